This design comes from an exercise in tuning for small area, a short achievable clock period and few clock cycles on the open sky130 flow, not from production work.
At most, simulation tests tie the RTL to the original design; equivalence was not proved.
Order is by start time. A run may have started before the one above it ended, and the first run may already hold edits.
Some runs may be left out. An edit can pass the tests and still lose a function that they never use.
For runs 10 to 12, 16, 18, 25 to 29 and 34, only the layout was checked, not whether the RTL still works.
Power is estimated from default activity; no workload was simulated.

==> design/flow/design.v <==
module butter_fly_1(
    input clk,
    input rst_n,
    input in_valid,
    input signed[21:0] data_in_real,
    input signed[21:0] data_in_imag,
    input signed[21:0] data_in_delay_real,
    input signed[21:0] data_in_delay_imag,
    output [5:0] counter,
    output reg out_valid,
    output reg signed[21:0] data_out_delay_real,
    output reg signed[21:0] data_out_delay_imag,
    output signed[15:0] data_out_real,
    output signed[15:0] data_out_imag
);
reg valid,nxt_valid;
reg [1:0] curr_state;
reg [1:0] next_state;
reg [5:0] reg_counter;
reg [5:0] nxt_counter;
reg [22:0] reg_data_out_real,reg_data_out_imag;
assign counter = reg_counter;
assign data_out_real = reg_data_out_real[21:6];
assign data_out_imag = reg_data_out_imag[21:6];
always@(*)begin
    nxt_valid = (reg_counter<31)?valid:'d0;
    nxt_counter = (valid || in_valid)?reg_counter + 'd1:reg_counter;
end
always@(*)begin
    case (curr_state)
    2'b00: begin
        data_out_delay_real = data_in_real;
        data_out_delay_imag = data_in_imag;
        reg_data_out_real = data_in_delay_real;
        reg_data_out_imag = data_in_delay_imag;
        out_valid = 'd0;
        next_state = 2'b01;
    end
    2'b01: begin
        data_out_delay_real = data_in_delay_real - data_in_real;
        data_out_delay_imag = data_in_delay_imag - data_in_imag;
        reg_data_out_real = data_in_delay_real + data_in_real;
        reg_data_out_imag = data_in_delay_imag + data_in_imag;
        out_valid = 'd1;
        next_state = 2'b10;
    end
    2'b10:begin
        data_out_delay_real = data_in_real;
        data_out_delay_imag = data_in_imag;
        reg_data_out_real = data_in_delay_real;
        reg_data_out_imag = data_in_delay_imag;
        out_valid = 'd1;
        next_state = (reg_counter==32)?2'b11:2'b01;
    end
    2'b11:begin
        next_state = 2'b11;
        data_out_delay_real = 'd0;
        data_out_delay_imag = 'd0;
        reg_data_out_real = 'd0;
        reg_data_out_imag = 'd0;
        out_valid = 'd0;
    end
    endcase
end
always@(posedge clk or negedge rst_n)begin
    if(!rst_n)begin
        reg_counter <= 0;
        valid <= 0;
        curr_state <= 0;
    end
    else begin
        if(in_valid)begin
            reg_counter <= nxt_counter;
            valid <= in_valid;
            curr_state <= next_state;
        end
        else if(valid)begin
            reg_counter <= nxt_counter;
            valid <= nxt_valid;
            curr_state <= next_state;
        end
        else if(next_state == 2'b11)begin
            curr_state <= 2'b11;
        end
    end
end
endmodule
module butter_fly_2(
    input clk,
    input rst_n,
    input in_valid,
    input signed[21:0] data_in_real,
    input signed[21:0] data_in_imag,
    input signed[21:0] wnr_in_real,
    input signed[21:0] wnr_in_imag,
    input signed[21:0] data_in_delay_real,
    input signed[21:0] data_in_delay_imag,
    output [5:0] counter,
    output reg out_valid,
    output reg signed[21:0] data_out_delay_real,
    output reg signed[21:0] data_out_delay_imag,
    output reg signed[21:0] data_out_real,
    output reg signed[21:0] data_out_imag
);
reg valid,nxt_valid;
reg [1:0] curr_state;
reg [1:0] next_state;
reg [5:0] reg_counter;
reg [5:0] nxt_counter;
wire signed [45:0] temp_real,temp_imag;
assign temp_real = wnr_in_real*data_in_delay_real - wnr_in_imag*data_in_delay_imag;
assign temp_imag = wnr_in_real*data_in_delay_imag + wnr_in_imag*data_in_delay_real;
assign counter = reg_counter;
always@(*)begin
    nxt_valid = (reg_counter<32)?valid:'d0;
    nxt_counter = (valid || in_valid)?reg_counter + 'd1:reg_counter;
end
always@(*)begin
    case (curr_state)
    2'b00: begin
        data_out_delay_real = data_in_real;
        data_out_delay_imag = data_in_imag;
        data_out_real = data_in_delay_real;
        data_out_imag = data_in_delay_imag;
        out_valid = 'd0;
        next_state = (reg_counter <1)?2'b00:2'b01;
    end
    2'b01: begin
        data_out_delay_real = data_in_delay_real - data_in_real;
        data_out_delay_imag = data_in_delay_imag - data_in_imag;
        data_out_real = data_in_delay_real + data_in_real;
        data_out_imag = data_in_delay_imag + data_in_imag;
        out_valid = 'd1;
        next_state = (reg_counter%4==3)?2'b10:2'b01;
    end
    2'b10:begin
        data_out_delay_real = data_in_real;
        data_out_delay_imag = data_in_imag;
        data_out_real = temp_real[29:6];
        data_out_imag = temp_imag[29:6];
        out_valid = 'd1;
        next_state = (reg_counter==33)?2'b11:(reg_counter%4==1)?2'b01:2'b10;
    end
    2'b11:begin
        next_state = 2'b11;
        data_out_delay_real = 'd0;
        data_out_delay_imag = 'd0;
        data_out_real = 'd0;
        data_out_imag = 'd0;
        out_valid = 'd0;
    end
    endcase
end
always@(posedge clk or negedge rst_n)begin
    if(!rst_n)begin
        reg_counter <= 0;
        valid <= 0;
        curr_state <= 0;
    end
    else begin
        if(in_valid)begin
            reg_counter <= nxt_counter;
            valid <= in_valid;
            curr_state <= next_state;
        end
        else if(valid)begin
            reg_counter <= nxt_counter;
            valid <= nxt_valid;
            curr_state <= next_state;
        end
        else if(next_state == 2'b11)begin
            curr_state <= 2'b11;
        end
    end
end
endmodule
module butter_fly_4(
    input clk,
    input rst_n,
    input in_valid,
    input signed[21:0] data_in_real,
    input signed[21:0] data_in_imag,
    input signed[21:0] wnr_in_real,
    input signed[21:0] wnr_in_imag,
    input signed[21:0] data_in_delay_real,
    input signed[21:0] data_in_delay_imag,
    output [5:0] counter,
    output reg out_valid,
    output reg signed[21:0] data_out_delay_real,
    output reg signed[21:0] data_out_delay_imag,
    output reg signed[21:0] data_out_real,
    output reg signed[21:0] data_out_imag
);
reg valid,nxt_valid;
reg [1:0] curr_state;
reg [1:0] next_state;
reg [5:0] reg_counter;
reg [5:0] nxt_counter;
wire signed [45:0] temp_real,temp_imag;
assign temp_real = wnr_in_real*data_in_delay_real - wnr_in_imag*data_in_delay_imag;
assign temp_imag = wnr_in_real*data_in_delay_imag + wnr_in_imag*data_in_delay_real;
assign counter = reg_counter;
always@(*)begin
    nxt_valid = (reg_counter<34)?valid:'d0;
    nxt_counter = (valid || in_valid)?reg_counter + 'd1:reg_counter;
end
always@(*)begin
    case (curr_state)
    2'b00: begin
        data_out_delay_real = data_in_real;
        data_out_delay_imag = data_in_imag;
        data_out_real = data_in_delay_real;
        data_out_imag = data_in_delay_imag;
        out_valid = 'd0;
        next_state = (reg_counter <3)?2'b00:2'b01;
    end
    2'b01: begin
        data_out_delay_real = data_in_delay_real - data_in_real;
        data_out_delay_imag = data_in_delay_imag - data_in_imag;
        data_out_real = data_in_delay_real + data_in_real;
        data_out_imag = data_in_delay_imag + data_in_imag;
        out_valid = 'd1;
        next_state = (reg_counter%8==7)?2'b10:2'b01;
    end
    2'b10:begin
        data_out_delay_real = data_in_real;
        data_out_delay_imag = data_in_imag;
        data_out_real = temp_real[29:6];
        data_out_imag = temp_imag[29:6];
        out_valid = 'd1;
        next_state = (reg_counter==35)?2'b11:(reg_counter%8==3)?2'b01:2'b10;
    end
    2'b11:begin
        next_state = 2'b11;
        data_out_delay_real = 'd0;
        data_out_delay_imag = 'd0;
        data_out_real = 'd0;
        data_out_imag = 'd0;
        out_valid = 'd0;
    end
    endcase
end
always@(posedge clk or negedge rst_n)begin
    if(!rst_n)begin
        reg_counter <= 0;
        valid <= 0;
        curr_state <= 0;
    end
    else begin
        if(in_valid)begin
            reg_counter <= nxt_counter;
            valid <= in_valid;
            curr_state <= next_state;
        end
        else if(valid)begin
            reg_counter <= nxt_counter;
            valid <= nxt_valid;
            curr_state <= next_state;
        end
        else if(next_state == 2'b11)begin
            curr_state <= 2'b11;
        end
    end
end
endmodule
module butter_fly_8(
    input clk,
    input rst_n,
    input in_valid,
    input signed[21:0] data_in_real,
    input signed[21:0] data_in_imag,
    input signed[21:0] wnr_in_real,
    input signed[21:0] wnr_in_imag,
    input signed[21:0] data_in_delay_real,
    input signed[21:0] data_in_delay_imag,
    output [5:0] counter,
    output reg out_valid,
    output reg signed[21:0] data_out_delay_real,
    output reg signed[21:0] data_out_delay_imag,
    output reg signed[21:0] data_out_real,
    output reg signed[21:0] data_out_imag
);
reg valid,nxt_valid;
reg [5:0] nxt_counter;
reg [1:0] curr_state;
reg [1:0] next_state;
reg [5:0] reg_counter;
wire signed [45:0] temp_real,temp_imag;
assign temp_real = wnr_in_real*data_in_delay_real - wnr_in_imag*data_in_delay_imag;
assign temp_imag = wnr_in_real*data_in_delay_imag + wnr_in_imag*data_in_delay_real;
assign counter = reg_counter;
always@(*)begin
    nxt_valid = (reg_counter<38)?valid:'d0;
    nxt_counter = (valid || in_valid)?reg_counter + 'd1:reg_counter;
end
always@(*)begin
    case (curr_state)
    2'b00: begin
        data_out_delay_real = data_in_real;
        data_out_delay_imag = data_in_imag;
        data_out_real = data_in_delay_real;
        data_out_imag = data_in_delay_imag;
        out_valid = 'd0;
        next_state = ((reg_counter%24) <7)?2'b00:2'b01;
    end
    2'b01: begin
        data_out_delay_real = data_in_delay_real - data_in_real;
        data_out_delay_imag = data_in_delay_imag - data_in_imag;
        data_out_real = data_in_delay_real + data_in_real;
        data_out_imag = data_in_delay_imag + data_in_imag;
        out_valid = 'd1;
        next_state = ((reg_counter%24) <15)? (reg_counter==31)?2'b10:2'b01   :2'b10;
    end
    2'b10:begin
        data_out_delay_real = data_in_real;
        data_out_delay_imag = data_in_imag;
        data_out_real = temp_real[29:6];
        data_out_imag = temp_imag[29:6];
        out_valid = 'd1;
        next_state = ((reg_counter%'d24) <23)?(reg_counter=='d39)?2'b11:2'b10:(reg_counter==23)?2'b01:2'b11;
    end
    2'b11:begin
        next_state = 2'b11;
        data_out_delay_real = 'd0;
        data_out_delay_imag = 'd0;
        data_out_real = 'd0;
        data_out_imag = 'd0;
        out_valid = 'd0;
    end
    default:begin
        next_state = 2'b11;
        data_out_delay_real = 'd0;
        data_out_delay_imag = 'd0;
        data_out_real = 'd0;
        data_out_imag = 'd0;
        out_valid = 'd0;
    end
    endcase
end
always@(posedge clk or negedge rst_n)begin
    if(!rst_n)begin
        reg_counter <= 0;
        valid <= 0;
        curr_state <= 0;
    end
    else begin
        if(in_valid)begin
            reg_counter <= nxt_counter;
            valid <= in_valid;
            curr_state <= next_state;
        end
        else if(valid)begin
            reg_counter <= nxt_counter;
            valid <= nxt_valid;
            curr_state <= next_state;
        end
        else if(next_state == 2'b11)begin
            curr_state <= 2'b11;
        end
    end
end
endmodule
module butter_fly_16(
    input clk,
    input rst_n,
    input in_valid,
    input signed[21:0] data_in_real,
    input signed[21:0] data_in_imag,
    input signed[21:0] wnr_in_real,
    input signed[21:0] wnr_in_imag,
    input signed[21:0] data_in_delay_real,
    input signed[21:0] data_in_delay_imag,
    output [5:0] counter,
    output reg out_valid,
    output reg signed[21:0] data_out_delay_real,
    output reg signed[21:0] data_out_delay_imag,
    output reg signed[21:0] data_out_real,
    output reg signed[21:0] data_out_imag
);
reg valid,nxt_valid;
reg [5:0] nxt_counter;
reg [1:0] curr_state;
reg [1:0] next_state;
reg [5:0] reg_counter;
wire signed [45:0] temp_real,temp_imag;
assign temp_real = wnr_in_real*data_in_delay_real - wnr_in_imag*data_in_delay_imag;
assign temp_imag = wnr_in_real*data_in_delay_imag + wnr_in_imag*data_in_delay_real;
assign counter = reg_counter;
always@(*)begin
    nxt_valid = (reg_counter<46)?valid:'d0;
    nxt_counter = (valid || in_valid)?reg_counter + 'd1:reg_counter;
end
always@(*)begin
    case (curr_state)
    2'b00: begin
        data_out_delay_real = data_in_real;
        data_out_delay_imag = data_in_imag;
        data_out_real = data_in_delay_real;
        data_out_imag = data_in_delay_imag;
        out_valid = 'd0;
        next_state = (reg_counter<15)?2'b00:2'b01;
    end
    2'b01: begin
        data_out_delay_real = data_in_delay_real - data_in_real;
        data_out_delay_imag = data_in_delay_imag - data_in_imag;
        data_out_real = data_in_delay_real + data_in_real;
        data_out_imag = data_in_delay_imag + data_in_imag;
        out_valid = 'd1;
        next_state = (reg_counter<31)?2'b01:2'b10;
    end
    2'b10:begin
        data_out_delay_real = data_in_real;
        data_out_delay_imag = data_in_imag;
        data_out_real = temp_real[29:6];
        data_out_imag = temp_imag[29:6];
        out_valid = 'd1;
        next_state = (reg_counter<47)?2'b10:2'b11;
    end
    2'b11:begin
        out_valid = 'd0;
        data_out_delay_real = 'd0;
        data_out_delay_imag = 'd0;
        data_out_real = 'd0;
        data_out_imag = 'd0;
        next_state = 2'b11;
    end
    endcase
end
always@(posedge clk or negedge rst_n)begin
    if(!rst_n)begin
        reg_counter <= 0;
        valid <= 0;
        curr_state <= 0;
    end
    else begin
        if(in_valid)begin
            reg_counter <= nxt_counter;
            valid <= in_valid;
            curr_state <= next_state;
        end
        else if(valid)begin
            reg_counter <= nxt_counter;
            valid <= nxt_valid;
            curr_state <= next_state;
        end
        else if(next_state == 2'b11)begin
            curr_state <= next_state;
        end
    end
end
endmodule
module Rom2(
    input clk,
    input rst_n,
    input [5:0] address,
    output reg [21:0] data_real_out,
    output reg [21:0] data_imag_out
);
always@(*)begin
    case (address)
    6'b000100:begin
        data_real_out=22'b0000000000000001000000;
        data_imag_out=22'b0000000000000000000000;
    end
    6'b000101:begin
        data_real_out=22'b0000000000000000000000;
        data_imag_out=22'b1111111111111111000000;
    end
    6'b001000:begin
        data_real_out=22'b0000000000000001000000;
        data_imag_out=22'b0000000000000000000000;
    end
    6'b001001:begin
        data_real_out=22'b0000000000000000000000;
        data_imag_out=22'b1111111111111111000000;
    end
    6'b001100:begin
        data_real_out=22'b0000000000000001000000;
        data_imag_out=22'b0000000000000000000000;
    end
    6'b001101:begin
        data_real_out=22'b0000000000000000000000;
        data_imag_out=22'b1111111111111111000000;
    end
    6'b010000:begin
        data_real_out=22'b0000000000000001000000;
        data_imag_out=22'b0000000000000000000000;
    end
    6'b010001:begin
        data_real_out=22'b0000000000000000000000;
        data_imag_out=22'b1111111111111111000000;
    end
    6'b010100:begin
        data_real_out=22'b0000000000000001000000;
        data_imag_out=22'b0000000000000000000000;
    end
    6'b010101:begin
        data_real_out=22'b0000000000000000000000;
        data_imag_out=22'b1111111111111111000000;
    end
    6'b011000:begin
        data_real_out=22'b0000000000000001000000;
        data_imag_out=22'b0000000000000000000000;
    end
    6'b011001:begin
        data_real_out=22'b0000000000000000000000;
        data_imag_out=22'b1111111111111111000000;
    end
    6'b011100:begin
        data_real_out=22'b0000000000000001000000;
        data_imag_out=22'b0000000000000000000000;
    end
    6'b011101:begin
        data_real_out=22'b0000000000000000000000;
        data_imag_out=22'b1111111111111111000000;
    end
    6'b100000:begin
        data_real_out=22'b0000000000000001000000;
        data_imag_out=22'b0000000000000000000000;
    end
    6'b100001:begin
        data_real_out=22'b0000000000000000000000;
        data_imag_out=22'b1111111111111111000000;
    end
    default:begin
        data_real_out=23'b0000000000000001000000;
        data_imag_out=23'b0000000000000000000000;
    end
    endcase
end
endmodule
module Rom4(
    input clk,
    input rst_n,
    input [5:0] address,
    output reg [21:0] data_real_out,
    output reg [21:0] data_imag_out
);
always@(*)begin
    case (address)
    6'b001000:begin
        data_real_out=22'b0000000000000001000000;
        data_imag_out=22'b0000000000000000000000;
    end
    6'b001001:begin
        data_real_out=22'b0000000000000000101101;
        data_imag_out=22'b1111111111111111010011;
    end
    6'b001010:begin
        data_real_out=22'b0000000000000000000000;
        data_imag_out=22'b1111111111111111000000;
    end
    6'b001011:begin
        data_real_out=22'b1111111111111111010011;
        data_imag_out=22'b1111111111111111010011;
    end
    6'b010000:begin
        data_real_out=22'b0000000000000001000000;
        data_imag_out=22'b0000000000000000000000;
    end
    6'b010001:begin
        data_real_out=22'b0000000000000000101101;
        data_imag_out=22'b1111111111111111010011;
    end
    6'b010010:begin
        data_real_out=22'b0000000000000000000000;
        data_imag_out=22'b1111111111111111000000;
    end
    6'b010011:begin
        data_real_out=22'b1111111111111111010011;
        data_imag_out=22'b1111111111111111010011;
    end
    6'b011000:begin
        data_real_out=22'b0000000000000001000000;
        data_imag_out=22'b0000000000000000000000;
    end
    6'b011001:begin
        data_real_out=22'b0000000000000000101101;
        data_imag_out=22'b1111111111111111010011;
    end
    6'b011010:begin
        data_real_out=22'b0000000000000000000000;
        data_imag_out=22'b1111111111111111000000;
    end
    6'b011011:begin
        data_real_out=22'b1111111111111111010011;
        data_imag_out=22'b1111111111111111010011;
    end
    6'b100000:begin
        data_real_out=22'b0000000000000001000000;
        data_imag_out=22'b0000000000000000000000;
    end
    6'b100001:begin
        data_real_out=22'b0000000000000000101101;
        data_imag_out=22'b1111111111111111010011;
    end
    6'b100010:begin
        data_real_out=22'b0000000000000000000000;
        data_imag_out=22'b1111111111111111000000;
    end
    6'b100011:begin
        data_real_out=22'b1111111111111111010011;
        data_imag_out=22'b1111111111111111010011;
    end
    default:begin
        data_real_out=23'b0000000000000001000000;
        data_imag_out=23'b0000000000000000000000;
    end
    endcase
end
endmodule
module Rom8(
    input clk,
    input rst_n,
    input [5:0] address,
    output reg [21:0] data_real_out,
    output reg [21:0] data_imag_out
);
always@(*)begin
    case (address)
    6'b010000:begin
        data_real_out=22'b0000000000000001000000;
        data_imag_out=22'b0000000000000000000000;
    end
    6'b010001:begin
        data_real_out=22'b0000000000000000111011;
        data_imag_out=22'b1111111111111111101000;
    end
    6'b010010:begin
        data_real_out=22'b0000000000000000101101;
        data_imag_out=22'b1111111111111111010011;
    end
    6'b010011:begin
        data_real_out=22'b0000000000000000011000;
        data_imag_out=22'b1111111111111111000101;
    end
    6'b010100:begin
        data_real_out=22'b0000000000000000000000;
        data_imag_out=22'b1111111111111111000000;
    end
    6'b010101:begin
        data_real_out=22'b1111111111111111101000;
        data_imag_out=22'b1111111111111111000101;
    end
    6'b010110:begin
        data_real_out=22'b1111111111111111010011;
        data_imag_out=22'b1111111111111111010011;
    end
    6'b010111:begin
        data_real_out=22'b1111111111111111000101;
        data_imag_out=22'b1111111111111111101000;
    end
    6'b100000:begin
        data_real_out=22'b0000000000000001000000;
        data_imag_out=22'b0000000000000000000000;
    end
    6'b100001:begin
        data_real_out=22'b0000000000000000111011;
        data_imag_out=22'b1111111111111111101000;
    end
    6'b100010:begin
        data_real_out=22'b0000000000000000101101;
        data_imag_out=22'b1111111111111111010011;
    end
    6'b100011:begin
        data_real_out=22'b0000000000000000011000;
        data_imag_out=22'b1111111111111111000101;
    end
    6'b100100:begin
        data_real_out=22'b0000000000000000000000;
        data_imag_out=22'b1111111111111111000000;
    end
    6'b100101:begin
        data_real_out=22'b1111111111111111101000;
        data_imag_out=22'b1111111111111111000101;
    end
    6'b100110:begin
        data_real_out=22'b1111111111111111010011;
        data_imag_out=22'b1111111111111111010011;
    end
    6'b100111:begin
        data_real_out=22'b1111111111111111000101;
        data_imag_out=22'b1111111111111111101000;
    end
    default:begin
        data_real_out=23'b0000000000000001000000;
        data_imag_out=23'b0000000000000000000000;
    end
    endcase
end
endmodule
module Rom16(
    input clk,
    input rst_n,
    input [5:0] address,
    output reg [21:0] data_real_out,
    output reg [21:0] data_imag_out
);
always@(*)begin
    case (address)
    6'b100000:begin
        data_real_out=22'b0000000000000001000000;
        data_imag_out=22'b0000000000000000000000;
    end
    6'b100001:begin
        data_real_out=22'b0000000000000000111111;
        data_imag_out=22'b1111111111111111110100;
    end
    6'b100010:begin
        data_real_out=22'b0000000000000000111011;
        data_imag_out=22'b1111111111111111101000;
    end
    6'b100011:begin
        data_real_out=22'b0000000000000000110101;
        data_imag_out=22'b1111111111111111011100;
    end
    6'b100100:begin
        data_real_out=22'b0000000000000000101101;
        data_imag_out=22'b1111111111111111010011;
    end
    6'b100101:begin
        data_real_out=22'b0000000000000000100100;
        data_imag_out=22'b1111111111111111001011;
    end
    6'b100110:begin
        data_real_out=22'b0000000000000000011000;
        data_imag_out=22'b1111111111111111000101;
    end
    6'b100111:begin
        data_real_out=22'b0000000000000000001100;
        data_imag_out=22'b1111111111111111000001;
    end
    6'b101000:begin
        data_real_out=22'b0000000000000000000000;
        data_imag_out=22'b1111111111111111000000;
    end
    6'b101001:begin
        data_real_out=22'b1111111111111111110100;
        data_imag_out=22'b1111111111111111000001;
    end
    6'b101010:begin
        data_real_out=22'b1111111111111111101000;
        data_imag_out=22'b1111111111111111000101;
    end
    6'b101011:begin
        data_real_out=22'b1111111111111111011100;
        data_imag_out=22'b1111111111111111001011;
    end
    6'b101100:begin
        data_real_out=22'b1111111111111111010011;
        data_imag_out=22'b1111111111111111010011;
    end
    6'b101101:begin
        data_real_out=22'b1111111111111111001011;
        data_imag_out=22'b1111111111111111011100;
    end
    6'b101110:begin
        data_real_out=22'b1111111111111111000101;
        data_imag_out=22'b1111111111111111101000;
    end
    6'b101111:begin
        data_real_out=22'b1111111111111111000001;
        data_imag_out=22'b1111111111111111110100;
    end
    default:begin
        data_real_out=23'b0000000000000001000000;
        data_imag_out=23'b0000000000000000000000;
    end
    endcase
end
endmodule
module shift_register_1(
    input clk,
    input in_valid,
    input rst_n,
    input signed [21:0] data_real_in,
    input signed [21:0] data_imag_in,
    output signed [21:0] data_real_out,
    output signed [21:0] data_imag_out
);
reg [5:0] nxt_counter,counter;
reg valid,nxt_valid;
reg [21:0] shift_register_real,shift_register_imag;
reg [21:0] t_shift_register_real,t_shift_register_imag;
assign data_real_out = shift_register_real[21:0];
assign data_imag_out = shift_register_imag[21:0];
always@(*)begin
    nxt_valid = (counter<31)?valid:'d0;
    nxt_counter = (valid || in_valid)?counter + 'd1:counter;
    t_shift_register_real = shift_register_real;
    t_shift_register_imag = shift_register_imag;
end
always@(posedge clk or negedge rst_n)begin
    if(!rst_n)begin
        counter <= 0;
        valid <= 0;
        shift_register_real <= 0;
        shift_register_imag <= 0;
    end
    else begin
        if(in_valid)begin
            shift_register_real <= (t_shift_register_real<<22) + data_real_in;
            shift_register_imag <= (t_shift_register_imag<<22) + data_imag_in;
            counter <= nxt_counter;
            valid <= in_valid;
        end
        else if(valid)begin
            shift_register_real <= (t_shift_register_real<<22) + data_real_in;
            shift_register_imag <= (t_shift_register_imag<<22) + data_imag_in;
            counter <= nxt_counter;
            valid <= nxt_valid;
        end
    end
end
endmodule
module shift_register_2(
    input clk,
    input in_valid,
    input rst_n,
    input signed [21:0] data_real_in,
    input signed [21:0] data_imag_in,
    output signed [21:0] data_real_out,
    output signed [21:0] data_imag_out
);
reg [5:0] nxt_counter,counter;
reg valid,nxt_valid;
reg [43:0] shift_register_real,shift_register_imag;
reg [43:0] t_shift_register_real,t_shift_register_imag;
assign data_real_out = shift_register_real[43:22];
assign data_imag_out = shift_register_imag[43:22];
always@(*)begin
    nxt_valid = (counter<32)?valid:'d0;
    nxt_counter = (valid || in_valid)?counter + 'd1:counter;
    t_shift_register_real = shift_register_real;
    t_shift_register_imag = shift_register_imag;
end
always@(posedge clk or negedge rst_n)begin
    if(!rst_n)begin
        counter <= 0;
        valid <= 0;
        shift_register_real <= 0;
        shift_register_imag <= 0;
    end
    else begin
        if(in_valid)begin
            shift_register_real <= (t_shift_register_real<<22) + data_real_in;
            shift_register_imag <= (t_shift_register_imag<<22) + data_imag_in;
            counter <= nxt_counter;
            valid <= in_valid;
        end
        else if(valid)begin
            shift_register_real <= (t_shift_register_real<<22) + data_real_in;
            shift_register_imag <= (t_shift_register_imag<<22) + data_imag_in;
            counter <= nxt_counter;
            valid <= nxt_valid;
        end
    end
end
endmodule
module shift_register_4(
    input clk,
    input in_valid,
    input rst_n,
    input signed [21:0] data_real_in,
    input signed [21:0] data_imag_in,
    output signed [21:0] data_real_out,
    output signed [21:0] data_imag_out
);
reg [5:0] nxt_counter,counter;
reg valid,nxt_valid;
reg [87:0] shift_register_real,shift_register_imag;
reg [87:0] t_shift_register_real,t_shift_register_imag;
assign data_real_out = shift_register_real[87:66];
assign data_imag_out = shift_register_imag[87:66];
always@(*)begin
    nxt_valid = (counter<34)?valid:'d0;
    nxt_counter = (valid || in_valid)?counter + 'd1:counter;
    t_shift_register_real = shift_register_real;
    t_shift_register_imag = shift_register_imag;
end
always@(posedge clk or negedge rst_n)begin
    if(!rst_n)begin
        counter <= 0;
        valid <= 0;
        shift_register_real <= 0;
        shift_register_imag <= 0;
    end
    else begin
        if(in_valid)begin
            shift_register_real <= (t_shift_register_real<<22) + data_real_in;
            shift_register_imag <= (t_shift_register_imag<<22) + data_imag_in;
            counter <= nxt_counter;
            valid <= in_valid;
        end
        else if(valid)begin
            shift_register_real <= (t_shift_register_real<<22) + data_real_in;
            shift_register_imag <= (t_shift_register_imag<<22) + data_imag_in;
            counter <= nxt_counter;
            valid <= nxt_valid;
        end
    end
end
endmodule
module shift_register_8(
    input clk,
    input in_valid,
    input rst_n,
    input signed [21:0] data_real_in,
    input signed [21:0] data_imag_in,
    output signed [21:0] data_real_out,
    output signed [21:0] data_imag_out
);
reg [5:0] nxt_counter,counter;
reg valid,nxt_valid;
reg [175:0] shift_register_real,shift_register_imag;
reg [175:0] t_shift_register_real,t_shift_register_imag;
assign data_real_out = shift_register_real[175:154];
assign data_imag_out = shift_register_imag[175:154];
always@(*)begin
    nxt_valid = (counter<38)?valid:'d0;
    nxt_counter = (valid || in_valid)?counter + 'd1:counter;
    t_shift_register_real = shift_register_real;
    t_shift_register_imag = shift_register_imag;
end
always@(posedge clk or negedge rst_n)begin
    if(!rst_n)begin
        counter <= 0;
        valid <= 0;
        shift_register_real <= 0;
        shift_register_imag <= 0;
    end
    else begin
        if(in_valid)begin
            shift_register_real <= (t_shift_register_real<<22) + data_real_in;
            shift_register_imag <= (t_shift_register_imag<<22) + data_imag_in;
            counter <= nxt_counter;
            valid <= in_valid;
        end
        else if(valid)begin
            shift_register_real <= (t_shift_register_real<<22) + data_real_in;
            shift_register_imag <= (t_shift_register_imag<<22) + data_imag_in;
            counter <= nxt_counter;
            valid <= nxt_valid;
        end
    end
end
endmodule
module shift_register_16(
    input clk,
    input in_valid,
    input rst_n,
    input signed [21:0] data_real_in,
    input signed [21:0] data_imag_in,
    output signed [21:0] data_real_out,
    output signed [21:0] data_imag_out
);
reg [5:0] nxt_counter,counter;
reg valid,nxt_valid;
reg [351:0] shift_register_real,shift_register_imag;
reg [351:0] t_shift_register_real,t_shift_register_imag;
assign data_real_out = shift_register_real[351:330];
assign data_imag_out = shift_register_imag[351:330];
always@(*)begin
    nxt_valid = (counter<46)?valid:'d0;
    nxt_counter = (valid || in_valid)?counter + 'd1:counter;
    t_shift_register_real = shift_register_real;
    t_shift_register_imag = shift_register_imag;
end
always@(posedge clk or negedge rst_n)begin
    if(!rst_n)begin
        counter <= 0;
        valid <= 0;
        shift_register_real <= 0;
        shift_register_imag <= 0;
    end
    else begin
        if(in_valid)begin
            shift_register_real <= (t_shift_register_real<<22) + data_real_in;
            shift_register_imag <= (t_shift_register_imag<<22) + data_imag_in;
            counter <= nxt_counter;
            valid <= in_valid;
        end
        else if(valid)begin
            shift_register_real <= (t_shift_register_real<<22) + data_real_in;
            shift_register_imag <= (t_shift_register_imag<<22) + data_imag_in;
            counter <= nxt_counter;
            valid <= nxt_valid;
        end
    end
end
endmodule
module FFT(
input clk,
input rst_n,
input in_valid,
input signed [11:0] din_r,
input signed [11:0] din_i,
output out_valid,
output signed [15:0] dout_r,
output signed [15:0] dout_i
);
wire signed [21:0] data_real_in_16,data_imag_in_16;
wire signed [21:0] data_real_in_8,data_imag_in_8;
wire signed [21:0] data_real_in_4,data_imag_in_4;
wire signed [21:0] data_real_in_2,data_imag_in_2;
wire signed [21:0] data_real_in_1,data_imag_in_1;
wire signed [21:0] stage5_data_real_out,stage5_data_imag_out;
wire signed [21:0] stage4_data_real_out,stage4_data_imag_out;
wire signed [21:0] stage3_data_real_out,stage3_data_imag_out;
wire signed [21:0] stage2_data_real_out,stage2_data_imag_out;
wire signed [15:0] stage1_data_real_out,stage1_data_imag_out;
wire signed [21:0] data_real_out_16,data_imag_out_16;
wire signed [21:0] data_real_out_8,data_imag_out_8;
wire signed [21:0] data_real_out_4,data_imag_out_4;
wire signed [21:0] data_real_out_2,data_imag_out_2;
wire signed [21:0] data_real_out_1,data_imag_out_1;
wire signed [21:0] wnr_real_out_16,wnr_imag_out_16;
wire signed [21:0] wnr_real_out_8,wnr_imag_out_8;
wire signed [21:0] wnr_real_out_4,wnr_imag_out_4;
wire signed [21:0] wnr_real_out_2,wnr_imag_out_2;
wire signed [21:0] wnr_real_out_1,wnr_imag_out_1;
reg signed [21:0] reg_din_r,reg_din_i;
reg reg_valid;
reg reg_valid_16;
reg reg_valid_8;
reg reg_valid_4;
reg reg_valid_2;
reg reg_valid_1;
wire [5:0] counter_16,counter_8,counter_4,counter_2,counter_1;
wire [4:0] counter;
assign counter = counter_1[4:0]-1;
wire out_valid_16,out_valid_8,out_valid_4,out_valid_2,out_valid_1;
reg reg_out_valid;
reg signed [15:0] r_dout_r,r_dout_i;
assign out_valid = reg_out_valid;
assign dout_r = r_dout_r;
assign dout_i = r_dout_i;
reg signed [21:0] reg_stage5_data_real_out,reg_stage5_data_imag_out;
reg signed [21:0] reg_stage4_data_real_out,reg_stage4_data_imag_out;
reg signed [21:0] reg_stage3_data_real_out,reg_stage3_data_imag_out;
reg signed [21:0] reg_stage2_data_real_out,reg_stage2_data_imag_out;
reg signed [15:0] reg_stage1_data_real_out,reg_stage1_data_imag_out;
reg signed [15:0] reg_dout_r[0:31];
reg signed [15:0] reg_dout_i[0:31];
reg [4:0] nxt_output_counter,output_counter;
reg ordering_done;
always @(*) begin
    nxt_output_counter = output_counter + 'd1;
end
always@(posedge clk or negedge rst_n)begin
    if(!rst_n)begin
        reg_din_r <= 'd0;
        reg_din_i <= 'd0;
        reg_valid <= 'd0;
        reg_valid_16 <= 'd0;
        reg_valid_8 <= 'd0;
        reg_valid_4 <= 'd0;
        reg_valid_2 <= 'd0;
        reg_valid_1 <= 'd0;
        reg_out_valid <= 'd0;
        r_dout_r <= 'd0;
        r_dout_i <= 'd0;
        reg_stage5_data_real_out <= 'd0;
        reg_stage5_data_imag_out <= 'd0;
        reg_stage4_data_real_out <= 'd0;
        reg_stage4_data_imag_out <= 'd0;
        reg_stage3_data_real_out <= 'd0;
        reg_stage3_data_imag_out <= 'd0;
        reg_stage2_data_real_out <= 'd0;
        reg_stage2_data_imag_out <= 'd0;
        reg_stage1_data_real_out <= 'd0;
        reg_stage1_data_imag_out <= 'd0;
        output_counter <= 'd0;
    end
    else begin
        reg_din_r <= { {4{din_r[11]}}, din_r, 6'b0};
        reg_din_i <= { {4{din_i[11]}}, din_i, 6'b0};
        reg_valid <= in_valid;
        reg_valid_16 <= out_valid_16;
        reg_valid_8 <= out_valid_8;
        reg_valid_4 <= out_valid_4;
        reg_valid_2 <= out_valid_2;
        reg_valid_1 <= out_valid_1;
        reg_stage5_data_real_out <= stage5_data_real_out;
        reg_stage5_data_imag_out <= stage5_data_imag_out;
        reg_stage4_data_real_out <= stage4_data_real_out;
        reg_stage4_data_imag_out <= stage4_data_imag_out;
        reg_stage3_data_real_out <= stage3_data_real_out;
        reg_stage3_data_imag_out <= stage3_data_imag_out;
        reg_stage2_data_real_out <= stage2_data_real_out;
        reg_stage2_data_imag_out <= stage2_data_imag_out;
        reg_stage1_data_real_out <= stage1_data_real_out;
        reg_stage1_data_imag_out <= stage1_data_imag_out;
        if(ordering_done)begin
            r_dout_r <= reg_dout_r[output_counter];
            r_dout_i <= reg_dout_i[output_counter];
            output_counter <= nxt_output_counter;
            reg_out_valid <= 1'd1;
        end
    end
end
always@(posedge clk or negedge rst_n)begin
    if(!rst_n)begin
        ordering_done <= 'd0;
         reg_dout_r[0]<='d0;
         reg_dout_i[0]<='d0;
         reg_dout_r[16]<='d0;
         reg_dout_i[16]<='d0;
         reg_dout_r[8]<='d0;
         reg_dout_i[8]<='d0;
         reg_dout_r[24]<='d0;
         reg_dout_i[24]<='d0;
         reg_dout_r[4]<='d0;
         reg_dout_i[4]<='d0;
         reg_dout_r[20]<='d0;
         reg_dout_i[20]<='d0;
         reg_dout_r[12]<='d0;
         reg_dout_i[12]<='d0;
         reg_dout_r[28]<='d0;
         reg_dout_i[28]<='d0;
         reg_dout_r[2]<='d0;
         reg_dout_i[2]<='d0;
         reg_dout_r[18]<='d0;
         reg_dout_i[18]<='d0;
         reg_dout_r[10]<='d0;
         reg_dout_i[10]<='d0;
         reg_dout_r[26]<='d0;
         reg_dout_i[26]<='d0;
         reg_dout_r[6]<='d0;
         reg_dout_i[6]<='d0;
         reg_dout_r[22]<='d0;
         reg_dout_i[22]<='d0;
         reg_dout_r[14]<='d0;
         reg_dout_i[14]<='d0;
         reg_dout_r[30]<='d0;
         reg_dout_i[30]<='d0;
         reg_dout_r[1]<='d0;
         reg_dout_i[1]<='d0;
         reg_dout_r[17]<='d0;
         reg_dout_i[17]<='d0;
         reg_dout_r[9]<='d0;
         reg_dout_i[9]<='d0;
         reg_dout_r[25]<='d0;
         reg_dout_i[25]<='d0;
         reg_dout_r[5]<='d0;
         reg_dout_i[5]<='d0;
         reg_dout_r[21]<='d0;
         reg_dout_i[21]<='d0;
         reg_dout_r[13]<='d0;
         reg_dout_i[13]<='d0;
         reg_dout_r[29]<='d0;
         reg_dout_i[29]<='d0;
         reg_dout_r[3]<='d0;
         reg_dout_i[3]<='d0;
         reg_dout_r[19]<='d0;
         reg_dout_i[19]<='d0;
         reg_dout_r[11]<='d0;
         reg_dout_i[11]<='d0;
         reg_dout_r[27]<='d0;
         reg_dout_i[27]<='d0;
         reg_dout_r[7]<='d0;
         reg_dout_i[7]<='d0;
         reg_dout_r[23]<='d0;
         reg_dout_i[23]<='d0;
         reg_dout_r[15]<='d0;
         reg_dout_i[15]<='d0;
         reg_dout_r[31]<='d0;
         reg_dout_i[31]<='d0;
    end
    else begin
    if (counter_1 >0 && counter_1<33)begin
    case(counter)
        5'b00000:begin
         reg_dout_r[0]<=stage1_data_real_out;
         reg_dout_i[0]<=stage1_data_imag_out;
         ordering_done <= 'd0;
         end
        5'b00001:begin
         reg_dout_r[16]<=stage1_data_real_out;
         reg_dout_i[16]<=stage1_data_imag_out;
         ordering_done <= 'd0;
         end
        5'b00010:begin
         reg_dout_r[8]<=stage1_data_real_out;
         reg_dout_i[8]<=stage1_data_imag_out;
         ordering_done <= 'd0;
         end
        5'b00011:begin
         reg_dout_r[24]<=stage1_data_real_out;
         reg_dout_i[24]<=stage1_data_imag_out;
         ordering_done <= 'd0;
         end
        5'b00100:begin
         reg_dout_r[4]<=stage1_data_real_out;
         reg_dout_i[4]<=stage1_data_imag_out;
         ordering_done <= 'd0;
         end
        5'b00101:begin
         reg_dout_r[20]<=stage1_data_real_out;
         reg_dout_i[20]<=stage1_data_imag_out;
         ordering_done <= 'd0;
         end
        5'b00110:begin
         reg_dout_r[12]<=stage1_data_real_out;
         reg_dout_i[12]<=stage1_data_imag_out;
         ordering_done <= 'd0;
         end
        5'b00111:begin
         reg_dout_r[28]<=stage1_data_real_out;
         reg_dout_i[28]<=stage1_data_imag_out;
         ordering_done <= 'd0;
         end
        5'b01000:begin
         reg_dout_r[2]<=stage1_data_real_out;
         reg_dout_i[2]<=stage1_data_imag_out;
         ordering_done <= 'd0;
         end
        5'b01001:begin
         reg_dout_r[18]<=stage1_data_real_out;
         reg_dout_i[18]<=stage1_data_imag_out;
         ordering_done <= 'd0;
         end
        5'b01010:begin
         reg_dout_r[10]<=stage1_data_real_out;
         reg_dout_i[10]<=stage1_data_imag_out;
         ordering_done <= 'd0;
         end
        5'b01011:begin
         reg_dout_r[26]<=stage1_data_real_out;
         reg_dout_i[26]<=stage1_data_imag_out;
         ordering_done <= 'd0;
         end
        5'b01100:begin
         reg_dout_r[6]<=stage1_data_real_out;
         reg_dout_i[6]<=stage1_data_imag_out;
         ordering_done <= 'd0;
         end
        5'b01101:begin
         reg_dout_r[22]<=stage1_data_real_out;
         reg_dout_i[22]<=stage1_data_imag_out;
         ordering_done <= 'd0;
         end
        5'b01110:begin
         reg_dout_r[14]<=stage1_data_real_out;
         reg_dout_i[14]<=stage1_data_imag_out;
         ordering_done <= 'd0;
         end
        5'b01111:begin
         reg_dout_r[30]<=stage1_data_real_out;
         reg_dout_i[30]<=stage1_data_imag_out;
         ordering_done <= 'd0;
         end
        5'b10000:begin
         reg_dout_r[1]<=stage1_data_real_out;
         reg_dout_i[1]<=stage1_data_imag_out;
         ordering_done <= 'd0;
         end
        5'b10001:begin
         reg_dout_r[17]<=stage1_data_real_out;
         reg_dout_i[17]<=stage1_data_imag_out;
         ordering_done <= 'd0;
         end
        5'b10010:begin
         reg_dout_r[9]<=stage1_data_real_out;
         reg_dout_i[9]<=stage1_data_imag_out;
         ordering_done <= 'd0;
         end
        5'b10011:begin
         reg_dout_r[25]<=stage1_data_real_out;
         reg_dout_i[25]<=stage1_data_imag_out;
         ordering_done <= 'd0;
         end
        5'b10100:begin
         reg_dout_r[5]<=stage1_data_real_out;
         reg_dout_i[5]<=stage1_data_imag_out;
         ordering_done <= 'd0;
         end
        5'b10101:begin
         reg_dout_r[21]<=stage1_data_real_out;
         reg_dout_i[21]<=stage1_data_imag_out;
         ordering_done <= 'd0;
         end
        5'b10110:begin
         reg_dout_r[13]<=stage1_data_real_out;
         reg_dout_i[13]<=stage1_data_imag_out;
         ordering_done <= 'd0;
         end
        5'b10111:begin
         reg_dout_r[29]<=stage1_data_real_out;
         reg_dout_i[29]<=stage1_data_imag_out;
         ordering_done <= 'd0;
         end
        5'b11000:begin
         reg_dout_r[3]<=stage1_data_real_out;
         reg_dout_i[3]<=stage1_data_imag_out;
         ordering_done <= 'd0;
         end
        5'b11001:begin
         reg_dout_r[19]<=stage1_data_real_out;
         reg_dout_i[19]<=stage1_data_imag_out;
         ordering_done <= 'd0;
         end
        5'b11010:begin
         reg_dout_r[11]<=stage1_data_real_out;
         reg_dout_i[11]<=stage1_data_imag_out;
         ordering_done <= 'd0;
         end
        5'b11011:begin
         reg_dout_r[27]<=stage1_data_real_out;
         reg_dout_i[27]<=stage1_data_imag_out;
         ordering_done <= 'd0;
         end
        5'b11100:begin
         reg_dout_r[7]<=stage1_data_real_out;
         reg_dout_i[7]<=stage1_data_imag_out;
         ordering_done <= 'd0;
         end
        5'b11101:begin
         reg_dout_r[23]<=stage1_data_real_out;
         reg_dout_i[23]<=stage1_data_imag_out;
         ordering_done <= 'd0;
         end
        5'b11110:begin
         reg_dout_r[15]<=stage1_data_real_out;
         reg_dout_i[15]<=stage1_data_imag_out;
         ordering_done <= 'd0;
         end
        5'b11111:begin
         reg_dout_r[31]<=stage1_data_real_out;
         reg_dout_i[31]<=stage1_data_imag_out;
         ordering_done <= 'd1;
         end
    endcase
    end
    end
end
butter_fly_16 butter16(
    .clk(clk),
    .rst_n(rst_n),
    .in_valid(reg_valid),
    .data_in_real(reg_din_r),
    .data_in_imag(reg_din_i),
    .wnr_in_real(wnr_real_out_16),
    .wnr_in_imag(wnr_imag_out_16),
    .data_in_delay_real(data_real_out_16),
    .data_in_delay_imag(data_imag_out_16),
    .out_valid(out_valid_16),
    .counter(counter_16),
    .data_out_delay_real(data_real_in_16),
    .data_out_delay_imag(data_imag_in_16),
    .data_out_real(stage5_data_real_out),
    .data_out_imag(stage5_data_imag_out)
);
Rom16 rom16(
    .clk(clk),
    .rst_n(rst_n),
    .address(counter_16),
    .data_real_out(wnr_real_out_16),
    .data_imag_out(wnr_imag_out_16)
);
shift_register_16 SR16 (
    .clk(clk),
    .in_valid(reg_valid),
    .rst_n(rst_n),
    .data_real_in(data_real_in_16),
    .data_imag_in(data_imag_in_16),
    .data_real_out(data_real_out_16),
    .data_imag_out(data_imag_out_16)
    );
butter_fly_8 butter8(
    .clk(clk),
    .rst_n(rst_n),
    .in_valid(reg_valid_16),
    .data_in_real(reg_stage5_data_real_out),
    .data_in_imag(reg_stage5_data_imag_out),
    .wnr_in_real(wnr_real_out_8),
    .wnr_in_imag(wnr_imag_out_8),
    .data_in_delay_real(data_real_out_8),
    .data_in_delay_imag(data_imag_out_8),
    .out_valid(out_valid_8),
    .counter(counter_8),
    .data_out_delay_real(data_real_in_8),
    .data_out_delay_imag(data_imag_in_8),
    .data_out_real(stage4_data_real_out),
    .data_out_imag(stage4_data_imag_out)
);
Rom8 rom8(
    .clk(clk),
    .rst_n(rst_n),
    .address(counter_8),
    .data_real_out(wnr_real_out_8),
    .data_imag_out(wnr_imag_out_8)
);
shift_register_8 SR8 (
    .clk(clk),
    .in_valid(reg_valid_16),
    .rst_n(rst_n),
    .data_real_in(data_real_in_8),
    .data_imag_in(data_imag_in_8),
    .data_real_out(data_real_out_8),
    .data_imag_out(data_imag_out_8)
    );
butter_fly_4 butter4(
    .clk(clk),
    .rst_n(rst_n),
    .in_valid(reg_valid_8),
    .data_in_real(reg_stage4_data_real_out),
    .data_in_imag(reg_stage4_data_imag_out),
    .wnr_in_real(wnr_real_out_4),
    .wnr_in_imag(wnr_imag_out_4),
    .data_in_delay_real(data_real_out_4),
    .data_in_delay_imag(data_imag_out_4),
    .out_valid(out_valid_4),
    .counter(counter_4),
    .data_out_delay_real(data_real_in_4),
    .data_out_delay_imag(data_imag_in_4),
    .data_out_real(stage3_data_real_out),
    .data_out_imag(stage3_data_imag_out)
);
shift_register_4 SR4 (
    .clk(clk),
    .in_valid(reg_valid_8),
    .rst_n(rst_n),
    .data_real_in(data_real_in_4),
    .data_imag_in(data_imag_in_4),
    .data_real_out(data_real_out_4),
    .data_imag_out(data_imag_out_4)
    );
Rom4 rom4(
    .clk(clk),
    .rst_n(rst_n),
    .address(counter_4),
    .data_real_out(wnr_real_out_4),
    .data_imag_out(wnr_imag_out_4)
);
butter_fly_2 butter2(
    .clk(clk),
    .rst_n(rst_n),
    .in_valid(reg_valid_4),
    .data_in_real(reg_stage3_data_real_out),
    .data_in_imag(reg_stage3_data_imag_out),
    .wnr_in_real(wnr_real_out_2),
    .wnr_in_imag(wnr_imag_out_2),
    .data_in_delay_real(data_real_out_2),
    .data_in_delay_imag(data_imag_out_2),
    .out_valid(out_valid_2),
    .counter(counter_2),
    .data_out_delay_real(data_real_in_2),
    .data_out_delay_imag(data_imag_in_2),
    .data_out_real(stage2_data_real_out),
    .data_out_imag(stage2_data_imag_out)
);
shift_register_2 SR2 (
    .clk(clk),
    .in_valid(reg_valid_4),
    .rst_n(rst_n),
    .data_real_in(data_real_in_2),
    .data_imag_in(data_imag_in_2),
    .data_real_out(data_real_out_2),
    .data_imag_out(data_imag_out_2)
    );
Rom2 rom2(
    .clk(clk),
    .rst_n(rst_n),
    .address(counter_2),
    .data_real_out(wnr_real_out_2),
    .data_imag_out(wnr_imag_out_2)
);
butter_fly_1 butter1(
    .clk(clk),
    .rst_n(rst_n),
    .in_valid(reg_valid_2),
    .data_in_real(reg_stage2_data_real_out),
    .data_in_imag(reg_stage2_data_imag_out),
    .data_in_delay_real(data_real_out_1),
    .data_in_delay_imag(data_imag_out_1),
    .out_valid(out_valid_1),
    .counter(counter_1),
    .data_out_delay_real(data_real_in_1),
    .data_out_delay_imag(data_imag_in_1),
    .data_out_real(stage1_data_real_out),
    .data_out_imag(stage1_data_imag_out)
);
shift_register_1 SR1 (
    .clk(clk),
    .in_valid(reg_valid_2),
    .rst_n(rst_n),
    .data_real_in(data_real_in_1),
    .data_imag_in(data_imag_in_1),
    .data_real_out(data_real_out_1),
    .data_imag_out(data_imag_out_1)
    );
endmodule
==> design/flow/run.sh <==
#!/bin/bash
# synth_recipe.tcl (not shown) runs the flow's synth.tcl, then flattens the netlist and writes it again
# the make line also repeats each setting of config.mk as NAME=value (left out here)
make -C /OpenROAD-flow-scripts/flow DESIGN_CONFIG=/design/flow/config.mk WORK_HOME=/design/flow/orfs CLKGATE_MAP_FILE= SYNTH_SCRIPT=/design/flow/synth_recipe.tcl finish
==> design/flow/config.mk <==
export PLATFORM = sky130hd
export DESIGN_NAME = FFT
export DESIGN_NICKNAME = FFT
export VERILOG_FILES = /design/flow/design.v
export SDC_FILE = /design/flow/constraint.sdc
export NUM_CORES = 4
export LEC_CHECK = 0
export CAP_MARGIN = 20
export CORE_MARGIN = 2
export CORE_UTILIZATION = 40
export SLEW_MARGIN = 20
==> design/flow/constraint.sdc <==
create_clock -name core_clock -period 12.0 [get_ports {clk}]
set_input_delay 2.4000 -clock core_clock [delete_from_list [all_inputs] [get_ports {clk}]]
set_output_delay 2.4000 -clock core_clock [all_outputs]
set_load 0.01 [all_outputs]
==> results.cfg, run 1 <==
[route]
ant_nets = 0
drt_wirelength_um = 664000
num_vias = 165000
detailedRoute.firstPassIterationCount = 10
viasPerCell = 5.17
detailedRoute.firstIterationViolations = 14100
routed_wire_length_per_instance_um = 20.8
route.detailed.drc = 0

[yosys]
synth_flop_cell = sky130_fd_sc_hd__dfrtp_1
yosysWarningCount = 17
post_synth.cell_area_avg_um2 = 9.33
netlist_instances = 24600
syn-num-nets = 29300
async_reset_ff_frac = 1.00
syn_area_um2 = 230000
synth-seq-cells = 2712
edff_count_synth = 0
library_cells_used_by_synthesis = 101
synth.yosys.seq_area_share = 0.296

[timing]
final_setup_violation_count = 0
unrepaired_setup_endpoints_after_global_routing = no
finalCriticalPeriod_ps = 10760
hold_viol = 0
skew_ps = 133
fin_setup_tns_ps = 0
number_of_max_slew_violations_in_the_final_report = 0
max_slew_margin = 0.214
fmax_mhz = 92.9
post-route-period-util = 0.897
worstMarginPinSlew_ps = 1180

[cts]
cts_sinks = 2712
clk_pin_slew_worst_paths_ps = 60
cts_buffer_depth = 4
tritoncts = done
clockRootBuffer = sky130_fd_sc_hd__clkbuf_16
clock_h_tree_levels = 5
tritoncts.num_buffers = 294
post_cts_buffers = 0
clk_latency_ps = 1000
ctsHoldBuffers = 0
cts_resized = 0

[worst_setup_path]
critical_path_s_slowest_cell = sky130_fd_sc_hd__fa_1
crit_fanout = 20
cp-end-kind = flip-flop
worstPathArrival_ps = 11500
slowest_delay_ps = 950
setup.worst_path.start_class = flip-flop
crit_path_frequent_cell = sky130_fd_sc_hd__fa_1
required_ps = 12740
crit_type = reg2reg

[global_route]
wire_length_of_the_first_global_routing_pass_um = 1030000
first_global_vias = 169000
groute.usage.overall = 0.230
antenna_found_initial = 16
grt_max_degree = 224
grt-ovfl-total = 0

[floorplan]
die_height_um = 762
core_area_um2 = 573000
top_level_ports = 60
floorplan.rows = 278
dieArea_um2 = 580000
dieWidth_um = 762
initial_core_util = 0.401

[final_layout]
fillCellCount = 55600
design.final.nets = 28900
synthToLayoutAreaGrowth_pct = 8.62
post_route_cells_drive_above_1_share = 0.0460

[run]
maxCapViolations = 0

[worst_hold_path]
hold_path_class = reg2reg

[placement]
place.gp.congestion = 0.920
place.detailed.hpwl_um = 484000
port_buffers = 59

[run_status]
outcome = no timing/DRC/antenna violations
kinds of logic after synthesis:
family          after synthesis  synth area share
fa+ha+maj                  4712             0.351
compound gates             3308            0.0908
mux                          97           0.00452
buf+inv                    5192            0.0849
flops                      2712             0.296
other cells                   1         0.0000163
simple gates               7791             0.143
xor+xnor                    793            0.0303
sequential cells by signal (all words and copies together) (netlist names), 44 cells and up:
name                      cells
SR8.shift_register_real     176
SR2.shift_register_real      44
SR2.shift_register_imag      44
SR8.shift_register_imag     176
SR16.shift_register_real    352
SR4.shift_register_imag      88
reg_dout_r                  512
reg_dout_i                  512
SR4.shift_register_real      88
SR16.shift_register_imag    352
worst max-delay path: cells and delay by family, from the launching register on:
family,cells,cell delay [ps]
mux,1,100
flops,1,570
simple gates,6,740
compound gates,9,2000
fa+ha+maj,11,5940
buf+inv,7,1260
cells in the mapped netlist, drive strengths merged, types with 54 or more instances:
master	instances	area, µm²
clkbuf	1123	4220
a222oi	65	651
inv	4021	15100
a21oi	1580	7920
nand3	126	631
a22oi	276	2070
xor2	184	1620
o21bai	71	537
a211oi	54	410
a221oi	277	2430
nand4	66	419
a21o	92	691
nand2	4350	16300
nand2b	121	757
fa	2883	57700
a22o	72	631
xnor2	609	5330
o21ai	407	2040
and2	595	3720
nor2	1859	6980
and3	158	988
ha	1829	22900
nor3	248	1240
dfrtp	2712	67900
nor2b	115	727
layout make-up:
type	instances	area, µm²	area share
Multi-Input combinational cell	16700	143000	0.574
Timing Repair Buffer	438	3690	0.0148
Clock inverter	128	1710	0.00686
Tap cell	7560	9460	0.0379
Sequential cell	2712	67900	0.272
Inverter	4028	15100	0.0606
Clock buffer	401	8370	0.0336
Antenna cell	13	32.5	0.000130
through the flow:
stage               hold slack, ps  instances  setup WS (ps)  cell area (µm²)  utilization
floorplan                      435      24600           2140           230000            -
global placement               448      31400           1300           239000        0.418
detailed placement             454      31400           1260           239000        0.418
CTS                            355      32000           1230           249000        0.436
global route                   377      32000            543           249000        0.436
finish                         334      32000           1240           249000        0.436
layout by cell type (no fill, tap or decap), types with 402 or more instances in the layout:
| cell | instances |
|---|---|
| sky130_fd_sc_hd__a21oi_1 | 1566 |
| sky130_fd_sc_hd__ha_1 | 1820 |
| sky130_fd_sc_hd__nor2_1 | 1786 |
| sky130_fd_sc_hd__fa_1 | 2883 |
| sky130_fd_sc_hd__dfrtp_1 | 2710 |
| sky130_fd_sc_hd__xnor2_1 | 608 |
| sky130_fd_sc_hd__inv_1 | 4019 |
| sky130_fd_sc_hd__and2_1 | 593 |
| sky130_fd_sc_hd__nand2_1 | 4350 |
| sky130_fd_sc_hd__o21ai_0 | 402 |
worst paths after layout:
check                                                           from                                        end  slack (ps)  cells after the start
min reg2reg                SR16.shift_register_imag[157]$_DFFE_PN0P_  SR16.shift_register_imag[179]$_DFFE_PN0P_         330                      2
max reg2reg                      butter16.reg_counter[1]$_DFFE_PN0P_     reg_stage5_data_imag_out[21]$_DFF_PN0_        1240                     34
min                        SR16.shift_register_imag[157]$_DFFE_PN0P_  SR16.shift_register_imag[179]$_DFFE_PN0P_         330                      2
min in group asynchronous                                      rst_n               reg_dout_i[5][3]$_DFFE_PN0P_        1370                      1
max in group asynchronous                                      rst_n                      reg_valid_8$_DFF_PN0_        8180                      3
max                              butter16.reg_counter[1]$_DFFE_PN0P_     reg_stage5_data_imag_out[21]$_DFF_PN0_        1240                     34
per-layer routing:
| layer | GRT usage | vias up | part of all wire |
|---|---|---|---|
| li1 | - | 76000 | - |
| met1 | 0.325 | 83600 | 0.44 |
| met2 | 0.372 | 4847 | 0.46 |
| met3 | 0.0299 | 963 | 0.064 |
| met4 | 0.0630 | 2 | 0.032 |
| met5 | 0 | - | 0.000020 |
Testbench counts, summed over its fixed seeds: cycles 25,600.
Power of run 1 is not shown: default switching activity piles up to over one toggle a cycle in this logic, so the estimate is an artifact.
==> inputs of run 2 (changes only) <==
==> design/flow/design.v (replaced) <==
module FFT(
input clk,
input rst_n,
input in_valid,
input signed [11:0] din_r,
input signed [11:0] din_i,
output out_valid,
output signed [15:0] dout_r,
output signed [15:0] dout_i
);
reg [6:0] cnt;       
reg       ov;
always @(posedge clk or negedge rst_n) begin
    if (!rst_n) begin
        cnt <= 7'd0;
        ov  <= 1'b0;
    end else begin
        if ((cnt != 7'd0 || in_valid) && cnt != 7'd127) cnt <= cnt + 7'd1;
        if (cnt == 7'd58) ov <= 1'b1;
    end
end
assign out_valid = ov;
wire [6:0] i1 = cnt - 7'd1;    
wire [6:0] i2 = cnt - 7'd18;   
wire [6:0] i3 = cnt - 7'd27;   
wire [6:0] i4 = cnt - 7'd32;   
wire [6:0] i5 = cnt - 7'd35;   
wire [6:0] pa = cnt - 7'd37;   
wire [6:0] pb = cnt - 7'd52;   
reg signed [11:0] xr, xi;
always @(posedge clk) begin
    xr <= din_r;
    xi <= din_i;
end
reg signed [12:0] d1r [0:15];
reg signed [12:0] d1i [0:15];
wire signed [12:0] t1r = d1r[15], t1i = d1i[15];
wire signed [12:0] s1r = t1r + xr, s1i = t1i + xi;
wire signed [12:0] f1r = t1r - xr, f1i = t1i - xi;
integer k;
always @(posedge clk) begin
    d1r[0] <= i1[4] ? f1r : {xr[11], xr};
    d1i[0] <= i1[4] ? f1i : {xi[11], xi};
    for (k = 1; k < 16; k = k + 1) begin
        d1r[k] <= d1r[k-1];
        d1i[k] <= d1i[k-1];
    end
end
wire [3:0] m1 = i1[3:0] + 4'd1;
wire signed [12:0] u1r = m1[3] ? d1i[14] : d1r[14];
wire signed [12:0] u1i = m1[3] ? -d1r[14] : d1i[14];
reg [6:0] c1, s1;
wire signed [7:0] c1x = {1'b0, c1}, s1x = {1'b0, s1};
always @(*) begin
    case (m1[2:0])
        3'd0: begin c1 = 7'd64; s1 = 7'd0;  end
        3'd1: begin c1 = 7'd63; s1 = 7'd12; end
        3'd2: begin c1 = 7'd59; s1 = 7'd24; end
        3'd3: begin c1 = 7'd53; s1 = 7'd36; end
        3'd4: begin c1 = 7'd45; s1 = 7'd45; end
        3'd5: begin c1 = 7'd36; s1 = 7'd53; end
        3'd6: begin c1 = 7'd24; s1 = 7'd59; end
        default: begin c1 = 7'd12; s1 = 7'd63; end
    endcase
end
wire signed [19:0] p1r = u1r * c1x + u1i * s1x;
wire signed [19:0] p1i = u1i * c1x - u1r * s1x;
reg signed [19:0] q1r, q1i, o1r, o1i;
always @(posedge clk) begin
    q1r <= p1r;
    q1i <= p1i;
    o1r <= i1[4] ? {s1r[12], s1r, 6'd0} : q1r;
    o1i <= i1[4] ? {s1i[12], s1i, 6'd0} : q1i;
end
reg signed [20:0] d2r [0:7];
reg signed [20:0] d2i [0:7];
wire signed [20:0] t2r = d2r[7], t2i = d2i[7];
wire signed [20:0] s2r = t2r + o1r, s2i = t2i + o1i;
wire signed [20:0] f2r = t2r - o1r, f2i = t2i - o1i;
always @(posedge clk) begin
    d2r[0] <= i2[3] ? f2r : o1r;
    d2i[0] <= i2[3] ? f2i : o1i;
    for (k = 1; k < 8; k = k + 1) begin
        d2r[k] <= d2r[k-1];
        d2i[k] <= d2i[k-1];
    end
end
wire [2:0] m2 = i2[2:0] + 3'd1;
wire signed [20:0] u2r = m2[2] ? d2i[6] : d2r[6];
wire signed [20:0] u2i = m2[2] ? -d2r[6] : d2i[6];
reg [6:0] c2, s2;
wire signed [7:0] c2x = {1'b0, c2}, s2x = {1'b0, s2};
always @(*) begin
    case (m2[1:0])
        2'd0: begin c2 = 7'd64; s2 = 7'd0;  end
        2'd1: begin c2 = 7'd59; s2 = 7'd24; end
        2'd2: begin c2 = 7'd45; s2 = 7'd45; end
        default: begin c2 = 7'd24; s2 = 7'd59; end
    endcase
end
wire signed [27:0] p2r = u2r * c2x + u2i * s2x;
wire signed [27:0] p2i = u2i * c2x - u2r * s2x;
reg signed [20:0] q2r, q2i, o2r, o2i;
always @(posedge clk) begin
    q2r <= p2r[26:6];
    q2i <= p2i[26:6];
    o2r <= i2[3] ? s2r : q2r;
    o2i <= i2[3] ? s2i : q2i;
end
reg signed [21:0] d3r [0:3];
reg signed [21:0] d3i [0:3];
wire signed [21:0] t3r = d3r[3], t3i = d3i[3];
wire signed [21:0] s3r = t3r + o2r, s3i = t3i + o2i;
wire signed [21:0] f3r = t3r - o2r, f3i = t3i - o2i;
always @(posedge clk) begin
    d3r[0] <= i3[2] ? f3r : o2r;
    d3i[0] <= i3[2] ? f3i : o2i;
    for (k = 1; k < 4; k = k + 1) begin
        d3r[k] <= d3r[k-1];
        d3i[k] <= d3i[k-1];
    end
end
wire [1:0] m3 = i3[1:0] + 2'd1;
wire signed [21:0] u3r = m3[1] ? d3i[2] : d3r[2];
wire signed [21:0] u3i = m3[1] ? -d3r[2] : d3i[2];
wire signed [22:0] a3 = u3r + u3i;      
wire signed [22:0] b3 = u3i - u3r;
wire signed [28:0] p3r = a3 * 29'sd45;
wire signed [28:0] p3i = b3 * 29'sd45;
reg signed [21:0] q3r, q3i, o3r, o3i;
always @(posedge clk) begin
    q3r <= m3[0] ? p3r[27:6] : u3r;
    q3i <= m3[0] ? p3i[27:6] : u3i;
    o3r <= i3[2] ? s3r : q3r;
    o3i <= i3[2] ? s3i : q3i;
end
reg signed [21:0] d4r [0:1];
reg signed [21:0] d4i [0:1];
wire signed [21:0] t4r = d4r[1], t4i = d4i[1];
wire signed [21:0] s4r = t4r + o3r, s4i = t4i + o3i;
wire signed [21:0] f4r = t4r - o3r, f4i = t4i - o3i;
reg signed [21:0] o4r, o4i;
always @(posedge clk) begin
    d4r[0] <= i4[1] ? f4r : o3r;
    d4i[0] <= i4[1] ? f4i : o3i;
    d4r[1] <= d4r[0];
    d4i[1] <= d4i[0];
    o4r <= i4[1] ? s4r : (i4[0] ? t4i : t4r);
    o4i <= i4[1] ? s4i : (i4[0] ? -t4r : t4i);
end
reg signed [21:0] d5r, d5i;
wire signed [21:0] s5r = d5r + o4r, s5i = d5i + o4i;
wire signed [21:0] f5r = d5r - o4r, f5i = d5i - o4i;
reg [31:0] o5;
always @(posedge clk) begin
    d5r <= i5[0] ? f5r : o4r;
    d5i <= i5[0] ? f5i : o4i;
    o5  <= i5[0] ? {s5r[21:6], s5i[21:6]} : {d5r[21:6], d5i[21:6]};
end
reg [31:0] ba [0:14];
wire sela = pa[4] & ~pa[0];
wire [31:0] outa = sela ? o5 : ba[14];
always @(posedge clk) begin
    ba[0] <= sela ? ba[14] : o5;
    for (k = 1; k < 15; k = k + 1) ba[k] <= ba[k-1];
end
reg [31:0] bb [0:5];
wire selb = pb[3] & ~pb[1];
wire [31:0] outb = selb ? outa : bb[5];
always @(posedge clk) begin
    bb[0] <= selb ? bb[5] : outa;
    for (k = 1; k < 6; k = k + 1) bb[k] <= bb[k-1];
end
reg [31:0] dout;
always @(posedge clk) dout <= outb;
assign dout_r = dout[31:16];
assign dout_i = dout[15:0];
endmodule
==> results.cfg, run 2 <==
[route]
viasPerCell = 4.88
detailedRoute.firstPassIterationCount = 6
detailedRoute.firstIterationViolations = 3640
route.detailed.drc = 0
routed_wire_length_per_instance_um = 18.5
num_vias = 66900
ant_nets = 0
drt_wirelength_um = 253000

[worst_setup_path]
slowest_delay_ps = 760
critical_path_s_slowest_cell = sky130_fd_sc_hd__dfrtp_4
rr_endpoint = q3r[20]$_DFF_P_
crit_fanout = 48
r2r_setup_slack_ps = 1510
crit_type = reg2reg
worstPathArrival_ps = 11180
required_ps = 12690
cell_depth_of_the_worst_flop_to_flop_path = 31
cp-end-kind = flip-flop
crit-reg2reg-launch = cnt[1]$_DFFE_PN0P_
timing.critical_path.from = cnt[1]$_DFFE_PN0P_
setup.worst_path.start_class = flip-flop

[cts]
cts_buffer_depth = 4
cts_sinks = 2124
tritoncts.num_buffers = 218
clk_pin_slew_worst_paths_ps = 60
clk_latency_ps = 900
cts_resized = 0
clockRootBuffer = sky130_fd_sc_hd__clkbuf_16
tritoncts = done
clock_h_tree_levels = 4
ctsHoldBuffers = 0
post_cts_buffers = 0

[worst_hold_path]
hp-start = ba[1][3]$_DFF_P_
hold_path_class = reg2reg
holdPathEnd = ba[2][3]$_DFF_P_
hold_path_depth = 0

[timing]
hold_viol = 0
skew_ps = 122
worstMarginPinSlew_ps = 1120
final_setup_violation_count = 0
max_slew_margin = 0.230
fmax_mhz = 95.3
post-route-period-util = 0.874
unrepaired_setup_endpoints_after_global_routing = no
number_of_max_slew_violations_in_the_final_report = 0
fin_setup_tns_ps = 0
finalCriticalPeriod_ps = 10490

[yosys]
netlist_instances = 10100
async_reset_ff_frac = 0.00377
post_synth.cell_area_avg_um2 = 10.3
syn_area_um2 = 104000
post-synth-top-count-cell = sky130_fd_sc_hd__dfxtp_1
syn-num-nets = 11900
synth.yosys.seq_area_share = 0.408
cell_accounting_for_the_most_synthesized_area = sky130_fd_sc_hd__dfxtp_1
synth-seq-cells = 2124
most_numerous_cell_types_in_the_synthesized_netlist = sky130_fd_sc_hd__dfxtp_1 (2116), sky130_fd_sc_hd__inv_1 (1435), sky130_fd_sc_hd__fa_1 (885), sky130_fd_sc_hd__ha_1 (883), sky130_fd_sc_hd__nand2_1 (819)
edff_count_synth = 0
yosysWarningCount = 11
netlist.area_leader.share = 0.406
ys_top_cells_by_area = sky130_fd_sc_hd__dfxtp_1 (41%), sky130_fd_sc_hd__fa_1 (17%), sky130_fd_sc_hd__ha_1 (11%)
synth_flop_cell = sky130_fd_sc_hd__dfxtp_1
library_cells_used_by_synthesis = 89

[global_route]
groute.usage.overall = 0.192
grt-ovfl-total = 0
wire_length_of_the_first_global_routing_pass_um = 399000
grt_max_degree = 84
antenna_found_initial = 15
first_global_vias = 70300

[floorplan]
initial_core_util = 0.402
core_area_um2 = 259000
floorplan.rows = 187
dieWidth_um = 515
dieArea_um2 = 265000
die_height_um = 515
top_level_ports = 60

[final_layout]
leading_cell_type_in_the_layout_fill_and_taps_excluded = sky130_fd_sc_hd__dfxtp_1
final_cell_mix = sky130_fd_sc_hd__dfxtp_1 (2116), sky130_fd_sc_hd__inv_1 (1434), sky130_fd_sc_hd__fa_1 (885)
synthToLayoutAreaGrowth_pct = 11.4
design.final.nets = 11900
post_route_cells_drive_above_1_share = 0.0579
largest-register = ba
largestRegisters = ba (480), d1i (208), d1r (208)
largest_reg_flops = 480

[placement]
place.gp.congestion = 0.910
place.detailed.hpwl_um = 200000
port_buffers = 59

[run_status]
outcome = no timing/DRC/antenna violations

[run]
maxCapViolations = 0
-- run 2: cells by family (layout without fill, tap and decap cells) --
kind of cell	count (synthesis)	after routing	synth area share
compound gates	1479	1479	0.0863
xor+xnor	534	534	0.0450
fa+ha+maj	1768	1768	0.276
buf+inv	1714	1940	0.0618
flops	2124	2124	0.408
mux	245	245	0.0249
other cells	0	5	0
simple gates	2222	2222	0.0980
-- run 2: how the worst max path moves through the flow --
stage          cells after the start  slack, ps         endpoint
2_1_floorplan                     37       2430  q1r[18]$_DFF_P_
3_3_place_gp                      31       1780  q3r[20]$_DFF_P_
5_1_grt                           31        860  q3r[20]$_DFF_P_
4_1_cts                           31       1550  q3r[20]$_DFF_P_
6_report                          31       1510  q3r[20]$_DFF_P_
3_5_place_dp                      31       1560  q3r[20]$_DFF_P_
-- run 2: area by class of cell --
type                    count  area [µm²]
fillers                 24100      143000
multi-input cells        6248       55400
flip-flops and latches   2124       42600
clock buffers             280        6070
inverters                1436        5390
well taps                3402        4260
clock inverters           111        1440
repair buffers            113         996
diodes                      5        12.5
-- run 2: routing by layer --
metal  GRT usage  part of all wire  up-vias
met5           0           0.00016        -
met4      0.0545             0.029        6
met3      0.0291             0.044      396
met2       0.330              0.48     1333
met1       0.250              0.45    32700
li1            -                 -    32500
-- run 2: critical path, delay by kind of cell (launching register included) --
kind | cells | cell delay (ps)
buffers and inverters | 3 | 920
and+or+nand+nor | 6 | 930
adders and majority gates | 7 | 2920
DFF | 1 | 760
AOI/OAI and AO/OA | 12 | 3770
xor gates and xnor gates | 2 | 550
muxes | 1 | 480
-- run 2: stage by stage --
step | setup slack [ps] | instances | cell area (µm²) | hold WS (ps) | util
2_1_floorplan | 2430 | 10100 | 104000 | 310 | -
3_3_place_gp | 1780 | 13300 | 109000 | 310 | 0.419
3_5_place_dp | 1560 | 13300 | 109000 | 312 | 0.419
4_1_cts | 1550 | 13700 | 116000 | 256 | 0.448
5_1_grt | 857 | 13700 | 116000 | 258 | 0.448
6_report | 1510 | 13700 | 116000 | 251 | 0.448
Testbench counts for the RTL of run 2, summed over its fixed seeds: cycles 23,040.
Power of run 2 is left out for the same reason.
==> inputs of run 3 (changes only) <==
--- a/design/flow/config.mk
+++ b/design/flow/config.mk
@@ -5,6 +5,7 @@
 export SDC_FILE = /design/flow/constraint.sdc
 export NUM_CORES = 4
 export LEC_CHECK = 0
+export ABC_CLOCK_PERIOD_IN_PS = 3000
 export CAP_MARGIN = 20
 export CORE_MARGIN = 2
 export CORE_UTILIZATION = 40
==> results.cfg, run 3 <==
[run_status]
outcome = no timing/DRC/antenna violations

[yosys]
syn_area_um2 = 104000
synth_compound_gate_area_share = 0.0863
ys_top_cells_by_area = sky130_fd_sc_hd__dfxtp_1 (41%), sky130_fd_sc_hd__fa_1 (17%), sky130_fd_sc_hd__ha_1 (11%)
syn-num-nets = 11900
most_numerous_cell_types_in_the_synthesized_netlist = sky130_fd_sc_hd__dfxtp_1 (2116), sky130_fd_sc_hd__inv_1 (1435), sky130_fd_sc_hd__fa_1 (885), sky130_fd_sc_hd__ha_1 (883), sky130_fd_sc_hd__nand2_1 (819)
synth.yosys.seq_area_share = 0.408
post-synth-top-count-cell = sky130_fd_sc_hd__dfxtp_1
edff_count_synth = 0
yosysWarningCount = 11
synth-simple-area-share = 0.0980
synth-seq-cells = 2124
async_reset_ff_frac = 0.00377
yosys.area_share.xor_xnor = 0.0450
synth_top_family_by_area = adder cells
synthMuxAreaShare = 0.0249
netlist.area_leader.share = 0.406
synth_fa_ha_area_frac = 0.276
library_cells_used_by_synthesis = 89
cell_accounting_for_the_most_synthesized_area = sky130_fd_sc_hd__dfxtp_1
synth_flop_cell = sky130_fd_sc_hd__dfxtp_1
netlist_instances = 10100
post_synth.cell_area_avg_um2 = 10.3

[run]
maxCapViolations = 0

[worst_setup_path]
worst-path-buf-inv = 3
critPathTopFamily = compound AO/OA/AOI/OAI gates
crit_fanout = 48
setup.worst_path.start_class = flip-flop
crit_type = reg2reg
cp-end-kind = flip-flop
r2r_setup_slack_ps = 1510
required_ps = 12690
crit-reg2reg-launch = cnt[1]$_DFFE_PN0P_
cell_depth_of_the_worst_flop_to_flop_path = 31
rr_endpoint = q3r[20]$_DFF_P_
slowest_delay_ps = 760
critical_path_s_slowest_cell = sky130_fd_sc_hd__dfrtp_4
worstPathArrival_ps = 11180

[worst_hold_path]
hp-start = ba[1][3]$_DFF_P_
hold_path_depth = 0
hold_path_class = reg2reg
holdPathEnd = ba[2][3]$_DFF_P_

[final_layout]
design.final.nets = 11900
register_area_um2 = 42600
largest_reg_flops = 480
finalCoreUtilization = 0.448
multi_input_gate_area_um2 = 55400
largest-register = ba
leading_cell_type_in_the_layout_fill_and_taps_excluded = sky130_fd_sc_hd__dfxtp_1
fillCellCount = 24100
largestRegisters = ba (480), d1i (208), d1r (208)
final_cell_mix = sky130_fd_sc_hd__dfxtp_1 (2116), sky130_fd_sc_hd__inv_1 (1434), sky130_fd_sc_hd__fa_1 (885)
post_route_cells_drive_above_1_share = 0.0579
synthToLayoutAreaGrowth_pct = 11.4

[cts]
clk_latency_ps = 900
tritoncts.num_buffers = 218
clk_pin_slew_worst_paths_ps = 60
ctsHoldBuffers = 0
clockRootBuffer = sky130_fd_sc_hd__clkbuf_16
clock_h_tree_levels = 4
cts_resized = 0
cts_sinks = 2124
tritoncts = done
post_cts_buffers = 0
cts_buffer_depth = 4

[timing]
hold_viol = 0
unrepaired_setup_endpoints_after_global_routing = no
final_critical_path_setup_slack_ps = 1510
post-route-period-util = 0.874
finalCriticalPeriod_ps = 10490
skew_ps = 122
final_setup_violation_count = 0
max_slew_margin = 0.230
fin_setup_tns_ps = 0
fmax_mhz = 95.3
worstMarginPinSlew_ps = 1120
number_of_max_slew_violations_in_the_final_report = 0

[placement]
placement_setup_slack_ps = 1560
port_buffers = 59
place.gp.congestion = 0.910
place.detailed.hpwl_um = 200000

[route]
detailedRoute.firstPassIterationCount = 6
viasPerCell = 4.88
routed_wire_length_per_instance_um = 18.5
drt_wirelength_um = 253000
ant_nets = 0
route.detailed.drc = 0
detailedRoute.firstIterationViolations = 3640
num_vias = 66900

[floorplan]
dieArea_um2 = 265000
initial_core_util = 0.402
core_area_um2 = 259000
top_level_ports = 60
floorplan.rows = 187
dieWidth_um = 515
die_height_um = 515

[global_route]
groute.usage.overall = 0.192
first_global_vias = 70300
antenna_found_initial = 15
wire_length_of_the_first_global_routing_pass_um = 399000
grt-ovfl-total = 0
grt_max_degree = 84
## run 3: cell counts after synthesis
Identical to the previous run, type by type.
## run 3: cell type report
class | instances | share of cell area
Multi-Input combinational cell | 6248 | 0.477
Antenna cell | 5 | 0.000108
Timing Repair Buffer | 113 | 0.00857
Clock buffer | 280 | 0.0523
Sequential cell | 2124 | 0.366
Inverter | 1436 | 0.0464
Tap cell | 3402 | 0.0366
Clock inverter | 111 | 0.0124
## run 3: through the flow
stage / cells / instance area, µm² / hold slack [ps]
2_1_floorplan: 10100 / 104000 / 310
3_3_place_gp: 13300 / 109000 / 310
3_5_place_dp: 13300 / 109000 / 312
4_1_cts: 13700 / 116000 / 256
5_1_grt: 13700 / 116000 / 258
6_report: 13700 / 116000 / 251
## run 3: logic make-up (layout without fill, tap and decap cells)
group | count (synthesis) | in the layout
adder cells (fa/ha/maj) | 1768 | 1768
buffers and inverters | 1714 | 1940
AO/OA/AOI/OAI | 1479 | 1479
XOR/XNOR | 534 | 534
other | 0 | 5
multiplexers | 245 | 245
flip-flops | 2124 | 2124
AND/OR/NAND/NOR | 2222 | 2222
## run 3: how the worst max path moves through the flow
stage	startpoint	end	slack, ps	cells past startpoint
floorplan	cnt[0]$_DFFE_PN0P_	q1r[18]$_DFF_P_	2430	37
global placement	cnt[1]$_DFFE_PN0P_	q3r[20]$_DFF_P_	1780	31
detailed placement	cnt[1]$_DFFE_PN0P_	q3r[20]$_DFF_P_	1560	31
CTS	cnt[1]$_DFFE_PN0P_	q3r[20]$_DFF_P_	1550	31
global route	cnt[1]$_DFFE_PN0P_	q3r[20]$_DFF_P_	860	31
finish	cnt[1]$_DFFE_PN0P_	q3r[20]$_DFF_P_	1510	31
## run 3: layer usage
metal,global-route usage,up-vias,wire length [µm]
met4,0.0545,6,7430
li1,-,32500,-
met1,0.250,32700,113000
met3,0.0291,396,11200
met2,0.330,1333,122000
met5,0,-,41
Power of run 3 is left out for the same reason.
--- run 4: outline of the changes from run 3 ---
design/flow/design.v: 178 -> 265 lines; modules unchanged: 0
  twb: new, 26 lines, not shown
  csa6: new, 13 lines, not shown
  FFT: edited, 178 -> 226 lines, not shown
--- a/design/flow/config.mk
+++ b/design/flow/config.mk
@@ -5,7 +5,6 @@
 export SDC_FILE = /design/flow/constraint.sdc
 export NUM_CORES = 4
 export LEC_CHECK = 0
-export ABC_CLOCK_PERIOD_IN_PS = 3000
 export CAP_MARGIN = 20
 export CORE_MARGIN = 2
 export CORE_UTILIZATION = 40
==> results.cfg, run 4 <==
[final_layout]
largestRegisters = ba (480), d1i (208), d1r (208)
finalNonFillerCells = 14000
largest_reg_flops = 480
largest-register = ba
register_area_um2 = 45000
fillCellCount = 23700
synthToLayoutAreaGrowth_pct = 11.9
leading_cell_type_in_the_layout_fill_and_taps_excluded = sky130_fd_sc_hd__dfxtp_1
multi_input_gate_area_um2 = 52000
design.final.nets = 11600
post_route_cells_drive_above_1_share = 0.0545
final_cell_mix = sky130_fd_sc_hd__dfxtp_1 (2230), sky130_fd_sc_hd__inv_1 (1011), sky130_fd_sc_hd__nand2_1 (832)

[cts]
cts_resized = 0
clk_pin_slew_worst_paths_ps = 60
clockRootBuffer = sky130_fd_sc_hd__clkbuf_16
post_cts_buffers = 0
ctsHoldBuffers = 0
cts_sinks = 2243
tritoncts.num_buffers = 232
tritoncts = done
cts_buffer_depth = 4
clock_h_tree_levels = 4
clk_latency_ps = 890

[yosys]
syn_area_um2 = 102000
synth_flop_cell = sky130_fd_sc_hd__dfxtp_1
async_reset_ff_frac = 0.00357
post_synth.cell_area_avg_um2 = 9.74
synth.yosys.seq_area_share = 0.440
edff_count_synth = 0
post-synth-top-count-cell = sky130_fd_sc_hd__dfxtp_1
synth-seq-cells = 2243
netlist_instances = 10500
syn-num-nets = 11700
netlist.area_leader.share = 0.439
most_numerous_cell_types_in_the_synthesized_netlist = sky130_fd_sc_hd__dfxtp_1 (2235), sky130_fd_sc_hd__inv_1 (1014), sky130_fd_sc_hd__nand2_1 (833), sky130_fd_sc_hd__ha_1 (774), sky130_fd_sc_hd__nor2_1 (711)
yosysWarningCount = 11
library_cells_used_by_synthesis = 93
ys_top_cells_by_area = sky130_fd_sc_hd__dfxtp_1 (44%), sky130_fd_sc_hd__ha_1 (9.5%), sky130_fd_sc_hd__fa_1 (7.6%)
cell_accounting_for_the_most_synthesized_area = sky130_fd_sc_hd__dfxtp_1

[worst_setup_path]
crit_type = reg2reg
slowest_delay_ps = 670
cp-end-kind = flip-flop
worstPathArrival_ps = 6550
setup.worst_path.start_class = flip-flop
r2r_setup_slack_ps = 6160
required_ps = 12710
timing.critical_path.from = a3i[5]$_DFF_P_
crit-reg2reg-launch = a3i[5]$_DFF_P_
crit_fanout = 5
list_of_cells_traversed_by_the_critical_path = inv_1, fa_1, ha_1, a21o_1, a2111oi_0, a211oi_1, o31a_1, a21oi_1, xnor2_1, nor2_1, ha_1, a21o_1, a21o_1, a2111oi_0, o211a_1, o21ai_0, nand4_1, a41oi_1, xnor2_1, xnor2_1, mux2i_1
critical_path_s_slowest_cell = sky130_fd_sc_hd__a2111oi_0

[timing]
number_of_max_slew_violations_in_the_final_report = 0
worstMarginPinSlew_ps = 1150
fin_setup_tns_ps = 0
skew_ps = 62.1
finalCriticalPeriod_ps = 5840
fmax_mhz = 171
post-route-period-util = 0.487
final_critical_path_setup_slack_ps = 6160
unrepaired_setup_endpoints_after_global_routing = no
hold_viol = 0
max_slew_margin = 0.228
final_setup_violation_count = 0

[route]
route.detailed.drc = 0
routed_wire_length_per_instance_um = 19.5
drt_wirelength_um = 274000
detailedRoute.firstIterationViolations = 5399
ant_nets = 0
detailedRoute.firstPassIterationCount = 7
num_vias = 72400
viasPerCell = 5.17

[floorplan]
initial_core_util = 0.402
dieWidth_um = 509
top_level_ports = 60
die_height_um = 509
core_area_um2 = 254000
floorplan.rows = 185
dieArea_um2 = 259000

[global_route]
antenna_found_initial = 12
grt-ovfl-total = 0
grt_max_degree = 103
first_global_vias = 72000
groute.usage.overall = 0.207
wire_length_of_the_first_global_routing_pass_um = 419000

[placement]
place.detailed.hpwl_um = 210000
placement_setup_slack_ps = 6150
port_buffers = 59
post-place-cells = 13600
place.gp.congestion = 0.931

[run]
maxCapViolations = 0

[run_status]
outcome = no timing/DRC/antenna violations

[worst_hold_path]
hold_path_class = reg2reg
hp-start = d4r[0][10]$_DFF_P_
-- run 4: changes by cell type after synthesis, moves of 119 or more --
cell / previous run / this run
sky130_fd_sc_hd__inv_1: 1435 / 1014
sky130_fd_sc_hd__xnor2_1: 423 / 543
sky130_fd_sc_hd__dfxtp_1: 2116 / 2235
sky130_fd_sc_hd__xor2_1: 110 / 247
sky130_fd_sc_hd__fa_1: 885 / 389
sky130_fd_sc_hd__a21oi_1: 393 / 599
-- run 4: final timing paths --
kind	to	cells after the start
setup / recovery	o3i[21]$_DFF_P_	21
hold reg to reg	d4r[1][10]$_DFF_P_	0
hold / removal	d4r[1][10]$_DFF_P_	0
setup reg to reg	o3i[21]$_DFF_P_	21
min in group asynchronous	cnt[4]$_DFFE_PN0P_	1
max in group asynchronous	cnt[0]$_DFFE_PN0P_	1
-- run 4: area by class of cell --
| cell class | count | area share |
|---|---|---|
| inverter | 1018 | 0.0335 |
| tap | 3366 | 0.0369 |
| timing repair buffer | 122 | 0.00931 |
| multi-input combinational | 6839 | 0.455 |
| sequential | 2243 | 0.394 |
| clock inverter | 108 | 0.0139 |
| clock buffer | 309 | 0.0573 |
| antenna | 3 | 0.0000657 |
-- run 4: cell families after synthesis --
group / synth area share
AO/OA/AOI/OAI: 0.139
XOR/XNOR: 0.0680
adder cells (fa/ha/maj): 0.171
buffers and inverters: 0.0512
flip-flops: 0.440
multiplexers: 0.0156
AND/OR/NAND/NOR: 0.115
-- run 4: routing by layer --
metal,vias to the layer above,share of wire,GRT usage
li1,35100,-,-
met1,34900,0.43,0.263
met2,1961,0.48,0.354
met3,483,0.051,0.0276
met4,6,0.039,0.0785
met5,-,0.00015,0
-- run 4: critical path, delay by kind of cell, from the launching register on --
family / cells / cell delay (ps)
AOI/OAI and AO/OA: 11 / 3270
adders and majority gates: 3 / 1200
xor gates and xnor gates: 3 / 500
DFF: 1 / 380
and+or+nand+nor: 2 / 200
buffers and inverters: 1 / 110
muxes: 1 / 80
-- run 4: through the flow --
stage / util / hold WS [ps] / instance area (µm²)
finish: 0.450 / 288 / 114000
global route: 0.450 / 304 / 114000
CTS: 0.450 / 292 / 114000
detailed placement: 0.418 / 312 / 106000
global placement: 0.418 / 309 / 106000
floorplan: - / 310 / 102000
Testbench counts for the RTL of run 4, summed over its fixed seeds: cycles 22,528.
Power of run 4 is left out for the same reason.
==> inputs of run 5 (changes only) <==
==> design/flow/design.v (replaced) <==
module twb #(parameter RW = 14, parameter PW = 20) (
    input  signed [RW-1:0] r1,
    input  signed [RW-1:0] r2,
    input  ben, bneg, cen, cneg, den, e16, e32, fen, f8, fneg,
    input  [5:0] kr,
    input  [5:0] ki,
    output [PW-1:0] sr, cr,
    output [PW-1:0] si, ci
);
wire signed [PW-1:0] x1 = r1, x2 = r2;
wire fpos = ~fneg;
wire [PW-1:0] a1 = {x1[PW-7:0], kr};
wire [PW-1:0] a2 = {x2[PW-7:0], ki};
wire [PW-1:0] b1 = ({PW{ben}} & x1) ^ {PW{bneg}};
wire [PW-1:0] b2 = ({PW{ben}} & x2) ^ {PW{bneg}};
wire [PW-1:0] c1 = ({PW{cen}} & (x1 <<< 2)) ^ {PW{cneg}};
wire [PW-1:0] c2 = ({PW{cen}} & (x2 <<< 2)) ^ {PW{cneg}};
wire [PW-1:0] d1 = ({PW{den}} & (x1 <<< 4)) ^ {PW{den}};
wire [PW-1:0] d2 = ({PW{den}} & (x2 <<< 4)) ^ {PW{den}};
wire [PW-1:0] e1 = ({PW{e16}} & (x1 <<< 4)) | ({PW{e32}} & (x1 <<< 5));
wire [PW-1:0] e2 = ({PW{e16}} & (x2 <<< 4)) | ({PW{e32}} & (x2 <<< 5));
wire [PW-1:0] g1 = {PW{fen}} & (f8 ? (x1 <<< 3) : (x1 <<< 2));
wire [PW-1:0] g2 = {PW{fen}} & (f8 ? (x2 <<< 3) : (x2 <<< 2));
csa6 #(.W(PW)) ur (.t1(a1), .t2(b1), .t3(c1), .t4(d1), .t5(e2), .t6(g2 ^ {PW{fneg}}), .s(sr), .c(cr));
csa6 #(.W(PW)) ui (.t1(a2), .t2(b2), .t3(c2), .t4(d2), .t5(~e1), .t6(g1 ^ {PW{fpos}}), .s(si), .c(ci));
endmodule
module csa6 #(parameter W = 20) (
    input  [W-1:0] t1, t2, t3, t4, t5, t6,
    output [W-1:0] s, c
);
wire [W-1:0] s1 = t1 ^ t2 ^ t3;
wire [W-1:0] c1 = {((t1 & t2) | (t1 & t3) | (t2 & t3)), 1'b0};
wire [W-1:0] s2 = t4 ^ t5 ^ t6;
wire [W-1:0] c2 = {((t4 & t5) | (t4 & t6) | (t5 & t6)), 1'b0};
wire [W-1:0] s3 = s1 ^ c1 ^ s2;
wire [W-1:0] c3 = {((s1 & c1) | (s1 & s2) | (c1 & s2)), 1'b0};
assign s = s3 ^ c3 ^ c2;
assign c = {((s3 & c3) | (s3 & c2) | (c3 & c2)), 1'b0};
endmodule
module twa #(parameter W = 14) (
    input  signed [W-2:0] vr,
    input  signed [W-2:0] vi,
    input  [4:0] c,
    output [W-1:0] r
);
wire signed [W-1:0] xr = vr, xi = vi;
wire [W-1:0] a = (c[4] ? xi : xr) ^ {W{c[3]}};
wire [W-1:0] b = {W{c[2]}} & ((c[1] ? xr : xi) ^ {W{c[0]}});
wire ci = c[3] | (c[2] & c[0]);
wire [W:0] t = {a, 1'b1} + {b, ci};
assign r = t[W:1];
endmodule
module FFT(
input clk,
input rst_n,
input in_valid,
input signed [11:0] din_r,
input signed [11:0] din_i,
output out_valid,
output signed [15:0] dout_r,
output signed [15:0] dout_i
);
reg [6:0] cnt;       
reg       ov;
wire [6:0] cnt_n = ((cnt != 7'd0 || in_valid) && cnt != 7'd127) ? cnt + 7'd1 : cnt;
function [16:0] ctlf;
    input [6:0] c;
    reg [6:0] j0, j1, j2, k2, j3, k3, j4, j5, ja, jb;
    begin
        j0 = c - 7'd1;      
        j1 = c + 7'd1;      
        k2 = c - 7'd18;     
        j2 = c - 7'd16;     
        k3 = c - 7'd27;     
        j3 = c - 7'd26;     
        j4 = c - 7'd32;     
        j5 = c - 7'd35;     
        ja = c - 7'd36;     
        jb = c - 7'd51;     
        ctlf = {j0[4], j1[3:0], k2[3], j2[2:0], k3[2], j3[1:0], j4[1:0], j5[0],
                ja[4] & ~ja[0], jb[3] & ~jb[1]};
    end
endfunction
reg [16:0] ctl;
always @(posedge clk or negedge rst_n) begin
    if (!rst_n) begin
        cnt <= 7'd0;
        ov  <= 1'b0;
        ctl <= ctlf(7'd0);
    end else begin
        cnt <= cnt_n;
        ctl <= (cnt != 7'd0 || in_valid) ? ctlf(cnt + 7'd1) : ctlf(7'd0);
        if (cnt == 7'd57) ov <= 1'b1;
    end
end
assign out_valid = ov;
wire       ph1 = ctl[16];
wire [3:0] m1  = ctl[15:12];
wire       ph2 = ctl[11];
wire [2:0] m2  = ctl[10:8];
wire       ph3 = ctl[7];
wire [1:0] m3  = ctl[6:5];
wire [1:0] i4  = ctl[4:3];
wire       i5  = ctl[2];
wire       sela = ctl[1];
wire       selb = ctl[0];
integer k;
reg signed [11:0] xr, xi;
always @(posedge clk) begin
    xr <= din_r;
    xi <= din_i;
end
reg signed [12:0] d1r [0:15];
reg signed [12:0] d1i [0:15];
wire signed [12:0] t1r = d1r[15], t1i = d1i[15];
wire signed [12:0] s1r = t1r + xr, s1i = t1i + xi;
wire signed [12:0] f1r = t1r - xr, f1i = t1i - xi;
always @(posedge clk) begin
    d1r[0] <= ph1 ? f1r : {xr[11], xr};
    d1i[0] <= ph1 ? f1i : {xi[11], xi};
    for (k = 1; k < 16; k = k + 1) begin
        d1r[k] <= d1r[k-1];
        d1i[k] <= d1i[k-1];
    end
end
function [9:0] op1;
    input [3:0] m;
    case (m)
        4'd0: op1 = 10'b00000_10000;   
        4'd1: op1 = 10'b00000_10000;   
        4'd2: op1 = 10'b00000_10000;   
        4'd3: op1 = 10'b00000_10000;   
        4'd4: op1 = 10'b00100_10111;   
        4'd5: op1 = 10'b01000_10000;   
        4'd6: op1 = 10'b01000_10000;   
        4'd7: op1 = 10'b01000_10000;   
        4'd8: op1 = 10'b10000_01000;   
        4'd9: op1 = 10'b10000_01000;   
        4'd10: op1 = 10'b10000_01000;   
        4'd11: op1 = 10'b10000_01000;   
        4'd12: op1 = 10'b10111_01101;   
        4'd13: op1 = 10'b11000_01000;   
        4'd14: op1 = 10'b11000_01000;   
        4'd15: op1 = 10'b11000_01000;   
        default: op1 = 10'd0;
    endcase
endfunction
function [21:0] tc1;
    input [3:0] m;
    case (m)
        4'd0: tc1 = 22'b0000000000_000000_000010;
        4'd1: tc1 = 22'b1100010101_000010_000010;
        4'd2: tc1 = 22'b1111001111_000011_000011;
        4'd3: tc1 = 22'b1010101100_000001_000011;
        4'd4: tc1 = 22'b1011100000_000010_000100;
        4'd5: tc1 = 22'b1010101100_000001_000011;
        4'd6: tc1 = 22'b1111001111_000011_000011;
        4'd7: tc1 = 22'b1100010101_000010_000010;
        4'd8: tc1 = 22'b0000000000_000000_000010;
        4'd9: tc1 = 22'b1100010101_000010_000010;
        4'd10: tc1 = 22'b1111001111_000011_000011;
        4'd11: tc1 = 22'b1010101100_000001_000011;
        4'd12: tc1 = 22'b1011100000_000010_110001;
        4'd13: tc1 = 22'b1010101100_000001_000011;
        4'd14: tc1 = 22'b1111001111_000011_000011;
        4'd15: tc1 = 22'b1100010101_000010_000010;
        default: tc1 = 22'd0;
    endcase
endfunction
function [0:0] ts1;
    input [3:0] m;
    case (m)
        4'd0: ts1 = 1'b0;
        4'd1: ts1 = 1'b0;
        4'd2: ts1 = 1'b0;
        4'd3: ts1 = 1'b0;
        4'd4: ts1 = 1'b0;
        4'd5: ts1 = 1'b1;
        4'd6: ts1 = 1'b1;
        4'd7: ts1 = 1'b1;
        4'd8: ts1 = 1'b0;
        4'd9: ts1 = 1'b0;
        4'd10: ts1 = 1'b0;
        4'd11: ts1 = 1'b0;
        4'd12: ts1 = 1'b0;
        4'd13: ts1 = 1'b1;
        4'd14: ts1 = 1'b1;
        4'd15: ts1 = 1'b1;
        default: ts1 = 1'd0;
    endcase
endfunction
reg [9:0] y1o;
always @(posedge clk) y1o <= op1(m1 + 4'd1);
wire [13:0] r1r, r1i;
twa #(.W(14)) ta1r (.vr(d1r[13]), .vi(d1i[13]), .c(y1o[9:5]), .r(r1r));
twa #(.W(14)) ta1i (.vr(d1r[13]), .vi(d1i[13]), .c(y1o[4:0]), .r(r1i));
reg signed [13:0] a1r, a1i;
reg [21:0] a1c;
reg a1s;
always @(posedge clk) begin
    a1r <= r1r; a1i <= r1i; a1c <= tc1(m1); a1s <= ts1(m1);
end
wire [19:0] b1sr, b1cr, b1si, b1ci;
twb #(.RW(14), .PW(20)) tw1 (.r1(a1r), .r2(a1i),
    .ben(a1c[21]), .bneg(a1c[20]), .cen(a1c[19]), .cneg(a1c[18]), .den(a1c[17]),
    .e16(a1c[16]), .e32(a1c[15]), .fen(a1c[14]), .f8(a1c[13]), .fneg(a1c[12]),
    .kr(a1c[11:6]), .ki(a1c[5:0]), .sr(b1sr), .cr(b1cr), .si(b1si), .ci(b1ci));
reg [19:0] q1sr, q1cr, q1si, q1ci;
reg q1s;
always @(posedge clk) begin
    q1sr <= b1sr; q1cr <= b1cr; q1si <= b1si; q1ci <= b1ci;
    q1s <= a1s;
end
wire [19:0] h1r = q1sr + q1cr, h1i = q1si + q1ci;
wire signed [19:0] p1r = q1s ? h1i : h1r;
wire signed [19:0] p1i = q1s ? h1r : h1i;
reg signed [19:0] o1r, o1i;
always @(posedge clk) begin
    o1r <= ph1 ? {s1r[12], s1r, 6'd0} : p1r;
    o1i <= ph1 ? {s1i[12], s1i, 6'd0} : p1i;
end
reg signed [20:0] d2r [0:7];
reg signed [20:0] d2i [0:7];
wire signed [20:0] t2r = d2r[7], t2i = d2i[7];
wire signed [20:0] s2r = t2r + o1r, s2i = t2i + o1i;
wire signed [20:0] f2r = t2r - o1r, f2i = t2i - o1i;
always @(posedge clk) begin
    d2r[0] <= ph2 ? f2r : o1r;
    d2i[0] <= ph2 ? f2i : o1i;
    for (k = 1; k < 8; k = k + 1) begin
        d2r[k] <= d2r[k-1];
        d2i[k] <= d2i[k-1];
    end
end
function [9:0] op2;
    input [2:0] m;
    case (m)
        3'd0: op2 = 10'b00000_10000;   
        3'd1: op2 = 10'b00000_10000;   
        3'd2: op2 = 10'b00100_10111;   
        3'd3: op2 = 10'b01000_10000;   
        3'd4: op2 = 10'b10000_01000;   
        3'd5: op2 = 10'b10000_01000;   
        3'd6: op2 = 10'b10111_01101;   
        3'd7: op2 = 10'b11000_01000;   
        default: op2 = 10'd0;
    endcase
endfunction
function [21:0] tc2;
    input [2:0] m;
    case (m)
        3'd0: tc2 = 22'b0000000000_000000_000010;
        3'd1: tc2 = 22'b1111001111_000011_000011;
        3'd2: tc2 = 22'b1011100000_000010_000100;
        3'd3: tc2 = 22'b1111001111_000011_000011;
        3'd4: tc2 = 22'b0000000000_000000_000010;
        3'd5: tc2 = 22'b1111001111_000011_000011;
        3'd6: tc2 = 22'b1011100000_000010_110001;
        3'd7: tc2 = 22'b1111001111_000011_000011;
        default: tc2 = 22'd0;
    endcase
endfunction
function [0:0] ts2;
    input [2:0] m;
    case (m)
        3'd0: ts2 = 1'b0;
        3'd1: ts2 = 1'b0;
        3'd2: ts2 = 1'b0;
        3'd3: ts2 = 1'b1;
        3'd4: ts2 = 1'b0;
        3'd5: ts2 = 1'b0;
        3'd6: ts2 = 1'b0;
        3'd7: ts2 = 1'b1;
        default: ts2 = 1'd0;
    endcase
endfunction
reg [9:0] y2o;
always @(posedge clk) y2o <= op2(m2 + 3'd1);
wire [21:0] r2r, r2i;
twa #(.W(22)) ta2r (.vr(d2r[5]), .vi(d2i[5]), .c(y2o[9:5]), .r(r2r));
twa #(.W(22)) ta2i (.vr(d2r[5]), .vi(d2i[5]), .c(y2o[4:0]), .r(r2i));
reg signed [21:0] a2r, a2i;
reg [21:0] a2c;
reg a2s;
always @(posedge clk) begin
    a2r <= r2r; a2i <= r2i; a2c <= tc2(m2); a2s <= ts2(m2);
end
wire [26:0] b2sr, b2cr, b2si, b2ci;
twb #(.RW(22), .PW(27)) tw2 (.r1(a2r), .r2(a2i),
    .ben(a2c[21]), .bneg(a2c[20]), .cen(a2c[19]), .cneg(a2c[18]), .den(a2c[17]),
    .e16(a2c[16]), .e32(a2c[15]), .fen(a2c[14]), .f8(a2c[13]), .fneg(a2c[12]),
    .kr(a2c[11:6]), .ki(a2c[5:0]), .sr(b2sr), .cr(b2cr), .si(b2si), .ci(b2ci));
wire [6:0] l2r = b2sr[5:0] + b2cr[5:0], l2i = b2si[5:0] + b2ci[5:0];
reg [20:0] q2sr, q2cr, q2si, q2ci;
reg q2lr, q2li, q2s;
always @(posedge clk) begin
    q2sr <= b2sr[26:6]; q2cr <= b2cr[26:6]; q2si <= b2si[26:6]; q2ci <= b2ci[26:6];
    q2lr <= l2r[6]; q2li <= l2i[6];
    q2s <= a2s;
end
wire [20:0] h2r = q2sr + q2cr + q2lr, h2i = q2si + q2ci + q2li;
wire signed [20:0] p2r = q2s ? h2i : h2r;
wire signed [20:0] p2i = q2s ? h2r : h2i;
reg signed [20:0] o2r, o2i;
always @(posedge clk) begin
    o2r <= ph2 ? s2r : p2r;
    o2i <= ph2 ? s2i : p2i;
end
reg signed [21:0] d3r [0:3];
reg signed [21:0] d3i [0:3];
wire signed [21:0] t3r = d3r[3], t3i = d3i[3];
wire signed [21:0] s3r = t3r + o2r, s3i = t3i + o2i;
wire signed [21:0] f3r = t3r - o2r, f3i = t3i - o2i;
always @(posedge clk) begin
    d3r[0] <= ph3 ? f3r : o2r;
    d3i[0] <= ph3 ? f3i : o2i;
    for (k = 1; k < 4; k = k + 1) begin
        d3r[k] <= d3r[k-1];
        d3i[k] <= d3i[k-1];
    end
end
function [11:0] op3;
    input [1:0] m;
    case (m)
        2'd0: op3 = {10'b00000_10000, 1'b0, 1'b0};   
        2'd1: op3 = {10'b00100_10111, 1'b1, 1'b0};   
        2'd2: op3 = {10'b10000_01000, 1'b0, 1'b0};   
        2'd3: op3 = {10'b10111_01101, 1'b1, 1'b1};   
        default: op3 = 12'd0;
    endcase
endfunction
reg [9:0] y3o;
always @(posedge clk) y3o <= op3(m3 + 2'd1) >> 2;
wire [11:0] y3 = op3(m3);
wire [22:0] r3r, r3i;
twa #(.W(23)) ta3r (.vr(d3r[2]), .vi(d3i[2]), .c(y3o[9:5]), .r(r3r));
twa #(.W(23)) ta3i (.vr(d3r[2]), .vi(d3i[2]), .c(y3o[4:0]), .r(r3i));
reg signed [22:0] a3r, a3i;
reg a3k, a3x;
always @(posedge clk) begin
    a3r <= r3r; a3i <= r3i; a3k <= y3[1]; a3x <= y3[0];
end
wire signed [27:0] x3r = a3r, x3i = a3i;
wire [27:0] h3r = {x3r[21:0], 6'd0} + x3r + ~(x3r <<< 2) + ~(x3r <<< 4) + 28'd2;
wire [27:0] h3i = {x3i[21:0], a3x, 1'b0, a3x, a3x, 1'b0, a3x} + x3i + ~(x3i <<< 2) + ~(x3i <<< 4) + 28'd2;
wire signed [21:0] p3r = a3k ? h3r[27:6] : a3r[21:0];
wire signed [21:0] p3i = a3k ? h3i[27:6] : a3i[21:0];
reg signed [21:0] o3r, o3i;
always @(posedge clk) begin
    o3r <= ph3 ? s3r : p3r;
    o3i <= ph3 ? s3i : p3i;
end
reg signed [21:0] d4r [0:1];
reg signed [21:0] d4i [0:1];
wire signed [21:0] t4r = d4r[1], t4i = d4i[1];
wire signed [21:0] s4r = t4r + o3r, s4i = t4i + o3i;
wire signed [21:0] f4r = t4r - o3r, f4i = t4i - o3i;
reg signed [21:0] o4r, o4i;
always @(posedge clk) begin
    d4r[0] <= i4[1] ? f4r : o3r;
    d4i[0] <= i4[1] ? f4i : o3i;
    d4r[1] <= d4r[0];
    d4i[1] <= d4i[0];
    o4r <= i4[1] ? s4r : (i4[0] ? t4i : t4r);
    o4i <= i4[1] ? s4i : (i4[0] ? -t4r : t4i);
end
reg signed [21:0] d5r, d5i;
wire signed [21:0] s5r = d5r + o4r, s5i = d5i + o4i;
wire signed [21:0] f5r = d5r - o4r, f5i = d5i - o4i;
always @(posedge clk) begin
    d5r <= i5 ? f5r : o4r;
    d5i <= i5 ? f5i : o4i;
end
wire [31:0] o5 = i5 ? {s5r[21:6], s5i[21:6]} : {d5r[21:6], d5i[21:6]};
reg [31:0] ba [0:14];
wire [31:0] outa = sela ? o5 : ba[14];
always @(posedge clk) begin
    ba[0] <= sela ? ba[14] : o5;
    for (k = 1; k < 15; k = k + 1) ba[k] <= ba[k-1];
end
reg [31:0] bb [0:5];
wire [31:0] outb = selb ? outa : bb[5];
always @(posedge clk) begin
    bb[0] <= selb ? bb[5] : outa;
    for (k = 1; k < 6; k = k + 1) bb[k] <= bb[k-1];
end
reg [31:0] dout;
always @(posedge clk) dout <= outb;
assign dout_r = dout[31:16];
assign dout_i = dout[15:0];
endmodule
==> results.cfg, run 5 <==
[run_status]
outcome = no timing/DRC/antenna violations

[global_route]
antenna_found_initial = 4
first_global_vias = 66100
grt_max_degree = 104
grt-ovfl-total = 0
wire_length_of_the_first_global_routing_pass_um = 370000
groute.usage.overall = 0.185

[yosys]
synth.yosys.seq_area_share = 0.464
post-synth-top-count-cell = sky130_fd_sc_hd__dfxtp_1
yosysWarningCount = 21
post_synth.cell_area_avg_um2 = 10.3
most_numerous_cell_types_in_the_synthesized_netlist = sky130_fd_sc_hd__dfxtp_1 (2282), sky130_fd_sc_hd__inv_1 (1032), sky130_fd_sc_hd__ha_1 (682), sky130_fd_sc_hd__nand2_1 (642), sky130_fd_sc_hd__xnor2_1 (564)
netlist_instances = 9650
syn-num-nets = 10800
async_reset_ff_frac = 0.00912
edff_count_synth = 0
synth_flop_cell = sky130_fd_sc_hd__dfxtp_1
netlist.area_leader.share = 0.458
cell_accounting_for_the_most_synthesized_area = sky130_fd_sc_hd__dfxtp_1
synth-seq-cells = 2303
ys_top_cells_by_area = sky130_fd_sc_hd__dfxtp_1 (46%), sky130_fd_sc_hd__fa_1 (8.7%), sky130_fd_sc_hd__ha_1 (8.6%)
library_cells_used_by_synthesis = 99
syn_area_um2 = 99700

[floorplan]
floorplan.rows = 183
dieArea_um2 = 253000
top_level_ports = 60
initial_core_util = 0.401
dieWidth_um = 503
die_height_um = 503
core_area_um2 = 248000

[cts]
cts_sinks = 2303
cts_resized = 0
clock_h_tree_levels = 4
tritoncts = done
ctsHoldBuffers = 0
clk_latency_ps = 900
clk_pin_slew_worst_paths_ps = 60
cts_buffer_depth = 3
clockRootBuffer = sky130_fd_sc_hd__clkbuf_16
post_cts_buffers = 0
tritoncts.num_buffers = 227

[worst_setup_path]
worstPathArrival_ps = 5260
setup.worst_path.start_class = flip-flop
cp-end-kind = flip-flop
list_of_cells_traversed_by_the_critical_path = inv_1, fa_1, inv_1, fa_1, ha_1, o21a_1, o2111ai_1, o21ai_1, a311oi_1, nor2b_1, a311oi_1, o2bb2ai_1, o21bai_1, xnor2_1, a211oi_1, a21oi_1
crit_type = reg2reg
crit_fanout = 5
slowest_delay_ps = 590
critical_path_s_slowest_cell = sky130_fd_sc_hd__fa_1
required_ps = 12700

[placement]
place.detailed.hpwl_um = 179000
port_buffers = 59
place.gp.congestion = 0.893
post-place-cells = 12700

[timing]
post-route-period-util = 0.380
fmax_mhz = 219
finalCriticalPeriod_ps = 4560
worstMarginPinSlew_ps = 1100
unrepaired_setup_endpoints_after_global_routing = no
max_slew_margin = 0.270
skew_ps = 108
fin_setup_tns_ps = 0
number_of_max_slew_violations_in_the_final_report = 0
final_setup_violation_count = 0
hold_viol = 0

[final_layout]
largest_reg_flops = 480
synthToLayoutAreaGrowth_pct = 12.2
final_cell_mix = sky130_fd_sc_hd__dfxtp_1 (2274), sky130_fd_sc_hd__inv_1 (1031), sky130_fd_sc_hd__ha_1 (682)
leading_cell_type_in_the_layout_fill_and_taps_excluded = sky130_fd_sc_hd__dfxtp_1
largest-register = ba
post_route_cells_drive_above_1_share = 0.0589
largestRegisters = ba (480), d1i (208), d1r (208)
finalNonFillerCells = 13200
design.final.nets = 10800

[route]
ant_nets = 0
routed_wire_length_per_instance_um = 17.9
viasPerCell = 4.91
detailedRoute.firstPassIterationCount = 5
num_vias = 64700
detailedRoute.firstIterationViolations = 3414
route.detailed.drc = 0
drt_wirelength_um = 235000

[run]
maxCapViolations = 0

[worst_hold_path]
hold_path_class = reg2reg
run 5: logic make-up after synthesis:
| group | count (synthesis) | synth area share |
|---|---|---|
| DFF | 2303 | 0.464 |
| and+or+nand+nor | 1966 | 0.0921 |
| AOI/OAI and AO/OA | 1742 | 0.113 |
| buffers and inverters | 1379 | 0.0522 |
| adders and majority gates | 1118 | 0.173 |
| xor gates and xnor gates | 776 | 0.0682 |
| muxes | 366 | 0.0377 |
run 5: per-stage QoR:
step                hold slack [ps]  setup WS (ps)   util  instance area [µm²]
finish                          269           7440  0.450               112000
global route                    276           7070  0.450               112000
CTS                             268           7410  0.450               112000
detailed placement              312           7480  0.417               104000
global placement                310           7440  0.417               104000
floorplan                       310           8110      -                99700
run 5: critical path, delay by kind of cell (launching register included):
family	cells	cell delay, ps
AO/OA/AOI/OAI	9	2140
adder cells (fa/ha/maj)	3	1320
flip-flops	1	400
XOR/XNOR	1	130
AND/OR/NAND/NOR	1	200
buffers and inverters	2	200
run 5: final timing paths:
kind | start | end | slack [ps] | cells past startpoint
max | a3i[1]$_DFF_P_ | o3i[21]$_DFF_P_ | 7440 | 16
max in group asynchronous | rst_n | ctl[9]$_DFF_PN0_ | 9270 | 1
min | d4r[0][4]$_DFF_P_ | d4r[1][4]$_DFF_P_ | 270 | 0
min in group asynchronous | rst_n | cnt[5]$_DFFE_PN0P_ | 2060 | 1
max reg2reg | a3i[1]$_DFF_P_ | o3i[21]$_DFF_P_ | 7440 | 16
min reg2reg | d4r[0][4]$_DFF_P_ | d4r[1][4]$_DFF_P_ | 270 | 0
run 5: layer usage:
| layer | up-vias | GRT usage | share of wire |
|---|---|---|---|
| met5 | - | 0 | 0.000085 |
| met4 | 2 | 0.0614 | 0.031 |
| met3 | 370 | 0.0235 | 0.037 |
| met2 | 1213 | 0.320 | 0.48 |
| met1 | 31400 | 0.239 | 0.45 |
| li1 | 31700 | - | - |
run 5: cell type report:
| cell class | count | area, µm² |
|---|---|---|
| multi-input combinational | 5968 | 48200 |
| tap | 3330 | 4170 |
| clock inverter | 115 | 1810 |
| fill | 23200 | 136000 |
| clock buffer | 308 | 6400 |
| antenna | 4 | 10.0 |
| timing repair buffer | 111 | 1020 |
| inverter | 1038 | 3900 |
| sequential | 2303 | 46300 |
Testbench counts for the RTL of run 5, summed over its fixed seeds: cycles 22,784.
Power of run 5 is not shown: the default activity estimate is doubtful for this run.
--- run 6: outline of the changes from run 5 ---
design/flow/design.v: 391 -> 487 lines; modules unchanged: 2
  tpa: new, 12 lines
  bfd: new, 12 lines, not shown
  t45: new, 16 lines, not shown
  FFT: edited, 339 -> 408 lines, shown in part
  removed: twa
==> module tpa as of run 6 <==
module tpa #(parameter W = 14) (
    input  signed [W-2:0] vr,
    input  signed [W-2:0] vi,
    input  e,
    output [W-1:0] r1,
    output [W-1:0] r2
);
wire signed [W-1:0] xr = vr, xi = vi;
assign r1 = xr + ({W{e}} & xi);
wire [W:0] t = {xi, 1'b1} + {({W{e}} & ~xr), e};
assign r2 = t[W:1];
endmodule
==> module FFT, changes in run 6, first 14 of 542 lines <==
@@ -8,51 +8,243 @@
 output signed [15:0] dout_r,
 output signed [15:0] dout_i
 );
+integer k;
+function [21:0] tc1;
+    input [3:0] n;
+    case (n)
+        4'd0: tc1 = 22'b0000000000_000000_000010;   
+        4'd1: tc1 = 22'b1100010101_000010_000010;   
+        4'd2: tc1 = 22'b1111001111_000011_000011;   
+        4'd3: tc1 = 22'b1010101100_000001_000011;   
+        4'd4: tc1 = 22'b1011100000_000010_000100;   
+        4'd5: tc1 = 22'b1010101100_000001_000011;   
==> results.cfg, run 6 <==
[run_status]
outcome = no timing/DRC/antenna violations

[route]
routed_wire_length_per_instance_um = 17.8
detailedRoute.firstPassIterationCount = 6
ant_nets = 0
drt_wirelength_um = 231000
viasPerCell = 4.95
detailedRoute.firstIterationViolations = 4206
route.detailed.drc = 0
num_vias = 64200

[cts]
clockRootBuffer = sky130_fd_sc_hd__clkbuf_16
clk_latency_ps = 890
tritoncts.num_buffers = 228
cts_buffer_depth = 3
cts_sinks = 2405
tritoncts = done
ctsHoldBuffers = 0
post_cts_buffers = 0
clock_h_tree_levels = 4
cts_resized = 0
clk_pin_slew_worst_paths_ps = 70

[yosys]
yosysWarningCount = 21
most_numerous_cell_types_in_the_synthesized_netlist = sky130_fd_sc_hd__dfxtp_1 (2381), sky130_fd_sc_hd__ha_1 (701), sky130_fd_sc_hd__inv_1 (697), sky130_fd_sc_hd__nor2_1 (631), sky130_fd_sc_hd__nand2_1 (560)
synth.yosys.seq_area_share = 0.482
async_reset_ff_frac = 0.00998
post_synth.cell_area_avg_um2 = 10.7
edff_count_synth = 0
library_cells_used_by_synthesis = 83
syn-num-nets = 10500
netlist_instances = 9388
cell_accounting_for_the_most_synthesized_area = sky130_fd_sc_hd__dfxtp_1
ys_top_cells_by_area = sky130_fd_sc_hd__dfxtp_1 (48%), sky130_fd_sc_hd__ha_1 (8.7%), sky130_fd_sc_hd__fa_1 (8.5%)
synth_flop_cell = sky130_fd_sc_hd__dfxtp_1
syn_area_um2 = 100000
synth-seq-cells = 2405
netlist.area_leader.share = 0.475
post-synth-top-count-cell = sky130_fd_sc_hd__dfxtp_1

[placement]
place.detailed.hpwl_um = 173000
place_area_um2 = 104000
place.gp.congestion = 0.890
placement_setup_slack_ps = 7100
port_buffers = 59
post-place-cells = 12500

[timing]
fin_setup_tns_ps = 0
final_setup_violation_count = 0
hold_viol = 0
post-route-period-util = 0.417
fmax_mhz = 200
skew_ps = 104
max_slew_margin = 0.240
finalCriticalPeriod_ps = 5000
worstMarginPinSlew_ps = 1130
number_of_max_slew_violations_in_the_final_report = 0
final_critical_path_setup_slack_ps = 7000
unrepaired_setup_endpoints_after_global_routing = no

[floorplan]
core_area_um2 = 249000
dieArea_um2 = 255000
die_height_um = 505
initial_core_util = 0.403
floorplan.rows = 183
dieWidth_um = 505
top_level_ports = 60

[global_route]
antenna_found_initial = 5
grt-ovfl-total = 0
grt_use_met2 = 0.293
groute.usage.overall = 0.179
met3_usage = 0.0261
global_route.peak_usage_layer = met2
globalRouteMet1Util = 0.243
grt_max_degree = 97
wire_length_of_the_first_global_routing_pass_um = 364000
first_global_vias = 65100

[worst_setup_path]
required_ps = 12720
cp-end-kind = flip-flop
worstPathArrival_ps = 5720
crit_fanout = 76
crit_type = reg2reg
setup.worst_path.start_class = flip-flop

[power_and_ir_drop]
cellPowerDensity_nw_per_um2 = 281
ir_worst_vdd_mv = 0.227
power.static_leakage_nw = 50.3

[final_layout]
leading_cell_type_in_the_layout_fill_and_taps_excluded = sky130_fd_sc_hd__dfxtp_1
largest-register = ba
finalCoreUtilization = 0.453
final_cell_mix = sky130_fd_sc_hd__dfxtp_1 (2376), sky130_fd_sc_hd__ha_1 (701), sky130_fd_sc_hd__inv_1 (694)
largestRegisters = ba (480), d1i (208), d1r (208)
synthToLayoutAreaGrowth_pct = 12.5
finalNonFillerCells = 13000
design.final.nets = 10600
largest_reg_flops = 480
post_route_cells_drive_above_1_share = 0.0718
fin_area_um2 = 113000

[worst_hold_path]
hold_path_class = reg2reg

[run]
maxCapViolations = 0
run 6: path summary, 6_finish.rpt:
kind / slack [ps] / end / start / depth (start not counted)
max in group asynchronous: 9560 / ctl[17]$_DFF_PN0_ / rst_n / 2
max reg2reg: 7000 / d2i[0][18]$_DFF_P_ / ctl[18]$_DFF_PN1_ / 13
min in group asynchronous: 2010 / ctl[28]$_DFF_PN0_ / rst_n / 2
min reg2reg: 280 / ba[4][17]$_DFF_P_ / ba[3][17]$_DFF_P_ / 0
max: 7000 / d2i[0][18]$_DFF_P_ / ctl[18]$_DFF_PN1_ / 13
min: 280 / ba[4][17]$_DFF_P_ / ba[3][17]$_DFF_P_ / 0
run 6: worst max-delay path, cell delays in order (launching register included):
cell	delay (ps)
sky130_fd_sc_hd__dfstp_4	850
sky130_fd_sc_hd__buf_4	830
sky130_fd_sc_hd__mux2i_1	270
sky130_fd_sc_hd__ha_1	310
sky130_fd_sc_hd__a21o_1	190
sky130_fd_sc_hd__a21oi_1	270
sky130_fd_sc_hd__o32ai_1	160
sky130_fd_sc_hd__a311oi_1	520
sky130_fd_sc_hd__o311ai_0	420
sky130_fd_sc_hd__a21oi_1	390
sky130_fd_sc_hd__o21bai_1	110
sky130_fd_sc_hd__a21oi_1	190
sky130_fd_sc_hd__xnor2_1	80
sky130_fd_sc_hd__mux2_2	250
run 6: cell type report:
cell class	count	area, µm²
fill	22800	136000
inverter	702	2640
clock inverter	137	2140
timing repair buffer	95	861
multi-input combinational	6008	48300
tap	3330	4170
antenna	1	2.50
clock buffer	295	6350
sequential	2405	48300
run 6: routing by layer:
metal | share of wire | routed length (µm)
met1 | 0.47 | 108000
met4 | 0.032 | 7470
met3 | 0.043 | 9880
met5 | 0 | 0
met2 | 0.46 | 106000
run 6: logic make-up after synthesis:
family | share of synthesized area
xor+xnor | 0.0643
flops | 0.482
buf+inv | 0.0366
simple gates | 0.0927
mux | 0.0444
fa+ha+maj | 0.172
compound gates | 0.108
run 6: through the flow:
stage          hold WS, ps  power [mW]
2_1_floorplan          310        20.4
3_3_place_gp           309        23.6
3_5_place_dp           312        23.9
4_1_cts                281        32.0
5_1_grt                285        33.9
6_report               277        31.7
run 6: power breakdown:
| part | internal [mW] | switching [mW] | total [mW] |
|---|---|---|---|
| Sequential | 11.0 | 1.55 | 12.6 |
| Clock | 4.61 | 3.25 | 7.87 |
| Combinational | 4.87 | 6.44 | 11.3 |
Testbench counts for the RTL of run 6, summed over its fixed seeds: cycles 22,784.
==> inputs of run 7 (changes only) <==
--- a/design/flow/design.v
+++ b/design/flow/design.v
@@ -54,12 +54,13 @@
     input  [1:0] w,
     output [W-1:0] fr, fi
 );
-wire [W-1:0] ar = w[1] ? ti : tr, br = w[1] ? vi : vr;
-wire [W-1:0] ai = w[1] ? tr : ti, bi = w[1] ? vr : vi;
-wire [W:0] ur = {ar ^ {W{w[0]}}, 1'b1} + {br ^ {W{~w[0]}}, 1'b1};
-wire [W:0] ui = {ai ^ {W{w[1]}}, 1'b1} + {bi ^ {W{~w[1]}}, 1'b1};
-assign fr = ur[W:1];
-assign fi = ui[W:1];
+wire nx = w[1] | w[0], ny = w[1] & w[0], px = ~nx, py = ~ny;
+wire [W:0] zx = {tr, 1'b1} + {~vr, px};
+wire [W:0] zy = {ti, 1'b1} + {~vi, py};
+wire [W-1:0] x = zx[W:1] ^ {W{nx}};
+wire [W-1:0] y = zy[W:1] ^ {W{ny}};
+assign fr = w[1] ? y : x;
+assign fi = w[1] ? x : y;
 endmodule
 module t45 (
     input  signed [22:0] x,
--- a/design/flow/config.mk
+++ b/design/flow/config.mk
@@ -7,5 +7,5 @@
 export LEC_CHECK = 0
 export CAP_MARGIN = 20
 export CORE_MARGIN = 2
-export CORE_UTILIZATION = 40
+export CORE_UTILIZATION = 60
 export SLEW_MARGIN = 20
==> results.cfg, run 7 <==
[run_status]
outcome = no timing/DRC/antenna violations

[worst_setup_path]
critPathTopFamily = compound AO/OA/AOI/OAI gates
slowest_delay_ps = 690
required_ps = 12760
crit_type = reg2reg
cp-end-kind = flip-flop
critical_path_s_slowest_cell = sky130_fd_sc_hd__inv_1
setup.worst_path.start_class = flip-flop
r2r_setup_slack_ps = 7290
crit_fanout = 23
list_of_cells_traversed_by_the_critical_path = inv_1, nor2_1, ha_1, fa_1, a21o_1, a21oi_2, o21ai_2, o41ai_4, o21ai_2, o41a_1, a31o_1, or4_1, a31o_1, a21oi_2, xnor2_1
worst-path-buf-inv = 1
worstPathArrival_ps = 5470

[cts]
post_cts_buffers = 0
cts_buffer_depth = 3
cts_resized = 0
clock_h_tree_levels = 4
clk_latency_ps = 880
tritoncts.num_buffers = 228
clk_pin_slew_worst_paths_ps = 60
ctsHoldBuffers = 0
cts_sinks = 2405
clockRootBuffer = sky130_fd_sc_hd__clkbuf_16
tritoncts = done

[floorplan]
dieArea_um2 = 167000
core_area_um2 = 163000
initial_core_util = 0.604
die_height_um = 409
floorplan.rows = 148
dieWidth_um = 409
top_level_ports = 60

[yosys]
cell_accounting_for_the_most_synthesized_area = sky130_fd_sc_hd__dfxtp_1
yosysWarningCount = 21
post-synth-top-count-cell = sky130_fd_sc_hd__dfxtp_1
synth.yosys.seq_area_share = 0.491
netlist.area_leader.share = 0.485
most_numerous_cell_types_in_the_synthesized_netlist = sky130_fd_sc_hd__dfxtp_1 (2381), sky130_fd_sc_hd__inv_1 (818), sky130_fd_sc_hd__nor2_1 (751), sky130_fd_sc_hd__ha_1 (701), sky130_fd_sc_hd__xnor2_1 (561)
edff_count_synth = 0
ys_top_cells_by_area = sky130_fd_sc_hd__dfxtp_1 (48%), sky130_fd_sc_hd__ha_1 (8.9%), sky130_fd_sc_hd__fa_1 (8.5%)
library_cells_used_by_synthesis = 104
async_reset_ff_frac = 0.00998
syn_area_um2 = 98400
syn-num-nets = 10500
synth-seq-cells = 2405
post_synth.cell_area_avg_um2 = 10.5
netlist_instances = 9352
synth_flop_cell = sky130_fd_sc_hd__dfxtp_1

[timing]
number_of_max_slew_violations_in_the_final_report = 0
finalCriticalPeriod_ps = 4710
hold_slack_ps = 296
worstMarginPinSlew_ps = 1130
fmax_mhz = 212
fin_setup_tns_ps = 0
final_setup_violation_count = 0
unrepaired_setup_endpoints_after_global_routing = no
skew_ps = 54.0
hold_viol = 0
max_slew_margin = 0.245
post-route-period-util = 0.393

[placement]
place_area_um2 = 101000
port_buffers = 59
post-place-cells = 11300
place.gp.congestion = 0.874
place.detailed.hpwl_um = 164000

[run]
maxCapViolations = 0

[power_and_ir_drop]
power.static_leakage_nw = 48.7
cellPowerDensity_nw_per_um2 = 289
ir_worst_vdd_mv = 0.197

[final_layout]
finalNonFillerCells = 11700
largest-register = ba
fin_area_um2 = 109000
largest_reg_flops = 480
leading_cell_type_in_the_layout_fill_and_taps_excluded = sky130_fd_sc_hd__dfxtp_1
largestRegisters = ba (480), d1i (208), d1r (208)
synthToLayoutAreaGrowth_pct = 10.8
post_route_cells_drive_above_1_share = 0.0602
final_cell_mix = sky130_fd_sc_hd__dfxtp_1 (2377), sky130_fd_sc_hd__inv_1 (815), sky130_fd_sc_hd__nor2_1 (751)
design.final.nets = 10500

[route]
routed_wire_length_per_instance_um = 18.8
drt_wirelength_um = 220000
viasPerCell = 5.33
detailedRoute.firstIterationViolations = 4033
route.detailed.drc = 0
ant_nets = 0
detailedRoute.firstPassIterationCount = 6
num_vias = 62600

[global_route]
groute.usage.overall = 0.264
first_global_vias = 62800
wire_length_of_the_first_global_routing_pass_um = 349000
grt_max_degree = 97
antenna_found_initial = 1
grt-ovfl-total = 0

[worst_hold_path]
hold_path_class = reg2reg
run 7: cell type report:
class,instances,area [µm²]
repair buffers,105,936
well taps,2175,2720
flip-flops and latches,2405,48300
multi-input cells,5803,45700
clock buffers,319,6570
fillers,12700,53800
diodes,1,2.50
clock inverters,109,1600
inverters,828,3110
run 7: stage by stage:
| step | total power, mW | worst slack [ps] | utilization |
|---|---|---|---|
| 3_5_place_dp | 24.0 | 7320 | 0.619 |
| 3_3_place_gp | 23.7 | 7320 | 0.619 |
| 5_1_grt | 33.7 | 6980 | 0.669 |
| 4_1_cts | 31.7 | 7290 | 0.669 |
| 6_report | 31.5 | 7290 | 0.669 |
| 2_1_floorplan | 20.7 | 7960 | - |
run 7: layer usage:
layer,vias to the layer above,share of wire,track usage
met1,30100,0.47,0.373
met4,0,0.027,0.0780
met3,341,0.047,0.0391
met2,1405,0.45,0.422
met5,-,0,0
li1,30800,-,-
run 7: final timing paths:
kind	from	end	cells after the start
setup reg to reg	ctl[19]$_DFF_PN0_	a2r[20]$_DFF_P_	15
hold / removal	d3r[2][21]$_DFF_P_	d3r[3][21]$_DFF_P_	0
hold reg to reg	d3r[2][21]$_DFF_P_	d3r[3][21]$_DFF_P_	0
setup / recovery	ctl[19]$_DFF_PN0_	a2r[20]$_DFF_P_	15
max in group asynchronous	rst_n	ctl[21]$_DFF_PN0_	2
min in group asynchronous	rst_n	ctl[20]$_DFF_PN0_	2
run 7: kinds of logic after synthesis:
| group | share of synthesized area |
|---|---|
| DFF | 0.491 |
| and+or+nand+nor | 0.0982 |
| AOI/OAI and AO/OA | 0.106 |
| buffers and inverters | 0.0442 |
| adders and majority gates | 0.174 |
| xor gates and xnor gates | 0.0658 |
| muxes | 0.0206 |
run 7: report_power, final:
part	total [mW]	switching, mW	leakage [nW]	internal [mW]
registers	12.4	1.37	20.3	11.0
logic	11.6	6.75	24.4	4.86
clock network	7.55	3.14	3.99	4.41
Testbench counts for the RTL of run 7, summed over its fixed seeds: cycles 22,784.
==> inputs of run 8 (changes only) <==
==> design/flow/flow/run.sh (new file) <==
#!/bin/bash
# Layout flow: the standard flow (standard.sh, unchanged synthesis),
# with repair_timing aiming for 8.5 ns of setup slack and the port buffers
# made from buf_4 cells. Full tool output goes to standard.log.
set -e
bash standard.sh SETUP_SLACK_MARGIN=8.5 TNS_END_PERCENT=100 \
    'BUFFER_PORTS_ARGS=-buffer_cell sky130_fd_sc_hd__buf_4' finish > standard.log 2>&1
==> design/flow/standard.sh (new file) <==
#!/bin/bash
# synth_recipe.tcl (not shown) runs the flow's synth.tcl, then flattens the netlist and writes it again
# the make line also repeats each setting of config.mk as NAME=value (left out here)
make -C /OpenROAD-flow-scripts/flow DESIGN_CONFIG=/design/flow/config.mk WORK_HOME=/design/flow/orfs CLKGATE_MAP_FILE= SYNTH_SCRIPT=/design/flow/synth_recipe.tcl "${@:-finish}"
--- a/design/flow/config.mk
+++ b/design/flow/config.mk
@@ -7,5 +7,5 @@
 export LEC_CHECK = 0
 export CAP_MARGIN = 20
 export CORE_MARGIN = 2
-export CORE_UTILIZATION = 60
+export CORE_UTILIZATION = 40
 export SLEW_MARGIN = 20
removed: design/flow/run.sh
==> results.cfg, run 8 <==
[run_status]
outcome = no timing/DRC/antenna violations

[timing]
fin_setup_tns_ps = 0
number_of_max_slew_violations_in_the_final_report = 0
unrepaired_setup_endpoints_after_global_routing = yes
post-route-period-util = 0.317
final_setup_violation_count = 0
skew_ps = 102
finalCriticalPeriod_ps = 3800
final_critical_path_setup_slack_ps = 8200
worstMarginPinSlew_ps = 972
hold_viol = 0
fmax_mhz = 263
max_slew_margin = 0.352

[floorplan]
floorplan.rows = 182
dieWidth_um = 500
initial_core_util = 0.401
top_level_ports = 60
die_height_um = 500
core_area_um2 = 245000
dieArea_um2 = 250000

[route]
num_vias = 62700
viasPerCell = 4.87
detailedRoute.firstIterationViolations = 3411
detailedRoute.firstPassIterationCount = 6
ant_nets = 0
route.detailed.drc = 0
routed_wire_length_per_instance_um = 17.4
drt_wirelength_um = 224000

[cts]
cts_sinks = 2405
clock_h_tree_levels = 4
tritoncts = done
cts_buffer_depth = 3
clk_latency_ps = 910
clk_pin_slew_worst_paths_ps = 60
clockRootBuffer = sky130_fd_sc_hd__clkbuf_16
tritoncts.num_buffers = 232
ctsHoldBuffers = 0

[global_route]
antenna_found_initial = 9
first_global_vias = 64200
grt-ovfl-total = 0
wire_length_of_the_first_global_routing_pass_um = 351000
groute.usage.overall = 0.177
grt_max_degree = 90

[yosys]
syn_area_um2 = 98400
post_synth.cell_area_avg_um2 = 10.5
cell_accounting_for_the_most_synthesized_area = sky130_fd_sc_hd__dfxtp_1
synthMuxAreaShare = 0.0206
netlist.area_leader.share = 0.485
synth_top_family_by_area = adder cells
synth_flop_cell = sky130_fd_sc_hd__dfxtp_1
most_numerous_cell_types_in_the_synthesized_netlist = sky130_fd_sc_hd__dfxtp_1 (2381), sky130_fd_sc_hd__inv_1 (818), sky130_fd_sc_hd__nor2_1 (751), sky130_fd_sc_hd__ha_1 (701), sky130_fd_sc_hd__xnor2_1 (561)
yosysWarningCount = 21
async_reset_ff_frac = 0.00998
syn-num-nets = 10500
synth_fa_ha_area_frac = 0.174
synth_compound_gate_area_share = 0.106
netlist_instances = 9352
synth.yosys.seq_area_share = 0.491
synth-seq-cells = 2405
synth-simple-area-share = 0.0982
edff_count_synth = 0
library_cells_used_by_synthesis = 104
post-synth-top-count-cell = sky130_fd_sc_hd__dfxtp_1
yosys.area_share.xor_xnor = 0.0658
ys_top_cells_by_area = sky130_fd_sc_hd__dfxtp_1 (48%), sky130_fd_sc_hd__ha_1 (8.9%), sky130_fd_sc_hd__fa_1 (8.5%)

[power_and_ir_drop]
pwr-share-clk = 0.244
ir_worst_vdd_mv = 0.177
swShare = 0.357
total_power_mw = 32.1
seq_power_share = 0.385
cellPowerDensity_nw_per_um2 = 286
power.static_leakage_nw = 49.5
internal_power_mw = 20.7
comb_power_share = 0.371
net_switching_mw = 11.5

[worst_setup_path]
worst-path-buf-inv = 1
cp-end-kind = output port
crit_fanout = 2
critPathTopFamily = flip-flops
worstPathArrival_ps = 1400
slowest_delay_ps = 390
crit_type = reg2out
critical_path_s_slowest_cell = sky130_fd_sc_hd__dfrtp_1
list_of_cells_traversed_by_the_critical_path = buf_6
required_ps = 9600
setup.worst_path.start_class = flip-flop

[placement]
place.gp.congestion = 0.884
post-place-cells = 12400
place_area_um2 = 102000
placement_setup_slack_ps = 7200
place.detailed.hpwl_um = 166000
port_buffers = 59

[final_layout]
register_area_um2 = 48400
fillCellCount = 22300
synthToLayoutAreaGrowth_pct = 14.2
finalNonFillerCells = 12900
largest-register = ba
design.final.nets = 10600
largest_reg_flops = 480
fin_area_um2 = 112000
leading_cell_type_in_the_layout_fill_and_taps_excluded = sky130_fd_sc_hd__dfxtp_1
final_cell_mix = sky130_fd_sc_hd__dfxtp_1 (2337), sky130_fd_sc_hd__inv_1 (815), sky130_fd_sc_hd__nor2_1 (749)
post_route_cells_drive_above_1_share = 0.0927
largestRegisters = ba (480), d1i (208), d1r (208)
multi_input_gate_area_um2 = 46600

[worst_hold_path]
hold_path_class = reg2reg

[run]
maxCapViolations = 0
-- run 8: power by group through the flow --
stage	logic, mW	clock network (mW)	registers (mW)
floorplan	8.73	0	12.0
global placement	11.2	0	12.4
detailed placement	11.4	0	12.5
CTS	11.7	8.02	12.4
global route	13.3	8.35	12.7
finish	11.9	7.83	12.4
-- run 8: through the flow --
step                hold WS [ps]   util
finish                       271  0.458
global route                 270  0.458
CTS                          276  0.454
detailed placement           312  0.416
global placement             309  0.416
floorplan                    310      -
-- run 8: cell type report --
class | instances | area share
Multi-Input combinational cell | 5803 | 0.415
Inverter | 828 | 0.0278
Timing Repair inverter | 1 | 0.0000669
Clock buffer | 320 | 0.0591
Timing Repair Buffer | 172 | 0.0144
Sequential cell | 2405 | 0.431
Antenna cell | 1 | 0.0000223
Tap cell | 3220 | 0.0359
Clock inverter | 120 | 0.0166
-- run 8: repair_timing --
item	CTS	global route
buffers inserted	32	24
resized for setup	142	119
endpoints found under the setup margin	118	152
pin swaps	34	38
cloned	4	2
-- run 8: cells by family after synthesis --
kind of cell,Yosys count
compound gates,1655
flops,2405
xor+xnor,739
mux,194
simple gates,2095
fa+ha+maj,1120
buf+inv,1144
-- run 8: worst reg2reg max path, cell delays in order, from the launching register on --
cell	delay, ps
sky130_fd_sc_hd__dfrtp_4	490
sky130_fd_sc_hd__buf_4	160
sky130_fd_sc_hd__and2_4	140
sky130_fd_sc_hd__fa_2	350
sky130_fd_sc_hd__a21o_1	170
sky130_fd_sc_hd__a21oi_2	190
sky130_fd_sc_hd__o21ai_2	110
sky130_fd_sc_hd__o41ai_4	280
sky130_fd_sc_hd__o21ai_2	130
sky130_fd_sc_hd__o41a_1	350
sky130_fd_sc_hd__a31o_1	250
sky130_fd_sc_hd__or4_4	420
sky130_fd_sc_hd__a31o_1	230
sky130_fd_sc_hd__a21oi_2	160
sky130_fd_sc_hd__xnor2_1	130
-- run 8: path summary, 6_finish.rpt --
path / cells past startpoint / end / slack (ps) / startpoint
min: 0 / ba[10][19]$_DFF_P_ / 270 / ba[9][19]$_DFF_P_
max: 1 / out_valid / 8200 / ov$_DFFE_PN0N_
max reg2reg: 14 / a2r[20]$_DFF_P_ / 8310 / ctl[19]$_DFF_PN0_
max in group asynchronous: 1 / ctl[26]$_DFF_PN0_ / 10130 / rst_n
min in group asynchronous: 1 / ctl[19]$_DFF_PN0_ / 1480 / rst_n
min reg2reg: 0 / ba[10][19]$_DFF_P_ / 270 / ba[9][19]$_DFF_P_
-- run 8: per-layer routing --
metal / GRT usage / part of all wire / up-vias
met1: 0.222 / 0.44 / 30300
met5: 0 / 0.000031 / -
met4: 0.0587 / 0.033 / 2
li1: - / - / 30900
met3: 0.0245 / 0.038 / 419
met2: 0.311 / 0.49 / 1135
==> inputs of run 9 (changes only) <==
==> design/flow/flow/run.sh (replaced) <==
#!/bin/bash
# Layout flow: the standard flow (standard.sh, unchanged synthesis),
# with repair_timing aiming for 8.0 ns of setup slack and the port buffers
# made from buf_4 cells. Full tool output goes to standard.log.
set -e
bash standard.sh SETUP_SLACK_MARGIN=8.0 TNS_END_PERCENT=100 \
    'BUFFER_PORTS_ARGS=-buffer_cell sky130_fd_sc_hd__buf_4' finish > standard.log 2>&1
==> results.cfg, run 9 <==
[run_status]
outcome = no timing/DRC/antenna violations

[timing]
post-route-period-util = 0.321
skew_ps = 103
max_slew_margin = 0.311
hold_viol = 0
unrepaired_setup_endpoints_after_global_routing = yes
worstMarginPinSlew_ps = 1030
fmax_mhz = 259
fin_setup_tns_ps = 0
number_of_max_slew_violations_in_the_final_report = 0
final_setup_violation_count = 0
finalCriticalPeriod_ps = 3850

[cts]
clk_pin_slew_worst_paths_ps = 60
clock_h_tree_levels = 4
tritoncts.num_buffers = 232
cts_buffer_depth = 3
clockRootBuffer = sky130_fd_sc_hd__clkbuf_16
clk_latency_ps = 910
tritoncts = done
cts_sinks = 2405

[worst_hold_path]
hp-start = ba[5][27]$_DFF_P_
hold_path_class = reg2reg
hold_path_depth = 0

[route]
drt_wirelength_um = 221000
detailedRoute.firstIterationViolations = 3378
num_vias = 62300
routed_wire_length_per_instance_um = 17.2
viasPerCell = 4.86
route.detailed.drc = 0
detailedRoute.firstPassIterationCount = 8
ant_nets = 0

[worst_setup_path]
critPathTopFamily = flip-flops
cp-end-kind = output port
setup.worst_path.start_class = flip-flop
crit_fanout = 1
required_ps = 9600
crit_cells = 1
crit-reg2reg-launch = ctl[19]$_DFF_PN0_
slowest_delay_ps = 400
timing.critical_path.from = dout[9]$_DFF_P_
worst-path-buf-inv = 1
critical_path_s_slowest_cell = sky130_fd_sc_hd__dfxtp_1
worstPathArrival_ps = 1450
crit_type = reg2out
cell_depth_of_the_worst_flop_to_flop_path = 15
list_of_cells_traversed_by_the_critical_path = buf_4

[global_route]
first_global_vias = 63500
grt_max_degree = 96
antenna_found_initial = 9
grt-ovfl-total = 0
groute.usage.overall = 0.174
wire_length_of_the_first_global_routing_pass_um = 346000

[placement]
place_area_um2 = 102000
place.gp.congestion = 0.869
place.detailed.hpwl_um = 166000
port_buffers = 59

[yosys]
netlist_instances = 9352
synth_flop_cell = sky130_fd_sc_hd__dfxtp_1
most_numerous_cell_types_in_the_synthesized_netlist = sky130_fd_sc_hd__dfxtp_1 (2381), sky130_fd_sc_hd__inv_1 (818), sky130_fd_sc_hd__nor2_1 (751), sky130_fd_sc_hd__ha_1 (701), sky130_fd_sc_hd__xnor2_1 (561)
post-synth-top-count-cell = sky130_fd_sc_hd__dfxtp_1
syn-num-nets = 10500
library_cells_used_by_synthesis = 104
cell_accounting_for_the_most_synthesized_area = sky130_fd_sc_hd__dfxtp_1
syn_area_um2 = 98400
synth-seq-cells = 2405
edff_count_synth = 0
ys_top_cells_by_area = sky130_fd_sc_hd__dfxtp_1 (48%), sky130_fd_sc_hd__ha_1 (8.9%), sky130_fd_sc_hd__fa_1 (8.5%)
synth.yosys.seq_area_share = 0.491
async_reset_ff_frac = 0.00998
post_synth.cell_area_avg_um2 = 10.5
netlist.area_leader.share = 0.485
yosysWarningCount = 21

[final_layout]
largestRegisters = ba (480), d1i (208), d1r (208)
largest_reg_flops = 480
design.final.nets = 10500
post_route_cells_drive_above_1_share = 0.0709
largest-register = ba
synthToLayoutAreaGrowth_pct = 12.5
fin_area_um2 = 111000
finalCoreUtilization = 0.451
leading_cell_type_in_the_layout_fill_and_taps_excluded = sky130_fd_sc_hd__dfxtp_1
final_cell_mix = sky130_fd_sc_hd__dfxtp_1 (2377), sky130_fd_sc_hd__inv_1 (814), sky130_fd_sc_hd__nor2_1 (751)
fillCellCount = 22500

[floorplan]
top_level_ports = 60
floorplan.rows = 182
initial_core_util = 0.401
dieArea_um2 = 250000
core_area_um2 = 245000
die_height_um = 500
dieWidth_um = 500

[power_and_ir_drop]
cellPowerDensity_nw_per_um2 = 286
ir_worst_vdd_mv = 0.156
power.static_leakage_nw = 48.9

[run]
maxCapViolations = 0
==> run 9: repair_timing <==
item	CTS	global route
setup endpoints to repair	16	14
pin swaps	0	14
gates cloned	1	0
hold buffers	0	0
gates resized for setup	6	14
setup buffers	2	8
==> run 9: path summary, 6_finish.rpt <==
check | end | slack (ps)
setup / recovery | dout_i[9] | 8150
hold / removal | ba[6][27]$_DFF_P_ | 270
setup reg to reg | a2r[20]$_DFF_P_ | 8160
hold reg to reg | ba[6][27]$_DFF_P_ | 270
max in group asynchronous | ctl[24]$_DFF_PN1_ | 10210
min in group asynchronous | ctl[19]$_DFF_PN0_ | 1430
==> run 9: layer usage <==
layer | global-route usage | share of wire
met5 | 0 | 0.000059
met2 | 0.305 | 0.48
met1 | 0.223 | 0.45
met3 | 0.0254 | 0.038
met4 | 0.0496 | 0.024
==> run 9: logic make-up (layout without fill, tap and decap cells) <==
| family | Yosys count | in the layout | synth area share |
|---|---|---|---|
| AOI/OAI and AO/OA | 1655 | 1655 | 0.106 |
| xor gates and xnor gates | 739 | 739 | 0.0658 |
| adders and majority gates | 1120 | 1120 | 0.174 |
| buffers and inverters | 1144 | 1384 | 0.0442 |
| DFF | 2405 | 2405 | 0.491 |
| muxes | 194 | 194 | 0.0206 |
| other | 0 | 5 | 0 |
| and+or+nand+nor | 2095 | 2095 | 0.0982 |
==> run 9: area by class of cell <==
class / count / area (µm²) / area share
diodes: 5 / 12.5 / 0.000113
clock buffers: 303 / 6420 / 0.0581
clock inverters: 135 / 2000 / 0.0181
inverters: 828 / 3110 / 0.0281
multi-input cells: 5803 / 45800 / 0.414
flip-flops and latches: 2405 / 48300 / 0.437
well taps: 3220 / 4030 / 0.0364
repair buffers: 117 / 903 / 0.00817
repair inverters: 1 / 5.00 / 0.0000452
==> run 9: report_power, final <==
group / switching (mW) / internal, mW
sequential: 1.33 / 11.0
combinational: 6.75 / 4.82
clock: 3.23 / 4.52
total: 11.3 / 20.3
==> run 9: through the flow <==
| step | setup WS (ps) | power [mW] | hold slack (ps) | instances |
|---|---|---|---|---|
| final | 8150 | 31.7 | 265 | 12800 |
| after CTS | 7970 | 31.9 | 251 | 12800 |
| after floorplan | 8010 | 20.7 | 310 | 9352 |
| after global routing | 7940 | 33.9 | 260 | 12800 |
| after detailed placement | 7250 | 24.0 | 312 | 12400 |
| after global placement | 7220 | 23.7 | 310 | 12400 |
==> inputs of run 10 (changes only) <==
--- a/design/flow/design.v
+++ b/design/flow/design.v
@@ -333,7 +333,6 @@
 reg signed [12:0] d1r [0:15];
 reg signed [12:0] d1i [0:15];
 wire signed [12:0] t1r = d1r[15], t1i = d1i[15];
-wire signed [12:0] s1r = t1r + xr, s1i = t1i + xi;
 wire signed [12:0] f1r, f1i;
 bfd #(.W(13)) bf1 (.tr(t1r), .ti(t1i), .vr({xr[11], xr}), .vi({xi[11], xi}), .w(w1), .fr(f1r), .fi(f1i));
 always @(posedge clk) begin
@@ -363,18 +362,18 @@
     q1sr <= b1sr; q1cr <= b1cr; q1si <= b1si; q1ci <= b1ci;
     q1s <= a1s;
 end
-wire [19:0] h1r = q1sr + q1cr, h1i = q1si + q1ci;
-wire signed [19:0] p1r = q1s ? h1i : h1r;
-wire signed [19:0] p1i = q1s ? h1r : h1i;
+wire [19:0] g1ar = ph1 ? {t1r[12], t1r, 6'd0} : q1sr, g1br = ph1 ? {xr[11], xr[11], xr, 6'd0} : q1cr;
+wire [19:0] g1ai = ph1 ? {t1i[12], t1i, 6'd0} : q1si, g1bi = ph1 ? {xi[11], xi[11], xi, 6'd0} : q1ci;
+wire [19:0] h1r = g1ar + g1br, h1i = g1ai + g1bi;
+wire sw1 = q1s & ~ph1;
 reg signed [19:0] o1r, o1i;
 always @(posedge clk) begin
-    o1r <= ph1 ? {s1r[12], s1r, 6'd0} : p1r;
-    o1i <= ph1 ? {s1i[12], s1i, 6'd0} : p1i;
+    o1r <= sw1 ? h1i : h1r;
+    o1i <= sw1 ? h1r : h1i;
 end
 reg signed [20:0] d2r [0:7];
 reg signed [20:0] d2i [0:7];
 wire signed [20:0] t2r = d2r[7], t2i = d2i[7];
-wire signed [20:0] s2r = t2r + o1r, s2i = t2i + o1i;
 wire signed [20:0] f2r, f2i;
 bfd #(.W(21)) bf2 (.tr(t2r), .ti(t2i), .vr({o1r[19], o1r}), .vi({o1i[19], o1i}), .w(w2), .fr(f2r), .fi(f2i));
 always @(posedge clk) begin
@@ -404,18 +403,18 @@
     q2sr <= b2sr; q2cr <= b2cr; q2si <= b2si; q2ci <= b2ci;
     q2s <= a2s;
 end
-wire [26:0] h2r = q2sr + q2cr, h2i = q2si + q2ci;
-wire signed [20:0] p2r = q2s ? h2i[26:6] : h2r[26:6];
-wire signed [20:0] p2i = q2s ? h2r[26:6] : h2i[26:6];
+wire [26:0] g2ar = ph2 ? {t2r, 6'd0} : q2sr, g2br = ph2 ? {o1r[19], o1r, 6'd0} : q2cr;
+wire [26:0] g2ai = ph2 ? {t2i, 6'd0} : q2si, g2bi = ph2 ? {o1i[19], o1i, 6'd0} : q2ci;
+wire [26:0] h2r = g2ar + g2br, h2i = g2ai + g2bi;
+wire sw2 = q2s & ~ph2;
 reg signed [20:0] o2r, o2i;
 always @(posedge clk) begin
-    o2r <= ph2 ? s2r : p2r;
-    o2i <= ph2 ? s2i : p2i;
+    o2r <= sw2 ? h2i[26:6] : h2r[26:6];
+    o2i <= sw2 ? h2r[26:6] : h2i[26:6];
 end
 reg signed [21:0] d3r [0:3];
 reg signed [21:0] d3i [0:3];
 wire signed [21:0] t3r = d3r[3], t3i = d3i[3];
-wire signed [21:0] s3r = t3r + o2r, s3i = t3i + o2i;
 wire signed [21:0] f3r, f3i;
 bfd #(.W(22)) bf3 (.tr(t3r), .ti(t3i), .vr({o2r[20], o2r}), .vi({o2i[20], o2i}), .w(w3), .fr(f3r), .fi(f3i));
 always @(posedge clk) begin
@@ -440,11 +439,13 @@
 always @(posedge clk) begin
     q3sr <= b3sr; q3cr <= b3cr; q3si <= b3si; q3ci <= b3ci;
 end
-wire [27:0] h3r = q3sr + q3cr, h3i = q3si + q3ci;
+wire [27:0] g3ar = ph3 ? {t3r, 6'd0} : q3sr, g3br = ph3 ? {o2r[20], o2r, 6'd0} : q3cr;
+wire [27:0] g3ai = ph3 ? {t3i, 6'd0} : q3si, g3bi = ph3 ? {o2i[20], o2i, 6'd0} : q3ci;
+wire [27:0] h3r = g3ar + g3br, h3i = g3ai + g3bi;
 reg signed [21:0] o3r, o3i;
 always @(posedge clk) begin
-    o3r <= ph3 ? s3r : h3r[27:6];
-    o3i <= ph3 ? s3i : h3i[27:6];
+    o3r <= h3r[27:6];
+    o3i <= h3i[27:6];
 end
 reg signed [21:0] d4r [0:1];
 reg signed [21:0] d4i [0:1];
==> design/flow/flow/run.sh (replaced) <==
#!/bin/bash
# Layout flow: the standard flow (standard.sh, unchanged synthesis),
# with repair_timing aiming for 8.6 ns of setup slack and the port buffers
# made from buf_4 cells. Full tool output goes to standard.log.
set -e
bash standard.sh SETUP_SLACK_MARGIN=8.6 TNS_END_PERCENT=100 \
    'BUFFER_PORTS_ARGS=-buffer_cell sky130_fd_sc_hd__buf_4' finish > standard.log 2>&1
==> results.cfg, run 10 <==
[timing]
worstMarginPinSlew_ps = 1030
post-route-period-util = 0.318
final_setup_violation_count = 0
finalCriticalPeriod_ps = 3810
fmax_mhz = 262
number_of_max_slew_violations_in_the_final_report = 0
hold_slack_ps = 277
unrepaired_setup_endpoints_after_global_routing = yes
skew_ps = 74.6
fin_setup_tns_ps = 0
max_slew_margin = 0.303
hold_viol = 0

[global_route]
antenna_found_initial = 9
groute.usage.overall = 0.189
wire_length_of_the_first_global_routing_pass_um = 362000
first_global_vias = 63800
grt_max_degree = 83
grt-ovfl-total = 0

[worst_setup_path]
worstPathArrival_ps = 1410
crit_type = reg2out
worst-path-buf-inv = 1
cp-end-kind = output port
required_ps = 9600
crit_fanout = 2
setup.worst_path.start_class = flip-flop
slowest_delay_ps = 390
critPathTopFamily = flip-flops
list_of_cells_traversed_by_the_critical_path = buf_6
critical_path_s_slowest_cell = sky130_fd_sc_hd__dfrtp_1

[cts]
clk_pin_slew_worst_paths_ps = 60
clockRootBuffer = sky130_fd_sc_hd__clkbuf_16
clock_h_tree_levels = 4
tritoncts.num_buffers = 238
cts_buffer_depth = 3
cts_sinks = 2405
tritoncts = done
clk_latency_ps = 900

[route]
num_vias = 62500
detailedRoute.firstPassIterationCount = 6
routed_wire_length_per_instance_um = 18.6
ant_nets = 0
drt_wirelength_um = 235000
detailedRoute.firstIterationViolations = 3387
viasPerCell = 4.94
route.detailed.drc = 0

[yosys]
synth.yosys.seq_area_share = 0.500
syn-num-nets = 10000
yosysWarningCount = 21
syn_area_um2 = 96500
ys_top_cells_by_area = sky130_fd_sc_hd__dfxtp_1 (49%), sky130_fd_sc_hd__fa_1 (8.5%), sky130_fd_sc_hd__ha_1 (7.7%)
post-synth-top-count-cell = sky130_fd_sc_hd__dfxtp_1
netlist_instances = 8991
edff_count_synth = 0
cell_accounting_for_the_most_synthesized_area = sky130_fd_sc_hd__dfxtp_1
async_reset_ff_frac = 0.00998
synth-seq-cells = 2405
synth_flop_cell = sky130_fd_sc_hd__dfxtp_1
library_cells_used_by_synthesis = 101
post_synth.cell_area_avg_um2 = 10.7
netlist.area_leader.share = 0.494
most_numerous_cell_types_in_the_synthesized_netlist = sky130_fd_sc_hd__dfxtp_1 (2381), sky130_fd_sc_hd__inv_1 (779), sky130_fd_sc_hd__nor2_1 (645), sky130_fd_sc_hd__ha_1 (595), sky130_fd_sc_hd__nand2_1 (573)

[final_layout]
final_cell_mix = sky130_fd_sc_hd__dfxtp_1 (2322), sky130_fd_sc_hd__inv_1 (767), sky130_fd_sc_hd__nor2_1 (632)
largest-register = ba
post_route_cells_drive_above_1_share = 0.156
fin_area_um2 = 114000
leading_cell_type_in_the_layout_fill_and_taps_excluded = sky130_fd_sc_hd__dfxtp_1
largest_reg_flops = 480
largestRegisters = ba (480), d1i (208), d1r (208)
finalNonFillerCells = 12600
design.final.nets = 10300
synthToLayoutAreaGrowth_pct = 18.3

[power_and_ir_drop]
cellPowerDensity_nw_per_um2 = 286
total_power_mw = 32.7
power.static_leakage_nw = 49.9
ir_worst_vdd_mv = 0.179

[floorplan]
dieArea_um2 = 245000
top_level_ports = 60
floorplan.rows = 180
initial_core_util = 0.402
die_height_um = 495
core_area_um2 = 240000
dieWidth_um = 495

[run]
maxCapViolations = 0

[placement]
place_area_um2 = 100000
place.detailed.hpwl_um = 168000
post-place-cells = 12000
place.gp.congestion = 0.904
port_buffers = 59

[run_status]
outcome = no timing/DRC/antenna violations

[worst_hold_path]
hold_path_class = reg2reg
run 10: repair_timing:
action,4_1_cts,5_1_grt
endpoints found under the setup margin,380,222
hold buffers,0,0
resized for setup,453,248
setup buffers,126,66
pin swaps,139,173
gates cloned,20,3
run 10: layout make-up:
cell class / instances / area, µm²
fill: 21500 / 126000
inverter: 782 / 2960
tap: 3185 / 3990
timing repair buffer: 322 / 3520
sequential: 2405 / 48400
clock inverter: 117 / 1690
timing repair inverter: 1 / 8.76
antenna: 6 / 15.0
multi-input combinational: 5508 / 46800
clock buffer: 323 / 6760
run 10: logic make-up (layout without fill, tap and decap cells):
logic type,count (synthesis),count (layout),synth area share
flip-flops,2405,2405,0.500
XOR/XNOR,598,598,0.0544
adder cells (fa/ha/maj),1008,1008,0.163
multiplexers,371,371,0.0421
other,0,6,0
AND/OR/NAND/NOR,2093,2093,0.102
AO/OA/AOI/OAI,1438,1438,0.0963
buffers and inverters,1078,1545,0.0421
run 10: worst paths after layout:
path | startpoint | endpoint | slack, ps | cells past startpoint
worst max register to register | ctl[23]$_DFF_PN1_ | o2r[19]$_DFF_P_ | 8300 | 17
worst min-delay path | d3r[2][10]$_DFF_P_ | d3r[3][10]$_DFF_P_ | 280 | 0
worst max-delay path | ov$_DFFE_PN0N_ | out_valid | 8190 | 1
max in group asynchronous | rst_n | ctl[21]$_DFF_PN0_ | 10220 | 1
min in group asynchronous | rst_n | ctl[19]$_DFF_PN0_ | 1420 | 1
worst min register to register | d3r[2][10]$_DFF_P_ | d3r[3][10]$_DFF_P_ | 280 | 0
run 10: stage by stage:
step                utilization  setup WS [ps]
floorplan                     -           8430
global placement          0.418           7070
detailed placement        0.418           7040
CTS                       0.468           8110
global route              0.475           8120
finish                    0.475           8190
run 10: report_power, final:
| group | leakage, nW | switching (mW) | internal [mW] |
|---|---|---|---|
| Combinational | 25.4 | 6.57 | 5.32 |
| Clock | 4.11 | 3.22 | 4.56 |
| Sequential | 20.3 | 1.86 | 11.1 |
| Total | 49.9 | 11.7 | 21.0 |
run 10: routing by layer:
metal / global-route usage / part of all wire / vias to the layer above
met5: 0 / 0.00021 / -
met1: 0.234 / 0.43 / 30500
met4: 0.0712 / 0.040 / 8
met3: 0.0261 / 0.040 / 466
met2: 0.330 / 0.49 / 1207
li1: - / - / 30300
==> inputs of run 11 (changes only) <==
--- a/design/flow/design.v
+++ b/design/flow/design.v
@@ -280,13 +280,13 @@
     input [6:0] c;
     reg [6:0] i1, i2, i3, i4, i5, ja, jb, n1, n2, n3;
     begin
-        i1 = c - 7'd1;  n1 = c + 7'd1;
-        i2 = c - 7'd18; n2 = c - 7'd16;
-        i3 = c - 7'd27; n3 = c - 7'd25;
-        i4 = c - 7'd32;
-        i5 = c - 7'd35;
-        ja = c - 7'd36;
-        jb = c - 7'd51;
+        i1 = c;         n1 = c + 7'd2;
+        i2 = c - 7'd17; n2 = c - 7'd15;
+        i3 = c - 7'd26; n3 = c - 7'd24;
+        i4 = c - 7'd31;
+        i5 = c - 7'd34;
+        ja = c - 7'd35;
+        jb = c - 7'd50;
         ctlf = {i1[4], n1[3:0], te1(n1[3:0]), wr1(i1[3:0]),         
                 i2[3], n2[2:0], te2(n2[2:0]), wr2(i2[2:0]),         
                 i3[2], n3[1:0], te3(n3[1:0]), wr3(i3[1:0]),         
@@ -304,7 +304,7 @@
     end else begin
         if ((cnt != 7'd0 || in_valid) && cnt != 7'd127) cnt <= cnt + 7'd1;
         ctl <= (cnt != 7'd0 || in_valid) ? ctlf(cnt + 7'd1) : ctlf(7'd0);
-        if (cnt == 7'd57) ov <= 1'b1;
+        if (cnt == 7'd56) ov <= 1'b1;
     end
 end
 assign out_valid = ov;
@@ -325,11 +325,7 @@
 wire       ph5 = ctl[7];
 wire       sela = ctl[6];
 wire       selb = ctl[5];
-reg signed [11:0] xr, xi;
-always @(posedge clk) begin
-    xr <= din_r;
-    xi <= din_i;
-end
+wire signed [11:0] xr = din_r, xi = din_i;
 reg signed [12:0] d1r [0:15];
 reg signed [12:0] d1i [0:15];
 wire signed [12:0] t1r = d1r[15], t1i = d1i[15];
==> results.cfg, run 11 <==
[final_layout]
fillCellCount = 21400
design.final.nets = 10200
largest_reg_flops = 480
largest-register = ba
post_route_cells_drive_above_1_share = 0.160
synthToLayoutAreaGrowth_pct = 18.5
largestRegisters = ba (480), d1i (208), d1r (208)
leading_cell_type_in_the_layout_fill_and_taps_excluded = sky130_fd_sc_hd__dfxtp_1
final_cell_mix = sky130_fd_sc_hd__dfxtp_1 (2312), sky130_fd_sc_hd__inv_1 (767), sky130_fd_sc_hd__nor2_1 (608)

[placement]
place.detailed.hpwl_um = 166000
place.gp.congestion = 0.878
port_buffers = 59

[timing]
fin_setup_tns_ps = 0
worstMarginPinSlew_ps = 1120
number_of_max_slew_violations_in_the_final_report = 0
hold_viol = 0
post-route-period-util = 0.333
fmax_mhz = 251
skew_ps = 88.5
final_setup_violation_count = 0
unrepaired_setup_endpoints_after_global_routing = yes
finalCriticalPeriod_ps = 3990
max_slew_margin = 0.250

[route]
viasPerCell = 4.86
num_vias = 61000
detailedRoute.firstPassIterationCount = 6
detailedRoute.firstIterationViolations = 2975
route.detailed.drc = 0
routed_wire_length_per_instance_um = 18.5
drt_wirelength_um = 232000
ant_nets = 0

[worst_setup_path]
critPathCapture = d1r[0][11]$_DFF_P_
crit_type = in2reg
critical_path_s_slowest_cell = sky130_fd_sc_hd__or4_4
rr_endpoint = o2i[12]$_DFF_P_
timing.critical_path.from = din_r[0]
cell_depth_of_the_worst_flop_to_flop_path = 15
list_of_cells_traversed_by_the_critical_path = buf_12, inv_12, ha_4, nor3b_2, o21ai_2, a21oi_2, and3b_2, o31ai_4, buf_6, a31o_4, or4_4, o21ai_2, xnor2_1, mux2i_1
crit_cells = 14
crit_path_frequent_cell = sky130_fd_sc_hd__o21ai_2
required_ps = 12740
critPathTopFamily = simple AND/OR/NAND/NOR gates
slowest_delay_ps = 510
crit_fanout = 3
crit-reg2reg-launch = ctl[23]$_DFF_PN1_
worstPathArrival_ps = 4730
cp-end-kind = flip-flop
r2r_setup_slack_ps = 8370
setup.worst_path.start_class = primary input
worst-path-buf-inv = 3

[global_route]
grt_max_degree = 88
antenna_found_initial = 10
grt-ovfl-total = 0
groute.usage.overall = 0.188
wire_length_of_the_first_global_routing_pass_um = 358000
first_global_vias = 62700

[cts]
cts_sinks = 2383
tritoncts.num_buffers = 236
clk_pin_slew_worst_paths_ps = 60
clockRootBuffer = sky130_fd_sc_hd__clkbuf_16
clock_h_tree_levels = 4
clk_latency_ps = 910
tritoncts = done
cts_buffer_depth = 3

[run_status]
outcome = no timing/DRC/antenna violations

[yosys]
library_cells_used_by_synthesis = 101
netlist_instances = 8902
cell_accounting_for_the_most_synthesized_area = sky130_fd_sc_hd__dfxtp_1
synth_flop_cell = sky130_fd_sc_hd__dfxtp_1
async_reset_ff_frac = 0.0109
syn_area_um2 = 95800
synth.yosys.seq_area_share = 0.500
yosysWarningCount = 21
ys_top_cells_by_area = sky130_fd_sc_hd__dfxtp_1 (49%), sky130_fd_sc_hd__fa_1 (8.6%), sky130_fd_sc_hd__ha_1 (7.7%)
post-synth-top-count-cell = sky130_fd_sc_hd__dfxtp_1
syn-num-nets = 9934
synth-seq-cells = 2383
post_synth.cell_area_avg_um2 = 10.8
edff_count_synth = 0
most_numerous_cell_types_in_the_synthesized_netlist = sky130_fd_sc_hd__dfxtp_1 (2357), sky130_fd_sc_hd__inv_1 (778), sky130_fd_sc_hd__nor2_1 (623), sky130_fd_sc_hd__ha_1 (593), sky130_fd_sc_hd__nand2_1 (552)
netlist.area_leader.share = 0.493

[run]
maxCapViolations = 0

[floorplan]
top_level_ports = 60
initial_core_util = 0.402
dieWidth_um = 493
floorplan.rows = 179
dieArea_um2 = 243000
core_area_um2 = 238000
die_height_um = 493

[worst_hold_path]
hold_path_class = reg2reg
[run 11: cell count changes after synthesis, moves of 13 or more]
cell | previous run | this run
sky130_fd_sc_hd__nor3_1 | 143 | 120
sky130_fd_sc_hd__a211oi_1 | 55 | 34
sky130_fd_sc_hd__nand2_1 | 573 | 552
sky130_fd_sc_hd__or3_1 | 51 | 35
sky130_fd_sc_hd__nand3_1 | 109 | 77
sky130_fd_sc_hd__a31oi_1 | 63 | 38
sky130_fd_sc_hd__dfxtp_1 | 2381 | 2357
sky130_fd_sc_hd__o22ai_1 | 6 | 19
sky130_fd_sc_hd__mux2i_1 | 93 | 121
sky130_fd_sc_hd__o21ai_0 | 307 | 328
sky130_fd_sc_hd__xor2_1 | 154 | 178
sky130_fd_sc_hd__a21oi_1 | 428 | 478
sky130_fd_sc_hd__nor2_1 | 645 | 623
[run 11: cells by family (layout without fill, tap and decap cells)]
| family | after synthesis | count (layout) | synth area share |
|---|---|---|---|
| flip-flops | 2383 | 2383 | 0.500 |
| buffers and inverters | 1079 | 1553 | 0.0424 |
| XOR/XNOR | 630 | 630 | 0.0578 |
| other | 0 | 3 | 0 |
| multiplexers | 403 | 403 | 0.0458 |
| AO/OA/AOI/OAI | 1429 | 1429 | 0.0939 |
| AND/OR/NAND/NOR | 1972 | 1972 | 0.0968 |
| adder cells (fa/ha/maj) | 1006 | 1006 | 0.164 |
[run 11: how the worst min path moves through the flow]
stage	startpoint	end	cells past startpoint
global route	d4r[0][21]$_DFF_P_	d4r[1][21]$_DFF_P_	0
detailed placement	ba[10][30]$_DFF_P_	ba[11][30]$_DFF_P_	0
floorplan	ba[9][0]$_DFF_P_	ba[10][0]$_DFF_P_	0
global placement	d2r[2][16]$_DFF_P_	d2r[3][16]$_DFF_P_	0
CTS	ba[5][9]$_DFF_P_	ba[6][9]$_DFF_P_	0
finish	ba[4][28]$_DFF_P_	ba[5][28]$_DFF_P_	0
[run 11: repair_timing]
item | CTS | global route
cloned | 14 | 4
pin swaps | 177 | 182
endpoints found under the setup margin | 353 | 219
hold buffers | 0 | 0
setup buffers | 128 | 87
gates resized for setup | 434 | 230
[run 11: worst register-to-register path, delay by kind of cell (launching register included)]
family          cells  cell delay, ps
flops               1             710
xor+xnor            1             190
compound gates      6            1540
mux                 1             110
buf+inv             4             380
simple gates        2             440
fa+ha+maj           1             170
[run 11: stage by stage]
stage	hold slack, ps	std cells	utilization	setup WS, ps	area (µm²)
CTS	246	12500	0.469	7990	112000
detailed placement	312	11900	0.419	6760	99800
floorplan	310	8902	-	7420	96200
global route	257	12500	0.477	7960	114000
global placement	310	11900	0.419	6860	99800
finish	256	12500	0.477	8010	114000
[run 11: layout make-up]
class                           count  area [µm²]  area share
Multi-Input combinational cell   5440       46700       0.412
Clock inverter                    124        1640      0.0144
Inverter                          781        2970      0.0262
Tap cell                         3167        3960      0.0349
Sequential cell                  2383       48000       0.423
Timing Repair Buffer              336        3610      0.0318
Antenna cell                        3        7.51   0.0000661
Clock buffer                      312        6630      0.0584
[run 11: layer usage]
layer	global-route usage	wire length, µm
met1	0.237	102000
met2	0.328	113000
met3	0.0253	8450
met4	0.0653	8740
met5	0	32
Power of run 11 is not shown: the default activity estimate is doubtful for this run.
==> inputs of run 12 (changes only) <==
--- a/design/flow/design.v
+++ b/design/flow/design.v
@@ -280,13 +280,13 @@
     input [6:0] c;
     reg [6:0] i1, i2, i3, i4, i5, ja, jb, n1, n2, n3;
     begin
-        i1 = c;         n1 = c + 7'd2;
-        i2 = c - 7'd17; n2 = c - 7'd15;
-        i3 = c - 7'd26; n3 = c - 7'd24;
-        i4 = c - 7'd31;
-        i5 = c - 7'd34;
-        ja = c - 7'd35;
-        jb = c - 7'd50;
+        i1 = c - 7'd1;  n1 = c + 7'd1;
+        i2 = c - 7'd18; n2 = c - 7'd16;
+        i3 = c - 7'd27; n3 = c - 7'd25;
+        i4 = c - 7'd32;
+        i5 = c - 7'd35;
+        ja = c - 7'd36;
+        jb = c - 7'd51;
         ctlf = {i1[4], n1[3:0], te1(n1[3:0]), wr1(i1[3:0]),         
                 i2[3], n2[2:0], te2(n2[2:0]), wr2(i2[2:0]),         
                 i3[2], n3[1:0], te3(n3[1:0]), wr3(i3[1:0]),         
@@ -304,7 +304,7 @@
     end else begin
         if ((cnt != 7'd0 || in_valid) && cnt != 7'd127) cnt <= cnt + 7'd1;
         ctl <= (cnt != 7'd0 || in_valid) ? ctlf(cnt + 7'd1) : ctlf(7'd0);
-        if (cnt == 7'd56) ov <= 1'b1;
+        if (cnt == 7'd57) ov <= 1'b1;
     end
 end
 assign out_valid = ov;
@@ -325,7 +325,11 @@
 wire       ph5 = ctl[7];
 wire       sela = ctl[6];
 wire       selb = ctl[5];
-wire signed [11:0] xr = din_r, xi = din_i;
+reg signed [11:0] xr, xi;
+always @(posedge clk) begin
+    xr <= din_r;
+    xi <= din_i;
+end
 reg signed [12:0] d1r [0:15];
 reg signed [12:0] d1i [0:15];
 wire signed [12:0] t1r = d1r[15], t1i = d1i[15];
==> design/flow/flow/run.sh (replaced) <==
#!/bin/bash
# Layout flow: the standard flow (standard.sh, unchanged synthesis),
# with repair_timing aiming for 8.25 ns of setup slack and the port buffers
# made from buf_4 cells. Full tool output goes to standard.log.
set -e
bash standard.sh SETUP_SLACK_MARGIN=8.25 TNS_END_PERCENT=100  \
    'BUFFER_PORTS_ARGS=-buffer_cell sky130_fd_sc_hd__buf_4' finish > standard.log 2>&1
==> results.cfg, run 12 <==
[run_status]
outcome = no timing/DRC/antenna violations

[timing]
hold_viol = 0
fin_setup_tns_ps = 0
finalCriticalPeriod_ps = 3810
post-route-period-util = 0.318
worstMarginPinSlew_ps = 1070
skew_ps = 102
fmax_mhz = 262
unrepaired_setup_endpoints_after_global_routing = yes
final_setup_violation_count = 0
max_slew_margin = 0.285
hold_slack_ps = 249
number_of_max_slew_violations_in_the_final_report = 0

[cts]
clockRootBuffer = sky130_fd_sc_hd__clkbuf_16
cts_buffer_depth = 3
tritoncts.num_buffers = 234
cts_sinks = 2405
clk_pin_slew_worst_paths_ps = 70
clk_latency_ps = 920
tritoncts = done
ctsHoldBuffers = 0
clock_h_tree_levels = 4

[route]
route.detailed.drc = 0
routed_wire_length_per_instance_um = 18.4
drt_wirelength_um = 231000
num_vias = 61800
ant_nets = 0
detailedRoute.firstPassIterationCount = 5
detailedRoute.firstIterationViolations = 3367
viasPerCell = 4.92

[worst_setup_path]
crit_fanout = 2
rr_endpoint = o2i[20]$_DFF_P_
crit-reg2reg-launch = ctl[23]$_DFF_PN1_
r2r_setup_slack_ps = 8230
list_of_cells_traversed_by_the_critical_path = buf_6
required_ps = 9600
cp-end-kind = output port
critPathTopFamily = flip-flops
slowest_delay_ps = 390
worstPathArrival_ps = 1410
cell_depth_of_the_worst_flop_to_flop_path = 15
worst-path-buf-inv = 1
setup.worst_path.start_class = flip-flop
crit_type = reg2out
critical_path_s_slowest_cell = sky130_fd_sc_hd__dfrtp_1

[yosys]
ys_top_cells_by_area = sky130_fd_sc_hd__dfxtp_1 (49%), sky130_fd_sc_hd__fa_1 (8.5%), sky130_fd_sc_hd__ha_1 (7.7%)
async_reset_ff_frac = 0.00998
post-synth-top-count-cell = sky130_fd_sc_hd__dfxtp_1
synth-simple-area-share = 0.102
netlist.area_leader.share = 0.494
library_cells_used_by_synthesis = 101
post_synth.cell_area_avg_um2 = 10.7
synth_fa_ha_area_frac = 0.163
yosys.area_share.xor_xnor = 0.0544
netlist_instances = 8991
synth_flop_cell = sky130_fd_sc_hd__dfxtp_1
edff_count_synth = 0
synthMuxAreaShare = 0.0421
yosysWarningCount = 21
synth_top_family_by_area = adder cells
synth_compound_gate_area_share = 0.0963
synth.yosys.seq_area_share = 0.500
syn_area_um2 = 96500
synth-seq-cells = 2405
most_numerous_cell_types_in_the_synthesized_netlist = sky130_fd_sc_hd__dfxtp_1 (2381), sky130_fd_sc_hd__inv_1 (779), sky130_fd_sc_hd__nor2_1 (645), sky130_fd_sc_hd__ha_1 (595), sky130_fd_sc_hd__nand2_1 (573)
syn-num-nets = 10000
cell_accounting_for_the_most_synthesized_area = sky130_fd_sc_hd__dfxtp_1

[power_and_ir_drop]
total_power_mw = 32.0
comb_power_share = 0.352
swShare = 0.356
ir_worst_vdd_mv = 0.199
internal_power_mw = 20.6
seq_power_share = 0.404
pwr-share-clk = 0.244
cellPowerDensity_nw_per_um2 = 286
power.static_leakage_nw = 49.1
net_switching_mw = 11.4

[final_layout]
leading_cell_type_in_the_layout_fill_and_taps_excluded = sky130_fd_sc_hd__dfxtp_1
post_route_cells_drive_above_1_share = 0.125
final_cell_mix = sky130_fd_sc_hd__dfxtp_1 (2346), sky130_fd_sc_hd__inv_1 (773), sky130_fd_sc_hd__nor2_1 (639)
synthToLayoutAreaGrowth_pct = 15.7
largest_reg_flops = 480
largestRegisters = ba (480), d1i (208), d1r (208)
largest-register = ba
design.final.nets = 10200

[floorplan]
floorplan.rows = 180
core_area_um2 = 240000
initial_core_util = 0.402
top_level_ports = 60
dieArea_um2 = 245000
dieWidth_um = 495
die_height_um = 495

[worst_hold_path]
hold_path_class = reg2reg
hp-start = d4r[0][10]$_DFF_P_
hold_path_depth = 0
holdPathEnd = d4r[1][10]$_DFF_P_

[placement]
place.detailed.hpwl_um = 167000
port_buffers = 59
place.gp.congestion = 0.894

[global_route]
antenna_found_initial = 11
grt-ovfl-total = 0
first_global_vias = 62700
wire_length_of_the_first_global_routing_pass_um = 356000
grt_max_degree = 83
groute.usage.overall = 0.186

[run]
maxCapViolations = 0
==> run 12: kinds of logic (layout without fill, tap and decap cells) <==
family	count (synthesis)	in the layout
AOI/OAI and AO/OA	1438	1438
xor gates and xnor gates	598	598
adders and majority gates	1008	1008
buffers and inverters	1078	1454
DFF	2405	2405
muxes	371	371
other	0	10
and+or+nand+nor	2093	2093
==> run 12: repair_timing <==
action / in CTS / in global routing
pin swaps: 38 / 78
setup endpoints to repair: 174 / 124
buffers inserted: 62 / 47
gates cloned: 11 / 6
gates resized for setup: 167 / 143
==> run 12: cell type report <==
cell class | count | area, µm²
tap | 3185 | 3990
multi-input combinational | 5508 | 45200
sequential | 2405 | 48400
timing repair buffer | 230 | 2590
clock buffer | 322 | 6740
antenna | 10 | 25.0
fill | 21700 | 129000
clock inverter | 120 | 1750
inverter | 782 | 2960
==> run 12: metal layers <==
metal | vias up | GRT usage | wire length (µm)
li1 | 30100 | - | -
met1 | 29900 | 0.235 | 101000
met2 | 1256 | 0.315 | 110000
met3 | 496 | 0.0264 | 9460
met4 | 10 | 0.0824 | 10400
met5 | - | 0 | 65
==> run 12: per-stage QoR <==
step	instance area [µm²]	util	setup WS (ps)	cells
2_1_floorplan	96500	-	8250	8991
3_3_place_gp	100000	0.417	7090	12000
3_5_place_dp	100000	0.417	7060	12000
4_1_cts	110000	0.459	8110	12500
5_1_grt	112000	0.464	8110	12600
6_report	112000	0.464	8190	12600
==> run 12: power groups by stage <==
| stage | registers [mW] | clock network [mW] | logic, mW |
|---|---|---|---|
| floorplan | 12.1 | 0 | 8.24 |
| global placement | 13.0 | 0 | 10.4 |
| detailed placement | 13.1 | 0 | 10.7 |
| CTS | 12.9 | 7.99 | 10.9 |
| global route | 13.2 | 8.31 | 12.6 |
| finish | 12.9 | 7.81 | 11.2 |
==> run 12: how the worst max path moves through the flow <==
| stage | start | end | slack [ps] | cells past startpoint |
|---|---|---|---|---|
| global route | ctl[23]$_DFF_PN1_ | o2i[19]$_DFF_P_ | 8110 | 17 |
| detailed placement | ctl[23]$_DFF_PN1_ | o2i[20]$_DFF_P_ | 7060 | 13 |
| global placement | ctl[23]$_DFF_PN1_ | o2i[20]$_DFF_P_ | 7090 | 13 |
| CTS | ov$_DFFE_PN0N_ | out_valid | 8110 | 1 |
| finish | ov$_DFFE_PN0N_ | out_valid | 8190 | 1 |
| floorplan | ctl[27]$_DFF_PN1_ | a3i[20]$_DFF_P_ | 8250 | 16 |
==> inputs of run 13 (changes only) <==
==> design/flow/design.v: back to that of run 7 <==
==> results.cfg, run 13 <==
[run_status]
outcome = no timing/DRC/antenna violations

[floorplan]
core_area_um2 = 245000
floorplan.rows = 182
die_height_um = 500
top_level_ports = 60
dieArea_um2 = 250000
initial_core_util = 0.401
dieWidth_um = 500

[timing]
final_setup_violation_count = 0
number_of_max_slew_violations_in_the_final_report = 0
post-route-period-util = 0.317
unrepaired_setup_endpoints_after_global_routing = yes
worstMarginPinSlew_ps = 1020
skew_ps = 73.9
hold_viol = 0
finalCriticalPeriod_ps = 3810
max_slew_margin = 0.319
fmax_mhz = 263
fin_setup_tns_ps = 0
hold_slack_ps = 286

[global_route]
grt_use_met2 = 0.306
first_global_vias = 63900
wire_length_of_the_first_global_routing_pass_um = 349000
antenna_found_initial = 6
met3_usage = 0.0255
globalRouteMet1Util = 0.222
groute.usage.overall = 0.176
global_route.peak_usage_layer = met2
grt-ovfl-total = 0
grt_max_degree = 82

[yosys]
yosysWarningCount = 21
syn_area_um2 = 98400
edff_count_synth = 0
cell_accounting_for_the_most_synthesized_area = sky130_fd_sc_hd__dfxtp_1
netlist_instances = 9352
most_numerous_cell_types_in_the_synthesized_netlist = sky130_fd_sc_hd__dfxtp_1 (2381), sky130_fd_sc_hd__inv_1 (818), sky130_fd_sc_hd__nor2_1 (751), sky130_fd_sc_hd__ha_1 (701), sky130_fd_sc_hd__xnor2_1 (561)
yosys.area_share.xor_xnor = 0.0658
library_cells_used_by_synthesis = 104
netlist.area_leader.share = 0.485
post-synth-top-count-cell = sky130_fd_sc_hd__dfxtp_1
synthMuxAreaShare = 0.0206
ys_top_cells_by_area = sky130_fd_sc_hd__dfxtp_1 (48%), sky130_fd_sc_hd__ha_1 (8.9%), sky130_fd_sc_hd__fa_1 (8.5%)
syn-num-nets = 10500
synth-simple-area-share = 0.0982
async_reset_ff_frac = 0.00998
synth-seq-cells = 2405
synth.yosys.seq_area_share = 0.491
synth_compound_gate_area_share = 0.106
post_synth.cell_area_avg_um2 = 10.5
synth_fa_ha_area_frac = 0.174
synth_top_family_by_area = adder cells
synth_flop_cell = sky130_fd_sc_hd__dfxtp_1

[route]
ant_nets = 0
num_vias = 62500
routed_wire_length_per_instance_um = 17.3
detailedRoute.firstIterationViolations = 3541
viasPerCell = 4.87
detailedRoute.firstPassIterationCount = 7
drt_wirelength_um = 222000
route.detailed.drc = 0

[placement]
place.gp.congestion = 0.874
port_buffers = 59
place.detailed.hpwl_um = 166000

[cts]
cts_buffer_depth = 3
clockRootBuffer = sky130_fd_sc_hd__clkbuf_16
cts_sinks = 2405
tritoncts.num_buffers = 233
clock_h_tree_levels = 4
clk_pin_slew_worst_paths_ps = 60
clk_latency_ps = 890
tritoncts = done

[final_layout]
multi_input_gate_area_um2 = 46000
design.final.nets = 10500
synthToLayoutAreaGrowth_pct = 13.1
largest_reg_flops = 480
fillCellCount = 22500
largestRegisters = ba (480), d1i (208), d1r (208)
final_cell_mix = sky130_fd_sc_hd__dfxtp_1 (2344), sky130_fd_sc_hd__inv_1 (814), sky130_fd_sc_hd__nor2_1 (751)
register_area_um2 = 48400
largest-register = ba
post_route_cells_drive_above_1_share = 0.0800
leading_cell_type_in_the_layout_fill_and_taps_excluded = sky130_fd_sc_hd__dfxtp_1

[worst_hold_path]
hp-start = ba[11][21]$_DFF_P_
hold_path_class = reg2reg

[worst_setup_path]
worstPathArrival_ps = 4590
critPathCapture = a2r[20]$_DFF_P_
crit_fanout = 4
required_ps = 12780
cp-end-kind = flip-flop
crit_type = reg2reg
timing.critical_path.from = ctl[19]$_DFF_PN0_
rr_endpoint = a2r[20]$_DFF_P_
r2r_setup_slack_ps = 8190
cell_depth_of_the_worst_flop_to_flop_path = 15
setup.worst_path.start_class = flip-flop
crit-reg2reg-launch = ctl[19]$_DFF_PN0_

[power_and_ir_drop]
ir_worst_vdd_mv = 0.180
cellPowerDensity_nw_per_um2 = 287
power.static_leakage_nw = 49.2

[run]
maxCapViolations = 0
## run 13: metrics by stage
stage / worst slack [ps] / total power [mW] / utilization / std cells / instance area, µm²
6_report: 8190 / 31.9 / 0.454 / 12800 / 111000
5_1_grt: 8080 / 34.2 / 0.454 / 12800 / 111000
4_1_cts: 8030 / 32.1 / 0.452 / 12800 / 111000
3_5_place_dp: 7260 / 24.0 / 0.416 / 12400 / 102000
3_3_place_gp: 7210 / 23.7 / 0.416 / 12400 / 102000
2_1_floorplan: 8260 / 20.7 / - / 9352 / 98400
## run 13: cell families (layout without fill, tap and decap cells)
logic type | after synthesis | after routing
AND/OR/NAND/NOR | 2095 | 2095
multiplexers | 194 | 194
AO/OA/AOI/OAI | 1655 | 1655
other | 0 | 4
adder cells (fa/ha/maj) | 1120 | 1120
XOR/XNOR | 739 | 739
buffers and inverters | 1144 | 1401
flip-flops | 2405 | 2405
## run 13: critical path: stages, from the launching register on
cell	delay, ps
sky130_fd_sc_hd__dfrtp_4	510
sky130_fd_sc_hd__clkinvlp_4	90
sky130_fd_sc_hd__nor2_1	50
sky130_fd_sc_hd__ha_2	180
sky130_fd_sc_hd__fa_2	350
sky130_fd_sc_hd__a21o_1	180
sky130_fd_sc_hd__a21oi_2	160
sky130_fd_sc_hd__o21ai_2	100
sky130_fd_sc_hd__o41ai_4	370
sky130_fd_sc_hd__o21ai_2	130
sky130_fd_sc_hd__o41a_1	460
sky130_fd_sc_hd__a31o_1	260
sky130_fd_sc_hd__or4_4	430
sky130_fd_sc_hd__a31o_1	200
sky130_fd_sc_hd__a21oi_2	140
sky130_fd_sc_hd__xnor2_1	120
## run 13: worst min path at each step
stage                         endpoint  slack, ps  depth (start not counted)
global route        d2r[5][10]$_DFF_P_        290                          0
floorplan            ba[10][0]$_DFF_P_        310                          0
CTS                 ba[12][21]$_DFF_P_        270                          0
global placement    ba[12][13]$_DFF_P_        310                          0
detailed placement  ba[14][11]$_DFF_P_        310                          0
finish              ba[12][21]$_DFF_P_        290                          0
## run 13: per-layer routing
metal,wire [µm],vias to the layer above
li1,-,30800
met1,99600,30200
met2,107000,1133
met3,8550,408
met4,7060,2
met5,11,-
## run 13: final cells by class
cell class,instances,area share
Sequential cell,2405,0.435
Multi-Input combinational cell,5803,0.414
Clock buffer,314,0.0600
Tap cell,3220,0.0362
Inverter,828,0.0280
Clock inverter,128,0.0172
Timing Repair Buffer,130,0.0102
Antenna cell,4,0.0000900
Timing Repair inverter,1,0.0000450
## run 13: repair_timing
action,in CTS,in global routing
setup buffers,8,14
cloned,1,0
pin swaps,0,17
setup endpoints to repair,67,77
hold buffers,0,0
resized for setup,78,45
## run 13: where the power goes
part	total (mW)	internal, mW	switching [mW]
clock network	7.88	4.66	3.22
logic	11.7	4.91	6.78
registers	12.4	11.0	1.35
total	31.9	20.6	11.4
Testbench counts for the RTL of run 13, summed over its fixed seeds: cycles 22,784.
==> inputs of run 14 (changes only) <==
--- a/design/flow/design.v
+++ b/design/flow/design.v
@@ -287,9 +287,9 @@
         i5 = c - 7'd35;
         ja = c - 7'd36;
         jb = c - 7'd51;
-        ctlf = {i1[4], n1[3:0], te1(n1[3:0]), wr1(i1[3:0]),         
-                i2[3], n2[2:0], te2(n2[2:0]), wr2(i2[2:0]),         
-                i3[2], n3[1:0], te3(n3[1:0]), wr3(i3[1:0]),         
+        ctlf = {i1[4], n1[3:0], te1(n1[3:0]) & ~n1[4], wr1(i1[3:0]),         
+                i2[3], n2[2:0], te2(n2[2:0]) & ~n2[3], wr2(i2[2:0]),         
+                i3[2], n3[1:0], te3(n3[1:0]) & ~n3[2], wr3(i3[1:0]),         
                 i4[1], i4[0], 1'b0,                                 
                 i5[0], ja[4] & ~ja[0], jb[3] & ~jb[1],              
                 5'd0};
@@ -330,30 +330,31 @@
     xr <= din_r;
     xi <= din_i;
 end
-reg signed [12:0] d1r [0:15];
-reg signed [12:0] d1i [0:15];
-wire signed [12:0] t1r = d1r[15], t1i = d1i[15];
-wire signed [12:0] s1r = t1r + xr, s1i = t1i + xi;
+reg signed [12:0] d1r [0:13];
+reg signed [12:0] d1i [0:13];
+reg signed [13:0] d1r14, d1i14, d1r15, d1i15;
+wire signed [12:0] t1r = d1r15[12:0], t1i = d1i15[12:0];
 wire signed [12:0] f1r, f1i;
 bfd #(.W(13)) bf1 (.tr(t1r), .ti(t1i), .vr({xr[11], xr}), .vi({xi[11], xi}), .w(w1), .fr(f1r), .fi(f1i));
 always @(posedge clk) begin
     d1r[0] <= ph1 ? f1r : {xr[11], xr};
     d1i[0] <= ph1 ? f1i : {xi[11], xi};
-    for (k = 1; k < 16; k = k + 1) begin
+    for (k = 1; k < 14; k = k + 1) begin
         d1r[k] <= d1r[k-1];
         d1i[k] <= d1i[k-1];
     end
+    d1r14 <= r1r; d1i14 <= r1i;
+    d1r15 <= d1r14; d1i15 <= d1i14;
 end
 wire [13:0] r1r, r1i;
 tpa #(.W(14)) ta1 (.vr(d1r[13]), .vi(d1i[13]), .e(e1), .r1(r1r), .r2(r1i));
-reg signed [13:0] a1r, a1i;
 reg [21:0] a1c;
 reg a1s;
 always @(posedge clk) begin
-    a1r <= r1r; a1i <= r1i; a1c <= tc1(m1); a1s <= ts1(m1);
+    a1c <= tc1(m1); a1s <= ts1(m1);
 end
 wire [19:0] b1sr, b1cr, b1si, b1ci;
-twb #(.RW(14), .PW(20)) tw1 (.r1(a1r), .r2(a1i),
+twb #(.RW(14), .PW(20)) tw1 (.r1(d1r14), .r2(d1i14),
     .ben(a1c[21]), .bneg(a1c[20]), .cen(a1c[19]), .cneg(a1c[18]), .den(a1c[17]),
     .e16(a1c[16]), .e32(a1c[15]), .fen(a1c[14]), .f8(a1c[13]), .fneg(a1c[12]),
     .kr(a1c[11:6]), .ki(a1c[5:0]), .sr(b1sr), .cr(b1cr), .si(b1si), .ci(b1ci));
@@ -363,38 +364,40 @@
     q1sr <= b1sr; q1cr <= b1cr; q1si <= b1si; q1ci <= b1ci;
     q1s <= a1s;
 end
-wire [19:0] h1r = q1sr + q1cr, h1i = q1si + q1ci;
-wire signed [19:0] p1r = q1s ? h1i : h1r;
-wire signed [19:0] p1i = q1s ? h1r : h1i;
+wire [19:0] g1ar = ph1 ? {t1r[12], t1r, 6'd0} : q1sr, g1br = ph1 ? {xr[11], xr[11], xr, 6'd0} : q1cr;
+wire [19:0] g1ai = ph1 ? {t1i[12], t1i, 6'd0} : q1si, g1bi = ph1 ? {xi[11], xi[11], xi, 6'd0} : q1ci;
+wire [19:0] h1r = g1ar + g1br, h1i = g1ai + g1bi;
+wire sw1 = q1s & ~ph1;
 reg signed [19:0] o1r, o1i;
 always @(posedge clk) begin
-    o1r <= ph1 ? {s1r[12], s1r, 6'd0} : p1r;
-    o1i <= ph1 ? {s1i[12], s1i, 6'd0} : p1i;
+    o1r <= sw1 ? h1i : h1r;
+    o1i <= sw1 ? h1r : h1i;
 end
-reg signed [20:0] d2r [0:7];
-reg signed [20:0] d2i [0:7];
-wire signed [20:0] t2r = d2r[7], t2i = d2i[7];
-wire signed [20:0] s2r = t2r + o1r, s2i = t2i + o1i;
+reg signed [20:0] d2r [0:5];
+reg signed [20:0] d2i [0:5];
+reg signed [21:0] d2r6, d2i6, d2r7, d2i7;
+wire signed [20:0] t2r = d2r7[20:0], t2i = d2i7[20:0];
 wire signed [20:0] f2r, f2i;
 bfd #(.W(21)) bf2 (.tr(t2r), .ti(t2i), .vr({o1r[19], o1r}), .vi({o1i[19], o1i}), .w(w2), .fr(f2r), .fi(f2i));
 always @(posedge clk) begin
     d2r[0] <= ph2 ? f2r : o1r;
     d2i[0] <= ph2 ? f2i : o1i;
-    for (k = 1; k < 8; k = k + 1) begin
+    for (k = 1; k < 6; k = k + 1) begin
         d2r[k] <= d2r[k-1];
         d2i[k] <= d2i[k-1];
     end
+    d2r6 <= r2r; d2i6 <= r2i;
+    d2r7 <= d2r6; d2i7 <= d2i6;
 end
 wire [21:0] r2r, r2i;
 tpa #(.W(22)) ta2 (.vr(d2r[5]), .vi(d2i[5]), .e(e2), .r1(r2r), .r2(r2i));
-reg signed [21:0] a2r, a2i;
 reg [21:0] a2c;
 reg a2s;
 always @(posedge clk) begin
-    a2r <= r2r; a2i <= r2i; a2c <= tc2(m2); a2s <= ts2(m2);
+    a2c <= tc2(m2); a2s <= ts2(m2);
 end
 wire [26:0] b2sr, b2cr, b2si, b2ci;
-twb #(.RW(22), .PW(27)) tw2 (.r1(a2r), .r2(a2i),
+twb #(.RW(22), .PW(27)) tw2 (.r1(d2r6), .r2(d2i6),
     .ben(a2c[21]), .bneg(a2c[20]), .cen(a2c[19]), .cneg(a2c[18]), .den(a2c[17]),
     .e16(a2c[16]), .e32(a2c[15]), .fen(a2c[14]), .f8(a2c[13]), .fneg(a2c[12]),
     .kr(a2c[11:6]), .ki(a2c[5:0]), .sr(b2sr), .cr(b2cr), .si(b2si), .ci(b2ci));
@@ -404,47 +407,47 @@
     q2sr <= b2sr; q2cr <= b2cr; q2si <= b2si; q2ci <= b2ci;
     q2s <= a2s;
 end
-wire [26:0] h2r = q2sr + q2cr, h2i = q2si + q2ci;
-wire signed [20:0] p2r = q2s ? h2i[26:6] : h2r[26:6];
-wire signed [20:0] p2i = q2s ? h2r[26:6] : h2i[26:6];
+wire [26:0] g2ar = ph2 ? {t2r, 6'd0} : q2sr, g2br = ph2 ? {o1r[19], o1r, 6'd0} : q2cr;
+wire [26:0] g2ai = ph2 ? {t2i, 6'd0} : q2si, g2bi = ph2 ? {o1i[19], o1i, 6'd0} : q2ci;
+wire [26:0] h2r = g2ar + g2br, h2i = g2ai + g2bi;
+wire sw2 = q2s & ~ph2;
 reg signed [20:0] o2r, o2i;
 always @(posedge clk) begin
-    o2r <= ph2 ? s2r : p2r;
-    o2i <= ph2 ? s2i : p2i;
+    o2r <= sw2 ? h2i[26:6] : h2r[26:6];
+    o2i <= sw2 ? h2r[26:6] : h2i[26:6];
 end
-reg signed [21:0] d3r [0:3];
-reg signed [21:0] d3i [0:3];
-wire signed [21:0] t3r = d3r[3], t3i = d3i[3];
-wire signed [21:0] s3r = t3r + o2r, s3i = t3i + o2i;
+reg signed [21:0] d3r [0:1];
+reg signed [21:0] d3i [0:1];
+reg signed [22:0] d3r2, d3i2, d3r3, d3i3;
+wire signed [21:0] t3r = d3r3[21:0], t3i = d3i3[21:0];
 wire signed [21:0] f3r, f3i;
 bfd #(.W(22)) bf3 (.tr(t3r), .ti(t3i), .vr({o2r[20], o2r}), .vi({o2i[20], o2i}), .w(w3), .fr(f3r), .fi(f3i));
 always @(posedge clk) begin
     d3r[0] <= ph3 ? f3r : o2r;
     d3i[0] <= ph3 ? f3i : o2i;
-    for (k = 1; k < 4; k = k + 1) begin
-        d3r[k] <= d3r[k-1];
-        d3i[k] <= d3i[k-1];
-    end
+    d3r[1] <= d3r[0];
+    d3i[1] <= d3i[0];
+    d3r2 <= r3r; d3i2 <= r3i;
+    d3r3 <= d3r2; d3i3 <= d3i2;
 end
 wire [22:0] r3r, r3i;
 tpa #(.W(23)) ta3 (.vr(d3r[1]), .vi(d3i[1]), .e(e3), .r1(r3r), .r2(r3i));
-reg signed [22:0] a3r, a3i;
 reg a3k;
-always @(posedge clk) begin
-    a3r <= r3r; a3i <= r3i; a3k <= te3(m3);
-end
+always @(posedge clk) a3k <= te3(m3);
 wire [27:0] b3sr, b3cr, b3si, b3ci;
-t45 tm3r (.x(a3r), .e(a3k), .s(b3sr), .c(b3cr));
-t45 tm3i (.x(a3i), .e(a3k), .s(b3si), .c(b3ci));
+t45 tm3r (.x(d3r2), .e(a3k), .s(b3sr), .c(b3cr));
+t45 tm3i (.x(d3i2), .e(a3k), .s(b3si), .c(b3ci));
 reg [27:0] q3sr, q3cr, q3si, q3ci;
 always @(posedge clk) begin
     q3sr <= b3sr; q3cr <= b3cr; q3si <= b3si; q3ci <= b3ci;
 end
-wire [27:0] h3r = q3sr + q3cr, h3i = q3si + q3ci;
+wire [27:0] g3ar = ph3 ? {t3r, 6'd0} : q3sr, g3br = ph3 ? {o2r[20], o2r, 6'd0} : q3cr;
+wire [27:0] g3ai = ph3 ? {t3i, 6'd0} : q3si, g3bi = ph3 ? {o2i[20], o2i, 6'd0} : q3ci;
+wire [27:0] h3r = g3ar + g3br, h3i = g3ai + g3bi;
 reg signed [21:0] o3r, o3i;
 always @(posedge clk) begin
-    o3r <= ph3 ? s3r : h3r[27:6];
-    o3i <= ph3 ? s3i : h3i[27:6];
+    o3r <= h3r[27:6];
+    o3i <= h3i[27:6];
 end
 reg signed [21:0] d4r [0:1];
 reg signed [21:0] d4i [0:1];
==> design/flow/flow/run.sh (replaced) <==
#!/bin/bash
# Layout flow: the standard flow (standard.sh, unchanged synthesis),
# with repair_timing aiming for 8.25 ns of setup slack and the port buffers
# made from buf_4 cells. Full tool output goes to standard.log.
set -e
bash standard.sh SETUP_SLACK_MARGIN=8.25 TNS_END_PERCENT=100 \
    'BUFFER_PORTS_ARGS=-buffer_cell sky130_fd_sc_hd__buf_4' finish > standard.log 2>&1
==> results.cfg, run 14 <==
[floorplan]
dieWidth_um = 486
dieArea_um2 = 237000
initial_core_util = 0.401
top_level_ports = 60
floorplan.rows = 177
core_area_um2 = 232000
die_height_um = 486

[yosys]
synth_top_family_by_area = adder cells
synth_flop_cell = sky130_fd_sc_hd__dfxtp_1
library_cells_used_by_synthesis = 92
synth-seq-cells = 2295
edff_count_synth = 0
post_synth.cell_area_avg_um2 = 10.7
syn-num-nets = 9715
netlist_instances = 8681
netlist.area_leader.share = 0.488
yosysWarningCount = 21
synth_fa_ha_area_frac = 0.169
synth-simple-area-share = 0.0956
synth_compound_gate_area_share = 0.0927
post-synth-top-count-cell = sky130_fd_sc_hd__dfxtp_1
most_numerous_cell_types_in_the_synthesized_netlist = sky130_fd_sc_hd__dfxtp_1 (2269), sky130_fd_sc_hd__inv_1 (736), sky130_fd_sc_hd__nor2_1 (652), sky130_fd_sc_hd__ha_1 (595), sky130_fd_sc_hd__nand2_1 (552)
synthMuxAreaShare = 0.0454
cell_accounting_for_the_most_synthesized_area = sky130_fd_sc_hd__dfxtp_1
synth.yosys.seq_area_share = 0.495
async_reset_ff_frac = 0.0113
ys_top_cells_by_area = sky130_fd_sc_hd__dfxtp_1 (49%), sky130_fd_sc_hd__fa_1 (8.9%), sky130_fd_sc_hd__ha_1 (8.0%)
syn_area_um2 = 93100
yosys.area_share.xor_xnor = 0.0611

[placement]
place.gp.congestion = 0.884
placement_setup_slack_ps = 6800
post-place-cells = 11500
place.detailed.hpwl_um = 158000
place_area_um2 = 96700
port_buffers = 59

[timing]
finalCriticalPeriod_ps = 3820
post-route-period-util = 0.318
fin_setup_tns_ps = 0
final_critical_path_setup_slack_ps = 8180
fmax_mhz = 262
hold_viol = 0
unrepaired_setup_endpoints_after_global_routing = yes
worstMarginPinSlew_ps = 1180
final_setup_violation_count = 0
max_slew_margin = 0.211
skew_ps = 103
number_of_max_slew_violations_in_the_final_report = 0

[worst_hold_path]
hp-start = d4i[0][8]$_DFF_P_
hold_path_depth = 0
hold_path_class = reg2reg

[route]
routed_wire_length_per_instance_um = 18.1
num_vias = 58900
route.detailed.drc = 0
viasPerCell = 4.88
detailedRoute.firstIterationViolations = 3545
drt_wirelength_um = 219000
ant_nets = 0
detailedRoute.firstPassIterationCount = 6

[global_route]
antenna_found_initial = 21
first_global_vias = 59800
grt-ovfl-total = 0
grt_max_degree = 93
groute.usage.overall = 0.182
wire_length_of_the_first_global_routing_pass_um = 339000

[final_layout]
leading_cell_type_in_the_layout_fill_and_taps_excluded = sky130_fd_sc_hd__dfxtp_1
fillCellCount = 21100
register_area_um2 = 46200
post_route_cells_drive_above_1_share = 0.125
finalCoreUtilization = 0.462
multi_input_gate_area_um2 = 44200
largestRegisters = ba (480), bb (192)
largest_reg_flops = 480
design.final.nets = 9858
fin_area_um2 = 107000
largest-register = ba
synthToLayoutAreaGrowth_pct = 15.1
final_cell_mix = sky130_fd_sc_hd__dfxtp_1 (2231), sky130_fd_sc_hd__inv_1 (730), sky130_fd_sc_hd__nor2_1 (645)
finalNonFillerCells = 12100

[worst_setup_path]
required_ps = 12700
cp-end-kind = flip-flop
setup.worst_path.start_class = flip-flop
crit_type = reg2reg
crit-reg2reg-launch = ctl[23]$_DFF_PN1_
crit_fanout = 8
worstPathArrival_ps = 4520
timing.critical_path.from = ctl[23]$_DFF_PN1_
cell_depth_of_the_worst_flop_to_flop_path = 15

[run_status]
outcome = no timing/DRC/antenna violations

[cts]
tritoncts = done
cts_sinks = 2295
clock_h_tree_levels = 4
clk_latency_ps = 900
clk_pin_slew_worst_paths_ps = 60
cts_buffer_depth = 3
tritoncts.num_buffers = 226
clockRootBuffer = sky130_fd_sc_hd__clkbuf_16

[power_and_ir_drop]
power.static_leakage_nw = 47.3
ir_worst_vdd_mv = 0.227
cellPowerDensity_nw_per_um2 = 265

[run]
maxCapViolations = 0
run 14: where the power goes:
group | switching (mW) | total [mW] | internal [mW]
clock | 3.12 | 7.40 | 4.28
combinational | 5.03 | 9.02 | 3.99
sequential | 1.47 | 12.0 | 10.5
run 14: worst paths after layout:
check	slack [ps]	end
worst max-delay path	8180	o2r[19]$_DFF_P_
worst min-delay path	290	d4i[1][8]$_DFF_P_
worst max register to register	8180	o2r[19]$_DFF_P_
worst min register to register	290	d4i[1][8]$_DFF_P_
max in group asynchronous	10150	ctl[21]$_DFF_PN0_
min in group asynchronous	1460	ov$_DFFE_PN0N_
run 14: logic make-up (layout without fill, tap and decap cells):
family	after synthesis	count (layout)
flops	2295	2295
fa+ha+maj	1008	1008
compound gates	1399	1399
other cells	0	6
mux	385	385
buf+inv	1022	1364
xor+xnor	649	649
simple gates	1923	1923
run 14: timing repair:
item | in CTS | in global routing
cloned | 7 | 8
pin swaps | 30 | 67
gates resized for setup | 200 | 130
hold buffers | 0 | 0
setup buffers | 39 | 36
endpoints found under the setup margin | 170 | 132
run 14: metrics by stage:
step | hold slack, ps | total power, mW
CTS | 290 | 28.5
floorplan | 310 | 18.1
finish | 289 | 28.4
detailed placement | 312 | 20.8
global placement | 310 | 20.5
global route | 292 | 30.3
run 14: critical path: stages (launching register included):
cell,delay (ps)
sky130_fd_sc_hd__dfstp_4,680
sky130_fd_sc_hd__buf_6,140
sky130_fd_sc_hd__buf_6,120
sky130_fd_sc_hd__buf_16,130
sky130_fd_sc_hd__mux2_4,320
sky130_fd_sc_hd__ha_4,280
sky130_fd_sc_hd__o21a_1,160
sky130_fd_sc_hd__nor2_2,60
sky130_fd_sc_hd__a211oi_4,240
sky130_fd_sc_hd__o2111ai_2,190
sky130_fd_sc_hd__a32oi_2,290
sky130_fd_sc_hd__a41oi_2,220
sky130_fd_sc_hd__a21oi_4,250
sky130_fd_sc_hd__a31oi_1,130
sky130_fd_sc_hd__xnor2_1,160
sky130_fd_sc_hd__mux2_2,260
run 14: routing by layer:
metal / wire [µm] / track usage
met5: 27 / 0
met4: 7170 / 0.0623
met3: 10800 / 0.0279
met2: 99500 / 0.296
met1: 101000 / 0.247
run 14: area by class of cell:
cell class / instances / share of cell area
Antenna cell: 6 / 0.000140
Clock buffer: 300 / 0.0590
Clock inverter: 127 / 0.0157
Inverter: 738 / 0.0260
Multi-Input combinational cell: 5364 / 0.413
Sequential cell: 2295 / 0.431
Tap cell: 3043 / 0.0355
Timing Repair Buffer: 198 / 0.0199
Timing Repair inverter: 1 / 0.0000467
Testbench counts for the RTL of run 14, summed over its fixed seeds: cycles 22,784.
==> inputs of run 15 (changes only) <==
==> design/flow/flow/run.sh (replaced) <==
#!/bin/bash
# Layout flow: the standard flow (standard.sh, unchanged synthesis),
# with repair_timing aiming for 8.5 ns of setup slack and the port buffers
# made from buf_4 cells. Full tool output goes to standard.log.
set -e
bash standard.sh SETUP_SLACK_MARGIN=8.5 TNS_END_PERCENT=100  \
    'BUFFER_PORTS_ARGS=-buffer_cell sky130_fd_sc_hd__buf_4' finish > standard.log 2>&1
==> results.cfg, run 15 <==
[run_status]
outcome = no timing/DRC/antenna violations

[final_layout]
leading_cell_type_in_the_layout_fill_and_taps_excluded = sky130_fd_sc_hd__dfxtp_1
largest-register = ba
post_route_cells_drive_above_1_share = 0.150
synthToLayoutAreaGrowth_pct = 17.6
register_area_um2 = 46200
design.final.nets = 9943
finalNonFillerCells = 12200
largest_reg_flops = 480
final_cell_mix = sky130_fd_sc_hd__dfxtp_1 (2214), sky130_fd_sc_hd__inv_1 (730), sky130_fd_sc_hd__nor2_1 (638)
fillCellCount = 20800
largestRegisters = ba (480), bb (192)
fin_area_um2 = 109000
multi_input_gate_area_um2 = 45300

[power_and_ir_drop]
swShare = 0.341
seq_power_share = 0.415
cellPowerDensity_nw_per_um2 = 264
power.static_leakage_nw = 48.1
total_power_mw = 28.9
pwr-share-clk = 0.261
net_switching_mw = 9.85
internal_power_mw = 19.0
ir_worst_vdd_mv = 0.183
comb_power_share = 0.324

[route]
routed_wire_length_per_instance_um = 18.4
detailedRoute.firstIterationViolations = 3657
ant_nets = 0
viasPerCell = 4.91
drt_wirelength_um = 224000
route.detailed.drc = 0
num_vias = 59600
detailedRoute.firstPassIterationCount = 6

[yosys]
async_reset_ff_frac = 0.0113
netlist_instances = 8681
yosysWarningCount = 21
most_numerous_cell_types_in_the_synthesized_netlist = sky130_fd_sc_hd__dfxtp_1 (2269), sky130_fd_sc_hd__inv_1 (736), sky130_fd_sc_hd__nor2_1 (652), sky130_fd_sc_hd__ha_1 (595), sky130_fd_sc_hd__nand2_1 (552)
syn-num-nets = 9715
post_synth.cell_area_avg_um2 = 10.7
ys_top_cells_by_area = sky130_fd_sc_hd__dfxtp_1 (49%), sky130_fd_sc_hd__fa_1 (8.9%), sky130_fd_sc_hd__ha_1 (8.0%)
cell_accounting_for_the_most_synthesized_area = sky130_fd_sc_hd__dfxtp_1
synth_flop_cell = sky130_fd_sc_hd__dfxtp_1
netlist.area_leader.share = 0.488
library_cells_used_by_synthesis = 92
edff_count_synth = 0
post-synth-top-count-cell = sky130_fd_sc_hd__dfxtp_1
synth.yosys.seq_area_share = 0.495
syn_area_um2 = 93100
synth-seq-cells = 2295

[placement]
place.gp.congestion = 0.884
port_buffers = 59
place_area_um2 = 96700
placement_setup_slack_ps = 6770
place.detailed.hpwl_um = 158000
post-place-cells = 11500

[floorplan]
core_area_um2 = 232000
dieWidth_um = 486
die_height_um = 486
top_level_ports = 60
floorplan.rows = 177
dieArea_um2 = 237000
initial_core_util = 0.401

[worst_hold_path]
hp-start = d1i[4][9]$_DFF_P_
hold_path_class = reg2reg

[global_route]
groute.usage.overall = 0.186
met3_usage = 0.0285
grt_use_met2 = 0.306
grt-ovfl-total = 0
first_global_vias = 60500
grt_max_degree = 84
globalRouteMet1Util = 0.250
global_route.peak_usage_layer = met2
wire_length_of_the_first_global_routing_pass_um = 345000
antenna_found_initial = 16

[timing]
skew_ps = 74.2
worstMarginPinSlew_ps = 1170
max_slew_margin = 0.218
unrepaired_setup_endpoints_after_global_routing = yes
finalCriticalPeriod_ps = 3810
fmax_mhz = 262
fin_setup_tns_ps = 0
number_of_max_slew_violations_in_the_final_report = 0
final_critical_path_setup_slack_ps = 8190
post-route-period-util = 0.318
final_setup_violation_count = 0
hold_viol = 0

[cts]
ctsHoldBuffers = 0
cts_buffer_depth = 3
tritoncts = done
clk_pin_slew_worst_paths_ps = 70
clock_h_tree_levels = 4
tritoncts.num_buffers = 225
clockRootBuffer = sky130_fd_sc_hd__clkbuf_16
clk_latency_ps = 910
cts_sinks = 2295

[worst_setup_path]
cp-end-kind = output port
critical_path_s_slowest_cell = sky130_fd_sc_hd__dfrtp_1
timing.critical_path.from = ov$_DFFE_PN0N_
crit-reg2reg-launch = ctl[23]$_DFF_PN1_
crit_type = reg2out
crit_fanout = 2
worstPathArrival_ps = 1410
critPathTopFamily = flip-flops
required_ps = 9600
list_of_cells_traversed_by_the_critical_path = buf_6
worst-path-buf-inv = 1
setup.worst_path.start_class = flip-flop
slowest_delay_ps = 390

[run]
maxCapViolations = 0
## run 15: cell types whose count changed in the layout (fill, tap and decap cells not counted), sizes merged, moves of 3 or more
cell / previous run / this run
buf: 187 / 265
bufbuf: 2 / 10
clkbuf: 309 / 301
bufinv: 24 / 30
clkinv: 69 / 63
clkinvlp: 26 / 29
## run 15: layout make-up
| cell class | count | share of cell area |
|---|---|---|
| flip-flops and latches | 2295 | 0.422 |
| multi-input cells | 5364 | 0.414 |
| clock buffers | 294 | 0.0573 |
| well taps | 3043 | 0.0348 |
| repair buffers | 282 | 0.0289 |
| inverters | 738 | 0.0254 |
| clock inverters | 130 | 0.0176 |
| repair inverters | 3 | 0.000137 |
| diodes | 4 | 0.0000914 |
## run 15: power groups by stage
stage | registers, mW | clock network [mW] | logic [mW]
4_1_cts | 12.0 | 7.70 | 9.00
6_report | 12.0 | 7.53 | 9.35
2_1_floorplan | 11.4 | 0 | 6.70
3_5_place_dp | 12.1 | 0 | 8.70
3_3_place_gp | 12.1 | 0 | 8.52
5_1_grt | 12.3 | 8.01 | 10.5
## run 15: through the flow
stage | utilization | hold slack (ps)
2_1_floorplan | - | 310
4_1_cts | 0.463 | 275
6_report | 0.472 | 282
3_3_place_gp | 0.417 | 310
3_5_place_dp | 0.417 | 312
5_1_grt | 0.472 | 285
## run 15: path summary, 6_finish.rpt
kind                       cells after the start                  to  slack [ps]
max in group asynchronous                      1   ctl[19]$_DFF_PN0_       10190
setup / recovery                               1           out_valid        8190
hold reg to reg                                0   d1i[5][9]$_DFF_P_         280
setup reg to reg                              16     o2r[19]$_DFF_P_        8210
min in group asynchronous                      1  cnt[1]$_DFFE_PN0P_        1440
hold / removal                                 0   d1i[5][9]$_DFF_P_         280
## run 15: what timing repair did
item,4_1_cts,5_1_grt
pin swaps,65,138
endpoints found under the setup margin,279,194
gates cloned,18,8
resized for setup,305,283
setup buffers,83,70
## run 15: kinds of logic (layout without fill, tap and decap cells)
| group | Yosys count | count (layout) | share of synthesized area |
|---|---|---|---|
| compound gates | 1399 | 1399 | 0.0927 |
| xor+xnor | 649 | 649 | 0.0611 |
| fa+ha+maj | 1008 | 1008 | 0.169 |
| buf+inv | 1022 | 1447 | 0.0413 |
| flops | 2295 | 2295 | 0.495 |
| mux | 385 | 385 | 0.0454 |
| other cells | 0 | 4 | 0 |
| simple gates | 1923 | 1923 | 0.0956 |
## run 15: per-layer routing
metal | up-vias | wire (µm)
met4 | 6 | 7550
met2 | 1315 | 103000
met1 | 28900 | 102000
li1 | 29000 | -
met3 | 406 | 10600
met5 | - | 35
==> inputs of run 16 (changes only) <==
--- a/design/flow/design.v
+++ b/design/flow/design.v
@@ -359,19 +359,17 @@
     .e16(a1c[16]), .e32(a1c[15]), .fen(a1c[14]), .f8(a1c[13]), .fneg(a1c[12]),
     .kr(a1c[11:6]), .ki(a1c[5:0]), .sr(b1sr), .cr(b1cr), .si(b1si), .ci(b1ci));
 reg [19:0] q1sr, q1cr, q1si, q1ci;
-reg q1s;
 always @(posedge clk) begin
-    q1sr <= b1sr; q1cr <= b1cr; q1si <= b1si; q1ci <= b1ci;
-    q1s <= a1s;
+    q1sr <= a1s ? b1si : b1sr; q1cr <= a1s ? b1ci : b1cr;
+    q1si <= a1s ? b1sr : b1si; q1ci <= a1s ? b1cr : b1ci;
 end
 wire [19:0] g1ar = ph1 ? {t1r[12], t1r, 6'd0} : q1sr, g1br = ph1 ? {xr[11], xr[11], xr, 6'd0} : q1cr;
 wire [19:0] g1ai = ph1 ? {t1i[12], t1i, 6'd0} : q1si, g1bi = ph1 ? {xi[11], xi[11], xi, 6'd0} : q1ci;
 wire [19:0] h1r = g1ar + g1br, h1i = g1ai + g1bi;
-wire sw1 = q1s & ~ph1;
 reg signed [19:0] o1r, o1i;
 always @(posedge clk) begin
-    o1r <= sw1 ? h1i : h1r;
-    o1i <= sw1 ? h1r : h1i;
+    o1r <= h1r;
+    o1i <= h1i;
 end
 reg signed [20:0] d2r [0:5];
 reg signed [20:0] d2i [0:5];
@@ -402,19 +400,17 @@
     .e16(a2c[16]), .e32(a2c[15]), .fen(a2c[14]), .f8(a2c[13]), .fneg(a2c[12]),
     .kr(a2c[11:6]), .ki(a2c[5:0]), .sr(b2sr), .cr(b2cr), .si(b2si), .ci(b2ci));
 reg [26:0] q2sr, q2cr, q2si, q2ci;
-reg q2s;
 always @(posedge clk) begin
-    q2sr <= b2sr; q2cr <= b2cr; q2si <= b2si; q2ci <= b2ci;
-    q2s <= a2s;
+    q2sr <= a2s ? b2si : b2sr; q2cr <= a2s ? b2ci : b2cr;
+    q2si <= a2s ? b2sr : b2si; q2ci <= a2s ? b2cr : b2ci;
 end
 wire [26:0] g2ar = ph2 ? {t2r, 6'd0} : q2sr, g2br = ph2 ? {o1r[19], o1r, 6'd0} : q2cr;
 wire [26:0] g2ai = ph2 ? {t2i, 6'd0} : q2si, g2bi = ph2 ? {o1i[19], o1i, 6'd0} : q2ci;
 wire [26:0] h2r = g2ar + g2br, h2i = g2ai + g2bi;
-wire sw2 = q2s & ~ph2;
 reg signed [20:0] o2r, o2i;
 always @(posedge clk) begin
-    o2r <= sw2 ? h2i[26:6] : h2r[26:6];
-    o2i <= sw2 ? h2r[26:6] : h2i[26:6];
+    o2r <= h2r[26:6];
+    o2i <= h2i[26:6];
 end
 reg signed [21:0] d3r [0:1];
 reg signed [21:0] d3i [0:1];
==> design/flow/flow/run.sh (replaced) <==
#!/bin/bash
# Layout flow: the standard flow (standard.sh, unchanged synthesis),
# with repair_timing aiming for 8.25 ns of setup slack and the port buffers
# made from buf_4 cells. Full tool output goes to standard.log.
set -e
bash standard.sh SETUP_SLACK_MARGIN=8.25 TNS_END_PERCENT=100 \
    'BUFFER_PORTS_ARGS=-buffer_cell sky130_fd_sc_hd__buf_4' finish > standard.log 2>&1
==> results.cfg, run 16 <==
[worst_setup_path]
cp-end-kind = output port
slowest_delay_ps = 360
worst-path-buf-inv = 1
critPathTopFamily = flip-flops
list_of_cells_traversed_by_the_critical_path = buf_6
required_ps = 9600
crit_fanout = 1
worstPathArrival_ps = 1380
crit_type = reg2out
crit-reg2reg-launch = ctl[16]$_DFF_PN1_
timing.critical_path.from = dout[5]$_DFF_P_
setup.worst_path.start_class = flip-flop
critical_path_s_slowest_cell = sky130_fd_sc_hd__dfxtp_2

[timing]
finalCriticalPeriod_ps = 3780
fin_setup_tns_ps = 0
post-route-period-util = 0.315
worstMarginPinSlew_ps = 1050
final_setup_violation_count = 0
hold_viol = 0
hold_slack_ps = 267
unrepaired_setup_endpoints_after_global_routing = yes
max_slew_margin = 0.298
final_critical_path_setup_slack_ps = 8220
number_of_max_slew_violations_in_the_final_report = 0
fmax_mhz = 264
skew_ps = 116

[final_layout]
finalCoreUtilization = 0.459
largestRegisters = ba (480), bb (192)
post_route_cells_drive_above_1_share = 0.129
largest_reg_flops = 480
largest-register = ba
fin_area_um2 = 108000
synthToLayoutAreaGrowth_pct = 13.9
design.final.nets = 9929
finalNonFillerCells = 12200
leading_cell_type_in_the_layout_fill_and_taps_excluded = sky130_fd_sc_hd__dfxtp_1
final_cell_mix = sky130_fd_sc_hd__dfxtp_1 (2230), sky130_fd_sc_hd__inv_1 (737), sky130_fd_sc_hd__nor2_1 (605)

[power_and_ir_drop]
seq_power_share = 0.399
net_switching_mw = 11.2
swShare = 0.361
total_power_mw = 30.9
pwr-share-clk = 0.244
cellPowerDensity_nw_per_um2 = 286
ir_worst_vdd_mv = 0.221
comb_power_share = 0.357
power.static_leakage_nw = 47.3
internal_power_mw = 19.8

[cts]
tritoncts.num_buffers = 226
ctsHoldBuffers = 0
clock_h_tree_levels = 4
clk_pin_slew_worst_paths_ps = 60
clk_latency_ps = 940
tritoncts = done
cts_sinks = 2293
cts_buffer_depth = 3
clockRootBuffer = sky130_fd_sc_hd__clkbuf_16

[placement]
place.gp.congestion = 0.900
placement_setup_slack_ps = 7150
place_area_um2 = 98600
place.detailed.hpwl_um = 163000
port_buffers = 59
post-place-cells = 11800

[route]
routed_wire_length_per_instance_um = 18.4
detailedRoute.firstIterationViolations = 3201
detailedRoute.firstPassIterationCount = 5
num_vias = 60200
route.detailed.drc = 0
viasPerCell = 4.92
drt_wirelength_um = 225000
ant_nets = 0

[floorplan]
floorplan.rows = 178
dieArea_um2 = 241000
top_level_ports = 60
dieWidth_um = 491
core_area_um2 = 236000
initial_core_util = 0.403
die_height_um = 491

[yosys]
netlist_instances = 8803
netlist.area_leader.share = 0.478
ys_top_cells_by_area = sky130_fd_sc_hd__dfxtp_1 (48%), sky130_fd_sc_hd__fa_1 (8.7%), sky130_fd_sc_hd__ha_1 (7.8%)
library_cells_used_by_synthesis = 101
synth_flop_cell = sky130_fd_sc_hd__dfxtp_1
synth.yosys.seq_area_share = 0.485
cell_accounting_for_the_most_synthesized_area = sky130_fd_sc_hd__dfxtp_1
syn-num-nets = 9836
post-synth-top-count-cell = sky130_fd_sc_hd__dfxtp_1
edff_count_synth = 0
yosysWarningCount = 21
synth-seq-cells = 2293
most_numerous_cell_types_in_the_synthesized_netlist = sky130_fd_sc_hd__dfxtp_1 (2267), sky130_fd_sc_hd__inv_1 (739), sky130_fd_sc_hd__nor2_1 (607), sky130_fd_sc_hd__ha_1 (594), sky130_fd_sc_hd__nand2_1 (531)
syn_area_um2 = 95000
post_synth.cell_area_avg_um2 = 10.8
async_reset_ff_frac = 0.0113

[global_route]
groute.usage.overall = 0.185
grt-ovfl-total = 0
antenna_found_initial = 9
wire_length_of_the_first_global_routing_pass_um = 352000
first_global_vias = 62000
grt_max_degree = 90

[run_status]
outcome = no timing/DRC/antenna violations

[worst_hold_path]
hp-start = bb[2][9]$_DFF_P_
hold_path_class = reg2reg

[run]
maxCapViolations = 0
==> run 16: changes by cell type after synthesis, sizes merged, moves of 16 or more <==
cell / delta
a211oi: +22
nand2: -20
nand2b: +31
nor2: -45
mux2: +140
a21oi: -35
xor2: -16
and2: -26
o31ai: +19
nor3: +34
o21ai: -54
==> run 16: worst register-to-register path, delay by kind of cell (launching register included) <==
kind | cells | cell delay, ps
buffers and inverters | 2 | 860
DFF | 1 | 680
and+or+nand+nor | 2 | 170
muxes | 2 | 670
AOI/OAI and AO/OA | 4 | 900
adders and majority gates | 1 | 360
==> run 16: final timing paths <==
path	end	depth (start not counted)	slack, ps
min reg2reg	bb[3][9]$_DFF_P_	0	270
max	dout_i[5]	1	8220
min in group asynchronous	ctl[19]$_DFF_PN0_	1	1480
max in group asynchronous	ctl[23]$_DFF_PN1_	1	10140
max reg2reg	o3r[21]$_DFF_P_	11	8270
min	bb[3][9]$_DFF_P_	0	270
==> run 16: cells by family after synthesis <==
group                    count (synthesis)  share of synthesized area
adder cells (fa/ha/maj)               1007                      0.165
flip-flops                            2293                      0.485
buffers and inverters                 1032                     0.0410
XOR/XNOR                               639                     0.0592
multiplexers                           531                     0.0617
AND/OR/NAND/NOR                       1940                     0.0964
AO/OA/AOI/OAI                         1361                     0.0918
==> run 16: layout make-up <==
cell class,count,area [µm²]
Fill cell,21700,127000
Sequential cell,2293,46100
Multi-Input combinational cell,5478,45500
Clock buffer,293,6340
Tap cell,3150,3940
Inverter,745,2810
Clock inverter,136,1900
Timing Repair Buffer,150,1570
Timing Repair inverter,2,10.0
Antenna cell,2,5.00
==> run 16: per-layer routing <==
metal | share of wire | vias to the layer above | global-route usage
met2 | 0.47 | 1280 | 0.312
li1 | - | 29300 | -
met3 | 0.046 | 460 | 0.0301
met4 | 0.042 | 2 | 0.0735
met5 | 0.000049 | - | 0
met1 | 0.44 | 29200 | 0.235
==> run 16: power groups by stage <==
| stage | sequential, mW | clock, mW | combinational (mW) |
|---|---|---|---|
| floorplan | 11.5 | 0 | 8.32 |
| global placement | 12.5 | 0 | 10.6 |
| detailed placement | 12.5 | 0 | 10.8 |
| CTS | 12.4 | 7.73 | 11.0 |
| global route | 12.6 | 8.04 | 12.4 |
| finish | 12.3 | 7.55 | 11.0 |
==> run 16: timing repair <==
action	in CTS	in global routing
gates resized for setup	106	66
cloned	6	1
pin swaps	12	29
setup buffers	27	22
setup endpoints to repair	197	93
==> inputs of run 17 (changes only) <==
--- a/design/flow/design.v
+++ b/design/flow/design.v
@@ -359,17 +359,19 @@
     .e16(a1c[16]), .e32(a1c[15]), .fen(a1c[14]), .f8(a1c[13]), .fneg(a1c[12]),
     .kr(a1c[11:6]), .ki(a1c[5:0]), .sr(b1sr), .cr(b1cr), .si(b1si), .ci(b1ci));
 reg [19:0] q1sr, q1cr, q1si, q1ci;
+reg q1s;
 always @(posedge clk) begin
-    q1sr <= a1s ? b1si : b1sr; q1cr <= a1s ? b1ci : b1cr;
-    q1si <= a1s ? b1sr : b1si; q1ci <= a1s ? b1cr : b1ci;
+    q1sr <= b1sr; q1cr <= b1cr; q1si <= b1si; q1ci <= b1ci;
+    q1s <= a1s;
 end
 wire [19:0] g1ar = ph1 ? {t1r[12], t1r, 6'd0} : q1sr, g1br = ph1 ? {xr[11], xr[11], xr, 6'd0} : q1cr;
 wire [19:0] g1ai = ph1 ? {t1i[12], t1i, 6'd0} : q1si, g1bi = ph1 ? {xi[11], xi[11], xi, 6'd0} : q1ci;
 wire [19:0] h1r = g1ar + g1br, h1i = g1ai + g1bi;
+wire sw1 = q1s & ~ph1;
 reg signed [19:0] o1r, o1i;
 always @(posedge clk) begin
-    o1r <= h1r;
-    o1i <= h1i;
+    o1r <= sw1 ? h1i : h1r;
+    o1i <= sw1 ? h1r : h1i;
 end
 reg signed [20:0] d2r [0:5];
 reg signed [20:0] d2i [0:5];
@@ -400,17 +402,19 @@
     .e16(a2c[16]), .e32(a2c[15]), .fen(a2c[14]), .f8(a2c[13]), .fneg(a2c[12]),
     .kr(a2c[11:6]), .ki(a2c[5:0]), .sr(b2sr), .cr(b2cr), .si(b2si), .ci(b2ci));
 reg [26:0] q2sr, q2cr, q2si, q2ci;
+reg q2s;
 always @(posedge clk) begin
-    q2sr <= a2s ? b2si : b2sr; q2cr <= a2s ? b2ci : b2cr;
-    q2si <= a2s ? b2sr : b2si; q2ci <= a2s ? b2cr : b2ci;
+    q2sr <= b2sr; q2cr <= b2cr; q2si <= b2si; q2ci <= b2ci;
+    q2s <= a2s;
 end
 wire [26:0] g2ar = ph2 ? {t2r, 6'd0} : q2sr, g2br = ph2 ? {o1r[19], o1r, 6'd0} : q2cr;
 wire [26:0] g2ai = ph2 ? {t2i, 6'd0} : q2si, g2bi = ph2 ? {o1i[19], o1i, 6'd0} : q2ci;
 wire [26:0] h2r = g2ar + g2br, h2i = g2ai + g2bi;
+wire sw2 = q2s & ~ph2;
 reg signed [20:0] o2r, o2i;
 always @(posedge clk) begin
-    o2r <= h2r[26:6];
-    o2i <= h2i[26:6];
+    o2r <= sw2 ? h2i[26:6] : h2r[26:6];
+    o2i <= sw2 ? h2r[26:6] : h2i[26:6];
 end
 reg signed [21:0] d3r [0:1];
 reg signed [21:0] d3i [0:1];
==> design/flow/flow/run.sh (replaced) <==
#!/bin/bash
# Layout flow: the standard flow (standard.sh, unchanged synthesis),
# with repair_timing aiming for 8.25 ns of setup slack and the port buffers
# made from buf_4 cells. Full tool output goes to standard.log.
set -e
bash standard.sh CORE_UTILIZATION=60 PLACE_DENSITY=0.7 SETUP_SLACK_MARGIN=8.25 TNS_END_PERCENT=100  \
    'BUFFER_PORTS_ARGS=-buffer_cell sky130_fd_sc_hd__buf_4' finish > standard.log 2>&1
--- a/design/flow/config.mk
+++ b/design/flow/config.mk
@@ -7,5 +7,6 @@
 export LEC_CHECK = 0
 export CAP_MARGIN = 20
 export CORE_MARGIN = 2
-export CORE_UTILIZATION = 40
+export CORE_UTILIZATION = 60
+export PLACE_DENSITY = 0.7
 export SLEW_MARGIN = 20
==> results.cfg, run 17 <==
[final_layout]
largestRegisters = ba (480), bb (192)
synthToLayoutAreaGrowth_pct = 13.0
fillCellCount = 11500
design.final.nets = 9825
fin_area_um2 = 105000
largest-register = ba
finalNonFillerCells = 11000
post_route_cells_drive_above_1_share = 0.115
largest_reg_flops = 480
leading_cell_type_in_the_layout_fill_and_taps_excluded = sky130_fd_sc_hd__dfxtp_1
final_cell_mix = sky130_fd_sc_hd__dfxtp_1 (2229), sky130_fd_sc_hd__inv_1 (733), sky130_fd_sc_hd__nor2_1 (650)

[run_status]
outcome = no timing/DRC/antenna violations

[worst_hold_path]
hold_path_class = reg2reg
hp-start = ba[9][17]$_DFF_P_

[yosys]
async_reset_ff_frac = 0.0113
synth_flop_cell = sky130_fd_sc_hd__dfxtp_1
syn-num-nets = 9715
netlist_instances = 8681
most_numerous_cell_types_in_the_synthesized_netlist = sky130_fd_sc_hd__dfxtp_1 (2269), sky130_fd_sc_hd__inv_1 (736), sky130_fd_sc_hd__nor2_1 (652), sky130_fd_sc_hd__ha_1 (595), sky130_fd_sc_hd__nand2_1 (552)
yosysWarningCount = 21
cell_accounting_for_the_most_synthesized_area = sky130_fd_sc_hd__dfxtp_1
edff_count_synth = 0
synth-seq-cells = 2295
post_synth.cell_area_avg_um2 = 10.7
netlist.area_leader.share = 0.488
library_cells_used_by_synthesis = 92
syn_area_um2 = 93100
ys_top_cells_by_area = sky130_fd_sc_hd__dfxtp_1 (49%), sky130_fd_sc_hd__fa_1 (8.9%), sky130_fd_sc_hd__ha_1 (8.0%)
post-synth-top-count-cell = sky130_fd_sc_hd__dfxtp_1
synth.yosys.seq_area_share = 0.495

[floorplan]
floorplan.rows = 144
top_level_ports = 60
dieWidth_um = 398
initial_core_util = 0.604
die_height_um = 398
core_area_um2 = 154000
dieArea_um2 = 158000

[cts]
ctsHoldBuffers = 0
clk_pin_slew_worst_paths_ps = 60
clockRootBuffer = sky130_fd_sc_hd__clkbuf_16
cts_sinks = 2295
tritoncts = done
clk_latency_ps = 900
cts_buffer_depth = 3
tritoncts.num_buffers = 215
clock_h_tree_levels = 4

[timing]
finalCriticalPeriod_ps = 3830
worstMarginPinSlew_ps = 1050
hold_viol = 0
max_slew_margin = 0.296
number_of_max_slew_violations_in_the_final_report = 0
fmax_mhz = 261
skew_ps = 84.2
fin_setup_tns_ps = 0
final_setup_violation_count = 0
unrepaired_setup_endpoints_after_global_routing = yes
post-route-period-util = 0.320

[route]
routed_wire_length_per_instance_um = 19.8
ant_nets = 0
detailedRoute.firstIterationViolations = 3928
route.detailed.drc = 0
drt_wirelength_um = 219000
num_vias = 59800
viasPerCell = 5.42
detailedRoute.firstPassIterationCount = 5

[global_route]
grt_max_degree = 97
wire_length_of_the_first_global_routing_pass_um = 338000
antenna_found_initial = 8
grt-ovfl-total = 0
groute.usage.overall = 0.275
first_global_vias = 60300

[worst_setup_path]
list_of_cells_traversed_by_the_critical_path = buf_6
setup.worst_path.start_class = flip-flop
worstPathArrival_ps = 1430
required_ps = 9600
cp-end-kind = output port
critical_path_s_slowest_cell = sky130_fd_sc_hd__dfrtp_2
crit_fanout = 2
crit-reg2reg-launch = ctl[16]$_DFF_PN1_
slowest_delay_ps = 450
crit_type = reg2out
timing.critical_path.from = ov$_DFFE_PN0N_
worst-path-buf-inv = 1
critPathTopFamily = flip-flops

[placement]
place.detailed.hpwl_um = 155000
port_buffers = 59
place.gp.congestion = 0.906
post-place-cells = 10500
place_area_um2 = 95400

[power_and_ir_drop]
ir_worst_vdd_mv = 0.178
total_power_mw = 28.4
cellPowerDensity_nw_per_um2 = 270
power.static_leakage_nw = 47.0

[run]
maxCapViolations = 0
-- run 17: what timing repair did --
| action | in CTS | in global routing |
|---|---|---|
| gates resized for setup | 141 | 107 |
| cloned | 6 | 7 |
| buffers inserted | 36 | 25 |
| endpoints found under the setup margin | 158 | 125 |
| pin swaps | 21 | 35 |
-- run 17: layout make-up --
| class | instances | area, µm² | area share |
|---|---|---|---|
| sequential | 2295 | 46200 | 0.439 |
| multi-input combinational | 5364 | 43800 | 0.416 |
| clock buffer | 288 | 6030 | 0.0574 |
| inverter | 738 | 2780 | 0.0264 |
| tap | 2044 | 2560 | 0.0243 |
| timing repair buffer | 176 | 1940 | 0.0184 |
| clock inverter | 114 | 1900 | 0.0181 |
| antenna | 3 | 7.51 | 0.0000714 |
| timing repair inverter | 1 | 5.00 | 0.0000476 |
-- run 17: path summary, 6_finish.rpt --
kind | endpoint | slack, ps | cells past startpoint
setup / recovery | out_valid | 8170 | 1
hold / removal | ba[10][17]$_DFF_P_ | 280 | 0
setup reg to reg | o3i[15]$_DFF_P_ | 8300 | 14
hold reg to reg | ba[10][17]$_DFF_P_ | 280 | 0
max in group asynchronous | ctl[23]$_DFF_PN1_ | 10120 | 1
min in group asynchronous | ctl[13]$_DFF_PN0_ | 1480 | 1
-- run 17: metal layers --
metal	vias up	global-route usage	share of wire
met4	8	0.0969	0.034
met3	454	0.0487	0.062
met2	1696	0.445	0.46
met5	-	0	0.00025
met1	28900	0.372	0.45
li1	28700	-	-
-- run 17: cell families after synthesis --
logic type | after synthesis | share of synthesized area
and+or+nand+nor | 1923 | 0.0956
DFF | 2295 | 0.495
buffers and inverters | 1022 | 0.0413
adders and majority gates | 1008 | 0.169
AOI/OAI and AO/OA | 1399 | 0.0927
xor gates and xnor gates | 649 | 0.0611
muxes | 385 | 0.0454
-- run 17: report_power, final --
part           total [mW]  switching (mW)  internal [mW]
Combinational        8.95            5.01           3.94
Clock                7.37            3.06           4.32
Sequential           12.1            1.58           10.5
Total                28.4            9.65           18.8
-- run 17: per-stage QoR --
stage | util | hold slack (ps) | worst slack (ps)
after floorplan | - | 310 | 8210
after global placement | 0.619 | 310 | 7110
after detailed placement | 0.619 | 312 | 7090
after CTS | 0.677 | 280 | 8110
after global routing | 0.683 | 288 | 8120
final | 0.683 | 279 | 8170
Testbench counts for the RTL of run 17, summed over its fixed seeds: cycles 22,784.
==> inputs of run 18 (changes only) <==
--- a/design/flow/design.v
+++ b/design/flow/design.v
@@ -359,19 +359,17 @@
     .e16(a1c[16]), .e32(a1c[15]), .fen(a1c[14]), .f8(a1c[13]), .fneg(a1c[12]),
     .kr(a1c[11:6]), .ki(a1c[5:0]), .sr(b1sr), .cr(b1cr), .si(b1si), .ci(b1ci));
 reg [19:0] q1sr, q1cr, q1si, q1ci;
-reg q1s;
 always @(posedge clk) begin
-    q1sr <= b1sr; q1cr <= b1cr; q1si <= b1si; q1ci <= b1ci;
-    q1s <= a1s;
+    q1sr <= a1s ? b1si : b1sr; q1cr <= a1s ? b1ci : b1cr;
+    q1si <= a1s ? b1sr : b1si; q1ci <= a1s ? b1cr : b1ci;
 end
 wire [19:0] g1ar = ph1 ? {t1r[12], t1r, 6'd0} : q1sr, g1br = ph1 ? {xr[11], xr[11], xr, 6'd0} : q1cr;
 wire [19:0] g1ai = ph1 ? {t1i[12], t1i, 6'd0} : q1si, g1bi = ph1 ? {xi[11], xi[11], xi, 6'd0} : q1ci;
 wire [19:0] h1r = g1ar + g1br, h1i = g1ai + g1bi;
-wire sw1 = q1s & ~ph1;
 reg signed [19:0] o1r, o1i;
 always @(posedge clk) begin
-    o1r <= sw1 ? h1i : h1r;
-    o1i <= sw1 ? h1r : h1i;
+    o1r <= h1r;
+    o1i <= h1i;
 end
 reg signed [20:0] d2r [0:5];
 reg signed [20:0] d2i [0:5];
@@ -402,19 +400,17 @@
     .e16(a2c[16]), .e32(a2c[15]), .fen(a2c[14]), .f8(a2c[13]), .fneg(a2c[12]),
     .kr(a2c[11:6]), .ki(a2c[5:0]), .sr(b2sr), .cr(b2cr), .si(b2si), .ci(b2ci));
 reg [26:0] q2sr, q2cr, q2si, q2ci;
-reg q2s;
 always @(posedge clk) begin
-    q2sr <= b2sr; q2cr <= b2cr; q2si <= b2si; q2ci <= b2ci;
-    q2s <= a2s;
+    q2sr <= a2s ? b2si : b2sr; q2cr <= a2s ? b2ci : b2cr;
+    q2si <= a2s ? b2sr : b2si; q2ci <= a2s ? b2cr : b2ci;
 end
 wire [26:0] g2ar = ph2 ? {t2r, 6'd0} : q2sr, g2br = ph2 ? {o1r[19], o1r, 6'd0} : q2cr;
 wire [26:0] g2ai = ph2 ? {t2i, 6'd0} : q2si, g2bi = ph2 ? {o1i[19], o1i, 6'd0} : q2ci;
 wire [26:0] h2r = g2ar + g2br, h2i = g2ai + g2bi;
-wire sw2 = q2s & ~ph2;
 reg signed [20:0] o2r, o2i;
 always @(posedge clk) begin
-    o2r <= sw2 ? h2i[26:6] : h2r[26:6];
-    o2i <= sw2 ? h2r[26:6] : h2i[26:6];
+    o2r <= h2r[26:6];
+    o2i <= h2i[26:6];
 end
 reg signed [21:0] d3r [0:1];
 reg signed [21:0] d3i [0:1];
==> results.cfg, run 18 <==
[run_status]
outcome = no timing/DRC/antenna violations

[yosys]
synth_flop_cell = sky130_fd_sc_hd__dfxtp_1
synth-seq-cells = 2293
post_synth.cell_area_avg_um2 = 10.8
post-synth-top-count-cell = sky130_fd_sc_hd__dfxtp_1
most_numerous_cell_types_in_the_synthesized_netlist = sky130_fd_sc_hd__dfxtp_1 (2267), sky130_fd_sc_hd__inv_1 (739), sky130_fd_sc_hd__nor2_1 (607), sky130_fd_sc_hd__ha_1 (594), sky130_fd_sc_hd__nand2_1 (531)
netlist_instances = 8803
yosysWarningCount = 21
syn_area_um2 = 95000
netlist.area_leader.share = 0.478
synth.yosys.seq_area_share = 0.485
library_cells_used_by_synthesis = 101
ys_top_cells_by_area = sky130_fd_sc_hd__dfxtp_1 (48%), sky130_fd_sc_hd__fa_1 (8.7%), sky130_fd_sc_hd__ha_1 (7.8%)
async_reset_ff_frac = 0.0113
edff_count_synth = 0
syn-num-nets = 9836
cell_accounting_for_the_most_synthesized_area = sky130_fd_sc_hd__dfxtp_1

[cts]
cts_buffer_depth = 3
clockRootBuffer = sky130_fd_sc_hd__clkbuf_16
tritoncts.num_buffers = 217
tritoncts = done
clk_pin_slew_worst_paths_ps = 70
ctsHoldBuffers = 0
clk_latency_ps = 890
cts_sinks = 2293
clock_h_tree_levels = 4

[global_route]
first_global_vias = 61400
grt_max_degree = 91
groute.usage.overall = 0.277
wire_length_of_the_first_global_routing_pass_um = 348000
antenna_found_initial = 11
grt-ovfl-total = 0

[worst_setup_path]
crit_type = reg2out
crit_cells = 1
crit_fanout = 2
list_of_cells_traversed_by_the_critical_path = buf_6
required_ps = 9600
cp-end-kind = output port
slowest_delay_ps = 410
critPathTopFamily = flip-flops
worst-path-buf-inv = 1
worstPathArrival_ps = 1430
setup.worst_path.start_class = flip-flop
critical_path_s_slowest_cell = sky130_fd_sc_hd__dfrtp_1
cell_depth_of_the_worst_flop_to_flop_path = 12

[final_layout]
synthToLayoutAreaGrowth_pct = 12.0
multi_input_gate_area_um2 = 45500
leading_cell_type_in_the_layout_fill_and_taps_excluded = sky130_fd_sc_hd__dfxtp_1
register_area_um2 = 46100
largest_reg_flops = 480
design.final.nets = 9906
post_route_cells_drive_above_1_share = 0.126
fillCellCount = 11900
largestRegisters = ba (480), bb (192)
largest-register = ba
final_cell_mix = sky130_fd_sc_hd__dfxtp_1 (2228), sky130_fd_sc_hd__inv_1 (737), sky130_fd_sc_hd__nor2_1 (605)

[timing]
fin_setup_tns_ps = 0
finalCriticalPeriod_ps = 3830
skew_ps = 49.8
max_slew_margin = 0.337
hold_slack_ps = 288
final_setup_violation_count = 0
hold_viol = 0
fmax_mhz = 261
unrepaired_setup_endpoints_after_global_routing = yes
post-route-period-util = 0.319
number_of_max_slew_violations_in_the_final_report = 0
worstMarginPinSlew_ps = 970

[floorplan]
top_level_ports = 60
floorplan.rows = 146
die_height_um = 402
core_area_um2 = 158000
dieWidth_um = 402
dieArea_um2 = 162000
initial_core_util = 0.602

[placement]
port_buffers = 59
place.gp.congestion = 0.915
place.detailed.hpwl_um = 164000

[power_and_ir_drop]
cellPowerDensity_nw_per_um2 = 292
ir_worst_vdd_mv = 0.245
power.static_leakage_nw = 47.1

[worst_hold_path]
hold_path_depth = 0
hold_path_class = reg2reg

[route]
highest_layer = met5
route.detailed.drc = 0
routed_wire_length_per_instance_um = 20.2
viasPerCell = 5.47
sum_of_met2_wire_segment_lengths_after_detailed_routing_um = 105000
wl_met3_um = 12300
ant_nets = 0
detailedRoute.firstPassIterationCount = 6
detailedRoute.firstIterationViolations = 4190
drt_wirelength_um = 225000
wl_met1_um = 98100
num_vias = 60900

[run]
maxCapViolations = 0
-- run 18: timing repair --
item / 4_1_cts / 5_1_grt
setup endpoints to repair: 176 / 97
pin swaps: 5 / 24
gates resized for setup: 89 / 73
buffers inserted: 17 / 21
gates cloned: 3 / 1
-- run 18: cells by family after synthesis --
logic type,share of synthesized area
flops,0.485
simple gates,0.0964
compound gates,0.0918
buf+inv,0.0410
fa+ha+maj,0.165
xor+xnor,0.0592
mux,0.0617
-- run 18: final timing paths --
check	from	endpoint	slack, ps
worst min register to register	d2i[4][2]$_DFF_P_	d2i[5][2]$_DFF_P_	290
min in group asynchronous	rst_n	ctl[13]$_DFF_PN0_	1470
worst min-delay path	d2i[4][2]$_DFF_P_	d2i[5][2]$_DFF_P_	290
worst max-delay path	ov$_DFFE_PN0N_	out_valid	8170
worst max register to register	ctl[16]$_DFF_PN1_	o3r[21]$_DFF_P_	8310
max in group asynchronous	rst_n	ctl[21]$_DFF_PN0_	10140
-- run 18: layer usage --
layer  vias to the layer above  track usage
met5                         -            0
met1                     29500        0.365
met2                      1600        0.454
li1                      29300            -
met4                         4        0.120
met3                       481       0.0426
-- run 18: final cells by class --
class,instances,area share
flip-flops and latches,2293,0.434
multi-input cells,5478,0.428
clock buffers,270,0.0558
inverters,745,0.0264
well taps,2072,0.0244
clock inverters,142,0.0194
repair buffers,136,0.0127
repair inverters,2,0.0000941
diodes,2,0.0000471
-- run 18: metrics by stage --
step,area (µm²),instances,power (mW),util,setup WS (ps)
finish,106000,11100,31.0,0.674,8170
floorplan,95000,8803,19.8,-,8260
global placement,97200,10700,23.1,0.616,7480
detailed placement,97200,10700,23.4,0.616,7390
CTS,106000,11100,31.0,0.670,8100
global route,106000,11100,33.0,0.674,8120
-- run 18: power by group --
part           switching (mW)  internal [mW]  total (mW)
logic                    6.34           4.82        11.2
clock network            3.10           4.33        7.43
registers                1.88           10.6        12.4
total                    11.3           19.7        31.0
==> inputs of run 19 (changes only) <==
--- a/design/flow/design.v
+++ b/design/flow/design.v
@@ -359,17 +359,19 @@
     .e16(a1c[16]), .e32(a1c[15]), .fen(a1c[14]), .f8(a1c[13]), .fneg(a1c[12]),
     .kr(a1c[11:6]), .ki(a1c[5:0]), .sr(b1sr), .cr(b1cr), .si(b1si), .ci(b1ci));
 reg [19:0] q1sr, q1cr, q1si, q1ci;
+reg q1s;
 always @(posedge clk) begin
-    q1sr <= a1s ? b1si : b1sr; q1cr <= a1s ? b1ci : b1cr;
-    q1si <= a1s ? b1sr : b1si; q1ci <= a1s ? b1cr : b1ci;
+    q1sr <= b1sr; q1cr <= b1cr; q1si <= b1si; q1ci <= b1ci;
+    q1s <= a1s;
 end
 wire [19:0] g1ar = ph1 ? {t1r[12], t1r, 6'd0} : q1sr, g1br = ph1 ? {xr[11], xr[11], xr, 6'd0} : q1cr;
 wire [19:0] g1ai = ph1 ? {t1i[12], t1i, 6'd0} : q1si, g1bi = ph1 ? {xi[11], xi[11], xi, 6'd0} : q1ci;
 wire [19:0] h1r = g1ar + g1br, h1i = g1ai + g1bi;
+wire sw1 = q1s & ~ph1;
 reg signed [19:0] o1r, o1i;
 always @(posedge clk) begin
-    o1r <= h1r;
-    o1i <= h1i;
+    o1r <= sw1 ? h1i : h1r;
+    o1i <= sw1 ? h1r : h1i;
 end
 reg signed [20:0] d2r [0:5];
 reg signed [20:0] d2i [0:5];
@@ -400,17 +402,19 @@
     .e16(a2c[16]), .e32(a2c[15]), .fen(a2c[14]), .f8(a2c[13]), .fneg(a2c[12]),
     .kr(a2c[11:6]), .ki(a2c[5:0]), .sr(b2sr), .cr(b2cr), .si(b2si), .ci(b2ci));
 reg [26:0] q2sr, q2cr, q2si, q2ci;
+reg q2s;
 always @(posedge clk) begin
-    q2sr <= a2s ? b2si : b2sr; q2cr <= a2s ? b2ci : b2cr;
-    q2si <= a2s ? b2sr : b2si; q2ci <= a2s ? b2cr : b2ci;
+    q2sr <= b2sr; q2cr <= b2cr; q2si <= b2si; q2ci <= b2ci;
+    q2s <= a2s;
 end
 wire [26:0] g2ar = ph2 ? {t2r, 6'd0} : q2sr, g2br = ph2 ? {o1r[19], o1r, 6'd0} : q2cr;
 wire [26:0] g2ai = ph2 ? {t2i, 6'd0} : q2si, g2bi = ph2 ? {o1i[19], o1i, 6'd0} : q2ci;
 wire [26:0] h2r = g2ar + g2br, h2i = g2ai + g2bi;
+wire sw2 = q2s & ~ph2;
 reg signed [20:0] o2r, o2i;
 always @(posedge clk) begin
-    o2r <= h2r[26:6];
-    o2i <= h2i[26:6];
+    o2r <= sw2 ? h2i[26:6] : h2r[26:6];
+    o2i <= sw2 ? h2r[26:6] : h2i[26:6];
 end
 reg signed [21:0] d3r [0:1];
 reg signed [21:0] d3i [0:1];
==> design/flow/flow/run.sh (replaced) <==
#!/bin/bash
# Layout flow: the standard flow (standard.sh, unchanged synthesis),
# with repair_timing aiming for 8.25 ns of setup slack and the port buffers
# made from buf_4 cells. Full tool output goes to standard.log.
set -e
bash standard.sh CORE_UTILIZATION=70 PLACE_DENSITY=0.8 SETUP_SLACK_MARGIN=8.25 TNS_END_PERCENT=100  \
    'BUFFER_PORTS_ARGS=-buffer_cell sky130_fd_sc_hd__buf_4' finish > standard.log 2>&1
--- a/design/flow/config.mk
+++ b/design/flow/config.mk
@@ -7,6 +7,6 @@
 export LEC_CHECK = 0
 export CAP_MARGIN = 20
 export CORE_MARGIN = 2
-export CORE_UTILIZATION = 60
-export PLACE_DENSITY = 0.7
+export CORE_UTILIZATION = 70
+export PLACE_DENSITY = 0.8
 export SLEW_MARGIN = 20
==> results.cfg, run 19 <==
[global_route]
grt_max_degree = 81
antenna_found_initial = 17
first_global_vias = 62600
wire_length_of_the_first_global_routing_pass_um = 349000
grt-ovfl-total = 0
groute.usage.overall = 0.331

[route]
detailedRoute.firstIterationViolations = 5383
viasPerCell = 5.74
num_vias = 61500
detailedRoute.firstPassIterationCount = 7
ant_nets = 0
route.detailed.drc = 0
routed_wire_length_per_instance_um = 21.2
drt_wirelength_um = 227000

[worst_setup_path]
critPathTopFamily = flip-flops
critical_path_s_slowest_cell = sky130_fd_sc_hd__dfrtp_2
cp-end-kind = output port
crit_fanout = 2
worst-path-buf-inv = 1
crit_type = reg2out
list_of_cells_traversed_by_the_critical_path = buf_6
required_ps = 9600
setup.worst_path.start_class = flip-flop
slowest_delay_ps = 480
worstPathArrival_ps = 1450

[cts]
clk_pin_slew_worst_paths_ps = 70
tritoncts.num_buffers = 210
tritoncts = done
clockRootBuffer = sky130_fd_sc_hd__clkbuf_16
clock_h_tree_levels = 4
cts_buffer_depth = 3
cts_sinks = 2295
ctsHoldBuffers = 0
clk_latency_ps = 910

[floorplan]
initial_core_util = 0.706
die_height_um = 369
dieWidth_um = 369
core_area_um2 = 132000
dieArea_um2 = 136000
floorplan.rows = 133
top_level_ports = 60

[final_layout]
post_route_cells_drive_above_1_share = 0.117
n_antenna_cell = 0
largest-register = ba
leading_cell_type_in_the_layout_fill_and_taps_excluded = sky130_fd_sc_hd__dfxtp_1
fin_area_um2 = 105000
design.final.nets = 9818
largest_reg_flops = 480
final_cell_mix = sky130_fd_sc_hd__dfxtp_1 (2229), sky130_fd_sc_hd__inv_1 (731), sky130_fd_sc_hd__nor2_1 (648)
fillCellCount = 7837
synthToLayoutAreaGrowth_pct = 12.4
largestRegisters = ba (480), bb (192)

[power_and_ir_drop]
total_power_mw = 28.5
power.static_leakage_nw = 46.9
cellPowerDensity_nw_per_um2 = 272
ir_worst_vdd_mv = 0.213

[timing]
fin_setup_tns_ps = 0
finalCriticalPeriod_ps = 3850
worstMarginPinSlew_ps = 1150
fmax_mhz = 260
post-route-period-util = 0.321
unrepaired_setup_endpoints_after_global_routing = yes
final_setup_violation_count = 0
hold_viol = 0
max_slew_margin = 0.234
number_of_max_slew_violations_in_the_final_report = 0
skew_ps = 100

[yosys]
synth-seq-cells = 2295
yosysWarningCount = 21
library_cells_used_by_synthesis = 92
most_numerous_cell_types_in_the_synthesized_netlist = sky130_fd_sc_hd__dfxtp_1 (2269), sky130_fd_sc_hd__inv_1 (736), sky130_fd_sc_hd__nor2_1 (652), sky130_fd_sc_hd__ha_1 (595), sky130_fd_sc_hd__nand2_1 (552)
syn-num-nets = 9715
synth_flop_cell = sky130_fd_sc_hd__dfxtp_1
syn_area_um2 = 93100
netlist_instances = 8681
async_reset_ff_frac = 0.0113
netlist.area_leader.share = 0.488
ys_top_cells_by_area = sky130_fd_sc_hd__dfxtp_1 (49%), sky130_fd_sc_hd__fa_1 (8.9%), sky130_fd_sc_hd__ha_1 (8.0%)
cell_accounting_for_the_most_synthesized_area = sky130_fd_sc_hd__dfxtp_1
synth.yosys.seq_area_share = 0.495
post-synth-top-count-cell = sky130_fd_sc_hd__dfxtp_1
post_synth.cell_area_avg_um2 = 10.7
edff_count_synth = 0

[run]
maxCapViolations = 0

[placement]
port_buffers = 59
place_area_um2 = 95000
place.gp.congestion = 0.936
place.detailed.hpwl_um = 153000

[worst_hold_path]
hold_path_class = reg2reg

[run_status]
outcome = no timing/DRC/antenna violations
==> run 19: changes by cell type after synthesis, moves of 16 or more <==
cell                       delta
sky130_fd_sc_hd__nand2_1     +21
sky130_fd_sc_hd__o31ai_1     -18
sky130_fd_sc_hd__and2_1      +25
sky130_fd_sc_hd__mux2_2     -142
sky130_fd_sc_hd__nand2b_1    -31
sky130_fd_sc_hd__xor2_1      +16
sky130_fd_sc_hd__a211oi_1    -21
sky130_fd_sc_hd__o21ai_0     +64
sky130_fd_sc_hd__a21oi_1     +37
sky130_fd_sc_hd__nor3_1      -34
sky130_fd_sc_hd__nor2_1      +45
==> run 19: layer usage <==
| metal | vias up | GRT usage | routed length, µm |
|---|---|---|---|
| met2 | 2340 | 0.542 | 107000 |
| met1 | 30000 | 0.436 | 93400 |
| met5 | - | 0 | 42 |
| li1 | 28700 | - | - |
| met4 | 6 | 0.129 | 9110 |
| met3 | 541 | 0.0609 | 17500 |
==> run 19: worst paths after layout <==
| check | slack, ps | endpoint | cells after the start | from |
|---|---|---|---|---|
| max | 8150 | out_valid | 1 | ov$_DFFE_PN0N_ |
| min | 260 | d2i[3][1]$_DFF_P_ | 0 | d2i[2][1]$_DFF_P_ |
| max reg2reg | 8200 | o2i[19]$_DFF_P_ | 14 | ctl[23]$_DFF_PN1_ |
| min reg2reg | 260 | d2i[3][1]$_DFF_P_ | 0 | d2i[2][1]$_DFF_P_ |
| max in group asynchronous | 10120 | ctl[18]$_DFF_PN1_ | 1 | rst_n |
| min in group asynchronous | 1490 | ctl[13]$_DFF_PN0_ | 1 | rst_n |
==> run 19: what timing repair did <==
| action | CTS | global route |
|---|---|---|
| cloned | 8 | 5 |
| endpoints found under the setup margin | 188 | 145 |
| endpoints found under the hold margin | 0 | 0 |
| pin swaps | 19 | 40 |
| gates resized for setup | 138 | 114 |
| buffers inserted | 32 | 34 |
==> run 19: cell type report <==
class | instances | area [µm²] | share of cell area
Sequential cell | 2295 | 46200 | 0.442
Multi-Input combinational cell | 5364 | 43800 | 0.419
Clock buffer | 278 | 6000 | 0.0574
Inverter | 738 | 2780 | 0.0266
Tap cell | 1755 | 2200 | 0.0210
Timing Repair Buffer | 174 | 1890 | 0.0181
Clock inverter | 115 | 1690 | 0.0162
Timing Repair inverter | 1 | 5.00 | 0.0000479
==> run 19: cell families after synthesis <==
family | Yosys count | share of synthesized area
xor gates and xnor gates | 649 | 0.0611
DFF | 2295 | 0.495
muxes | 385 | 0.0454
adders and majority gates | 1008 | 0.169
and+or+nand+nor | 1923 | 0.0956
AOI/OAI and AO/OA | 1399 | 0.0927
buffers and inverters | 1022 | 0.0413
==> run 19: power by group <==
part,total (mW),internal [mW],switching (mW)
Sequential,12.2,10.5,1.66
Clock,7.21,4.14,3.07
Combinational,9.08,3.96,5.12
==> run 19: per-stage QoR <==
step / worst slack [ps] / instances / hold WS [ps] / util
after floorplan: 8210 / 8681 / 310 / -
after global placement: 6420 / 10200 / 310 / 0.720
after detailed placement: 6350 / 10200 / 312 / 0.720
after CTS: 8110 / 10700 / 258 / 0.787
after global routing: 8090 / 10700 / 273 / 0.794
final: 8150 / 10700 / 257 / 0.794
Testbench counts for the RTL of run 19, summed over its fixed seeds: cycles 22,784.
==> inputs of run 20 (changes only) <==
==> design/flow/flow/run.sh (replaced) <==
#!/bin/bash
# Layout flow: the standard flow (standard.sh, unchanged synthesis),
# with repair_timing aiming for 8.25 ns of setup slack and the port buffers
# made from buf_4 cells. Full tool output goes to standard.log.
set -e
bash standard.sh CORE_UTILIZATION=60 PLACE_DENSITY=0.7 SETUP_SLACK_MARGIN=8.25 TNS_END_PERCENT=100 GPL_TIMING_DRIVEN=1 \
    'BUFFER_PORTS_ARGS=-buffer_cell sky130_fd_sc_hd__buf_4' finish > standard.log 2>&1
--- a/design/flow/config.mk
+++ b/design/flow/config.mk
@@ -7,6 +7,6 @@
 export LEC_CHECK = 0
 export CAP_MARGIN = 20
 export CORE_MARGIN = 2
-export CORE_UTILIZATION = 70
-export PLACE_DENSITY = 0.8
+export CORE_UTILIZATION = 60
+export PLACE_DENSITY = 0.7
 export SLEW_MARGIN = 20
==> results.cfg, run 20 <==
[yosys]
synth-seq-cells = 2295
syn_area_um2 = 93100
library_cells_used_by_synthesis = 92
most_numerous_cell_types_in_the_synthesized_netlist = sky130_fd_sc_hd__dfxtp_1 (2269), sky130_fd_sc_hd__inv_1 (736), sky130_fd_sc_hd__nor2_1 (652), sky130_fd_sc_hd__ha_1 (595), sky130_fd_sc_hd__nand2_1 (552)
netlist.area_leader.share = 0.488
synth.yosys.seq_area_share = 0.495
ys_top_cells_by_area = sky130_fd_sc_hd__dfxtp_1 (49%), sky130_fd_sc_hd__fa_1 (8.9%), sky130_fd_sc_hd__ha_1 (8.0%)
syn-num-nets = 9715
synth_flop_cell = sky130_fd_sc_hd__dfxtp_1
netlist_instances = 8681
async_reset_ff_frac = 0.0113
cell_accounting_for_the_most_synthesized_area = sky130_fd_sc_hd__dfxtp_1
edff_count_synth = 0
yosysWarningCount = 21
post-synth-top-count-cell = sky130_fd_sc_hd__dfxtp_1
post_synth.cell_area_avg_um2 = 10.7

[timing]
skew_ps = 84.2
fin_setup_tns_ps = 0
fmax_mhz = 261
hold_viol = 0
unrepaired_setup_endpoints_after_global_routing = yes
hold_slack_ps = 279
number_of_max_slew_violations_in_the_final_report = 0
worstMarginPinSlew_ps = 1050
max_slew_margin = 0.296
post-route-period-util = 0.320
final_critical_path_setup_slack_ps = 8170
finalCriticalPeriod_ps = 3830
final_setup_violation_count = 0

[cts]
clock_h_tree_levels = 4
clk_latency_ps = 900
tritoncts = done
clk_pin_slew_worst_paths_ps = 60
ctsHoldBuffers = 0
clockRootBuffer = sky130_fd_sc_hd__clkbuf_16
tritoncts.num_buffers = 215
cts_buffer_depth = 3
cts_sinks = 2295

[run]
maxCapViolations = 0

[worst_setup_path]
critPathTopFamily = flip-flops
slowest_delay_ps = 450
critical_path_s_slowest_cell = sky130_fd_sc_hd__dfrtp_2
cp-end-kind = output port
worstPathArrival_ps = 1430
required_ps = 9600
crit_fanout = 2
setup.worst_path.start_class = flip-flop
r2r_setup_slack_ps = 8300
list_of_cells_traversed_by_the_critical_path = buf_6
worst-path-buf-inv = 1
crit_type = reg2out

[placement]
placement_setup_slack_ps = 7090
port_buffers = 59
place.gp.congestion = 0.906
place.detailed.hpwl_um = 155000

[route]
drt_wirelength_um = 219000
route.detailed.drc = 0
detailedRoute.firstIterationViolations = 3928
num_vias = 59800
viasPerCell = 5.42
routed_wire_length_per_instance_um = 19.8
detailedRoute.firstPassIterationCount = 5
ant_nets = 0

[floorplan]
dieWidth_um = 398
floorplan.rows = 144
top_level_ports = 60
core_area_um2 = 154000
initial_core_util = 0.604
die_height_um = 398
dieArea_um2 = 158000

[final_layout]
largest_reg_flops = 480
largestRegisters = ba (480), bb (192)
post_route_cells_drive_above_1_share = 0.115
fillCellCount = 11500
leading_cell_type_in_the_layout_fill_and_taps_excluded = sky130_fd_sc_hd__dfxtp_1
final_cell_mix = sky130_fd_sc_hd__dfxtp_1 (2229), sky130_fd_sc_hd__inv_1 (733), sky130_fd_sc_hd__nor2_1 (650)
largest-register = ba
design.final.nets = 9825
synthToLayoutAreaGrowth_pct = 13.0

[global_route]
wire_length_of_the_first_global_routing_pass_um = 338000
grt-ovfl-total = 0
grt_max_degree = 97
groute.usage.overall = 0.275
first_global_vias = 60300
antenna_found_initial = 8

[power_and_ir_drop]
cellPowerDensity_nw_per_um2 = 270
total_power_mw = 28.4
ir_worst_vdd_mv = 0.178
power.static_leakage_nw = 47.0

[worst_hold_path]
hold_path_class = reg2reg

[run_status]
outcome = no timing/DRC/antenna violations
## run 20: cell count changes in the layout (fill, tap and decap cells not counted), sizes merged
cell      before  now
bufbuf         4    5
inv          742  744
bufinv        26   34
clkbuf       283  297
diode          0    3
buf          165  162
clkinvlp      24   17
clkinv        62   58
## run 20: cell type report
cell class / count / area (µm²) / share of cell area
Timing Repair inverter: 1 / 5.00 / 0.0000476
Timing Repair Buffer: 176 / 1940 / 0.0184
Sequential cell: 2295 / 46200 / 0.439
Multi-Input combinational cell: 5364 / 43800 / 0.416
Antenna cell: 3 / 7.51 / 0.0000714
Clock inverter: 114 / 1900 / 0.0181
Tap cell: 2044 / 2560 / 0.0243
Clock buffer: 288 / 6030 / 0.0574
Inverter: 738 / 2780 / 0.0264
## run 20: cell families after synthesis
family | after synthesis | synth area share
flip-flops | 2295 | 0.495
AND/OR/NAND/NOR | 1923 | 0.0956
AO/OA/AOI/OAI | 1399 | 0.0927
buffers and inverters | 1022 | 0.0413
adder cells (fa/ha/maj) | 1008 | 0.169
XOR/XNOR | 649 | 0.0611
multiplexers | 385 | 0.0454
## run 20: path summary, 6_finish.rpt
path	depth (start not counted)	to	startpoint
max	1	out_valid	ov$_DFFE_PN0N_
min	0	ba[10][17]$_DFF_P_	ba[9][17]$_DFF_P_
max reg2reg	14	o3i[15]$_DFF_P_	ctl[16]$_DFF_PN1_
min reg2reg	0	ba[10][17]$_DFF_P_	ba[9][17]$_DFF_P_
max in group asynchronous	1	ctl[23]$_DFF_PN1_	rst_n
min in group asynchronous	1	ctl[13]$_DFF_PN0_	rst_n
## run 20: power breakdown
part           switching, mW  internal [mW]  leakage [nW]
Clock                   3.06           4.32          3.83
Combinational           5.01           3.94          23.8
Sequential              1.58           10.5          19.4
Total                   9.65           18.8          47.0
## run 20: through the flow
step	area [µm²]	util	cells
floorplan	93100	-	8681
global placement	95400	0.619	10500
detailed placement	95400	0.619	10500
CTS	104000	0.677	11000
global route	105000	0.683	11000
finish	105000	0.683	11000
## run 20: layer usage
layer	track usage	part of all wire	wire length, µm
met5	0	0.00025	54
met4	0.0969	0.034	7410
met3	0.0487	0.062	13700
met2	0.445	0.46	99800
met1	0.372	0.45	97700
## run 20: repair_timing
action / 4_1_cts / 5_1_grt
hold endpoints to repair: 0 / 0
pin swaps: 21 / 35
setup buffers: 36 / 25
resized for setup: 141 / 107
gates cloned: 6 / 7
setup endpoints to repair: 158 / 125
==> inputs of run 21 (changes only) <==
==> design/flow/flow/run.sh (replaced) <==
#!/bin/bash
# Layout flow: the standard flow (standard.sh, unchanged synthesis),
# with repair_timing aiming for 8.35 ns of setup slack and the port buffers
# made from buf_4 cells. Full tool output goes to standard.log.
set -e
bash standard.sh CORE_UTILIZATION=60 PLACE_DENSITY=0.7 SETUP_SLACK_MARGIN=8.35 TNS_END_PERCENT=100  \
    'BUFFER_PORTS_ARGS=-buffer_cell sky130_fd_sc_hd__buf_4' finish > standard.log 2>&1
==> results.cfg, run 21 <==
[final_layout]
largest_reg_flops = 480
finalCoreUtilization = 0.687
leading_cell_type_in_the_layout_fill_and_taps_excluded = sky130_fd_sc_hd__dfxtp_1
final_cell_mix = sky130_fd_sc_hd__dfxtp_1 (2229), sky130_fd_sc_hd__inv_1 (733), sky130_fd_sc_hd__nor2_1 (648)
largest-register = ba
post_route_cells_drive_above_1_share = 0.126
fillCellCount = 11200
design.final.nets = 9856
largestRegisters = ba (480), bb (192)
synthToLayoutAreaGrowth_pct = 13.7

[route]
num_vias = 59900
detailedRoute.firstPassIterationCount = 6
routed_wire_length_per_instance_um = 19.8
route.detailed.drc = 0
ant_nets = 0
viasPerCell = 5.42
drt_wirelength_um = 219000
detailedRoute.firstIterationViolations = 3805

[worst_setup_path]
critical_path_s_slowest_cell = sky130_fd_sc_hd__dfrtp_2
cp-end-kind = output port
required_ps = 9600
crit_type = reg2out
crit_fanout = 2
worstPathArrival_ps = 1420
list_of_cells_traversed_by_the_critical_path = buf_6
setup.worst_path.start_class = flip-flop
worst-path-buf-inv = 1
critPathTopFamily = flip-flops
slowest_delay_ps = 460

[global_route]
wire_length_of_the_first_global_routing_pass_um = 335000
grt-ovfl-total = 0
grt_max_degree = 99
first_global_vias = 60300
antenna_found_initial = 16
groute.usage.overall = 0.273

[placement]
place.detailed.hpwl_um = 153000
placement_setup_slack_ps = 7200
port_buffers = 59
place.gp.congestion = 0.935

[yosys]
syn_area_um2 = 93100
netlist_instances = 8681
most_numerous_cell_types_in_the_synthesized_netlist = sky130_fd_sc_hd__dfxtp_1 (2269), sky130_fd_sc_hd__inv_1 (736), sky130_fd_sc_hd__nor2_1 (652), sky130_fd_sc_hd__ha_1 (595), sky130_fd_sc_hd__nand2_1 (552)
async_reset_ff_frac = 0.0113
library_cells_used_by_synthesis = 92
post-synth-top-count-cell = sky130_fd_sc_hd__dfxtp_1
yosysWarningCount = 21
synth.yosys.seq_area_share = 0.495
netlist.area_leader.share = 0.488
edff_count_synth = 0
post_synth.cell_area_avg_um2 = 10.7
cell_accounting_for_the_most_synthesized_area = sky130_fd_sc_hd__dfxtp_1
syn-num-nets = 9715
synth-seq-cells = 2295
ys_top_cells_by_area = sky130_fd_sc_hd__dfxtp_1 (49%), sky130_fd_sc_hd__fa_1 (8.9%), sky130_fd_sc_hd__ha_1 (8.0%)
synth_flop_cell = sky130_fd_sc_hd__dfxtp_1

[power_and_ir_drop]
cellPowerDensity_nw_per_um2 = 267
ir_worst_vdd_mv = 0.192
total_power_mw = 28.3
power.static_leakage_nw = 47.1

[cts]
tritoncts.num_buffers = 213
clk_pin_slew_worst_paths_ps = 60
clk_latency_ps = 870
cts_sinks = 2295
tritoncts = done
clockRootBuffer = sky130_fd_sc_hd__clkbuf_16
cts_buffer_depth = 3
clock_h_tree_levels = 4

[floorplan]
floorplan.rows = 144
top_level_ports = 60
dieWidth_um = 398
initial_core_util = 0.604
dieArea_um2 = 158000
die_height_um = 398
core_area_um2 = 154000

[timing]
final_critical_path_setup_slack_ps = 8180
number_of_max_slew_violations_in_the_final_report = 0
skew_ps = 66.7
unrepaired_setup_endpoints_after_global_routing = yes
fin_setup_tns_ps = 0
fmax_mhz = 262
post-route-period-util = 0.318
final_setup_violation_count = 0
hold_viol = 0
finalCriticalPeriod_ps = 3820
worstMarginPinSlew_ps = 1160
max_slew_margin = 0.228

[worst_hold_path]
hold_path_class = reg2reg

[run]
maxCapViolations = 0

[run_status]
outcome = no timing/DRC/antenna violations
## run 21: cell counts after synthesis
No cell type changed its count.
## run 21: layout make-up
type / instances / area (µm²) / share of cell area
flip-flops and latches: 2295 / 46200 / 0.436
multi-input cells: 5364 / 44400 / 0.419
clock buffers: 289 / 6080 / 0.0574
inverters: 738 / 2780 / 0.0263
well taps: 2044 / 2560 / 0.0242
repair buffers: 208 / 2250 / 0.0213
clock inverters: 102 / 1570 / 0.0148
repair inverters: 2 / 10.0 / 0.0000946
diodes: 4 / 10.0 / 0.0000946
## run 21: logic make-up after synthesis
kind of cell,Yosys count,share of synthesized area
DFF,2295,0.495
and+or+nand+nor,1923,0.0956
AOI/OAI and AO/OA,1399,0.0927
buffers and inverters,1022,0.0413
adders and majority gates,1008,0.169
xor gates and xnor gates,649,0.0611
muxes,385,0.0454
## run 21: layer usage
metal  part of all wire  track usage  up-vias
li1                   -            -    28800
met1               0.44        0.364    29100
met2               0.47        0.450     1651
met3              0.057       0.0434      419
met4              0.036        0.100        4
met5            0.00014            0        -
## run 21: what timing repair did
item | 4_1_cts | 5_1_grt
setup endpoints to repair | 168 | 143
gates resized for setup | 183 | 192
gates cloned | 5 | 6
setup buffers | 54 | 43
pin swaps | 34 | 77
hold buffers | 0 | 0
## run 21: report_power, final
part           internal [mW]  total [mW]  switching [mW]  leakage, nW
Sequential              10.5        12.1            1.56         19.4
Combinational           4.01        9.06            5.05         24.1
Clock                   4.15        7.16            3.01         3.70
## run 21: metrics by stage
stage	instances	hold slack, ps	instance area [µm²]
floorplan	8681	310	93200
detailed placement	10500	312	95400
global route	11000	281	106000
global placement	10500	309	95400
finish	11000	278	106000
CTS	11000	278	104000
## run 21: worst paths after layout
path                              startpoint           endpoint  slack, ps  depth (start not counted)
max                           ov$_DFFE_PN0N_          out_valid       8180                          1
min                        d1r[4][0]$_DFF_P_  d1r[5][0]$_DFF_P_        280                          0
max reg2reg                ctl[23]$_DFF_PN1_    o2i[20]$_DFF_P_       8250                         16
min reg2reg                d1r[4][0]$_DFF_P_  d1r[5][0]$_DFF_P_        280                          0
max in group asynchronous              rst_n  ctl[21]$_DFF_PN0_      10080                          1
min in group asynchronous              rst_n  ctl[13]$_DFF_PN0_       1480                          1
==> inputs of run 22 (changes only) <==
--- a/design/flow/design.v
+++ b/design/flow/design.v
@@ -304,7 +304,7 @@
     end else begin
         if ((cnt != 7'd0 || in_valid) && cnt != 7'd127) cnt <= cnt + 7'd1;
         ctl <= (cnt != 7'd0 || in_valid) ? ctlf(cnt + 7'd1) : ctlf(7'd0);
-        if (cnt == 7'd57) ov <= 1'b1;
+        ov  <= (cnt >= 7'd57);     
     end
 end
 assign out_valid = ov;
==> design/flow/flow/run.sh (replaced) <==
#!/bin/bash
# Layout flow: the standard flow (standard.sh, unchanged synthesis),
# with repair_timing aiming for 8.25 ns of setup slack and the port buffers
# made from buf_4 cells. Full tool output goes to standard.log.
set -e
bash standard.sh CORE_UTILIZATION=60 PLACE_DENSITY=0.7 SETUP_SLACK_MARGIN=8.25 TNS_END_PERCENT=100  \
    'BUFFER_PORTS_ARGS=-buffer_cell sky130_fd_sc_hd__buf_4' finish > standard.log 2>&1
==> results.cfg, run 22 <==
[worst_setup_path]
worst-path-buf-inv = 1
critPathTopFamily = flip-flops
cp-end-kind = output port
slowest_delay_ps = 460
crit_fanout = 1
list_of_cells_traversed_by_the_critical_path = buf_6
critical_path_s_slowest_cell = sky130_fd_sc_hd__dfrtp_2
worstPathArrival_ps = 1440
setup.worst_path.start_class = flip-flop
crit_type = reg2out
required_ps = 9600

[timing]
max_slew_margin = 0.362
skew_ps = 94.6
worstMarginPinSlew_ps = 956
finalCriticalPeriod_ps = 3840
hold_viol = 0
post-route-period-util = 0.320
unrepaired_setup_endpoints_after_global_routing = yes
fmax_mhz = 261
number_of_max_slew_violations_in_the_final_report = 0
final_setup_violation_count = 0
fin_setup_tns_ps = 0

[yosys]
syn_area_um2 = 93600
yosysWarningCount = 21
synth_fa_ha_area_frac = 0.168
synth-simple-area-share = 0.0968
async_reset_ff_frac = 0.0113
synth-seq-cells = 2295
synth.yosys.seq_area_share = 0.492
netlist_instances = 8714
library_cells_used_by_synthesis = 112
post_synth.cell_area_avg_um2 = 10.7
post-synth-top-count-cell = sky130_fd_sc_hd__dfxtp_1
ys_top_cells_by_area = sky130_fd_sc_hd__dfxtp_1 (49%), sky130_fd_sc_hd__fa_1 (8.8%), sky130_fd_sc_hd__ha_1 (8.0%)
synth_top_family_by_area = adder cells
synth_flop_cell = sky130_fd_sc_hd__dfxtp_1
synthMuxAreaShare = 0.0462
yosys.area_share.xor_xnor = 0.0595
syn-num-nets = 9751
synth_compound_gate_area_share = 0.0947
edff_count_synth = 0
most_numerous_cell_types_in_the_synthesized_netlist = sky130_fd_sc_hd__dfxtp_1 (2269), sky130_fd_sc_hd__inv_1 (756), sky130_fd_sc_hd__nor2_1 (637), sky130_fd_sc_hd__ha_1 (598), sky130_fd_sc_hd__nand2_1 (554)
cell_accounting_for_the_most_synthesized_area = sky130_fd_sc_hd__dfxtp_1
netlist.area_leader.share = 0.485

[route]
routed_wire_length_per_instance_um = 19.4
drt_wirelength_um = 215000
detailedRoute.firstIterationViolations = 4220
route.detailed.drc = 0
viasPerCell = 5.39
num_vias = 59500
ant_nets = 0
detailedRoute.firstPassIterationCount = 6

[floorplan]
top_level_ports = 60
initial_core_util = 0.606
core_area_um2 = 155000
die_height_um = 399
dieArea_um2 = 159000
floorplan.rows = 144
dieWidth_um = 399

[cts]
cts_sinks = 2295
clockRootBuffer = sky130_fd_sc_hd__clkbuf_16
tritoncts.num_buffers = 217
clock_h_tree_levels = 4
cts_buffer_depth = 3
clk_pin_slew_worst_paths_ps = 60
tritoncts = done
clk_latency_ps = 870

[final_layout]
post_route_cells_drive_above_1_share = 0.114
leading_cell_type_in_the_layout_fill_and_taps_excluded = sky130_fd_sc_hd__dfxtp_1
synthToLayoutAreaGrowth_pct = 12.5
design.final.nets = 9841
finalCoreUtilization = 0.682
final_cell_mix = sky130_fd_sc_hd__dfxtp_1 (2248), sky130_fd_sc_hd__inv_1 (753), sky130_fd_sc_hd__nor2_1 (636)
largest_reg_flops = 480
largestRegisters = ba (480), bb (192)
largest-register = ba

[global_route]
antenna_found_initial = 13
first_global_vias = 59200
grt-ovfl-total = 0
grt_max_degree = 78
groute.usage.overall = 0.267
wire_length_of_the_first_global_routing_pass_um = 331000

[power_and_ir_drop]
total_power_mw = 28.4
power.static_leakage_nw = 47.3
ir_worst_vdd_mv = 0.163
cellPowerDensity_nw_per_um2 = 269

[run_status]
outcome = no timing/DRC/antenna violations

[run]
maxCapViolations = 0

[placement]
port_buffers = 59
place.gp.congestion = 0.899
place.detailed.hpwl_um = 154000

[worst_hold_path]
hold_path_class = reg2reg
==> run 22: metrics by stage <==
stage / setup WS, ps / instance area (µm²) / cells / hold slack [ps]
2_1_floorplan: 8220 / 93700 / 8714 / 310
3_3_place_gp: 7120 / 95900 / 10600 / 309
3_5_place_dp: 7100 / 95900 / 10600 / 312
4_1_cts: 8100 / 104000 / 11000 / 271
5_1_grt: 8090 / 105000 / 11000 / 268
6_report: 8160 / 105000 / 11000 / 275
==> run 22: cell type report <==
class,count,area [µm²]
Fill cell,11500,49200
Clock inverter,116,1790
Clock buffer,290,6090
Timing Repair Buffer,162,1650
Multi-Input combinational cell,5366,44200
Tap cell,2044,2560
Timing Repair inverter,2,10.0
Antenna cell,3,7.51
Inverter,760,2860
Sequential cell,2295,46200
==> run 22: report_power, final <==
| part | total [mW] | switching (mW) | internal [mW] |
|---|---|---|---|
| clock network | 7.32 | 3.07 | 4.25 |
| registers | 12.0 | 1.52 | 10.5 |
| logic | 9.05 | 5.11 | 3.94 |
==> run 22: cell families (layout without fill, tap and decap cells) <==
kind of cell / count (synthesis) / count (layout)
flip-flops: 2295 / 2295
adder cells (fa/ha/maj): 1011 / 1011
buffers and inverters: 1053 / 1330
XOR/XNOR: 634 / 634
other: 0 / 3
AND/OR/NAND/NOR: 1939 / 1939
AO/OA/AOI/OAI: 1387 / 1387
multiplexers: 395 / 395
==> run 22: what timing repair did <==
action	CTS	global route
setup buffers	25	29
hold buffers	0	0
resized for setup	65	122
pin swaps	5	46
endpoints found under the setup margin	123	94
cloned	3	7
==> run 22: path summary, 6_finish.rpt <==
kind | startpoint | cells past startpoint | slack (ps) | to
min | d2r[3][11]$_DFF_P_ | 0 | 270 | d2r[4][11]$_DFF_P_
max | ov$_DFF_PN0_ | 1 | 8160 | out_valid
max in group asynchronous | rst_n | 1 | 10070 | ctl[21]$_DFF_PN0_
max reg2reg | ctl[16]$_DFF_PN1_ | 12 | 8220 | o3r[21]$_DFF_P_
min in group asynchronous | rst_n | 1 | 1530 | cnt[2]$_DFFE_PN0P_
min reg2reg | d2r[3][11]$_DFF_P_ | 0 | 270 | d2r[4][11]$_DFF_P_
==> run 22: per-layer routing <==
| layer | vias up | global-route usage | routed length (µm) | share of wire |
|---|---|---|---|---|
| met5 | - | 0 | 26 | 0.00012 |
| met4 | 4 | 0.0761 | 6240 | 0.029 |
| met3 | 375 | 0.0419 | 12200 | 0.057 |
| met2 | 1490 | 0.423 | 96000 | 0.45 |
| met1 | 28900 | 0.379 | 100000 | 0.47 |
| li1 | 28800 | - | - | - |
Testbench counts for the RTL of run 22, summed over its fixed seeds: cycles 22,784.
==> inputs of run 23 (changes only) <==
==> design/flow/flow/run.sh (replaced) <==
#!/bin/bash
# Layout flow: the standard flow (standard.sh, unchanged synthesis),
# with repair_timing aiming for 8.25 ns of setup slack and the port buffers
# made from buf_4 cells. Full tool output goes to standard.log.
set -e
bash standard.sh CORE_UTILIZATION=60 PLACE_DENSITY=0.7 SETUP_SLACK_MARGIN=8.25 TNS_END_PERCENT=100 CTS_CLUSTER_SIZE=30 CTS_CLUSTER_DIAMETER=60 \
    'BUFFER_PORTS_ARGS=-buffer_cell sky130_fd_sc_hd__buf_4' finish > standard.log 2>&1
==> results.cfg, run 23 <==
[final_layout]
post_route_cells_drive_above_1_share = 0.100
fillCellCount = 11800
largestRegisters = ba (480), bb (192)
final_cell_mix = sky130_fd_sc_hd__dfxtp_1 (2263), sky130_fd_sc_hd__inv_1 (753), sky130_fd_sc_hd__nor2_1 (635)
fin_area_um2 = 103000
largest_reg_flops = 480
largest-register = ba
synthToLayoutAreaGrowth_pct = 9.71
leading_cell_type_in_the_layout_fill_and_taps_excluded = sky130_fd_sc_hd__dfxtp_1
design.final.nets = 9769

[yosys]
yosysWarningCount = 21
cell_accounting_for_the_most_synthesized_area = sky130_fd_sc_hd__dfxtp_1
synth-simple-area-share = 0.0968
most_numerous_cell_types_in_the_synthesized_netlist = sky130_fd_sc_hd__dfxtp_1 (2269), sky130_fd_sc_hd__inv_1 (756), sky130_fd_sc_hd__nor2_1 (637), sky130_fd_sc_hd__ha_1 (598), sky130_fd_sc_hd__nand2_1 (554)
library_cells_used_by_synthesis = 112
yosys.area_share.xor_xnor = 0.0595
post_synth.cell_area_avg_um2 = 10.7
syn_area_um2 = 93600
synth_flop_cell = sky130_fd_sc_hd__dfxtp_1
synth_compound_gate_area_share = 0.0947
ys_top_cells_by_area = sky130_fd_sc_hd__dfxtp_1 (49%), sky130_fd_sc_hd__fa_1 (8.8%), sky130_fd_sc_hd__ha_1 (8.0%)
post-synth-top-count-cell = sky130_fd_sc_hd__dfxtp_1
synth.yosys.seq_area_share = 0.492
syn-num-nets = 9751
netlist_instances = 8714
synth_top_family_by_area = adder cells
async_reset_ff_frac = 0.0113
synth-seq-cells = 2295
synth_fa_ha_area_frac = 0.168
edff_count_synth = 0
synthMuxAreaShare = 0.0462
netlist.area_leader.share = 0.485

[timing]
unrepaired_setup_endpoints_after_global_routing = yes
fmax_mhz = 263
final_setup_violation_count = 0
skew_ps = 44.0
post-route-period-util = 0.317
number_of_max_slew_violations_in_the_final_report = 0
max_slew_margin = 0.335
hold_viol = 0
finalCriticalPeriod_ps = 3800
fin_setup_tns_ps = 0
worstMarginPinSlew_ps = 996

[worst_setup_path]
crit_type = reg2out
r2r_setup_slack_ps = 8290
setup.worst_path.start_class = flip-flop
list_of_cells_traversed_by_the_critical_path = buf_6
critical_path_s_slowest_cell = sky130_fd_sc_hd__dfrtp_2
slowest_delay_ps = 470
crit_fanout = 1
cp-end-kind = output port
worst-path-buf-inv = 1
required_ps = 9600
critPathTopFamily = flip-flops
worstPathArrival_ps = 1400

[route]
detailedRoute.firstIterationViolations = 4154
route.detailed.drc = 0
viasPerCell = 5.41
routed_wire_length_per_instance_um = 19.3
detailedRoute.firstPassIterationCount = 5
num_vias = 58900
ant_nets = 0
drt_wirelength_um = 210000

[floorplan]
core_area_um2 = 155000
die_height_um = 399
floorplan.rows = 144
initial_core_util = 0.606
dieArea_um2 = 159000
dieWidth_um = 399
top_level_ports = 60

[power_and_ir_drop]
comb_power_share = 0.340
net_switching_mw = 9.54
power.static_leakage_nw = 46.0
cellPowerDensity_nw_per_um2 = 258
ir_worst_vdd_mv = 0.170
pwr-share-clk = 0.209
internal_power_mw = 16.9
seq_power_share = 0.452
swShare = 0.360

[run_status]
outcome = no timing/DRC/antenna violations

[cts]
clockRootBuffer = sky130_fd_sc_hd__clkbuf_16
clk_latency_ps = 800
cts_sinks = 2295
clock_h_tree_levels = 4
tritoncts.num_buffers = 141
ctsHoldBuffers = 0
tritoncts = done
clk_pin_slew_worst_paths_ps = 100
cts_buffer_depth = 3

[worst_hold_path]
hold_path_class = reg2reg

[global_route]
globalRouteMet1Util = 0.378
first_global_vias = 58200
grt-ovfl-total = 0
groute.usage.overall = 0.262
grt_use_met2 = 0.413
global_route.peak_usage_layer = met2
grt_max_degree = 78
antenna_found_initial = 9
wire_length_of_the_first_global_routing_pass_um = 325000
met3_usage = 0.0373

[placement]
place_area_um2 = 95900
place.detailed.hpwl_um = 154000
port_buffers = 59
place.gp.congestion = 0.899

[run]
maxCapViolations = 0
## run 23: metrics by stage
stage	util	hold WS (ps)	instances	setup slack (ps)	total power, mW
2_1_floorplan	-	310	8714	8220	18.2
3_3_place_gp	0.620	309	10600	7120	20.5
3_5_place_dp	0.620	312	10600	7100	20.8
4_1_cts	0.658	300	10800	8140	26.5
5_1_grt	0.664	299	10900	8160	28.2
6_report	0.665	300	10900	8200	26.5
## run 23: layout make-up
type                    instances  area, µm²  share of cell area
clock buffers                 150       3690              0.0359
inverters                     760       2860              0.0278
clock inverters                94       1570              0.0152
diodes                         10       25.0            0.000244
well taps                    2044       2560              0.0249
multi-input cells            5366      44200               0.431
repair buffers                166       1650              0.0161
repair inverters                2       10.0           0.0000974
flip-flops and latches       2295      46100               0.449
## run 23: cells by family (layout without fill, tap and decap cells)
family                   after synthesis  in the layout
multiplexers                         395            395
XOR/XNOR                             634            634
flip-flops                          2295           2295
adder cells (fa/ha/maj)             1011           1011
buffers and inverters               1053           1172
AO/OA/AOI/OAI                       1387           1387
other                                  0             10
AND/OR/NAND/NOR                     1939           1939
## run 23: path summary, 6_finish.rpt
kind                                    start                 end  cells after the start
hold / removal             d2i[1][20]$_DFF_P_  d2i[2][20]$_DFF_P_                      0
min in group asynchronous               rst_n   ctl[13]$_DFF_PN0_                      1
setup reg to reg            ctl[23]$_DFF_PN1_     o2r[14]$_DFF_P_                     15
setup / recovery                 ov$_DFF_PN0_           out_valid                      1
max in group asynchronous               rst_n   ctl[21]$_DFF_PN0_                      1
hold reg to reg            d2i[1][20]$_DFF_P_  d2i[2][20]$_DFF_P_                      0
## run 23: layer usage
layer  routed length, µm  vias up
met3               10600      338
met4                5870        0
met1              100000    28500
met5                   0        -
met2               93600     1416
li1                    -    28600
## run 23: what timing repair did
item | CTS | global route
setup endpoints to repair | 111 | 78
buffers inserted | 28 | 31
resized for setup | 49 | 99
cloned | 4 | 5
pin swaps | 8 | 47
## run 23: worst register-to-register path, cell delays in order (launching register included)
cell                        delay (ps)
sky130_fd_sc_hd__dfstp_4           680
sky130_fd_sc_hd__buf_12            170
sky130_fd_sc_hd__nor2b_1            80
sky130_fd_sc_hd__ha_1              280
sky130_fd_sc_hd__and4b_1           200
sky130_fd_sc_hd__o21a_1            170
sky130_fd_sc_hd__o21a_2            230
sky130_fd_sc_hd__o2111ai_4         270
sky130_fd_sc_hd__a311oi_4          180
sky130_fd_sc_hd__o2111ai_4         280
sky130_fd_sc_hd__buf_4             160
sky130_fd_sc_hd__nand2_2            70
sky130_fd_sc_hd__a21o_1            220
sky130_fd_sc_hd__a21oi_1           170
sky130_fd_sc_hd__xnor2_1           140
sky130_fd_sc_hd__mux2_2            290
## run 23: power by group through the flow
stage / Clock (mW) / Sequential [mW] / Combinational [mW]
after global placement: 0 / 12.0 / 8.46
final: 5.52 / 12.0 / 9.00
after detailed placement: 0 / 12.1 / 8.73
after CTS: 5.63 / 12.0 / 8.85
after floorplan: 0 / 11.4 / 6.81
after global routing: 5.91 / 12.2 / 10.0
==> inputs of run 24 (changes only) <==
==> design/flow/flow/run.sh (replaced) <==
#!/bin/bash
# Layout flow: the standard flow (standard.sh, unchanged synthesis),
# with repair_timing aiming for 8.25 ns of setup slack and the port buffers
# made from buf_4 cells. Full tool output goes to standard.log.
set -e
bash standard.sh CORE_UTILIZATION=60 PLACE_DENSITY=0.7 SETUP_SLACK_MARGIN=8.25 TNS_END_PERCENT=100 CTS_CLUSTER_SIZE=30 CTS_CLUSTER_DIAMETER=80 \
    'BUFFER_PORTS_ARGS=-buffer_cell sky130_fd_sc_hd__buf_4' finish > standard.log 2>&1
==> results.cfg, run 24 <==
[placement]
place.detailed.hpwl_um = 154000
place_area_um2 = 95900
place.gp.congestion = 0.899
post-place-cells = 10600
port_buffers = 59

[yosys]
synth-simple-area-share = 0.0968
yosys.area_share.xor_xnor = 0.0595
yosysWarningCount = 21
netlist_instances = 8714
synthMuxAreaShare = 0.0462
netlist.area_leader.share = 0.485
post_synth.cell_area_avg_um2 = 10.7
most_numerous_cell_types_in_the_synthesized_netlist = sky130_fd_sc_hd__dfxtp_1 (2269), sky130_fd_sc_hd__inv_1 (756), sky130_fd_sc_hd__nor2_1 (637), sky130_fd_sc_hd__ha_1 (598), sky130_fd_sc_hd__nand2_1 (554)
synth_fa_ha_area_frac = 0.168
library_cells_used_by_synthesis = 112
cell_accounting_for_the_most_synthesized_area = sky130_fd_sc_hd__dfxtp_1
synth_top_family_by_area = adder cells
edff_count_synth = 0
post-synth-top-count-cell = sky130_fd_sc_hd__dfxtp_1
async_reset_ff_frac = 0.0113
ys_top_cells_by_area = sky130_fd_sc_hd__dfxtp_1 (49%), sky130_fd_sc_hd__fa_1 (8.8%), sky130_fd_sc_hd__ha_1 (8.0%)
synth-seq-cells = 2295
syn-num-nets = 9751
syn_area_um2 = 93600
synth_flop_cell = sky130_fd_sc_hd__dfxtp_1
synth_compound_gate_area_share = 0.0947
synth.yosys.seq_area_share = 0.492

[worst_setup_path]
setup.worst_path.start_class = flip-flop
worst-path-buf-inv = 1
list_of_cells_traversed_by_the_critical_path = buf_6
crit_type = reg2out
critical_path_s_slowest_cell = sky130_fd_sc_hd__dfrtp_2
cp-end-kind = output port
rr_endpoint = o2r[14]$_DFF_P_
r2r_setup_slack_ps = 8280
cell_depth_of_the_worst_flop_to_flop_path = 15
critPathTopFamily = flip-flops
crit_fanout = 1
required_ps = 9600
slowest_delay_ps = 470
crit-reg2reg-launch = ctl[23]$_DFF_PN1_
worstPathArrival_ps = 1400

[cts]
tritoncts.num_buffers = 108
clockRootBuffer = sky130_fd_sc_hd__clkbuf_16
cts_sinks = 2295
clk_pin_slew_worst_paths_ps = 110
tritoncts = done
clock_h_tree_levels = 3
ctsHoldBuffers = 0
cts_buffer_depth = 3
clk_latency_ps = 790

[floorplan]
core_area_um2 = 155000
initial_core_util = 0.606
top_level_ports = 60
dieWidth_um = 399
dieArea_um2 = 159000
die_height_um = 399
floorplan.rows = 144

[final_layout]
final_cell_mix = sky130_fd_sc_hd__dfxtp_1 (2263), sky130_fd_sc_hd__inv_1 (753), sky130_fd_sc_hd__nor2_1 (634)
largest_reg_flops = 480
largest-register = ba
register_area_um2 = 46100
multi_input_gate_area_um2 = 44300
design.final.nets = 9742
synthToLayoutAreaGrowth_pct = 8.29
leading_cell_type_in_the_layout_fill_and_taps_excluded = sky130_fd_sc_hd__dfxtp_1
finalNonFillerCells = 10800
fin_area_um2 = 101000
post_route_cells_drive_above_1_share = 0.0942
largestRegisters = ba (480), bb (192)
fillCellCount = 12000
finalCoreUtilization = 0.656

[timing]
fin_setup_tns_ps = 0
max_slew_margin = 0.359
final_setup_violation_count = 0
number_of_max_slew_violations_in_the_final_report = 0
unrepaired_setup_endpoints_after_global_routing = yes
finalCriticalPeriod_ps = 3800
skew_ps = 52.3
worstMarginPinSlew_ps = 961
fmax_mhz = 263
post-route-period-util = 0.317
hold_viol = 0

[route]
ant_nets = 0
num_vias = 58500
detailedRoute.firstPassIterationCount = 6
drt_wirelength_um = 210000
viasPerCell = 5.40
detailedRoute.firstIterationViolations = 4269
routed_wire_length_per_instance_um = 19.4
route.detailed.drc = 0

[power_and_ir_drop]
cellPowerDensity_nw_per_um2 = 251
ir_worst_vdd_mv = 0.171
power.static_leakage_nw = 45.4

[run]
maxCapViolations = 0

[worst_hold_path]
hold_path_depth = 0
holdPathEnd = d3i[1][19]$_DFF_P_
hp-start = d3i[0][19]$_DFF_P_
hold_path_class = reg2reg

[global_route]
first_global_vias = 57400
wire_length_of_the_first_global_routing_pass_um = 323000
grt-ovfl-total = 0
groute.usage.overall = 0.260
grt_max_degree = 78
antenna_found_initial = 16

[run_status]
outcome = no timing/DRC/antenna violations
run 24: cell counts after synthesis:
No cell type changed its count.
run 24: cell families (layout without fill, tap and decap cells):
| family | after synthesis | after routing |
|---|---|---|
| compound gates | 1387 | 1387 |
| xor+xnor | 634 | 634 |
| fa+ha+maj | 1011 | 1011 |
| buf+inv | 1053 | 1107 |
| flops | 2295 | 2295 |
| mux | 395 | 395 |
| other cells | 0 | 7 |
| simple gates | 1939 | 1939 |
run 24: timing repair:
action	in CTS	in global routing
resized for setup	61	118
endpoints found under the setup margin	114	96
gates cloned	6	5
pin swaps	12	57
setup buffers	28	35
run 24: worst max-delay path by stage:
stage	start	to	slack [ps]	cells past startpoint
floorplan	ctl[16]$_DFF_PN1_	o3i[21]$_DFF_P_	8220	16
global placement	ctl[23]$_DFF_PN1_	o2i[20]$_DFF_P_	7120	13
detailed placement	ctl[23]$_DFF_PN1_	o2r[20]$_DFF_P_	7100	13
CTS	ov$_DFF_PN0_	out_valid	8130	1
global route	ctl[16]$_DFF_PN1_	o3i[21]$_DFF_P_	8140	16
finish	ov$_DFF_PN0_	out_valid	8200	1
run 24: metal layers:
layer	wire length, µm	vias to the layer above	track usage
met1	99400	28300	0.378
met5	193	-	0.00696
li1	-	28500	-
met4	5930	8	0.0668
met2	93200	1339	0.411
met3	11100	306	0.0318
run 24: cell type report:
| class | instances | area share |
|---|---|---|
| flip-flops and latches | 2295 | 0.455 |
| multi-input cells | 5366 | 0.437 |
| inverters | 760 | 0.0282 |
| clock buffers | 117 | 0.0273 |
| well taps | 2044 | 0.0252 |
| repair buffers | 172 | 0.0171 |
| clock inverters | 56 | 0.00983 |
| diodes | 7 | 0.000173 |
| repair inverters | 2 | 0.0000987 |
run 24: power breakdown:
group / internal, mW / switching, mW / total, mW
logic: 3.93 / 5.08 / 9.01
registers: 10.5 / 1.49 / 12.0
clock network: 1.87 / 2.66 / 4.52
run 24: per-stage QoR:
stage | power, mW | hold slack (ps) | setup slack [ps]
after floorplan | 18.2 | 310 | 8220
after global placement | 20.5 | 309 | 7120
after detailed placement | 20.8 | 312 | 7100
after CTS | 25.4 | 306 | 8130
after global routing | 27.2 | 320 | 8140
final | 25.5 | 306 | 8200
==> inputs of run 25 (changes only) <==
--- a/design/flow/design.v
+++ b/design/flow/design.v
@@ -78,6 +78,31 @@
 assign s = s1 ^ c1 ^ t4;
 assign c = {((s1 & c1) | (s1 & t4) | (c1 & t4)), 1'b0};
 endmodule
+module twb2 #(parameter RW = 22, parameter PW = 27) (
+    input  signed [RW-1:0] r1,
+    input  signed [RW-1:0] r2,
+    input  k2, k4,
+    output [PW-1:0] sr, cr,
+    output [PW-1:0] si, ci
+);
+wire signed [PW-1:0] x1 = r1, x2 = r2;
+wire en = k2 | k4;
+wire [1:0] k = {k2 | k4, k2};    
+wire [PW-1:0] a1 = {x1[PW-7:0], 4'b0000, k};
+wire [PW-1:0] a2 = {x2[PW-7:0], 4'b0000, k};
+wire [PW-1:0] b1 = ({PW{en}} & x1) ^ {PW{k2}};
+wire [PW-1:0] b2 = ({PW{en}} & x2) ^ {PW{k2}};
+wire [PW-1:0] c1 = ~(x1 <<< 2) & {PW{en}};
+wire [PW-1:0] c2 = ~(x2 <<< 2) & {PW{en}};
+wire [PW-1:0] d1 = ~(x1 <<< 4) & {PW{k4}};
+wire [PW-1:0] d2 = ~(x2 <<< 4) & {PW{k4}};
+wire [PW-1:0] e2 = (x2 <<< 5) & {PW{k2}};         
+wire [PW-1:0] e1 = ~(x1 <<< 5) & {PW{k2}};        
+wire [PW-1:0] f2 = ~(x2 <<< 3) & {PW{k2}};        
+wire [PW-1:0] f1 = (x1 <<< 3) & {PW{k2}};         
+csa6 #(.W(PW)) ur (.t1(a1), .t2(b1), .t3(c1), .t4(d1), .t5(e2), .t6(f2), .s(sr), .c(cr));
+csa6 #(.W(PW)) ui (.t1(a2), .t2(b2), .t3(c2), .t4(d2), .t5(e1), .t6(f1), .s(si), .c(ci));
+endmodule
 module FFT(
 input clk,
 input rst_n,
@@ -233,6 +258,20 @@
         default: wr2 = 2'd0;
     endcase
 endfunction
+function te2k;
+    input [2:0] n;
+    case (n)
+        3'd0: te2k = 1'b0;
+        3'd1: te2k = 1'b0;
+        3'd2: te2k = 1'b1;
+        3'd3: te2k = 1'b0;
+        3'd4: te2k = 1'b0;
+        3'd5: te2k = 1'b0;
+        3'd6: te2k = 1'b1;
+        3'd7: te2k = 1'b0;
+        default: te2k = 1'b0;
+    endcase
+endfunction
 function [21:0] tc3;
     input [1:0] n;
     case (n)
@@ -391,16 +430,14 @@
 end
 wire [21:0] r2r, r2i;
 tpa #(.W(22)) ta2 (.vr(d2r[5]), .vi(d2i[5]), .e(e2), .r1(r2r), .r2(r2i));
-reg [21:0] a2c;
+reg a2k2, a2k4;
 reg a2s;
 always @(posedge clk) begin
-    a2c <= tc2(m2); a2s <= ts2(m2);
+    a2k2 <= tc2(m2) == tc2(3'd1); a2k4 <= te2k(m2); a2s <= ts2(m2);
 end
 wire [26:0] b2sr, b2cr, b2si, b2ci;
-twb #(.RW(22), .PW(27)) tw2 (.r1(d2r6), .r2(d2i6),
-    .ben(a2c[21]), .bneg(a2c[20]), .cen(a2c[19]), .cneg(a2c[18]), .den(a2c[17]),
-    .e16(a2c[16]), .e32(a2c[15]), .fen(a2c[14]), .f8(a2c[13]), .fneg(a2c[12]),
-    .kr(a2c[11:6]), .ki(a2c[5:0]), .sr(b2sr), .cr(b2cr), .si(b2si), .ci(b2ci));
+twb2 #(.RW(22), .PW(27)) tw2 (.r1(d2r6), .r2(d2i6), .k2(a2k2), .k4(a2k4),
+    .sr(b2sr), .cr(b2cr), .si(b2si), .ci(b2ci));
 reg [26:0] q2sr, q2cr, q2si, q2ci;
 reg q2s;
 always @(posedge clk) begin
==> results.cfg, run 25 <==
[floorplan]
die_height_um = 397
dieWidth_um = 397
initial_core_util = 0.604
floorplan.rows = 144
core_area_um2 = 154000
top_level_ports = 60
dieArea_um2 = 158000

[final_layout]
design.final.nets = 9678
final_cell_mix = sky130_fd_sc_hd__dfxtp_1 (2260), sky130_fd_sc_hd__inv_1 (757), sky130_fd_sc_hd__nor2_1 (683)
register_area_um2 = 46100
fillCellCount = 11900
multi_input_gate_area_um2 = 43900
synthToLayoutAreaGrowth_pct = 9.01
largest-register = ba
largestRegisters = ba (480), bb (192)
post_route_cells_drive_above_1_share = 0.103
leading_cell_type_in_the_layout_fill_and_taps_excluded = sky130_fd_sc_hd__dfxtp_1
largest_reg_flops = 480
finalNonFillerCells = 10800

[route]
ant_nets = 0
route.detailed.drc = 0
viasPerCell = 5.42
detailedRoute.firstPassIterationCount = 5
detailedRoute.firstIterationViolations = 4083
num_vias = 58300
drt_wirelength_um = 210000
routed_wire_length_per_instance_um = 19.5

[cts]
cts_sinks = 2293
clock_h_tree_levels = 3
clk_pin_slew_worst_paths_ps = 110
tritoncts = done
ctsHoldBuffers = 0
clockRootBuffer = sky130_fd_sc_hd__clkbuf_16
tritoncts.num_buffers = 109
clk_latency_ps = 770
cts_buffer_depth = 3

[global_route]
antenna_found_initial = 8
grt_max_degree = 69
groute.usage.overall = 0.266
wire_length_of_the_first_global_routing_pass_um = 329000
first_global_vias = 57700
grt-ovfl-total = 0

[yosys]
ys_top_cells_by_area = sky130_fd_sc_hd__dfxtp_1 (49%), sky130_fd_sc_hd__fa_1 (8.9%), sky130_fd_sc_hd__ha_1 (8.0%)
library_cells_used_by_synthesis = 98
most_numerous_cell_types_in_the_synthesized_netlist = sky130_fd_sc_hd__dfxtp_1 (2267), sky130_fd_sc_hd__inv_1 (759), sky130_fd_sc_hd__nor2_1 (691), sky130_fd_sc_hd__ha_1 (593), sky130_fd_sc_hd__xnor2_1 (496)
post_synth.cell_area_avg_um2 = 10.8
synth-seq-cells = 2293
netlist.area_leader.share = 0.489
netlist_instances = 8622
syn_area_um2 = 92900
post-synth-top-count-cell = sky130_fd_sc_hd__dfxtp_1
syn-num-nets = 9653
synth.yosys.seq_area_share = 0.496
edff_count_synth = 0
cell_accounting_for_the_most_synthesized_area = sky130_fd_sc_hd__dfxtp_1
yosysWarningCount = 21
async_reset_ff_frac = 0.0113
synth_flop_cell = sky130_fd_sc_hd__dfxtp_1

[timing]
post-route-period-util = 0.316
worstMarginPinSlew_ps = 1050
final_critical_path_setup_slack_ps = 8210
skew_ps = 36.1
final_setup_violation_count = 0
max_slew_margin = 0.296
finalCriticalPeriod_ps = 3800
hold_viol = 0
fin_setup_tns_ps = 0
unrepaired_setup_endpoints_after_global_routing = yes
fmax_mhz = 264
number_of_max_slew_violations_in_the_final_report = 0

[power_and_ir_drop]
cellPowerDensity_nw_per_um2 = 252
ir_worst_vdd_mv = 0.148
power.static_leakage_nw = 45.3

[worst_setup_path]
crit_fanout = 7
worstPathArrival_ps = 4420
r2r_setup_slack_ps = 8210
cell_depth_of_the_worst_flop_to_flop_path = 16
setup.worst_path.start_class = flip-flop
cp-end-kind = flip-flop
crit-reg2reg-launch = ctl[23]$_DFF_PN1_
crit_type = reg2reg
rr_endpoint = o2i[20]$_DFF_P_
required_ps = 12630

[placement]
placement_setup_slack_ps = 6490
port_buffers = 59
place.detailed.hpwl_um = 154000
place.gp.congestion = 0.902
post-place-cells = 10500

[worst_hold_path]
holdPathEnd = d1r[11][10]$_DFF_P_
hold_path_class = reg2reg
hold_path_depth = 0
hp-start = d1r[10][10]$_DFF_P_

[run]
maxCapViolations = 0

[run_status]
outcome = no timing/DRC/antenna violations
[run 25: cell count changes after synthesis, sizes merged, moves of 13 or more]
cell    previous run  this run
nand2b            97        72
nand2            554       476
nor2             637       692
a21oi            485       439
o21ai            302       361
buf               71        58
and2             150       124
a21o              94       110
a31oi             52        36
xnor2            465       496
[run 25: timing repair]
item,4_1_cts,5_1_grt
setup endpoints to repair,217,103
resized for setup,118,141
buffers inserted,50,29
cloned,13,2
pin swaps,24,53
[run 25: routing by layer]
layer,GRT usage,share of wire,up-vias,wire length [µm]
met3,0.0416,0.063,255,13200
met2,0.408,0.44,1563,91800
met1,0.393,0.48,28300,99700
met5,0,0.000062,-,13
met4,0.0715,0.025,2,5210
li1,-,-,28300,-
[run 25: power breakdown]
| group | leakage, nW | switching, mW | internal [mW] |
|---|---|---|---|
| Sequential | 19.3 | 1.44 | 10.5 |
| Combinational | 24.1 | 5.11 | 3.93 |
| Clock | 1.84 | 2.63 | 1.91 |
| Total | 45.3 | 9.18 | 16.3 |
[run 25: cell type report]
| class | count | area share |
|---|---|---|
| sequential | 2293 | 0.455 |
| timing repair inverter | 2 | 0.0000989 |
| timing repair buffer | 193 | 0.0200 |
| clock inverter | 59 | 0.00904 |
| tap | 2044 | 0.0253 |
| clock buffer | 118 | 0.0286 |
| multi-input combinational | 5282 | 0.433 |
| inverter | 766 | 0.0285 |
| antenna | 4 | 0.0000989 |
[run 25: critical path, cell delays in order (launching register included)]
cell and delay (ps):
sky130_fd_sc_hd__dfstp_4 690, sky130_fd_sc_hd__buf_16 160, sky130_fd_sc_hd__buf_12 130, sky130_fd_sc_hd__mux2_2 360, sky130_fd_sc_hd__ha_4 260, sky130_fd_sc_hd__a21o_1 160
sky130_fd_sc_hd__nand2_2 110, sky130_fd_sc_hd__o211ai_4 120, sky130_fd_sc_hd__a2111oi_4 350, sky130_fd_sc_hd__buf_4 190, sky130_fd_sc_hd__o31ai_4 80, sky130_fd_sc_hd__and4_4 180
sky130_fd_sc_hd__o31a_1 310, sky130_fd_sc_hd__o21a_1 210, sky130_fd_sc_hd__nor2_2 100, sky130_fd_sc_hd__xnor2_1 140, sky130_fd_sc_hd__mux2i_1 100
[run 25: kinds of logic after synthesis]
| logic type | Yosys count | synth area share |
|---|---|---|
| buffers and inverters | 1047 | 0.0424 |
| muxes | 397 | 0.0468 |
| DFF | 2293 | 0.496 |
| AOI/OAI and AO/OA | 1380 | 0.0933 |
| and+or+nand+nor | 1839 | 0.0909 |
| xor gates and xnor gates | 660 | 0.0622 |
| adders and majority gates | 1006 | 0.169 |
[run 25: through the flow]
step	hold WS, ps	instance area [µm²]	total power, mW	util
after detailed placement	312	95200	20.8	0.619
after global routing	324	101000	27.2	0.658
after CTS	316	100000	25.5	0.653
final	309	101000	25.5	0.658
after floorplan	310	92900	18.1	-
after global placement	309	95200	20.5	0.619
[run 25: worst max-delay path by stage]
stage | startpoint | to
finish | ctl[23]$_DFF_PN1_ | o2i[20]$_DFF_P_
global route | ctl[23]$_DFF_PN1_ | o2i[20]$_DFF_P_
CTS | ov$_DFF_PN0_ | out_valid
detailed placement | ctl[23]$_DFF_PN1_ | o2i[20]$_DFF_P_
global placement | ctl[23]$_DFF_PN1_ | o2i[20]$_DFF_P_
floorplan | ctl[16]$_DFF_PN1_ | o3r[21]$_DFF_P_
==> inputs of run 26 (changes only) <==
--- a/design/flow/design.v
+++ b/design/flow/design.v
@@ -321,7 +321,7 @@
     begin
         i1 = c - 7'd1;  n1 = c + 7'd1;
         i2 = c - 7'd18; n2 = c - 7'd16;
-        i3 = c - 7'd27; n3 = c - 7'd25;
+        i3 = c - 7'd27; n3 = c - 7'd26;
         i4 = c - 7'd32;
         i5 = c - 7'd35;
         ja = c - 7'd36;
@@ -453,9 +453,9 @@
     o2r <= sw2 ? h2i[26:6] : h2r[26:6];
     o2i <= sw2 ? h2r[26:6] : h2i[26:6];
 end
-reg signed [21:0] d3r [0:1];
-reg signed [21:0] d3i [0:1];
-reg signed [22:0] d3r2, d3i2, d3r3, d3i3;
+reg signed [21:0] d3r [0:2];
+reg signed [21:0] d3i [0:2];
+reg signed [22:0] d3r3, d3i3;
 wire signed [21:0] t3r = d3r3[21:0], t3i = d3i3[21:0];
 wire signed [21:0] f3r, f3i;
 bfd #(.W(22)) bf3 (.tr(t3r), .ti(t3i), .vr({o2r[20], o2r}), .vi({o2i[20], o2i}), .w(w3), .fr(f3r), .fi(f3i));
@@ -464,20 +464,18 @@
     d3i[0] <= ph3 ? f3i : o2i;
     d3r[1] <= d3r[0];
     d3i[1] <= d3i[0];
-    d3r2 <= r3r; d3i2 <= r3i;
-    d3r3 <= d3r2; d3i3 <= d3i2;
+    d3r[2] <= d3r[1];
+    d3i[2] <= d3i[1];
+    d3r3 <= r3r; d3i3 <= r3i;
 end
 wire [22:0] r3r, r3i;
-tpa #(.W(23)) ta3 (.vr(d3r[1]), .vi(d3i[1]), .e(e3), .r1(r3r), .r2(r3i));
+tpa #(.W(23)) ta3 (.vr(d3r[2]), .vi(d3i[2]), .e(e3), .r1(r3r), .r2(r3i));
 reg a3k;
 always @(posedge clk) a3k <= te3(m3);
 wire [27:0] b3sr, b3cr, b3si, b3ci;
-t45 tm3r (.x(d3r2), .e(a3k), .s(b3sr), .c(b3cr));
-t45 tm3i (.x(d3i2), .e(a3k), .s(b3si), .c(b3ci));
-reg [27:0] q3sr, q3cr, q3si, q3ci;
-always @(posedge clk) begin
-    q3sr <= b3sr; q3cr <= b3cr; q3si <= b3si; q3ci <= b3ci;
-end
+t45 tm3r (.x(d3r3), .e(a3k), .s(b3sr), .c(b3cr));
+t45 tm3i (.x(d3i3), .e(a3k), .s(b3si), .c(b3ci));
+wire [27:0] q3sr = b3sr, q3cr = b3cr, q3si = b3si, q3ci = b3ci;
 wire [27:0] g3ar = ph3 ? {t3r, 6'd0} : q3sr, g3br = ph3 ? {o2r[20], o2r, 6'd0} : q3cr;
 wire [27:0] g3ai = ph3 ? {t3i, 6'd0} : q3si, g3bi = ph3 ? {o2i[20], o2i, 6'd0} : q3ci;
 wire [27:0] h3r = g3ar + g3br, h3i = g3ai + g3bi;
==> results.cfg, run 26 <==
[power_and_ir_drop]
total_power_mw = 24.9
pwr-share-clk = 0.170
seq_power_share = 0.457
swShare = 0.368
net_switching_mw = 9.16
power.static_leakage_nw = 44.5
cellPowerDensity_nw_per_um2 = 250
ir_worst_vdd_mv = 0.169
comb_power_share = 0.373
internal_power_mw = 15.7

[global_route]
grt_max_degree = 92
groute.usage.overall = 0.268
first_global_vias = 57900
grt-ovfl-total = 0
wire_length_of_the_first_global_routing_pass_um = 327000
antenna_found_initial = 6

[worst_setup_path]
cp-end-kind = flip-flop
crit_type = reg2reg
setup.worst_path.start_class = flip-flop
critical_path_s_slowest_cell = sky130_fd_sc_hd__dfxtp_4
r2r_setup_slack_ps = 7940
list_of_cells_traversed_by_the_critical_path = buf_4, buf_6, and2_4, ha_4, fa_1, nor2b_2, ha_1, nor4bb_1, a221o_1, a21o_1, a21oi_4, o21ai_4, a22oi_2, o31a_1, buf_4, buf_6, o21bai_4, a211oi_2, nor2_1
slowest_delay_ps = 400
crit_fanout = 5
required_ps = 12670
worstPathArrival_ps = 4730

[yosys]
synth-seq-cells = 2185
syn-num-nets = 9820
most_numerous_cell_types_in_the_synthesized_netlist = sky130_fd_sc_hd__dfxtp_1 (2159), sky130_fd_sc_hd__inv_1 (855), sky130_fd_sc_hd__nor2_1 (729), sky130_fd_sc_hd__nand2_1 (660), sky130_fd_sc_hd__ha_1 (591)
async_reset_ff_frac = 0.0119
cell_accounting_for_the_most_synthesized_area = sky130_fd_sc_hd__dfxtp_1
synthMuxAreaShare = 0.0385
synth_fa_ha_area_frac = 0.171
post_synth.cell_area_avg_um2 = 10.4
synth_flop_cell = sky130_fd_sc_hd__dfxtp_1
yosys.area_share.xor_xnor = 0.0608
library_cells_used_by_synthesis = 94
ys_top_cells_by_area = sky130_fd_sc_hd__dfxtp_1 (47%), sky130_fd_sc_hd__fa_1 (9.0%), sky130_fd_sc_hd__ha_1 (8.1%)
synth.yosys.seq_area_share = 0.482
synth-simple-area-share = 0.0993
yosysWarningCount = 21
netlist_instances = 8793
edff_count_synth = 0
syn_area_um2 = 91000
synth_compound_gate_area_share = 0.101
netlist.area_leader.share = 0.475
synth_top_family_by_area = adder cells
post-synth-top-count-cell = sky130_fd_sc_hd__dfxtp_1

[floorplan]
dieArea_um2 = 155000
die_height_um = 393
top_level_ports = 60
core_area_um2 = 150000
floorplan.rows = 142
dieWidth_um = 393
initial_core_util = 0.606

[cts]
tritoncts.num_buffers = 102
cts_buffer_depth = 3
clock_h_tree_levels = 3
ctsHoldBuffers = 0
cts_sinks = 2185
tritoncts = done
clk_latency_ps = 770
clk_pin_slew_worst_paths_ps = 120
clockRootBuffer = sky130_fd_sc_hd__clkbuf_16

[route]
routed_wire_length_per_instance_um = 19.3
num_vias = 59400
viasPerCell = 5.45
detailedRoute.firstPassIterationCount = 9
drt_wirelength_um = 211000
route.detailed.drc = 0
ant_nets = 0
detailedRoute.firstIterationViolations = 4180

[final_layout]
largest-register = ba
final_cell_mix = sky130_fd_sc_hd__dfxtp_1 (2143), sky130_fd_sc_hd__inv_1 (846), sky130_fd_sc_hd__nor2_1 (720)
fin_area_um2 = 99400
synthToLayoutAreaGrowth_pct = 9.22
leading_cell_type_in_the_layout_fill_and_taps_excluded = sky130_fd_sc_hd__dfxtp_1
post_route_cells_drive_above_1_share = 0.0986
largestRegisters = ba (480), bb (192)
largest_reg_flops = 480
design.final.nets = 9866

[timing]
fin_setup_tns_ps = 0
final_setup_violation_count = 0
max_slew_margin = 0.398
hold_viol = 0
worstMarginPinSlew_ps = 902
number_of_max_slew_violations_in_the_final_report = 0
skew_ps = 66.2
fmax_mhz = 246
finalCriticalPeriod_ps = 4060
unrepaired_setup_endpoints_after_global_routing = yes
post-route-period-util = 0.338

[run]
maxCapViolations = 0

[placement]
place.gp.congestion = 0.931
port_buffers = 59
place.detailed.hpwl_um = 155000
place_area_um2 = 93400

[worst_hold_path]
hold_path_class = reg2reg

[run_status]
outcome = no timing/DRC/antenna violations
## run 26: stage by stage
| step | hold slack (ps) | setup WS (ps) | util | std cells |
|---|---|---|---|---|
| 2_1_floorplan | 310 | 7880 | - | 8793 |
| 3_3_place_gp | 310 | 6760 | 0.621 | 10600 |
| 3_5_place_dp | 312 | 6700 | 0.621 | 10600 |
| 4_1_cts | 312 | 7960 | 0.653 | 10900 |
| 5_1_grt | 313 | 7760 | 0.661 | 10900 |
| 6_report | 313 | 7940 | 0.661 | 10900 |
## run 26: path summary, 6_finish.rpt
path / depth (start not counted) / end / start
min in group asynchronous: 1 / ctl[21]$_DFF_PN0_ / rst_n
hold / removal: 0 / d3r[1][1]$_DFF_P_ / d3r[0][1]$_DFF_P_
setup / recovery: 19 / o3i[18]$_DFF_P_ / a3k$_DFF_P_
setup reg to reg: 19 / o3i[18]$_DFF_P_ / a3k$_DFF_P_
hold reg to reg: 0 / d3r[1][1]$_DFF_P_ / d3r[0][1]$_DFF_P_
max in group asynchronous: 1 / ctl[23]$_DFF_PN1_ / rst_n
## run 26: cell type report
cell class	instances	area (µm²)
sequential	2185	43900
multi-input combinational	5467	43900
antenna	2	5.00
inverter	862	3250
clock buffer	109	2590
fill	11800	50900
timing repair inverter	1	5.00
clock inverter	52	922
timing repair buffer	220	2250
tap	2016	2520
## run 26: per-layer routing
metal  vias to the layer above  track usage  wire length (µm)
li1                      28700            -                 -
met1                     28700        0.379             95600
met2                      1572        0.422             94600
met3                       440       0.0293             10900
met4                         8        0.106              9540
met5                         -            0                50
## run 26: worst max-delay path, delay by kind of cell (launching register included)
family / cells / cell delay, ps
buffers and inverters: 4 / 510
adders and majority gates: 3 / 960
and+or+nand+nor: 4 / 490
DFF: 1 / 400
AOI/OAI and AO/OA: 8 / 1590
## run 26: kinds of logic (layout without fill, tap and decap cells)
| logic type | count (synthesis) | in the layout |
|---|---|---|
| flops | 2185 | 2185 |
| xor+xnor | 632 | 632 |
| simple gates | 2020 | 2020 |
| buf+inv | 1141 | 1244 |
| compound gates | 1490 | 1490 |
| mux | 323 | 323 |
| fa+ha+maj | 1002 | 1002 |
| other cells | 0 | 2 |
## run 26: power by group through the flow
stage / sequential (mW) / clock (mW) / combinational [mW]
2_1_floorplan: 10.9 / 0 / 6.88
3_3_place_gp: 11.4 / 0 / 8.62
3_5_place_dp: 11.5 / 0 / 8.81
4_1_cts: 11.4 / 4.32 / 8.98
5_1_grt: 11.6 / 4.58 / 10.3
6_report: 11.4 / 4.23 / 9.28
## run 26: timing repair
| item | CTS | global route |
|---|---|---|
| gates cloned | 9 | 3 |
| endpoints found under the setup margin | 255 | 217 |
| buffers inserted | 55 | 50 |
| resized for setup | 152 | 191 |
| pin swaps | 45 | 78 |
==> inputs of run 27 (changes only) <==
--- a/design/flow/design.v
+++ b/design/flow/design.v
@@ -54,11 +54,10 @@
     input  [1:0] w,
     output [W-1:0] fr, fi
 );
-wire nx = w[1] | w[0], ny = w[1] & w[0], px = ~nx, py = ~ny;
+wire nx = w[1] ^ w[0], px = ~nx;
 wire [W:0] zx = {tr, 1'b1} + {~vr, px};
-wire [W:0] zy = {ti, 1'b1} + {~vi, py};
 wire [W-1:0] x = zx[W:1] ^ {W{nx}};
-wire [W-1:0] y = zy[W:1] ^ {W{ny}};
+wire [W-1:0] y = ti - vi;
 assign fr = w[1] ? y : x;
 assign fi = w[1] ? x : y;
 endmodule
@@ -81,15 +80,15 @@
 module twb2 #(parameter RW = 22, parameter PW = 27) (
     input  signed [RW-1:0] r1,
     input  signed [RW-1:0] r2,
-    input  k2, k4,
+    input  k2, k4, cj,
     output [PW-1:0] sr, cr,
     output [PW-1:0] si, ci
 );
 wire signed [PW-1:0] x1 = r1, x2 = r2;
 wire en = k2 | k4;
-wire [1:0] k = {k2 | k4, k2};    
-wire [PW-1:0] a1 = {x1[PW-7:0], 4'b0000, k};
-wire [PW-1:0] a2 = {x2[PW-7:0], 4'b0000, k};
+wire [1:0] kr = {k2 | k4, k2}, ki = {k2 | k4, k2 & ~cj};
+wire [PW-1:0] a1 = {x1[PW-7:0], 4'b0000, kr};
+wire [PW-1:0] a2 = {x2[PW-7:0], 4'b0000, ki};
 wire [PW-1:0] b1 = ({PW{en}} & x1) ^ {PW{k2}};
 wire [PW-1:0] b2 = ({PW{en}} & x2) ^ {PW{k2}};
 wire [PW-1:0] c1 = ~(x1 <<< 2) & {PW{en}};
@@ -122,17 +121,17 @@
         4'd2: tc1 = 22'b1111001111_000011_000011;   
         4'd3: tc1 = 22'b1010101100_000001_000011;   
         4'd4: tc1 = 22'b1011100000_000010_000100;   
-        4'd5: tc1 = 22'b1010101100_000001_000011;   
-        4'd6: tc1 = 22'b1111001111_000011_000011;   
-        4'd7: tc1 = 22'b1100010101_000010_000010;   
+        4'd5: tc1 = 22'b1010101100_000001_000010;   
+        4'd6: tc1 = 22'b1111001111_000011_000010;   
+        4'd7: tc1 = 22'b1100010101_000010_000001;   
         4'd8: tc1 = 22'b0000000000_000000_000010;   
         4'd9: tc1 = 22'b1100010101_000010_000010;   
         4'd10: tc1 = 22'b1111001111_000011_000011;   
         4'd11: tc1 = 22'b1010101100_000001_000011;   
         4'd12: tc1 = 22'b1011100000_000010_000100;   
-        4'd13: tc1 = 22'b1010101100_000001_000011;   
-        4'd14: tc1 = 22'b1111001111_000011_000011;   
-        4'd15: tc1 = 22'b1100010101_000010_000010;   
+        4'd13: tc1 = 22'b1010101100_000001_000010;   
+        4'd14: tc1 = 22'b1111001111_000011_000010;   
+        4'd15: tc1 = 22'b1100010101_000010_000001;   
         default: tc1 = 22'd0;
     endcase
 endfunction
@@ -188,17 +187,17 @@
         4'd2: wr1 = 2'b00;
         4'd3: wr1 = 2'b00;
         4'd4: wr1 = 2'b00;
-        4'd5: wr1 = 2'b01;
-        4'd6: wr1 = 2'b01;
-        4'd7: wr1 = 2'b01;
+        4'd5: wr1 = 2'b11;
+        4'd6: wr1 = 2'b11;
+        4'd7: wr1 = 2'b11;
         4'd8: wr1 = 2'b10;
         4'd9: wr1 = 2'b10;
         4'd10: wr1 = 2'b10;
         4'd11: wr1 = 2'b10;
         4'd12: wr1 = 2'b10;
-        4'd13: wr1 = 2'b11;
-        4'd14: wr1 = 2'b11;
-        4'd15: wr1 = 2'b11;
+        4'd13: wr1 = 2'b01;
+        4'd14: wr1 = 2'b01;
+        4'd15: wr1 = 2'b01;
         default: wr1 = 2'd0;
     endcase
 endfunction
@@ -208,11 +207,11 @@
         3'd0: tc2 = 22'b0000000000_000000_000010;   
         3'd1: tc2 = 22'b1111001111_000011_000011;   
         3'd2: tc2 = 22'b1011100000_000010_000100;   
-        3'd3: tc2 = 22'b1111001111_000011_000011;   
+        3'd3: tc2 = 22'b1111001111_000011_000010;   
         3'd4: tc2 = 22'b0000000000_000000_000010;   
         3'd5: tc2 = 22'b1111001111_000011_000011;   
         3'd6: tc2 = 22'b1011100000_000010_000100;   
-        3'd7: tc2 = 22'b1111001111_000011_000011;   
+        3'd7: tc2 = 22'b1111001111_000011_000010;   
         default: tc2 = 22'd0;
     endcase
 endfunction
@@ -250,11 +249,11 @@
         3'd0: wr2 = 2'b00;
         3'd1: wr2 = 2'b00;
         3'd2: wr2 = 2'b00;
-        3'd3: wr2 = 2'b01;
+        3'd3: wr2 = 2'b11;
         3'd4: wr2 = 2'b10;
         3'd5: wr2 = 2'b10;
         3'd6: wr2 = 2'b10;
-        3'd7: wr2 = 2'b11;
+        3'd7: wr2 = 2'b01;
         default: wr2 = 2'd0;
     endcase
 endfunction
@@ -321,7 +320,7 @@
     begin
         i1 = c - 7'd1;  n1 = c + 7'd1;
         i2 = c - 7'd18; n2 = c - 7'd16;
-        i3 = c - 7'd27; n3 = c - 7'd26;
+        i3 = c - 7'd27; n3 = c - 7'd25;
         i4 = c - 7'd32;
         i5 = c - 7'd35;
         ja = c - 7'd36;
@@ -406,11 +405,11 @@
 wire [19:0] g1ar = ph1 ? {t1r[12], t1r, 6'd0} : q1sr, g1br = ph1 ? {xr[11], xr[11], xr, 6'd0} : q1cr;
 wire [19:0] g1ai = ph1 ? {t1i[12], t1i, 6'd0} : q1si, g1bi = ph1 ? {xi[11], xi[11], xi, 6'd0} : q1ci;
 wire [19:0] h1r = g1ar + g1br, h1i = g1ai + g1bi;
-wire sw1 = q1s & ~ph1;
+wire cj1 = q1s & ~ph1;
 reg signed [19:0] o1r, o1i;
 always @(posedge clk) begin
-    o1r <= sw1 ? h1i : h1r;
-    o1i <= sw1 ? h1r : h1i;
+    o1r <= h1r;
+    o1i <= h1i ^ {20{cj1}};
 end
 reg signed [20:0] d2r [0:5];
 reg signed [20:0] d2i [0:5];
@@ -433,10 +432,11 @@
 reg a2k2, a2k4;
 reg a2s;
 always @(posedge clk) begin
-    a2k2 <= tc2(m2) == tc2(3'd1); a2k4 <= te2k(m2); a2s <= ts2(m2);
+    a2k2 <= m2[0];        
+    a2k4 <= te2k(m2); a2s <= ts2(m2);
 end
 wire [26:0] b2sr, b2cr, b2si, b2ci;
-twb2 #(.RW(22), .PW(27)) tw2 (.r1(d2r6), .r2(d2i6), .k2(a2k2), .k4(a2k4),
+twb2 #(.RW(22), .PW(27)) tw2 (.r1(d2r6), .r2(d2i6), .k2(a2k2), .k4(a2k4), .cj(a2s),
     .sr(b2sr), .cr(b2cr), .si(b2si), .ci(b2ci));
 reg [26:0] q2sr, q2cr, q2si, q2ci;
 reg q2s;
@@ -447,15 +447,15 @@
 wire [26:0] g2ar = ph2 ? {t2r, 6'd0} : q2sr, g2br = ph2 ? {o1r[19], o1r, 6'd0} : q2cr;
 wire [26:0] g2ai = ph2 ? {t2i, 6'd0} : q2si, g2bi = ph2 ? {o1i[19], o1i, 6'd0} : q2ci;
 wire [26:0] h2r = g2ar + g2br, h2i = g2ai + g2bi;
-wire sw2 = q2s & ~ph2;
+wire cj2 = q2s & ~ph2;
 reg signed [20:0] o2r, o2i;
 always @(posedge clk) begin
-    o2r <= sw2 ? h2i[26:6] : h2r[26:6];
-    o2i <= sw2 ? h2r[26:6] : h2i[26:6];
+    o2r <= h2r[26:6];
+    o2i <= h2i[26:6] ^ {21{cj2}};
 end
-reg signed [21:0] d3r [0:2];
-reg signed [21:0] d3i [0:2];
-reg signed [22:0] d3r3, d3i3;
+reg signed [21:0] d3r [0:1];
+reg signed [21:0] d3i [0:1];
+reg signed [22:0] d3r2, d3i2, d3r3, d3i3;
 wire signed [21:0] t3r = d3r3[21:0], t3i = d3i3[21:0];
 wire signed [21:0] f3r, f3i;
 bfd #(.W(22)) bf3 (.tr(t3r), .ti(t3i), .vr({o2r[20], o2r}), .vi({o2i[20], o2i}), .w(w3), .fr(f3r), .fi(f3i));
@@ -464,18 +464,20 @@
     d3i[0] <= ph3 ? f3i : o2i;
     d3r[1] <= d3r[0];
     d3i[1] <= d3i[0];
-    d3r[2] <= d3r[1];
-    d3i[2] <= d3i[1];
-    d3r3 <= r3r; d3i3 <= r3i;
+    d3r2 <= r3r; d3i2 <= r3i;
+    d3r3 <= d3r2; d3i3 <= d3i2;
 end
 wire [22:0] r3r, r3i;
-tpa #(.W(23)) ta3 (.vr(d3r[2]), .vi(d3i[2]), .e(e3), .r1(r3r), .r2(r3i));
+tpa #(.W(23)) ta3 (.vr(d3r[1]), .vi(d3i[1]), .e(e3), .r1(r3r), .r2(r3i));
 reg a3k;
 always @(posedge clk) a3k <= te3(m3);
 wire [27:0] b3sr, b3cr, b3si, b3ci;
-t45 tm3r (.x(d3r3), .e(a3k), .s(b3sr), .c(b3cr));
-t45 tm3i (.x(d3i3), .e(a3k), .s(b3si), .c(b3ci));
-wire [27:0] q3sr = b3sr, q3cr = b3cr, q3si = b3si, q3ci = b3ci;
+t45 tm3r (.x(d3r2), .e(a3k), .s(b3sr), .c(b3cr));
+t45 tm3i (.x(d3i2), .e(a3k), .s(b3si), .c(b3ci));
+reg [27:0] q3sr, q3cr, q3si, q3ci;
+always @(posedge clk) begin
+    q3sr <= b3sr; q3cr <= b3cr; q3si <= b3si; q3ci <= b3ci;
+end
 wire [27:0] g3ar = ph3 ? {t3r, 6'd0} : q3sr, g3br = ph3 ? {o2r[20], o2r, 6'd0} : q3cr;
 wire [27:0] g3ai = ph3 ? {t3i, 6'd0} : q3si, g3bi = ph3 ? {o2i[20], o2i, 6'd0} : q3ci;
 wire [27:0] h3r = g3ar + g3br, h3i = g3ai + g3bi;
==> results.cfg, run 27 <==
[yosys]
synth_flop_cell = sky130_fd_sc_hd__dfxtp_1
async_reset_ff_frac = 0.0113
syn-num-nets = 9681
post_synth.cell_area_avg_um2 = 10.7
netlist_instances = 8648
ys_top_cells_by_area = sky130_fd_sc_hd__dfxtp_1 (49%), sky130_fd_sc_hd__fa_1 (8.9%), sky130_fd_sc_hd__ha_1 (8.0%)
netlist.area_leader.share = 0.488
library_cells_used_by_synthesis = 91
syn_area_um2 = 93000
edff_count_synth = 0
cell_accounting_for_the_most_synthesized_area = sky130_fd_sc_hd__dfxtp_1
synth.yosys.seq_area_share = 0.496
most_numerous_cell_types_in_the_synthesized_netlist = sky130_fd_sc_hd__dfxtp_1 (2268), sky130_fd_sc_hd__inv_1 (783), sky130_fd_sc_hd__nor2_1 (737), sky130_fd_sc_hd__ha_1 (592), sky130_fd_sc_hd__xnor2_1 (515)
synth-seq-cells = 2294
post-synth-top-count-cell = sky130_fd_sc_hd__dfxtp_1
yosysWarningCount = 21

[worst_hold_path]
hp-start = ba[0][1]$_DFF_P_
hold_path_depth = 0
holdPathEnd = ba[1][1]$_DFF_P_
hold_path_class = reg2reg

[timing]
worstMarginPinSlew_ps = 1110
unrepaired_setup_endpoints_after_global_routing = yes
final_setup_violation_count = 0
finalCriticalPeriod_ps = 3790
hold_viol = 0
post-route-period-util = 0.316
number_of_max_slew_violations_in_the_final_report = 0
skew_ps = 47.7
fmax_mhz = 264
max_slew_margin = 0.263
fin_setup_tns_ps = 0

[worst_setup_path]
cp-end-kind = flip-flop
r2r_setup_slack_ps = 8210
crit_type = reg2reg
crit_fanout = 4
crit-reg2reg-launch = ctl[16]$_DFF_PN1_
required_ps = 12690
cell_depth_of_the_worst_flop_to_flop_path = 14
rr_endpoint = o3r[20]$_DFF_P_
setup.worst_path.start_class = flip-flop
worstPathArrival_ps = 4480

[run_status]
outcome = no timing/DRC/antenna violations

[route]
detailedRoute.firstPassIterationCount = 7
num_vias = 58900
highest_layer = met5
wl_met1_um = 96000
routed_wire_length_per_instance_um = 19.9
sum_of_met2_wire_segment_lengths_after_detailed_routing_um = 101000
drt_wirelength_um = 215000
wl_met3_um = 11000
route.detailed.drc = 0
detailedRoute.firstIterationViolations = 3967
viasPerCell = 5.46
ant_nets = 0

[final_layout]
largestRegisters = ba (480), bb (192)
synthToLayoutAreaGrowth_pct = 9.21
post_route_cells_drive_above_1_share = 0.0968
largest_reg_flops = 480
design.final.nets = 9718
leading_cell_type_in_the_layout_fill_and_taps_excluded = sky130_fd_sc_hd__dfxtp_1
largest-register = ba
finalCoreUtilization = 0.659
final_cell_mix = sky130_fd_sc_hd__dfxtp_1 (2257), sky130_fd_sc_hd__inv_1 (780), sky130_fd_sc_hd__nor2_1 (736)

[run]
maxCapViolations = 0

[floorplan]
dieWidth_um = 398
core_area_um2 = 154000
floorplan.rows = 144
die_height_um = 398
dieArea_um2 = 158000
top_level_ports = 60
initial_core_util = 0.603

[cts]
clock_h_tree_levels = 3
cts_buffer_depth = 3
tritoncts.num_buffers = 107
cts_sinks = 2294
clk_pin_slew_worst_paths_ps = 110
clockRootBuffer = sky130_fd_sc_hd__clkbuf_16
tritoncts = done
clk_latency_ps = 780

[placement]
port_buffers = 59
place.detailed.hpwl_um = 157000
place.gp.congestion = 0.913

[power_and_ir_drop]
cellPowerDensity_nw_per_um2 = 251
ir_worst_vdd_mv = 0.148
power.static_leakage_nw = 45.3

[global_route]
first_global_vias = 58800
wire_length_of_the_first_global_routing_pass_um = 332000
grt-ovfl-total = 0
grt_max_degree = 89
antenna_found_initial = 9
groute.usage.overall = 0.269
-- run 27: cell types whose count changed after synthesis, moves of 21 or more --
| cell | before | now |
|---|---|---|
| sky130_fd_sc_hd__xor2_1 | 190 | 157 |
| sky130_fd_sc_hd__or3_1 | 30 | 55 |
| sky130_fd_sc_hd__nor3_1 | 90 | 122 |
| sky130_fd_sc_hd__nand2_1 | 660 | 437 |
| sky130_fd_sc_hd__dfxtp_1 | 2159 | 2268 |
| sky130_fd_sc_hd__inv_1 | 855 | 783 |
| sky130_fd_sc_hd__o21ai_0 | 429 | 294 |
| sky130_fd_sc_hd__mux2i_1 | 108 | 77 |
| sky130_fd_sc_hd__xnor2_1 | 442 | 515 |
| sky130_fd_sc_hd__o21a_1 | 55 | 76 |
| sky130_fd_sc_hd__mux2_2 | 213 | 269 |
| sky130_fd_sc_hd__and2_1 | 90 | 131 |
| sky130_fd_sc_hd__a21oi_1 | 469 | 428 |
| sky130_fd_sc_hd__a31oi_1 | 48 | 74 |
-- run 27: per-stage QoR --
stage	std cells	total power, mW	hold slack, ps	area (µm²)	setup slack [ps]
3_3_place_gp	10500	20.6	310	95300	6890
2_1_floorplan	8648	18.0	310	93000	8190
5_1_grt	10800	27.2	314	102000	8050
4_1_cts	10700	25.5	309	101000	8080
3_5_place_dp	10500	20.9	312	95300	6810
6_report	10800	25.5	303	102000	8210
-- run 27: layout make-up --
| class | instances | area [µm²] |
|---|---|---|
| Clock inverter | 56 | 921 |
| Clock buffer | 115 | 2770 |
| Fill cell | 11800 | 52500 |
| Antenna cell | 2 | 5.00 |
| Timing Repair inverter | 2 | 10.0 |
| Tap cell | 2044 | 2560 |
| Multi-Input combinational cell | 5292 | 44000 |
| Timing Repair Buffer | 200 | 2220 |
| Inverter | 788 | 2960 |
| Sequential cell | 2294 | 46100 |
-- run 27: logic make-up (layout without fill, tap and decap cells) --
logic type                 after synthesis  after routing  synth area share
buffers and inverters                 1062           1161            0.0430
muxes                                  346            346            0.0409
DFF                                   2294           2294             0.496
and+or+nand+nor                       1909           1909            0.0952
adders and majority gates             1006           1006             0.169
xor gates and xnor gates               674            674            0.0637
AOI/OAI and AO/OA                     1357           1357            0.0929
other                                    0              2                 0
-- run 27: worst max path at each step --
| stage | from | end | slack [ps] | depth (start not counted) |
|---|---|---|---|---|
| after floorplan | ctl[16]$_DFF_PN1_ | o3r[21]$_DFF_P_ | 8190 | 14 |
| after detailed placement | ctl[23]$_DFF_PN1_ | o2i[20]$_DFF_P_ | 6810 | 13 |
| final | ctl[16]$_DFF_PN1_ | o3r[20]$_DFF_P_ | 8210 | 14 |
| after global placement | ctl[23]$_DFF_PN1_ | o2i[20]$_DFF_P_ | 6890 | 13 |
| after CTS | ctl[23]$_DFF_PN1_ | o2i[20]$_DFF_P_ | 8080 | 13 |
| after global routing | ctl[16]$_DFF_PN1_ | o3i[21]$_DFF_P_ | 8050 | 14 |
-- run 27: what timing repair did --
| item | CTS | global route |
|---|---|---|
| cloned | 12 | 5 |
| resized for setup | 148 | 116 |
| hold buffers | 0 | 0 |
| pin swaps | 32 | 54 |
| setup endpoints to repair | 202 | 91 |
| buffers inserted | 42 | 40 |
-- run 27: worst max-delay path, cell delays in order (launching register included) --
cell and delay [ps]:
sky130_fd_sc_hd__dfstp_4 700, sky130_fd_sc_hd__buf_12 150, sky130_fd_sc_hd__buf_12 100, sky130_fd_sc_hd__buf_16 110
sky130_fd_sc_hd__mux2_4 310, sky130_fd_sc_hd__ha_4 290, sky130_fd_sc_hd__nand4_1 130, sky130_fd_sc_hd__or3b_4 430
sky130_fd_sc_hd__o21a_4 220, sky130_fd_sc_hd__o31a_1 360, sky130_fd_sc_hd__o21ai_4 230, sky130_fd_sc_hd__o41ai_4 100
sky130_fd_sc_hd__nor2b_1 170, sky130_fd_sc_hd__o21ai_1 100, sky130_fd_sc_hd__a2111oi_2 280
-- run 27: per-layer routing --
layer	track usage	vias to the layer above
met4	0.0824	6
li1	-	28400
met5	0	-
met1	0.366	28700
met2	0.450	1466
met3	0.0327	338
-- run 27: power breakdown --
| part | total, mW | internal (mW) | leakage, nW | switching, mW |
|---|---|---|---|---|
| Combinational | 9.02 | 3.90 | 24.2 | 5.12 |
| Clock | 4.46 | 1.84 | 1.77 | 2.62 |
| Sequential | 12.0 | 10.5 | 19.4 | 1.55 |
| Total | 25.5 | 16.2 | 45.3 | 9.29 |
==> inputs of run 28 (changes only) <==
==> design/flow/flow/run.sh (replaced) <==
#!/bin/bash
# Layout flow: the standard flow (standard.sh, unchanged synthesis),
# with repair_timing aiming for 8.35 ns of setup slack and the port buffers
# made from buf_4 cells. Full tool output goes to standard.log.
set -e
bash standard.sh CORE_UTILIZATION=60 PLACE_DENSITY=0.7 SETUP_SLACK_MARGIN=8.35 TNS_END_PERCENT=100 CTS_CLUSTER_SIZE=30 CTS_CLUSTER_DIAMETER=80 \
    'BUFFER_PORTS_ARGS=-buffer_cell sky130_fd_sc_hd__buf_4' finish > standard.log 2>&1
==> results.cfg, run 28 <==
[route]
sum_of_met2_wire_segment_lengths_after_detailed_routing_um = 101000
num_vias = 58500
highest_layer = met5
detailedRoute.firstIterationViolations = 3861
ant_nets = 0
wl_met1_um = 96900
viasPerCell = 5.42
drt_wirelength_um = 216000
route.detailed.drc = 0
wl_met3_um = 11700
detailedRoute.firstPassIterationCount = 6
routed_wire_length_per_instance_um = 20.0

[floorplan]
dieWidth_um = 398
top_level_ports = 60
core_area_um2 = 154000
dieArea_um2 = 158000
floorplan.rows = 144
die_height_um = 398
initial_core_util = 0.603

[timing]
final_critical_path_setup_slack_ps = 8290
hold_viol = 0
unrepaired_setup_endpoints_after_global_routing = yes
max_slew_margin = 0.335
fmax_mhz = 269
fin_setup_tns_ps = 0
final_setup_violation_count = 0
hold_slack_ps = 280
number_of_max_slew_violations_in_the_final_report = 0
finalCriticalPeriod_ps = 3710
worstMarginPinSlew_ps = 988
skew_ps = 72.6
post-route-period-util = 0.309

[global_route]
groute.usage.overall = 0.270
grt_max_degree = 83
first_global_vias = 58100
grt-ovfl-total = 0
antenna_found_initial = 15
wire_length_of_the_first_global_routing_pass_um = 333000

[run]
maxCapViolations = 0

[worst_setup_path]
crit_fanout = 1
crit_type = reg2out
required_ps = 9600
critical_path_s_slowest_cell = sky130_fd_sc_hd__dfxtp_4
cell_depth_of_the_worst_flop_to_flop_path = 13
cp-end-kind = output port
slowest_delay_ps = 410
list_of_cells_traversed_by_the_critical_path = buf_6
worstPathArrival_ps = 1310
worst-path-buf-inv = 1
setup.worst_path.start_class = flip-flop
critPathTopFamily = flip-flops
crit_cells = 1

[yosys]
syn_area_um2 = 93000
most_numerous_cell_types_in_the_synthesized_netlist = sky130_fd_sc_hd__dfxtp_1 (2268), sky130_fd_sc_hd__inv_1 (783), sky130_fd_sc_hd__nor2_1 (737), sky130_fd_sc_hd__ha_1 (592), sky130_fd_sc_hd__xnor2_1 (515)
async_reset_ff_frac = 0.0113
edff_count_synth = 0
library_cells_used_by_synthesis = 91
ys_top_cells_by_area = sky130_fd_sc_hd__dfxtp_1 (49%), sky130_fd_sc_hd__fa_1 (8.9%), sky130_fd_sc_hd__ha_1 (8.0%)
netlist_instances = 8648
post-synth-top-count-cell = sky130_fd_sc_hd__dfxtp_1
yosysWarningCount = 21
syn-num-nets = 9681
netlist.area_leader.share = 0.488
synth-seq-cells = 2294
synth_fa_ha_area_frac = 0.169
synth_flop_cell = sky130_fd_sc_hd__dfxtp_1
yosys.area_share.xor_xnor = 0.0637
synth_compound_gate_area_share = 0.0929
synth-simple-area-share = 0.0952
synth_top_family_by_area = adder cells
cell_accounting_for_the_most_synthesized_area = sky130_fd_sc_hd__dfxtp_1
synth.yosys.seq_area_share = 0.496
synthMuxAreaShare = 0.0409
post_synth.cell_area_avg_um2 = 10.7

[final_layout]
leading_cell_type_in_the_layout_fill_and_taps_excluded = sky130_fd_sc_hd__dfxtp_1
finalCoreUtilization = 0.662
largest-register = ba
fillCellCount = 11900
design.final.nets = 9730
largest_reg_flops = 480
final_cell_mix = sky130_fd_sc_hd__dfxtp_1 (2226), sky130_fd_sc_hd__inv_1 (780), sky130_fd_sc_hd__nor2_1 (733)
fin_area_um2 = 102000
finalNonFillerCells = 10800
post_route_cells_drive_above_1_share = 0.104
synthToLayoutAreaGrowth_pct = 9.73
largestRegisters = ba (480), bb (192)

[power_and_ir_drop]
cellPowerDensity_nw_per_um2 = 252
ir_worst_vdd_mv = 0.179
power.static_leakage_nw = 45.4
total_power_mw = 25.7

[placement]
post-place-cells = 10500
port_buffers = 59
placement_setup_slack_ps = 7150
place_area_um2 = 95300
place.detailed.hpwl_um = 159000
place.gp.congestion = 0.925

[cts]
clk_pin_slew_worst_paths_ps = 110
clock_h_tree_levels = 3
cts_buffer_depth = 3
clockRootBuffer = sky130_fd_sc_hd__clkbuf_16
tritoncts.num_buffers = 108
tritoncts = done
cts_sinks = 2294
ctsHoldBuffers = 0
clk_latency_ps = 800

[run_status]
outcome = no timing/DRC/antenna violations

[worst_hold_path]
hold_path_class = reg2reg
hold_path_depth = 0
[run 28: cell counts after synthesis]
No cell type changed its count.
[run 28: metal layers]
| layer | GRT usage | vias to the layer above |
|---|---|---|
| met3 | 0.0385 | 321 |
| met5 | 0 | - |
| met1 | 0.373 | 28300 |
| li1 | - | 28400 |
| met2 | 0.441 | 1433 |
| met4 | 0.0847 | 10 |
[run 28: cells by family (layout without fill, tap and decap cells)]
family	Yosys count	after routing
adders and majority gates	1006	1006
xor gates and xnor gates	674	674
other	0	3
AOI/OAI and AO/OA	1357	1357
muxes	346	346
buffers and inverters	1062	1173
and+or+nand+nor	1909	1909
DFF	2294	2294
[run 28: worst paths after layout]
kind                            slack [ps]                 end          startpoint
worst max register to register        8290     o3r[20]$_DFF_P_   ctl[16]$_DFF_PN1_
worst max-delay path                  8290           dout_i[8]     dout[8]$_DFF_P_
min in group asynchronous             1590   ctl[17]$_DFF_PN0_               rst_n
worst min-delay path                   280  d1i[9][12]$_DFF_P_  d1i[8][12]$_DFF_P_
worst min register to register         280  d1i[9][12]$_DFF_P_  d1i[8][12]$_DFF_P_
max in group asynchronous             9950   ctl[21]$_DFF_PN0_               rst_n
[run 28: power breakdown]
group | leakage [nW] | internal [mW] | switching [mW]
Combinational | 24.3 | 3.99 | 5.25
Sequential | 19.4 | 10.5 | 1.52
Clock | 1.79 | 1.84 | 2.67
[run 28: final cells by class]
type                    count  area (µm²)  share of cell area
inverters                 788        2980              0.0292
flip-flops and latches   2294       46200               0.452
well taps                2044        2560              0.0251
repair buffers            211        2390              0.0235
multi-input cells        5292       44100               0.433
diodes                      3        7.51           0.0000736
clock buffers             115        2740              0.0269
clock inverters            57        1020              0.0100
repair inverters            2        10.0           0.0000981
[run 28: what timing repair did]
item                                    CTS  global route
gates resized for setup                 245           134
setup buffers                            58            35
endpoints found under the setup margin  256           140
pin swaps                                43            77
cloned                                    8             7
==> inputs of run 29 (changes only) <==
==> design/flow/flow/run.sh (replaced) <==
#!/bin/bash
# Layout flow: the standard flow (standard.sh, unchanged synthesis),
# with repair_timing aiming for 8.35 ns of setup slack and the port buffers
# made from buf_4 cells. Full tool output goes to standard.log.
set -e
bash standard.sh CORE_UTILIZATION=65 PLACE_DENSITY=0.75 SETUP_SLACK_MARGIN=8.35 TNS_END_PERCENT=100 CTS_CLUSTER_SIZE=30 CTS_CLUSTER_DIAMETER=80 \
    'BUFFER_PORTS_ARGS=-buffer_cell sky130_fd_sc_hd__buf_4' finish > standard.log 2>&1
--- a/design/flow/config.mk
+++ b/design/flow/config.mk
@@ -7,6 +7,6 @@
 export LEC_CHECK = 0
 export CAP_MARGIN = 20
 export CORE_MARGIN = 2
-export CORE_UTILIZATION = 60
-export PLACE_DENSITY = 0.7
+export CORE_UTILIZATION = 65
+export PLACE_DENSITY = 0.75
 export SLEW_MARGIN = 20
==> results.cfg, run 29 <==
[worst_setup_path]
setup.worst_path.start_class = flip-flop
cp-end-kind = flip-flop
critical_path_s_slowest_cell = sky130_fd_sc_hd__dfstp_4
r2r_setup_slack_ps = 8200
required_ps = 12660
list_of_cells_traversed_by_the_critical_path = buf_12, buf_16, buf_16, mux2_2, ha_4, and3_2, a221oi_4, a31oi_4, a22o_1, or4_4, a31oi_4, o21bai_1, xnor2_1
timing.critical_path.from = ctl[16]$_DFF_PN1_
crit_fanout = 12
crit-reg2reg-launch = ctl[16]$_DFF_PN1_
rr_endpoint = o3i[21]$_DFF_P_
worstPathArrival_ps = 4460
cell_depth_of_the_worst_flop_to_flop_path = 13
crit_type = reg2reg
slowest_delay_ps = 710

[cts]
tritoncts = done
cts_sinks = 2294
clk_latency_ps = 790
tritoncts.num_buffers = 106
cts_buffer_depth = 3
clockRootBuffer = sky130_fd_sc_hd__clkbuf_16
clock_h_tree_levels = 3
clk_pin_slew_worst_paths_ps = 100

[final_layout]
largest_reg_flops = 480
final_cell_mix = sky130_fd_sc_hd__dfxtp_1 (2228), sky130_fd_sc_hd__inv_1 (781), sky130_fd_sc_hd__nor2_1 (732)
leading_cell_type_in_the_layout_fill_and_taps_excluded = sky130_fd_sc_hd__dfxtp_1
n_antenna_cell = 0
synthToLayoutAreaGrowth_pct = 9.90
fillCellCount = 10000
post_route_cells_drive_above_1_share = 0.111
largest-register = ba
design.final.nets = 9753
largestRegisters = ba (480), bb (192)

[power_and_ir_drop]
total_power_mw = 25.7
seq_power_share = 0.467
internal_power_mw = 16.3
power.static_leakage_nw = 45.6
comb_power_share = 0.361
net_switching_mw = 9.37
cellPowerDensity_nw_per_um2 = 251
pwr-share-clk = 0.172
swShare = 0.365
ir_worst_vdd_mv = 0.223

[yosys]
synth-seq-cells = 2294
netlist.area_leader.share = 0.488
netlist_instances = 8648
synth.yosys.seq_area_share = 0.496
yosys.area_share.xor_xnor = 0.0637
ys_top_cells_by_area = sky130_fd_sc_hd__dfxtp_1 (49%), sky130_fd_sc_hd__fa_1 (8.9%), sky130_fd_sc_hd__ha_1 (8.0%)
yosysWarningCount = 21
post-synth-top-count-cell = sky130_fd_sc_hd__dfxtp_1
synth-simple-area-share = 0.0952
syn_area_um2 = 93000
synth_flop_cell = sky130_fd_sc_hd__dfxtp_1
library_cells_used_by_synthesis = 91
syn-num-nets = 9681
edff_count_synth = 0
synth_top_family_by_area = adder cells
async_reset_ff_frac = 0.0113
post_synth.cell_area_avg_um2 = 10.7
cell_accounting_for_the_most_synthesized_area = sky130_fd_sc_hd__dfxtp_1
synth_compound_gate_area_share = 0.0929
most_numerous_cell_types_in_the_synthesized_netlist = sky130_fd_sc_hd__dfxtp_1 (2268), sky130_fd_sc_hd__inv_1 (783), sky130_fd_sc_hd__nor2_1 (737), sky130_fd_sc_hd__ha_1 (592), sky130_fd_sc_hd__xnor2_1 (515)
synthMuxAreaShare = 0.0409
synth_fa_ha_area_frac = 0.169

[route]
detailedRoute.firstIterationViolations = 4294
ant_nets = 0
drt_wirelength_um = 217000
detailedRoute.firstPassIterationCount = 6
viasPerCell = 5.57
num_vias = 59400
route.detailed.drc = 0
routed_wire_length_per_instance_um = 20.4

[floorplan]
core_area_um2 = 142000
die_height_um = 382
top_level_ports = 60
dieArea_um2 = 146000
initial_core_util = 0.656
dieWidth_um = 382
floorplan.rows = 138

[timing]
unrepaired_setup_endpoints_after_global_routing = yes
fmax_mhz = 263
post-route-period-util = 0.316
hold_viol = 0
max_slew_margin = 0.344
number_of_max_slew_violations_in_the_final_report = 0
skew_ps = 36.2
worstMarginPinSlew_ps = 983
fin_setup_tns_ps = 0
finalCriticalPeriod_ps = 3800
final_setup_violation_count = 0

[global_route]
antenna_found_initial = 13
first_global_vias = 58800
grt-ovfl-total = 0
wire_length_of_the_first_global_routing_pass_um = 333000
grt_max_degree = 76
groute.usage.overall = 0.292

[run_status]
outcome = no timing/DRC/antenna violations

[worst_hold_path]
holdPathEnd = d1i[2][6]$_DFF_P_
hold_path_depth = 0
hp-start = d1i[1][6]$_DFF_P_
hold_path_class = reg2reg

[run]
maxCapViolations = 0

[placement]
port_buffers = 59
place.detailed.hpwl_um = 156000
place.gp.congestion = 0.906
[run 29: through the flow]
stage	setup WS, ps	hold slack, ps	std cells	util	cell area [µm²]
2_1_floorplan	8270	310	8648	-	93000
3_3_place_gp	6780	309	10400	0.671	95100
3_5_place_dp	6680	312	10400	0.671	95100
4_1_cts	8200	300	10600	0.712	101000
5_1_grt	8110	300	10700	0.721	102000
6_report	8200	297	10700	0.721	102000
[run 29: layout make-up]
type | instances | area (µm²) | area share
clock buffer | 109 | 2670 | 0.0262
multi-input combinational | 5292 | 44400 | 0.435
tap | 1890 | 2360 | 0.0231
clock inverter | 57 | 896 | 0.00877
inverter | 788 | 2970 | 0.0291
sequential | 2294 | 46200 | 0.452
timing repair buffer | 237 | 2690 | 0.0263
timing repair inverter | 1 | 5.00 | 0.0000490
[run 29: power by group through the flow]
stage,combinational (mW),sequential [mW],clock (mW)
6_report,9.27,12.0,4.41
5_1_grt,10.3,12.2,4.75
4_1_cts,9.03,12.0,4.48
3_5_place_dp,8.76,12.1,0
3_3_place_gp,8.50,12.0,0
2_1_floorplan,6.68,11.4,0
[run 29: worst max path at each step]
stage,slack (ps),cells after the start,endpoint
floorplan,8270,15,o2i[20]$_DFF_P_
global placement,6780,12,o3i[21]$_DFF_P_
detailed placement,6680,12,o3i[21]$_DFF_P_
CTS,8200,15,o3i[21]$_DFF_P_
global route,8110,13,o3i[21]$_DFF_P_
finish,8200,13,o3i[21]$_DFF_P_
[run 29: per-layer routing]
layer,global-route usage,part of all wire,vias up
li1,-,-,28400
met1,0.401,0.44,29000
met2,0.482,0.47,1588
met3,0.0369,0.054,352
met4,0.0927,0.036,10
met5,0,0.00030,-
[run 29: repair_timing]
| item | CTS | global route |
|---|---|---|
| resized for setup | 274 | 150 |
| hold buffers | 0 | 0 |
| setup buffers | 67 | 48 |
| pin swaps | 59 | 79 |
| cloned | 15 | 5 |
| setup endpoints to repair | 290 | 167 |
[run 29: worst max-delay path, delay by kind of cell, from the launching register on]
| kind | cells | cell delay [ps] |
|---|---|---|
| AO/OA/AOI/OAI | 5 | 1060 |
| buffers and inverters | 3 | 420 |
| XOR/XNOR | 1 | 130 |
| multiplexers | 1 | 370 |
| flip-flops | 1 | 710 |
| adder cells (fa/ha/maj) | 1 | 260 |
| AND/OR/NAND/NOR | 2 | 750 |
[run 29: logic make-up (layout without fill, tap and decap cells)]
logic type / after synthesis / after routing
compound gates: 1357 / 1357
xor+xnor: 674 / 674
fa+ha+maj: 1006 / 1006
buf+inv: 1062 / 1192
flops: 2294 / 2294
mux: 346 / 346
simple gates: 1909 / 1909
==> inputs of run 30 (changes only) <==
--- a/design/flow/design.v
+++ b/design/flow/design.v
@@ -330,7 +330,7 @@
                 i3[2], n3[1:0], te3(n3[1:0]) & ~n3[2], wr3(i3[1:0]),         
                 i4[1], i4[0], 1'b0,                                 
                 i5[0], ja[4] & ~ja[0], jb[3] & ~jb[1],              
-                5'd0};
+                ~i1[4], ~i2[3], ~i3[2], 2'd0};
     end
 endfunction
 reg [CW-1:0] ctl;
@@ -363,6 +363,9 @@
 wire       ph5 = ctl[7];
 wire       sela = ctl[6];
 wire       selb = ctl[5];
+wire       pa1 = ~ctl[4];
+wire       pa2 = ~ctl[3];
+wire       pa3 = ~ctl[2];
 reg signed [11:0] xr, xi;
 always @(posedge clk) begin
     xr <= din_r;
@@ -402,8 +405,8 @@
     q1sr <= b1sr; q1cr <= b1cr; q1si <= b1si; q1ci <= b1ci;
     q1s <= a1s;
 end
-wire [19:0] g1ar = ph1 ? {t1r[12], t1r, 6'd0} : q1sr, g1br = ph1 ? {xr[11], xr[11], xr, 6'd0} : q1cr;
-wire [19:0] g1ai = ph1 ? {t1i[12], t1i, 6'd0} : q1si, g1bi = ph1 ? {xi[11], xi[11], xi, 6'd0} : q1ci;
+wire [19:0] g1ar = pa1 ? {t1r[12], t1r, 6'd0} : q1sr, g1br = pa1 ? {xr[11], xr[11], xr, 6'd0} : q1cr;
+wire [19:0] g1ai = pa1 ? {t1i[12], t1i, 6'd0} : q1si, g1bi = pa1 ? {xi[11], xi[11], xi, 6'd0} : q1ci;
 wire [19:0] h1r = g1ar + g1br, h1i = g1ai + g1bi;
 wire cj1 = q1s & ~ph1;
 reg signed [19:0] o1r, o1i;
@@ -444,8 +447,8 @@
     q2sr <= b2sr; q2cr <= b2cr; q2si <= b2si; q2ci <= b2ci;
     q2s <= a2s;
 end
-wire [26:0] g2ar = ph2 ? {t2r, 6'd0} : q2sr, g2br = ph2 ? {o1r[19], o1r, 6'd0} : q2cr;
-wire [26:0] g2ai = ph2 ? {t2i, 6'd0} : q2si, g2bi = ph2 ? {o1i[19], o1i, 6'd0} : q2ci;
+wire [26:0] g2ar = pa2 ? {t2r, 6'd0} : q2sr, g2br = pa2 ? {o1r[19], o1r, 6'd0} : q2cr;
+wire [26:0] g2ai = pa2 ? {t2i, 6'd0} : q2si, g2bi = pa2 ? {o1i[19], o1i, 6'd0} : q2ci;
 wire [26:0] h2r = g2ar + g2br, h2i = g2ai + g2bi;
 wire cj2 = q2s & ~ph2;
 reg signed [20:0] o2r, o2i;
@@ -478,8 +481,8 @@
 always @(posedge clk) begin
     q3sr <= b3sr; q3cr <= b3cr; q3si <= b3si; q3ci <= b3ci;
 end
-wire [27:0] g3ar = ph3 ? {t3r, 6'd0} : q3sr, g3br = ph3 ? {o2r[20], o2r, 6'd0} : q3cr;
-wire [27:0] g3ai = ph3 ? {t3i, 6'd0} : q3si, g3bi = ph3 ? {o2i[20], o2i, 6'd0} : q3ci;
+wire [27:0] g3ar = pa3 ? {t3r, 6'd0} : q3sr, g3br = pa3 ? {o2r[20], o2r, 6'd0} : q3cr;
+wire [27:0] g3ai = pa3 ? {t3i, 6'd0} : q3si, g3bi = pa3 ? {o2i[20], o2i, 6'd0} : q3ci;
 wire [27:0] h3r = g3ar + g3br, h3i = g3ai + g3bi;
 reg signed [21:0] o3r, o3i;
 always @(posedge clk) begin
==> design/flow/flow/run.sh (replaced) <==
#!/bin/bash
# Layout flow: the standard flow (standard.sh, unchanged synthesis),
# with repair_timing aiming for 8.35 ns of setup slack and the port buffers
# made from buf_4 cells. Full tool output goes to standard.log.
set -e
bash standard.sh CORE_UTILIZATION=60 PLACE_DENSITY=0.7 SETUP_SLACK_MARGIN=8.35 TNS_END_PERCENT=100 CTS_CLUSTER_SIZE=30 CTS_CLUSTER_DIAMETER=80 \
    'BUFFER_PORTS_ARGS=-buffer_cell sky130_fd_sc_hd__buf_4' finish > standard.log 2>&1
--- a/design/flow/config.mk
+++ b/design/flow/config.mk
@@ -7,6 +7,6 @@
 export LEC_CHECK = 0
 export CAP_MARGIN = 20
 export CORE_MARGIN = 2
-export CORE_UTILIZATION = 65
-export PLACE_DENSITY = 0.75
+export CORE_UTILIZATION = 60
+export PLACE_DENSITY = 0.7
 export SLEW_MARGIN = 20
==> results.cfg, run 30 <==
[run_status]
outcome = no timing/DRC/antenna violations

[final_layout]
synthToLayoutAreaGrowth_pct = 8.85
design.final.nets = 9699
post_route_cells_drive_above_1_share = 0.0932
leading_cell_type_in_the_layout_fill_and_taps_excluded = sky130_fd_sc_hd__dfxtp_1
largest-register = ba
register_area_um2 = 46200
largestRegisters = ba (480), bb (192)
multi_input_gate_area_um2 = 43600
fillCellCount = 12000
final_cell_mix = sky130_fd_sc_hd__dfxtp_1 (2228), sky130_fd_sc_hd__inv_1 (751), sky130_fd_sc_hd__nor2_1 (720)
fin_area_um2 = 101000
largest_reg_flops = 480

[timing]
skew_ps = 69.0
hold_viol = 0
final_critical_path_setup_slack_ps = 8330
worstMarginPinSlew_ps = 1050
hold_slack_ps = 309
final_setup_violation_count = 0
fin_setup_tns_ps = 0
fmax_mhz = 272
number_of_max_slew_violations_in_the_final_report = 0
finalCriticalPeriod_ps = 3670
post-route-period-util = 0.306
max_slew_margin = 0.301
unrepaired_setup_endpoints_after_global_routing = yes

[power_and_ir_drop]
swShare = 0.362
cellPowerDensity_nw_per_um2 = 254
power.static_leakage_nw = 44.8
seq_power_share = 0.464
ir_worst_vdd_mv = 0.160
net_switching_mw = 9.26
pwr-share-clk = 0.172
comb_power_share = 0.364
internal_power_mw = 16.3
total_power_mw = 25.6

[cts]
cts_sinks = 2297
clock_h_tree_levels = 3
clk_latency_ps = 780
tritoncts.num_buffers = 105
ctsHoldBuffers = 0
cts_buffer_depth = 3
clk_pin_slew_worst_paths_ps = 110
tritoncts = done
clockRootBuffer = sky130_fd_sc_hd__clkbuf_16

[route]
ant_nets = 0
viasPerCell = 5.41
detailedRoute.firstPassIterationCount = 6
routed_wire_length_per_instance_um = 19.5
detailedRoute.firstIterationViolations = 3878
num_vias = 58200
route.detailed.drc = 0
drt_wirelength_um = 210000

[placement]
placement_setup_slack_ps = 6550
place.gp.congestion = 0.943
port_buffers = 59
place_area_um2 = 94800
place.detailed.hpwl_um = 154000

[global_route]
antenna_found_initial = 10
groute.usage.overall = 0.261
grt-ovfl-total = 0
wire_length_of_the_first_global_routing_pass_um = 321000
first_global_vias = 57800
grt_max_degree = 97

[worst_setup_path]
crit-reg2reg-launch = ctl[2]$_DFF_PN0_
r2r_setup_slack_ps = 8330
critical_path_s_slowest_cell = sky130_fd_sc_hd__dfrtp_4
worstPathArrival_ps = 4290
rr_endpoint = o3i[21]$_DFF_P_
list_of_cells_traversed_by_the_critical_path = buf_16, and2_4, ha_1, o21a_1, o2bb2ai_4, o21ai_4, o41ai_4, a21oi_2, a2111oi_4, buf_4, a2bb2oi_4, o31ai_4, o41ai_4, mux2i_1, nand4_1
crit_type = reg2reg
critPathTopFamily = compound AO/OA/AOI/OAI gates
cp-end-kind = flip-flop
cell_depth_of_the_worst_flop_to_flop_path = 15
required_ps = 12620
worst-path-buf-inv = 2
setup.worst_path.start_class = flip-flop
crit_path_frequent_cell = sky130_fd_sc_hd__o41ai_4
slowest_delay_ps = 570
crit_fanout = 7

[worst_hold_path]
hold_path_depth = 0
holdPathEnd = d4i[1][12]$_DFF_P_
hold_path_class = reg2reg
hp-start = d4i[0][12]$_DFF_P_

[yosys]
yosysWarningCount = 21
synth.yosys.seq_area_share = 0.499
netlist.area_leader.share = 0.491
syn-num-nets = 9678
edff_count_synth = 0
ys_top_cells_by_area = sky130_fd_sc_hd__dfxtp_1 (49%), sky130_fd_sc_hd__fa_1 (9.0%), sky130_fd_sc_hd__ha_1 (8.0%)
cell_accounting_for_the_most_synthesized_area = sky130_fd_sc_hd__dfxtp_1
post_synth.cell_area_avg_um2 = 10.7
async_reset_ff_frac = 0.0126
post-synth-top-count-cell = sky130_fd_sc_hd__dfxtp_1
netlist_instances = 8645
library_cells_used_by_synthesis = 86
synth_flop_cell = sky130_fd_sc_hd__dfxtp_1
syn_area_um2 = 92500
synth-seq-cells = 2297
most_numerous_cell_types_in_the_synthesized_netlist = sky130_fd_sc_hd__dfxtp_1 (2268), sky130_fd_sc_hd__inv_1 (756), sky130_fd_sc_hd__nor2_1 (721), sky130_fd_sc_hd__ha_1 (592), sky130_fd_sc_hd__xnor2_1 (515)

[floorplan]
initial_core_util = 0.602
die_height_um = 397
top_level_ports = 60
floorplan.rows = 144
core_area_um2 = 154000
dieWidth_um = 397
dieArea_um2 = 157000

[run]
maxCapViolations = 0
[run 30: changes by cell type in the layout (fill, tap and decap cells not counted), sizes merged, moves of 25 or more]
| cell | delta |
|---|---|
| o21ai | +51 |
| inv | -25 |
| o21a | -31 |
| buf | -51 |
| nand2 | +62 |
| nor2b | -33 |
| and2 | +53 |
| mux2 | -70 |
| a31oi | -28 |
[run 30: logic make-up (layout without fill, tap and decap cells)]
| group | after synthesis | after routing | synth area share |
|---|---|---|---|
| xor gates and xnor gates | 665 | 665 | 0.0632 |
| adders and majority gates | 1006 | 1006 | 0.170 |
| buffers and inverters | 1035 | 1117 | 0.0421 |
| muxes | 287 | 287 | 0.0338 |
| other | 0 | 1 | 0 |
| and+or+nand+nor | 1973 | 1973 | 0.0985 |
| AOI/OAI and AO/OA | 1382 | 1382 | 0.0936 |
| DFF | 2297 | 2297 | 0.499 |
[run 30: how the worst max path moves through the flow]
stage / slack (ps) / endpoint / start / cells after the start
CTS: 8250 / d1i14[13]$_DFF_P_ / ctl[26]$_DFF_PN0_ / 13
detailed placement: 6550 / o3i[21]$_DFF_P_ / ctl[2]$_DFF_PN0_ / 14
global placement: 6620 / o3i[21]$_DFF_P_ / ctl[2]$_DFF_PN0_ / 14
global route: 8180 / o3i[21]$_DFF_P_ / ctl[2]$_DFF_PN0_ / 15
finish: 8330 / o3i[21]$_DFF_P_ / ctl[2]$_DFF_PN0_ / 15
floorplan: 8350 / o3i[21]$_DFF_P_ / ctl[2]$_DFF_PN0_ / 17
[run 30: metal layers]
| metal | vias up | global-route usage | part of all wire |
|---|---|---|---|
| met5 | - | 0 | 0.000062 |
| met3 | 373 | 0.0381 | 0.052 |
| li1 | 28300 | - | - |
| met1 | 28100 | 0.359 | 0.45 |
| met4 | 2 | 0.0812 | 0.034 |
| met2 | 1405 | 0.428 | 0.47 |
[run 30: cell type report]
cell class	instances	area share
flip-flops and latches	2297	0.459
multi-input cells	5313	0.433
inverters	762	0.0285
clock buffers	112	0.0264
well taps	2044	0.0254
repair buffers	185	0.0187
clock inverters	56	0.00880
repair inverters	2	0.0000995
diodes	1	0.0000249
[run 30: repair_timing]
item	in CTS	in global routing
pin swaps	26	74
setup endpoints to repair	259	155
gates cloned	3	7
buffers inserted	38	36
resized for setup	185	149
[run 30: stage by stage]
step	utilization	instances
floorplan	-	8645
global placement	0.618	10500
global route	0.656	10800
finish	0.656	10800
detailed placement	0.618	10500
CTS	0.648	10700
[run 30: power groups by stage]
stage	clock network [mW]	registers, mW	logic (mW)
after floorplan	0	11.4	6.65
after global placement	0	11.9	8.51
after detailed placement	0	12.0	8.74
after CTS	4.51	11.9	8.98
after global routing	4.78	12.1	10.4
final	4.40	11.9	9.32
Testbench counts for the RTL of run 30, summed over its fixed seeds: cycles 22,784.
==> inputs of run 31 (changes only) <==
--- a/design/flow/design.v
+++ b/design/flow/design.v
@@ -477,13 +477,17 @@
 wire [27:0] b3sr, b3cr, b3si, b3ci;
 t45 tm3r (.x(d3r2), .e(a3k), .s(b3sr), .c(b3cr));
 t45 tm3i (.x(d3i2), .e(a3k), .s(b3si), .c(b3ci));
-reg [27:0] q3sr, q3cr, q3si, q3ci;
+wire [6:0] l3r = b3sr[5:0] + b3cr[5:0], l3i = b3si[5:0] + b3ci[5:0];
+reg [21:0] q3sr, q3cr, q3si, q3ci;
+reg q3lr, q3li;
 always @(posedge clk) begin
-    q3sr <= b3sr; q3cr <= b3cr; q3si <= b3si; q3ci <= b3ci;
+    q3sr <= b3sr[27:6]; q3cr <= b3cr[27:6]; q3si <= b3si[27:6]; q3ci <= b3ci[27:6];
+    q3lr <= l3r[6]; q3li <= l3i[6];
 end
-wire [27:0] g3ar = pa3 ? {t3r, 6'd0} : q3sr, g3br = pa3 ? {o2r[20], o2r, 6'd0} : q3cr;
-wire [27:0] g3ai = pa3 ? {t3i, 6'd0} : q3si, g3bi = pa3 ? {o2i[20], o2i, 6'd0} : q3ci;
-wire [27:0] h3r = g3ar + g3br, h3i = g3ai + g3bi;
+wire [21:0] g3ar = pa3 ? t3r : q3sr, g3br = pa3 ? {o2r[20], o2r} : q3cr;
+wire [21:0] g3ai = pa3 ? t3i : q3si, g3bi = pa3 ? {o2i[20], o2i} : q3ci;
+wire [22:0] u3r = {g3ar, 1'b1} + {g3br, q3lr & ~pa3}, u3i = {g3ai, 1'b1} + {g3bi, q3li & ~pa3};
+wire [27:0] h3r = {u3r[22:1], 6'd0}, h3i = {u3i[22:1], 6'd0};
 reg signed [21:0] o3r, o3i;
 always @(posedge clk) begin
     o3r <= h3r[27:6];
==> results.cfg, run 31 <==
[cts]
clk_latency_ps = 770
clock_h_tree_levels = 3
clockRootBuffer = sky130_fd_sc_hd__clkbuf_16
tritoncts.num_buffers = 106
tritoncts = done
clk_pin_slew_worst_paths_ps = 110
cts_buffer_depth = 3
cts_sinks = 2279

[yosys]
syn_area_um2 = 92000
yosysWarningCount = 21
most_numerous_cell_types_in_the_synthesized_netlist = sky130_fd_sc_hd__dfxtp_1 (2250), sky130_fd_sc_hd__inv_1 (762), sky130_fd_sc_hd__nor2_1 (735), sky130_fd_sc_hd__ha_1 (593), sky130_fd_sc_hd__nand2_1 (539)
netlist.area_leader.share = 0.490
synth_flop_cell = sky130_fd_sc_hd__dfxtp_1
synth-seq-cells = 2279
async_reset_ff_frac = 0.0127
library_cells_used_by_synthesis = 91
ys_top_cells_by_area = sky130_fd_sc_hd__dfxtp_1 (49%), sky130_fd_sc_hd__fa_1 (9.1%), sky130_fd_sc_hd__ha_1 (8.1%)
post_synth.cell_area_avg_um2 = 10.6
netlist_instances = 8659
cell_accounting_for_the_most_synthesized_area = sky130_fd_sc_hd__dfxtp_1
post-synth-top-count-cell = sky130_fd_sc_hd__dfxtp_1
syn-num-nets = 9695
edff_count_synth = 0
synth.yosys.seq_area_share = 0.498

[floorplan]
top_level_ports = 60
dieWidth_um = 396
floorplan.rows = 143
core_area_um2 = 152000
initial_core_util = 0.605
die_height_um = 396
dieArea_um2 = 156000

[route]
num_vias = 57800
viasPerCell = 5.37
drt_wirelength_um = 210000
ant_nets = 0
detailedRoute.firstPassIterationCount = 5
routed_wire_length_per_instance_um = 19.5
detailedRoute.firstIterationViolations = 3560
route.detailed.drc = 0

[worst_setup_path]
worstPathArrival_ps = 1370
setup.worst_path.start_class = flip-flop
worst-path-buf-inv = 1
list_of_cells_traversed_by_the_critical_path = buf_6
crit_type = reg2out
slowest_delay_ps = 470
critical_path_s_slowest_cell = sky130_fd_sc_hd__dfrtp_2
crit_fanout = 1
critPathTopFamily = flip-flops
cp-end-kind = output port
required_ps = 9600

[global_route]
groute.usage.overall = 0.264
first_global_vias = 57800
antenna_found_initial = 5
wire_length_of_the_first_global_routing_pass_um = 322000
grt_max_degree = 94
grt-ovfl-total = 0

[final_layout]
largest-register = ba
design.final.nets = 9700
largest_reg_flops = 480
finalCoreUtilization = 0.657
leading_cell_type_in_the_layout_fill_and_taps_excluded = sky130_fd_sc_hd__dfxtp_1
largestRegisters = ba (480), bb (192)
synthToLayoutAreaGrowth_pct = 8.56
fillCellCount = 11800
post_route_cells_drive_above_1_share = 0.0867
finalNonFillerCells = 10800
final_cell_mix = sky130_fd_sc_hd__dfxtp_1 (2214), sky130_fd_sc_hd__inv_1 (758), sky130_fd_sc_hd__nor2_1 (734)

[power_and_ir_drop]
seq_power_share = 0.463
pwr-share-clk = 0.173
comb_power_share = 0.364
ir_worst_vdd_mv = 0.162
total_power_mw = 25.6
cellPowerDensity_nw_per_um2 = 256
power.static_leakage_nw = 44.4
net_switching_mw = 9.35
swShare = 0.366
internal_power_mw = 16.2

[worst_hold_path]
hold_path_class = reg2reg

[timing]
final_setup_violation_count = 0
max_slew_margin = 0.339
hold_viol = 0
finalCriticalPeriod_ps = 3770
fmax_mhz = 266
unrepaired_setup_endpoints_after_global_routing = yes
skew_ps = 32.8
number_of_max_slew_violations_in_the_final_report = 0
post-route-period-util = 0.314
fin_setup_tns_ps = 0
worstMarginPinSlew_ps = 990

[run_status]
outcome = no timing/DRC/antenna violations

[placement]
port_buffers = 59
post-place-cells = 10500
place.gp.congestion = 0.951
place.detailed.hpwl_um = 158000

[run]
maxCapViolations = 0
[run 31: changes by cell type in the layout (fill, tap and decap cells not counted), sizes merged, moves of 18 or more]
cell / previous run / this run
a21oi: 442 / 467
and2: 184 / 160
dfxtp: 2268 / 2250
mux2: 199 / 168
nand2: 499 / 539
nand3: 83 / 59
nor3: 112 / 73
o21ai: 348 / 440
or3: 53 / 34
[run 31: final timing paths]
check	from	end	slack [ps]	depth (start not counted)
max in group asynchronous	rst_n	ctl[3]$_DFF_PN0_	9920	1
setup / recovery	ov$_DFF_PN0_	out_valid	8230	1
min in group asynchronous	rst_n	ctl[13]$_DFF_PN0_	1620	1
setup reg to reg	ctl[2]$_DFF_PN0_	o3r[20]$_DFF_P_	8400	15
hold / removal	ba[9][14]$_DFF_P_	ba[10][14]$_DFF_P_	310	0
hold reg to reg	ba[9][14]$_DFF_P_	ba[10][14]$_DFF_P_	310	0
[run 31: through the flow]
step / area (µm²) / hold WS, ps / setup slack [ps]
2_1_floorplan: 92000 / 310 / 8290
3_3_place_gp: 94300 / 310 / 7120
3_5_place_dp: 94300 / 312 / 7170
4_1_cts: 98900 / 306 / 8170
5_1_grt: 99800 / 305 / 8170
6_report: 99800 / 314 / 8230
[run 31: repair_timing]
action | in CTS | in global routing
gates resized for setup | 184 | 138
endpoints found under the setup margin | 306 | 141
buffers inserted | 26 | 31
pin swaps | 21 | 71
hold buffers | 0 | 0
gates cloned | 4 | 5
[run 31: metal layers]
metal / wire length (µm) / GRT usage / vias to the layer above
met3: 8870 / 0.0282 / 348
li1: - / - / 28200
met1: 89300 / 0.336 / 27900
met5: 0 / 0 / -
met2: 101000 / 0.454 / 1291
met4: 10200 / 0.117 / 0
[run 31: cells by family (layout without fill, tap and decap cells)]
family / Yosys count / in the layout / synth area share
AOI/OAI and AO/OA: 1507 / 1507 / 0.101
other: 0 / 1 / 0
xor gates and xnor gates: 680 / 680 / 0.0650
buffers and inverters: 1043 / 1113 / 0.0426
DFF: 2279 / 2279 / 0.498
muxes: 251 / 251 / 0.0296
and+or+nand+nor: 1888 / 1888 / 0.0927
adders and majority gates: 1011 / 1011 / 0.171
[run 31: power groups by stage]
stage	sequential (mW)	clock, mW	combinational [mW]
finish	11.8	4.42	9.32
global route	12.1	4.79	10.4
CTS	11.9	4.53	9.17
detailed placement	12.0	0	8.98
global placement	11.9	0	8.78
floorplan	11.3	0	6.82
[run 31: layout make-up]
class / count / area [µm²] / area share
sequential: 2279 / 45900 / 0.459
inverter: 771 / 2910 / 0.0292
multi-input combinational: 5337 / 43100 / 0.432
clock buffer: 115 / 2750 / 0.0275
antenna: 1 / 2.50 / 0.0000251
timing repair inverter: 1 / 5.00 / 0.0000501
timing repair buffer: 168 / 1780 / 0.0178
clock inverter: 58 / 878 / 0.00880
tap: 2030 / 2540 / 0.0254
Testbench counts for the RTL of run 31, summed over its fixed seeds: cycles 22,784.
==> inputs of run 32 (changes only) <==
==> design/flow/flow/run.sh (replaced) <==
#!/bin/bash
# Layout flow: the standard flow (standard.sh, unchanged synthesis),
# with repair_timing aiming for 8.45 ns of setup slack and the port buffers
# made from buf_4 cells. Full tool output goes to standard.log.
set -e
bash standard.sh CORE_UTILIZATION=60 PLACE_DENSITY=0.7 SETUP_SLACK_MARGIN=8.45 TNS_END_PERCENT=100 CTS_CLUSTER_SIZE=30 CTS_CLUSTER_DIAMETER=80 \
    'BUFFER_PORTS_ARGS=-buffer_cell sky130_fd_sc_hd__buf_4' finish > standard.log 2>&1
==> results.cfg, run 32 <==
[worst_hold_path]
hp-start = d2i[1][15]$_DFF_P_
hold_path_depth = 0
hold_path_class = reg2reg
holdPathEnd = d2i[2][15]$_DFF_P_

[final_layout]
largestRegisters = ba (480), bb (192)
design.final.nets = 9735
final_cell_mix = sky130_fd_sc_hd__dfxtp_1 (2205), sky130_fd_sc_hd__inv_1 (754), sky130_fd_sc_hd__nor2_1 (730)
leading_cell_type_in_the_layout_fill_and_taps_excluded = sky130_fd_sc_hd__dfxtp_1
post_route_cells_drive_above_1_share = 0.0977
largest_reg_flops = 480
fillCellCount = 11900
synthToLayoutAreaGrowth_pct = 9.45
largest-register = ba

[timing]
number_of_max_slew_violations_in_the_final_report = 0
fmax_mhz = 265
skew_ps = 53.8
final_setup_violation_count = 0
post-route-period-util = 0.315
final_critical_path_setup_slack_ps = 8220
fin_setup_tns_ps = 0
worstMarginPinSlew_ps = 1010
finalCriticalPeriod_ps = 3780
hold_viol = 0
unrepaired_setup_endpoints_after_global_routing = yes
max_slew_margin = 0.325

[worst_setup_path]
slowest_delay_ps = 460
list_of_cells_traversed_by_the_critical_path = buf_6
critical_path_s_slowest_cell = sky130_fd_sc_hd__dfrtp_1
worst-path-buf-inv = 1
r2r_setup_slack_ps = 8420
required_ps = 9600
crit-reg2reg-launch = ctl[19]$_DFF_PN0_
critPathTopFamily = flip-flops
cp-end-kind = output port
crit_fanout = 1
worstPathArrival_ps = 1380
cell_depth_of_the_worst_flop_to_flop_path = 16
crit_type = reg2out
setup.worst_path.start_class = flip-flop
rr_endpoint = d2i6[19]$_DFF_P_

[yosys]
yosys.area_share.xor_xnor = 0.0650
ys_top_cells_by_area = sky130_fd_sc_hd__dfxtp_1 (49%), sky130_fd_sc_hd__fa_1 (9.1%), sky130_fd_sc_hd__ha_1 (8.1%)
synth_fa_ha_area_frac = 0.171
post-synth-top-count-cell = sky130_fd_sc_hd__dfxtp_1
synth-seq-cells = 2279
synth_flop_cell = sky130_fd_sc_hd__dfxtp_1
most_numerous_cell_types_in_the_synthesized_netlist = sky130_fd_sc_hd__dfxtp_1 (2250), sky130_fd_sc_hd__inv_1 (762), sky130_fd_sc_hd__nor2_1 (735), sky130_fd_sc_hd__ha_1 (593), sky130_fd_sc_hd__nand2_1 (539)
synthMuxAreaShare = 0.0296
synth_compound_gate_area_share = 0.101
yosysWarningCount = 21
synth_top_family_by_area = adder cells
edff_count_synth = 0
library_cells_used_by_synthesis = 91
syn-num-nets = 9695
post_synth.cell_area_avg_um2 = 10.6
synth.yosys.seq_area_share = 0.498
synth-simple-area-share = 0.0927
async_reset_ff_frac = 0.0127
netlist_instances = 8659
syn_area_um2 = 92000
netlist.area_leader.share = 0.490
cell_accounting_for_the_most_synthesized_area = sky130_fd_sc_hd__dfxtp_1

[global_route]
groute.usage.overall = 0.267
antenna_found_initial = 6
first_global_vias = 58800
grt-ovfl-total = 0
wire_length_of_the_first_global_routing_pass_um = 326000
grt_max_degree = 90

[cts]
clock_h_tree_levels = 3
cts_buffer_depth = 3
tritoncts = done
cts_sinks = 2279
ctsHoldBuffers = 0
tritoncts.num_buffers = 107
clk_pin_slew_worst_paths_ps = 110
clockRootBuffer = sky130_fd_sc_hd__clkbuf_16
clk_latency_ps = 790

[floorplan]
initial_core_util = 0.605
core_area_um2 = 152000
die_height_um = 396
top_level_ports = 60
floorplan.rows = 143
dieWidth_um = 396
dieArea_um2 = 156000

[route]
num_vias = 58300
ant_nets = 0
routed_wire_length_per_instance_um = 19.6
viasPerCell = 5.40
detailedRoute.firstIterationViolations = 3578
detailedRoute.firstPassIterationCount = 6
route.detailed.drc = 0
drt_wirelength_um = 212000

[placement]
placement_setup_slack_ps = 7180
port_buffers = 59
place.gp.congestion = 0.938
place.detailed.hpwl_um = 157000

[power_and_ir_drop]
total_power_mw = 25.8
ir_worst_vdd_mv = 0.160
cellPowerDensity_nw_per_um2 = 256
power.static_leakage_nw = 44.7

[run]
maxCapViolations = 0

[run_status]
outcome = no timing/DRC/antenna violations
==> run 32: cell families after synthesis <==
| group | Yosys count |
|---|---|
| AOI/OAI and AO/OA | 1507 |
| xor gates and xnor gates | 680 |
| adders and majority gates | 1011 |
| buffers and inverters | 1043 |
| DFF | 2279 |
| muxes | 251 |
| and+or+nand+nor | 1888 |
==> run 32: per-layer routing <==
| metal | part of all wire | global-route usage |
|---|---|---|
| met5 | 0.00022 | 0 |
| met4 | 0.055 | 0.127 |
| met3 | 0.043 | 0.0300 |
| met2 | 0.48 | 0.458 |
| met1 | 0.42 | 0.336 |
==> run 32: through the flow <==
| step | cell area [µm²] | hold WS (ps) | instances | utilization |
|---|---|---|---|---|
| global route | 101000 | 305 | 10800 | 0.662 |
| global placement | 94300 | 310 | 10500 | 0.620 |
| finish | 101000 | 297 | 10800 | 0.662 |
| detailed placement | 94300 | 312 | 10500 | 0.620 |
| CTS | 99400 | 296 | 10700 | 0.654 |
| floorplan | 92000 | 310 | 8659 | - |
==> run 32: power breakdown <==
group          internal (mW)  switching, mW  leakage (nW)  total [mW]
registers               10.4           1.43          19.2        11.9
clock network           1.89           2.62          1.81        4.52
logic                   4.03           5.39          23.7        9.42
total                   16.4           9.44          44.7        25.8
==> run 32: layout make-up <==
type | count | area [µm²] | share of cell area
Sequential cell | 2279 | 45900 | 0.456
Clock buffer | 118 | 2780 | 0.0276
Inverter | 771 | 2910 | 0.0289
Multi-Input combinational cell | 5337 | 43400 | 0.432
Tap cell | 2030 | 2540 | 0.0252
Clock inverter | 61 | 976 | 0.00969
Antenna cell | 1 | 2.50 | 0.0000249
Timing Repair Buffer | 202 | 2140 | 0.0213
Timing Repair inverter | 1 | 5.00 | 0.0000497
==> run 32: worst reg2reg max path: cells and delay by family (launching register included) <==
kind / cells / cell delay [ps]
AOI/OAI and AO/OA: 8 / 1340
and+or+nand+nor: 3 / 750
DFF: 1 / 570
buffers and inverters: 3 / 430
adders and majority gates: 1 / 250
xor gates and xnor gates: 1 / 130
==> run 32: how the worst max path moves through the flow <==
stage / slack [ps] / startpoint / end / cells after the start
final: 8220 / ov$_DFF_PN0_ / out_valid / 1
after global routing: 8160 / ov$_DFF_PN0_ / out_valid / 1
after CTS: 8170 / ov$_DFF_PN0_ / out_valid / 1
after detailed placement: 7180 / ctl[3]$_DFF_PN0_ / o2r[19]$_DFF_P_ / 14
after global placement: 7190 / ctl[3]$_DFF_PN0_ / o2r[19]$_DFF_P_ / 14
after floorplan: 8370 / ctl[2]$_DFF_PN0_ / o3r[20]$_DFF_P_ / 16
==> run 32: repair_timing <==
item	4_1_cts	5_1_grt
pin swaps	31	105
setup endpoints to repair	318	150
buffers inserted	40	50
gates resized for setup	227	185
cloned	7	5
hold endpoints to repair	0	0
==> inputs of run 33 (changes only) <==
==> design/flow/flow/run.sh (replaced) <==
#!/bin/bash
# Layout flow: the standard flow (standard.sh, unchanged synthesis),
# with repair_timing aiming for 8.35 ns of setup slack and the port buffers
# made from buf_4 cells. Full tool output goes to standard.log.
set -e
bash standard.sh CORE_UTILIZATION=60 PLACE_DENSITY=0.7 SETUP_SLACK_MARGIN=8.35 TNS_END_PERCENT=20 CTS_CLUSTER_SIZE=30 CTS_CLUSTER_DIAMETER=80 \
    'BUFFER_PORTS_ARGS=-buffer_cell sky130_fd_sc_hd__buf_4' finish > standard.log 2>&1
==> results.cfg, run 33 <==
[final_layout]
synthToLayoutAreaGrowth_pct = 7.89
leading_cell_type_in_the_layout_fill_and_taps_excluded = sky130_fd_sc_hd__dfxtp_1
finalCoreUtilization = 0.652
fin_area_um2 = 99200
largest_reg_flops = 480
finalNonFillerCells = 10700
post_route_cells_drive_above_1_share = 0.0771
final_cell_mix = sky130_fd_sc_hd__dfxtp_1 (2244), sky130_fd_sc_hd__inv_1 (759), sky130_fd_sc_hd__nor2_1 (734)
largest-register = ba
design.final.nets = 9683
largestRegisters = ba (480), bb (192)
fillCellCount = 12100

[power_and_ir_drop]
power.static_leakage_nw = 44.2
cellPowerDensity_nw_per_um2 = 257
total_power_mw = 25.5
ir_worst_vdd_mv = 0.166

[timing]
final_critical_path_setup_slack_ps = 8240
post-route-period-util = 0.314
max_slew_margin = 0.310
number_of_max_slew_violations_in_the_final_report = 0
hold_viol = 0
worstMarginPinSlew_ps = 1030
fmax_mhz = 266
skew_ps = 51.3
fin_setup_tns_ps = 0
finalCriticalPeriod_ps = 3760
hold_slack_ps = 315
final_setup_violation_count = 0
unrepaired_setup_endpoints_after_global_routing = yes

[yosys]
cell_accounting_for_the_most_synthesized_area = sky130_fd_sc_hd__dfxtp_1
ys_top_cells_by_area = sky130_fd_sc_hd__dfxtp_1 (49%), sky130_fd_sc_hd__fa_1 (9.1%), sky130_fd_sc_hd__ha_1 (8.1%)
syn-num-nets = 9695
netlist.area_leader.share = 0.490
post_synth.cell_area_avg_um2 = 10.6
post-synth-top-count-cell = sky130_fd_sc_hd__dfxtp_1
async_reset_ff_frac = 0.0127
syn_area_um2 = 92000
synth-seq-cells = 2279
synth.yosys.seq_area_share = 0.498
synth_flop_cell = sky130_fd_sc_hd__dfxtp_1
most_numerous_cell_types_in_the_synthesized_netlist = sky130_fd_sc_hd__dfxtp_1 (2250), sky130_fd_sc_hd__inv_1 (762), sky130_fd_sc_hd__nor2_1 (735), sky130_fd_sc_hd__ha_1 (593), sky130_fd_sc_hd__nand2_1 (539)
netlist_instances = 8659
edff_count_synth = 0
yosysWarningCount = 21
library_cells_used_by_synthesis = 91

[global_route]
met3_usage = 0.0309
globalRouteMet1Util = 0.335
first_global_vias = 58300
grt-ovfl-total = 0
grt_max_degree = 96
groute.usage.overall = 0.267
wire_length_of_the_first_global_routing_pass_um = 326000
global_route.peak_usage_layer = met2
grt_use_met2 = 0.460
antenna_found_initial = 7

[route]
routed_wire_length_per_instance_um = 19.6
num_vias = 58200
route.detailed.drc = 0
drt_wirelength_um = 211000
detailedRoute.firstPassIterationCount = 5
viasPerCell = 5.42
ant_nets = 0
detailedRoute.firstIterationViolations = 3779

[worst_setup_path]
list_of_cells_traversed_by_the_critical_path = buf_6
cp-end-kind = output port
critPathTopFamily = flip-flops
required_ps = 9600
crit_fanout = 1
crit_type = reg2out
setup.worst_path.start_class = flip-flop
critical_path_s_slowest_cell = sky130_fd_sc_hd__dfrtp_2
worstPathArrival_ps = 1360
worst-path-buf-inv = 1
crit-reg2reg-launch = ctl[2]$_DFF_PN0_
slowest_delay_ps = 460
r2r_setup_slack_ps = 8310
rr_endpoint = o3r[20]$_DFF_P_
cell_depth_of_the_worst_flop_to_flop_path = 15

[placement]
port_buffers = 59
place_area_um2 = 94300
placement_setup_slack_ps = 7160
place.gp.congestion = 0.953
place.detailed.hpwl_um = 159000
post-place-cells = 10500

[worst_hold_path]
hp-start = d4i[0][15]$_DFF_P_
holdPathEnd = d4i[1][15]$_DFF_P_
hold_path_class = reg2reg
hold_path_depth = 0

[floorplan]
dieArea_um2 = 156000
die_height_um = 396
floorplan.rows = 143
top_level_ports = 60
initial_core_util = 0.605
core_area_um2 = 152000
dieWidth_um = 396

[run]
maxCapViolations = 0

[cts]
clockRootBuffer = sky130_fd_sc_hd__clkbuf_16
cts_sinks = 2279
tritoncts.num_buffers = 105
cts_buffer_depth = 3
tritoncts = done
clk_latency_ps = 790
clock_h_tree_levels = 3
ctsHoldBuffers = 0
clk_pin_slew_worst_paths_ps = 110

[run_status]
outcome = no timing/DRC/antenna violations
==> run 33: report_power, final <==
part	switching [mW]	internal [mW]
Sequential	1.42	10.4
Clock	2.60	1.81
Combinational	5.34	3.92
==> run 33: worst max-delay path by stage <==
stage,slack (ps),to,depth (start not counted),from
floorplan,8280,q2si[23]$_DFF_P_,12,a2k2$_DFF_P_
global placement,7220,o2r[19]$_DFF_P_,14,ctl[3]$_DFF_PN0_
detailed placement,7160,o2r[20]$_DFF_P_,13,ctl[3]$_DFF_PN0_
CTS,8130,d4r[0][21]$_DFF_P_,13,o3i[2]$_DFF_P_
global route,8170,d2r6[21]$_DFF_P_,14,ctl[19]$_DFF_PN0_
finish,8240,out_valid,1,ov$_DFF_PN0_
==> run 33: repair_timing <==
item | in CTS | in global routing
setup endpoints to repair | 259 | 166
gates resized for setup | 84 | 114
buffers inserted | 25 | 17
gates cloned | 5 | 2
pin swaps | 12 | 32
==> run 33: metal layers <==
layer,vias up,wire [µm]
li1,28200,-
met1,28100,88100
met2,1496,101000
met3,410,9700
met4,2,11400
met5,-,15
==> run 33: area by class of cell <==
| cell class | instances | area, µm² | share of cell area |
|---|---|---|---|
| Clock buffer | 117 | 2740 | 0.0276 |
| Clock inverter | 51 | 872 | 0.00879 |
| Antenna cell | 2 | 5.00 | 0.0000504 |
| Timing Repair inverter | 1 | 5.00 | 0.0000504 |
| Inverter | 771 | 2900 | 0.0292 |
| Timing Repair Buffer | 152 | 1430 | 0.0144 |
| Multi-Input combinational cell | 5337 | 42900 | 0.433 |
| Sequential cell | 2279 | 45800 | 0.462 |
| Tap cell | 2030 | 2540 | 0.0256 |
==> run 33: cell families after synthesis <==
kind of cell / Yosys count / share of synthesized area
AND/OR/NAND/NOR: 1888 / 0.0927
multiplexers: 251 / 0.0296
buffers and inverters: 1043 / 0.0426
adder cells (fa/ha/maj): 1011 / 0.171
XOR/XNOR: 680 / 0.0650
AO/OA/AOI/OAI: 1507 / 0.101
flip-flops: 2279 / 0.498
==> run 33: worst reg2reg max path, cell delays in order (launching register included) <==
cell and delay, ps:
sky130_fd_sc_hd__dfrtp_4 510, sky130_fd_sc_hd__buf_12 150, sky130_fd_sc_hd__buf_16 160, sky130_fd_sc_hd__mux2_2 310
sky130_fd_sc_hd__ha_1 280, sky130_fd_sc_hd__a31o_2 230, sky130_fd_sc_hd__a21o_1 210, sky130_fd_sc_hd__a41oi_2 180
sky130_fd_sc_hd__a21oi_2 120, sky130_fd_sc_hd__o211a_1 270, sky130_fd_sc_hd__o31a_1 260, sky130_fd_sc_hd__or3_1 370
sky130_fd_sc_hd__a21oi_2 180, sky130_fd_sc_hd__o21bai_1 80, sky130_fd_sc_hd__a21oi_1 160, sky130_fd_sc_hd__xnor2_1 140
==> inputs of run 34 (changes only) <==
--- a/design/flow/design.v
+++ b/design/flow/design.v
@@ -441,15 +441,18 @@
 wire [26:0] b2sr, b2cr, b2si, b2ci;
 twb2 #(.RW(22), .PW(27)) tw2 (.r1(d2r6), .r2(d2i6), .k2(a2k2), .k4(a2k4), .cj(a2s),
     .sr(b2sr), .cr(b2cr), .si(b2si), .ci(b2ci));
-reg [26:0] q2sr, q2cr, q2si, q2ci;
-reg q2s;
+wire [6:0] l2r = b2sr[5:0] + b2cr[5:0], l2i = b2si[5:0] + b2ci[5:0];
+reg [20:0] q2sr, q2cr, q2si, q2ci;
+reg q2lr, q2li, q2s;
 always @(posedge clk) begin
-    q2sr <= b2sr; q2cr <= b2cr; q2si <= b2si; q2ci <= b2ci;
+    q2sr <= b2sr[26:6]; q2cr <= b2cr[26:6]; q2si <= b2si[26:6]; q2ci <= b2ci[26:6];
+    q2lr <= l2r[6]; q2li <= l2i[6];
     q2s <= a2s;
 end
-wire [26:0] g2ar = pa2 ? {t2r, 6'd0} : q2sr, g2br = pa2 ? {o1r[19], o1r, 6'd0} : q2cr;
-wire [26:0] g2ai = pa2 ? {t2i, 6'd0} : q2si, g2bi = pa2 ? {o1i[19], o1i, 6'd0} : q2ci;
-wire [26:0] h2r = g2ar + g2br, h2i = g2ai + g2bi;
+wire [20:0] g2ar = pa2 ? t2r : q2sr, g2br = pa2 ? {o1r[19], o1r} : q2cr;
+wire [20:0] g2ai = pa2 ? t2i : q2si, g2bi = pa2 ? {o1i[19], o1i} : q2ci;
+wire [21:0] u2r = {g2ar, 1'b1} + {g2br, q2lr & ~pa2}, u2i = {g2ai, 1'b1} + {g2bi, q2li & ~pa2};
+wire [26:0] h2r = {u2r[21:1], 6'd0}, h2i = {u2i[21:1], 6'd0};
 wire cj2 = q2s & ~ph2;
 reg signed [20:0] o2r, o2i;
 always @(posedge clk) begin
==> design/flow/flow/run.sh (replaced) <==
#!/bin/bash
# Layout flow: the standard flow (standard.sh, unchanged synthesis),
# with repair_timing aiming for 8.35 ns of setup slack and the port buffers
# made from buf_4 cells. Full tool output goes to standard.log.
set -e
bash standard.sh CORE_UTILIZATION=60 PLACE_DENSITY=0.7 SETUP_SLACK_MARGIN=8.35 TNS_END_PERCENT=100 CTS_CLUSTER_SIZE=30 CTS_CLUSTER_DIAMETER=80 \
    'BUFFER_PORTS_ARGS=-buffer_cell sky130_fd_sc_hd__buf_4' finish > standard.log 2>&1
==> results.cfg, run 34 <==
[yosys]
synth_flop_cell = sky130_fd_sc_hd__dfxtp_1
async_reset_ff_frac = 0.0128
netlist.area_leader.share = 0.483
post_synth.cell_area_avg_um2 = 10.5
syn_area_um2 = 92600
synth.yosys.seq_area_share = 0.491
yosysWarningCount = 21
library_cells_used_by_synthesis = 91
edff_count_synth = 0
ys_top_cells_by_area = sky130_fd_sc_hd__dfxtp_1 (48%), sky130_fd_sc_hd__fa_1 (9.0%), sky130_fd_sc_hd__ha_1 (8.0%)
syn-num-nets = 9879
post-synth-top-count-cell = sky130_fd_sc_hd__dfxtp_1
cell_accounting_for_the_most_synthesized_area = sky130_fd_sc_hd__dfxtp_1
netlist_instances = 8841
synth-seq-cells = 2265
most_numerous_cell_types_in_the_synthesized_netlist = sky130_fd_sc_hd__dfxtp_1 (2236), sky130_fd_sc_hd__inv_1 (810), sky130_fd_sc_hd__nor2_1 (761), sky130_fd_sc_hd__nand2_1 (609), sky130_fd_sc_hd__ha_1 (593)

[timing]
post-route-period-util = 0.310
number_of_max_slew_violations_in_the_final_report = 0
skew_ps = 66.6
max_slew_margin = 0.222
final_setup_violation_count = 0
worstMarginPinSlew_ps = 1170
fin_setup_tns_ps = 0
unrepaired_setup_endpoints_after_global_routing = yes
hold_slack_ps = 277
finalCriticalPeriod_ps = 3720
fmax_mhz = 269
hold_viol = 0

[route]
num_vias = 59800
viasPerCell = 5.46
detailedRoute.firstPassIterationCount = 8
ant_nets = 0
drt_wirelength_um = 216000
detailedRoute.firstIterationViolations = 4101
route.detailed.drc = 0
routed_wire_length_per_instance_um = 19.7

[worst_setup_path]
setup.worst_path.start_class = flip-flop
crit_fanout = 15
required_ps = 12660
r2r_setup_slack_ps = 8280
rr_endpoint = o2i[20]$_DFF_P_
crit-reg2reg-launch = ctl[3]$_DFF_PN0_
cp-end-kind = flip-flop
crit_type = reg2reg
cell_depth_of_the_worst_flop_to_flop_path = 13
worstPathArrival_ps = 4380

[final_layout]
synthToLayoutAreaGrowth_pct = 8.51
largest-register = ba
largest_reg_flops = 480
multi_input_gate_area_um2 = 43700
register_area_um2 = 45600
fillCellCount = 12000
largestRegisters = ba (480), bb (192)
leading_cell_type_in_the_layout_fill_and_taps_excluded = sky130_fd_sc_hd__dfxtp_1
finalNonFillerCells = 11000
final_cell_mix = sky130_fd_sc_hd__dfxtp_1 (2199), sky130_fd_sc_hd__inv_1 (806), sky130_fd_sc_hd__nor2_1 (759)
post_route_cells_drive_above_1_share = 0.0818
design.final.nets = 9876

[floorplan]
die_height_um = 397
core_area_um2 = 154000
initial_core_util = 0.603
dieArea_um2 = 158000
top_level_ports = 60
floorplan.rows = 144
dieWidth_um = 397

[global_route]
grt_max_degree = 102
groute.usage.overall = 0.271
antenna_found_initial = 6
wire_length_of_the_first_global_routing_pass_um = 332000
first_global_vias = 59300
grt-ovfl-total = 0

[placement]
post-place-cells = 10700
place.detailed.hpwl_um = 162000
place.gp.congestion = 0.935
port_buffers = 59

[cts]
clock_h_tree_levels = 3
tritoncts.num_buffers = 108
cts_buffer_depth = 3
clk_latency_ps = 790
clockRootBuffer = sky130_fd_sc_hd__clkbuf_16
tritoncts = done
ctsHoldBuffers = 0
clk_pin_slew_worst_paths_ps = 110
cts_sinks = 2265

[run_status]
outcome = no timing/DRC/antenna violations

[power_and_ir_drop]
power.static_leakage_nw = 44.7
total_power_mw = 26.0
ir_worst_vdd_mv = 0.177
cellPowerDensity_nw_per_um2 = 258

[worst_hold_path]
hold_path_class = reg2reg
hold_path_depth = 0
hp-start = d3i[0][5]$_DFF_P_
holdPathEnd = d3i[1][5]$_DFF_P_

[run]
maxCapViolations = 0
## run 34: cell types whose count changed after synthesis, moves of 29 or more
cell,delta
sky130_fd_sc_hd__and2_1,-30
sky130_fd_sc_hd__nor3_1,+57
sky130_fd_sc_hd__nand2_1,+70
sky130_fd_sc_hd__o21bai_1,-29
sky130_fd_sc_hd__inv_1,+48
sky130_fd_sc_hd__o21ai_0,-37
## run 34: logic make-up after synthesis
kind of cell | synth area share
AO/OA/AOI/OAI | 0.0997
adder cells (fa/ha/maj) | 0.171
flip-flops | 0.491
multiplexers | 0.0306
XOR/XNOR | 0.0618
buffers and inverters | 0.0445
AND/OR/NAND/NOR | 0.102
## run 34: routing by layer
layer  share of wire  vias up  wire length (µm)  GRT usage
li1                -    28900                 -          -
met1            0.45    28900             96600      0.372
met2            0.47     1563            101000      0.450
met3           0.049      365             10600     0.0315
met4           0.034        2              7310     0.0811
met5        0.000060        -                13          0
## run 34: timing repair
item                                   4_1_cts  5_1_grt
gates cloned                                 6        6
pin swaps                                   14       39
setup endpoints to repair                  262      142
endpoints found under the hold margin        0        0
buffers inserted                            20       34
gates resized for setup                    167       86
## run 34: through the flow
stage,utilization,cell area (µm²),setup slack (ps)
after global placement,0.618,94900,7090
after CTS,0.649,99700,8220
after global routing,0.654,100000,8150
after floorplan,-,92700,8300
after detailed placement,0.618,94900,7070
final,0.654,101000,8280
## run 34: worst max path at each step
stage	from	end	slack [ps]	cells past startpoint
detailed placement	ctl[3]$_DFF_PN0_	o2i[20]$_DFF_P_	7070	12
global route	ctl[3]$_DFF_PN0_	o2i[20]$_DFF_P_	8150	13
floorplan	a2k2$_DFF_P_	q2li$_DFF_P_	8300	18
finish	ctl[3]$_DFF_PN0_	o2i[20]$_DFF_P_	8280	13
global placement	ctl[3]$_DFF_PN0_	o2i[20]$_DFF_P_	7090	12
CTS	ctl[3]$_DFF_PN0_	o2i[20]$_DFF_P_	8220	12
## run 34: area by class of cell
class,instances,share of cell area
flip-flops and latches,2265,0.454
diodes,4,0.0000996
clock inverters,58,0.0103
multi-input cells,5481,0.434
clock buffers,118,0.0279
inverters,817,0.0307
repair inverters,2,0.0000996
well taps,2044,0.0254
repair buffers,163,0.0173
## run 34: where the power goes
group | total, mW | switching (mW) | internal [mW]
clock | 4.56 | 2.64 | 1.91
combinational | 9.67 | 5.57 | 4.10
sequential | 11.7 | 1.36 | 10.4
## run 34: critical path: stages, from the launching register on
cell	delay, ps
sky130_fd_sc_hd__dfrtp_4	520
sky130_fd_sc_hd__buf_12	160
sky130_fd_sc_hd__buf_16	150
sky130_fd_sc_hd__mux2_2	280
sky130_fd_sc_hd__ha_2	300
sky130_fd_sc_hd__or4_1	550
sky130_fd_sc_hd__o22ai_2	150
sky130_fd_sc_hd__o31ai_2	120
sky130_fd_sc_hd__a2111oi_4	410
sky130_fd_sc_hd__o31a_1	240
sky130_fd_sc_hd__o21a_1	180
sky130_fd_sc_hd__o21ai_1	140
sky130_fd_sc_hd__nor4_1	310
sky130_fd_sc_hd__nor3_1	80
==> inputs of run 35 (changes only) <==
--- a/design/flow/design.v
+++ b/design/flow/design.v
@@ -441,18 +441,15 @@
 wire [26:0] b2sr, b2cr, b2si, b2ci;
 twb2 #(.RW(22), .PW(27)) tw2 (.r1(d2r6), .r2(d2i6), .k2(a2k2), .k4(a2k4), .cj(a2s),
     .sr(b2sr), .cr(b2cr), .si(b2si), .ci(b2ci));
-wire [6:0] l2r = b2sr[5:0] + b2cr[5:0], l2i = b2si[5:0] + b2ci[5:0];
-reg [20:0] q2sr, q2cr, q2si, q2ci;
-reg q2lr, q2li, q2s;
+reg [26:0] q2sr, q2cr, q2si, q2ci;
+reg q2s;
 always @(posedge clk) begin
-    q2sr <= b2sr[26:6]; q2cr <= b2cr[26:6]; q2si <= b2si[26:6]; q2ci <= b2ci[26:6];
-    q2lr <= l2r[6]; q2li <= l2i[6];
+    q2sr <= b2sr; q2cr <= b2cr; q2si <= b2si; q2ci <= b2ci;
     q2s <= a2s;
 end
-wire [20:0] g2ar = pa2 ? t2r : q2sr, g2br = pa2 ? {o1r[19], o1r} : q2cr;
-wire [20:0] g2ai = pa2 ? t2i : q2si, g2bi = pa2 ? {o1i[19], o1i} : q2ci;
-wire [21:0] u2r = {g2ar, 1'b1} + {g2br, q2lr & ~pa2}, u2i = {g2ai, 1'b1} + {g2bi, q2li & ~pa2};
-wire [26:0] h2r = {u2r[21:1], 6'd0}, h2i = {u2i[21:1], 6'd0};
+wire [26:0] g2ar = pa2 ? {t2r, 6'd0} : q2sr, g2br = pa2 ? {o1r[19], o1r, 6'd0} : q2cr;
+wire [26:0] g2ai = pa2 ? {t2i, 6'd0} : q2si, g2bi = pa2 ? {o1i[19], o1i, 6'd0} : q2ci;
+wire [26:0] h2r = g2ar + g2br, h2i = g2ai + g2bi;
 wire cj2 = q2s & ~ph2;
 reg signed [20:0] o2r, o2i;
 always @(posedge clk) begin
==> design/flow/flow/run.sh (replaced) <==
#!/bin/bash
# Layout flow: the standard flow (standard.sh, unchanged synthesis),
# with repair_timing aiming for 8.35 ns of setup slack and the port buffers
# made from buf_4 cells. Full tool output goes to standard.log.
set -e
bash standard.sh CORE_UTILIZATION=60 PLACE_DENSITY=0.7 SETUP_SLACK_MARGIN=8.35 TNS_END_PERCENT=5 CTS_CLUSTER_SIZE=30 CTS_CLUSTER_DIAMETER=80 \
    'BUFFER_PORTS_ARGS=-buffer_cell sky130_fd_sc_hd__buf_4' finish > standard.log 2>&1
==> results.cfg, run 35 <==
[yosys]
ys_top_cells_by_area = sky130_fd_sc_hd__dfxtp_1 (49%), sky130_fd_sc_hd__fa_1 (9.1%), sky130_fd_sc_hd__ha_1 (8.1%)
syn-num-nets = 9695
netlist.area_leader.share = 0.490
async_reset_ff_frac = 0.0127
edff_count_synth = 0
syn_area_um2 = 92000
post_synth.cell_area_avg_um2 = 10.6
yosysWarningCount = 21
cell_accounting_for_the_most_synthesized_area = sky130_fd_sc_hd__dfxtp_1
synth.yosys.seq_area_share = 0.498
library_cells_used_by_synthesis = 91
post-synth-top-count-cell = sky130_fd_sc_hd__dfxtp_1
netlist_instances = 8659
synth-seq-cells = 2279
most_numerous_cell_types_in_the_synthesized_netlist = sky130_fd_sc_hd__dfxtp_1 (2250), sky130_fd_sc_hd__inv_1 (762), sky130_fd_sc_hd__nor2_1 (735), sky130_fd_sc_hd__ha_1 (593), sky130_fd_sc_hd__nand2_1 (539)
synth_flop_cell = sky130_fd_sc_hd__dfxtp_1

[global_route]
first_global_vias = 58100
wire_length_of_the_first_global_routing_pass_um = 328000
antenna_found_initial = 6
groute.usage.overall = 0.269
grt-ovfl-total = 0
grt_max_degree = 101

[power_and_ir_drop]
ir_worst_vdd_mv = 0.174
comb_power_share = 0.362
seq_power_share = 0.466
internal_power_mw = 16.1
net_switching_mw = 9.31
swShare = 0.366
pwr-share-clk = 0.172
power.static_leakage_nw = 44.2
cellPowerDensity_nw_per_um2 = 256

[run]
maxCapViolations = 0

[worst_hold_path]
hold_path_depth = 0
holdPathEnd = d2r[1][14]$_DFF_P_
hold_path_class = reg2reg
hp-start = d2r[0][14]$_DFF_P_

[worst_setup_path]
timing.critical_path.from = ov$_DFF_PN0_
required_ps = 9600
cell_depth_of_the_worst_flop_to_flop_path = 13
cp-end-kind = output port
crit_fanout = 1
worst-path-buf-inv = 1
list_of_cells_traversed_by_the_critical_path = buf_6
crit_type = reg2out
crit-reg2reg-launch = ctl[19]$_DFF_PN0_
setup.worst_path.start_class = flip-flop
critPathTopFamily = flip-flops
worstPathArrival_ps = 1380
rr_endpoint = d2r6[21]$_DFF_P_
critical_path_s_slowest_cell = sky130_fd_sc_hd__dfrtp_2
slowest_delay_ps = 470
r2r_setup_slack_ps = 8270

[route]
ant_nets = 0
drt_wirelength_um = 212000
routed_wire_length_per_instance_um = 19.7
detailedRoute.firstIterationViolations = 3602
detailedRoute.firstPassIterationCount = 6
route.detailed.drc = 0
num_vias = 57900
viasPerCell = 5.39

[cts]
clk_pin_slew_worst_paths_ps = 110
cts_buffer_depth = 3
ctsHoldBuffers = 0
tritoncts.num_buffers = 105
tritoncts = done
clockRootBuffer = sky130_fd_sc_hd__clkbuf_16
clk_latency_ps = 780
clock_h_tree_levels = 3
cts_sinks = 2279

[final_layout]
largest-register = ba
n_antenna_cell = 0
fillCellCount = 11900
multi_input_gate_area_um2 = 42800
synthToLayoutAreaGrowth_pct = 7.80
design.final.nets = 9686
largestRegisters = ba (480), bb (192)
final_cell_mix = sky130_fd_sc_hd__dfxtp_1 (2245), sky130_fd_sc_hd__inv_1 (759), sky130_fd_sc_hd__nor2_1 (734)
register_area_um2 = 45800
post_route_cells_drive_above_1_share = 0.0765
largest_reg_flops = 480
leading_cell_type_in_the_layout_fill_and_taps_excluded = sky130_fd_sc_hd__dfxtp_1

[timing]
unrepaired_setup_endpoints_after_global_routing = yes
post-route-period-util = 0.315
final_critical_path_setup_slack_ps = 8220
skew_ps = 44.4
hold_viol = 0
number_of_max_slew_violations_in_the_final_report = 0
fin_setup_tns_ps = 0
fmax_mhz = 264
worstMarginPinSlew_ps = 1080
max_slew_margin = 0.273
hold_slack_ps = 303
final_setup_violation_count = 0
finalCriticalPeriod_ps = 3780

[floorplan]
dieWidth_um = 396
floorplan.rows = 143
dieArea_um2 = 156000
top_level_ports = 60
initial_core_util = 0.605
die_height_um = 396
core_area_um2 = 152000

[run_status]
outcome = no timing/DRC/antenna violations

[placement]
place.gp.congestion = 0.930
placement_setup_slack_ps = 7090
place.detailed.hpwl_um = 161000
port_buffers = 59
==> run 35: worst max-delay path by stage <==
stage / end / cells after the start
3_3_place_gp: q2si[24]$_DFF_P_ / 10
2_1_floorplan: q2si[23]$_DFF_P_ / 12
6_report: out_valid / 1
5_1_grt: o3r[21]$_DFF_P_ / 15
3_5_place_dp: q2si[24]$_DFF_P_ / 10
4_1_cts: out_valid / 1
==> run 35: what timing repair did <==
item | CTS | global route
setup endpoints to repair | 284 | 203
gates cloned | 3 | 4
pin swaps | 14 | 33
setup buffers | 21 | 22
gates resized for setup | 77 | 99
==> run 35: cell type report <==
class,count,share of cell area
inverters,771,0.0294
flip-flops and latches,2279,0.462
well taps,2030,0.0256
clock inverters,57,0.00819
repair buffers,156,0.0152
clock buffers,118,0.0276
multi-input cells,5337,0.432
==> run 35: metal layers <==
| layer | global-route usage | vias to the layer above | wire length (µm) |
|---|---|---|---|
| met4 | 0.130 | 0 | 11500 |
| li1 | - | 28200 | - |
| met3 | 0.0288 | 408 | 8920 |
| met1 | 0.339 | 27900 | 88800 |
| met5 | 0 | - | 0 |
| met2 | 0.463 | 1405 | 103000 |
==> run 35: power by group through the flow <==
stage / combinational, mW / sequential, mW / clock [mW]
final: 9.19 / 11.8 / 4.38
after global routing: 10.3 / 12.1 / 4.76
after CTS: 9.11 / 11.9 / 4.50
after detailed placement: 9.00 / 12.0 / 0
after global placement: 8.82 / 11.9 / 0
after floorplan: 6.82 / 11.3 / 0
==> run 35: through the flow <==
stage	total power, mW	instance area [µm²]	cells	util
after floorplan	18.1	92000	8659	-
after global placement	20.8	94300	10500	0.620
after detailed placement	21.0	94300	10500	0.620
after CTS	25.5	98500	10700	0.647
after global routing	27.2	99200	10700	0.652
final	25.4	99200	10700	0.652
==> run 35: kinds of logic (layout without fill, tap and decap cells) <==
group	Yosys count	count (layout)	synth area share
muxes	251	251	0.0296
buffers and inverters	1043	1102	0.0426
and+or+nand+nor	1888	1888	0.0927
adders and majority gates	1011	1011	0.171
DFF	2279	2279	0.498
xor gates and xnor gates	680	680	0.0650
AOI/OAI and AO/OA	1507	1507	0.101
Testbench counts for the RTL of run 35, summed over its fixed seeds: cycles 22,784.
==> inputs of run 36 (changes only) <==
==> design/flow/flow/run.sh (replaced) <==
#!/bin/bash
# Layout flow: the standard flow (standard.sh, its synthesis unchanged)
# with these settings:
#   - 60% core utilization, placement density 0.7;
#   - repair_timing aiming for 8.35 ns of setup slack on the design's
#     12 ns clock (the clock and constraints themselves are unchanged),
#     on the worst 20% of the endpoints that miss that;
#   - clock tree sinks clustered 30 at a time within 80 um;
#   - port buffers made from buf_4 cells.
# Full tool output goes to standard.log (and ORFS's per-step logs under orfs/).
set -e
bash standard.sh CORE_UTILIZATION=60 PLACE_DENSITY=0.7 \
    SETUP_SLACK_MARGIN=8.35 TNS_END_PERCENT=20 \
    CTS_CLUSTER_SIZE=30 CTS_CLUSTER_DIAMETER=80 \
    'BUFFER_PORTS_ARGS=-buffer_cell sky130_fd_sc_hd__buf_4' finish > standard.log 2>&1
==> results.cfg, run 36 <==
[run_status]
outcome = no timing/DRC/antenna violations

[yosys]
synth_flop_cell = sky130_fd_sc_hd__dfxtp_1
syn_area_um2 = 92000
post-synth-top-count-cell = sky130_fd_sc_hd__dfxtp_1
library_cells_used_by_synthesis = 91
synth.yosys.seq_area_share = 0.498
most_numerous_cell_types_in_the_synthesized_netlist = sky130_fd_sc_hd__dfxtp_1 (2250), sky130_fd_sc_hd__inv_1 (762), sky130_fd_sc_hd__nor2_1 (735), sky130_fd_sc_hd__ha_1 (593), sky130_fd_sc_hd__nand2_1 (539)
ys_top_cells_by_area = sky130_fd_sc_hd__dfxtp_1 (49%), sky130_fd_sc_hd__fa_1 (9.1%), sky130_fd_sc_hd__ha_1 (8.1%)
netlist_instances = 8659
yosysWarningCount = 21
edff_count_synth = 0
post_synth.cell_area_avg_um2 = 10.6
netlist.area_leader.share = 0.490
syn-num-nets = 9695
cell_accounting_for_the_most_synthesized_area = sky130_fd_sc_hd__dfxtp_1
synth-seq-cells = 2279
async_reset_ff_frac = 0.0127

[final_layout]
largest-register = ba
leading_cell_type_in_the_layout_fill_and_taps_excluded = sky130_fd_sc_hd__dfxtp_1
synthToLayoutAreaGrowth_pct = 7.89
final_cell_mix = sky130_fd_sc_hd__dfxtp_1 (2244), sky130_fd_sc_hd__inv_1 (759), sky130_fd_sc_hd__nor2_1 (734)
largestRegisters = ba (480), bb (192)
post_route_cells_drive_above_1_share = 0.0771
design.final.nets = 9683
largest_reg_flops = 480

[worst_setup_path]
critical_path_s_slowest_cell = sky130_fd_sc_hd__dfrtp_2
r2r_setup_slack_ps = 8310
cell_depth_of_the_worst_flop_to_flop_path = 15
crit_fanout = 1
rr_endpoint = o3r[20]$_DFF_P_
worst-path-buf-inv = 1
setup.worst_path.start_class = flip-flop
worstPathArrival_ps = 1360
critPathTopFamily = flip-flops
required_ps = 9600
crit_type = reg2out
list_of_cells_traversed_by_the_critical_path = buf_6
cp-end-kind = output port
crit-reg2reg-launch = ctl[2]$_DFF_PN0_
slowest_delay_ps = 460

[timing]
skew_ps = 51.3
number_of_max_slew_violations_in_the_final_report = 0
max_slew_margin = 0.310
final_setup_violation_count = 0
hold_slack_ps = 315
unrepaired_setup_endpoints_after_global_routing = yes
finalCriticalPeriod_ps = 3760
post-route-period-util = 0.314
worstMarginPinSlew_ps = 1030
hold_viol = 0
fin_setup_tns_ps = 0
fmax_mhz = 266

[placement]
place.detailed.hpwl_um = 159000
place.gp.congestion = 0.953
port_buffers = 59

[route]
ant_nets = 0
route.detailed.drc = 0
highest_layer = met5
routed_wire_length_per_instance_um = 19.6
viasPerCell = 5.42
num_vias = 58200
drt_wirelength_um = 211000
wl_met1_um = 88100
detailedRoute.firstPassIterationCount = 5
detailedRoute.firstIterationViolations = 3779
wl_met3_um = 9700
sum_of_met2_wire_segment_lengths_after_detailed_routing_um = 101000

[floorplan]
die_height_um = 396
dieWidth_um = 396
floorplan.rows = 143
dieArea_um2 = 156000
initial_core_util = 0.605
top_level_ports = 60
core_area_um2 = 152000

[worst_hold_path]
hp-start = d4i[0][15]$_DFF_P_
holdPathEnd = d4i[1][15]$_DFF_P_
hold_path_depth = 0
hold_path_class = reg2reg

[cts]
clockRootBuffer = sky130_fd_sc_hd__clkbuf_16
tritoncts.num_buffers = 105
tritoncts = done
clk_latency_ps = 790
cts_buffer_depth = 3
ctsHoldBuffers = 0
clock_h_tree_levels = 3
cts_sinks = 2279
clk_pin_slew_worst_paths_ps = 110

[power_and_ir_drop]
ir_worst_vdd_mv = 0.166
cellPowerDensity_nw_per_um2 = 257
power.static_leakage_nw = 44.2

[global_route]
antenna_found_initial = 7
grt_max_degree = 96
groute.usage.overall = 0.267
first_global_vias = 58300
wire_length_of_the_first_global_routing_pass_um = 326000
grt-ovfl-total = 0

[run]
maxCapViolations = 0
[run 36: what timing repair did]
item	in CTS	in global routing
setup endpoints to repair	259	166
setup buffers	25	17
cloned	5	2
pin swaps	12	32
resized for setup	84	114
[run 36: layer usage]
layer  track usage  vias up
li1              -    28200
met1         0.335    28100
met2         0.460     1496
met3        0.0309      410
met4         0.124        2
met5             0        -
[run 36: worst max path at each step]
stage	startpoint	to	slack, ps	cells past startpoint
floorplan	a2k2$_DFF_P_	q2si[23]$_DFF_P_	8280	12
global placement	ctl[3]$_DFF_PN0_	o2r[19]$_DFF_P_	7220	14
detailed placement	ctl[3]$_DFF_PN0_	o2r[20]$_DFF_P_	7160	13
CTS	o3i[2]$_DFF_P_	d4r[0][21]$_DFF_P_	8130	13
global route	ctl[19]$_DFF_PN0_	d2r6[21]$_DFF_P_	8170	14
finish	ov$_DFF_PN0_	out_valid	8240	1
[run 36: cell type report]
type	instances	area, µm²
inverter	771	2900
timing repair buffer	152	1430
sequential	2279	45800
antenna	2	5.00
clock inverter	51	872
clock buffer	117	2740
fill	12100	52900
multi-input combinational	5337	42900
timing repair inverter	1	5.00
tap	2030	2540
[run 36: logic make-up (layout without fill, tap and decap cells)]
family / after synthesis / count (layout) / synth area share
multiplexers: 251 / 251 / 0.0296
AO/OA/AOI/OAI: 1507 / 1507 / 0.101
flip-flops: 2279 / 2279 / 0.498
other: 0 / 2 / 0
buffers and inverters: 1043 / 1092 / 0.0426
XOR/XNOR: 680 / 680 / 0.0650
AND/OR/NAND/NOR: 1888 / 1888 / 0.0927
adder cells (fa/ha/maj): 1011 / 1011 / 0.171
[run 36: per-stage QoR]
step                      cells   util  power (mW)  setup slack (ps)  cell area, µm²
after global routing      10700  0.652        27.2              8170           99200
after floorplan            8659      -        18.1              8280           92000
final                     10700  0.652        25.5              8240           99200
after CTS                 10700  0.648        25.5              8130           98600
after detailed placement  10500  0.620        21.0              7160           94300
after global placement    10500  0.620        20.7              7220           94300
[run 36: power by group]
part,internal (mW),switching [mW]
clock network,1.81,2.60
registers,10.4,1.42
logic,3.92,5.34
==> inputs of run 37 (changes only) <==
==> design/flow/flow/run.sh (replaced) <==
#!/bin/bash
# Layout flow: the standard flow (standard.sh, its synthesis unchanged)
# with these settings:
#   - 60% core utilization, placement density 0.7;
#   - repair_timing aiming for 8.3 ns of setup slack on the design's
#     12 ns clock (the clock and constraints themselves are unchanged),
#     on the worst 20% of the endpoints that miss that;
#   - clock tree sinks clustered 30 at a time within 80 um;
#   - port buffers made from buf_4 cells.
# Full tool output goes to standard.log (and ORFS's per-step logs under orfs/).
set -e
bash standard.sh CORE_UTILIZATION=60 PLACE_DENSITY=0.7 \
    SETUP_SLACK_MARGIN=8.3 TNS_END_PERCENT=20 \
    CTS_CLUSTER_SIZE=30 CTS_CLUSTER_DIAMETER=80 \
    'BUFFER_PORTS_ARGS=-buffer_cell sky130_fd_sc_hd__buf_4' finish > standard.log 2>&1
==> results.cfg, run 37 <==
[timing]
final_setup_violation_count = 0
fmax_mhz = 265
number_of_max_slew_violations_in_the_final_report = 0
worstMarginPinSlew_ps = 1070
max_slew_margin = 0.280
fin_setup_tns_ps = 0
finalCriticalPeriod_ps = 3780
post-route-period-util = 0.315
unrepaired_setup_endpoints_after_global_routing = yes
hold_viol = 0
skew_ps = 46.7

[worst_setup_path]
critical_path_s_slowest_cell = sky130_fd_sc_hd__dfrtp_2
crit-reg2reg-launch = ctl[2]$_DFF_PN0_
rr_endpoint = o3r[20]$_DFF_P_
worst-path-buf-inv = 1
r2r_setup_slack_ps = 8250
cell_depth_of_the_worst_flop_to_flop_path = 15
crit_fanout = 1
list_of_cells_traversed_by_the_critical_path = buf_6
crit_cells = 1
setup.worst_path.start_class = flip-flop
timing.critical_path.from = ov$_DFF_PN0_
crit_type = reg2out
slowest_delay_ps = 470
critPathCapture = out_valid
required_ps = 9600
worstPathArrival_ps = 1380
cp-end-kind = output port
critPathTopFamily = flip-flops

[yosys]
synth_top_family_by_area = adder cells
post_synth.cell_area_avg_um2 = 10.6
post-synth-top-count-cell = sky130_fd_sc_hd__dfxtp_1
synth.yosys.seq_area_share = 0.498
synth-simple-area-share = 0.0927
most_numerous_cell_types_in_the_synthesized_netlist = sky130_fd_sc_hd__dfxtp_1 (2250), sky130_fd_sc_hd__inv_1 (762), sky130_fd_sc_hd__nor2_1 (735), sky130_fd_sc_hd__ha_1 (593), sky130_fd_sc_hd__nand2_1 (539)
cell_accounting_for_the_most_synthesized_area = sky130_fd_sc_hd__dfxtp_1
edff_count_synth = 0
synth-seq-cells = 2279
ys_top_cells_by_area = sky130_fd_sc_hd__dfxtp_1 (49%), sky130_fd_sc_hd__fa_1 (9.1%), sky130_fd_sc_hd__ha_1 (8.1%)
syn_area_um2 = 92000
synth_flop_cell = sky130_fd_sc_hd__dfxtp_1
synth_fa_ha_area_frac = 0.171
yosysWarningCount = 21
netlist.area_leader.share = 0.490
synthMuxAreaShare = 0.0296
netlist_instances = 8659
syn-num-nets = 9695
library_cells_used_by_synthesis = 91
yosys.area_share.xor_xnor = 0.0650
synth_compound_gate_area_share = 0.101
async_reset_ff_frac = 0.0127

[placement]
port_buffers = 59
place.gp.congestion = 0.930
place_area_um2 = 94300
place.detailed.hpwl_um = 161000

[global_route]
grt-ovfl-total = 0
groute.usage.overall = 0.270
wire_length_of_the_first_global_routing_pass_um = 328000
first_global_vias = 58000
grt_max_degree = 97
antenna_found_initial = 4

[final_layout]
largestRegisters = ba (480), bb (192)
final_cell_mix = sky130_fd_sc_hd__dfxtp_1 (2243), sky130_fd_sc_hd__inv_1 (759), sky130_fd_sc_hd__nor2_1 (735)
fin_area_um2 = 99200
post_route_cells_drive_above_1_share = 0.0771
fillCellCount = 11900
largest-register = ba
design.final.nets = 9685
largest_reg_flops = 480
leading_cell_type_in_the_layout_fill_and_taps_excluded = sky130_fd_sc_hd__dfxtp_1
synthToLayoutAreaGrowth_pct = 7.82

[floorplan]
dieArea_um2 = 156000
top_level_ports = 60
dieWidth_um = 396
die_height_um = 396
core_area_um2 = 152000
floorplan.rows = 143
initial_core_util = 0.605

[cts]
tritoncts.num_buffers = 105
cts_buffer_depth = 3
clock_h_tree_levels = 3
cts_sinks = 2279
ctsHoldBuffers = 0
clk_latency_ps = 770
tritoncts = done
clockRootBuffer = sky130_fd_sc_hd__clkbuf_16
clk_pin_slew_worst_paths_ps = 110

[power_and_ir_drop]
swShare = 0.367
comb_power_share = 0.363
seq_power_share = 0.465
pwr-share-clk = 0.172
ir_worst_vdd_mv = 0.174
total_power_mw = 25.5
internal_power_mw = 16.1
net_switching_mw = 9.33
power.static_leakage_nw = 44.2
cellPowerDensity_nw_per_um2 = 257

[route]
drt_wirelength_um = 212000
detailedRoute.firstPassIterationCount = 6
num_vias = 57900
detailedRoute.firstIterationViolations = 3517
routed_wire_length_per_instance_um = 19.7
viasPerCell = 5.39
route.detailed.drc = 0
ant_nets = 0

[worst_hold_path]
hold_path_class = reg2reg

[run_status]
outcome = no timing/DRC/antenna violations

[run]
maxCapViolations = 0
-- run 37: how the worst min path moves through the flow --
stage                       startpoint            endpoint  slack (ps)  cells past startpoint
floorplan             ba[9][0]$_DFF_P_   ba[10][0]$_DFF_P_         310                      0
global placement     d1i[8][0]$_DFF_P_   d1i[9][0]$_DFF_P_         310                      0
detailed placement   d1i[4][2]$_DFF_P_   d1i[5][2]$_DFF_P_         310                      0
CTS                  ba[5][19]$_DFF_P_   ba[6][19]$_DFF_P_         310                      0
global route        d2r[0][10]$_DFF_P_  d2r[1][10]$_DFF_P_         310                      0
finish              d2r[0][14]$_DFF_P_  d2r[1][14]$_DFF_P_         300                      0
-- run 37: timing repair --
action,CTS,global route
endpoints found under the setup margin,248,140
cloned,4,2
resized for setup,67,121
endpoints found under the hold margin,0,0
buffers inserted,17,26
pin swaps,12,43
-- run 37: kinds of logic after synthesis --
family	count (synthesis)
AO/OA/AOI/OAI	1507
XOR/XNOR	680
adder cells (fa/ha/maj)	1011
buffers and inverters	1043
flip-flops	2279
multiplexers	251
AND/OR/NAND/NOR	1888
-- run 37: layer usage --
metal / up-vias / GRT usage / wire [µm]
met2: 1414 / 0.464 / 102000
li1: 28200 / - / -
met3: 418 / 0.0302 / 9430
met4: 0 / 0.131 / 11900
met1: 27900 / 0.338 / 88500
met5: - / 0 / 0
-- run 37: final cells by class --
cell class / instances / area (µm²) / share of cell area
Multi-Input combinational cell: 5337 / 42900 / 0.432
Inverter: 771 / 2910 / 0.0293
Tap cell: 2030 / 2540 / 0.0256
Clock inverter: 57 / 812 / 0.00819
Timing Repair Buffer: 155 / 1490 / 0.0150
Antenna cell: 1 / 2.50 / 0.0000252
Sequential cell: 2279 / 45800 / 0.462
Clock buffer: 118 / 2740 / 0.0276
-- run 37: stage by stage --
| step | utilization | hold WS (ps) | worst slack [ps] | std cells |
|---|---|---|---|---|
| 6_report | 0.652 | 302 | 8220 | 10700 |
| 5_1_grt | 0.652 | 314 | 8170 | 10700 |
| 4_1_cts | 0.647 | 312 | 8060 | 10700 |
| 3_5_place_dp | 0.620 | 312 | 7090 | 10500 |
| 3_3_place_gp | 0.620 | 309 | 7170 | 10500 |
| 2_1_floorplan | - | 310 | 8280 | 8659 |
-- run 37: power groups by stage --
stage | Clock (mW) | Sequential [mW] | Combinational [mW]
floorplan | 0 | 11.3 | 6.82
global placement | 0 | 11.9 | 8.82
detailed placement | 0 | 12.0 | 9.00
CTS | 4.50 | 11.9 | 9.10
global route | 4.76 | 12.1 | 10.4
finish | 4.38 | 11.8 | 9.24
==> inputs of run 38 (changes only) <==
==> design/flow/flow/run.sh (replaced) <==
#!/bin/bash
# Layout flow: the standard flow (standard.sh, its synthesis unchanged)
# with these settings:
#   - 60% core utilization, placement density 0.8;
#   - repair_timing aiming for 8.35 ns of setup slack on the design's
#     12 ns clock (the clock and constraints themselves are unchanged),
#     on the worst 20% of the endpoints that miss that;
#   - clock tree sinks clustered 30 at a time within 80 um;
#   - port buffers made from buf_4 cells.
# Full tool output goes to standard.log (and ORFS's per-step logs under orfs/).
set -e
bash standard.sh CORE_UTILIZATION=60 PLACE_DENSITY=0.8 \
    SETUP_SLACK_MARGIN=8.35 TNS_END_PERCENT=20 \
    CTS_CLUSTER_SIZE=30 CTS_CLUSTER_DIAMETER=80 \
    'BUFFER_PORTS_ARGS=-buffer_cell sky130_fd_sc_hd__buf_4' finish > standard.log 2>&1
--- a/design/flow/config.mk
+++ b/design/flow/config.mk
@@ -8,5 +8,5 @@
 export CAP_MARGIN = 20
 export CORE_MARGIN = 2
 export CORE_UTILIZATION = 60
-export PLACE_DENSITY = 0.7
+export PLACE_DENSITY = 0.8
 export SLEW_MARGIN = 20
==> results.cfg, run 38 <==
[yosys]
netlist.area_leader.share = 0.490
syn_area_um2 = 92000
ys_top_cells_by_area = sky130_fd_sc_hd__dfxtp_1 (49%), sky130_fd_sc_hd__fa_1 (9.1%), sky130_fd_sc_hd__ha_1 (8.1%)
async_reset_ff_frac = 0.0127
synth_fa_ha_area_frac = 0.171
netlist_instances = 8659
library_cells_used_by_synthesis = 91
yosys.area_share.xor_xnor = 0.0650
synthMuxAreaShare = 0.0296
syn-num-nets = 9695
synth_top_family_by_area = adder cells
synth.yosys.seq_area_share = 0.498
synth-seq-cells = 2279
synth_compound_gate_area_share = 0.101
post_synth.cell_area_avg_um2 = 10.6
edff_count_synth = 0
yosysWarningCount = 21
synth_flop_cell = sky130_fd_sc_hd__dfxtp_1
cell_accounting_for_the_most_synthesized_area = sky130_fd_sc_hd__dfxtp_1
synth-simple-area-share = 0.0927
post-synth-top-count-cell = sky130_fd_sc_hd__dfxtp_1
most_numerous_cell_types_in_the_synthesized_netlist = sky130_fd_sc_hd__dfxtp_1 (2250), sky130_fd_sc_hd__inv_1 (762), sky130_fd_sc_hd__nor2_1 (735), sky130_fd_sc_hd__ha_1 (593), sky130_fd_sc_hd__nand2_1 (539)

[power_and_ir_drop]
comb_power_share = 0.365
seq_power_share = 0.465
pwr-share-clk = 0.170
cellPowerDensity_nw_per_um2 = 256
swShare = 0.367
internal_power_mw = 16.1
power.static_leakage_nw = 44.3
ir_worst_vdd_mv = 0.171
net_switching_mw = 9.34

[final_layout]
n_antenna_cell = 0
finalNonFillerCells = 10800
synthToLayoutAreaGrowth_pct = 8.24
fin_area_um2 = 99500
largestRegisters = ba (480), bb (192)
design.final.nets = 9710
leading_cell_type_in_the_layout_fill_and_taps_excluded = sky130_fd_sc_hd__dfxtp_1
final_cell_mix = sky130_fd_sc_hd__dfxtp_1 (2242), sky130_fd_sc_hd__inv_1 (759), sky130_fd_sc_hd__nor2_1 (733)
post_route_cells_drive_above_1_share = 0.0811
largest_reg_flops = 480
largest-register = ba

[placement]
place_area_um2 = 94300
place.detailed.hpwl_um = 155000
post-place-cells = 10500
place.gp.congestion = 0.932
port_buffers = 59

[route]
highest_layer = met5
detailedRoute.firstPassIterationCount = 6
route.detailed.drc = 0
drt_wirelength_um = 208000
ant_nets = 0
sum_of_met2_wire_segment_lengths_after_detailed_routing_um = 102000
routed_wire_length_per_instance_um = 19.3
num_vias = 58900
wl_met3_um = 10400
detailedRoute.firstIterationViolations = 3951
viasPerCell = 5.48
wl_met1_um = 83800

[timing]
skew_ps = 44.1
fmax_mhz = 263
post-route-period-util = 0.317
finalCriticalPeriod_ps = 3800
unrepaired_setup_endpoints_after_global_routing = yes
final_setup_violation_count = 0
max_slew_margin = 0.342
hold_viol = 0
number_of_max_slew_violations_in_the_final_report = 0
fin_setup_tns_ps = 0
worstMarginPinSlew_ps = 986

[floorplan]
dieArea_um2 = 156000
core_area_um2 = 152000
floorplan.rows = 143
dieWidth_um = 396
initial_core_util = 0.605
die_height_um = 396
top_level_ports = 60

[worst_setup_path]
setup.worst_path.start_class = flip-flop
critPathTopFamily = flip-flops
crit_type = reg2out
worst-path-buf-inv = 1
critical_path_s_slowest_cell = sky130_fd_sc_hd__dfrtp_2
worstPathArrival_ps = 1400
cp-end-kind = output port
required_ps = 9600
crit_fanout = 1
list_of_cells_traversed_by_the_critical_path = buf_6
slowest_delay_ps = 480

[cts]
cts_buffer_depth = 3
clockRootBuffer = sky130_fd_sc_hd__clkbuf_16
cts_sinks = 2279
tritoncts = done
clock_h_tree_levels = 3
clk_pin_slew_worst_paths_ps = 110
ctsHoldBuffers = 0
clk_latency_ps = 780
tritoncts.num_buffers = 103

[global_route]
wire_length_of_the_first_global_routing_pass_um = 323000
groute.usage.overall = 0.262
antenna_found_initial = 4
grt-ovfl-total = 0
first_global_vias = 59300
grt_max_degree = 92

[run_status]
outcome = no timing/DRC/antenna violations

[worst_hold_path]
hold_path_class = reg2reg

[run]
maxCapViolations = 0
run 38: cell counts after synthesis:
Identical to the previous run, type by type.
run 38: power groups by stage:
stage	clock network [mW]	registers (mW)	logic [mW]
floorplan	0	11.3	6.82
detailed placement	0	12.0	8.99
global placement	0	11.9	8.73
finish	4.34	11.8	9.30
CTS	4.42	11.9	9.13
global route	4.68	12.1	10.4
run 38: cells by family after synthesis:
kind of cell / Yosys count
XOR/XNOR: 680
AO/OA/AOI/OAI: 1507
adder cells (fa/ha/maj): 1011
AND/OR/NAND/NOR: 1888
buffers and inverters: 1043
flip-flops: 2279
multiplexers: 251
run 38: cell type report:
class / instances / area, µm²
Multi-Input combinational cell: 5337 / 43000
Clock buffer: 110 / 2640
Sequential cell: 2279 / 45800
Clock inverter: 52 / 840
Fill cell: 11500 / 52500
Inverter: 771 / 2910
Tap cell: 2030 / 2540
Timing Repair inverter: 1 / 5.00
Timing Repair Buffer: 181 / 1800
run 38: per-stage QoR:
| stage | total power, mW | setup WS (ps) | util | hold slack [ps] |
|---|---|---|---|---|
| after detailed placement | 21.0 | 7020 | 0.620 | 312 |
| after global placement | 20.6 | 7010 | 0.620 | 310 |
| final | 25.5 | 8200 | 0.655 | 290 |
| after floorplan | 18.1 | 8280 | - | 310 |
| after global routing | 27.1 | 8090 | 0.655 | 274 |
| after CTS | 25.4 | 8130 | 0.648 | 285 |
run 38: metal layers:
layer / vias up / GRT usage
li1: 28300 / -
met1: 28500 / 0.317
met2: 1695 / 0.461
met3: 506 / 0.0332
met4: 4 / 0.125
met5: - / 0
run 38: worst paths after layout:
kind / slack [ps] / from / end / cells after the start
max: 8200 / ov$_DFF_PN0_ / out_valid / 1
min: 290 / ba[6][12]$_DFF_P_ / ba[7][12]$_DFF_P_ / 0
max reg2reg: 8310 / o4r[2]$_DFF_P_ / d5r[20]$_DFF_P_ / 13
min reg2reg: 290 / ba[6][12]$_DFF_P_ / ba[7][12]$_DFF_P_ / 0
max in group asynchronous: 10000 / rst_n / ctl[26]$_DFF_PN0_ / 1
min in group asynchronous: 1570 / rst_n / ctl[13]$_DFF_PN0_ / 1
run 38: repair_timing:
action	in CTS	in global routing
hold endpoints to repair	0	0
gates cloned	5	7
buffers inserted	28	37
endpoints found under the setup margin	279	200
pin swaps	15	52
resized for setup	100	130
==> inputs of run 39 (changes only) <==
==> design/flow/flow/run.sh (replaced) <==
#!/bin/bash
# Layout flow: the standard flow (standard.sh, its synthesis unchanged)
# with these settings:
#   - 60% core utilization, placement density 0.7;
#   - repair_timing aiming for 8.35 ns of setup slack on the design's
#     12 ns clock (the clock and constraints themselves are unchanged),
#     on the worst 20% of the endpoints that miss that;
#   - clock tree sinks clustered 30 at a time within 80 um;
#   - port buffers made from buf_4 cells.
# Full tool output goes to standard.log (and ORFS's per-step logs under orfs/).
set -e
bash standard.sh CORE_UTILIZATION=60 PLACE_DENSITY=0.7 \
    SETUP_SLACK_MARGIN=8.35 TNS_END_PERCENT=20 \
    CTS_CLUSTER_SIZE=28 CTS_CLUSTER_DIAMETER=90 \
    'BUFFER_PORTS_ARGS=-buffer_cell sky130_fd_sc_hd__buf_4' finish > standard.log 2>&1
--- a/design/flow/config.mk
+++ b/design/flow/config.mk
@@ -8,5 +8,5 @@
 export CAP_MARGIN = 20
 export CORE_MARGIN = 2
 export CORE_UTILIZATION = 60
-export PLACE_DENSITY = 0.8
+export PLACE_DENSITY = 0.7
 export SLEW_MARGIN = 20
==> results.cfg, run 39 <==
[route]
routed_wire_length_per_instance_um = 19.6
detailedRoute.firstIterationViolations = 3396
detailedRoute.firstPassIterationCount = 5
drt_wirelength_um = 210000
route.detailed.drc = 0
num_vias = 58200
viasPerCell = 5.43
ant_nets = 0

[power_and_ir_drop]
net_switching_mw = 9.15
ir_worst_vdd_mv = 0.157
swShare = 0.364
internal_power_mw = 16.0
pwr-share-clk = 0.161
seq_power_share = 0.471
cellPowerDensity_nw_per_um2 = 255
comb_power_share = 0.368
power.static_leakage_nw = 43.9
total_power_mw = 25.2

[yosys]
ys_top_cells_by_area = sky130_fd_sc_hd__dfxtp_1 (49%), sky130_fd_sc_hd__fa_1 (9.1%), sky130_fd_sc_hd__ha_1 (8.1%)
syn_area_um2 = 92000
syn-num-nets = 9695
netlist_instances = 8659
synth-seq-cells = 2279
edff_count_synth = 0
yosysWarningCount = 21
most_numerous_cell_types_in_the_synthesized_netlist = sky130_fd_sc_hd__dfxtp_1 (2250), sky130_fd_sc_hd__inv_1 (762), sky130_fd_sc_hd__nor2_1 (735), sky130_fd_sc_hd__ha_1 (593), sky130_fd_sc_hd__nand2_1 (539)
post_synth.cell_area_avg_um2 = 10.6
async_reset_ff_frac = 0.0127
netlist.area_leader.share = 0.490
cell_accounting_for_the_most_synthesized_area = sky130_fd_sc_hd__dfxtp_1
synth_flop_cell = sky130_fd_sc_hd__dfxtp_1
post-synth-top-count-cell = sky130_fd_sc_hd__dfxtp_1
library_cells_used_by_synthesis = 91
synth.yosys.seq_area_share = 0.498

[global_route]
wire_length_of_the_first_global_routing_pass_um = 325000
met3_usage = 0.0294
antenna_found_initial = 6
global_route.peak_usage_layer = met2
first_global_vias = 58100
grt_max_degree = 96
grt-ovfl-total = 0
groute.usage.overall = 0.266
grt_use_met2 = 0.459
globalRouteMet1Util = 0.336

[floorplan]
initial_core_util = 0.605
top_level_ports = 60
floorplan.rows = 143
dieArea_um2 = 156000
die_height_um = 396
dieWidth_um = 396
core_area_um2 = 152000

[run]
maxCapViolations = 0

[timing]
final_critical_path_setup_slack_ps = 8230
number_of_max_slew_violations_in_the_final_report = 0
hold_viol = 0
skew_ps = 43.1
max_slew_margin = 0.317
unrepaired_setup_endpoints_after_global_routing = yes
fin_setup_tns_ps = 0
finalCriticalPeriod_ps = 3770
final_setup_violation_count = 0
worstMarginPinSlew_ps = 1020
fmax_mhz = 265
post-route-period-util = 0.314

[worst_setup_path]
worstPathArrival_ps = 1370
worst-path-buf-inv = 1
crit_type = reg2out
critical_path_s_slowest_cell = sky130_fd_sc_hd__dfrtp_2
slowest_delay_ps = 470
list_of_cells_traversed_by_the_critical_path = buf_6
crit_fanout = 1
required_ps = 9600
critPathTopFamily = flip-flops
setup.worst_path.start_class = flip-flop
cp-end-kind = output port

[final_layout]
fin_area_um2 = 98600
post_route_cells_drive_above_1_share = 0.0731
largest_reg_flops = 480
finalCoreUtilization = 0.648
leading_cell_type_in_the_layout_fill_and_taps_excluded = sky130_fd_sc_hd__dfxtp_1
synthToLayoutAreaGrowth_pct = 7.20
final_cell_mix = sky130_fd_sc_hd__dfxtp_1 (2245), sky130_fd_sc_hd__inv_1 (759), sky130_fd_sc_hd__nor2_1 (734)
largestRegisters = ba (480), bb (192)
largest-register = ba
design.final.nets = 9673

[cts]
ctsHoldBuffers = 0
tritoncts.num_buffers = 98
cts_sinks = 2279
clockRootBuffer = sky130_fd_sc_hd__clkbuf_16
clk_pin_slew_worst_paths_ps = 100
tritoncts = done
clk_latency_ps = 770
clock_h_tree_levels = 3
cts_buffer_depth = 3

[placement]
port_buffers = 59
place.detailed.hpwl_um = 159000
placement_setup_slack_ps = 7160
place.gp.congestion = 0.953
place_area_um2 = 94300

[run_status]
outcome = no timing/DRC/antenna violations

[worst_hold_path]
hold_path_class = reg2reg
-- run 39: cell counts after synthesis --
Identical to the previous run, type by type.
-- run 39: through the flow --
step                cells  hold WS [ps]
global route        10700           320
detailed placement  10500           312
CTS                 10700           319
global placement    10500           310
finish              10700           317
floorplan            8659           310
-- run 39: repair_timing --
action / CTS / global route
pin swaps: 14 / 29
gates cloned: 5 / 1
buffers inserted: 25 / 15
setup endpoints to repair: 261 / 161
gates resized for setup: 84 / 107
-- run 39: logic make-up after synthesis --
group | after synthesis | share of synthesized area
buf+inv | 1043 | 0.0426
xor+xnor | 680 | 0.0650
fa+ha+maj | 1011 | 0.171
mux | 251 | 0.0296
simple gates | 1888 | 0.0927
flops | 2279 | 0.498
compound gates | 1507 | 0.101
-- run 39: power groups by stage --
stage	Combinational [mW]	Clock [mW]	Sequential, mW
finish	9.26	4.05	11.8
global placement	8.77	0	11.9
floorplan	6.82	0	11.3
detailed placement	8.98	0	12.0
global route	10.4	4.41	12.1
CTS	9.09	4.16	11.9
-- run 39: worst paths after layout --
check                                         from  slack [ps]                 end  depth (start not counted)
worst max-delay path                  ov$_DFF_PN0_        8230           out_valid                          1
worst min-delay path            d2i[3][15]$_DFF_P_         320  d2i[4][15]$_DFF_P_                          0
worst max register to register   ctl[19]$_DFF_PN0_        8290    d2i6[19]$_DFF_P_                         16
worst min register to register  d2i[3][15]$_DFF_P_         320  d2i[4][15]$_DFF_P_                          0
max in group asynchronous                    rst_n        9940    ctl[3]$_DFF_PN0_                          1
min in group asynchronous                    rst_n        1610    ctl[2]$_DFF_PN0_                          1
-- run 39: cell type report --
class,count,area [µm²]
timing repair buffer,149,1400
fill,12100,53500
clock inverter,29,477
tap,2030,2540
inverter,771,2900
antenna,4,10.0
multi-input combinational,5337,42900
sequential,2279,45800
timing repair inverter,1,5.00
clock buffer,112,2560
-- run 39: per-layer routing --
metal,share of wire,wire length (µm)
met5,0.000062,13
met3,0.045,9380
met2,0.48,102000
met1,0.42,87900
met4,0.052,10900
==> inputs of run 40 (changes only) <==
--- a/design/flow/flow/run.sh
+++ b/design/flow/flow/run.sh
@@ -11,5 +11,5 @@
 set -e
 bash standard.sh CORE_UTILIZATION=60 PLACE_DENSITY=0.7 \
     SETUP_SLACK_MARGIN=8.35 TNS_END_PERCENT=20 \
-    CTS_CLUSTER_SIZE=28 CTS_CLUSTER_DIAMETER=90 \
+    CTS_CLUSTER_SIZE=30 CTS_CLUSTER_DIAMETER=80 SKIP_GATE_CLONING=1 \
     'BUFFER_PORTS_ARGS=-buffer_cell sky130_fd_sc_hd__buf_4' finish > standard.log 2>&1
==> results.cfg, run 40 <==
[worst_setup_path]
worst-path-buf-inv = 1
slowest_delay_ps = 460
crit_fanout = 1
cp-end-kind = output port
critical_path_s_slowest_cell = sky130_fd_sc_hd__dfrtp_2
rr_endpoint = d2r6[21]$_DFF_P_
crit-reg2reg-launch = ctl[19]$_DFF_PN0_
worstPathArrival_ps = 1370
critPathTopFamily = flip-flops
cell_depth_of_the_worst_flop_to_flop_path = 14
required_ps = 9600
r2r_setup_slack_ps = 8320
crit_type = reg2out
list_of_cells_traversed_by_the_critical_path = buf_6
setup.worst_path.start_class = flip-flop

[global_route]
antenna_found_initial = 7
global_route.peak_usage_layer = met2
wire_length_of_the_first_global_routing_pass_um = 326000
grt_use_met2 = 0.459
groute.usage.overall = 0.267
met3_usage = 0.0316
first_global_vias = 58300
grt-ovfl-total = 0
globalRouteMet1Util = 0.335
grt_max_degree = 96

[placement]
post-place-cells = 10500
place.gp.congestion = 0.953
place.detailed.hpwl_um = 159000
port_buffers = 59
place_area_um2 = 94300

[final_layout]
register_area_um2 = 45800
largestRegisters = ba (480), bb (192)
multi_input_gate_area_um2 = 42900
largest-register = ba
leading_cell_type_in_the_layout_fill_and_taps_excluded = sky130_fd_sc_hd__dfxtp_1
largest_reg_flops = 480
final_cell_mix = sky130_fd_sc_hd__dfxtp_1 (2244), sky130_fd_sc_hd__inv_1 (759), sky130_fd_sc_hd__nor2_1 (734)
fillCellCount = 12100
finalNonFillerCells = 10700
fin_area_um2 = 99200
synthToLayoutAreaGrowth_pct = 7.84
design.final.nets = 9683
post_route_cells_drive_above_1_share = 0.0773

[power_and_ir_drop]
internal_power_mw = 16.1
comb_power_share = 0.363
swShare = 0.367
total_power_mw = 25.5
seq_power_share = 0.464
net_switching_mw = 9.37
cellPowerDensity_nw_per_um2 = 257
power.static_leakage_nw = 44.2
ir_worst_vdd_mv = 0.166
pwr-share-clk = 0.173

[yosys]
async_reset_ff_frac = 0.0127
netlist.area_leader.share = 0.490
library_cells_used_by_synthesis = 91
cell_accounting_for_the_most_synthesized_area = sky130_fd_sc_hd__dfxtp_1
post_synth.cell_area_avg_um2 = 10.6
ys_top_cells_by_area = sky130_fd_sc_hd__dfxtp_1 (49%), sky130_fd_sc_hd__fa_1 (9.1%), sky130_fd_sc_hd__ha_1 (8.1%)
edff_count_synth = 0
syn_area_um2 = 92000
most_numerous_cell_types_in_the_synthesized_netlist = sky130_fd_sc_hd__dfxtp_1 (2250), sky130_fd_sc_hd__inv_1 (762), sky130_fd_sc_hd__nor2_1 (735), sky130_fd_sc_hd__ha_1 (593), sky130_fd_sc_hd__nand2_1 (539)
synth-seq-cells = 2279
netlist_instances = 8659
synth.yosys.seq_area_share = 0.498
yosysWarningCount = 21
syn-num-nets = 9695
post-synth-top-count-cell = sky130_fd_sc_hd__dfxtp_1
synth_flop_cell = sky130_fd_sc_hd__dfxtp_1

[route]
viasPerCell = 5.42
drt_wirelength_um = 211000
num_vias = 58200
route.detailed.drc = 0
ant_nets = 0
detailedRoute.firstPassIterationCount = 6
routed_wire_length_per_instance_um = 19.6
detailedRoute.firstIterationViolations = 3760

[worst_hold_path]
hold_path_class = reg2reg
hp-start = d2r[0][14]$_DFF_P_
hold_path_depth = 0
holdPathEnd = d2r[1][14]$_DFF_P_

[floorplan]
floorplan.rows = 143
die_height_um = 396
top_level_ports = 60
core_area_um2 = 152000
dieWidth_um = 396
dieArea_um2 = 156000
initial_core_util = 0.605

[timing]
finalCriticalPeriod_ps = 3770
max_slew_margin = 0.314
final_setup_violation_count = 0
post-route-period-util = 0.314
hold_viol = 0
skew_ps = 51.1
fmax_mhz = 265
worstMarginPinSlew_ps = 1030
number_of_max_slew_violations_in_the_final_report = 0
fin_setup_tns_ps = 0
unrepaired_setup_endpoints_after_global_routing = yes

[cts]
clk_pin_slew_worst_paths_ps = 110
clock_h_tree_levels = 3
tritoncts = done
clockRootBuffer = sky130_fd_sc_hd__clkbuf_16
cts_buffer_depth = 3
tritoncts.num_buffers = 105
clk_latency_ps = 790
cts_sinks = 2279

[run_status]
outcome = no timing/DRC/antenna violations

[run]
maxCapViolations = 0
## run 40: cell counts after synthesis
Identical to the previous run, type by type.
## run 40: cells by family after synthesis
family,synth area share
mux,0.0296
fa+ha+maj,0.171
xor+xnor,0.0650
buf+inv,0.0426
simple gates,0.0927
flops,0.498
compound gates,0.101
## run 40: layer usage
| metal | vias up | wire, µm |
|---|---|---|
| li1 | 28200 | - |
| met1 | 28100 | 88400 |
| met2 | 1497 | 102000 |
| met3 | 412 | 9520 |
| met4 | 2 | 11300 |
| met5 | - | 15 |
## run 40: per-stage QoR
step	utilization	hold slack, ps	setup slack (ps)
2_1_floorplan	-	310	8280
3_3_place_gp	0.620	310	7220
3_5_place_dp	0.620	312	7160
4_1_cts	0.648	306	8130
5_1_grt	0.652	313	8170
6_report	0.652	313	8230
## run 40: worst max-delay path by stage
stage / start / endpoint / slack (ps) / depth (start not counted)
floorplan: a2k2$_DFF_P_ / q2si[23]$_DFF_P_ / 8280 / 12
global placement: ctl[3]$_DFF_PN0_ / o2r[19]$_DFF_P_ / 7220 / 14
detailed placement: ctl[3]$_DFF_PN0_ / o2r[20]$_DFF_P_ / 7160 / 13
CTS: o3i[2]$_DFF_P_ / d4r[0][21]$_DFF_P_ / 8130 / 13
global route: ctl[19]$_DFF_PN0_ / d2r6[21]$_DFF_P_ / 8170 / 14
finish: ov$_DFF_PN0_ / out_valid / 8230 / 1
## run 40: area by class of cell
type | instances | area share
Antenna cell | 3 | 0.0000757
Clock buffer | 117 | 0.0276
Tap cell | 2030 | 0.0256
Clock inverter | 51 | 0.00879
Inverter | 771 | 0.0292
Multi-Input combinational cell | 5337 | 0.433
Timing Repair Buffer | 153 | 0.0139
Sequential cell | 2279 | 0.462
## run 40: timing repair
| action | in CTS | in global routing |
|---|---|---|
| hold buffers | 0 | 0 |
| setup buffers | 31 | 18 |
| pin swaps | 16 | 37 |
| endpoints found under the setup margin | 259 | 168 |
| gates resized for setup | 86 | 114 |
## run 40: power groups by stage
| stage | clock [mW] | combinational (mW) | sequential (mW) |
|---|---|---|---|
| 6_report | 4.41 | 9.26 | 11.8 |
| 5_1_grt | 4.77 | 10.4 | 12.1 |
| 4_1_cts | 4.51 | 9.10 | 11.9 |
| 3_5_place_dp | 0 | 8.98 | 12.0 |
| 3_3_place_gp | 0 | 8.77 | 11.9 |
| 2_1_floorplan | 0 | 6.82 | 11.3 |
==> inputs of run 41 (changes only) <==
==> design/flow/flow/run.sh (replaced) <==
#!/bin/bash
# Layout flow: the standard flow (standard.sh, its synthesis unchanged)
# with these settings:
#   - 60% core utilization, placement density 0.7;
#   - repair_timing aiming for 8.35 ns of setup slack on the design's
#     12 ns clock (the clock and constraints themselves are unchanged),
#     on the worst 20% of the endpoints that miss that;
#   - clock tree sinks clustered 28 at a time within 90 um;
#   - port buffers made from buf_4 cells.
# Full tool output goes to standard.log (and ORFS's per-step logs under orfs/).
set -e
bash standard.sh CORE_UTILIZATION=60 PLACE_DENSITY=0.7 \
    SETUP_SLACK_MARGIN=8.35 TNS_END_PERCENT=20 \
    CTS_CLUSTER_SIZE=28 CTS_CLUSTER_DIAMETER=90 \
    'BUFFER_PORTS_ARGS=-buffer_cell sky130_fd_sc_hd__buf_4' finish > standard.log 2>&1
==> results.cfg, run 41 <==
[route]
detailedRoute.firstPassIterationCount = 5
ant_nets = 0
viasPerCell = 5.43
detailedRoute.firstIterationViolations = 3396
routed_wire_length_per_instance_um = 19.6
drt_wirelength_um = 210000
num_vias = 58200
route.detailed.drc = 0

[timing]
hold_viol = 0
worstMarginPinSlew_ps = 1020
max_slew_margin = 0.317
number_of_max_slew_violations_in_the_final_report = 0
post-route-period-util = 0.314
final_setup_violation_count = 0
unrepaired_setup_endpoints_after_global_routing = yes
fin_setup_tns_ps = 0
skew_ps = 43.1
fmax_mhz = 265
finalCriticalPeriod_ps = 3770

[yosys]
syn-num-nets = 9695
synth_flop_cell = sky130_fd_sc_hd__dfxtp_1
post_synth.cell_area_avg_um2 = 10.6
yosysWarningCount = 21
async_reset_ff_frac = 0.0127
library_cells_used_by_synthesis = 91
edff_count_synth = 0
synth-seq-cells = 2279
post-synth-top-count-cell = sky130_fd_sc_hd__dfxtp_1
cell_accounting_for_the_most_synthesized_area = sky130_fd_sc_hd__dfxtp_1
syn_area_um2 = 92000
most_numerous_cell_types_in_the_synthesized_netlist = sky130_fd_sc_hd__dfxtp_1 (2250), sky130_fd_sc_hd__inv_1 (762), sky130_fd_sc_hd__nor2_1 (735), sky130_fd_sc_hd__ha_1 (593), sky130_fd_sc_hd__nand2_1 (539)
ys_top_cells_by_area = sky130_fd_sc_hd__dfxtp_1 (49%), sky130_fd_sc_hd__fa_1 (9.1%), sky130_fd_sc_hd__ha_1 (8.1%)
synth.yosys.seq_area_share = 0.498
netlist.area_leader.share = 0.490
netlist_instances = 8659

[cts]
tritoncts = done
clock_h_tree_levels = 3
ctsHoldBuffers = 0
clk_pin_slew_worst_paths_ps = 100
clk_latency_ps = 770
cts_sinks = 2279
tritoncts.num_buffers = 98
clockRootBuffer = sky130_fd_sc_hd__clkbuf_16
cts_buffer_depth = 3

[floorplan]
core_area_um2 = 152000
die_height_um = 396
initial_core_util = 0.605
top_level_ports = 60
dieArea_um2 = 156000
floorplan.rows = 143
dieWidth_um = 396

[worst_setup_path]
crit-reg2reg-launch = ctl[19]$_DFF_PN0_
rr_endpoint = d2i6[19]$_DFF_P_
list_of_cells_traversed_by_the_critical_path = buf_6
crit_type = reg2out
setup.worst_path.start_class = flip-flop
critical_path_s_slowest_cell = sky130_fd_sc_hd__dfrtp_2
slowest_delay_ps = 470
r2r_setup_slack_ps = 8290
worstPathArrival_ps = 1370
required_ps = 9600
worst-path-buf-inv = 1
critPathTopFamily = flip-flops
crit_fanout = 1
cell_depth_of_the_worst_flop_to_flop_path = 16
cp-end-kind = output port

[placement]
place.gp.congestion = 0.953
place_area_um2 = 94300
port_buffers = 59
place.detailed.hpwl_um = 159000

[global_route]
wire_length_of_the_first_global_routing_pass_um = 325000
groute.usage.overall = 0.266
first_global_vias = 58100
grt-ovfl-total = 0
grt_max_degree = 96
antenna_found_initial = 6

[final_layout]
fillCellCount = 12100
design.final.nets = 9673
largest_reg_flops = 480
largest-register = ba
largestRegisters = ba (480), bb (192)
post_route_cells_drive_above_1_share = 0.0731
fin_area_um2 = 98600
final_cell_mix = sky130_fd_sc_hd__dfxtp_1 (2245), sky130_fd_sc_hd__inv_1 (759), sky130_fd_sc_hd__nor2_1 (734)
leading_cell_type_in_the_layout_fill_and_taps_excluded = sky130_fd_sc_hd__dfxtp_1
synthToLayoutAreaGrowth_pct = 7.20

[worst_hold_path]
holdPathEnd = d2i[4][15]$_DFF_P_
hold_path_class = reg2reg
hold_path_depth = 0
hp-start = d2i[3][15]$_DFF_P_

[run]
maxCapViolations = 0

[power_and_ir_drop]
comb_power_share = 0.368
net_switching_mw = 9.15
power.static_leakage_nw = 43.9
ir_worst_vdd_mv = 0.157
cellPowerDensity_nw_per_um2 = 255
seq_power_share = 0.471
swShare = 0.364
internal_power_mw = 16.0
pwr-share-clk = 0.161

[run_status]
outcome = no timing/DRC/antenna violations
## run 41: layout make-up
type	count	area, µm²	area share
repair inverters	1	5.00	0.0000508
repair buffers	149	1400	0.0141
flip-flops and latches	2279	45800	0.465
well taps	2030	2540	0.0258
inverters	771	2900	0.0294
clock buffers	112	2560	0.0259
clock inverters	29	477	0.00484
diodes	4	10.0	0.000102
multi-input cells	5337	42900	0.435
## run 41: worst register-to-register path, cell delays in order, from the launching register on
cell                       delay [ps]
sky130_fd_sc_hd__dfrtp_4          540
sky130_fd_sc_hd__inv_1            110
sky130_fd_sc_hd__buf_12           170
sky130_fd_sc_hd__nor2_1            90
sky130_fd_sc_hd__ha_1             320
sky130_fd_sc_hd__nor2b_1          150
sky130_fd_sc_hd__o21ai_0          190
sky130_fd_sc_hd__a21boi_0         150
sky130_fd_sc_hd__o21a_1           220
sky130_fd_sc_hd__o21ai_2          170
sky130_fd_sc_hd__a211oi_2         130
sky130_fd_sc_hd__o211ai_1         200
sky130_fd_sc_hd__buf_4            180
sky130_fd_sc_hd__a31oi_1          110
sky130_fd_sc_hd__or4_1            450
sky130_fd_sc_hd__a31o_2           290
sky130_fd_sc_hd__xor2_1           140
## run 41: worst max-delay path by stage
stage                                  from                end  slack, ps  cells after the start
final                          ov$_DFF_PN0_          out_valid       8230                      1
after global routing           ov$_DFF_PN0_          out_valid       8170                      1
after CTS                 ctl[26]$_DFF_PN0_  d1i14[12]$_DFF_P_       8130                     14
after detailed placement   ctl[3]$_DFF_PN0_    o2r[20]$_DFF_P_       7160                     13
after global placement     ctl[3]$_DFF_PN0_    o2r[19]$_DFF_P_       7220                     14
after floorplan                a2k2$_DFF_P_   q2si[23]$_DFF_P_       8280                     12
## run 41: metal layers
layer	vias up	share of wire	track usage
li1	28200	-	-
met1	28200	0.42	0.336
met2	1392	0.48	0.459
met3	418	0.045	0.0294
met4	2	0.052	0.123
met5	-	0.000062	0
## run 41: power by group through the flow
stage	combinational, mW	sequential [mW]	clock [mW]
after floorplan	6.82	11.3	0
after global placement	8.77	11.9	0
after detailed placement	8.98	12.0	0
after CTS	9.09	11.9	4.16
after global routing	10.4	12.1	4.41
final	9.26	11.8	4.05
## run 41: what timing repair did
action,CTS,global route
gates cloned,5,1
endpoints found under the setup margin,261,161
resized for setup,84,107
pin swaps,14,29
setup buffers,25,15
## run 41: kinds of logic (layout without fill, tap and decap cells)
logic type | count (synthesis) | after routing | synth area share
DFF | 2279 | 2279 | 0.498
and+or+nand+nor | 1888 | 1888 | 0.0927
AOI/OAI and AO/OA | 1507 | 1507 | 0.101
buffers and inverters | 1043 | 1062 | 0.0426
adders and majority gates | 1011 | 1011 | 0.171
xor gates and xnor gates | 680 | 680 | 0.0650
muxes | 251 | 251 | 0.0296
other | 0 | 4 | 0
## run 41: through the flow
step | cells | hold slack (ps) | util | worst slack, ps | total power, mW
CTS | 10700 | 319 | 0.645 | 8130 | 25.1
finish | 10700 | 317 | 0.648 | 8230 | 25.2
global route | 10700 | 320 | 0.648 | 8170 | 26.9
detailed placement | 10500 | 312 | 0.620 | 7160 | 21.0
global placement | 10500 | 310 | 0.620 | 7220 | 20.7
floorplan | 8659 | 310 | - | 8280 | 18.1
==> inputs of run 42 (changes only) <==
--- a/design/flow/flow/run.sh
+++ b/design/flow/flow/run.sh
@@ -11,5 +11,5 @@
 set -e
 bash standard.sh CORE_UTILIZATION=60 PLACE_DENSITY=0.7 \
     SETUP_SLACK_MARGIN=8.35 TNS_END_PERCENT=20 \
-    CTS_CLUSTER_SIZE=28 CTS_CLUSTER_DIAMETER=90 \
+    CTS_CLUSTER_SIZE=28 CTS_CLUSTER_DIAMETER=90 SKIP_GATE_CLONING=1 \
     'BUFFER_PORTS_ARGS=-buffer_cell sky130_fd_sc_hd__buf_4' finish > standard.log 2>&1
==> results.cfg, run 42 <==
[timing]
hold_viol = 0
unrepaired_setup_endpoints_after_global_routing = yes
post-route-period-util = 0.314
fmax_mhz = 266
number_of_max_slew_violations_in_the_final_report = 0
finalCriticalPeriod_ps = 3770
final_setup_violation_count = 0
fin_setup_tns_ps = 0
hold_slack_ps = 316
worstMarginPinSlew_ps = 1040
max_slew_margin = 0.307
skew_ps = 45.2

[route]
detailedRoute.firstIterationViolations = 3755
detailedRoute.firstPassIterationCount = 6
drt_wirelength_um = 210000
route.detailed.drc = 0
ant_nets = 0
num_vias = 58000
viasPerCell = 5.42
routed_wire_length_per_instance_um = 19.6

[power_and_ir_drop]
comb_power_share = 0.368
seq_power_share = 0.471
total_power_mw = 25.1
cellPowerDensity_nw_per_um2 = 255
ir_worst_vdd_mv = 0.156
swShare = 0.364
pwr-share-clk = 0.161
net_switching_mw = 9.14
power.static_leakage_nw = 43.9
internal_power_mw = 16.0

[global_route]
wire_length_of_the_first_global_routing_pass_um = 325000
antenna_found_initial = 7
grt_max_degree = 96
groute.usage.overall = 0.267
grt-ovfl-total = 0
first_global_vias = 58100

[cts]
clk_latency_ps = 780
tritoncts.num_buffers = 98
tritoncts = done
clock_h_tree_levels = 3
clockRootBuffer = sky130_fd_sc_hd__clkbuf_16
cts_sinks = 2279
clk_pin_slew_worst_paths_ps = 100
cts_buffer_depth = 3
ctsHoldBuffers = 0

[worst_setup_path]
crit_fanout = 1
cp-end-kind = output port
timing.critical_path.from = ov$_DFF_PN0_
crit_type = reg2out
critPathTopFamily = flip-flops
worst-path-buf-inv = 1
critical_path_s_slowest_cell = sky130_fd_sc_hd__dfrtp_2
setup.worst_path.start_class = flip-flop
worstPathArrival_ps = 1370
required_ps = 9600
crit-reg2reg-launch = ctl[19]$_DFF_PN0_
slowest_delay_ps = 460
list_of_cells_traversed_by_the_critical_path = buf_6

[run_status]
outcome = no timing/DRC/antenna violations

[floorplan]
top_level_ports = 60
core_area_um2 = 152000
floorplan.rows = 143
dieWidth_um = 396
initial_core_util = 0.605
die_height_um = 396
dieArea_um2 = 156000

[yosys]
post-synth-top-count-cell = sky130_fd_sc_hd__dfxtp_1
synth-seq-cells = 2279
library_cells_used_by_synthesis = 91
most_numerous_cell_types_in_the_synthesized_netlist = sky130_fd_sc_hd__dfxtp_1 (2250), sky130_fd_sc_hd__inv_1 (762), sky130_fd_sc_hd__nor2_1 (735), sky130_fd_sc_hd__ha_1 (593), sky130_fd_sc_hd__nand2_1 (539)
post_synth.cell_area_avg_um2 = 10.6
async_reset_ff_frac = 0.0127
ys_top_cells_by_area = sky130_fd_sc_hd__dfxtp_1 (49%), sky130_fd_sc_hd__fa_1 (9.1%), sky130_fd_sc_hd__ha_1 (8.1%)
edff_count_synth = 0
netlist.area_leader.share = 0.490
synth.yosys.seq_area_share = 0.498
netlist_instances = 8659
syn_area_um2 = 92000
yosysWarningCount = 21
syn-num-nets = 9695
synth_flop_cell = sky130_fd_sc_hd__dfxtp_1
cell_accounting_for_the_most_synthesized_area = sky130_fd_sc_hd__dfxtp_1

[placement]
place.detailed.hpwl_um = 159000
port_buffers = 59
place.gp.congestion = 0.953

[final_layout]
final_cell_mix = sky130_fd_sc_hd__dfxtp_1 (2245), sky130_fd_sc_hd__inv_1 (759), sky130_fd_sc_hd__nor2_1 (734)
synthToLayoutAreaGrowth_pct = 7.17
leading_cell_type_in_the_layout_fill_and_taps_excluded = sky130_fd_sc_hd__dfxtp_1
largest-register = ba
finalCoreUtilization = 0.648
post_route_cells_drive_above_1_share = 0.0735
largestRegisters = ba (480), bb (192)
largest_reg_flops = 480
design.final.nets = 9674

[run]
maxCapViolations = 0

[worst_hold_path]
hold_path_class = reg2reg
hp-start = d2i[3][15]$_DFF_P_
[run 42: cell counts after synthesis]
No cell type changed its count.
[run 42: layout make-up]
cell class | instances | area, µm²
clock buffer | 112 | 2560
sequential | 2279 | 45800
multi-input combinational | 5337 | 42900
antenna | 2 | 5.00
tap | 2030 | 2540
timing repair buffer | 151 | 1350
clock inverter | 29 | 477
fill | 12100 | 53500
inverter | 771 | 2900
[run 42: metal layers]
layer / wire, µm / vias to the layer above / share of wire / track usage
met5: 13 / - / 0.000062 / 0
met4: 11400 / 2 / 0.054 / 0.124
met3: 8930 / 419 / 0.043 / 0.0293
met2: 101000 / 1374 / 0.48 / 0.459
met1: 88500 / 28100 / 0.42 / 0.336
li1: - / 28200 / - / -
[run 42: worst reg2reg max path: cells and delay by family, from the launching register on]
family / cells / cell delay [ps]
adders and majority gates: 1 / 330
DFF: 1 / 530
and+or+nand+nor: 3 / 700
AOI/OAI and AO/OA: 8 / 1440
xor gates and xnor gates: 1 / 140
buffers and inverters: 3 / 470
[run 42: cell families (layout without fill, tap and decap cells)]
| group | count (synthesis) | count (layout) | share of synthesized area |
|---|---|---|---|
| flops | 2279 | 2279 | 0.498 |
| simple gates | 1888 | 1888 | 0.0927 |
| compound gates | 1507 | 1507 | 0.101 |
| buf+inv | 1043 | 1063 | 0.0426 |
| fa+ha+maj | 1011 | 1011 | 0.171 |
| xor+xnor | 680 | 680 | 0.0650 |
| mux | 251 | 251 | 0.0296 |
| other cells | 0 | 2 | 0 |
[run 42: metrics by stage]
| stage | setup WS (ps) | area [µm²] | instances |
|---|---|---|---|
| floorplan | 8280 | 92000 | 8659 |
| global placement | 7220 | 94300 | 10500 |
| detailed placement | 7160 | 94300 | 10500 |
| CTS | 8130 | 98000 | 10700 |
| global route | 8160 | 98600 | 10700 |
| finish | 8230 | 98600 | 10700 |
[run 42: worst paths after layout]
path | to | slack (ps) | cells past startpoint
worst max-delay path | out_valid | 8230 | 1
worst min-delay path | d2i[4][15]$_DFF_P_ | 320 | 0
worst max register to register | d2i6[19]$_DFF_P_ | 8290 | 16
worst min register to register | d2i[4][15]$_DFF_P_ | 320 | 0
max in group asynchronous | ctl[3]$_DFF_PN0_ | 9940 | 1
min in group asynchronous | ctl[2]$_DFF_PN0_ | 1610 | 1
[run 42: repair_timing]
action,in CTS,in global routing
endpoints found under the setup margin,261,162
pin swaps,14,32
resized for setup,86,109
buffers inserted,31,16
[run 42: power groups by stage]
stage	Combinational (mW)	Sequential [mW]	Clock, mW
6_report	9.25	11.8	4.04
4_1_cts	9.09	11.9	4.16
3_3_place_gp	8.77	11.9	0
5_1_grt	10.4	12.1	4.40
2_1_floorplan	6.82	11.3	0
3_5_place_dp	8.98	12.0	0

[port drivers added, routing unchanged]
In the flow no input, the clock included, has a driving cell. The finished layouts below were timed again as built, in two steps.
Step 1 sets driving cells, clkbuf_16 on the clock port and buf_2 on the other inputs (assumed; they add their load-dependent delay and slew).
Step 2 moves the port delays by t, midway between the first and last clock arrival at a register: inputs arrive t later, outputs are due t later. That takes back most of the time a late clock gives input paths.
Three values: ideal ports, drivers, drivers and shift; two values: the first two.
run | t, ns | slack for setup (ns) | hold slack, ns | clock arrival spread, ns
run 1 | 1.066 | 1.239 / 1.239 / 1.239 | 0.334 / 0.334 / 0.334 | 0.156 / 0.156
run 2 | 0.940 | 1.512 / 1.512 / 1.512 | 0.251 / 0.251 / 0.251 | 0.128 / 0.128
run 3 | 0.940 | 1.512 / 1.512 / 1.512 | 0.251 / 0.251 / 0.251 | 0.128 / 0.128
run 4 | 0.954 | 6.158 / 6.158 / 6.158 | 0.288 / 0.288 / 0.288 | 0.073 / 0.073
run 5 | 0.934 | 7.437 / 7.437 / 7.437 | 0.269 / 0.269 / 0.269 | 0.111 / 0.110
run 6 | 0.932 | 7.000 / 7.000 / 7.000 | 0.277 / 0.277 / 0.277 | 0.106 / 0.105
run 7 | 0.940 | 7.287 / 7.287 / 7.287 | 0.296 / 0.296 / 0.296 | 0.055 / 0.055
run 8 | 0.962 | 8.199 / 8.102 / 8.230 | 0.271 / 0.271 / 0.271 | 0.109 / 0.109
run 9 | 0.948 | 8.145 / 8.054 / 8.158 | 0.265 / 0.265 / 0.265 | 0.111 / 0.111
run 10 | 0.951 | 8.189 / 8.102 / 7.976 | 0.277 / 0.277 / 0.277 | 0.076 / 0.077
run 11 | 0.948 | 8.009 / 8.025 / 7.077 | 0.256 / 0.256 / 0.256 | 0.096 / 0.096
run 12 | 0.944 | 8.189 / 8.107 / 7.982 | 0.249 / 0.249 / 0.249 | 0.113 / 0.114
run 13 | 0.949 | 8.193 / 8.118 / 8.193 | 0.286 / 0.286 / 0.286 | 0.083 / 0.083
run 14 | 0.931 | 8.183 / 8.123 / 7.952 | 0.289 / 0.289 / 0.289 | 0.113 / 0.113
run 15 | 0.952 | 8.190 / 8.108 / 7.952 | 0.282 / 0.282 / 0.282 | 0.085 / 0.085
run 16 | 0.968 | 8.216 / 8.128 / 8.268 | 0.267 / 0.267 / 0.267 | 0.119 / 0.119
run 17 | 0.934 | 8.165 / 8.091 / 8.148 | 0.279 / 0.279 / 0.279 | 0.093 / 0.093
run 18 | 0.952 | 8.173 / 8.085 / 8.310 | 0.288 / 0.288 / 0.288 | 0.052 / 0.052
run 19 | 0.940 | 8.151 / 8.067 / 8.051 | 0.257 / 0.257 / 0.257 | 0.107 / 0.107
run 20 | 0.934 | 8.165 / 8.091 / 8.148 | 0.279 / 0.279 / 0.279 | 0.093 / 0.093
run 21 | 0.930 | 8.183 / 8.092 / 8.105 | 0.278 / 0.278 / 0.278 | 0.071 / 0.070
run 22 | 0.921 | 8.161 / 8.067 / 8.216 | 0.275 / 0.275 / 0.275 | 0.097 / 0.096
run 23 | 0.877 | 8.201 / 8.107 / 8.291 | 0.300 / 0.300 / 0.300 | 0.051 / 0.051
run 24 | 0.853 | 8.200 / 8.116 / 8.283 | 0.306 / 0.306 / 0.306 | 0.060 / 0.060
run 25 | 0.828 | 8.205 / 8.205 / 8.095 | 0.309 / 0.309 / 0.309 | 0.042 / 0.042
run 26 | 0.818 | 7.939 / 7.939 / 7.939 | 0.313 / 0.313 / 0.313 | 0.073 / 0.072
run 27 | 0.839 | 8.208 / 8.208 / 8.078 | 0.303 / 0.303 / 0.303 | 0.051 / 0.051
run 28 | 0.846 | 8.289 / 8.205 / 7.940 | 0.280 / 0.280 / 0.280 | 0.073 / 0.073
run 29 | 0.847 | 8.205 / 8.205 / 8.000 | 0.297 / 0.297 / 0.297 | 0.054 / 0.053
run 30 | 0.825 | 8.329 / 8.256 / 8.033 | 0.309 / 0.309 / 0.309 | 0.069 / 0.069
run 31 | 0.833 | 8.235 / 8.155 / 7.731 | 0.314 / 0.314 / 0.314 | 0.035 / 0.035
run 32 | 0.841 | 8.223 / 8.140 / 7.947 | 0.297 / 0.297 / 0.297 | 0.055 / 0.055
run 33 | 0.845 | 8.237 / 8.157 / 7.891 | 0.315 / 0.315 / 0.315 | 0.051 / 0.051
run 34 | 0.843 | 8.285 / 8.235 / 8.106 | 0.277 / 0.277 / 0.277 | 0.072 / 0.071
run 35 | 0.833 | 8.218 / 8.140 / 7.648 | 0.303 / 0.303 / 0.303 | 0.048 / 0.047
run 36 | 0.845 | 8.237 / 8.157 / 7.891 | 0.315 / 0.315 / 0.315 | 0.051 / 0.051
run 37 | 0.831 | 8.221 / 8.143 / 7.644 | 0.302 / 0.302 / 0.302 | 0.049 / 0.050
run 38 | 0.845 | 8.197 / 8.116 / 7.862 | 0.290 / 0.290 / 0.290 | 0.058 / 0.058
run 39 | 0.835 | 8.229 / 8.147 / 7.881 | 0.317 / 0.317 / 0.317 | 0.052 / 0.053
run 40 | 0.847 | 8.233 / 8.152 / 7.869 | 0.313 / 0.313 / 0.313 | 0.051 / 0.051
run 41 | 0.835 | 8.229 / 8.147 / 7.881 | 0.317 / 0.317 / 0.317 | 0.052 / 0.053
run 42 | 0.838 | 8.234 / 8.150 / 7.888 | 0.316 / 0.316 / 0.316 | 0.056 / 0.056
After both steps every run listed still meets setup and hold. For run 11, which loses most, drivers alone change the setup slack by +0.016 ns; drivers and shift together by -0.932 ns.
